Background: an optimization exercise with open tools, aiming at small area. Do not read the settings as production practice.
RTL that was checked went through simulation tests only; none was proved equivalent to the original.
Runs are listed by start time; runs that overlapped did not see each other's results, and the first one shown may already differ from the original design.
Some runs may be left out. An edit can pass the tests and still lose a function that they never use.
The RTL of runs 1, 3 and 4 was laid out without a check of its function.
Power figures rest on the tool's default switching activity, not on a simulated workload.

$ cat config.mk
export PLATFORM = sky130hd
export DESIGN_NAME = top_fft
export DESIGN_NICKNAME = top_fft
export VERILOG_FILES = /design/flow/design.v
export SDC_FILE = /design/flow/constraint.sdc
export NUM_CORES = 4
export LEC_CHECK = 0
export CAP_MARGIN = 20
export CORE_MARGIN = 2
export CORE_UTILIZATION = 30
export PLACE_DENSITY = 0.4
export SLEW_MARGIN = 20
$ cat run.sh
#!/bin/bash
# synth_recipe.tcl (not shown) runs the flow's synth.tcl, then flattens the netlist and writes it again
# the make line also repeats each setting of config.mk as NAME=value (left out here)
make -C /OpenROAD-flow-scripts/flow DESIGN_CONFIG=/design/flow/config.mk WORK_HOME=/design/flow/orfs CLKGATE_MAP_FILE= SYNTH_SCRIPT=/design/flow/synth_recipe.tcl finish
$ cat constraint.sdc
create_clock -name core_clock -period 30.0 [get_ports {clk}]
set_input_delay 6.0000 -clock core_clock [delete_from_list [all_inputs] [get_ports {clk}]]
set_output_delay 6.0000 -clock core_clock [all_outputs]
set_load 0.01 [all_outputs]
$ cat design.v
module add(s,a,b,ci,co);
input ci;
input a;
input b;
output co;
output s;
assign s = (a^b)^ci;
assign co = ((a^b)&ci)|(a&b);
endmodule 
module adder8(out,a,b,cin);
parameter WIDTH=8;
input  [WIDTH-1:0]a;
input  [WIDTH-1:0]b;
input  cin;
output [WIDTH-1:0]out;
wire [WIDTH:0]s;
wire [WIDTH-1:0]c;
assign out = s[WIDTH-1:0];
add add_01(.s(s[0]),.a(a[0]),.b(b[0]^cin),.ci(cin),.co(c[0]));
add add_02(.s(s[1]),.a(a[1]),.b(b[1]^cin),.ci(c[0]),.co(c[1]));
add add_03(.s(s[2]),.a(a[2]),.b(b[2]^cin),.ci(c[1]),.co(c[2]));
add add_04(.s(s[3]),.a(a[3]),.b(b[3]^cin),.ci(c[2]),.co(c[3]));
add add_05(.s(s[4]),.a(a[4]),.b(b[4]^cin),.ci(c[3]),.co(c[4]));
add add_06(.s(s[5]),.a(a[5]),.b(b[5]^cin),.ci(c[4]),.co(c[5]));
add add_07(.s(s[6]),.a(a[6]),.b(b[6]^cin),.ci(c[5]),.co(c[6]));
add add_08(.s(s[7]),.a(a[7]),.b(b[7]^cin),.ci(c[6]),.co(c[7]));
assign s[8] = c[7]^cin;
endmodule
module adder24(out,a,b,cin,clk,rst_n);
parameter WIDTH=24;
input  clk;
input  rst_n;
input  [WIDTH-1:0]a;
input  [WIDTH-1:0]b;
input  cin;
output [WIDTH:0]out;
reg    [WIDTH:0]out;
wire [WIDTH:0]s;
wire [WIDTH-1:0]c;
always@(posedge clk or negedge rst_n) begin
	if (!rst_n) begin
		out <= 0;
	end
	else begin
		out <= s[WIDTH:0];
	end
end
add add_01(.s(s[0]),.a(a[0]),.b(b[0]^cin),.ci(cin),.co(c[0]));
add add_02(.s(s[1]),.a(a[1]),.b(b[1]^cin),.ci(c[0]),.co(c[1]));
add add_03(.s(s[2]),.a(a[2]),.b(b[2]^cin),.ci(c[1]),.co(c[2]));
add add_04(.s(s[3]),.a(a[3]),.b(b[3]^cin),.ci(c[2]),.co(c[3]));
add add_05(.s(s[4]),.a(a[4]),.b(b[4]^cin),.ci(c[3]),.co(c[4]));
add add_06(.s(s[5]),.a(a[5]),.b(b[5]^cin),.ci(c[4]),.co(c[5]));
add add_07(.s(s[6]),.a(a[6]),.b(b[6]^cin),.ci(c[5]),.co(c[6]));
add add_08(.s(s[7]),.a(a[7]),.b(b[7]^cin),.ci(c[6]),.co(c[7]));
add add_09(.s(s[8]),.a(a[8]),.b(b[8]^cin),.ci(c[7]),.co(c[8]));
add add_10(.s(s[9]),.a(a[9]),.b(b[9]^cin),.ci(c[8]),.co(c[9]));
add add_11(.s(s[10]),.a(a[10]),.b(b[10]^cin),.ci(c[9]),.co(c[10]));
add add_12(.s(s[11]),.a(a[11]),.b(b[11]^cin),.ci(c[10]),.co(c[11]));
add add_13(.s(s[12]),.a(a[12]),.b(b[12]^cin),.ci(c[11]),.co(c[12]));
add add_14(.s(s[13]),.a(a[13]),.b(b[13]^cin),.ci(c[12]),.co(c[13]));
add add_15(.s(s[14]),.a(a[14]),.b(b[14]^cin),.ci(c[13]),.co(c[14]));
add add_16(.s(s[15]),.a(a[15]),.b(b[15]^cin),.ci(c[14]),.co(c[15]));
add add_17(.s(s[16]),.a(a[16]),.b(b[16]^cin),.ci(c[15]),.co(c[16]));
add add_18(.s(s[17]),.a(a[17]),.b(b[17]^cin),.ci(c[16]),.co(c[17]));
add add_19(.s(s[18]),.a(a[18]),.b(b[18]^cin),.ci(c[17]),.co(c[18]));
add add_20(.s(s[19]),.a(a[19]),.b(b[19]^cin),.ci(c[18]),.co(c[19]));
add add_21(.s(s[20]),.a(a[20]),.b(b[20]^cin),.ci(c[19]),.co(c[20]));
add add_22(.s(s[21]),.a(a[21]),.b(b[21]^cin),.ci(c[20]),.co(c[21]));
add add_23(.s(s[22]),.a(a[22]),.b(b[22]^cin),.ci(c[21]),.co(c[22]));
add add_24(.s(s[23]),.a(a[23]),.b(b[23]^cin),.ci(c[22]),.co(c[23]));
assign s[24] = c[23]^cin;
endmodule
module cla_12bit(a,b,c_in,sum);
parameter ADDR_WIDTH = 12;
input [ADDR_WIDTH-1:0] a;
input [ADDR_WIDTH-1:0] b;
input c_in;
output [ADDR_WIDTH:0] sum;
wire [ADDR_WIDTH-1:0] p;
wire [ADDR_WIDTH-1:0] g;
wire [ADDR_WIDTH:0] c;
assign p[ADDR_WIDTH-1:0] = a[ADDR_WIDTH-1:0] ^ b[ADDR_WIDTH-1:0];
assign g[ADDR_WIDTH-1:0] = a[ADDR_WIDTH-1:0] & b[ADDR_WIDTH-1:0];
assign c[0] = c_in;
assign c[1] = g[0] | (p[0] & c[0]);
assign c[2] = g[1] | (p[1] & g[0]) | (p[1] & p[0] & c[0]);
assign c[3] = g[2] | (p[2] &  g[1]) | (p[2] & p[1] & g[0]) | (p[2] & p[1] & p[0] & c[0]);
assign c[4] = g[3] | (p[3] &  g[2]) | (p[3] & p[2] &  g[1]) | (p[3] & p[2] & p[1] & g[0]) | (p[3] & p[2] & p[1] & p[0] & c[0]);
assign c[5] = g[4] | (p[4] &  g[3]) | (p[4] & p[3] &  g[2]) | (p[4] & p[3] & p[2] &  g[1]) | (p[4] & p[3] & p[2] & p[1] & g[0]) | (p[4] & p[3] & p[2] & p[1] & p[0] & c[0]);
assign c[6] = g[5] | (p[5] &  g[4]) | (p[5] & p[4] &  g[3]) | (p[5] & p[4] & p[3] &  g[2]) | (p[5] & p[4] & p[3] & p[2] &  g[1]) | (p[5] & p[4] & p[3] & p[2] & p[1] & g[0]) | (p[5] & p[4] & p[3] & p[2] & p[1] & p[0] & c[0]);
assign c[7] = g[6] | (p[6] &  g[5]) | (p[6] & p[5] &  g[4]) | (p[6] & p[5] & p[4] &  g[3]) | (p[6] & p[5] & p[4] & p[3] &  g[2]) | (p[6] & p[5] & p[4] & p[3] & p[2] &  g[1]) | (p[6] & p[5] & p[4] & p[3] & p[2] & p[1] & g[0]) | (p[6] & p[5] & p[4] & p[3] & p[2] & p[1] & p[0] & c[0]);
assign c[8] = g[7] | (p[7] &  g[6]) | (p[7] & p[6] &  g[5]) | (p[7] & p[6] & p[5] &  g[4]) | (p[7] & p[6] & p[5] & p[4] &  g[3]) | (p[7] & p[6] & p[5] & p[4] & p[3] &  g[2]) | (p[7] & p[6] & p[5] & p[4] & p[3] & p[2] &  g[1]) | (p[7] & p[6] & p[5] & p[4] & p[3] & p[2] & p[1] & g[0]) | (p[7] & p[6] & p[5] & p[4] & p[3] & p[2] & p[1] & p[0] & c[0]);
assign c[9] = g[8] | (p[8] &  g[7]) | (p[8] & p[7] &  g[6]) | (p[8] & p[7] & p[6] &  g[5]) | (p[8] & p[7] & p[6] & p[5] &  g[4]) | (p[8] & p[7] & p[6] & p[5] & p[4] &  g[3]) | (p[8] & p[7] & p[6] & p[5] & p[4] & p[3] &  g[2]) | (p[8] & p[7] & p[6] & p[5] & p[4] & p[3] & p[2] &  g[1]) | (p[8] & p[7] & p[6] & p[5] & p[4] & p[3] & p[2] & p[1] & g[0]) | (p[8] & p[7] & p[6] & p[5] & p[4] & p[3] & p[2] & p[1] & p[0] & c[0]);
assign c[10] = g[9] | (p[9] &  g[8]) | (p[9] & p[8] &  g[7]) | (p[9] & p[8] & p[7] &  g[6]) | (p[9] & p[8] & p[7] & p[6] &  g[5]) | (p[9] & p[8] & p[7] & p[6] & p[5] &  g[4]) | (p[9] & p[8] & p[7] & p[6] & p[5] & p[4] &  g[3]) | (p[9] & p[8] & p[7] & p[6] & p[5] & p[4] & p[3] &  g[2]) | (p[9] & p[8] & p[7] & p[6] & p[5] & p[4] & p[3] & p[2] &  g[1]) | (p[9] & p[8] & p[7] & p[6] & p[5] & p[4] & p[3] & p[2] & p[1] & g[0]) | (p[9] & p[8] & p[7] & p[6] & p[5] & p[4] & p[3] & p[2] & p[1] & p[0] & c[0]);
assign c[11] = g[10] | (p[10] &  g[9]) | (p[10] & p[9] &  g[8]) | (p[10] & p[9] & p[8] &  g[7]) | (p[10] & p[9] & p[8] & p[7] &  g[6]) | (p[10] & p[9] & p[8] & p[7] & p[6] &  g[5]) | (p[10] & p[9] & p[8] & p[7] & p[6] & p[5] &  g[4]) | (p[10] & p[9] & p[8] & p[7] & p[6] & p[5] & p[4] &  g[3]) | (p[10] & p[9] & p[8] & p[7] & p[6] & p[5] & p[4] & p[3] &  g[2]) | (p[10] & p[9] & p[8] & p[7] & p[6] & p[5] & p[4] & p[3] & p[2] &  g[1]) | (p[10] & p[9] & p[8] & p[7] & p[6] & p[5] & p[4] & p[3] & p[2] & p[1] & g[0]) | (p[10] & p[9] & p[8] & p[7] & p[6] & p[5] & p[4] & p[3] & p[2] & p[1] & p[0] & c[0]);
assign c[12] = g[11] | (p[11] &  g[10]) | (p[11] & p[10] &  g[9]) | (p[11] & p[10] & p[9] &  g[8]) | (p[11] & p[10] & p[9] & p[8] &  g[7]) | (p[11] & p[10] & p[9] & p[8] & p[7] &  g[6]) | (p[11] & p[10] & p[9] & p[8] & p[7] & p[6] &  g[5]) | (p[11] & p[10] & p[9] & p[8] & p[7] & p[6] & p[5] &  g[4]) | (p[11] & p[10] & p[9] & p[8] & p[7] & p[5] & p[4] &  g[3]) | (p[11] & p[10] & p[9] & p[8] & p[7] & p[6] & p[5] & p[4] & p[3] &  g[2]) | (p[11] & p[10] & p[9] & p[8] & p[7] & p[6] & p[5] & p[4] & p[3] & p[2] &  g[1]) | (p[11] & p[10] & p[9] & p[8] & p[7] & p[6] & p[5] & p[4] & p[3] & p[2] & p[1] & g[0]) | (p[11] & p[10] & p[9] & p[8] & p[7] & p[6] & p[5] & p[4] & p[3] & p[2] & p[1] & p[0] & c[0]);
assign sum[ADDR_WIDTH:0] = {1'b0,p[ADDR_WIDTH-1:0]} ^ c[ADDR_WIDTH:0];
endmodule
module mul26(mulout
		,in1
		,in2
		,en
		,clk
		,reset
		);
input [25:0]in1;  
input [25:0]in2;  
input en;
input clk;
input reset;
output [50:0]mulout;  
wire   [50:0]mulout; 
wire [26:0]boothout1; 
wire [26:0]boothout2;
wire [26:0]boothout3;
wire [26:0]boothout4;
wire [26:0]boothout5;
wire [26:0]boothout6;
wire [26:0]boothout7;
wire [26:0]boothout8;
wire [26:0]boothout9;
wire [26:0]boothout10;
wire [26:0]boothout11;
wire [26:0]boothout12;
wire [26:0]boothout13;
wire [50:0]cout1;
wire [50:0]cout2;
wire [50:0]cout3;
wire [50:0]cout4;
wire [50:0]cout5;
wire [50:0]cout6;
wire [50:0]cout7;
wire [50:0]cout8;
wire [50:0]cout9;
wire [50:0]cout10;
wire [50:0]cout11;
wire [50:0]cout12;
wire [50:0]mulout1;
wire [50:0]mulout2;
wire [50:0]mulout3;
wire [50:0]mulout4;
wire [50:0]mulout5;
wire [50:0]mulout6;
wire [50:0]mulout7;
wire [50:0]mulout8;
wire [50:0]mulout9;
wire [50:0]mulout10;
wire [50:0]mulout11;
wire [50:0]mulout12;
reg  [50:0]a;
reg  [50:0]b;
wire [50:0]sum;
booth27 booth1(boothout1,{in1[1:0],1'b0},in2);
booth27 booth2(boothout2,in1[3:1],in2);
booth27 booth3(boothout3,in1[5:3],in2);
booth27 booth4(boothout4,in1[7:5],in2);
booth27 booth5(boothout5,in1[9:7],in2);
booth27 booth6(boothout6,in1[11:9],in2);
booth27 booth7(boothout7,in1[13:11],in2);
booth27 booth8(boothout8,in1[15:13],in2);
booth27 booth9(boothout9,in1[17:15],in2);
booth27 booth10(boothout10,in1[19:17],in2);
booth27 booth11(boothout11,in1[21:19],in2);
booth27 booth12(boothout12,in1[23:21],in2);
booth27 booth13(boothout13,{in1[25:23]},in2);
csa51squ csa51squ1(cout1,mulout1
			,{23'b0,~boothout1[26],boothout1}
			,{21'b0,~boothout2[26],boothout2,2'b0}
			,{19'b0,~boothout3[26],boothout3,4'b0});
csa51squ csa51squ2(cout2,mulout2
			,{17'b0,~boothout4[26],boothout4,6'b0}
			,{15'b0,~boothout5[26],boothout5,8'b0}
			,{13'b0,~boothout6[26],boothout6,10'b0});
csa51squ csa51squ3(cout3,mulout3
			,{11'b0,~boothout7[26],boothout7,12'b0}
			,{9'b0,~boothout8[26],boothout8,14'b0}
			,{7'b0,~boothout9[26],boothout9,16'b0});
csa51squ csa51squ4(cout4,mulout4
			,{5'b0,~boothout10[26],boothout10,18'b0}
			,{3'b0,~boothout11[26],boothout11,20'b0}
			,{1'b0,~boothout12[26],boothout12,22'b0});
csa51squ csa51squ5(cout5,mulout5
			,{cout1[49:0],1'b0}
			,mulout1
			,{boothout13,24'b0});
csa51squ csa51squ6(cout6,mulout6
			,{cout2[49:0],1'b0}
			,mulout2
			,{cout3[49:0],1'b0});
csa51squ csa51squ7(cout7,mulout7
			,mulout3
			,{cout4[49:0],1'b0}
			,mulout4);
csa51squ csa51squ8(cout8,mulout8
			,{cout5[49:0],1'b0}
			,mulout5
			,{cout6[49:0],1'b0});
csa51squ csa51squ9(cout9,mulout9
			,mulout6
			,{cout7[49:0],1'b0}
			,mulout7);
csa51squ csa51squ10(cout10,mulout10
			,{cout8[49:0],1'b0}
			,mulout8
			,{cout9[49:0],1'b0});
csa51squ csa51squ11(cout11,mulout11
			,mulout9
			,{cout10[49:0],1'b0}
			,mulout10);
csa51squ csa51squ12(cout12,mulout12
			,mulout11
			,{cout11[49:0],1'b0}
			,{24'b101010101010101010101011,27'b0});
cla51squ cla51squ(sum,a,b);
always @(negedge clk or negedge reset) begin
  if(!reset) begin
    a <= 0;
    b <= 0;
  end
  else begin
      	if(en==1)begin
        	a <= {cout12[49:0],1'b0};
        	b <= mulout12;
      	end
	else begin
		a <= 0;
		b <= 0;
    	end
  end
end
assign mulout = sum;
endmodule
module booth27(out1,in1,in2);
input  [2:0]in1;
input  [25:0]in2;
output [26:0]out1;
reg [26:0]out1_r;
always @(*) begin
  case (in1)
    3'b001: out1_r = {in2[25],in2};
    3'b010: out1_r = {in2[25],in2};
    3'b011: out1_r = {in2,1'b0};
    3'b100: out1_r = ~{in2,1'b0}+1'b1;
    3'b101: out1_r = (~{in2[25],in2})+1'b1;
    3'b110: out1_r = (~{in2[25],in2})+1'b1;
    default: out1_r = 27'b0;
  endcase
end
assign out1=out1_r;
endmodule
module csa51squ(cout,sumout,in1,in2,in3);
input[50:0]in1;
input[50:0]in2;
input[50:0]in3;
output[50:0]cout;
output[50:0]sumout;
assign sumout=(in1^in2)^in3;
assign cout=((in1^in2)&in3)|(in1&in2);
endmodule
module cla51squ(out,a,b);
parameter WIDTH=50;
input  [WIDTH:0]a;
input  [WIDTH:0]b;
output [WIDTH:0]out;
wire [WIDTH+1:0]s;
wire [WIDTH+1:0]c;
wire [WIDTH:0]g;
wire [WIDTH:0]p;
assign out = s[WIDTH:0];
assign c[0] = 1'b0;
assign g[0] = a[0] &  b[0];
assign p[0] = a[0] ^  b[0];
assign c[1] = g[0] | (p[0] & c[0]);
assign s[0] = p[0] ^  c[0];
assign g[1] = a[1] &  b[1];
assign p[1] = a[1] ^  b[1];
assign c[2] = g[1] | (p[1] & c[1]);
assign s[1] = p[1] ^  c[1];
assign g[2] = a[2] &  b[2];
assign p[2] = a[2] ^  b[2];
assign c[3] = g[2] | (p[2] & c[2]);
assign s[2] = p[2] ^  c[2];
assign g[3] = a[3] &  b[3];
assign p[3] = a[3] ^  b[3];
assign c[4] = g[3] | (p[3] & c[3]);
assign s[3] = p[3] ^  c[3];
assign g[4] = a[4] &  b[4];
assign p[4] = a[4] ^  b[4];
assign c[5] = g[4] | (p[4] & c[4]);
assign s[4] = p[4] ^  c[4];
assign g[5] = a[5] &  b[5];
assign p[5] = a[5] ^  b[5];
assign c[6] = g[5] | (p[5] & c[5]);
assign s[5] = p[5] ^  c[5];
assign g[6] = a[6] &  b[6];
assign p[6] = a[6] ^  b[6];
assign c[7] = g[6] | (p[6] & c[6]);
assign s[6] = p[6] ^  c[6];
assign g[7] = a[7] &  b[7];
assign p[7] = a[7] ^  b[7];
assign c[8] = g[7] | (p[7] & c[7]);
assign s[7] = p[7] ^  c[7];
assign g[8] = a[8] &  b[8];
assign p[8] = a[8] ^  b[8];
assign c[9] = g[8] | (p[8] & c[8]);
assign s[8] = p[8] ^  c[8];
assign g[9] = a[9] &  b[9];
assign p[9] = a[9] ^  b[9];
assign c[10] =g[9] | (p[9] & c[9]);
assign s[9] = p[9] ^  c[9];
assign g[10] = a[10] &  b[10];
assign p[10] = a[10] ^  b[10];
assign c[11] = g[10] | (p[10] & c[10]);
assign s[10] = p[10] ^  c[10];
assign g[11] = a[11] &  b[11];
assign p[11] = a[11] ^  b[11];
assign c[12] = g[11] | (p[11] & c[11]);
assign s[11] = p[11] ^  c[11];
assign g[12] = a[12] &  b[12];
assign p[12] = a[12] ^  b[12];
assign c[13] = g[12] | (p[12] & c[12]);
assign s[12] = p[12] ^  c[12];
assign g[13] = a[13] &  b[13];
assign p[13] = a[13] ^  b[13];
assign c[14] = g[13] | (p[13] & c[13]);
assign s[13] = p[13] ^  c[13];
assign g[14] = a[14] &  b[14];
assign p[14] = a[14] ^  b[14];
assign c[15] = g[14] | (p[14] & c[14]);
assign s[14] = p[14] ^  c[14];
assign g[15] = a[15] &  b[15];
assign p[15] = a[15] ^  b[15];
assign c[16] = g[15] | (p[15] & c[15]);
assign s[15] = p[15] ^  c[15];
assign g[16] = a[16] &  b[16];
assign p[16] = a[16] ^  b[16];
assign c[17] = g[16] | (p[16] & c[16]);
assign s[16] = p[16] ^  c[16];
assign g[17] = a[17] &  b[17];
assign p[17] = a[17] ^  b[17];
assign c[18] = g[17] | (p[17] & c[17]);
assign s[17] = p[17] ^  c[17];
assign g[18] = a[18] &  b[18];
assign p[18] = a[18] ^  b[18];
assign c[19] = g[18] | (p[18] & c[18]);
assign s[18] = p[18] ^  c[18];
assign g[19] = a[19] &  b[19];
assign p[19] = a[19] ^  b[19];
assign c[20] = g[19] | (p[19] & c[19]);
assign s[19] = p[19] ^  c[19];
assign g[20] = a[20] &  b[20];
assign p[20] = a[20] ^  b[20];
assign c[21] = g[20] | (p[20] & c[20]);
assign s[20] = p[20] ^  c[20];
assign g[21] = a[21] &  b[21];
assign p[21] = a[21] ^  b[21];
assign c[22] = g[21] | (p[21] & c[21]);
assign s[21] = p[21] ^  c[21];
assign g[22] = a[22] &  b[22];
assign p[22] = a[22] ^  b[22];
assign c[23] = g[22] | (p[22] & c[22]);
assign s[22] = p[22] ^  c[22];
assign g[23] = a[23] &  b[23];
assign p[23] = a[23] ^  b[23];
assign c[24] = g[23] | (p[23] & c[23]);
assign s[23] = p[23] ^  c[23];
assign g[24] = a[24] &  b[24];
assign p[24] = a[24] ^  b[24];
assign c[25] = g[24] | (p[24] & c[24]);
assign s[24] = p[24] ^  c[24];
assign g[25] = a[25] &  b[25];
assign p[25] = a[25] ^  b[25];
assign c[26] = g[25] | (p[25] & c[25]);
assign s[25] = p[25] ^  c[25];
assign g[26] = a[26] &  b[26];
assign p[26] = a[26] ^  b[26];
assign c[27] = g[26] | (p[26] & c[26]);
assign s[26] = p[26] ^  c[26];
assign g[27] = a[27] &  b[27];
assign p[27] = a[27] ^  b[27];
assign c[28] = g[27] | (p[27] & c[27]);
assign s[27] = p[27] ^  c[27];
assign g[28] = a[28] &  b[28];
assign p[28] = a[28] ^  b[28];
assign c[29] = g[28] | (p[28] & c[28]);
assign s[28] = p[28] ^  c[28];
assign g[29] = a[29] &  b[29];
assign p[29] = a[29] ^  b[29];
assign c[30] = g[29] | (p[29] & c[29]);
assign s[29] = p[29] ^  c[29];
assign g[30] = a[30] &  b[30];
assign p[30] = a[30] ^  b[30];
assign c[31] = g[30] | (p[30] & c[30]);
assign s[30] = p[30] ^  c[30];
assign g[31] = a[31] &  b[31];
assign p[31] = a[31] ^  b[31];
assign c[32] = g[31] | (p[31] & c[31]);
assign s[31] = p[31] ^  c[31];
assign g[32] = a[32] &  b[32];
assign p[32] = a[32] ^  b[32];
assign c[33] = g[32] | (p[32] & c[32]);
assign s[32] = p[32] ^  c[32];
assign g[33] = a[33] &  b[33];
assign p[33] = a[33] ^  b[33];
assign c[34] = g[33] | (p[33] & c[33]);
assign s[33] = p[33] ^  c[33];
assign g[34] = a[34] &  b[34];
assign p[34] = a[34] ^  b[34];
assign c[35] = g[34] | (p[34] & c[34]);
assign s[34] = p[34] ^  c[34];
assign g[35] = a[35] &  b[35];
assign p[35] = a[35] ^  b[35];
assign c[36] = g[35] | (p[35] & c[35]);
assign s[35] = p[35] ^  c[35];
assign g[36] = a[36] &  b[36];
assign p[36] = a[36] ^  b[36];
assign c[37] = g[36] | (p[36] & c[36]);
assign s[36] = p[36] ^  c[36];
assign g[37] = a[37] &  b[37];
assign p[37] = a[37] ^  b[37];
assign c[38] = g[37] | (p[37] & c[37]);
assign s[37] = p[37] ^  c[37];
assign g[38] = a[38] &  b[38];
assign p[38] = a[38] ^  b[38];
assign c[39] = g[38] | (p[38] & c[38]);
assign s[38] = p[38] ^  c[38];
assign g[39] = a[39] &  b[39];
assign p[39] = a[39] ^  b[39];
assign c[40] = g[39] | (p[39] & c[39]);
assign s[39] = p[39] ^  c[39];
assign g[40] = a[40] &  b[40];
assign p[40] = a[40] ^  b[40];
assign c[41] = g[40] | (p[40] & c[40]);
assign s[40] = p[40] ^  c[40];
assign g[41] = a[41] &  b[41];
assign p[41] = a[41] ^  b[41];
assign c[42] = g[41] | (p[41] & c[41]);
assign s[41] = p[41] ^  c[41];
assign g[42] = a[42] &  b[42];
assign p[42] = a[42] ^  b[42];
assign c[43] = g[42] | (p[42] & c[42]);
assign s[42] = p[42] ^  c[42];
assign g[43] = a[43] &  b[43];
assign p[43] = a[43] ^  b[43];
assign c[44] = g[43] | (p[43] & c[43]);
assign s[43] = p[43] ^  c[43];
assign g[44] = a[44] &  b[44];
assign p[44] = a[44] ^  b[44];
assign c[45] = g[44] | (p[44] & c[44]);
assign s[44] = p[44] ^  c[44];
assign g[45] = a[45] &  b[45];
assign p[45] = a[45] ^  b[45];
assign c[46] = g[45] | (p[45] & c[45]);
assign s[45] = p[45] ^  c[45];
assign g[46] = a[46] &  b[46];
assign p[46] = a[46] ^  b[46];
assign c[47] = g[46] | (p[46] & c[46]);
assign s[46] = p[46] ^  c[46];
assign g[47] = a[47] &  b[47];
assign p[47] = a[47] ^  b[47];
assign c[48] = g[47] | (p[47] & c[47]);
assign s[47] = p[47] ^  c[47];
assign g[48] = a[48] &  b[48];
assign p[48] = a[48] ^  b[48];
assign c[49] = g[48] | (p[48] & c[48]);
assign s[48] = p[48] ^  c[48];
assign g[49] = a[49] &  b[49];
assign p[49] = a[49] ^  b[49];
assign c[50] = g[49] | (p[49] & c[49]);
assign s[49] = p[49] ^  c[49];
assign g[50] = a[50] &  b[50];
assign p[50] = a[50] ^  b[50];
assign c[51] = g[50] | (p[50] & c[50]);
assign s[50] = p[50] ^  c[50];
assign s[51] = c[51];
endmodule
module floating_point_multiple (clk, rst_n, input_factor_01, input_factor_02, output_multiply);
parameter DATA_WIDTH         = 32;
parameter EXPONENT_WIDTH     = 8;
parameter SIGNIFICANDS_WIDTH = 23;
parameter MULTIPLY_WIDTH     = 48;
input clk;
input rst_n;
input [DATA_WIDTH-1:0] input_factor_01;
input [DATA_WIDTH-1:0] input_factor_02;
output [DATA_WIDTH-1:0] output_multiply;
wire   [DATA_WIDTH-1:0] output_multiply;
wire [EXPONENT_WIDTH-1:0]     exponent_factor_01;
wire [EXPONENT_WIDTH-1:0]     exponent_factor_02;
wire [EXPONENT_WIDTH-1:0]     exponent_factor_12;
wire [SIGNIFICANDS_WIDTH-1:0] significand_factor_01;
wire [SIGNIFICANDS_WIDTH-1:0] significand_factor_02;
wire [SIGNIFICANDS_WIDTH:0]   add_1_sig_factor_01;
wire [SIGNIFICANDS_WIDTH:0]   add_1_sig_factor_02;
wire [50:0] mulout;
wire sign_factor_01;
wire sign_factor_02;
wire is_factor_01_zero;
wire is_factor_02_zero;
wire is_factor_zero;
reg  exponent_larger_bias_flag_factor_01;
reg  exponent_larger_bias_flag_factor_02;
wire is_exp_01_lgr_eqr_bias;
wire is_exp_02_lgr_eqr_bias;
reg  [MULTIPLY_WIDTH-1:0] base_multiply_result;
wire  is_1_final_flag;
reg  mul_output_sign;
wire [EXPONENT_WIDTH-1:0]pre_mul_output_exponent;
reg  [EXPONENT_WIDTH-1:0]mul_output_exponent;
reg  [SIGNIFICANDS_WIDTH-1:0] mul_output_significand;
assign sign_factor_01        = input_factor_01[DATA_WIDTH-1]; 
assign sign_factor_02        = input_factor_02[DATA_WIDTH-1]; 
assign exponent_factor_01    = input_factor_01[DATA_WIDTH-2: DATA_WIDTH-9]; 
assign exponent_factor_02    = input_factor_02[DATA_WIDTH-2: DATA_WIDTH-9];
assign significand_factor_01 = input_factor_01[SIGNIFICANDS_WIDTH-1: 0]; 
assign significand_factor_02 = input_factor_02[SIGNIFICANDS_WIDTH-1: 0];
assign add_1_sig_factor_01[SIGNIFICANDS_WIDTH]     = 1'b1;    
assign add_1_sig_factor_02[SIGNIFICANDS_WIDTH]     = 1'b1;
assign add_1_sig_factor_01[SIGNIFICANDS_WIDTH-1:0] = significand_factor_01;
assign add_1_sig_factor_02[SIGNIFICANDS_WIDTH-1:0] = significand_factor_02;
assign is_factor_01_zero = !(|input_factor_01) ; 
assign is_factor_02_zero = !(|input_factor_02) ; 
assign is_factor_zero    = is_factor_01_zero || is_factor_02_zero; 
assign is_exp_01_lgr_eqr_bias = exponent_factor_01[7] || (&exponent_factor_01[6:0]);
assign is_exp_02_lgr_eqr_bias = exponent_factor_02[7] || (&exponent_factor_01[6:0]);
always@(posedge clk or negedge rst_n) begin 
    if(!rst_n) begin
        mul_output_sign <= 0;
    end
    else if (is_factor_zero) begin
        mul_output_sign <= 0;
    end
    else begin
        mul_output_sign <= sign_factor_01 ^ sign_factor_02;
    end
end
always@(posedge clk or negedge rst_n) begin
    if(!rst_n) begin
        base_multiply_result <= 0;
    end
    else begin
        base_multiply_result <= mulout[47:0]; 
    end
end
mul26 mul26_01(.mulout(mulout)
		, .in1({2'b0,add_1_sig_factor_01})
		, .in2({2'b0,add_1_sig_factor_02})
		, .en(1'b1)
		, .clk(clk) ,.reset(rst_n));
assign is_1_final_flag   = base_multiply_result[MULTIPLY_WIDTH -1];
adder8 adder8_01(.out(exponent_factor_12),.a(exponent_factor_01),.b(exponent_factor_02),.cin(1'b0));
adder8 adder8_02(.out(pre_mul_output_exponent),.a(exponent_factor_12),.b(8'b01111110),.cin(1'b1));
always@(posedge clk or negedge rst_n)begin
    if(!rst_n) begin
        mul_output_significand <= 0;
    end
    else if (is_factor_zero) begin
        mul_output_significand <= 0;
    end
    else if (is_1_final_flag) begin 
        mul_output_significand <= base_multiply_result[MULTIPLY_WIDTH-2: MULTIPLY_WIDTH-24]; 
    end
    else begin
        mul_output_significand <= base_multiply_result[MULTIPLY_WIDTH-3: MULTIPLY_WIDTH-25]; 
    end
end
always@(posedge clk or negedge rst_n) begin
    if(!rst_n) begin
        mul_output_exponent <= 0;
    end
    else if (is_factor_zero) begin
        mul_output_exponent <= 0;
    end
    else if (is_1_final_flag) begin
        mul_output_exponent <= pre_mul_output_exponent;
    end
    else begin 
        mul_output_exponent <= pre_mul_output_exponent - 1;
    end
end
assign output_multiply[DATA_WIDTH-1]                  = mul_output_sign;
assign output_multiply[(DATA_WIDTH-2):(DATA_WIDTH-9)] = mul_output_exponent;
assign output_multiply[(DATA_WIDTH-10):0]             = mul_output_significand;
endmodule
module floating_point_adder (clk, rst_n, input_factor_01, input_factor_02, output_adder);
parameter DATA_WIDTH         = 32;
parameter EXPONENT_WIDTH     = 8;
parameter SIGNIFICANDS_WIDTH = 23;
parameter ADDER_WIDTH        = 25;
input clk;
input rst_n;
input [DATA_WIDTH-1:0] input_factor_01;
input [DATA_WIDTH-1:0] input_factor_02;
output [DATA_WIDTH-1:0] output_adder;
wire   [DATA_WIDTH-1:0] output_adder;
wire sign_factor_01;
wire sign_factor_02;
wire [EXPONENT_WIDTH-1:0]   exponent_factor_01;
wire [EXPONENT_WIDTH-1:0]   exponent_factor_02;
wire [EXPONENT_WIDTH-1:0]   exponent_factor_21;
wire [EXPONENT_WIDTH-1:0]   exponent_factor_12;
wire [SIGNIFICANDS_WIDTH:0] significand_factor_01;
wire [SIGNIFICANDS_WIDTH:0] significand_factor_02;
wire [ADDER_WIDTH-1:0]      add_sub_result;
wire [ADDER_WIDTH-1:0]      sub_result;
wire [ADDER_WIDTH-1:0]      add_result;
wire is_factor_01_zero;
wire is_factor_02_zero;
wire [DATA_WIDTH-1:0]exp_xor_bit;
wire is_exp_eqr;
wire e0, e1, e2, e3, e4, e5, e6, e7;
wire s0, s1, s2, s3, s4, s5, s6, s7, s8, s9, s10, s11, s12, s13, s14, s15, s16, s17, s18, s19, s20, s21, s22;
wire is_sig2_lgr_eqr_sig1;
wire is_exp2_lgr_eqr_exp1;
wire is_add_sub_result_zero;
wire is_same_sign;
wire bit_00, bit_01,  bit_02,  bit_03,  bit_04,  bit_05,  bit_06,  bit_07,  bit_08,  bit_09;
wire bit_10, bit_11,  bit_12,  bit_13,  bit_14,  bit_15,  bit_16,  bit_17;
wire bit_18, bit_19,  bit_20, bit_21, bit_22, bit_23, bit_24;
wire bit_temp_01;
wire bit_temp_02;
wire bit_temp_03;
wire bit_temp_04;
reg [EXPONENT_WIDTH-1:0] exp_diff_value;
reg [EXPONENT_WIDTH-1:0] shift_temp_01;
reg [EXPONENT_WIDTH-1:0] shift_temp_02;
reg [EXPONENT_WIDTH-1:0] shift_temp_03;
reg [EXPONENT_WIDTH-1:0] shift_temp_04;
reg [EXPONENT_WIDTH-1:0] larger_exponent;
reg [SIGNIFICANDS_WIDTH:0] shift_smaller_factor;
reg [SIGNIFICANDS_WIDTH:0] larger_factor;
reg [SIGNIFICANDS_WIDTH-1:0] pre_sig_res_01;
reg [SIGNIFICANDS_WIDTH-1:0] pre_sig_res_02;
reg [SIGNIFICANDS_WIDTH-1:0] pre_sig_res_03;
reg [SIGNIFICANDS_WIDTH-1:0] pre_sig_res_04;
wire [SIGNIFICANDS_WIDTH:0] add_1_significand_01;  
wire [SIGNIFICANDS_WIDTH:0] add_1_significand_02;
reg  add_output_sign; 
reg  [EXPONENT_WIDTH-1:0]     add_output_exponent;
wire [EXPONENT_WIDTH-1:0]     add_output_exponent_w1;
wire [EXPONENT_WIDTH-1:0]     add_output_exponent_w2;
wire [EXPONENT_WIDTH-1:0]     add_output_exponent_w3;
wire [EXPONENT_WIDTH-1:0]     add_output_exponent_w4;
reg  [SIGNIFICANDS_WIDTH-1:0] add_output_significands;
assign sign_factor_01        = input_factor_01[DATA_WIDTH-1]; 
assign sign_factor_02        = input_factor_02[DATA_WIDTH-1]; 
assign exponent_factor_01    = input_factor_01[DATA_WIDTH-2: DATA_WIDTH-9]; 
assign exponent_factor_02    = input_factor_02[DATA_WIDTH-2: DATA_WIDTH-9];
assign significand_factor_01 = input_factor_01[SIGNIFICANDS_WIDTH-1: 0]; 
assign significand_factor_02 = input_factor_02[SIGNIFICANDS_WIDTH-1: 0];
assign is_factor_01_zero = !(|input_factor_01) ;  
assign is_factor_02_zero = !(|input_factor_02) ;  
assign exp_xor_bit = exponent_factor_01 ^ exponent_factor_02;  
assign is_exp_eqr = !(|exp_xor_bit); 
assign is_same_sign           = !(sign_factor_01 ^ sign_factor_02);  
assign e0 = (!exponent_factor_01[0]) || exponent_factor_02[0]; 
assign e1 = (e0 && exponent_factor_02[1]) || ( (!exponent_factor_01[1]) && (exponent_factor_02[1] || e0) );
assign e2 = (e1 && exponent_factor_02[2]) || ( (!exponent_factor_01[2]) && (exponent_factor_02[2] || e1) );
assign e3 = (e2 && exponent_factor_02[3]) || ( (!exponent_factor_01[3]) && (exponent_factor_02[3] || e2) );
assign e4 = (e3 && exponent_factor_02[4]) || ( (!exponent_factor_01[4]) && (exponent_factor_02[4] || e3) );
assign e5 = (e4 && exponent_factor_02[5]) || ( (!exponent_factor_01[5]) && (exponent_factor_02[5] || e4) );
assign e6 = (e5 && exponent_factor_02[6]) || ( (!exponent_factor_01[6]) && (exponent_factor_02[6] || e5) );
assign e7 = (e6 && exponent_factor_02[7]) || ( (!exponent_factor_01[7]) && (exponent_factor_02[7] || e6) );
assign is_exp2_lgr_eqr_exp1 = e7;
assign s0  = (!significand_factor_01[0]) || significand_factor_02[0]; 
assign s1  = (s0  && significand_factor_02[1 ]) || ( (!significand_factor_01[1 ]) && (significand_factor_02[1 ] || s0 ) );
assign s2  = (s1  && significand_factor_02[2 ]) || ( (!significand_factor_01[2 ]) && (significand_factor_02[2 ] || s1 ) );
assign s3  = (s2  && significand_factor_02[3 ]) || ( (!significand_factor_01[3 ]) && (significand_factor_02[3 ] || s2 ) );
assign s4  = (s3  && significand_factor_02[4 ]) || ( (!significand_factor_01[4 ]) && (significand_factor_02[4 ] || s3 ) );
assign s5  = (s4  && significand_factor_02[5 ]) || ( (!significand_factor_01[5 ]) && (significand_factor_02[5 ] || s4 ) );
assign s6  = (s5  && significand_factor_02[6 ]) || ( (!significand_factor_01[6 ]) && (significand_factor_02[6 ] || s5 ) );
assign s7  = (s6  && significand_factor_02[7 ]) || ( (!significand_factor_01[7 ]) && (significand_factor_02[7 ] || s6 ) );
assign s8  = (s7  && significand_factor_02[8 ]) || ( (!significand_factor_01[8 ]) && (significand_factor_02[8 ] || s7 ) );
assign s9  = (s8  && significand_factor_02[9 ]) || ( (!significand_factor_01[9 ]) && (significand_factor_02[9 ] || s8 ) );
assign s10 = (s9  && significand_factor_02[10]) || ( (!significand_factor_01[10]) && (significand_factor_02[10] || s9 ) );
assign s11 = (s10 && significand_factor_02[11]) || ( (!significand_factor_01[11]) && (significand_factor_02[11] || s10) );
assign s12 = (s11 && significand_factor_02[12]) || ( (!significand_factor_01[12]) && (significand_factor_02[12] || s11) );
assign s13 = (s12 && significand_factor_02[13]) || ( (!significand_factor_01[13]) && (significand_factor_02[13] || s12) );
assign s14 = (s13 && significand_factor_02[14]) || ( (!significand_factor_01[14]) && (significand_factor_02[14] || s13) );
assign s15 = (s14 && significand_factor_02[15]) || ( (!significand_factor_01[15]) && (significand_factor_02[15] || s14) );
assign s16 = (s15 && significand_factor_02[16]) || ( (!significand_factor_01[16]) && (significand_factor_02[16] || s15) );
assign s17 = (s16 && significand_factor_02[17]) || ( (!significand_factor_01[17]) && (significand_factor_02[17] || s16) );
assign s18 = (s17 && significand_factor_02[18]) || ( (!significand_factor_01[18]) && (significand_factor_02[18] || s17) );
assign s19 = (s18 && significand_factor_02[19]) || ( (!significand_factor_01[19]) && (significand_factor_02[19] || s18) );
assign s20 = (s19 && significand_factor_02[20]) || ( (!significand_factor_01[20]) && (significand_factor_02[20] || s19) );
assign s21 = (s20 && significand_factor_02[21]) || ( (!significand_factor_01[21]) && (significand_factor_02[21] || s20) );
assign s22 = (s21 && significand_factor_02[22]) || ( (!significand_factor_01[22]) && (significand_factor_02[22] || s21) );
assign is_sig2_lgr_eqr_sig1 = s22;
assign add_1_significand_01[SIGNIFICANDS_WIDTH-1:0] = significand_factor_01;
assign add_1_significand_02[SIGNIFICANDS_WIDTH-1:0] = significand_factor_02;
assign add_1_significand_01[SIGNIFICANDS_WIDTH] = 1'b1;
assign add_1_significand_02[SIGNIFICANDS_WIDTH] = 1'b1;
always@(posedge clk or negedge rst_n) begin
    if(rst_n == 1'b0) begin
        exp_diff_value <= 0;
    end
    else if(is_exp_eqr)begin
        exp_diff_value <= 0;
    end
    else if(is_exp2_lgr_eqr_exp1) begin
        exp_diff_value <= exponent_factor_21;  
    end
    else begin
        exp_diff_value <= exponent_factor_12; 
    end
end
adder8 adder8_01(.out(exponent_factor_21),.a(exponent_factor_02),.b(exponent_factor_01),.cin(1'b1));
adder8 adder8_02(.out(exponent_factor_12),.a(exponent_factor_01),.b(exponent_factor_02),.cin(1'b1));
always@(posedge clk or negedge rst_n) begin
    if(rst_n == 1'b0) begin
        shift_smaller_factor <= 0;
        larger_factor        <= 0;
    end
    else if(is_exp_eqr)begin
        if(is_sig2_lgr_eqr_sig1) begin
            shift_smaller_factor <= add_1_significand_01;
            larger_factor        <= add_1_significand_02;
            larger_exponent      <= exponent_factor_01;
        end
        else begin
            shift_smaller_factor <= add_1_significand_02;
            larger_factor        <= add_1_significand_01;
            larger_exponent      <= exponent_factor_01;
        end
    end
    else if(is_exp2_lgr_eqr_exp1) begin
        shift_smaller_factor <= (add_1_significand_01 >> exp_diff_value);
        larger_factor        <= add_1_significand_02;
        larger_exponent      <= exponent_factor_02;
    end
    else begin
        shift_smaller_factor <= (add_1_significand_02 >> exp_diff_value);
        larger_factor        <= add_1_significand_01;
        larger_exponent      <= exponent_factor_01;
    end
end
assign add_sub_result         = (is_same_sign) ? add_result : sub_result;
assign is_add_sub_result_zero = !(|add_sub_result);
adder24 adder24_01(.out(sub_result),.a(larger_factor),.b(shift_smaller_factor),.cin(1'b1),.clk(clk),.rst_n(rst_n));
adder24 adder24_02(.out(add_result),.a(larger_factor),.b(shift_smaller_factor),.cin(1'b0),.clk(clk),.rst_n(rst_n));
always@(posedge clk or negedge rst_n) begin
    if(rst_n == 1'b0) begin
        add_output_sign <= 0;
    end 
    else if(is_add_sub_result_zero) begin 
        add_output_sign <= 0;
    end
    else if(is_same_sign) begin  
        add_output_sign <= sign_factor_01;
    end
    else begin  
        if(is_factor_01_zero)begin
            add_output_sign <= sign_factor_02; 
        end
        else if(is_factor_02_zero) begin
            add_output_sign <= sign_factor_01; 
        end
        else if(is_exp_eqr) begin
            if(is_sig2_lgr_eqr_sig1)begin
                add_output_sign <= sign_factor_02 && (!sign_factor_01);
            end
            else begin
                add_output_sign <= (!sign_factor_02) && sign_factor_01;
            end
        end
        else if(is_exp2_lgr_eqr_exp1) begin
            add_output_sign <= sign_factor_02 && (!sign_factor_01);
        end
        else begin     
            add_output_sign <= (!sign_factor_02) && sign_factor_01;
        end            
    end                
end   
assign bit_24 = add_sub_result[24];
assign bit_23 = add_sub_result[23] && (!add_sub_result[24]);
assign bit_22 = add_sub_result[22] && (!(|add_sub_result[24:23]));
assign bit_21 = add_sub_result[21] && (!(|add_sub_result[24:22]));
assign bit_20 = add_sub_result[20] && (!(|add_sub_result[24:21]));
assign bit_19 = add_sub_result[19] && (!(|add_sub_result[24:20]));
assign bit_18 = add_sub_result[18] && (!(|add_sub_result[24:19]));
assign bit_17 = add_sub_result[17] && (!(|add_sub_result[24:18]));
assign bit_16 = add_sub_result[16] && (!(|add_sub_result[24:17]));
assign bit_15 = add_sub_result[15] && (!(|add_sub_result[24:16]));
assign bit_14 = add_sub_result[14] && (!(|add_sub_result[24:15]));
assign bit_13 = add_sub_result[13] && (!(|add_sub_result[24:14]));
assign bit_12 = add_sub_result[12] && (!(|add_sub_result[24:13]));
assign bit_11 = add_sub_result[11] && (!(|add_sub_result[24:12]));
assign bit_10 = add_sub_result[10] && (!(|add_sub_result[24:11]));
assign bit_09 = add_sub_result[09] && (!(|add_sub_result[24:10]));
assign bit_08 = add_sub_result[08] && (!(|add_sub_result[24:9] ));
assign bit_07 = add_sub_result[07] && (!(|add_sub_result[24:8] ));
assign bit_06 = add_sub_result[06] && (!(|add_sub_result[24:7] ));
assign bit_05 = add_sub_result[05] && (!(|add_sub_result[24:6] ));
assign bit_04 = add_sub_result[04] && (!(|add_sub_result[24:5] ));
assign bit_03 = add_sub_result[03] && (!(|add_sub_result[24:4] ));
assign bit_02 = add_sub_result[02] && (!(|add_sub_result[24:3] ));
assign bit_01 = add_sub_result[01] && (!(|add_sub_result[24:2] ));
assign bit_00 = add_sub_result[00] && (!(|add_sub_result[24:1] ));
assign bit_temp_01 = bit_24|bit_23;
assign bit_temp_02 = bit_22|bit_21|bit_20|bit_19|bit_18|bit_17|bit_16|bit_15;
assign bit_temp_03 = bit_14|bit_13|bit_12|bit_11|bit_10|bit_09|bit_08;
assign bit_temp_04 = bit_07|bit_06|bit_05|bit_04|bit_03|bit_02|bit_01|bit_00;
always@(posedge clk or negedge rst_n) begin
    if(!rst_n) begin
        shift_temp_01  <= 0;
        pre_sig_res_01 <= 0;
    end
    else if(bit_24) begin
        shift_temp_01  <= 1;
        pre_sig_res_01 <= add_sub_result[23:1];
    end
    else begin
        shift_temp_01  <= 0;
        pre_sig_res_01 <= add_sub_result[22:0];
    end
end 
always@(posedge clk or negedge rst_n) begin
    if(!rst_n) begin
        shift_temp_02  <= 0;
        pre_sig_res_02 <= 0;
    end
    else if(bit_22) begin
        shift_temp_02  <= 1; 
        pre_sig_res_02 <= {add_sub_result[21:0],1'b0};
    end
    else if(bit_21) begin
        shift_temp_02  <= 2;
        pre_sig_res_02 <= {add_sub_result[20:0],{2{1'b0}}};
    end
    else if(bit_20) begin
        shift_temp_02  <= 3;
        pre_sig_res_02 <= {add_sub_result[19:0],{3{1'b0}}};
    end
    else if(bit_19)begin
        shift_temp_02  <= 4; 
        pre_sig_res_02 <= {add_sub_result[18:0],{4{1'b0}}};
    end
    else if(bit_18) begin
        shift_temp_02  <= 5;
        pre_sig_res_02 <= {add_sub_result[17:0],{5{1'b0}}};
    end
    else if(bit_17) begin
        shift_temp_02  <= 6;
        pre_sig_res_02 <= {add_sub_result[16:0],{6{1'b0}}};
    end
    else if(bit_16) begin
        shift_temp_02  <= 7;
        pre_sig_res_02 <= {add_sub_result[15:0],{7{1'b0}}};
    end
    else begin
        shift_temp_02  <= 8;  
        pre_sig_res_02 <= {add_sub_result[14:0],{8{1'b0}}};
    end
end 
always@(posedge clk or negedge rst_n) begin
    if(!rst_n) begin
        shift_temp_03  <= 0;
    end
    else if(bit_14) begin
        shift_temp_03  <= 9;
        pre_sig_res_03 <= {add_sub_result[13:0],{9{1'b0}}};
    end
    else if(bit_13) begin
        shift_temp_03  <= 10;
        pre_sig_res_03 <= {add_sub_result[12:0],{10{1'b0}}};
    end
    else if(bit_12) begin
        shift_temp_03  <= 11;
        pre_sig_res_03 <= {add_sub_result[11:0],{11{1'b0}}};
    end
    else if(bit_11) begin
        shift_temp_03  <= 12;
        pre_sig_res_03 <= {add_sub_result[10:0],{12{1'b0}}};
    end
    else if(bit_10) begin
        shift_temp_03  <= 13;
        pre_sig_res_03 <= {add_sub_result[9:0], {13{1'b0}}};
    end
    else if(bit_09) begin
        shift_temp_03  <= 14;
        pre_sig_res_03 <= {add_sub_result[8:0], {14{1'b0}}};
    end
    else begin
        shift_temp_03  <= 15;  
        pre_sig_res_03 <= {add_sub_result[7:0], {15{1'b0}}};
    end
end
always@(posedge clk or negedge rst_n) begin
    if(!rst_n) begin
        shift_temp_04  <= 0;
        pre_sig_res_04 <= 0;
    end
    else if(bit_07) begin
        shift_temp_04  <= 16;
        pre_sig_res_04 <= {add_sub_result[6:0], {16{1'b0}}};
    end
    else if(bit_06) begin
        shift_temp_04 <= 17;
        pre_sig_res_04 <= {add_sub_result[5:0], {17{1'b0}}};
    end
    else if(bit_05) begin
        shift_temp_04 <= 18;
        pre_sig_res_04 <= {add_sub_result[4:0], {18{1'b0}}};
    end
    else if(bit_04) begin
        shift_temp_04 <= 19;
        pre_sig_res_04 <= {add_sub_result[3:0], {19{1'b0}}};
    end
    else if(bit_03) begin
        shift_temp_04 <= 20;
        pre_sig_res_04 <= {add_sub_result[2:0], {20{1'b0}}};
    end
    else if(bit_02) begin
        shift_temp_04 <= 21;
        pre_sig_res_04 <= {add_sub_result[1:0], {21{1'b0}}};
    end
    else if(bit_01) begin
        shift_temp_04 <= 22;
        pre_sig_res_04 <= {add_sub_result[0],   {22{1'b0}}};
    end
    else begin
        shift_temp_04  <= 23;  
        pre_sig_res_04 <= {23{1'b0}};
    end
end                      
always@(posedge clk or negedge rst_n) begin
    if(!rst_n) begin
         add_output_exponent     <= 0;
         add_output_significands <= 0;
    end
    else if(is_factor_01_zero) begin
         add_output_exponent     <= exponent_factor_02;
         add_output_significands <= significand_factor_02;
    end
    else if(is_factor_02_zero) begin
         add_output_exponent     <= exponent_factor_01;
         add_output_significands <= significand_factor_01;
    end
    else if(is_add_sub_result_zero) begin
         add_output_exponent     <= 0;
         add_output_significands <= 0;
    end
    else if(bit_temp_01) begin
         add_output_exponent     <= add_output_exponent_w1; 
         add_output_significands <= pre_sig_res_01;
    end
    else if(bit_temp_02) begin
         add_output_exponent     <= add_output_exponent_w2; 
         add_output_significands <= pre_sig_res_02;
    end
    else if(bit_temp_03) begin
         add_output_exponent     <= add_output_exponent_w3; 
         add_output_significands <= pre_sig_res_03;
    end
    else begin
         add_output_exponent     <= add_output_exponent_w4; 
         add_output_significands <= pre_sig_res_04;
    end
end
adder8 adder8_03(.out(add_output_exponent_w1),.a(larger_exponent),.b(shift_temp_01),.cin(1'b0));
adder8 adder8_04(.out(add_output_exponent_w2),.a(larger_exponent),.b(shift_temp_02),.cin(1'b1));
adder8 adder8_05(.out(add_output_exponent_w3),.a(larger_exponent),.b(shift_temp_03),.cin(1'b1));
adder8 adder8_06(.out(add_output_exponent_w4),.a(larger_exponent),.b(shift_temp_04),.cin(1'b1));
assign output_adder[DATA_WIDTH-1]                  = add_output_sign;
assign output_adder[(DATA_WIDTH-2):(DATA_WIDTH-9)] = add_output_exponent;
assign output_adder[(DATA_WIDTH-10):0]             = add_output_significands;
endmodule
module fft_core( clk, rst_n
                , ena_fft_core
                , ena_mul_fp_clk
                , ena_add_fp_clk
                , real_fft_input
                , image_fft_input
                , real_fft_input_jump
                , image_fft_input_jump
                , real_w_input
                , image_w_input
                , real_fft_core
                , image_fft_core
                );
parameter DATA_WIDTH = 32;
input clk;
input rst_n;
input ena_fft_core;
input ena_mul_fp_clk;
input ena_add_fp_clk;
input [DATA_WIDTH-1:0] real_fft_input;
input [DATA_WIDTH-1:0] image_fft_input;
input [DATA_WIDTH-1:0] real_fft_input_jump;
input [DATA_WIDTH-1:0] image_fft_input_jump;
input [DATA_WIDTH-1:0] real_w_input;
input [DATA_WIDTH-1:0] image_w_input;
output [DATA_WIDTH-1:0] real_fft_core;
output [DATA_WIDTH-1:0] image_fft_core;
reg    [DATA_WIDTH-1:0] real_fft_core;
reg    [DATA_WIDTH-1:0] image_fft_core;
reg   [DATA_WIDTH-1:0] real_next_fft_input;
reg   [DATA_WIDTH-1:0] real_next_fft_input_jump;
reg   [DATA_WIDTH-1:0] real_next_w_input;
reg   [DATA_WIDTH-1:0] real_next_fft_input_01;
reg   [DATA_WIDTH-1:0] real_next_fft_input_03;
reg   [DATA_WIDTH-1:0] real_next_mul_out_01;
reg   [DATA_WIDTH-1:0] real_next_mul_out_02;
wire  [DATA_WIDTH-1:0] sub_real_next_mul_out_02;
reg   [DATA_WIDTH-1:0] real_next_add_out_01;
reg   [DATA_WIDTH-1:0] image_next_fft_input;
reg   [DATA_WIDTH-1:0] image_next_fft_input_jump;
reg   [DATA_WIDTH-1:0] image_next_w_input;
reg   [DATA_WIDTH-1:0] image_next_fft_input_01;
reg   [DATA_WIDTH-1:0] image_next_fft_input_03;
reg   [DATA_WIDTH-1:0] image_next_mul_out_01;
reg   [DATA_WIDTH-1:0] image_next_mul_out_02;
reg   [DATA_WIDTH-1:0] image_next_add_out_01;
wire   [DATA_WIDTH-1:0] real_next_fft_input_02;
wire   [DATA_WIDTH-1:0] real_next_fft_input_04;
wire   [DATA_WIDTH-1:0] real_mul_out_01;
wire   [DATA_WIDTH-1:0] real_mul_out_02;
wire   [DATA_WIDTH-1:0] real_add_out_01;
wire   [DATA_WIDTH-1:0] real_add_out_02;
wire   [DATA_WIDTH-1:0] image_next_fft_input_02;
wire   [DATA_WIDTH-1:0] image_next_fft_input_04;
wire   [DATA_WIDTH-1:0] image_mul_out_01;
wire   [DATA_WIDTH-1:0] image_mul_out_02;
wire   [DATA_WIDTH-1:0] image_add_out_01;
wire   [DATA_WIDTH-1:0] image_add_out_02;
wire   [DATA_WIDTH-1:0] pre_real_fft_input; 
wire   [DATA_WIDTH-1:0] pre_image_fft_input;
wire   [DATA_WIDTH-1:0] pre_real_fft_input_jump;
wire   [DATA_WIDTH-1:0] pre_image_fft_input_jump;
wire   [DATA_WIDTH-1:0] pre_real_w_input;
wire   [DATA_WIDTH-1:0] pre_image_w_input;
wire   [DATA_WIDTH-1:0] pre_real_mul_out_01;
wire   [DATA_WIDTH-1:0] pre_real_mul_out_02;
wire   [DATA_WIDTH-1:0] pre_image_mul_out_01;
wire   [DATA_WIDTH-1:0] pre_image_mul_out_02;
wire   [DATA_WIDTH-1:0] pre_real_next_fft_input_02;
wire   [DATA_WIDTH-1:0] pre_image_next_fft_input_02;
wire   [DATA_WIDTH-1:0] pre_real_next_fft_input_04;
wire   [DATA_WIDTH-1:0] pre_image_next_fft_input_04;
wire   [DATA_WIDTH-1:0] pre_real_add_out_01;
wire   [DATA_WIDTH-1:0] pre_image_add_out_01;
wire   [DATA_WIDTH-1:0] pre_real_add_out_02;
wire   [DATA_WIDTH-1:0] pre_image_add_out_02;
always@(posedge clk or negedge rst_n) begin
    if(!rst_n) begin
       real_next_fft_input <= 0;
    end
    else if(ena_fft_core) begin 
            if(ena_mul_fp_clk)begin    
            	real_next_fft_input <= real_fft_input;
            end
            else begin
            	real_next_fft_input <= pre_real_fft_input;
            end
    end
    else begin
        real_next_fft_input <= 0;
    end
end
assign pre_real_fft_input = real_next_fft_input;
always@(posedge clk or negedge rst_n) begin
    if(!rst_n) begin
       image_next_fft_input <= 0;
    end
    else if(ena_fft_core) begin
            if(ena_mul_fp_clk)begin
                image_next_fft_input <= image_fft_input;
            end
            else begin
               image_next_fft_input <= pre_image_fft_input;
            end
    end
    else begin
        image_next_fft_input <= 0;
    end
end
assign pre_image_fft_input = image_next_fft_input;
always@(posedge clk or negedge rst_n) begin
    if(!rst_n) begin
        real_next_fft_input_jump <= 0;
    end
    else if(ena_fft_core) begin
             if(ena_mul_fp_clk)begin
                real_next_fft_input_jump <= real_fft_input_jump;
             end
             else begin
                real_next_fft_input_jump <= pre_real_fft_input_jump;
             end
    end
    else begin
        real_next_fft_input_jump <= 0;
    end
end
assign pre_real_fft_input_jump = real_next_fft_input_jump;
always@(posedge clk or negedge rst_n) begin
    if(!rst_n) begin
        image_next_fft_input_jump <= 0;
    end
    else if(ena_fft_core) begin
             if(ena_mul_fp_clk)begin
                image_next_fft_input_jump <= image_fft_input_jump;
             end
             else begin
                image_next_fft_input_jump <= pre_image_fft_input_jump;
             end
   end
   else begin
        image_next_fft_input_jump <= 0;
    end
end
assign pre_image_fft_input_jump = image_next_fft_input_jump;
always@(posedge clk or negedge rst_n) begin
    if(!rst_n) begin
        real_next_w_input <= 0;
    end
    else if(ena_fft_core) begin
             if(ena_mul_fp_clk)begin
                 real_next_w_input <= real_w_input;
             end
             else begin
                 real_next_w_input <= pre_real_w_input;
             end
    end
    else begin
        real_next_w_input <= 0;
    end
end
assign pre_real_w_input = real_next_w_input;
always@(posedge clk or negedge rst_n) begin
    if(!rst_n) begin
        image_next_w_input <= 0;
    end
    else if(ena_fft_core) begin
             if(ena_mul_fp_clk)begin
                 image_next_w_input <= image_w_input;
             end
             else begin
                 image_next_w_input <= pre_image_w_input;
             end
    end
    else begin
        image_next_w_input <= 0;
    end
end
assign pre_image_w_input = image_next_w_input;
floating_point_multiple floating_point_multiple_01 ( .clk(clk)
                                         , .rst_n(rst_n)
                                         , .input_factor_01(real_next_w_input)
                                         , .input_factor_02(real_next_fft_input_jump)
                                         , .output_multiply(real_mul_out_01)
                                         );
floating_point_multiple floating_point_multiple_02 ( .clk(clk)
                                         , .rst_n(rst_n)
                                         , .input_factor_01(image_next_w_input)
                                         , .input_factor_02(image_next_fft_input_jump)
                                         , .output_multiply(real_mul_out_02)
                                         );
floating_point_multiple floating_point_multiple_03 ( .clk(clk)
                                         , .rst_n(rst_n)
                                         , .input_factor_01(real_next_w_input)
                                         , .input_factor_02(image_next_fft_input_jump)
                                         , .output_multiply(image_mul_out_01)
                                         );
floating_point_multiple floating_point_multiple_04 ( .clk(clk)
                                         , .rst_n(rst_n)
                                         , .input_factor_01(image_next_w_input)
                                         , .input_factor_02(real_next_fft_input_jump)
                                         , .output_multiply(image_mul_out_02)
                                         );
always@(posedge clk or negedge rst_n) begin
    if(!rst_n) begin
       real_next_mul_out_01 <= 0;
    end
    else if(ena_fft_core)begin
             if(ena_add_fp_clk)begin
                 real_next_mul_out_01 <= real_mul_out_01;
             end
             else begin
                 real_next_mul_out_01 <= pre_real_mul_out_01;
             end
    end
    else begin
      real_next_mul_out_01 <= 0;
    end
end
assign pre_real_mul_out_01 = real_next_mul_out_01;
always@(posedge clk or negedge rst_n) begin
    if(!rst_n) begin
       real_next_mul_out_02 <= 0;
    end
    else if(ena_fft_core)begin
             if(ena_add_fp_clk)begin
             real_next_mul_out_02 <= real_mul_out_02;
             end
             else begin
             real_next_mul_out_02 <= pre_real_mul_out_02;
             end
    end
    else begin
       real_next_mul_out_02 <= 0;
    end
end
assign pre_real_mul_out_02 = real_next_mul_out_02;
assign sub_real_next_mul_out_02 = {~real_next_mul_out_02[31],real_next_mul_out_02[30:0]};
always@(posedge clk or negedge rst_n) begin
    if(!rst_n) begin
       image_next_mul_out_01 <= 0;
    end
    else if(ena_fft_core)begin
             if(ena_add_fp_clk)begin
                image_next_mul_out_01 <= image_mul_out_01;
             end
             else begin
                image_next_mul_out_01 <= pre_image_mul_out_01;
             end
    end
    else begin
       image_next_mul_out_01 <= 0;
    end
end
assign pre_image_mul_out_01 = image_next_mul_out_01;
always@(posedge clk or negedge rst_n) begin
    if(!rst_n) begin
       image_next_mul_out_02 <= 0;
    end
    else if(ena_fft_core)begin
             if(ena_add_fp_clk)begin
                 image_next_mul_out_02 <= image_mul_out_02;
             end
             else begin
                 image_next_mul_out_02 <= pre_image_mul_out_02;
             end
    end
    else begin
       image_next_mul_out_02 <= 0;
    end
end
assign pre_image_mul_out_02 = image_next_mul_out_02;
assign  real_next_fft_input_02 = real_next_fft_input;
always@(posedge clk or negedge rst_n) begin
    if(!rst_n) begin
        real_next_fft_input_01 <= 0;
    end
    else if(ena_fft_core)begin
             if(ena_add_fp_clk)begin
                real_next_fft_input_01 <= real_next_fft_input_02;
             end
             else begin
                real_next_fft_input_01 <= pre_real_next_fft_input_02; 
             end
    end
    else begin
        real_next_fft_input_01 <= 0;
    end
end
assign pre_real_next_fft_input_02 = real_next_fft_input_01;
assign  image_next_fft_input_02 = image_next_fft_input;
always@(posedge clk or negedge rst_n) begin
    if(!rst_n) begin
        image_next_fft_input_01 <= 0;
    end
    else if(ena_fft_core)begin
             if(ena_add_fp_clk)begin
                 image_next_fft_input_01 <= image_next_fft_input_02;
             end
             else begin
                 image_next_fft_input_01 <= pre_image_next_fft_input_02;
             end
    end
    else begin
        image_next_fft_input_01 <= 0;
    end   
end
assign pre_image_next_fft_input_02 = image_next_fft_input_01;
floating_point_adder floating_point_adder_01 ( .clk(clk)
                                      , .rst_n(rst_n)
                                      , .input_factor_01(real_next_mul_out_01)
                                      , .input_factor_02(sub_real_next_mul_out_02)
                                      , .output_adder(real_add_out_01)
                                      );
floating_point_adder floating_point_adder_02 ( .clk(clk)
                                      , .rst_n(rst_n)
                                      , .input_factor_01(image_next_mul_out_01)
                                      , .input_factor_02(image_next_mul_out_02)
                                      , .output_adder(image_add_out_01)
                                      );
assign  real_next_fft_input_04 = real_next_fft_input_01;
always@(posedge clk or negedge rst_n) begin
    if(!rst_n) begin
        real_next_fft_input_03 <= 0;
    end
    else if(ena_fft_core)begin
             if(ena_add_fp_clk)begin
                 real_next_fft_input_03 <= real_next_fft_input_04;
             end
             else begin
                 real_next_fft_input_03 <= pre_real_next_fft_input_04;
             end
    end
    else begin
         real_next_fft_input_03 <= 0;
    end
end
assign pre_real_next_fft_input_04 = real_next_fft_input_03;
assign  image_next_fft_input_04 = image_next_fft_input_01;
always@(posedge clk or negedge rst_n) begin
    if(!rst_n) begin
        image_next_fft_input_03 <= 0;
    end
    else if(ena_fft_core)begin
             if(ena_add_fp_clk)begin
                 image_next_fft_input_03 <= image_next_fft_input_04;
             end
             else begin
                 image_next_fft_input_03 <= pre_image_next_fft_input_04;
             end
    end
    else begin
        image_next_fft_input_03 <= 0;
    end
end
assign pre_image_next_fft_input_04 = image_next_fft_input_03;
always@(posedge clk or negedge rst_n) begin
    if(!rst_n) begin
        real_next_add_out_01 <= 0;
    end
    else if(ena_fft_core)begin
             if(ena_add_fp_clk)begin
                 real_next_add_out_01 <= real_add_out_01;
             end
             else begin
                 real_next_add_out_01 <= pre_real_add_out_01;
             end
    end
    else begin
        real_next_add_out_01 <= 0;
    end
end
assign pre_real_add_out_01 = real_next_add_out_01;
always@(posedge clk or negedge rst_n) begin
    if(!rst_n) begin
        image_next_add_out_01 <= 0;
    end
    else if(ena_fft_core)begin
             if(ena_add_fp_clk)begin
                 image_next_add_out_01 <= image_add_out_01;
             end
             else begin
                 image_next_add_out_01 <= pre_image_add_out_01;
             end
    end
    else begin
        image_next_add_out_01 <= 0;
    end
end
assign pre_image_add_out_01 = image_next_add_out_01;
floating_point_adder floating_point_adder_03 ( .clk(clk)
                                      , .rst_n(rst_n)
                                      , .input_factor_01(real_next_fft_input_03)
                                      , .input_factor_02(real_next_add_out_01)
                                      , .output_adder(real_add_out_02)
                                      );
floating_point_adder floating_point_adder_04 ( .clk(clk)
                                      , .rst_n(rst_n)
                                      , .input_factor_01(image_next_fft_input_03)
                                      , .input_factor_02(image_next_add_out_01)
                                      , .output_adder(image_add_out_02)
                                      );
always@(posedge clk or negedge rst_n) begin
    if(!rst_n) begin
       real_fft_core <= 0;
    end
    else begin
       if(ena_add_fp_clk) begin
       real_fft_core  <= real_add_out_02;
       end
       else begin
       real_fft_core  <= pre_real_add_out_02;
       end
    end
end
assign pre_real_add_out_02 = real_fft_core;
always@(posedge clk or negedge rst_n) begin
    if(!rst_n) begin
       image_fft_core <= 0;
    end
    else begin
       if(ena_add_fp_clk) begin
       image_fft_core  <= image_add_out_02;
       end
       else begin
       image_fft_core  <= pre_image_add_out_02;
       end
    end
end
assign pre_image_add_out_02 = image_fft_core;
endmodule
module control_floating_point(clk,rst_n
                              ,ena_fft_core
                              ,ena_mul_fp_clk
                              ,ena_add_fp_clk
                             );
parameter OVERLOAD = 9;
input clk;
input rst_n;
input ena_fft_core;
output ena_mul_fp_clk;
output ena_add_fp_clk;
reg [3:0] counter;
reg ena_mul_fp_clk;
reg ena_add_fp_clk;
reg  w1;
reg  w2;
reg  w3;
reg  w4;
reg  w5;
reg  w6;
reg  w7;
reg  w8;
reg  w9;
wire[3:0]pre_counter;
wire ena_fft_core;
always@(posedge clk or negedge rst_n) begin
    if(!rst_n) begin
      counter    <= 0;
      ena_mul_fp_clk <= 1'b0;
    end
    else begin
      if(ena_fft_core) begin
        if (pre_counter == OVERLOAD) begin
          counter    <= 0;
          ena_mul_fp_clk <= 1'b1;
        end
        else begin
          counter    <= pre_counter + 1;
          ena_mul_fp_clk <= 1'b0;
        end
       end
     else begin
          counter    <= 0;
          ena_mul_fp_clk <= 1'b0;
       end
    end
end
assign pre_counter = counter;
always@(posedge clk or negedge rst_n) begin
  if (!rst_n) begin
    w1        <= 0;
  end
  else begin
    w1        <= ena_mul_fp_clk;
  end
end
always@(posedge clk or negedge rst_n) begin
  if (!rst_n) begin
    w2        <= 0;
  end
  else begin
    w2        <= w1;
  end
end
always@(posedge clk or negedge rst_n) begin
  if (!rst_n) begin
    w3        <= 0;
  end
  else begin
    w3        <= w2;
  end
end
always@(posedge clk or negedge rst_n) begin
  if (!rst_n) begin
    w4        <= 0;
  end
  else begin
    w4        <= w3;
  end
end
always@(posedge clk or negedge rst_n) begin
  if (!rst_n) begin
    w5        <= 0;
  end
  else begin
    w5        <= w4;
  end
end
always@(posedge clk or negedge rst_n) begin
  if (!rst_n) begin
    w6        <= 0;
  end
  else begin
    w6        <= w5;
  end
end
always@(posedge clk or negedge rst_n) begin
  if (!rst_n) begin
    w7        <= 0;
  end
  else begin
    w7        <= w6;
  end
end
always@(posedge clk or negedge rst_n) begin
  if (!rst_n) begin
    w8        <= 0;
  end
  else begin
    w8        <= w7;
  end
end
always@(posedge clk or negedge rst_n) begin
  if (!rst_n) begin
    w9        <= 0;
  end
  else begin
    w9        <= w8;
  end
end
always@(posedge clk or negedge rst_n) begin
  if (!rst_n) begin
    ena_add_fp_clk        <= 0;
  end
  else begin
    ena_add_fp_clk        <= w9;
  end
end
endmodule
module arrange (clk,rst_n
            , ena_arrange
            , max_point_fft
            , arrange_addr
            , arrange_addr_out
            );
parameter ADDR_WIDTH = 12;
input clk;
input rst_n;
input ena_arrange;
input  [ADDR_WIDTH-1:0]max_point_fft;
output [ADDR_WIDTH-1:0]arrange_addr;
wire   [ADDR_WIDTH-1:0]arrange_addr;
output [ADDR_WIDTH-1:0]arrange_addr_out;
reg    [ADDR_WIDTH-1:0]arrange_addr_out; 
reg    [ADDR_WIDTH-1:0]w1;               
reg    [ADDR_WIDTH-1:0]w2;               
wire   [ADDR_WIDTH-1:0]pre_count_addr;
reg    [ADDR_WIDTH-1:0]count_addr;
always@(posedge clk or negedge rst_n) begin
  if (!rst_n) begin
    count_addr <= 0;
  end
  else if (ena_arrange) begin
    if (pre_count_addr == max_point_fft) begin
      count_addr <= 0;
    end
    else begin
      count_addr <= pre_count_addr + 1;
    end
  end
  else begin
    count_addr <= 0;
  end
end
assign pre_count_addr = count_addr;
assign arrange_addr = count_addr;
always@(posedge clk or negedge rst_n) begin 
  if (!rst_n) begin
    w1 <= 0;
  end
  else begin
    w1 <= arrange_addr;
  end
end
always@(posedge clk or negedge rst_n) begin 
  if (!rst_n) begin
    w2 <= 0;
  end
  else begin
    w2 <= w1;
  end
end
always@(posedge clk or negedge rst_n) begin 
  if (!rst_n) begin
    arrange_addr_out <= 0;
  end
  else begin
    arrange_addr_out <= w2;
  end
end
endmodule
module prepare(clk,rst_n
                , ena_prepare
                , stage_number
                , max_point_fft
                , input_addr
                , fft_addr_prepare);
parameter ADDR_WIDTH = 12;
input clk;
input rst_n;
input ena_prepare;
input [3:0]stage_number;
input [ADDR_WIDTH-1:0]max_point_fft;
output [ADDR_WIDTH-1:0]input_addr;
wire   [ADDR_WIDTH-1:0]input_addr;
output [ADDR_WIDTH-1:0]fft_addr_prepare;
reg    [ADDR_WIDTH-1:0]fft_addr_prepare;
wire [ADDR_WIDTH-1:0]pre_count_addr;
reg  [ADDR_WIDTH-1:0]count_addr;
reg  [ADDR_WIDTH-1:0]w1;
wire [ADDR_WIDTH-1:0]w2;
always@(posedge clk or negedge rst_n) begin
  if (!rst_n) begin
    count_addr <= 0;
  end
  else if (ena_prepare) begin
    if (pre_count_addr == max_point_fft) begin
      count_addr <= 0;
    end
    else begin
      count_addr <= pre_count_addr + 1;
    end
  end
  else begin
    count_addr <= 0;
  end
end
assign pre_count_addr = count_addr;
assign    input_addr = pre_count_addr;
always@(posedge clk or negedge rst_n) begin
  if (!rst_n) begin
    w1 <= 0;
  end
  else begin
    case (stage_number)
      1: begin
        w1 <= {11'b0,pre_count_addr[0]};
      end
      2: begin
        w1 <= {10'b0,pre_count_addr[0],pre_count_addr[1]};
      end
      3: begin
        w1 <= {9'b0,pre_count_addr[0],pre_count_addr[1],pre_count_addr[2]};
      end
      4: begin
        w1 <= {8'b0,pre_count_addr[0],pre_count_addr[1],pre_count_addr[2],pre_count_addr[3]};
      end
      5: begin
        w1 <= {7'b0,pre_count_addr[0],pre_count_addr[1],pre_count_addr[2],pre_count_addr[3],pre_count_addr[4]};
      end
      6: begin
        w1 <= {6'b0,pre_count_addr[0],pre_count_addr[1],pre_count_addr[2],pre_count_addr[3],pre_count_addr[4],pre_count_addr[5]};
      end
      7: begin
        w1 <= {5'b0,pre_count_addr[0],pre_count_addr[1],pre_count_addr[2],pre_count_addr[3],pre_count_addr[4],pre_count_addr[5],pre_count_addr[6]};
      end
      8: begin
        w1 <= {4'b0,pre_count_addr[0],pre_count_addr[1],pre_count_addr[2],pre_count_addr[3],pre_count_addr[4],pre_count_addr[5],pre_count_addr[6],pre_count_addr[7]};
      end
      9: begin
        w1 <= {3'b0,pre_count_addr[0],pre_count_addr[1],pre_count_addr[2],pre_count_addr[3],pre_count_addr[4],pre_count_addr[5],pre_count_addr[6],pre_count_addr[7],pre_count_addr[8]};
      end
      default: begin
        w1 <= {2'b0,pre_count_addr[0],pre_count_addr[1],pre_count_addr[2],pre_count_addr[3],pre_count_addr[4],pre_count_addr[5],pre_count_addr[6],pre_count_addr[7],pre_count_addr[8],pre_count_addr[9]};
      end
    endcase
  end
end
assign w2 = w1;
always@(posedge clk or negedge rst_n) begin
  if(!rst_n) begin
    fft_addr_prepare <= 0;
  end
  else if (ena_prepare) begin
    fft_addr_prepare <= w2+1;
  end
  else begin
    fft_addr_prepare <= 0;
  end
end
endmodule
module fft_core_control(clk,rst_n
                      , ena_fft_core
                      , ena_fft_wait
                      , ena_mul_fp_clk
                      , stage_number
                      , stage_level
                      , max_point_fft
                      , fft_addr
                      , jump_fft_addr
                      , w_addr
                      , out_fft_addr
                      );
parameter ADDR_WIDTH = 12;
input clk;
input rst_n;
input ena_fft_core;
input ena_mul_fp_clk;
input ena_fft_wait;
reg ena_fft_result;
input [3:0] stage_level;
input [3:0] stage_number;
input [ADDR_WIDTH-1:0] max_point_fft; 
output [ADDR_WIDTH-1:0] fft_addr;
reg    [ADDR_WIDTH-1:0] fft_addr;
output [ADDR_WIDTH-1:0] w_addr;
reg    [ADDR_WIDTH-1:0] w_addr;
output [ADDR_WIDTH:0] jump_fft_addr;
reg    [ADDR_WIDTH:0] jump_fft_addr;
output [ADDR_WIDTH-1:0] out_fft_addr;
wire   [ADDR_WIDTH-1:0] out_fft_addr;
wire [ADDR_WIDTH-1:0] w2;
wire [ADDR_WIDTH-1:0] w3;
wire [ADDR_WIDTH-1:0] w4;
wire [ADDR_WIDTH-1:0] jump_factor;
wire [ADDR_WIDTH-1:0] pre_w_addr;
wire [ADDR_WIDTH-1:0] pre_sub_jump_factor;  
wire [ADDR_WIDTH-1:0] sub_jump_factor;  
wire c_in = 1'b0;                       
wire [ADDR_WIDTH-1:0] pre_count_pos;
wire [ADDR_WIDTH-1:0] pre_count_addr;
wire [ADDR_WIDTH-1:0] pre_count_addr_out;
wire pre_is_low_pos;
wire [ADDR_WIDTH:0] jump_fft_addr_inc;
wire [ADDR_WIDTH:0] jump_fft_addr_dec;
wire [3:0] w5;
wire [3:0] w6;
reg ena_rd_w1;
reg [5:0] count_result;
wire [5:0] pre_count_result;
reg [5:0] count_rd;
wire [5:0] pre_count_rd;
wire ena_fft_result_xor_ena_fft_core;
reg ena_fft_core_delay_1clk;
reg [ADDR_WIDTH-1:0] w1;
reg [ADDR_WIDTH-1:0] count_pos;
reg [ADDR_WIDTH-1:0] count_addr;
reg [ADDR_WIDTH-1:0] count_addr_out;
reg is_low_pos;
reg [ADDR_WIDTH-1:0] w7;
wire [ADDR_WIDTH-1:0] w10;
wire w8;
reg w9;
wire pre_w9;
always@(posedge clk or negedge rst_n) begin
  if (!rst_n) begin
    w1 <= 0;
  end
  else begin
    case (stage_level)
      0: begin
        w1 <= 0;
      end
      1: begin
        w1 <= 1;
      end
      2: begin
        w1 <= 3;
      end
      3: begin
        w1 <= 7;
      end
      4: begin
        w1 <= 15;
      end
      5: begin
        w1 <= 31;
      end
      6: begin
        w1 <= 63;
      end
      7: begin
        w1 <= 127;
      end
      8: begin
        w1 <= 255;
      end
      9: begin
        w1 <= 511;
      end
      default: begin
        w1 <= 1023;
      end
    endcase
  end
end
assign w2 = w1;
assign w3 = w2 << 1;
assign w4 = w3 + 1;
assign jump_factor = w2 + 1;
always@(posedge clk or negedge rst_n) begin
	if (!rst_n) begin 
		ena_rd_w1 <= 0;
		count_rd <= 0;
	end
	else if (ena_fft_core) begin
	if (pre_count_rd == 9) begin
		ena_rd_w1 <= 0;
		count_rd  <= 0;
	end
	else if (pre_count_rd == 0) begin
		count_rd <= pre_count_rd + 1;
		ena_rd_w1 <= 1;
	end
	else begin
 		count_rd <= pre_count_rd + 1;
		ena_rd_w1 <= 0;
	end
	end
	else begin
		count_rd <= 0;
		ena_rd_w1 <= 0;
	end
end
assign pre_count_rd	= count_rd;
always@(posedge clk or negedge rst_n) begin
  if (!rst_n) begin
    count_pos <= 0;
    is_low_pos <= 1'b1;
  end
  else if (ena_fft_core) begin
	if (ena_rd_w1) begin
	    if (pre_count_pos == w4) begin
	      count_pos <= 0;
	      is_low_pos <= 1'b1;
	    end
	    else if (pre_count_pos == w2) begin
	      count_pos <= pre_count_pos + 1;
	      is_low_pos <= 1'b0;
	    end
	    else begin
	      count_pos <= pre_count_pos + 1;
	      is_low_pos <= pre_is_low_pos;
	    end
	end
	else begin
		count_pos <= pre_count_pos;
		is_low_pos <= pre_is_low_pos;
	end
  end
  else begin
    count_pos <= 0;
    is_low_pos <= 1'b1;
  end
end
assign pre_count_pos = count_pos;
assign pre_is_low_pos = is_low_pos;
assign pre_sub_jump_factor = {~jump_factor[11:0]};  
assign sub_jump_factor = pre_sub_jump_factor +1 ;  
always@(posedge clk or negedge rst_n) begin
  if (!rst_n) begin
    count_addr <= 0;
  end
  else if (ena_fft_core) begin
	if (ena_rd_w1) begin
	    if (pre_count_addr == max_point_fft) begin
	      count_addr <= 0;
	    end
	    else begin
	      count_addr <= pre_count_addr + 1;
	    end
	end
	else begin
	count_addr <= pre_count_addr;
	end
  end
  else begin
    count_addr <= 0;
  end
end
assign pre_count_addr = count_addr;
always@(posedge clk or negedge rst_n) begin
  if (!rst_n) begin
    count_addr_out <= 0;
  end
  else if (ena_fft_result_xor_ena_fft_core || ena_fft_wait) begin
	if(ena_mul_fp_clk) begin
          if (pre_count_addr_out == max_point_fft) begin
          count_addr_out <= 0;
          end
          else begin
          count_addr_out <= pre_count_addr_out + 1;
          end
        end
        else begin
        count_addr_out <= pre_count_addr_out;
        end
  end
  else begin
    count_addr_out <= 0;
  end
end
assign pre_count_addr_out = count_addr_out;
assign out_fft_addr = count_addr_out; 
assign ena_fft_result_xor_ena_fft_core = ena_fft_result ^ ena_fft_core;
always@(posedge clk or negedge rst_n) begin
        if (!rst_n) begin
                ena_fft_result <= 0;
                count_result <= 0;
        end
        else if (ena_fft_core) begin
        if (pre_count_result == 32) begin
                ena_fft_result <= 0;
                count_result  <= 0;
        end
	else if ((pre_count_result == 0) && ena_fft_core_delay_1clk) begin
                ena_fft_result <= 0;
                count_result  <= pre_count_result; 
	end
        else begin
                count_result <= pre_count_result + 1;
                ena_fft_result <= 1;
        end
        end
        else begin
                count_result <= 0;
                ena_fft_result <= 0;
        end
end
assign pre_count_result     = count_result;
always@(posedge clk or negedge rst_n) begin
	if(!rst_n) begin
		ena_fft_core_delay_1clk <= 0;
	end
	else begin
		ena_fft_core_delay_1clk <= ena_fft_core;
	end
end
cla_12bit cla_12bit_01(   .a(count_addr)
                         ,.b(jump_factor)
                         ,.c_in(c_in)
                         ,.sum(jump_fft_addr_inc)
                         );
cla_12bit cla_12bit_02(   .a(count_addr)
                         ,.b(sub_jump_factor)
                         ,.c_in(c_in)
                         ,.sum(jump_fft_addr_dec)
                         );
assign pre_count_addr = count_addr;
assign w8 = is_low_pos;
always@(posedge clk or negedge rst_n) begin
  if (!rst_n) begin
    w9 <=0;
  end
  else begin
	if (ena_rd_w1) begin
   	 w9 <=is_low_pos;
	end
	else begin
	w9 <= pre_w9;
	end
  end
end
assign pre_w9 = w9;
always@(posedge clk or negedge rst_n) begin
  if (!rst_n) begin
    jump_fft_addr <= 0;
    fft_addr      <= 0;
  end
  else begin
    if (ena_fft_core) begin
      if (w9) begin
        jump_fft_addr <= jump_fft_addr_inc;
        fft_addr      <= count_addr;
      end
      else begin
        jump_fft_addr <= count_addr;
        fft_addr      <= jump_fft_addr_dec;
      end
    end
    else begin
      jump_fft_addr   <= 0;
      fft_addr        <= 0;
    end
  end
end
assign w5 = stage_level + 1;
assign w6 = stage_number - w5;
always@(posedge clk or negedge rst_n) begin
  if (!rst_n) begin
    w7 <= 0;
  end
  else begin
    case (w6)
      0: begin
        w7 <= pre_count_pos;
      end
      1: begin
        w7 <= {pre_count_pos[10:0],1'b0};
      end
      2: begin
        w7 <= {pre_count_pos[9:0],2'b00};
      end
      3: begin
        w7 <= {pre_count_pos[8:0],3'b000};
      end
      4: begin
        w7 <= {pre_count_pos[7:0],4'b0000};
      end
      5: begin
        w7 <= {pre_count_pos[6:0],5'b0000_0};
      end
      6: begin
        w7 <= {pre_count_pos[5:0],6'b0000_00};
      end
      7: begin
        w7 <= {pre_count_pos[4:0],7'b0000_000};
      end
      8: begin
        w7 <= {pre_count_pos[3:0],8'b0000_0000};
      end
      default: begin
        w7 <= {pre_count_pos[2:0],9'b0000_0000_0};
      end
    endcase
  end
end
assign w10 = w7+1;
always@(posedge clk or negedge rst_n) begin
  if (!rst_n) begin
    w_addr <= 0;
  end
  else if (ena_fft_core) begin
	if (ena_rd_w1) begin
	    w_addr <= w10;
	end
	else begin
	    w_addr <= pre_w_addr;
	end
  end
  else begin
    w_addr <= 0;
  end
end
assign pre_w_addr = w_addr;
endmodule
module network_control (clk
           , rst_n
           , ena_fft
           , ena_prepare
           , ena_fft_core
           , ena_fft_wait
           , ena_arrange
           , end_fft
           , max_point_fft
           , max_point_fft_core
	         , stage_level
           , stage_number
           , wr_ena_int_01
           , wr_ena_int_02
           , wr_ena_int_03
           , wr_ena_int_04
           , wr_ena_int_05
           , wr_ena_int_06
           );
parameter RESET          = 0;
parameter INITIAL        = 1;
parameter PREPARE        = 2;
parameter FFT_CORE       = 3;
parameter FFT_WAIT       = 4;
parameter ARRANGE        = 5;
parameter ADDR_WIDTH = 12;
parameter MAX_WAIT_TIME = 7;
input clk;
input rst_n;
input ena_fft;
output ena_prepare;
reg    ena_prepare;
output ena_fft_core;
reg    ena_fft_core;
output ena_fft_wait;
reg    ena_fft_wait;
output ena_arrange;
reg    ena_arrange;
output end_fft;
wire   end_fft;
input  [ADDR_WIDTH -1:0]max_point_fft;
wire   [ADDR_WIDTH -1:0]max_point_fft;
input  [15:0]max_point_fft_core;
wire   [15:0]max_point_fft_core;
input  [3:0]stage_number;
wire   [3:0]stage_number;
output [3:0]stage_level;
output wr_ena_int_01;
output wr_ena_int_02;
output wr_ena_int_03;
output wr_ena_int_04;
output wr_ena_int_05;
output wr_ena_int_06;
reg    wr_ena_int_01;
reg    wr_ena_int_02;
reg    wr_ena_int_03;
reg    wr_ena_int_04;
reg    wr_ena_int_05;
reg    wr_ena_int_06;
reg    w_01;
reg    w_02;
reg    w_03;
reg    w_04;
reg    w_05;
reg    w_06;
reg    flag_end;
wire   pre_flag_end;
reg    [2:0] state;
reg    [ADDR_WIDTH -1:0] counter_prepare;
wire   [ADDR_WIDTH -1:0] pre_counter_prepare;
reg    [15:0] counter_fft_core;
wire   [15:0] pre_counter_fft_core;
reg    [ADDR_WIDTH -1:0] counter_fft_wait;
wire   [ADDR_WIDTH -1:0] pre_counter_fft_wait;
reg    [ADDR_WIDTH -1:0] counter_arrange;
wire   [ADDR_WIDTH -1:0] pre_counter_arrange;
reg    ena_state1;
reg    ena_state2;
reg    ena_state3;
reg    ena_state4;
wire   ena_state;   
reg    [2:0] next_state;
reg    w1;
wire   ena_fft_core_flag;
wire   w2;
reg    w3;
wire   w4;
wire pre_end_fft;
reg w5;
reg w6;
reg w7;
reg w8;
reg w9;
reg w10;
reg w11;
reg w12;
reg w13;
reg w14;
reg    [3:0]stage_level;
wire   [3:0]pre_stage_level;
always@(posedge clk or negedge rst_n) begin
    if(!rst_n) begin
        state <= RESET;
    end
    else begin
        state <= next_state;
    end
end
always@(*) begin
    case (state) 
        RESET: begin
            next_state <= INITIAL;
        end
        INITIAL: begin
            if (ena_fft) begin
               next_state   <= PREPARE;
            end
            else begin
               next_state <= state;
            end
        end
        PREPARE: begin
            if (ena_state) begin
               next_state <= FFT_CORE;
            end
            else begin
               next_state   <= state;
            end
        end
        ARRANGE: begin
            if(!flag_end) begin
               if (ena_state) begin
                  next_state <= FFT_CORE;
               end
               else begin
                  next_state   <= state;
               end
            end
            else begin
               next_state   <= INITIAL;
            end
        end
        FFT_CORE: begin
            if(ena_state) begin
               next_state <= FFT_WAIT;
            end
            else begin
               next_state   <= state;
            end
        end
        FFT_WAIT: begin
            if(ena_state) begin
               next_state <= ARRANGE;
            end
            else begin
               next_state   <= state;
            end
        end
        default: begin
            next_state <= RESET;
        end
  endcase
end
always@(state) begin
        case(state)
          INITIAL: begin
            ena_prepare    <= 1'b0;
            ena_fft_core   <= 1'b0;
            ena_fft_wait   <= 1'b0;
            ena_arrange    <= 1'b0;
            w_01  <= 1'b0;
            w_02  <= 1'b0;
            w_03  <= 1'b0;
            w_04  <= 1'b0;
            w_05  <= 1'b0;
            w_06  <= 1'b0;
          end
          PREPARE: begin
            ena_prepare    <= 1'b1;
            ena_fft_core   <= 1'b0;
            ena_fft_wait   <= 1'b0;
            ena_arrange    <= 1'b0;
            w_01  <= 1'b1;
            w_02  <= 1'b1;
            w_03  <= 1'b0;
            w_04  <= 1'b1;
            w_05  <= 1'b1;
            w_06  <= 1'b0;
          end
          FFT_CORE: begin
            ena_prepare    <= 1'b0;
            ena_fft_core   <= 1'b1;
            ena_fft_wait   <= 1'b0;
            ena_arrange    <= 1'b0;
            w_01  <= 1'b0;
            w_02  <= 1'b0;
            w_03  <= 1'b1;
            w_04  <= 1'b0;
            w_05  <= 1'b0;
            w_06  <= 1'b1;
          end
          FFT_WAIT: begin
            ena_prepare    <= 1'b0;
            ena_fft_core   <= 1'b0;
            ena_fft_wait   <= 1'b1;
            ena_arrange    <= 1'b0;
            w_01  <= 1'b0;
            w_02  <= 1'b0;
            w_03  <= 1'b1;
            w_04  <= 1'b0;
            w_05  <= 1'b0;
            w_06  <= 1'b1;
          end
          ARRANGE: begin
            ena_prepare    <= 1'b0;
            ena_fft_core   <= 1'b0;
            ena_fft_wait   <= 1'b0;
            ena_arrange    <= 1'b1;
            w_01  <= 1'b1;
            w_02  <= 1'b1;
            w_03  <= 1'b0;
            w_04  <= 1'b1;
            w_05  <= 1'b1;
            w_06  <= 1'b0;
          end
          default: begin 
            ena_prepare    <= 1'b0;
            ena_fft_core   <= 1'b0;
            ena_fft_wait   <= 1'b0;
            ena_arrange    <= 1'b0;
            w_01  <= 1'b0;
            w_02  <= 1'b0;
            w_03  <= 1'b0;
            w_04  <= 1'b0;
            w_05  <= 1'b0;
            w_06  <= 1'b0;
           end
        endcase
    end
always@(posedge clk or negedge rst_n) begin    
    if(!rst_n) begin
      counter_prepare  <= 0;
      ena_state1     <= 1'b0;
    end
    else begin
      if(ena_prepare) begin
        if (pre_counter_prepare == max_point_fft) begin
          counter_prepare  <= 0;
          ena_state1     <= 1'b1;
        end
        else begin               
          counter_prepare  <= pre_counter_prepare + 1;
          ena_state1     <= 1'b0;
        end
       end
       else begin
               counter_prepare <= 0;
               ena_state1    <= 1'b0;
       end
    end
end
assign pre_counter_prepare = counter_prepare;
always@(posedge clk or negedge rst_n) begin    
    if(!rst_n) begin
      counter_fft_core  <= 0;
      ena_state2        <= 1'b0;
    end
    else begin
      if(ena_fft_core) begin
        if (pre_counter_fft_core == max_point_fft_core) begin  
          counter_fft_core  <= 0;
          ena_state2        <= 1'b1;
        end
        else begin               
          counter_fft_core  <= pre_counter_fft_core + 1;
          ena_state2        <= 1'b0;
        end
       end
       else begin
          counter_fft_core <= 0;
          ena_state2       <= 1'b0;
       end
    end
end
assign pre_counter_fft_core = counter_fft_core;
always@(posedge clk or negedge rst_n) begin    
    if(!rst_n) begin
      counter_fft_wait  <= 0;
      ena_state3        <= 1'b0;
    end
    else begin
      if(ena_fft_wait) begin
        if (pre_counter_fft_wait == MAX_WAIT_TIME) begin  
          counter_fft_wait  <= 0;
          ena_state3        <= 1'b1;
        end
        else begin               
          counter_fft_wait  <= pre_counter_fft_wait + 1;
          ena_state3        <= 1'b0;
        end
       end
       else begin
          counter_fft_wait <= 0;
          ena_state3       <= 1'b0;
       end
    end
end
assign pre_counter_fft_wait = counter_fft_wait;
always@(posedge clk or negedge rst_n) begin    
    if(!rst_n) begin
      counter_arrange  <= 0;
      ena_state4        <= 1'b0;
    end
    else begin
      if(ena_arrange) begin
        if (pre_counter_arrange == max_point_fft+2) begin
          counter_arrange  <= 0;
          ena_state4        <= 1'b1;
        end
        else begin               
          counter_arrange  <= pre_counter_arrange + 1;
          ena_state4        <= 1'b0;
        end
       end
       else begin
               counter_arrange <= 0;
               ena_state4       <= 1'b0;
       end
    end
end
assign pre_counter_arrange = counter_arrange;
assign ena_state = ((ena_state1 | ena_state2) | ena_state3 | ena_state4); 
always@(posedge clk or negedge rst_n) begin
    if(!rst_n) begin
     	stage_level <= 0;
      flag_end    <= 1'b0;
    end
    else begin
      if (ena_fft_core_flag) begin
          if (stage_level == (stage_number - 1)) begin
            stage_level <= 0;
            flag_end    <= 1'b1;
          end
          else begin
            stage_level <= pre_stage_level + 1;
            flag_end    <= 1'b0;
          end
      end
      else begin
         stage_level <= pre_stage_level;
         flag_end    <= pre_flag_end;
      end
    end
end
assign pre_stage_level = stage_level;
assign pre_flag_end    = flag_end;
always@(posedge clk or negedge rst_n) begin
  if (!rst_n) begin
    wr_ena_int_01 <= 0;
    wr_ena_int_02 <= 0;
    wr_ena_int_03 <= 0;
    wr_ena_int_04 <= 0;
    wr_ena_int_05 <= 0;
    wr_ena_int_06 <= 0;
  end
  else begin
    wr_ena_int_01 <= w_01;
    wr_ena_int_02 <= w_02;
    wr_ena_int_03 <= w_03;
    wr_ena_int_04 <= w_04;
    wr_ena_int_05 <= w_05;
    wr_ena_int_06 <= w_06;
  end
end
always@(posedge clk or negedge rst_n) begin
	if (!rst_n) begin
		w1 <= 0;
	end
	else begin 
        	w1 <= ena_fft_core;
	end
end
assign w2 = w1 ^ ena_fft_core;
assign ena_fft_core_flag = w1 &  w2;
always@(posedge clk or negedge rst_n) begin
	if (!rst_n) begin
		w3 <= 1'b0;
	end
	else begin
       	 	w3 <= flag_end;
	end
end
assign w4 = w3 ^ flag_end;
assign pre_end_fft = flag_end &  w4;
always@(posedge clk or negedge rst_n) begin
        if (!rst_n) begin
                w5 <= 0;
        end
        else begin
                w5 <= pre_end_fft;
        end
end
always@(posedge clk or negedge rst_n) begin
        if (!rst_n) begin
                w6 <= 0;
        end
        else begin
                w6 <= w5;
        end
end
always@(posedge clk or negedge rst_n) begin
        if (!rst_n) begin
                w7 <= 0;
        end
        else begin
                w7 <= w6;
        end
end
always@(posedge clk or negedge rst_n) begin
        if (!rst_n) begin
                w8 <= 0;
        end
        else begin
                w8 <= w7;
        end
end
always@(posedge clk or negedge rst_n) begin
        if (!rst_n) begin
                w9 <= 0;
        end
        else begin
                w9 <= w8;
        end
end
always@(posedge clk or negedge rst_n) begin
        if (!rst_n) begin
                w10 <= 0;
        end
        else begin
                w10 <= w9;
        end
end
always@(posedge clk or negedge rst_n) begin
        if (!rst_n) begin
                w11 <= 0;
        end
        else begin
                w11 <= w10;
        end
end
always@(posedge clk or negedge rst_n) begin
        if (!rst_n) begin
                w12 <= 0;
        end
        else begin
                w12 <= w11;
        end
end
always@(posedge clk or negedge rst_n) begin
        if (!rst_n) begin
                w13 <= 0;
        end
        else begin
                w13 <= w12;
        end
end
always@(posedge clk or negedge rst_n) begin
        if (!rst_n) begin
                w14 <= 0;
        end
        else begin
                w14 <= w13;
        end
end
assign end_fft = w14;
endmodule
module top_fft(clk
               ,rst_n
               ,ena_fft
               ,ena_mag
               ,data_rd_int_01
               ,data_rd_int_02
               ,data_rd_int_03
               ,data_rd_int_04
               ,data_rd_int_05
               ,data_rd_int_06
               ,data_w_real
               ,data_w_image
               ,wr_ena_int_01        
               ,wr_ena_int_02
               ,wr_ena_int_03
               ,wr_ena_int_04
               ,wr_ena_int_05
               ,wr_ena_int_06
               ,addr_mem_int_01
               ,addr_mem_int_02
               ,addr_mem_int_03
               ,addr_mem_int_04
               ,addr_mem_int_05
               ,addr_mem_int_06
               ,addr_input
               ,addr_w
               ,data_wr_int_01
               ,data_wr_int_02
               ,data_wr_int_03
               ,data_wr_int_04
               ,data_wr_int_05
               ,data_wr_int_06
               ,data_input
               ,stage_number
               ,max_point_fft
               ,max_point_fft_core
               );
parameter ADDR_WIDTH = 12;
parameter DATA_WIDTH = 32;
input clk;
input rst_n;
input ena_fft;
input [3:0]stage_number;
input [ADDR_WIDTH-1:0]max_point_fft;
input [15:0]max_point_fft_core;
wire [3:0]stage_number;
wire [ADDR_WIDTH-1:0]max_point_fft;
wire [15:0]max_point_fft_core;
output ena_mag;
input[DATA_WIDTH-1:0] data_rd_int_01;
input[DATA_WIDTH-1:0] data_rd_int_02;
input[DATA_WIDTH-1:0] data_rd_int_03;
input[DATA_WIDTH-1:0] data_rd_int_04;
input[DATA_WIDTH-1:0] data_rd_int_05;
input[DATA_WIDTH-1:0] data_rd_int_06;
input[DATA_WIDTH-1:0] data_w_real;
input[DATA_WIDTH-1:0] data_w_image;
output wr_ena_int_01;
output wr_ena_int_02;
output wr_ena_int_03;
output wr_ena_int_04;
output wr_ena_int_05;
output wr_ena_int_06;
output[ADDR_WIDTH-1:0] addr_mem_int_01;
output[ADDR_WIDTH-1:0] addr_mem_int_02;
output[ADDR_WIDTH-1:0] addr_mem_int_03;
output[ADDR_WIDTH-1:0] addr_mem_int_04;
output[ADDR_WIDTH-1:0] addr_mem_int_05;
output[ADDR_WIDTH-1:0] addr_mem_int_06;
output[ADDR_WIDTH-1:0] addr_input;
output[ADDR_WIDTH-1:0] addr_w;
output[DATA_WIDTH-1:0] data_wr_int_01;
output[DATA_WIDTH-1:0] data_wr_int_02;
output[DATA_WIDTH-1:0] data_wr_int_03;
output[DATA_WIDTH-1:0] data_wr_int_04;
output[DATA_WIDTH-1:0] data_wr_int_05;
output[DATA_WIDTH-1:0] data_wr_int_06;
input [DATA_WIDTH-1:0] data_input;
wire ena_mag;
wire clk;
wire  wr_ena_int_01;
wire  wr_ena_int_02;
wire  wr_ena_int_03;
wire  wr_ena_int_04;
wire  wr_ena_int_05;
wire  wr_ena_int_06;
wire ena_prepare;
wire ena_fft_core;
wire ena_mul_fp_clk;
wire ena_add_fp_clk;
reg  w1;
reg  w2;
reg  w3;
reg  w4;
reg  w5;
reg  w6;
reg  w7;
reg  w8;
wire ena_fft_wait;
wire ena_arrange;
reg  w9;
reg  w10;
wire w11;
wire [3:0]ena_sel;
reg  [ADDR_WIDTH-1:0]addr_rd_int_01;
reg  [ADDR_WIDTH-1:0]addr_rd_int_02;
reg  [ADDR_WIDTH-1:0]addr_rd_int_03;
reg  [ADDR_WIDTH-1:0]addr_rd_int_04;
reg  [ADDR_WIDTH-1:0]addr_rd_int_05;
reg  [ADDR_WIDTH-1:0]addr_rd_int_06;
reg  [ADDR_WIDTH-1:0]addr_wr_int_01;
reg  [ADDR_WIDTH-1:0]addr_wr_int_02;
reg  [ADDR_WIDTH-1:0]addr_wr_int_03;
reg  [ADDR_WIDTH-1:0]addr_wr_int_04;
reg  [ADDR_WIDTH-1:0]addr_wr_int_05;
reg  [ADDR_WIDTH-1:0]addr_wr_int_06;
wire [ADDR_WIDTH-1:0]addr_input;
wire [ADDR_WIDTH-1:0]addr_fft_prepare;
wire [ADDR_WIDTH-1:0]addr_fft;
wire [ADDR_WIDTH:0]addr_jump_fft;
wire [ADDR_WIDTH-1:0]addr_fft_out;
reg  [ADDR_WIDTH-1:0]addr_w;
wire [ADDR_WIDTH-1:0]addr_w1;
reg  [ADDR_WIDTH-1:0]addr_w2;
wire [ADDR_WIDTH-1:0]addr_arrange;
wire [ADDR_WIDTH-1:0]addr_arrange_out;
wire [3:0]stage_level;
wire [DATA_WIDTH-1:0]data_rd_int_01;
wire [DATA_WIDTH-1:0]data_rd_int_02;
wire [DATA_WIDTH-1:0]data_rd_int_03;
wire [DATA_WIDTH-1:0]data_rd_int_04;
wire [DATA_WIDTH-1:0]data_rd_int_05;
wire [DATA_WIDTH-1:0]data_rd_int_06;
reg  [DATA_WIDTH-1:0]data_wr_int_01;
reg  [DATA_WIDTH-1:0]data_wr_int_02;
reg  [DATA_WIDTH-1:0]data_wr_int_03;
reg  [DATA_WIDTH-1:0]data_wr_int_04;
reg  [DATA_WIDTH-1:0]data_wr_int_05;
reg  [DATA_WIDTH-1:0]data_wr_int_06;
wire [DATA_WIDTH-1:0]data_w_real;
wire [DATA_WIDTH-1:0]data_w_image;
wire [DATA_WIDTH-1:0]data_input;
reg  [DATA_WIDTH-1:0]real_fft_input;
reg  [DATA_WIDTH-1:0]real_arrange_in;
wire [DATA_WIDTH-1:0]real_arrange_out;
wire [DATA_WIDTH-1:0]real_fft_core;
wire [DATA_WIDTH-1:0]real_w_input;
reg  [DATA_WIDTH-1:0]real_fft_input_jump;
reg  [DATA_WIDTH-1:0]image_arrange_in;
wire [DATA_WIDTH-1:0]image_arrange_out;
wire [DATA_WIDTH-1:0]image_fft_core;
reg  [DATA_WIDTH-1:0]image_fft_input;
reg  [DATA_WIDTH-1:0]image_fft_input_jump;
wire [DATA_WIDTH-1:0]image_w_input;
assign addr_mem_int_01 = (wr_ena_int_01)?addr_wr_int_01:addr_rd_int_01;
assign addr_mem_int_02 = (wr_ena_int_02)?addr_wr_int_02:addr_rd_int_02;
assign addr_mem_int_03 = (wr_ena_int_03)?addr_wr_int_03:addr_rd_int_03;
assign addr_mem_int_04 = (wr_ena_int_04)?addr_wr_int_04:addr_rd_int_04;
assign addr_mem_int_05 = (wr_ena_int_05)?addr_wr_int_05:addr_rd_int_05;
assign addr_mem_int_06 = (wr_ena_int_06)?addr_wr_int_06:addr_rd_int_06;
control_floating_point control_floating_point_01(.clk(clk)
                              , .rst_n(rst_n)
                              , .ena_fft_core(ena_fft_core)
                              , .ena_mul_fp_clk(ena_mul_fp_clk)
                              , .ena_add_fp_clk(ena_add_fp_clk)
                              );
assign ena_sel = {ena_arrange,ena_fft_wait,ena_fft_core,ena_prepare};
always@(posedge clk or negedge rst_n) begin
  if (!rst_n) begin
        addr_rd_int_01 <= 0; 
        addr_rd_int_02 <= 0;
        addr_rd_int_03 <= 0;
        addr_rd_int_04 <= 0;
        addr_rd_int_05 <= 0;
        addr_rd_int_06 <= 0;
        addr_wr_int_01 <= 0;
        addr_wr_int_02 <= 0;
        addr_wr_int_03 <= 0;
        addr_wr_int_04 <= 0;
        addr_wr_int_05 <= 0;
        addr_wr_int_06 <= 0;
        data_wr_int_01 <= 0;
        data_wr_int_02 <= 0;
        data_wr_int_03 <= 0;
        data_wr_int_04 <= 0;
        data_wr_int_05 <= 0;
        data_wr_int_06 <= 0;
  end
  else begin
    case (ena_sel)
      4'b0001: begin  
        addr_rd_int_01 <= 0;
        addr_rd_int_02 <= 0;
        addr_rd_int_03 <= 0;
        addr_rd_int_04 <= 0;
        addr_rd_int_05 <= 0;
        addr_rd_int_06 <= 0;
        addr_wr_int_01 <= addr_fft_prepare;
        addr_wr_int_02 <= addr_fft_prepare;
        addr_wr_int_03 <= 0;
        addr_wr_int_04 <= addr_fft_prepare;
        addr_wr_int_05 <= addr_fft_prepare;
        addr_wr_int_06 <= 0;
        data_wr_int_01 <= data_input;
        data_wr_int_02 <= data_input;
        data_wr_int_03 <= 0;
        data_wr_int_04 <= 0; 
        data_wr_int_05 <= 0;
        data_wr_int_06 <= 0;
      end
      4'b0010: begin  
        addr_rd_int_01 <= addr_fft; 
        addr_rd_int_02 <= addr_jump_fft;
        addr_rd_int_03 <= 0;
        addr_rd_int_04 <= addr_fft;
        addr_rd_int_05 <= addr_jump_fft;
        addr_rd_int_06 <= 0;
        addr_wr_int_01 <= 0;
        addr_wr_int_02 <= 0;
        addr_wr_int_03 <= addr_fft_out;
        addr_wr_int_04 <= 0;
        addr_wr_int_05 <= 0;
        addr_wr_int_06 <= addr_fft_out;
        data_wr_int_01 <= 0;
        data_wr_int_02 <= 0;
        data_wr_int_03 <= real_fft_core;
        data_wr_int_04 <= 0;
        data_wr_int_05 <= 0;
        data_wr_int_06 <= image_fft_core;
      end
      4'b0100: begin  
        addr_rd_int_01 <= 0; 
        addr_rd_int_02 <= 0;
        addr_rd_int_03 <= 0;
        addr_rd_int_04 <= 0;
        addr_rd_int_05 <= 0;
        addr_rd_int_06 <= 0;
        addr_wr_int_01 <= 0;
        addr_wr_int_02 <= 0;
        addr_wr_int_03 <= addr_fft_out;
        addr_wr_int_04 <= 0;
        addr_wr_int_05 <= 0;
        addr_wr_int_06 <= addr_fft_out;
        data_wr_int_01 <= 0;
        data_wr_int_02 <= 0;
        data_wr_int_03 <= real_fft_core;
        data_wr_int_04 <= 0;
        data_wr_int_05 <= 0;
        data_wr_int_06 <= image_fft_core;
      end
      4'b1000: begin  
        addr_rd_int_01 <= 0;
        addr_rd_int_02 <= 0;
        addr_rd_int_03 <= addr_arrange;
        addr_rd_int_04 <= 0;
        addr_rd_int_05 <= 0;
        addr_rd_int_06 <= addr_arrange;
        addr_wr_int_01 <= addr_arrange_out;
        addr_wr_int_02 <= addr_arrange_out;
        addr_wr_int_03 <= 0;
        addr_wr_int_04 <= addr_arrange_out;
        addr_wr_int_05 <= addr_arrange_out;
        addr_wr_int_06 <= 0;
        data_wr_int_01 <= real_arrange_out;
        data_wr_int_02 <= real_arrange_out;
        data_wr_int_03 <= 0;
        data_wr_int_04 <= image_arrange_out;
        data_wr_int_05 <= image_arrange_out;
        data_wr_int_06 <= 0;
      end
      default: begin
        addr_rd_int_01 <= 0; 
        addr_rd_int_02 <= 0;
        addr_rd_int_03 <= 0;
        addr_rd_int_04 <= 0;
        addr_rd_int_05 <= 0;
        addr_rd_int_06 <= 0;
        addr_wr_int_01 <= 0;
        addr_wr_int_02 <= 0;
        addr_wr_int_03 <= 0;
        addr_wr_int_04 <= 0;
        addr_wr_int_05 <= 0;
        addr_wr_int_06 <= 0;
        data_wr_int_01 <= 0;
        data_wr_int_02 <= 0;
        data_wr_int_03 <= 0;
        data_wr_int_04 <= 0;
        data_wr_int_05 <= 0;
        data_wr_int_06 <= 0;
      end
    endcase
  end
end
prepare prepare_01(.clk(clk), .rst_n(rst_n)
           , .ena_prepare(ena_prepare)
           , .stage_number(stage_number)
           , .max_point_fft(max_point_fft)
           , .input_addr(addr_input)
           , .fft_addr_prepare(addr_fft_prepare)
           );
always@(posedge clk or negedge rst_n) begin
  if (!rst_n) begin
    addr_w2 <= 0;
  end
  else begin
    addr_w2 <= addr_w1;
  end
end
always@(posedge clk or negedge rst_n) begin
  if (!rst_n) begin
    addr_w <= 0;
  end
  else begin
    addr_w <= addr_w2;
  end
end
assign real_w_input = data_w_real; 
assign image_w_input = data_w_image; 
fft_core_control fft_core_control_01(.clk(clk), .rst_n(rst_n)
           , .ena_fft_core(ena_fft_core)
           , .ena_mul_fp_clk(ena_mul_fp_clk)
           , .ena_fft_wait(ena_fft_wait)
           , .stage_number(stage_number)
           , .stage_level(stage_level)
           , .max_point_fft(max_point_fft)
           , .fft_addr(addr_fft)
           , .jump_fft_addr(addr_jump_fft)
           , .w_addr(addr_w1)
           , .out_fft_addr(addr_fft_out)
           );
always@(posedge clk or negedge rst_n) begin
  if (!rst_n) begin
    w1        <= 0;
  end
  else begin
    w1        <= ena_fft_core;
  end
end
always@(posedge clk or negedge rst_n) begin
  if (!rst_n) begin
    w2        <= 0;
  end
  else begin
    w2        <= w1;
  end
end 
always@(posedge clk or negedge rst_n) begin
  if (!rst_n) begin
    w3        <= 0;
  end
  else begin
    w3        <= w2;
  end
end 
always@(posedge clk or negedge rst_n) begin
  if (!rst_n) begin
    w4        <= 0;
  end
  else begin
    w4        <= w3;
  end
end 
always@(posedge clk or negedge rst_n) begin
  if (!rst_n) begin
    w5        <= 0;
  end
  else begin
    w5        <= w4;
  end
end 
always@(posedge clk or negedge rst_n) begin
  if (!rst_n) begin
    w6        <= 0;
  end
  else begin
    w6        <= w5;
  end
end 
always@(posedge clk or negedge rst_n) begin
  if (!rst_n) begin
    w7        <= 0;
  end
  else begin
    w7        <= w6;
  end
end 
always@(posedge clk or negedge rst_n) begin
  if (!rst_n) begin
    w8        <= 0;
  end
  else begin
    w8        <= w7;
  end
end 
always@(posedge clk or negedge rst_n) begin
  if (!rst_n) begin
    real_fft_input        <= 0;
    real_fft_input_jump   <= 0;
    image_fft_input       <= 0;
    image_fft_input_jump  <= 0;
  end
  else if (w2) begin
    real_fft_input        <= data_rd_int_01;
    real_fft_input_jump   <= data_rd_int_02;
    image_fft_input       <= data_rd_int_04;
    image_fft_input_jump  <= data_rd_int_05;
  end
  else begin
    real_fft_input        <= 0;
    real_fft_input_jump   <= 0;
    image_fft_input       <= 0;
    image_fft_input_jump  <= 0;
  end
end    
fft_core fft_core_01(.clk(clk), .rst_n(rst_n)
           , .ena_fft_core(ena_fft_core) 
           , .ena_mul_fp_clk(ena_mul_fp_clk)
           , .ena_add_fp_clk(ena_add_fp_clk)
           , .real_fft_input(real_fft_input)
           , .image_fft_input(image_fft_input)
           , .real_fft_input_jump(real_fft_input_jump)
           , .image_fft_input_jump(image_fft_input_jump)
           , .real_w_input(real_w_input)
           , .image_w_input(image_w_input)
           , .real_fft_core(real_fft_core)
           , .image_fft_core(image_fft_core)
           );
arrange arrange_01(.clk(clk), .rst_n(rst_n)
           , .ena_arrange(ena_arrange)
           , .max_point_fft(max_point_fft)
           , .arrange_addr(addr_arrange)
           , .arrange_addr_out(addr_arrange_out)
           );
always@(posedge clk or negedge rst_n) begin
  if (!rst_n) begin
    w9        <= 0;
  end
  else begin
    w9        <= ena_arrange;
  end
end 
always@(posedge clk or negedge rst_n) begin
  if (!rst_n) begin
    w10        <= 0;
  end
  else begin
    w10        <= w9;
  end
end 
assign w11 = w10 & ena_arrange;
always@(posedge clk or negedge rst_n) begin
  if (!rst_n) begin
    real_arrange_in   <= 0;
    image_arrange_in  <= 0;
  end
  else if (w11) begin
    real_arrange_in   <= data_rd_int_03;
    image_arrange_in  <= data_rd_int_06;
  end
  else begin
    real_arrange_in   <= 0;
    image_arrange_in  <= 0;
  end
end
assign real_arrange_out = real_arrange_in;
assign image_arrange_out = image_arrange_in;
network_control network_control_01 (.clk(clk)
          , .rst_n(rst_n)
          , .ena_fft(ena_fft)
          , .ena_prepare(ena_prepare)
          , .ena_fft_core(ena_fft_core)
          , .ena_fft_wait(ena_fft_wait)
          , .ena_arrange(ena_arrange)
          , .end_fft(ena_mag)
          , .max_point_fft(max_point_fft)
          , .max_point_fft_core(max_point_fft_core)
          , .stage_level(stage_level)
          , .stage_number(stage_number)
          , .wr_ena_int_01(wr_ena_int_01)
          , .wr_ena_int_02(wr_ena_int_02)
          , .wr_ena_int_03(wr_ena_int_03)
          , .wr_ena_int_04(wr_ena_int_04)
          , .wr_ena_int_05(wr_ena_int_05)
          , .wr_ena_int_06(wr_ena_int_06)
          );
endmodule
==> results of run 1 <==
[layer usage]
layer  vias to the layer above  share of wire  global-route usage
li1                      77300              -                   -
met1                     92800           0.41               0.397
met2                     10500           0.43               0.439
met3                      2637          0.091              0.0641
met4                        34          0.069               0.162
met5                         -        0.00029             0.00116
[where the power goes]
group / switching [mW] / internal [mW] / total (mW)
clock: 1.79 / 2.54 / 4.32
sequential: 0.0766 / 3.72 / 3.80
combinational: 0.453 / 0.296 / 0.750
[cell usage after synthesis (308+ instances only)]
cell,n,area share
xnor2_1,428,0.018
mux2i_1,1144,0.056
ha_1,761,0.046
o22ai_1,354,0.011
a221oi_1,596,0.025
dfrtn_1,320,0.039
xor2_1,320,0.014
nand2_1,1966,0.036
a21oi_1,1366,0.033
inv_1,1871,0.034
clkbuf_1,1866,0.034
dfrtp_1,2291,0.28
o21ai_0,1461,0.036
nor2_1,2343,0.043
fa_1,1431,0.14
a22oi_1,424,0.015
and2_1,308,0.0094
[cells in the final DEF, fill, tap and decap left out, drive strengths merged, types with 184 or more instances in the layout]
cell,Yosys,layout
nor2,2343,2343
dfrtp,2291,2291
nand2,1967,1967
inv,1876,1884
o21ai,1578,1578
fa,1431,1431
a21oi,1367,1367
mux2i,1148,1148
buf,374,831
ha,761,761
clkdlybuf4s50,0,616
a221oi,596,596
clkbuf,1868,482
xnor2,431,431
a22oi,424,424
o22ai,354,354
dfrtn,320,320
xor2,320,320
and2,310,310
mux2,262,262
nand3,240,240
o211ai,234,234
o221ai,198,198
a31oi,184,184
[what timing repair did]
item,in CTS,in global routing
resized for setup,0,6
endpoints found under the setup margin,0,5
hold buffers,0,0
buffers inserted,0,0
[cell families after synthesis]
logic type	synth area share
other cells	0.0000182
buf+inv	0.0778
simple gates	0.119
fa+ha+maj	0.186
mux	0.0727
compound gates	0.182
flops	0.330
xor+xnor	0.0320
[worst min path at each step]
stage	to	slack [ns]
after floorplan	addr_w[0]	0.33
after global placement	arrange_01.w2[10]	0.33
after detailed placement	network_control_01.w11	0.33
after CTS	arrange_01.arrange_addr_out[11]	0.31
after global routing	arrange_01.arrange_addr_out[11]	0.32
final	arrange_01.arrange_addr_out[11]	0.31
[through the flow]
stage	setup slack [ns]	total power [mW]	utilization	area (µm²)	hold WS, ns
2_1_floorplan	1.74	4.27	-	206000	0.331
3_3_place_gp	0.0783	4.62	0.325	223000	0.332
3_5_place_dp	0.207	4.62	0.326	223000	0.335
4_1_cts	0.235	9.02	0.343	235000	0.312
5_1_grt	0.0754	9.24	0.343	235000	0.319
6_report	0.518	8.87	0.343	235000	0.313
[final cells by class]
class	count	area, µm²
Clock buffer	482	9750
Antenna cell	48	120
Inverter	1889	7090
Clock inverter	132	1900
Tap cell	9027	11300
Sequential cell	2700	68200
Timing Repair Buffer	1447	12700
Multi-Input combinational cell	15900	124000
Fill cell	70700	450000
[registers in the layout (all words and copies together), names as in the netlist, 40 cells and up, named ones only]
name                                               flops
fft_core_01.floating_point_multiple_01.mul26_01.a     40
fft_core_01.floating_point_multiple_01.mul26_01.b     40
fft_core_01.floating_point_multiple_02.mul26_01.a     40
fft_core_01.floating_point_multiple_02.mul26_01.b     40
fft_core_01.floating_point_multiple_03.mul26_01.a     40
fft_core_01.floating_point_multiple_03.mul26_01.b     40
fft_core_01.floating_point_multiple_04.mul26_01.a     40
fft_core_01.floating_point_multiple_04.mul26_01.b     40
==> metrics.md, run 1 <==
| Metric | Value |
|---|---|
| Worst-Margin Slew | `1.24 ns` |
| DR vias/cell | `5.80` |
| Synth warnings | `12` |
| Die W | `833 µm` |
| Sequential area share after synthesis | `0.330` |
| First drt pass iteration count | `9` |
| Main flop type after synthesis | `dfrtp_1` |
| Vias in the first global route | `180,000` |
| P&R area growth vs syn | `14.0%` |
| Die footprint | `0.693 mm²` |
| Most used cell, CP | `fa_1` |
| Port bufs | `617` |
| First DRT Iteration DRCs | `23,600` |
| # rows | `304` |
| Crit Path Max Fanout | `1` |
| TritonCTS Buffers | `337` |
| Hold Vio Cnt, Final | `0` |
| Syn avg cell area | `9.06 µm²` |
| Total Nets Final | `24,800` |
| Max_slew headroom | `0.177` |
| Number of flops mapped to enable cells by yosys | `88` |
| RSZ-0062 raised after global routing | `false` |
| Root buf cell | `clkbuf_16` |
| Sink Count | `2,700` |
| Critical path class | `register to register` |
| Max Slew Vio Count | `0` |
| Async set-reset flop share out of synthesis | `0.967` |
| Post-placement cell count | `31,000` |
| Initial Utilization | `0.301` |
| Clock-pin slew on the worst setup and hold paths | `0.06 ns` |
| Final ANT Viol Nets | `0` |
| PwrDens | `37.8 mW/mm²` |
| Leak pwr | `98.6 nW` |
| Max-cap violations | `0` |
| Critical Path Source Type | `register` |
| DRC | `0` |
| Global route overflow | `0` |
| CTS tree | `built` |
| Vias | `183,000` |
| WP buf/inv | `0` |
| Maximum vdd drop | `0.0465 mV` |
| Gr usage total | `0.295` |
| Routed WL | `1,050,000 µm` |
| Initial antenna violation count | `119` |
| Yosys reg bits | `2,700` |
| Clock Tree Buf Depth | `4` |
| Largest net degree at the start of global routing | `158` |
| Die height | `833 µm` |
| RePlAce Congestion | `0.996` |
| Setup violations, final | `0` |
| Register-to-Register Path Depth | `36` |
| Finished Layout Cells | `31,600` |
| Drt wl/cell | `33.3 µm` |
| Critical Path RT | `30.89 ns` |
| Clk Latency, worst-skew pair | `1.08 ns` |
| Crit end category | `register` |
| R2R Setup Slk | `0.52 ns` |
| Mapped Area | `0.206 mm²` |
| Fraction of layout cells with a size suffix above 1 | `0.0921` |
| Hold depth | `0` |
| Slowest cell on the critical path | `fa_1` |
| Hold Path Origin | `arrange_01.w2[11]` |
| H-tree Lvls | `5` |
| Hold WC Path Type | `register to register` |
| Wire length of the first global-routing pass | `1,470,000 µm` |
| Number of cells on the critical path | `36` |
| I/O pin total | `618` |
| Status | `finished clean` |
| Post-Synthesis Cells | `22,700` |
| Family with the most delay on the worst path | `adder cells` |
| Final TNS setup | `0 ns` |
| Count of cell types in the netlist | `103` |
| Final HPWL DP | `743,000 µm` |
| Worst path max stage delay | `0.53 ns` |
| Clock Skew | `0.170 ns` |
| Critical Path AT | `30.37 ns` |
| Core area | `0.685 mm²` |
==> run 2: changes to the inputs <==
==> design.v (replaced) <==
module cla_12bit(a,b,c_in,sum);
parameter ADDR_WIDTH = 12;
input [ADDR_WIDTH-1:0] a;
input [ADDR_WIDTH-1:0] b;
input c_in;
output [ADDR_WIDTH:0] sum;
wire [ADDR_WIDTH-1:0] p;
wire [ADDR_WIDTH-1:0] g;
wire [ADDR_WIDTH:0] c;
assign p[ADDR_WIDTH-1:0] = a[ADDR_WIDTH-1:0] ^ b[ADDR_WIDTH-1:0];
assign g[ADDR_WIDTH-1:0] = a[ADDR_WIDTH-1:0] & b[ADDR_WIDTH-1:0];
assign c[0] = c_in;
assign c[1] = g[0] | (p[0] & c[0]);
assign c[2] = g[1] | (p[1] & g[0]) | (p[1] & p[0] & c[0]);
assign c[3] = g[2] | (p[2] &  g[1]) | (p[2] & p[1] & g[0]) | (p[2] & p[1] & p[0] & c[0]);
assign c[4] = g[3] | (p[3] &  g[2]) | (p[3] & p[2] &  g[1]) | (p[3] & p[2] & p[1] & g[0]) | (p[3] & p[2] & p[1] & p[0] & c[0]);
assign c[5] = g[4] | (p[4] &  g[3]) | (p[4] & p[3] &  g[2]) | (p[4] & p[3] & p[2] &  g[1]) | (p[4] & p[3] & p[2] & p[1] & g[0]) | (p[4] & p[3] & p[2] & p[1] & p[0] & c[0]);
assign c[6] = g[5] | (p[5] &  g[4]) | (p[5] & p[4] &  g[3]) | (p[5] & p[4] & p[3] &  g[2]) | (p[5] & p[4] & p[3] & p[2] &  g[1]) | (p[5] & p[4] & p[3] & p[2] & p[1] & g[0]) | (p[5] & p[4] & p[3] & p[2] & p[1] & p[0] & c[0]);
assign c[7] = g[6] | (p[6] &  g[5]) | (p[6] & p[5] &  g[4]) | (p[6] & p[5] & p[4] &  g[3]) | (p[6] & p[5] & p[4] & p[3] &  g[2]) | (p[6] & p[5] & p[4] & p[3] & p[2] &  g[1]) | (p[6] & p[5] & p[4] & p[3] & p[2] & p[1] & g[0]) | (p[6] & p[5] & p[4] & p[3] & p[2] & p[1] & p[0] & c[0]);
assign c[8] = g[7] | (p[7] &  g[6]) | (p[7] & p[6] &  g[5]) | (p[7] & p[6] & p[5] &  g[4]) | (p[7] & p[6] & p[5] & p[4] &  g[3]) | (p[7] & p[6] & p[5] & p[4] & p[3] &  g[2]) | (p[7] & p[6] & p[5] & p[4] & p[3] & p[2] &  g[1]) | (p[7] & p[6] & p[5] & p[4] & p[3] & p[2] & p[1] & g[0]) | (p[7] & p[6] & p[5] & p[4] & p[3] & p[2] & p[1] & p[0] & c[0]);
assign c[9] = g[8] | (p[8] &  g[7]) | (p[8] & p[7] &  g[6]) | (p[8] & p[7] & p[6] &  g[5]) | (p[8] & p[7] & p[6] & p[5] &  g[4]) | (p[8] & p[7] & p[6] & p[5] & p[4] &  g[3]) | (p[8] & p[7] & p[6] & p[5] & p[4] & p[3] &  g[2]) | (p[8] & p[7] & p[6] & p[5] & p[4] & p[3] & p[2] &  g[1]) | (p[8] & p[7] & p[6] & p[5] & p[4] & p[3] & p[2] & p[1] & g[0]) | (p[8] & p[7] & p[6] & p[5] & p[4] & p[3] & p[2] & p[1] & p[0] & c[0]);
assign c[10] = g[9] | (p[9] &  g[8]) | (p[9] & p[8] &  g[7]) | (p[9] & p[8] & p[7] &  g[6]) | (p[9] & p[8] & p[7] & p[6] &  g[5]) | (p[9] & p[8] & p[7] & p[6] & p[5] &  g[4]) | (p[9] & p[8] & p[7] & p[6] & p[5] & p[4] &  g[3]) | (p[9] & p[8] & p[7] & p[6] & p[5] & p[4] & p[3] &  g[2]) | (p[9] & p[8] & p[7] & p[6] & p[5] & p[4] & p[3] & p[2] &  g[1]) | (p[9] & p[8] & p[7] & p[6] & p[5] & p[4] & p[3] & p[2] & p[1] & g[0]) | (p[9] & p[8] & p[7] & p[6] & p[5] & p[4] & p[3] & p[2] & p[1] & p[0] & c[0]);
assign c[11] = g[10] | (p[10] &  g[9]) | (p[10] & p[9] &  g[8]) | (p[10] & p[9] & p[8] &  g[7]) | (p[10] & p[9] & p[8] & p[7] &  g[6]) | (p[10] & p[9] & p[8] & p[7] & p[6] &  g[5]) | (p[10] & p[9] & p[8] & p[7] & p[6] & p[5] &  g[4]) | (p[10] & p[9] & p[8] & p[7] & p[6] & p[5] & p[4] &  g[3]) | (p[10] & p[9] & p[8] & p[7] & p[6] & p[5] & p[4] & p[3] &  g[2]) | (p[10] & p[9] & p[8] & p[7] & p[6] & p[5] & p[4] & p[3] & p[2] &  g[1]) | (p[10] & p[9] & p[8] & p[7] & p[6] & p[5] & p[4] & p[3] & p[2] & p[1] & g[0]) | (p[10] & p[9] & p[8] & p[7] & p[6] & p[5] & p[4] & p[3] & p[2] & p[1] & p[0] & c[0]);
assign c[12] = g[11] | (p[11] &  g[10]) | (p[11] & p[10] &  g[9]) | (p[11] & p[10] & p[9] &  g[8]) | (p[11] & p[10] & p[9] & p[8] &  g[7]) | (p[11] & p[10] & p[9] & p[8] & p[7] &  g[6]) | (p[11] & p[10] & p[9] & p[8] & p[7] & p[6] &  g[5]) | (p[11] & p[10] & p[9] & p[8] & p[7] & p[6] & p[5] &  g[4]) | (p[11] & p[10] & p[9] & p[8] & p[7] & p[5] & p[4] &  g[3]) | (p[11] & p[10] & p[9] & p[8] & p[7] & p[6] & p[5] & p[4] & p[3] &  g[2]) | (p[11] & p[10] & p[9] & p[8] & p[7] & p[6] & p[5] & p[4] & p[3] & p[2] &  g[1]) | (p[11] & p[10] & p[9] & p[8] & p[7] & p[6] & p[5] & p[4] & p[3] & p[2] & p[1] & g[0]) | (p[11] & p[10] & p[9] & p[8] & p[7] & p[6] & p[5] & p[4] & p[3] & p[2] & p[1] & p[0] & c[0]);
assign sum[ADDR_WIDTH:0] = {1'b0,p[ADDR_WIDTH-1:0]} ^ c[ADDR_WIDTH:0];
endmodule
module mul24x12 (a, b, c, p);
input  [23:0] a;
input  [11:0] b;
input  [23:0] c;
output [35:0] p;
wire [23:0] s [0:12];
wire [23:0] k [0:12];
assign s[0] = c;
assign k[0] = 24'd0;
genvar i, j;
generate
  for (i = 0; i < 12; i = i + 1) begin : row
    for (j = 0; j < 24; j = j + 1) begin : col
      wire x = a[j] & b[i];
      wire y = s[i][j];
      wire z = k[i][j];
      wire sum = x ^ y ^ z;
      if (j > 0) begin : sh
        assign s[i+1][j-1] = sum;
      end else begin : lo
        assign p[i] = sum;
      end
      assign k[i+1][j] = (x & y) | (x & z) | (y & z);
    end
    assign s[i+1][23] = 1'b0;
  end
endgenerate
wire [24:0] cc;
assign cc[0] = 1'b0;
generate
  for (j = 0; j < 24; j = j + 1) begin : fin
    assign p[12+j] = s[12][j] ^ k[12][j] ^ cc[j];
    assign cc[j+1] = (s[12][j] & k[12][j]) | (s[12][j] & cc[j]) | (k[12][j] & cc[j]);
  end
endgenerate
endmodule
module fp_mul_fin (x, y, p, z);
input  [31:0] x;
input  [31:0] y;
input  [35:0] p;
output [31:0] z;
wire zr = ~(|x) | ~(|y);
wire n  = p[35];
wire [7:0] e = x[30:23] + y[30:23] + 8'd129 + {7'd0, n};
wire [22:0] f = n ? p[34:12] : p[33:11];
assign z = zr ? 32'd0 : {x[31] ^ y[31], e, f};
endmodule
module fp_add (x, y, z);
input  [31:0] x;
input  [31:0] y;
output [31:0] z;
wire s1 = x[31];
wire s2 = y[31];
wire [7:0] e1 = x[30:23];
wire [7:0] e2 = y[30:23];
wire zz = ~(|x) | ~(|y);
wire [31:0] cmp_c;
assign cmp_c[0] = 1'b1;
genvar i;
generate
  for (i = 0; i < 31; i = i + 1) begin : cmp
    assign cmp_c[i+1] = (y[i] & ~x[i]) | (y[i] & cmp_c[i]) | (~x[i] & cmp_c[i]);
  end
endgenerate
wire swap = cmp_c[31];
wire [8:0] dc;
wire [7:0] d;
assign dc[0] = 1'b1;
generate
  for (i = 0; i < 8; i = i + 1) begin : dsub
    assign d[i] = e2[i] ^ ~e1[i] ^ dc[i];
    assign dc[i+1] = (e2[i] & ~e1[i]) | (e2[i] & dc[i]) | (~e1[i] & dc[i]);
  end
endgenerate
wire [7:0] dn = d ^ {8{~swap}};
wire [8:0] nc;
wire [7:0] ed;
assign nc[0] = ~swap;
generate
  for (i = 0; i < 8; i = i + 1) begin : dneg
    assign ed[i] = dn[i] ^ nc[i];
    assign nc[i+1] = dn[i] & nc[i];
  end
endgenerate
wire [23:0] lg  = swap ? {1'b1, y[22:0]} : {1'b1, x[22:0]};
wire [23:0] msm = swap ? {1'b1, x[22:0]} : {1'b1, y[22:0]};
wire [7:0]  le  = swap ? e2 : e1;
wire [23:0] sh0 = ed[0] ? {1'b0,  msm[23:1]}  : msm;
wire [23:0] sh1 = ed[1] ? {2'b0,  sh0[23:2]}  : sh0;
wire [23:0] sh2 = ed[2] ? {4'b0,  sh1[23:4]}  : sh1;
wire [23:0] sh3 = ed[3] ? {8'b0,  sh2[23:8]}  : sh2;
wire [23:0] sh4 = ed[4] ? {16'b0, sh3[23:16]} : sh3;
wire [23:0] sm  = (|ed[7:5]) ? 24'd0 : sh4;
wire same = ~(s1 ^ s2);
wire [23:0] t = sm ^ {24{~same}};
wire [24:0] ac;
wire [24:0] r;
assign ac[0] = ~same;
generate
  for (i = 0; i < 24; i = i + 1) begin : addsub
    assign r[i] = lg[i] ^ t[i] ^ ac[i];
    assign ac[i+1] = (lg[i] & t[i]) | (lg[i] & ac[i]) | (t[i] & ac[i]);
  end
endgenerate
assign r[24] = ac[24] ^ ~same;
wire rz = ~(|r);
wire l4 = ~(|r[24:9]);
wire [24:0] n4 = l4 ? {r[8:0], 16'd0} : r;
wire l3 = ~(|n4[24:17]);
wire [24:0] n3 = l3 ? {n4[16:0], 8'd0} : n4;
wire l2 = ~(|n3[24:21]);
wire [24:0] n2 = l2 ? {n3[20:0], 4'd0} : n3;
wire l1 = ~(|n2[24:23]);
wire [24:0] n1 = l1 ? {n2[22:0], 2'd0} : n2;
wire l0 = ~n1[24];
wire [24:0] n0 = l0 ? {n1[23:0], 1'b0} : n1;
wire [4:0] lz = {l4, l3, l2, l1, l0};
wire [7:0] eo = le + 8'd1 - {3'b000, lz};
assign z[31]    = ~rz & (swap ? s2 : s1);
assign z[30:23] = zz ? le : (rz ? 8'd0 : eo);
assign z[22:0]  = zz ? lg[22:0] : n0[23:1];
endmodule
module fft_core (clk, rst_n
                , ena_fft_core
                , ena_arrange
                , w11
                , ena_mul_fp_clk
                , phase
                , data_rd_01, data_rd_02, data_rd_03
                , data_rd_04, data_rd_05, data_rd_06
                , data_w_real, data_w_image
                , q1_real, q1_image
                , q3_real, q3_image
                , load_out
                );
input clk;
input rst_n;
input ena_fft_core;
input ena_arrange;
input w11;
input ena_mul_fp_clk;
input [3:0] phase;
input [31:0] data_rd_01, data_rd_02, data_rd_03, data_rd_04, data_rd_05, data_rd_06;
input [31:0] data_w_real, data_w_image;
output [31:0] q1_real, q1_image, q3_real, q3_image;
output load_out;
reg started;    
reg started2;   
always @(posedge clk or negedge rst_n) begin
  if (!rst_n) begin
    started  <= 1'b0;
    started2 <= 1'b0;
  end else begin
    started  <= ena_fft_core & (started | ena_mul_fp_clk);
    started2 <= ena_fft_core & (started2 | (started & ena_mul_fp_clk));
  end
end
wire ph0 = (phase == 4'd0);
wire ph1 = (phase == 4'd1);
wire ph2 = (phase == 4'd2);
wire ph3 = (phase == 4'd3);
wire ph4 = (phase == 4'd4);
wire ph6 = (phase == 4'd6);
wire ph8 = (phase == 4'd8);
wire ph9 = (phase == 4'd9);
assign load_out = started2 & ph1;
reg [23:0] l;
reg [31:0] t1, t2;
reg [31:0] q1r, q1i, q2r, q2i, q3r, q3i;
wire x_im = phase[0] ? (phase == 4'd7 || phase == 4'd1) : (phase == 4'd8 || phase == 4'd2);
wire y_im = (phase >= 4'd7 && phase <= 4'd9) || ph0;
wire hi   = ~phase[0];
wire [31:0] mx = x_im ? data_w_image : data_w_real;
wire [31:0] my = y_im ? data_rd_05 : data_rd_02;
wire [35:0] mp;
mul24x12 mul (.a({1'b1, mx[22:0]}), .b(hi ? {1'b1, my[22:12]} : my[11:0]),
              .c(hi ? l : 24'd0), .p(mp));
wire [31:0] mf;
fp_mul_fin mfin (.x(mx), .y(my), .p(mp), .z(mf));
wire [31:0] a1 = ph2 ? data_rd_01 : ph4 ? data_rd_04 : t2;
wire [31:0] a2s = (ph3 | ph4) ? q1i : t1;
wire [31:0] a2 = {a2s[31] ^ ph9, a2s[30:0]};
wire [31:0] as;
fp_add add (.x(a1), .y(a2), .z(as));
always @(posedge clk) begin
  l <= mp[35:12];
  if (ph6 | ph0) t2 <= mf;
  if (ph8) t1 <= mf;
  else if (ph9) t1 <= as;
  if (ena_arrange) begin
    q1r <= w11 ? data_rd_03 : 32'd0;
    q1i <= w11 ? data_rd_06 : 32'd0;
  end else if (!started) begin
    q1r <= 32'd0;
    q1i <= 32'd0;
  end else begin
    if (ph2) q1r <= as;
    if (ph2) q1i <= mf;
    else if (ph3 | ph4) q1i <= as;
  end
  if (ph1) begin
    q2r <= q1r;
    q2i <= q1i;
    q3r <= q2r;
    q3i <= q2i;
  end
end
assign q1_real  = q1r;
assign q1_image = q1i;
assign q3_real  = q3r;
assign q3_image = q3i;
endmodule
module control_floating_point(clk,rst_n
                              ,ena_fft_core
                              ,ena_mul_fp_clk
                              ,phase
                             );
parameter OVERLOAD = 9;
input clk;
input rst_n;
input ena_fft_core;
output ena_mul_fp_clk;
output [3:0] phase;
reg [3:0] counter;
reg ena_mul_fp_clk;
always@(posedge clk or negedge rst_n) begin
    if(!rst_n) begin
      counter    <= 0;
      ena_mul_fp_clk <= 1'b0;
    end
    else begin
      if(ena_fft_core) begin
        if (counter == OVERLOAD) begin
          counter    <= 0;
          ena_mul_fp_clk <= 1'b1;
        end
        else begin
          counter    <= counter + 1;
          ena_mul_fp_clk <= 1'b0;
        end
       end
     else begin
          counter    <= 0;
          ena_mul_fp_clk <= 1'b0;
       end
    end
end
assign phase = counter;
endmodule
module arrange (clk,rst_n
            , ena_arrange
            , max_point_fft
            , arrange_addr
            , arrange_addr_out
            );
parameter ADDR_WIDTH = 12;
input clk;
input rst_n;
input ena_arrange;
input  [ADDR_WIDTH-1:0]max_point_fft;
output [ADDR_WIDTH-1:0]arrange_addr;
wire   [ADDR_WIDTH-1:0]arrange_addr;
output [ADDR_WIDTH-1:0]arrange_addr_out;
reg    [ADDR_WIDTH-1:0]arrange_addr_out; 
reg    [ADDR_WIDTH-1:0]w1;               
reg    [ADDR_WIDTH-1:0]w2;               
wire   [ADDR_WIDTH-1:0]pre_count_addr;
reg    [ADDR_WIDTH-1:0]count_addr;
always@(posedge clk or negedge rst_n) begin
  if (!rst_n) begin
    count_addr <= 0;
  end
  else if (ena_arrange) begin
    if (pre_count_addr == max_point_fft) begin
      count_addr <= 0;
    end
    else begin
      count_addr <= pre_count_addr + 1;
    end
  end
  else begin
    count_addr <= 0;
  end
end
assign pre_count_addr = count_addr;
assign arrange_addr = count_addr;
always@(posedge clk or negedge rst_n) begin 
  if (!rst_n) begin
    w1 <= 0;
  end
  else begin
    w1 <= arrange_addr;
  end
end
always@(posedge clk or negedge rst_n) begin 
  if (!rst_n) begin
    w2 <= 0;
  end
  else begin
    w2 <= w1;
  end
end
always@(posedge clk or negedge rst_n) begin 
  if (!rst_n) begin
    arrange_addr_out <= 0;
  end
  else begin
    arrange_addr_out <= w2;
  end
end
endmodule
module prepare(clk,rst_n
                , ena_prepare
                , stage_number
                , max_point_fft
                , input_addr
                , fft_addr_prepare);
parameter ADDR_WIDTH = 12;
input clk;
input rst_n;
input ena_prepare;
input [3:0]stage_number;
input [ADDR_WIDTH-1:0]max_point_fft;
output [ADDR_WIDTH-1:0]input_addr;
wire   [ADDR_WIDTH-1:0]input_addr;
output [ADDR_WIDTH-1:0]fft_addr_prepare;
reg    [ADDR_WIDTH-1:0]fft_addr_prepare;
wire [ADDR_WIDTH-1:0]pre_count_addr;
reg  [ADDR_WIDTH-1:0]count_addr;
reg  [ADDR_WIDTH-1:0]w1;
wire [ADDR_WIDTH-1:0]w2;
always@(posedge clk or negedge rst_n) begin
  if (!rst_n) begin
    count_addr <= 0;
  end
  else if (ena_prepare) begin
    if (pre_count_addr == max_point_fft) begin
      count_addr <= 0;
    end
    else begin
      count_addr <= pre_count_addr + 1;
    end
  end
  else begin
    count_addr <= 0;
  end
end
assign pre_count_addr = count_addr;
assign    input_addr = pre_count_addr;
always@(posedge clk or negedge rst_n) begin
  if (!rst_n) begin
    w1 <= 0;
  end
  else begin
    case (stage_number)
      1: begin
        w1 <= {11'b0,pre_count_addr[0]};
      end
      2: begin
        w1 <= {10'b0,pre_count_addr[0],pre_count_addr[1]};
      end
      3: begin
        w1 <= {9'b0,pre_count_addr[0],pre_count_addr[1],pre_count_addr[2]};
      end
      4: begin
        w1 <= {8'b0,pre_count_addr[0],pre_count_addr[1],pre_count_addr[2],pre_count_addr[3]};
      end
      5: begin
        w1 <= {7'b0,pre_count_addr[0],pre_count_addr[1],pre_count_addr[2],pre_count_addr[3],pre_count_addr[4]};
      end
      6: begin
        w1 <= {6'b0,pre_count_addr[0],pre_count_addr[1],pre_count_addr[2],pre_count_addr[3],pre_count_addr[4],pre_count_addr[5]};
      end
      7: begin
        w1 <= {5'b0,pre_count_addr[0],pre_count_addr[1],pre_count_addr[2],pre_count_addr[3],pre_count_addr[4],pre_count_addr[5],pre_count_addr[6]};
      end
      8: begin
        w1 <= {4'b0,pre_count_addr[0],pre_count_addr[1],pre_count_addr[2],pre_count_addr[3],pre_count_addr[4],pre_count_addr[5],pre_count_addr[6],pre_count_addr[7]};
      end
      9: begin
        w1 <= {3'b0,pre_count_addr[0],pre_count_addr[1],pre_count_addr[2],pre_count_addr[3],pre_count_addr[4],pre_count_addr[5],pre_count_addr[6],pre_count_addr[7],pre_count_addr[8]};
      end
      default: begin
        w1 <= {2'b0,pre_count_addr[0],pre_count_addr[1],pre_count_addr[2],pre_count_addr[3],pre_count_addr[4],pre_count_addr[5],pre_count_addr[6],pre_count_addr[7],pre_count_addr[8],pre_count_addr[9]};
      end
    endcase
  end
end
assign w2 = w1;
always@(posedge clk or negedge rst_n) begin
  if(!rst_n) begin
    fft_addr_prepare <= 0;
  end
  else if (ena_prepare) begin
    fft_addr_prepare <= w2+1;
  end
  else begin
    fft_addr_prepare <= 0;
  end
end
endmodule
module fft_core_control(clk,rst_n
                      , ena_fft_core
                      , ena_fft_wait
                      , ena_mul_fp_clk
                      , stage_number
                      , stage_level
                      , max_point_fft
                      , fft_addr
                      , jump_fft_addr
                      , w_addr
                      , out_fft_addr
                      );
parameter ADDR_WIDTH = 12;
input clk;
input rst_n;
input ena_fft_core;
input ena_mul_fp_clk;
input ena_fft_wait;
reg ena_fft_result;
input [3:0] stage_level;
input [3:0] stage_number;
input [ADDR_WIDTH-1:0] max_point_fft; 
output [ADDR_WIDTH-1:0] fft_addr;
reg    [ADDR_WIDTH-1:0] fft_addr;
output [ADDR_WIDTH-1:0] w_addr;
reg    [ADDR_WIDTH-1:0] w_addr;
output [ADDR_WIDTH:0] jump_fft_addr;
reg    [ADDR_WIDTH:0] jump_fft_addr;
output [ADDR_WIDTH-1:0] out_fft_addr;
wire   [ADDR_WIDTH-1:0] out_fft_addr;
wire [ADDR_WIDTH-1:0] w2;
wire [ADDR_WIDTH-1:0] w3;
wire [ADDR_WIDTH-1:0] w4;
wire [ADDR_WIDTH-1:0] jump_factor;
wire [ADDR_WIDTH-1:0] pre_w_addr;
wire [ADDR_WIDTH-1:0] pre_sub_jump_factor;  
wire [ADDR_WIDTH-1:0] sub_jump_factor;  
wire c_in = 1'b0;                       
wire [ADDR_WIDTH-1:0] pre_count_pos;
wire [ADDR_WIDTH-1:0] pre_count_addr;
wire [ADDR_WIDTH-1:0] pre_count_addr_out;
wire pre_is_low_pos;
wire [ADDR_WIDTH:0] jump_fft_addr_inc;
wire [ADDR_WIDTH:0] jump_fft_addr_dec;
wire [3:0] w5;
wire [3:0] w6;
reg ena_rd_w1;
reg [5:0] count_result;
wire [5:0] pre_count_result;
reg [5:0] count_rd;
wire [5:0] pre_count_rd;
wire ena_fft_result_xor_ena_fft_core;
reg ena_fft_core_delay_1clk;
reg [ADDR_WIDTH-1:0] w1;
reg [ADDR_WIDTH-1:0] count_pos;
reg [ADDR_WIDTH-1:0] count_addr;
reg [ADDR_WIDTH-1:0] count_addr_out;
reg is_low_pos;
reg [ADDR_WIDTH-1:0] w7;
wire [ADDR_WIDTH-1:0] w10;
wire w8;
reg w9;
wire pre_w9;
always@(posedge clk or negedge rst_n) begin
  if (!rst_n) begin
    w1 <= 0;
  end
  else begin
    case (stage_level)
      0: begin
        w1 <= 0;
      end
      1: begin
        w1 <= 1;
      end
      2: begin
        w1 <= 3;
      end
      3: begin
        w1 <= 7;
      end
      4: begin
        w1 <= 15;
      end
      5: begin
        w1 <= 31;
      end
      6: begin
        w1 <= 63;
      end
      7: begin
        w1 <= 127;
      end
      8: begin
        w1 <= 255;
      end
      9: begin
        w1 <= 511;
      end
      default: begin
        w1 <= 1023;
      end
    endcase
  end
end
assign w2 = w1;
assign w3 = w2 << 1;
assign w4 = w3 + 1;
assign jump_factor = w2 + 1;
always@(posedge clk or negedge rst_n) begin
	if (!rst_n) begin 
		ena_rd_w1 <= 0;
		count_rd <= 0;
	end
	else if (ena_fft_core) begin
	if (pre_count_rd == 9) begin
		ena_rd_w1 <= 0;
		count_rd  <= 0;
	end
	else if (pre_count_rd == 0) begin
		count_rd <= pre_count_rd + 1;
		ena_rd_w1 <= 1;
	end
	else begin
 		count_rd <= pre_count_rd + 1;
		ena_rd_w1 <= 0;
	end
	end
	else begin
		count_rd <= 0;
		ena_rd_w1 <= 0;
	end
end
assign pre_count_rd	= count_rd;
always@(posedge clk or negedge rst_n) begin
  if (!rst_n) begin
    count_pos <= 0;
    is_low_pos <= 1'b1;
  end
  else if (ena_fft_core) begin
	if (ena_rd_w1) begin
	    if (pre_count_pos == w4) begin
	      count_pos <= 0;
	      is_low_pos <= 1'b1;
	    end
	    else if (pre_count_pos == w2) begin
	      count_pos <= pre_count_pos + 1;
	      is_low_pos <= 1'b0;
	    end
	    else begin
	      count_pos <= pre_count_pos + 1;
	      is_low_pos <= pre_is_low_pos;
	    end
	end
	else begin
		count_pos <= pre_count_pos;
		is_low_pos <= pre_is_low_pos;
	end
  end
  else begin
    count_pos <= 0;
    is_low_pos <= 1'b1;
  end
end
assign pre_count_pos = count_pos;
assign pre_is_low_pos = is_low_pos;
assign pre_sub_jump_factor = {~jump_factor[11:0]};  
assign sub_jump_factor = pre_sub_jump_factor +1 ;  
always@(posedge clk or negedge rst_n) begin
  if (!rst_n) begin
    count_addr <= 0;
  end
  else if (ena_fft_core) begin
	if (ena_rd_w1) begin
	    if (pre_count_addr == max_point_fft) begin
	      count_addr <= 0;
	    end
	    else begin
	      count_addr <= pre_count_addr + 1;
	    end
	end
	else begin
	count_addr <= pre_count_addr;
	end
  end
  else begin
    count_addr <= 0;
  end
end
assign pre_count_addr = count_addr;
always@(posedge clk or negedge rst_n) begin
  if (!rst_n) begin
    count_addr_out <= 0;
  end
  else if (ena_fft_result_xor_ena_fft_core || ena_fft_wait) begin
	if(ena_mul_fp_clk) begin
          if (pre_count_addr_out == max_point_fft) begin
          count_addr_out <= 0;
          end
          else begin
          count_addr_out <= pre_count_addr_out + 1;
          end
        end
        else begin
        count_addr_out <= pre_count_addr_out;
        end
  end
  else begin
    count_addr_out <= 0;
  end
end
assign pre_count_addr_out = count_addr_out;
assign out_fft_addr = count_addr_out; 
assign ena_fft_result_xor_ena_fft_core = ena_fft_result ^ ena_fft_core;
always@(posedge clk or negedge rst_n) begin
        if (!rst_n) begin
                ena_fft_result <= 0;
                count_result <= 0;
        end
        else if (ena_fft_core) begin
        if (pre_count_result == 32) begin
                ena_fft_result <= 0;
                count_result  <= 0;
        end
	else if ((pre_count_result == 0) && ena_fft_core_delay_1clk) begin
                ena_fft_result <= 0;
                count_result  <= pre_count_result; 
	end
        else begin
                count_result <= pre_count_result + 1;
                ena_fft_result <= 1;
        end
        end
        else begin
                count_result <= 0;
                ena_fft_result <= 0;
        end
end
assign pre_count_result     = count_result;
always@(posedge clk or negedge rst_n) begin
	if(!rst_n) begin
		ena_fft_core_delay_1clk <= 0;
	end
	else begin
		ena_fft_core_delay_1clk <= ena_fft_core;
	end
end
cla_12bit cla_12bit_01(   .a(count_addr)
                         ,.b(jump_factor)
                         ,.c_in(c_in)
                         ,.sum(jump_fft_addr_inc)
                         );
cla_12bit cla_12bit_02(   .a(count_addr)
                         ,.b(sub_jump_factor)
                         ,.c_in(c_in)
                         ,.sum(jump_fft_addr_dec)
                         );
assign pre_count_addr = count_addr;
assign w8 = is_low_pos;
always@(posedge clk or negedge rst_n) begin
  if (!rst_n) begin
    w9 <=0;
  end
  else begin
	if (ena_rd_w1) begin
   	 w9 <=is_low_pos;
	end
	else begin
	w9 <= pre_w9;
	end
  end
end
assign pre_w9 = w9;
always@(posedge clk or negedge rst_n) begin
  if (!rst_n) begin
    jump_fft_addr <= 0;
    fft_addr      <= 0;
  end
  else begin
    if (ena_fft_core) begin
      if (w9) begin
        jump_fft_addr <= jump_fft_addr_inc;
        fft_addr      <= count_addr;
      end
      else begin
        jump_fft_addr <= count_addr;
        fft_addr      <= jump_fft_addr_dec;
      end
    end
    else begin
      jump_fft_addr   <= 0;
      fft_addr        <= 0;
    end
  end
end
assign w5 = stage_level + 1;
assign w6 = stage_number - w5;
always@(posedge clk or negedge rst_n) begin
  if (!rst_n) begin
    w7 <= 0;
  end
  else begin
    case (w6)
      0: begin
        w7 <= pre_count_pos;
      end
      1: begin
        w7 <= {pre_count_pos[10:0],1'b0};
      end
      2: begin
        w7 <= {pre_count_pos[9:0],2'b00};
      end
      3: begin
        w7 <= {pre_count_pos[8:0],3'b000};
      end
      4: begin
        w7 <= {pre_count_pos[7:0],4'b0000};
      end
      5: begin
        w7 <= {pre_count_pos[6:0],5'b0000_0};
      end
      6: begin
        w7 <= {pre_count_pos[5:0],6'b0000_00};
      end
      7: begin
        w7 <= {pre_count_pos[4:0],7'b0000_000};
      end
      8: begin
        w7 <= {pre_count_pos[3:0],8'b0000_0000};
      end
      default: begin
        w7 <= {pre_count_pos[2:0],9'b0000_0000_0};
      end
    endcase
  end
end
assign w10 = w7+1;
always@(posedge clk or negedge rst_n) begin
  if (!rst_n) begin
    w_addr <= 0;
  end
  else if (ena_fft_core) begin
	if (ena_rd_w1) begin
	    w_addr <= w10;
	end
	else begin
	    w_addr <= pre_w_addr;
	end
  end
  else begin
    w_addr <= 0;
  end
end
assign pre_w_addr = w_addr;
endmodule
module network_control (clk
           , rst_n
           , ena_fft
           , ena_prepare
           , ena_fft_core
           , ena_fft_wait
           , ena_arrange
           , end_fft
           , max_point_fft
           , max_point_fft_core
	         , stage_level
           , stage_number
           , wr_ena_int_01
           , wr_ena_int_02
           , wr_ena_int_03
           , wr_ena_int_04
           , wr_ena_int_05
           , wr_ena_int_06
           );
parameter RESET          = 0;
parameter INITIAL        = 1;
parameter PREPARE        = 2;
parameter FFT_CORE       = 3;
parameter FFT_WAIT       = 4;
parameter ARRANGE        = 5;
parameter ADDR_WIDTH = 12;
parameter MAX_WAIT_TIME = 7;
input clk;
input rst_n;
input ena_fft;
output ena_prepare;
reg    ena_prepare;
output ena_fft_core;
reg    ena_fft_core;
output ena_fft_wait;
reg    ena_fft_wait;
output ena_arrange;
reg    ena_arrange;
output end_fft;
wire   end_fft;
input  [ADDR_WIDTH -1:0]max_point_fft;
wire   [ADDR_WIDTH -1:0]max_point_fft;
input  [15:0]max_point_fft_core;
wire   [15:0]max_point_fft_core;
input  [3:0]stage_number;
wire   [3:0]stage_number;
output [3:0]stage_level;
output wr_ena_int_01;
output wr_ena_int_02;
output wr_ena_int_03;
output wr_ena_int_04;
output wr_ena_int_05;
output wr_ena_int_06;
reg    wr_ena_int_01;
reg    wr_ena_int_02;
reg    wr_ena_int_03;
reg    wr_ena_int_04;
reg    wr_ena_int_05;
reg    wr_ena_int_06;
reg    w_01;
reg    w_02;
reg    w_03;
reg    w_04;
reg    w_05;
reg    w_06;
reg    flag_end;
wire   pre_flag_end;
reg    [2:0] state;
reg    [ADDR_WIDTH -1:0] counter_prepare;
wire   [ADDR_WIDTH -1:0] pre_counter_prepare;
reg    [15:0] counter_fft_core;
wire   [15:0] pre_counter_fft_core;
reg    [ADDR_WIDTH -1:0] counter_fft_wait;
wire   [ADDR_WIDTH -1:0] pre_counter_fft_wait;
reg    [ADDR_WIDTH -1:0] counter_arrange;
wire   [ADDR_WIDTH -1:0] pre_counter_arrange;
reg    ena_state1;
reg    ena_state2;
reg    ena_state3;
reg    ena_state4;
wire   ena_state;   
reg    [2:0] next_state;
reg    w1;
wire   ena_fft_core_flag;
wire   w2;
reg    w3;
wire   w4;
wire pre_end_fft;
reg w5;
reg w6;
reg w7;
reg w8;
reg w9;
reg w10;
reg w11;
reg w12;
reg w13;
reg w14;
reg    [3:0]stage_level;
wire   [3:0]pre_stage_level;
always@(posedge clk or negedge rst_n) begin
    if(!rst_n) begin
        state <= RESET;
    end
    else begin
        state <= next_state;
    end
end
always@(*) begin
    case (state) 
        RESET: begin
            next_state <= INITIAL;
        end
        INITIAL: begin
            if (ena_fft) begin
               next_state   <= PREPARE;
            end
            else begin
               next_state <= state;
            end
        end
        PREPARE: begin
            if (ena_state) begin
               next_state <= FFT_CORE;
            end
            else begin
               next_state   <= state;
            end
        end
        ARRANGE: begin
            if(!flag_end) begin
               if (ena_state) begin
                  next_state <= FFT_CORE;
               end
               else begin
                  next_state   <= state;
               end
            end
            else begin
               next_state   <= INITIAL;
            end
        end
        FFT_CORE: begin
            if(ena_state) begin
               next_state <= FFT_WAIT;
            end
            else begin
               next_state   <= state;
            end
        end
        FFT_WAIT: begin
            if(ena_state) begin
               next_state <= ARRANGE;
            end
            else begin
               next_state   <= state;
            end
        end
        default: begin
            next_state <= RESET;
        end
  endcase
end
always@(state) begin
        case(state)
          INITIAL: begin
            ena_prepare    <= 1'b0;
            ena_fft_core   <= 1'b0;
            ena_fft_wait   <= 1'b0;
            ena_arrange    <= 1'b0;
            w_01  <= 1'b0;
            w_02  <= 1'b0;
            w_03  <= 1'b0;
            w_04  <= 1'b0;
            w_05  <= 1'b0;
            w_06  <= 1'b0;
          end
          PREPARE: begin
            ena_prepare    <= 1'b1;
            ena_fft_core   <= 1'b0;
            ena_fft_wait   <= 1'b0;
            ena_arrange    <= 1'b0;
            w_01  <= 1'b1;
            w_02  <= 1'b1;
            w_03  <= 1'b0;
            w_04  <= 1'b1;
            w_05  <= 1'b1;
            w_06  <= 1'b0;
          end
          FFT_CORE: begin
            ena_prepare    <= 1'b0;
            ena_fft_core   <= 1'b1;
            ena_fft_wait   <= 1'b0;
            ena_arrange    <= 1'b0;
            w_01  <= 1'b0;
            w_02  <= 1'b0;
            w_03  <= 1'b1;
            w_04  <= 1'b0;
            w_05  <= 1'b0;
            w_06  <= 1'b1;
          end
          FFT_WAIT: begin
            ena_prepare    <= 1'b0;
            ena_fft_core   <= 1'b0;
            ena_fft_wait   <= 1'b1;
            ena_arrange    <= 1'b0;
            w_01  <= 1'b0;
            w_02  <= 1'b0;
            w_03  <= 1'b1;
            w_04  <= 1'b0;
            w_05  <= 1'b0;
            w_06  <= 1'b1;
          end
          ARRANGE: begin
            ena_prepare    <= 1'b0;
            ena_fft_core   <= 1'b0;
            ena_fft_wait   <= 1'b0;
            ena_arrange    <= 1'b1;
            w_01  <= 1'b1;
            w_02  <= 1'b1;
            w_03  <= 1'b0;
            w_04  <= 1'b1;
            w_05  <= 1'b1;
            w_06  <= 1'b0;
          end
          default: begin 
            ena_prepare    <= 1'b0;
            ena_fft_core   <= 1'b0;
            ena_fft_wait   <= 1'b0;
            ena_arrange    <= 1'b0;
            w_01  <= 1'b0;
            w_02  <= 1'b0;
            w_03  <= 1'b0;
            w_04  <= 1'b0;
            w_05  <= 1'b0;
            w_06  <= 1'b0;
           end
        endcase
    end
always@(posedge clk or negedge rst_n) begin    
    if(!rst_n) begin
      counter_prepare  <= 0;
      ena_state1     <= 1'b0;
    end
    else begin
      if(ena_prepare) begin
        if (pre_counter_prepare == max_point_fft) begin
          counter_prepare  <= 0;
          ena_state1     <= 1'b1;
        end
        else begin               
          counter_prepare  <= pre_counter_prepare + 1;
          ena_state1     <= 1'b0;
        end
       end
       else begin
               counter_prepare <= 0;
               ena_state1    <= 1'b0;
       end
    end
end
assign pre_counter_prepare = counter_prepare;
always@(posedge clk or negedge rst_n) begin    
    if(!rst_n) begin
      counter_fft_core  <= 0;
      ena_state2        <= 1'b0;
    end
    else begin
      if(ena_fft_core) begin
        if (pre_counter_fft_core == max_point_fft_core) begin  
          counter_fft_core  <= 0;
          ena_state2        <= 1'b1;
        end
        else begin               
          counter_fft_core  <= pre_counter_fft_core + 1;
          ena_state2        <= 1'b0;
        end
       end
       else begin
          counter_fft_core <= 0;
          ena_state2       <= 1'b0;
       end
    end
end
assign pre_counter_fft_core = counter_fft_core;
always@(posedge clk or negedge rst_n) begin    
    if(!rst_n) begin
      counter_fft_wait  <= 0;
      ena_state3        <= 1'b0;
    end
    else begin
      if(ena_fft_wait) begin
        if (pre_counter_fft_wait == MAX_WAIT_TIME) begin  
          counter_fft_wait  <= 0;
          ena_state3        <= 1'b1;
        end
        else begin               
          counter_fft_wait  <= pre_counter_fft_wait + 1;
          ena_state3        <= 1'b0;
        end
       end
       else begin
          counter_fft_wait <= 0;
          ena_state3       <= 1'b0;
       end
    end
end
assign pre_counter_fft_wait = counter_fft_wait;
always@(posedge clk or negedge rst_n) begin    
    if(!rst_n) begin
      counter_arrange  <= 0;
      ena_state4        <= 1'b0;
    end
    else begin
      if(ena_arrange) begin
        if (pre_counter_arrange == max_point_fft+2) begin
          counter_arrange  <= 0;
          ena_state4        <= 1'b1;
        end
        else begin               
          counter_arrange  <= pre_counter_arrange + 1;
          ena_state4        <= 1'b0;
        end
       end
       else begin
               counter_arrange <= 0;
               ena_state4       <= 1'b0;
       end
    end
end
assign pre_counter_arrange = counter_arrange;
assign ena_state = ((ena_state1 | ena_state2) | ena_state3 | ena_state4); 
always@(posedge clk or negedge rst_n) begin
    if(!rst_n) begin
     	stage_level <= 0;
      flag_end    <= 1'b0;
    end
    else begin
      if (ena_fft_core_flag) begin
          if (stage_level == (stage_number - 1)) begin
            stage_level <= 0;
            flag_end    <= 1'b1;
          end
          else begin
            stage_level <= pre_stage_level + 1;
            flag_end    <= 1'b0;
          end
      end
      else begin
         stage_level <= pre_stage_level;
         flag_end    <= pre_flag_end;
      end
    end
end
assign pre_stage_level = stage_level;
assign pre_flag_end    = flag_end;
always@(posedge clk or negedge rst_n) begin
  if (!rst_n) begin
    wr_ena_int_01 <= 0;
    wr_ena_int_02 <= 0;
    wr_ena_int_03 <= 0;
    wr_ena_int_04 <= 0;
    wr_ena_int_05 <= 0;
    wr_ena_int_06 <= 0;
  end
  else begin
    wr_ena_int_01 <= w_01;
    wr_ena_int_02 <= w_02;
    wr_ena_int_03 <= w_03;
    wr_ena_int_04 <= w_04;
    wr_ena_int_05 <= w_05;
    wr_ena_int_06 <= w_06;
  end
end
always@(posedge clk or negedge rst_n) begin
	if (!rst_n) begin
		w1 <= 0;
	end
	else begin 
        	w1 <= ena_fft_core;
	end
end
assign w2 = w1 ^ ena_fft_core;
assign ena_fft_core_flag = w1 &  w2;
always@(posedge clk or negedge rst_n) begin
	if (!rst_n) begin
		w3 <= 1'b0;
	end
	else begin
       	 	w3 <= flag_end;
	end
end
assign w4 = w3 ^ flag_end;
assign pre_end_fft = flag_end &  w4;
always@(posedge clk or negedge rst_n) begin
        if (!rst_n) begin
                w5 <= 0;
        end
        else begin
                w5 <= pre_end_fft;
        end
end
always@(posedge clk or negedge rst_n) begin
        if (!rst_n) begin
                w6 <= 0;
        end
        else begin
                w6 <= w5;
        end
end
always@(posedge clk or negedge rst_n) begin
        if (!rst_n) begin
                w7 <= 0;
        end
        else begin
                w7 <= w6;
        end
end
always@(posedge clk or negedge rst_n) begin
        if (!rst_n) begin
                w8 <= 0;
        end
        else begin
                w8 <= w7;
        end
end
always@(posedge clk or negedge rst_n) begin
        if (!rst_n) begin
                w9 <= 0;
        end
        else begin
                w9 <= w8;
        end
end
always@(posedge clk or negedge rst_n) begin
        if (!rst_n) begin
                w10 <= 0;
        end
        else begin
                w10 <= w9;
        end
end
always@(posedge clk or negedge rst_n) begin
        if (!rst_n) begin
                w11 <= 0;
        end
        else begin
                w11 <= w10;
        end
end
always@(posedge clk or negedge rst_n) begin
        if (!rst_n) begin
                w12 <= 0;
        end
        else begin
                w12 <= w11;
        end
end
always@(posedge clk or negedge rst_n) begin
        if (!rst_n) begin
                w13 <= 0;
        end
        else begin
                w13 <= w12;
        end
end
always@(posedge clk or negedge rst_n) begin
        if (!rst_n) begin
                w14 <= 0;
        end
        else begin
                w14 <= w13;
        end
end
assign end_fft = w14;
endmodule
module top_fft(clk
               ,rst_n
               ,ena_fft
               ,ena_mag
               ,data_rd_int_01
               ,data_rd_int_02
               ,data_rd_int_03
               ,data_rd_int_04
               ,data_rd_int_05
               ,data_rd_int_06
               ,data_w_real
               ,data_w_image
               ,wr_ena_int_01        
               ,wr_ena_int_02
               ,wr_ena_int_03
               ,wr_ena_int_04
               ,wr_ena_int_05
               ,wr_ena_int_06
               ,addr_mem_int_01
               ,addr_mem_int_02
               ,addr_mem_int_03
               ,addr_mem_int_04
               ,addr_mem_int_05
               ,addr_mem_int_06
               ,addr_input
               ,addr_w
               ,data_wr_int_01
               ,data_wr_int_02
               ,data_wr_int_03
               ,data_wr_int_04
               ,data_wr_int_05
               ,data_wr_int_06
               ,data_input
               ,stage_number
               ,max_point_fft
               ,max_point_fft_core
               );
parameter ADDR_WIDTH = 12;
parameter DATA_WIDTH = 32;
input clk;
input rst_n;
input ena_fft;
input [3:0]stage_number;
input [ADDR_WIDTH-1:0]max_point_fft;
input [15:0]max_point_fft_core;
wire [3:0]stage_number;
wire [ADDR_WIDTH-1:0]max_point_fft;
wire [15:0]max_point_fft_core;
output ena_mag;
input[DATA_WIDTH-1:0] data_rd_int_01;
input[DATA_WIDTH-1:0] data_rd_int_02;
input[DATA_WIDTH-1:0] data_rd_int_03;
input[DATA_WIDTH-1:0] data_rd_int_04;
input[DATA_WIDTH-1:0] data_rd_int_05;
input[DATA_WIDTH-1:0] data_rd_int_06;
input[DATA_WIDTH-1:0] data_w_real;
input[DATA_WIDTH-1:0] data_w_image;
output wr_ena_int_01;
output wr_ena_int_02;
output wr_ena_int_03;
output wr_ena_int_04;
output wr_ena_int_05;
output wr_ena_int_06;
output[ADDR_WIDTH-1:0] addr_mem_int_01;
output[ADDR_WIDTH-1:0] addr_mem_int_02;
output[ADDR_WIDTH-1:0] addr_mem_int_03;
output[ADDR_WIDTH-1:0] addr_mem_int_04;
output[ADDR_WIDTH-1:0] addr_mem_int_05;
output[ADDR_WIDTH-1:0] addr_mem_int_06;
output[ADDR_WIDTH-1:0] addr_input;
output[ADDR_WIDTH-1:0] addr_w;
output[DATA_WIDTH-1:0] data_wr_int_01;
output[DATA_WIDTH-1:0] data_wr_int_02;
output[DATA_WIDTH-1:0] data_wr_int_03;
output[DATA_WIDTH-1:0] data_wr_int_04;
output[DATA_WIDTH-1:0] data_wr_int_05;
output[DATA_WIDTH-1:0] data_wr_int_06;
input [DATA_WIDTH-1:0] data_input;
wire ena_mag;
wire ena_prepare;
wire ena_fft_core;
wire ena_fft_wait;
wire ena_arrange;
wire ena_mul_fp_clk;
wire [3:0] phase;
wire [ADDR_WIDTH-1:0] addr_fft_prepare;
wire [ADDR_WIDTH-1:0] addr_fft;
wire [ADDR_WIDTH:0]   addr_jump_fft;
wire [ADDR_WIDTH-1:0] addr_fft_out;
wire [ADDR_WIDTH-1:0] addr_w1;
wire [ADDR_WIDTH-1:0] addr_arrange;
wire [ADDR_WIDTH-1:0] addr_arrange_out;
wire [3:0] stage_level;
reg  [ADDR_WIDTH-1:0] addr_w2;
reg  [ADDR_WIDTH-1:0] addr_w_r;
reg  [ADDR_WIDTH-1:0] a01, a02, a03;
reg  [DATA_WIDTH-1:0] out_real, out_image;
reg  w9, w10;
wire w11;
wire [DATA_WIDTH-1:0] q1_real, q1_image, q3_real, q3_image;
wire load_out;
control_floating_point control_floating_point_01(.clk(clk), .rst_n(rst_n)
                              , .ena_fft_core(ena_fft_core)
                              , .ena_mul_fp_clk(ena_mul_fp_clk)
                              , .phase(phase)
                              );
always@(posedge clk or negedge rst_n) begin
  if (!rst_n) begin
    a01 <= 0;
    a02 <= 0;
    a03 <= 0;
  end
  else begin
    a01 <= ena_prepare ? addr_fft_prepare : ena_arrange ? addr_arrange_out : ena_fft_core ? addr_fft : {ADDR_WIDTH{1'b0}};
    a02 <= ena_prepare ? addr_fft_prepare : ena_arrange ? addr_arrange_out : ena_fft_core ? addr_jump_fft[ADDR_WIDTH-1:0] : {ADDR_WIDTH{1'b0}};
    a03 <= (ena_fft_core | ena_fft_wait) ? addr_fft_out : ena_arrange ? addr_arrange : {ADDR_WIDTH{1'b0}};
  end
end
assign addr_mem_int_01 = a01;
assign addr_mem_int_04 = a01;
assign addr_mem_int_02 = a02;
assign addr_mem_int_05 = a02;
assign addr_mem_int_03 = a03;
assign addr_mem_int_06 = a03;
always@(posedge clk) begin
  if (ena_prepare) begin
    out_real  <= data_input;
    out_image <= 0;
  end
  else if (ena_fft_core | ena_fft_wait) begin
    if (!wr_ena_int_03) begin
      out_real  <= 0;
      out_image <= 0;
    end
    else if (load_out) begin
      out_real  <= q3_real;
      out_image <= q3_image;
    end
  end
  else begin
    out_real  <= q1_real;
    out_image <= q1_image;
  end
end
assign data_wr_int_01 = out_real;
assign data_wr_int_02 = out_real;
assign data_wr_int_03 = out_real;
assign data_wr_int_04 = out_image;
assign data_wr_int_05 = out_image;
assign data_wr_int_06 = out_image;
prepare prepare_01(.clk(clk), .rst_n(rst_n)
           , .ena_prepare(ena_prepare)
           , .stage_number(stage_number)
           , .max_point_fft(max_point_fft)
           , .input_addr(addr_input)
           , .fft_addr_prepare(addr_fft_prepare)
           );
always@(posedge clk or negedge rst_n) begin
  if (!rst_n) begin
    addr_w2  <= 0;
    addr_w_r <= 0;
  end
  else begin
    addr_w2  <= addr_w1;
    addr_w_r <= addr_w2;
  end
end
assign addr_w = addr_w_r;
fft_core_control fft_core_control_01(.clk(clk), .rst_n(rst_n)
           , .ena_fft_core(ena_fft_core)
           , .ena_mul_fp_clk(ena_mul_fp_clk)
           , .ena_fft_wait(ena_fft_wait)
           , .stage_number(stage_number)
           , .stage_level(stage_level)
           , .max_point_fft(max_point_fft)
           , .fft_addr(addr_fft)
           , .jump_fft_addr(addr_jump_fft)
           , .w_addr(addr_w1)
           , .out_fft_addr(addr_fft_out)
           );
fft_core fft_core_01(.clk(clk), .rst_n(rst_n)
           , .ena_fft_core(ena_fft_core)
           , .ena_arrange(ena_arrange)
           , .w11(w11)
           , .ena_mul_fp_clk(ena_mul_fp_clk)
           , .phase(phase)
           , .data_rd_01(data_rd_int_01), .data_rd_02(data_rd_int_02), .data_rd_03(data_rd_int_03)
           , .data_rd_04(data_rd_int_04), .data_rd_05(data_rd_int_05), .data_rd_06(data_rd_int_06)
           , .data_w_real(data_w_real), .data_w_image(data_w_image)
           , .q1_real(q1_real), .q1_image(q1_image)
           , .q3_real(q3_real), .q3_image(q3_image)
           , .load_out(load_out)
           );
arrange arrange_01(.clk(clk), .rst_n(rst_n)
           , .ena_arrange(ena_arrange)
           , .max_point_fft(max_point_fft)
           , .arrange_addr(addr_arrange)
           , .arrange_addr_out(addr_arrange_out)
           );
always@(posedge clk or negedge rst_n) begin
  if (!rst_n) begin
    w9  <= 0;
    w10 <= 0;
  end
  else begin
    w9  <= ena_arrange;
    w10 <= w9;
  end
end
assign w11 = w10 & ena_arrange;
network_control network_control_01 (.clk(clk)
          , .rst_n(rst_n)
          , .ena_fft(ena_fft)
          , .ena_prepare(ena_prepare)
          , .ena_fft_core(ena_fft_core)
          , .ena_fft_wait(ena_fft_wait)
          , .ena_arrange(ena_arrange)
          , .end_fft(ena_mag)
          , .max_point_fft(max_point_fft)
          , .max_point_fft_core(max_point_fft_core)
          , .stage_level(stage_level)
          , .stage_number(stage_number)
          , .wr_ena_int_01(wr_ena_int_01)
          , .wr_ena_int_02(wr_ena_int_02)
          , .wr_ena_int_03(wr_ena_int_03)
          , .wr_ena_int_04(wr_ena_int_04)
          , .wr_ena_int_05(wr_ena_int_05)
          , .wr_ena_int_06(wr_ena_int_06)
          );
endmodule
==> run 2 against run 1 <==
- critical path type is now input port to register
- clock skew decreased by 0.15 ns
- flip-flop and latch count decreased by 2018
- worst setup slack improved by 4.6 ns
- area after synthesis decreased by 77%
- count of clock-buffer cells in the layout decreased by 361
- core utilization increased by 2.3 points
- synthesized cell count decreased by 78%
- still clean
- largest cell class unchanged
- first-iteration DRC count decreased by 87%
==> metrics.md, run 2 <==
| Metric | Value |
|---|---|
| Core area | `0.159 mm² (-77%)` |
| Final core occ | `0.366 (+0.0232)` |
| Gr usage total | `0.224 (-0.0707)` |
| Die footprint | `0.163 mm² (-76%)` |
| Largest net degree at the start of global routing | `127 (-20%)` |
| Final period util | `0.829` |
| Vias in the first global route | `38,200 (-79%)` |
| R2R Setup Slk | `8.35 ns (+7.83 ns)` |
| Global route overflow | `0 (unchanged)` |
| P&R area growth vs syn | `21.0%` |
| RePlAce Congestion | `0.880 (-12%)` |
| Vias | `38,600 (-79%)` |
| Clock Tree Buf Depth | `3 (-1)` |
| Root buf cell | `clkbuf_16` |
| Crit path capture | `fft_core_01.q1i[30]` |
| Commonest non-fill, non-tap cell in the layout | `nor2_1` |
| Status | `finished clean` |
| Worst path max stage delay | `0.85 ns (+0.32 ns)` |
| Most common cell in the synthesized netlist | `nor2_1` |
| Count of cell types in the netlist | `109 (+5.8%)` |
| Commonest cells post-synth | `nor2_1, nand2_1, dfrtp_1` |
| Max Slew Vio Count | `0 (unchanged)` |
| Register-to-Register Path Depth | `60 (+67%)` |
| First drt pass iteration count | `8 (-1)` |
| Crit end category | `register` |
| Final ANT Viol Nets | `0 (unchanged)` |
| Critical Path Source Type | `input port` |
| DR vias/cell | `5.14 (-11%)` |
| Port bufs | `617 (unchanged)` |
| H-tree Lvls | `3 (-2)` |
| Sequential area share after synthesis | `0.380 (+0.0498)` |
| Routed WL | `185,000 µm (-82%)` |
| TritonCTS Buffers | `80 (-76%)` |
| Hold-fix buffers, CTS | `0 (unchanged)` |
| Main flop type after synthesis | `dfrtp_1` |
| CTS tree | `built` |
| Slowest cell on the critical path | `mux4_2` |
| Clock Skew | `0.0216 ns (-0.148 ns)` |
| Critical Path AT | `25.30 ns (-5.07 ns)` |
| Syn avg cell area | `9.55 µm² (+5.4%)` |
| Die height | `404 µm (-51%)` |
| Synth top area cells | `edfxtp_1, dfrtp_1, fa_1, nor2_1, nand2_1` |
| Fill cells | `16,100 (-77%)` |
| Post-CTS setup buffer count | `0 (unchanged)` |
| Synth top area share | `0.180 (-0.0981)` |
| Post-Synthesis Cells | `5,024 (-78%)` |
| Post-CTS Resized | `0 (unchanged)` |
| Highest-count cells in the layout ignoring fill and taps | `nor2_1, clkdlybuf4s50_1, nand2_1` |
| I/O pin total | `618 (unchanged)` |
| Clock-pin slew on the worst setup and hold paths | `0.06 ns (about the same)` |
| Most used cell, CP | `fa_1` |
| Hold Vio Cnt, Final | `0 (unchanged)` |
| Final TNS setup | `0 ns (unchanged)` |
| Synth warnings | `8 (-4)` |
| Worst-Margin Slew | `1.29 ns (+0.0533 ns)` |
| Crit Path Max Fanout | `25 (+24)` |
| Drt wl/cell | `24.7 µm (-26%)` |
| Yosys reg bits | `682 (-75%)` |
| DRC | `0 (unchanged)` |
| Fraction of layout cells with a size suffix above 1 | `0.0705 (-0.0215)` |
| Critical Path RT | `30.44 ns (-0.45 ns)` |
| Wire length of the first global-routing pass | `270,000 µm (-82%)` |
| Critical R2R Capture | `fft_core_01.q1i[30]` |
| Mapped Area | `0.0480 mm² (-77%)` |
| RSZ-0062 raised after global routing | `false` |
| # rows | `146 (-52%)` |
| Die W | `404 µm (-51%)` |
| Yosys top cell by area | `edfxtp_1` |
| Post-route minimum period | `24.86 ns` |
| First DRT Iteration DRCs | `3,077 (-87%)` |
| Sink Count | `682 (-75%)` |
| Async set-reset flop share out of synthesis | `0.496 (-0.472)` |
| Total Nets Final | `6,097 (-75%)` |
| Critical path class | `input port to register` |
| Worst r2r src | `control_floating_point_01.counter[0]` |
| Number of flops mapped to enable cells by yosys | `288 (+230%)` |
| Crit path launch | `data_rd_int_05[13]` |
| Peak Freq | `40.2 MHz` |
| Hold WC Path Type | `register to register` |
| Clk Latency, worst-skew pair | `0.68 ns (-0.40 ns)` |
| Setup violations, final | `0 (unchanged)` |
| Initial antenna violation count | `11 (-91%)` |
| Max-cap violations | `0 (unchanged)` |
| Final HPWL DP | `142,000 µm (-81%)` |
| Max_slew headroom | `0.132 (-0.0446)` |
| Initial Utilization | `0.303 (+0.00175)` |
-- run 2: how the worst min path moves through the flow --
stage	startpoint	endpoint	cells after the start
CTS	arrange_01.w2[5]	arrange_01.arrange_addr_out[5]	0
global placement	network_control_01.w7	network_control_01.w8	0
global route	arrange_01.w1[11]	arrange_01.w2[11]	0
finish	arrange_01.w1[11]	arrange_01.w2[11]	0
floorplan	addr_w2[0]	addr_w_r[0]	0
detailed placement	addr_w2[4]	addr_w_r[4]	0
-- run 2: critical path: cells and delay by family --
family | cells | cell delay, ns
buffers and inverters | 5 | 1.59
AND/OR/NAND/NOR | 3 | 0.40
multiplexers | 1 | 0.85
XOR/XNOR | 2 | 0.23
AO/OA/AOI/OAI | 7 | 1.25
adder cells (fa/ha/maj) | 36 | 14.91
-- run 2: routing by layer --
layer	GRT usage	vias up	wire, µm	share of wire
li1	-	17800	-	-
met1	0.315	19400	84400	0.46
met2	0.364	1181	86700	0.47
met3	0.0292	200	9820	0.053
met4	0.0551	6	4140	0.022
met5	0	-	37	0.00020
-- run 2: metrics by stage --
step           instances  hold slack (ns)  setup WS (ns)  instance area [µm²]
4_1_cts             7488            0.335           4.79                58000
2_1_floorplan       5024            0.331           6.12                48000
3_5_place_dp        7339            0.335           4.05                55300
6_report            7494            0.336           5.14                58000
3_3_place_gp        7339            0.332           4.12                55300
5_1_grt             7488            0.346           4.15                58000
-- run 2: kinds of logic (layout without fill, tap and decap cells) --
| group | after synthesis | in the layout | synth area share |
|---|---|---|---|
| buffers and inverters | 772 | 1164 | 0.0753 |
| flip-flops | 682 | 682 | 0.380 |
| AO/OA/AOI/OAI | 880 | 880 | 0.120 |
| adder cells (fa/ha/maj) | 430 | 430 | 0.159 |
| XOR/XNOR | 298 | 298 | 0.0544 |
| multiplexers | 192 | 192 | 0.0435 |
| other | 0 | 6 | 0 |
| AND/OR/NAND/NOR | 1770 | 1770 | 0.168 |
-- run 2: layout make-up --
type | instances | area (µm²) | area share
inverters | 288 | 1090 | 0.0187
multi-input cells | 3570 | 26300 | 0.454
repair buffers | 727 | 7020 | 0.121
clock buffers | 121 | 2430 | 0.0419
flip-flops and latches | 682 | 18200 | 0.314
clock inverters | 28 | 337 | 0.00580
well taps | 2072 | 2590 | 0.0447
diodes | 6 | 15.0 | 0.000259
Power of run 2 is left out: the tool's default activity adds up to more than one toggle a clock period on the data nets, which glitch-free logic cannot reach.
==> run 3: changes to the inputs <==
==> design.v (replaced) <==
module mul24x12 (a, b, c, p);
input  [23:0] a;
input  [11:0] b;
input  [23:0] c;
output [35:0] p;
wire [23:0] s [0:12];
wire [23:0] k [0:12];
assign s[0] = c;
assign k[0] = 24'd0;
genvar i, j;
generate
  for (i = 0; i < 12; i = i + 1) begin : row
    for (j = 0; j < 24; j = j + 1) begin : col
      wire x = a[j] & b[i];
      wire y = s[i][j];
      wire z = k[i][j];
      wire sum = x ^ y ^ z;
      if (j > 0) begin : sh
        assign s[i+1][j-1] = sum;
      end else begin : lo
        assign p[i] = sum;
      end
      assign k[i+1][j] = (x & y) | (x & z) | (y & z);
    end
    assign s[i+1][23] = 1'b0;
  end
endgenerate
wire [24:0] cc;
assign cc[0] = 1'b0;
generate
  for (j = 0; j < 24; j = j + 1) begin : fin
    assign p[12+j] = s[12][j] ^ k[12][j] ^ cc[j];
    assign cc[j+1] = (s[12][j] & k[12][j]) | (s[12][j] & cc[j]) | (k[12][j] & cc[j]);
  end
endgenerate
endmodule
module fp_mul_fin (x, y, p, z);
input  [31:0] x;
input  [31:0] y;
input  [35:0] p;
output [31:0] z;
wire zr = ~(|x) | ~(|y);
wire n  = p[35];
wire [7:0] e = x[30:23] + y[30:23] + 8'd129 + {7'd0, n};
wire [22:0] f = n ? p[34:12] : p[33:11];
assign z = zr ? 32'd0 : {x[31] ^ y[31], e, f};
endmodule
module fp_add (x, y, z);
input  [31:0] x;
input  [31:0] y;
output [31:0] z;
wire s1 = x[31];
wire s2 = y[31];
wire [7:0] e1 = x[30:23];
wire [7:0] e2 = y[30:23];
wire zz = ~(|x) | ~(|y);
wire [31:0] cmp_c;
assign cmp_c[0] = 1'b1;
genvar i;
generate
  for (i = 0; i < 31; i = i + 1) begin : cmp
    assign cmp_c[i+1] = (y[i] & ~x[i]) | (y[i] & cmp_c[i]) | (~x[i] & cmp_c[i]);
  end
endgenerate
wire swap = cmp_c[31];
wire [8:0] dc;
wire [7:0] d;
assign dc[0] = 1'b1;
generate
  for (i = 0; i < 8; i = i + 1) begin : dsub
    assign d[i] = e2[i] ^ ~e1[i] ^ dc[i];
    assign dc[i+1] = (e2[i] & ~e1[i]) | (e2[i] & dc[i]) | (~e1[i] & dc[i]);
  end
endgenerate
wire [7:0] dn = d ^ {8{~swap}};
wire [8:0] nc;
wire [7:0] ed;
assign nc[0] = ~swap;
generate
  for (i = 0; i < 8; i = i + 1) begin : dneg
    assign ed[i] = dn[i] ^ nc[i];
    assign nc[i+1] = dn[i] & nc[i];
  end
endgenerate
wire [23:0] lg  = swap ? {1'b1, y[22:0]} : {1'b1, x[22:0]};
wire [23:0] msm = swap ? {1'b1, x[22:0]} : {1'b1, y[22:0]};
wire [7:0]  le  = swap ? e2 : e1;
wire [23:0] sh0 = ed[0] ? {1'b0,  msm[23:1]}  : msm;
wire [23:0] sh1 = ed[1] ? {2'b0,  sh0[23:2]}  : sh0;
wire [23:0] sh2 = ed[2] ? {4'b0,  sh1[23:4]}  : sh1;
wire [23:0] sh3 = ed[3] ? {8'b0,  sh2[23:8]}  : sh2;
wire [23:0] sh4 = ed[4] ? {16'b0, sh3[23:16]} : sh3;
wire [23:0] sm  = (|ed[7:5]) ? 24'd0 : sh4;
wire same = ~(s1 ^ s2);
wire [23:0] t = sm ^ {24{~same}};
wire [24:0] ac;
wire [24:0] r;
assign ac[0] = ~same;
generate
  for (i = 0; i < 24; i = i + 1) begin : addsub
    assign r[i] = lg[i] ^ t[i] ^ ac[i];
    assign ac[i+1] = (lg[i] & t[i]) | (lg[i] & ac[i]) | (t[i] & ac[i]);
  end
endgenerate
assign r[24] = ac[24] ^ ~same;
wire rz = ~(|r);
wire l4 = ~(|r[24:9]);
wire [24:0] n4 = l4 ? {r[8:0], 16'd0} : r;
wire l3 = ~(|n4[24:17]);
wire [24:0] n3 = l3 ? {n4[16:0], 8'd0} : n4;
wire l2 = ~(|n3[24:21]);
wire [24:0] n2 = l2 ? {n3[20:0], 4'd0} : n3;
wire l1 = ~(|n2[24:23]);
wire [24:0] n1 = l1 ? {n2[22:0], 2'd0} : n2;
wire l0 = ~n1[24];
wire [24:0] n0 = l0 ? {n1[23:0], 1'b0} : n1;
wire [4:0] lz = {l4, l3, l2, l1, l0};
wire [7:0] eo = le + 8'd1 - {3'b000, lz};
assign z[31]    = ~rz & (swap ? s2 : s1);
assign z[30:23] = zz ? le : (rz ? 8'd0 : eo);
assign z[22:0]  = zz ? lg[22:0] : n0[23:1];
endmodule
module fft_core (clk, rst_n
                , ena_fft_core
                , ena_arrange
                , w11
                , started
                , started2
                , phase
                , data_rd_01, data_rd_02, data_rd_03
                , data_rd_04, data_rd_05, data_rd_06
                , data_w_real, data_w_image
                , q1_real, q1_image
                , q3_real, q3_image
                , load_out
                );
input clk;
input rst_n;
input ena_fft_core;
input ena_arrange;
input w11;
input started;    
input started2;   
input [3:0] phase;
input [31:0] data_rd_01, data_rd_02, data_rd_03, data_rd_04, data_rd_05, data_rd_06;
input [31:0] data_w_real, data_w_image;
output [31:0] q1_real, q1_image, q3_real, q3_image;
output load_out;
wire ph0 = (phase == 4'd0);
wire ph1 = (phase == 4'd1);
wire ph2 = (phase == 4'd2);
wire ph3 = (phase == 4'd3);
wire ph4 = (phase == 4'd4);
wire ph6 = (phase == 4'd6);
wire ph8 = (phase == 4'd8);
wire ph9 = (phase == 4'd9);
assign load_out = started2 & ph1;
reg [23:0] l;
reg [31:0] t1, t2;
reg [31:0] q1r, q1i, q2r, q2i, q3r, q3i;
wire x_im = phase[0] ? (phase == 4'd7 || phase == 4'd1) : (phase == 4'd8 || phase == 4'd2);
wire y_im = (phase >= 4'd7 && phase <= 4'd9) || ph0;
wire hi   = ~phase[0];
wire [31:0] mx = x_im ? data_w_image : data_w_real;
wire [31:0] my = y_im ? data_rd_05 : data_rd_02;
wire [35:0] mp;
mul24x12 mul (.a({1'b1, mx[22:0]}), .b(hi ? {1'b1, my[22:12]} : my[11:0]),
              .c(hi ? l : 24'd0), .p(mp));
wire [31:0] mf;
fp_mul_fin mfin (.x(mx), .y(my), .p(mp), .z(mf));
wire [31:0] a1 = ph2 ? data_rd_01 : ph4 ? data_rd_04 : t2;
wire [31:0] a2s = (ph3 | ph4) ? q1i : t1;
wire [31:0] a2 = {a2s[31] ^ ph9, a2s[30:0]};
wire [31:0] as;
fp_add add (.x(a1), .y(a2), .z(as));
always @(posedge clk) begin
  l <= mp[35:12];
  if (ph6 | ph0) t2 <= mf;
  if (ph8) t1 <= mf;
  else if (ph9) t1 <= as;
  if (ena_arrange) begin
    q1r <= w11 ? data_rd_03 : 32'd0;
    q1i <= w11 ? data_rd_06 : 32'd0;
  end else if (!started) begin
    q1r <= 32'd0;
    q1i <= 32'd0;
  end else begin
    if (ph2) q1r <= as;
    if (ph2) q1i <= mf;
    else if (ph3 | ph4) q1i <= as;
  end
  if (ph1) begin
    q2r <= q1r;
    q2i <= q1i;
    q3r <= q2r;
    q3i <= q2i;
  end
end
assign q1_real  = q1r;
assign q1_image = q1i;
assign q3_real  = q3r;
assign q3_image = q3i;
endmodule
module top_fft(clk
               ,rst_n
               ,ena_fft
               ,ena_mag
               ,data_rd_int_01
               ,data_rd_int_02
               ,data_rd_int_03
               ,data_rd_int_04
               ,data_rd_int_05
               ,data_rd_int_06
               ,data_w_real
               ,data_w_image
               ,wr_ena_int_01        
               ,wr_ena_int_02
               ,wr_ena_int_03
               ,wr_ena_int_04
               ,wr_ena_int_05
               ,wr_ena_int_06
               ,addr_mem_int_01
               ,addr_mem_int_02
               ,addr_mem_int_03
               ,addr_mem_int_04
               ,addr_mem_int_05
               ,addr_mem_int_06
               ,addr_input
               ,addr_w
               ,data_wr_int_01
               ,data_wr_int_02
               ,data_wr_int_03
               ,data_wr_int_04
               ,data_wr_int_05
               ,data_wr_int_06
               ,data_input
               ,stage_number
               ,max_point_fft
               ,max_point_fft_core
               );
parameter ADDR_WIDTH = 12;
parameter DATA_WIDTH = 32;
input clk;
input rst_n;
input ena_fft;
input [3:0]stage_number;
input [ADDR_WIDTH-1:0]max_point_fft;
input [15:0]max_point_fft_core;
wire [3:0]stage_number;
wire [ADDR_WIDTH-1:0]max_point_fft;
wire [15:0]max_point_fft_core;
output ena_mag;
input[DATA_WIDTH-1:0] data_rd_int_01;
input[DATA_WIDTH-1:0] data_rd_int_02;
input[DATA_WIDTH-1:0] data_rd_int_03;
input[DATA_WIDTH-1:0] data_rd_int_04;
input[DATA_WIDTH-1:0] data_rd_int_05;
input[DATA_WIDTH-1:0] data_rd_int_06;
input[DATA_WIDTH-1:0] data_w_real;
input[DATA_WIDTH-1:0] data_w_image;
output wr_ena_int_01;
output wr_ena_int_02;
output wr_ena_int_03;
output wr_ena_int_04;
output wr_ena_int_05;
output wr_ena_int_06;
output[ADDR_WIDTH-1:0] addr_mem_int_01;
output[ADDR_WIDTH-1:0] addr_mem_int_02;
output[ADDR_WIDTH-1:0] addr_mem_int_03;
output[ADDR_WIDTH-1:0] addr_mem_int_04;
output[ADDR_WIDTH-1:0] addr_mem_int_05;
output[ADDR_WIDTH-1:0] addr_mem_int_06;
output[ADDR_WIDTH-1:0] addr_input;
output[ADDR_WIDTH-1:0] addr_w;
output[DATA_WIDTH-1:0] data_wr_int_01;
output[DATA_WIDTH-1:0] data_wr_int_02;
output[DATA_WIDTH-1:0] data_wr_int_03;
output[DATA_WIDTH-1:0] data_wr_int_04;
output[DATA_WIDTH-1:0] data_wr_int_05;
output[DATA_WIDTH-1:0] data_wr_int_06;
input [DATA_WIDTH-1:0] data_input;
wire ena_mag;
localparam RESET    = 3'd0;
localparam INITIAL  = 3'd1;
localparam PREPARE  = 3'd2;
localparam FFT_CORE = 3'd3;
localparam FFT_WAIT = 3'd4;
localparam ARRANGE  = 3'd5;
reg  [2:0] state;
reg  [2:0] next_state;
reg        ena_state;     
reg        flag_end;
reg  [3:0] stage_level;
reg  [10:0] c;            
reg        arr_hit1, arr_hit2;
reg        mag_pending;
reg        ena_mag_r;
reg        wr01, wr03;
reg  [3:0] phase;         
reg  [3:0] pc;            
reg        w9;            
reg  [9:0] xw;            
reg        xw_v;
reg  [9:0] rc;            
reg  [11:0] a01, a02;
reg  [10:0] a03;
wire prep   = (state == PREPARE);
wire core   = (state == FFT_CORE);
wire wait_s = (state == FFT_WAIT);
wire arr    = (state == ARRANGE);
always @(*) begin
  case (state)
    RESET:    next_state = INITIAL;
    INITIAL:  next_state = ena_fft ? PREPARE : INITIAL;
    PREPARE:  next_state = ena_state ? FFT_CORE : PREPARE;
    ARRANGE:  next_state = flag_end ? INITIAL : (ena_state ? FFT_CORE : ARRANGE);
    FFT_CORE: next_state = ena_state ? FFT_WAIT : FFT_CORE;
    FFT_WAIT: next_state = ena_state ? ARRANGE : FFT_WAIT;
    default:  next_state = RESET;
  endcase
end
wire ph0 = (phase == 4'd0);
wire ph1 = (phase == 4'd1);
wire ph2 = (phase == 4'd2);
wire ph3 = (phase == 4'd3);
wire ena_mul = core & ph0 & wr03;           
wire [10:0] c_inc = c + 11'd1;
wire c_eqN  = ({1'b0, c} == max_point_fft);
wire c_eq0  = (c == 11'd0);
wire c_eq1  = (c == 11'd1);
wire wait0  = wait_s & c_eq0;               
wire wait1  = wait_s & c_eq1;               
wire [3:0] sn = stage_number;
wire [3:0] sh = sn - stage_level - 4'd1;    
reg  [9:0] sh_1h, sl_1h, sn_mask, sn_top;
integer i;
always @(*) begin
  for (i = 0; i < 10; i = i + 1) begin
    sh_1h[i]   = (sh == i) || (i == 9 && sh > 4'd9);
    sl_1h[i]   = (stage_level == i);
    sn_mask[i] = (i < sn) || (sn == 4'd0) || (sn > 4'd10);
    sn_top[i]  = (i == sn - 1) || (i == 9 && (sn == 4'd0 || sn > 4'd10));
  end
end
always @(posedge clk or negedge rst_n) begin
  if (!rst_n) begin
    state <= RESET;
    ena_state <= 1'b0;
    c <= 0;
    arr_hit1 <= 1'b0;
    arr_hit2 <= 1'b0;
    flag_end <= 1'b0;
    stage_level <= 0;
    mag_pending <= 1'b0;
    ena_mag_r <= 1'b0;
    wr01 <= 1'b0;
    wr03 <= 1'b0;
    phase <= 0;
    pc <= 0;
  end
  else begin
    state <= next_state;
    if (ena_state | (arr & flag_end) | ~(prep | core | wait_s | arr))
      c <= 0;
    else if (core) begin
      if (ph2) c <= c_eqN ? 11'd0 : c_inc;
    end
    else
      c <= c_inc;
    ena_state <= (prep & c_eqN) | (wait_s & (c == 11'd7)) | (arr & arr_hit2)
               | (ena_mul & ({1'b0, a03_inc} == max_point_fft));
    arr_hit1 <= arr & c_eqN;
    arr_hit2 <= arr & arr_hit1;
    if (wait0) flag_end <= (stage_level == sn - 4'd1);
    if (wait1) stage_level <= flag_end ? 4'd0 : stage_level + 4'd1;
    if (wait0 & (stage_level == sn - 4'd1) & ~flag_end) mag_pending <= 1'b1;
    else if (ena_mag_r) mag_pending <= 1'b0;
    ena_mag_r <= mag_pending & (state == INITIAL) & wr01;
    wr01 <= prep | arr;
    wr03 <= core | wait_s;
    phase <= (core & (phase != 4'd9)) ? phase + 4'd1 : 4'd0;
    pc <= core ? (pc | ({pc[2:0], 1'b1} & {4{ena_mul}})) : 4'd0;
  end
end
assign ena_mag = ena_mag_r;
assign wr_ena_int_01 = wr01;
assign wr_ena_int_02 = wr01;
assign wr_ena_int_04 = wr01;
assign wr_ena_int_05 = wr01;
assign wr_ena_int_03 = wr03;
assign wr_ena_int_06 = wr03;
wire [9:0] xw_step = sh_1h;
wire [9:0] xw_next;
wire [10:0] xw_c;
assign xw_c[0] = 1'b0;
genvar g;
generate
  for (g = 0; g < 10; g = g + 1) begin : xwadd
    assign xw_next[g] = (xw[g] ^ xw_step[g] ^ xw_c[g]) & sn_mask[g];
    assign xw_c[g+1] = (xw[g] & xw_step[g]) | (xw[g] & xw_c[g]) | (xw_step[g] & xw_c[g]);
  end
endgenerate
wire xw_ld = (core & ph3) | wait1;
wire xw_keep = core | wait0 | wait1;
always @(posedge clk) begin
  if (!xw_keep) begin
    xw <= 0;
    xw_v <= 1'b0;
  end
  else if (xw_ld) begin
    xw <= xw_v ? xw_next : 10'd0;
    xw_v <= 1'b1;
  end
end
assign addr_w = xw_v ? {2'b00, xw} + 12'd1 : 12'd0;
always @(posedge clk or negedge rst_n) begin
  if (!rst_n) w9 <= 1'b0;
  else if (ph2) w9 <= xw_v ? ~(|(xw_next & sn_top)) : 1'b1;
end
wire [9:0] rc_next;
wire [10:0] rc_c;
assign rc_c[10] = 1'b0;
generate
  for (g = 9; g >= 0; g = g - 1) begin : rcinc
    wire cin = sn_top[g] | rc_c[g+1];
    assign rc_next[g] = (rc[g] ^ cin) & sn_mask[g];
    assign rc_c[g] = cin & rc[g];
  end
endgenerate
always @(posedge clk) begin
  if (prep & ~c_eq0 & ~c_eq1) rc <= rc_next;
  else rc <= 0;
end
wire [11:0] jf = {2'b00, sl_1h};
wire [11:0] c_pj = {1'b0, c} + jf;
wire [11:0] c_mj = {1'b0, c} - jf;
wire [11:0] inc_in = prep ? {2'b00, rc} : a01;
wire [11:0] inc_out = inc_in + 12'd1;
wire [10:0] a03_inc = a03 + 11'd1;
reg  [11:0] a01_n, a02_n;
always @(*) begin
  if (prep) begin
    a01_n = wr01 ? inc_out : 12'd0;
    a02_n = a01_n;
  end else if (arr) begin
    a01_n = (|c[10:2]) ? inc_out : 12'd0;
    a02_n = a01_n;
  end else if (core) begin
    a01_n = ~wr03 ? 12'd0 : (w9 ? {1'b0, c} : c_mj);
    a02_n = ~wr03 ? 12'd0 : (w9 ? c_pj : {1'b0, c});
  end else begin
    a01_n = 12'd0;
    a02_n = 12'd0;
  end
end
always @(posedge clk or negedge rst_n) begin
  if (!rst_n) begin
    a01 <= 0;
    a02 <= 0;
    a03 <= 0;
  end
  else begin
    a01 <= a01_n;
    a02 <= a02_n;
    if (core)
      a03 <= ~wr03 ? 11'd0 : (ph1 & pc[3]) ? a03_inc : a03;
    else if (arr)
      a03 <= (~wr01 | arr_hit1) ? 11'd0 : a03_inc;
    else if (~wait_s)
      a03 <= 0;
  end
end
assign addr_mem_int_01 = a01;
assign addr_mem_int_04 = a01;
assign addr_mem_int_02 = a02;
assign addr_mem_int_05 = a02;
assign addr_mem_int_03 = {1'b0, a03};
assign addr_mem_int_06 = {1'b0, a03};
assign addr_input = (prep & ~ena_state) ? {1'b0, c} : {11'd0, core & ~wr03 & (stage_level == 4'd0)};
wire [DATA_WIDTH-1:0] q1_real, q1_image, q3_real, q3_image;
wire load_out;
reg  [DATA_WIDTH-1:0] out_real, out_image;
wire w11 = arr & (|c[10:1]);
fft_core fft_core_01(.clk(clk), .rst_n(rst_n)
           , .ena_fft_core(core)
           , .ena_arrange(arr)
           , .w11(w11)
           , .started(pc[0])
           , .started2(pc[1])
           , .phase(phase)
           , .data_rd_01(data_rd_int_01), .data_rd_02(data_rd_int_02), .data_rd_03(data_rd_int_03)
           , .data_rd_04(data_rd_int_04), .data_rd_05(data_rd_int_05), .data_rd_06(data_rd_int_06)
           , .data_w_real(data_w_real), .data_w_image(data_w_image)
           , .q1_real(q1_real), .q1_image(q1_image)
           , .q3_real(q3_real), .q3_image(q3_image)
           , .load_out(load_out)
           );
always@(posedge clk) begin
  if (prep) begin
    out_real  <= data_input;
    out_image <= 0;
  end
  else if (core | wait_s) begin
    if (!wr03) begin
      out_real  <= 0;
      out_image <= 0;
    end
    else if (load_out) begin
      out_real  <= q3_real;
      out_image <= q3_image;
    end
  end
  else begin
    out_real  <= q1_real;
    out_image <= q1_image;
  end
end
assign data_wr_int_01 = out_real;
assign data_wr_int_02 = out_real;
assign data_wr_int_03 = out_real;
assign data_wr_int_04 = out_image;
assign data_wr_int_05 = out_image;
assign data_wr_int_06 = out_image;
endmodule
--- a/config.mk
+++ b/config.mk
@@ -8,5 +8,6 @@
 export CAP_MARGIN = 20
 export CORE_MARGIN = 2
 export CORE_UTILIZATION = 30
+export CTS_BUF_LIST = sky130_fd_sc_hd__clkbuf_4
 export PLACE_DENSITY = 0.4
 export SLEW_MARGIN = 20
==> run 3 against run 2 <==
- clock skew grew 0.053 ns
- synthesized cell count shrank 17%
- area after synthesis shrank 20%
- global-route usage grew 1.3 points
- first-iteration DRC count shrank 15%
- count of clock-buffer cells in the layout grew 93
- register-to-register slack lost 0.96 ns
- cell count shrank 15%
- core utilization grew 0.32 points
==> metrics.md, run 3 <==
| Metric | Value |
|---|---|
| Main flop type after synthesis | `edfxtp_1` |
| Max-cap violations | `0 (unchanged)` |
| Wire length of the first global-routing pass | `230,000 µm (-15%)` |
| Finished Layout Cells | `6,348 (-15%)` |
| I/O pin total | `618 (unchanged)` |
| Final TNS setup | `0 ns (unchanged)` |
| Crit end category | `register` |
| Post-CTS setup buffer count | `0 (unchanged)` |
| Die W | `363 µm (-10%)` |
| Critical path class | `input port to register` |
| Final HPWL DP | `122,000 µm (-14%)` |
| Setup violations, final | `0 (unchanged)` |
| Hold WC Path Type | `register to register` |
| CTS tree | `built` |
| Post-Synthesis Cells | `4,150 (-17%)` |
| Worst-Margin Slew | `1.28 ns (-0.00483 ns)` |
| Crit Path Max Fanout | `34 (+36%)` |
| Core area | `0.128 mm² (-19%)` |
| Clock-pin slew on the worst setup and hold paths | `0.07 ns (about the same)` |
| Synth warnings | `3 (-5)` |
| Sequential area share after synthesis | `0.309 (-0.0707)` |
| Wire length on met2 | `70,300 µm (-19%)` |
| Fraction of layout cells with a size suffix above 1 | `0.107 (+0.0368)` |
| Mux cell area share after synthesis | `0.0700 (+0.0265)` |
| # rows | `131 (-10%)` |
| Final period util | `0.854 (+0.0254)` |
| Number of flops mapped to enable cells by yosys | `288 (unchanged)` |
| Count of cell types in the netlist | `105 (-3.7%)` |
| Status | `finished clean` |
| Gr usage total | `0.237 (+0.0131)` |
| Port bufs | `597 (-3.2%)` |
| Slowest cell on the critical path | `clkinv_1` |
| Mapped Area | `0.0386 mm² (-20%)` |
| WL met3 | `9980 µm (+1.6%)` |
| XOR/XNOR Fraction of Synth Area | `0.0274 (-0.0270)` |
| Hold Vio Cnt, Final | `0 (unchanged)` |
| Post-synthesis adder-cell area fraction | `0.203 (+0.0441)` |
| Synth top area cells | `edfxtp_1, fa_1, nor2_1, dfrtp_1, ha_1` |
| Highest-count cells in the layout ignoring fill and taps | `clkdlybuf4s50_1, nor2_1, nand2_1` |
| Syn avg cell area | `9.30 µm² (-2.6%)` |
| Critical Path AT | `26.36 ns (+1.06 ns)` |
| Die height | `363 µm (-10%)` |
| First drt pass iteration count | `8 (unchanged)` |
| Vias in the first global route | `33,000 (-14%)` |
| Die footprint | `0.132 mm² (-19%)` |
| P&R area growth vs syn | `22.1%` |
| Post-route minimum period | `25.63 ns (+0.763 ns)` |
| Root buf cell | `clkbuf_4` |
| Clock Tree Buf Depth | `3 (unchanged)` |
| Worst path max stage delay | `0.65 ns (-0.20 ns)` |
| Vias | `32,900 (-15%)` |
| Peak Freq | `39.0 MHz (-3.0%)` |
| Post-Synth Simple-Gate Area | `0.157 (-0.0109)` |
| Most used cell, CP | `fa_1` |
| Global route overflow | `0 (unchanged)` |
| Routed WL | `157,000 µm (-15%)` |
| Post-placement cell count | `6,094 (-17%)` |
| DRC | `0 (unchanged)` |
| Commonest cells post-synth | `nor2_1, nand2_1, fa_1` |
| Max_slew headroom | `0.144 (+0.0123)` |
| Yosys top cell by area | `edfxtp_1` |
| Async set-reset flop share out of synthesis | `0.161 (-0.335)` |
| Max Slew Vio Count | `0 (unchanged)` |
| Drt wl/cell | `24.8 µm (+0.32%)` |
| Initial antenna violation count | `16 (+5)` |
| Initial Utilization | `0.302 (about the same)` |
| First DRT Iteration DRCs | `2,629 (-15%)` |
| RePlAce Congestion | `0.892 (+1.3%)` |
| Sink Count | `435 (-36%)` |
| Largest net degree at the start of global routing | `86 (-32%)` |
| RSZ-0062 raised after global routing | `false` |
| Final ANT Viol Nets | `0 (unchanged)` |
| WL met1 | `73,400 µm (-13%)` |
| Most common cell in the synthesized netlist | `nor2_1` |
| DR top layer | `met5` |
| Yosys reg bits | `435 (-36%)` |
| TritonCTS Buffers | `138 (+73%)` |
| Commonest non-fill, non-tap cell in the layout | `clkdlybuf4s50_1` |
| Post-CTS Resized | `0 (unchanged)` |
| Hold-fix buffers, CTS | `0 (unchanged)` |
| Critical Path RT | `30.73 ns (+0.29 ns)` |
| Critical Path Source Type | `input port` |
| Synth top area share | `0.224 (+0.0437)` |
| Compound-cell area share of the yosys netlist | `0.143 (+0.0230)` |
| DR vias/cell | `5.19 (+0.84%)` |
| Clock Skew | `0.0750 ns (+0.0535 ns)` |
| H-tree Lvls | `4 (+1)` |
| Main combinational cell family by area after synthesis | `adder cells` |
| Clk Latency, worst-skew pair | `1.02 ns (+0.34 ns)` |
| Total Nets Final | `5,334 (-13%)` |
==> run 3: cell count changes after synthesis, sizes merged, moves of 28 or more <==
| cell | change |
|---|---|
| mux2i | +32 |
| nor2 | -155 |
| nor4 | -28 |
| xnor2 | -54 |
| nand3 | -33 |
| nand2 | -88 |
| xor2 | -124 |
| clkbuf | -72 |
| a22o | -65 |
| dfrtp | -267 |
| nor3 | -29 |
==> run 3: worst paths after layout <==
check                               startpoint                   to  slack (ns)  cells after the start
max in group asynchronous                rst_n             phase[2]       24.04                      2
setup / recovery            data_rd_int_01[24]  fft_core_01.q1i[30]        4.37                     71
hold reg to reg            fft_core_01.q2i[26]  fft_core_01.q3i[26]        0.38                      0
hold / removal             fft_core_01.q2i[26]  fft_core_01.q3i[26]        0.38                      0
setup reg to reg                      phase[0]  fft_core_01.q1i[30]        7.39                     75
min in group asynchronous                rst_n               a02[0]        5.02                      1
==> run 3: metrics by stage <==
stage	cell area, µm²	hold slack [ns]	utilization	setup slack [ns]
5_1_grt	47100	0.389	0.369	3.68
2_1_floorplan	38600	0.400	-	5.93
3_3_place_gp	45300	0.401	0.354	3.61
3_5_place_dp	45300	0.405	0.354	3.64
6_report	47100	0.375	0.369	4.37
4_1_cts	47100	0.365	0.369	4.70
==> run 3: layout make-up <==
class                      count  area, µm²
antenna                        8       20.0
clock buffer                 214       1610
clock inverter                29        196
fill                       13200      80500
inverter                     294       1110
multi-input combinational   3005      23400
sequential                   435      11900
tap                         1662       2080
timing repair buffer         701       6790
==> run 3: logic make-up after synthesis <==
kind of cell | after synthesis
buf+inv | 713
flops | 435
compound gates | 832
other cells | 1
xor+xnor | 120
fa+ha+maj | 443
simple gates | 1362
mux | 244
==> run 3: critical path, delay by kind of cell <==
kind,cells,cell delay (ns)
adders and majority gates,27,8.88
AOI/OAI and AO/OA,19,4.90
buffers and inverters,9,3.05
and+or+nand+nor,9,1.75
muxes,5,1.44
xor gates and xnor gates,2,0.23
==> run 3: layer usage <==
metal / GRT usage / vias up
li1: - / 15200
met1: 0.338 / 16300
met2: 0.371 / 1211
met3: 0.0370 / 181
met4: 0.0639 / 2
met5: 0 / -
Power of run 3 is left out for the same reason.
==> run 4: changes to the inputs <==
==> flow/run.sh (new file) <==
#!/bin/bash
set -euo pipefail
bash standard.sh "BUFFER_PORTS_ARGS=-buffer_cell sky130_fd_sc_hd__buf_1" finish > layout.log 2>&1
==> standard.sh (new file) <==
#!/bin/bash
# synth_recipe.tcl (not shown) runs the flow's synth.tcl, then flattens the netlist and writes it again
# the make line also repeats each setting of config.mk as NAME=value (left out here)
make -C /OpenROAD-flow-scripts/flow DESIGN_CONFIG=/design/flow/config.mk WORK_HOME=/design/flow/orfs CLKGATE_MAP_FILE= SYNTH_SCRIPT=/design/flow/synth_recipe.tcl "${@:-finish}"
removed: run.sh
==> run 4 against run 3 <==
- still clean
- hold slack improved by 0.0085 ns
- critical path depth decreased by 2
- area after synthesis unchanged
- global-route usage decreased by 0.69 points
- critical path type unchanged
- critical endpoint unchanged
- largest cell class unchanged
- highest routed layer unchanged
==> metrics.md, run 4 <==
| Metric | Value |
|---|---|
| Yosys reg bits | `435 (unchanged)` |
| Post-CTS setup buffer count | `0 (unchanged)` |
| RePlAce Congestion | `0.904 (+1.4%)` |
| Sequential area share after synthesis | `0.309 (unchanged)` |
| Post-Synth Simple-Gate Area | `0.157 (unchanged)` |
| Yosys top cell by area | `edfxtp_1` |
| Setup violations, final | `0 (unchanged)` |
| Slowest cell on the critical path | `xnor2_1` |
| RSZ-0062 raised after global routing | `false` |
| Critical path class | `input port to register` |
| Compound-cell area share of the yosys netlist | `0.143 (unchanged)` |
| Commonest non-fill, non-tap cell in the layout | `buf_1` |
| Peak Freq | `39.9 MHz (+2.3%)` |
| CTS tree | `built` |
| Initial antenna violation count | `21 (+5)` |
| Final TNS setup | `0 ns (unchanged)` |
| # rows | `131 (unchanged)` |
| Async set-reset flop share out of synthesis | `0.161 (unchanged)` |
| Synth warnings | `3 (unchanged)` |
| Port bufs | `597 (unchanged)` |
| DRC | `0 (unchanged)` |
| Hold Vio Cnt, Final | `0 (unchanged)` |
| Critical Path Source Type | `input port` |
| Post-CTS Resized | `0 (unchanged)` |
| P&R area growth vs syn | `12.3%` |
| Die height | `363 µm (unchanged)` |
| Post-Synthesis Cells | `4,150 (unchanged)` |
| Mux cell area share after synthesis | `0.0700 (unchanged)` |
| Crit Path Max Fanout | `30 (-12%)` |
| Wire length of the first global-routing pass | `223,000 µm (-3.0%)` |
| Hold WC Path Type | `register to register` |
| Worst-Margin Slew | `1.17 ns (-0.112 ns)` |
| Routed WL | `153,000 µm (-2.8%)` |
| Total Nets Final | `5,324 (-0.19%)` |
| Root buf cell | `clkbuf_4` |
| Post-synthesis adder-cell area fraction | `0.203 (unchanged)` |
| Global route overflow | `0 (unchanged)` |
| First drt pass iteration count | `9 (+1)` |
| First DRT Iteration DRCs | `2,970 (+13%)` |
| Post-DP Area | `0.0415 mm² (-8.3%)` |
| Number of flops mapped to enable cells by yosys | `288 (unchanged)` |
| Die footprint | `0.132 mm² (unchanged)` |
| H-tree Lvls | `4 (unchanged)` |
| Most used cell, CP | `fa_1` |
| Setup ws final | `4.94 ns (+0.568 ns)` |
| Core area | `0.128 mm² (unchanged)` |
| Final ANT Viol Nets | `0 (unchanged)` |
| Final HPWL DP | `119,000 µm (-2.7%)` |
| Fraction of layout cells with a size suffix above 1 | `0.105 (-0.00210)` |
| I/O pin total | `618 (unchanged)` |
| Family with the most delay on the worst path | `adder cells` |
| Clk Latency, worst-skew pair | `1.06 ns (+0.04 ns)` |
| Status | `finished clean` |
| Max_slew headroom | `0.211 (+0.0665)` |
| Syn avg cell area | `9.30 µm² (unchanged)` |
| Hold_ws | `0.384 ns (+0.00847 ns)` |
| Vias | `32,800 (-0.31%)` |
| Gr usage total | `0.230 (-0.00694)` |
| Clock-pin slew on the worst setup and hold paths | `0.07 ns (about the same)` |
| DR vias/cell | `5.18 (about the same)` |
| Max Slew Vio Count | `0 (unchanged)` |
| Drt wl/cell | `24.1 µm (-2.5%)` |
| Worst path max stage delay | `0.74 ns (+0.09 ns)` |
| Max-cap violations | `0 (unchanged)` |
| Crit end category | `register` |
| Die W | `363 µm (unchanged)` |
| Synth top area cells | `edfxtp_1, fa_1, nor2_1, dfrtp_1, ha_1` |
| Post-route minimum period | `25.06 ns (-0.568 ns)` |
| Highest-count cells in the layout ignoring fill and taps | `buf_1, nor2_1, nand2_1` |
| WP buf/inv | `6 (-3)` |
| Synth top area share | `0.224 (unchanged)` |
| Critical Path RT | `30.72 ns (about the same)` |
| Initial Utilization | `0.302 (unchanged)` |
| TritonCTS Buffers | `133 (-3.6%)` |
| XOR/XNOR Fraction of Synth Area | `0.0274 (unchanged)` |
| Main flop type after synthesis | `edfxtp_1` |
| Critical Path AT | `25.78 ns (-0.58 ns)` |
| Mapped Area | `0.0386 mm² (unchanged)` |
| Clock Skew | `0.153 ns (+0.0779 ns)` |
| Count of cell types in the netlist | `105 (unchanged)` |
| Clock Tree Buf Depth | `3 (unchanged)` |
| DP Worst Slack | `4.06 ns (+0.422 ns)` |
| Most common cell in the synthesized netlist | `nor2_1` |
| Sink Count | `435 (unchanged)` |
| Main combinational cell family by area after synthesis | `adder cells` |
| Largest net degree at the start of global routing | `79 (-8.1%)` |
| Vias in the first global route | `32,400 (-2.0%)` |
| Fin area | `0.0434 mm² (-8.0%)` |
| Final period util | `0.835 (-0.0189)` |
| Commonest cells post-synth | `nor2_1, nand2_1, fa_1` |
| Hold-fix buffers, CTS | `0 (unchanged)` |
-- run 4: worst paths after layout --
path | cells past startpoint | to | startpoint | slack (ns)
hold / removal | 0 | fft_core_01.q3i[30] | fft_core_01.q2i[30] | 0.38
hold reg to reg | 0 | fft_core_01.q3i[30] | fft_core_01.q2i[30] | 0.38
setup / recovery | 69 | fft_core_01.q1i[30] | data_rd_int_01[24] | 4.94
setup reg to reg | 78 | fft_core_01.q1i[30] | phase[0] | 7.70
min in group asynchronous | 1 | a03[4] | rst_n | 4.98
max in group asynchronous | 2 | phase[0] | rst_n | 23.97
-- run 4: layout make-up --
cell class,instances,area [µm²]
Timing Repair Buffer,696,3020
Fill cell,13500,84300
Clock inverter,33,251
Multi-Input combinational cell,3005,23400
Antenna cell,5,12.5
Sequential cell,435,11900
Clock buffer,204,1530
Tap cell,1662,2080
Inverter,294,1110
-- run 4: metal layers --
| metal | vias to the layer above | part of all wire | track usage |
|---|---|---|---|
| met5 | - | 0.00043 | 0 |
| met4 | 10 | 0.019 | 0.0548 |
| met3 | 171 | 0.071 | 0.0476 |
| met2 | 1219 | 0.45 | 0.359 |
| met1 | 16300 | 0.46 | 0.325 |
| li1 | 15200 | - | - |
-- run 4: worst register-to-register path: cells and delay by family (launching register included) --
family,cells,cell delay (ns)
compound gates,16,4.10
xor+xnor,4,1.14
fa+ha+maj,33,9.88
buf+inv,9,2.69
flops,1,0.52
mux,5,1.54
simple gates,11,2.15
-- run 4: cell families after synthesis --
group                      Yosys count
other                                1
adders and majority gates          443
muxes                              244
DFF                                435
buffers and inverters              713
xor gates and xnor gates           120
AOI/OAI and AO/OA                  832
and+or+nand+nor                   1362
-- run 4: stage by stage --
step / utilization / std cells
global placement: 0.325 / 6089
floorplan: - / 4153
finish: 0.340 / 6334
CTS: 0.339 / 6327
detailed placement: 0.325 / 6090
global route: 0.340 / 6330
Power of run 4 is left out for the same reason.
==> run 5: changes to the inputs <==
==> design.v: back to that of run 2 <==
==> run 5 against run 4 <==
- non-clock buffer count rose by 43
- fmax is 3.2% higher
- cell area increased by 25%
==> metrics.md, run 5 <==
| Metric | Value |
|---|---|
| Main flop type after synthesis | `dfrtp_1` |
| Port bufs | `617 (+3.4%)` |
| Fill cells | `16,500 (+22%)` |
| Initial Utilization | `0.303 (about the same)` |
| Most common cell in the synthesized netlist | `nor2_1` |
| Global routing met1 resource utilization | `0.313 (-0.0117)` |
| Vias in the first global route | `38,500 (+19%)` |
| Critical Path Source Type | `input port` |
| Worst-Margin Slew | `1.25 ns (+0.0766 ns)` |
| Wire length of the first global-routing pass | `266,000 µm (+19%)` |
| Family with the most delay on the worst path | `adder cells` |
| First DRT Iteration DRCs | `3,419 (+15%)` |
| RSZ-0062 raised after global routing | `false` |
| Synth top area cells | `edfxtp_1, dfrtp_1, fa_1, nor2_1, nand2_1` |
| Die footprint | `0.163 mm² (+24%)` |
| Async set-reset flop share out of synthesis | `0.496 (+0.335)` |
| Root buf cell | `clkbuf_4` |
| Register-to-Register Path Depth | `62 (-21%)` |
| Initial antenna violation count | `10 (-52%)` |
| First drt pass iteration count | `9 (unchanged)` |
| Routed WL | `182,000 µm (+19%)` |
| Final period util | `0.810 (-0.0256)` |
| Die height | `404 µm (+11%)` |
| P&R area growth vs syn | `12.6%` |
| Status | `finished clean` |
| Drt wl/cell | `23.6 µm (-2.2%)` |
| Most used cell, CP | `fa_1` |
| Slowest cell on the critical path | `mux4_2` |
| Yosys top cell by area | `edfxtp_1` |
| Met3 usage | `0.0326 (-0.0149)` |
| Critical Path AT | `25.18 ns (-0.60 ns)` |
| Number of flops mapped to enable cells by yosys | `288 (unchanged)` |
| Setup ws final | `5.71 ns (+0.767 ns)` |
| Critical Path RT | `30.89 ns (+0.17 ns)` |
| Setup violations, final | `0 (unchanged)` |
| Count of cell types in the netlist | `109 (+3.8%)` |
| Die W | `404 µm (+11%)` |
| Peak Freq | `41.2 MHz (+3.2%)` |
| Hold Vio Cnt, Final | `0 (unchanged)` |
| Post-CTS setup buffer count | `0 (unchanged)` |
| I/O pin total | `618 (unchanged)` |
| Critical path class | `input port to register` |
| GRT met2 Usage | `0.353 (-0.00529)` |
| Post-Synthesis Cells | `5,024 (+21%)` |
| Fraction of layout cells with a size suffix above 1 | `0.102 (-0.00309)` |
| Yosys reg bits | `682 (+57%)` |
| Final TNS setup | `0 ns (unchanged)` |
| H-tree Lvls | `4 (unchanged)` |
| Global route overflow | `0 (unchanged)` |
| Largest net degree at the start of global routing | `160 (+100%)` |
| R2R Setup Slk | `8.51 ns (+0.81 ns)` |
| Clock-pin slew on the worst setup and hold paths | `0.06 ns (about the same)` |
| Commonest cells post-synth | `nor2_1, nand2_1, dfrtp_1` |
| Clock Tree Buf Depth | `3 (unchanged)` |
| GR peak layer | `met2` |
| RePlAce Congestion | `0.880 (-2.7%)` |
| TritonCTS Buffers | `187 (+41%)` |
| Hold-fix buffers, CTS | `0 (unchanged)` |
| Hold WC Path Type | `register to register` |
| Number of cells on the critical path | `54 (-22%)` |
| Synth top area share | `0.180 (-0.0437)` |
| Clock Skew | `0.0691 ns (-0.0838 ns)` |
| Vias | `39,300 (+20%)` |
| Gr usage total | `0.220 (-0.00954)` |
| Core area | `0.159 mm² (+24%)` |
| Sink Count | `682 (+57%)` |
| Max Slew Vio Count | `0 (unchanged)` |
| Total Nets Final | `6,216 (+17%)` |
| Sequential area share after synthesis | `0.380 (+0.0707)` |
| Post-route minimum period | `24.29 ns (-0.767 ns)` |
| CTS tree | `built` |
| # rows | `146 (+11%)` |
| Highest-count cells in the layout ignoring fill and taps | `nor2_1, buf_1, nand2_1` |
| DP Worst Slack | `4.38 ns (+0.325 ns)` |
| Mapped Area | `0.0480 mm² (+24%)` |
| Post-CTS Resized | `0 (unchanged)` |
| Synth warnings | `8 (+5)` |
| DR vias/cell | `5.11 (-1.5%)` |
| WP buf/inv | `5 (-1)` |
| Syn avg cell area | `9.55 µm² (+2.6%)` |
| Max_slew headroom | `0.168 (-0.0428)` |
| Max-cap violations | `0 (unchanged)` |
| Hold depth | `0 (unchanged)` |
| Worst path max stage delay | `0.85 ns (+0.11 ns)` |
| Final ANT Viol Nets | `0 (unchanged)` |
| Clk Latency, worst-skew pair | `1.16 ns (+0.10 ns)` |
| Crit end category | `register` |
| Fin area | `0.0540 mm² (+25%)` |
| DRC | `0 (unchanged)` |
| Crit Path Max Fanout | `25 (-17%)` |
| Commonest non-fill, non-tap cell in the layout | `nor2_1` |
| Final HPWL DP | `138,000 µm (+16%)` |
| Post-DP Area | `0.0515 mm² (+24%)` |
[run 5: worst register-to-register path: cells and delay by family (launching register included)]
kind            cells  cell delay (ns)
buf+inv             9             2.12
mux                 1             0.30
fa+ha+maj          38            15.53
xor+xnor            2             0.83
compound gates      7             1.04
flops               1             0.34
simple gates        5             1.01
[run 5: kinds of logic (layout without fill, tap and decap cells)]
kind of cell	count (synthesis)	in the layout	synth area share
other	0	12	0
AOI/OAI and AO/OA	880	880	0.120
adders and majority gates	430	430	0.159
muxes	192	192	0.0435
and+or+nand+nor	1770	1770	0.168
DFF	682	682	0.380
xor gates and xnor gates	298	298	0.0544
buffers and inverters	772	1369	0.0753
[run 5: worst paths after layout]
path | start | endpoint
hold reg to reg | addr_w2[6] | addr_w_r[6]
setup / recovery | data_rd_int_02[13] | fft_core_01.q1i[29]
hold / removal | addr_w2[6] | addr_w_r[6]
max in group asynchronous | rst_n | control_floating_point_01.counter[0]
setup reg to reg | control_floating_point_01.counter[3] | fft_core_01.q1i[29]
min in group asynchronous | rst_n | network_control_01.counter_fft_core[6]
[run 5: layout make-up]
type,instances,area [µm²],area share
clock buffer,284,2130,0.0395
multi-input combinational,3570,26300,0.487
timing repair buffer,739,3250,0.0602
inverter,288,1090,0.0201
tap,2072,2590,0.0480
clock inverter,58,367,0.00679
sequential,682,18200,0.338
antenna,12,30.0,0.000556
[run 5: per-layer routing]
layer,routed length (µm),share of wire
met4,3490,0.019
met3,10500,0.057
met2,84800,0.47
met1,83100,0.46
met5,0,0
[run 5: stage by stage]
step | util | hold WS (ns) | cells
global route | 0.341 | 0.345 | 7702
detailed placement | 0.325 | 0.335 | 7351
floorplan | - | 0.331 | 5024
global placement | 0.325 | 0.332 | 7351
CTS | 0.340 | 0.328 | 7693
finish | 0.341 | 0.331 | 7705
Power of run 5 is left out for the same reason.
==> run 6: changes to the inputs <==
==> design.v (replaced) <==
module mul24x12 (a, b, c, p);
input  [23:0] a;
input  [11:0] b;
input  [23:0] c;
output [35:0] p;
wire [23:0] s0  = c;
wire [23:0] k0  = 24'd0;
wire [23:0] x0  = a & {24{b[0]}};
wire [23:0] u0  = s0 ^ k0 ^ x0;
wire [23:0] k1  = (s0 & k0) | (s0 & x0) | (k0 & x0);
wire [23:0] s1  = {1'b0, u0[23:1]};
wire [23:0] x1  = a & {24{b[1]}};
wire [23:0] u1  = s1 ^ k1 ^ x1;
wire [23:0] k2  = (s1 & k1) | (s1 & x1) | (k1 & x1);
wire [23:0] s2  = {1'b0, u1[23:1]};
wire [23:0] x2  = a & {24{b[2]}};
wire [23:0] u2  = s2 ^ k2 ^ x2;
wire [23:0] k3  = (s2 & k2) | (s2 & x2) | (k2 & x2);
wire [23:0] s3  = {1'b0, u2[23:1]};
wire [23:0] x3  = a & {24{b[3]}};
wire [23:0] u3  = s3 ^ k3 ^ x3;
wire [23:0] k4  = (s3 & k3) | (s3 & x3) | (k3 & x3);
wire [23:0] s4  = {1'b0, u3[23:1]};
wire [23:0] x4  = a & {24{b[4]}};
wire [23:0] u4  = s4 ^ k4 ^ x4;
wire [23:0] k5  = (s4 & k4) | (s4 & x4) | (k4 & x4);
wire [23:0] s5  = {1'b0, u4[23:1]};
wire [23:0] x5  = a & {24{b[5]}};
wire [23:0] u5  = s5 ^ k5 ^ x5;
wire [23:0] k6  = (s5 & k5) | (s5 & x5) | (k5 & x5);
wire [23:0] s6  = {1'b0, u5[23:1]};
wire [23:0] x6  = a & {24{b[6]}};
wire [23:0] u6  = s6 ^ k6 ^ x6;
wire [23:0] k7  = (s6 & k6) | (s6 & x6) | (k6 & x6);
wire [23:0] s7  = {1'b0, u6[23:1]};
wire [23:0] x7  = a & {24{b[7]}};
wire [23:0] u7  = s7 ^ k7 ^ x7;
wire [23:0] k8  = (s7 & k7) | (s7 & x7) | (k7 & x7);
wire [23:0] s8  = {1'b0, u7[23:1]};
wire [23:0] x8  = a & {24{b[8]}};
wire [23:0] u8  = s8 ^ k8 ^ x8;
wire [23:0] k9  = (s8 & k8) | (s8 & x8) | (k8 & x8);
wire [23:0] s9  = {1'b0, u8[23:1]};
wire [23:0] x9  = a & {24{b[9]}};
wire [23:0] u9  = s9 ^ k9 ^ x9;
wire [23:0] k10 = (s9 & k9) | (s9 & x9) | (k9 & x9);
wire [23:0] s10 = {1'b0, u9[23:1]};
wire [23:0] x10 = a & {24{b[10]}};
wire [23:0] u10 = s10 ^ k10 ^ x10;
wire [23:0] k11 = (s10 & k10) | (s10 & x10) | (k10 & x10);
wire [23:0] s11 = {1'b0, u10[23:1]};
wire [23:0] x11 = a & {24{b[11]}};
wire [23:0] u11 = s11 ^ k11 ^ x11;
wire [23:0] k12 = (s11 & k11) | (s11 & x11) | (k11 & x11);
wire [23:0] s12 = {1'b0, u11[23:1]};
assign p[11:0] = {u11[0], u10[0], u9[0], u8[0], u7[0], u6[0], u5[0], u4[0], u3[0], u2[0], u1[0], u0[0]};
wire fa_c0 = 1'b0;
assign p[12+0] = s12[0] ^ k12[0] ^ fa_c0;
wire fa_c1 = (s12[0] & k12[0]) | ((s12[0] | k12[0]) & fa_c0);
assign p[12+1] = s12[1] ^ k12[1] ^ fa_c1;
wire fa_c2 = (s12[1] & k12[1]) | ((s12[1] | k12[1]) & fa_c1);
assign p[12+2] = s12[2] ^ k12[2] ^ fa_c2;
wire fa_c3 = (s12[2] & k12[2]) | ((s12[2] | k12[2]) & fa_c2);
assign p[12+3] = s12[3] ^ k12[3] ^ fa_c3;
wire fa_c4 = (s12[3] & k12[3]) | ((s12[3] | k12[3]) & fa_c3);
assign p[12+4] = s12[4] ^ k12[4] ^ fa_c4;
wire fa_c5 = (s12[4] & k12[4]) | ((s12[4] | k12[4]) & fa_c4);
assign p[12+5] = s12[5] ^ k12[5] ^ fa_c5;
wire fa_c6 = (s12[5] & k12[5]) | ((s12[5] | k12[5]) & fa_c5);
assign p[12+6] = s12[6] ^ k12[6] ^ fa_c6;
wire fa_c7 = (s12[6] & k12[6]) | ((s12[6] | k12[6]) & fa_c6);
assign p[12+7] = s12[7] ^ k12[7] ^ fa_c7;
wire fa_c8 = (s12[7] & k12[7]) | ((s12[7] | k12[7]) & fa_c7);
assign p[12+8] = s12[8] ^ k12[8] ^ fa_c8;
wire fa_c9 = (s12[8] & k12[8]) | ((s12[8] | k12[8]) & fa_c8);
assign p[12+9] = s12[9] ^ k12[9] ^ fa_c9;
wire fa_c10 = (s12[9] & k12[9]) | ((s12[9] | k12[9]) & fa_c9);
assign p[12+10] = s12[10] ^ k12[10] ^ fa_c10;
wire fa_c11 = (s12[10] & k12[10]) | ((s12[10] | k12[10]) & fa_c10);
assign p[12+11] = s12[11] ^ k12[11] ^ fa_c11;
wire fa_c12 = (s12[11] & k12[11]) | ((s12[11] | k12[11]) & fa_c11);
assign p[12+12] = s12[12] ^ k12[12] ^ fa_c12;
wire fa_c13 = (s12[12] & k12[12]) | ((s12[12] | k12[12]) & fa_c12);
assign p[12+13] = s12[13] ^ k12[13] ^ fa_c13;
wire fa_c14 = (s12[13] & k12[13]) | ((s12[13] | k12[13]) & fa_c13);
assign p[12+14] = s12[14] ^ k12[14] ^ fa_c14;
wire fa_c15 = (s12[14] & k12[14]) | ((s12[14] | k12[14]) & fa_c14);
assign p[12+15] = s12[15] ^ k12[15] ^ fa_c15;
wire fa_c16 = (s12[15] & k12[15]) | ((s12[15] | k12[15]) & fa_c15);
assign p[12+16] = s12[16] ^ k12[16] ^ fa_c16;
wire fa_c17 = (s12[16] & k12[16]) | ((s12[16] | k12[16]) & fa_c16);
assign p[12+17] = s12[17] ^ k12[17] ^ fa_c17;
wire fa_c18 = (s12[17] & k12[17]) | ((s12[17] | k12[17]) & fa_c17);
assign p[12+18] = s12[18] ^ k12[18] ^ fa_c18;
wire fa_c19 = (s12[18] & k12[18]) | ((s12[18] | k12[18]) & fa_c18);
assign p[12+19] = s12[19] ^ k12[19] ^ fa_c19;
wire fa_c20 = (s12[19] & k12[19]) | ((s12[19] | k12[19]) & fa_c19);
assign p[12+20] = s12[20] ^ k12[20] ^ fa_c20;
wire fa_c21 = (s12[20] & k12[20]) | ((s12[20] | k12[20]) & fa_c20);
assign p[12+21] = s12[21] ^ k12[21] ^ fa_c21;
wire fa_c22 = (s12[21] & k12[21]) | ((s12[21] | k12[21]) & fa_c21);
assign p[12+22] = s12[22] ^ k12[22] ^ fa_c22;
wire fa_c23 = (s12[22] & k12[22]) | ((s12[22] | k12[22]) & fa_c22);
assign p[12+23] = s12[23] ^ k12[23] ^ fa_c23;
wire fa_c24 = (s12[23] & k12[23]) | ((s12[23] | k12[23]) & fa_c23);
endmodule
module fp_mul_fin (x, y, p, z);
input  [31:0] x;
input  [31:0] y;
input  [35:0] p;
output [31:0] z;
wire zr = ~(|x) | ~(|y);
wire n  = p[35];
wire [7:0] e = x[30:23] + y[30:23] + 8'd129 + {7'd0, n};
wire [22:0] f = n ? p[34:12] : p[33:11];
assign z = zr ? 32'd0 : {x[31] ^ y[31], e, f};
endmodule
module fp_add (x, y, z);
input  [31:0] x;
input  [31:0] y;
output [31:0] z;
wire s1 = x[31];
wire s2 = y[31];
wire [7:0] e1 = x[30:23];
wire [7:0] e2 = y[30:23];
wire zz = ~(|x) | ~(|y);
wire cmp_c0 = 1'b1;
wire cmp_c1 = (y[0] & ~x[0]) | ((y[0] | ~x[0]) & cmp_c0);
wire cmp_c2 = (y[1] & ~x[1]) | ((y[1] | ~x[1]) & cmp_c1);
wire cmp_c3 = (y[2] & ~x[2]) | ((y[2] | ~x[2]) & cmp_c2);
wire cmp_c4 = (y[3] & ~x[3]) | ((y[3] | ~x[3]) & cmp_c3);
wire cmp_c5 = (y[4] & ~x[4]) | ((y[4] | ~x[4]) & cmp_c4);
wire cmp_c6 = (y[5] & ~x[5]) | ((y[5] | ~x[5]) & cmp_c5);
wire cmp_c7 = (y[6] & ~x[6]) | ((y[6] | ~x[6]) & cmp_c6);
wire cmp_c8 = (y[7] & ~x[7]) | ((y[7] | ~x[7]) & cmp_c7);
wire cmp_c9 = (y[8] & ~x[8]) | ((y[8] | ~x[8]) & cmp_c8);
wire cmp_c10 = (y[9] & ~x[9]) | ((y[9] | ~x[9]) & cmp_c9);
wire cmp_c11 = (y[10] & ~x[10]) | ((y[10] | ~x[10]) & cmp_c10);
wire cmp_c12 = (y[11] & ~x[11]) | ((y[11] | ~x[11]) & cmp_c11);
wire cmp_c13 = (y[12] & ~x[12]) | ((y[12] | ~x[12]) & cmp_c12);
wire cmp_c14 = (y[13] & ~x[13]) | ((y[13] | ~x[13]) & cmp_c13);
wire cmp_c15 = (y[14] & ~x[14]) | ((y[14] | ~x[14]) & cmp_c14);
wire cmp_c16 = (y[15] & ~x[15]) | ((y[15] | ~x[15]) & cmp_c15);
wire cmp_c17 = (y[16] & ~x[16]) | ((y[16] | ~x[16]) & cmp_c16);
wire cmp_c18 = (y[17] & ~x[17]) | ((y[17] | ~x[17]) & cmp_c17);
wire cmp_c19 = (y[18] & ~x[18]) | ((y[18] | ~x[18]) & cmp_c18);
wire cmp_c20 = (y[19] & ~x[19]) | ((y[19] | ~x[19]) & cmp_c19);
wire cmp_c21 = (y[20] & ~x[20]) | ((y[20] | ~x[20]) & cmp_c20);
wire cmp_c22 = (y[21] & ~x[21]) | ((y[21] | ~x[21]) & cmp_c21);
wire cmp_c23 = (y[22] & ~x[22]) | ((y[22] | ~x[22]) & cmp_c22);
wire cmp_c24 = (y[23] & ~x[23]) | ((y[23] | ~x[23]) & cmp_c23);
wire cmp_c25 = (y[24] & ~x[24]) | ((y[24] | ~x[24]) & cmp_c24);
wire cmp_c26 = (y[25] & ~x[25]) | ((y[25] | ~x[25]) & cmp_c25);
wire cmp_c27 = (y[26] & ~x[26]) | ((y[26] | ~x[26]) & cmp_c26);
wire cmp_c28 = (y[27] & ~x[27]) | ((y[27] | ~x[27]) & cmp_c27);
wire cmp_c29 = (y[28] & ~x[28]) | ((y[28] | ~x[28]) & cmp_c28);
wire cmp_c30 = (y[29] & ~x[29]) | ((y[29] | ~x[29]) & cmp_c29);
wire cmp_c31 = (y[30] & ~x[30]) | ((y[30] | ~x[30]) & cmp_c30);
wire swap = cmp_c31;
wire [7:0] ed = swap ? e2 - e1 : e1 - e2;
wire [23:0] lg  = swap ? {1'b1, y[22:0]} : {1'b1, x[22:0]};
wire [23:0] msm = swap ? {1'b1, x[22:0]} : {1'b1, y[22:0]};
wire [7:0]  le  = swap ? e2 : e1;
wire [23:0] sh0 = ed[0] ? {1'b0,  msm[23:1]}  : msm;
wire [23:0] sh1 = ed[1] ? {2'b0,  sh0[23:2]}  : sh0;
wire [23:0] sh2 = ed[2] ? {4'b0,  sh1[23:4]}  : sh1;
wire [23:0] sh3 = ed[3] ? {8'b0,  sh2[23:8]}  : sh2;
wire [23:0] sh4 = ed[4] ? {16'b0, sh3[23:16]} : sh3;
wire [23:0] sm  = (|ed[7:5]) ? 24'd0 : sh4;
wire same = ~(s1 ^ s2);
wire [23:0] t = sm ^ {24{~same}};
wire [24:0] r;
wire as_c0 = ~same;
assign r[0] = lg[0] ^ t[0] ^ as_c0;
wire as_c1 = (lg[0] & t[0]) | ((lg[0] | t[0]) & as_c0);
assign r[1] = lg[1] ^ t[1] ^ as_c1;
wire as_c2 = (lg[1] & t[1]) | ((lg[1] | t[1]) & as_c1);
assign r[2] = lg[2] ^ t[2] ^ as_c2;
wire as_c3 = (lg[2] & t[2]) | ((lg[2] | t[2]) & as_c2);
assign r[3] = lg[3] ^ t[3] ^ as_c3;
wire as_c4 = (lg[3] & t[3]) | ((lg[3] | t[3]) & as_c3);
assign r[4] = lg[4] ^ t[4] ^ as_c4;
wire as_c5 = (lg[4] & t[4]) | ((lg[4] | t[4]) & as_c4);
assign r[5] = lg[5] ^ t[5] ^ as_c5;
wire as_c6 = (lg[5] & t[5]) | ((lg[5] | t[5]) & as_c5);
assign r[6] = lg[6] ^ t[6] ^ as_c6;
wire as_c7 = (lg[6] & t[6]) | ((lg[6] | t[6]) & as_c6);
assign r[7] = lg[7] ^ t[7] ^ as_c7;
wire as_c8 = (lg[7] & t[7]) | ((lg[7] | t[7]) & as_c7);
assign r[8] = lg[8] ^ t[8] ^ as_c8;
wire as_c9 = (lg[8] & t[8]) | ((lg[8] | t[8]) & as_c8);
assign r[9] = lg[9] ^ t[9] ^ as_c9;
wire as_c10 = (lg[9] & t[9]) | ((lg[9] | t[9]) & as_c9);
assign r[10] = lg[10] ^ t[10] ^ as_c10;
wire as_c11 = (lg[10] & t[10]) | ((lg[10] | t[10]) & as_c10);
assign r[11] = lg[11] ^ t[11] ^ as_c11;
wire as_c12 = (lg[11] & t[11]) | ((lg[11] | t[11]) & as_c11);
assign r[12] = lg[12] ^ t[12] ^ as_c12;
wire as_c13 = (lg[12] & t[12]) | ((lg[12] | t[12]) & as_c12);
assign r[13] = lg[13] ^ t[13] ^ as_c13;
wire as_c14 = (lg[13] & t[13]) | ((lg[13] | t[13]) & as_c13);
assign r[14] = lg[14] ^ t[14] ^ as_c14;
wire as_c15 = (lg[14] & t[14]) | ((lg[14] | t[14]) & as_c14);
assign r[15] = lg[15] ^ t[15] ^ as_c15;
wire as_c16 = (lg[15] & t[15]) | ((lg[15] | t[15]) & as_c15);
assign r[16] = lg[16] ^ t[16] ^ as_c16;
wire as_c17 = (lg[16] & t[16]) | ((lg[16] | t[16]) & as_c16);
assign r[17] = lg[17] ^ t[17] ^ as_c17;
wire as_c18 = (lg[17] & t[17]) | ((lg[17] | t[17]) & as_c17);
assign r[18] = lg[18] ^ t[18] ^ as_c18;
wire as_c19 = (lg[18] & t[18]) | ((lg[18] | t[18]) & as_c18);
assign r[19] = lg[19] ^ t[19] ^ as_c19;
wire as_c20 = (lg[19] & t[19]) | ((lg[19] | t[19]) & as_c19);
assign r[20] = lg[20] ^ t[20] ^ as_c20;
wire as_c21 = (lg[20] & t[20]) | ((lg[20] | t[20]) & as_c20);
assign r[21] = lg[21] ^ t[21] ^ as_c21;
wire as_c22 = (lg[21] & t[21]) | ((lg[21] | t[21]) & as_c21);
assign r[22] = lg[22] ^ t[22] ^ as_c22;
wire as_c23 = (lg[22] & t[22]) | ((lg[22] | t[22]) & as_c22);
assign r[23] = lg[23] ^ t[23] ^ as_c23;
wire as_c24 = (lg[23] & t[23]) | ((lg[23] | t[23]) & as_c23);
assign r[24] = as_c24 ^ ~same;
wire rz = ~(|r);
wire l4 = ~(|r[24:9]);
wire [24:0] n4 = l4 ? {r[8:0], 16'd0} : r;
wire l3 = ~(|n4[24:17]);
wire [24:0] n3 = l3 ? {n4[16:0], 8'd0} : n4;
wire l2 = ~(|n3[24:21]);
wire [24:0] n2 = l2 ? {n3[20:0], 4'd0} : n3;
wire l1 = ~(|n2[24:23]);
wire [24:0] n1 = l1 ? {n2[22:0], 2'd0} : n2;
wire l0 = ~n1[24];
wire [24:0] n0 = l0 ? {n1[23:0], 1'b0} : n1;
wire [4:0] lz = {l4, l3, l2, l1, l0};
wire [7:0] eo = le + 8'd1 - {3'b000, lz};
assign z[31]    = ~rz & (swap ? s2 : s1);
assign z[30:23] = zz ? le : (rz ? 8'd0 : eo);
assign z[22:0]  = zz ? lg[22:0] : n0[23:1];
endmodule
module fft_core (clk, rst_n
                , ena_fft_core
                , ena_arrange
                , w11
                , started
                , started2
                , phase
                , data_rd_01, data_rd_02, data_rd_03
                , data_rd_04, data_rd_05, data_rd_06
                , data_w_real, data_w_image
                , q1_real, q1_image
                , q3_real, q3_image
                , load_out
                );
input clk;
input rst_n;
input ena_fft_core;
input ena_arrange;
input w11;
input started;    
input started2;   
input [3:0] phase;
input [31:0] data_rd_01, data_rd_02, data_rd_03, data_rd_04, data_rd_05, data_rd_06;
input [31:0] data_w_real, data_w_image;
output [31:0] q1_real, q1_image, q3_real, q3_image;
output load_out;
wire ph0 = (phase == 4'd0);
wire ph1 = (phase == 4'd1);
wire ph2 = (phase == 4'd2);
wire ph3 = (phase == 4'd3);
wire ph4 = (phase == 4'd4);
wire ph6 = (phase == 4'd6);
wire ph8 = (phase == 4'd8);
wire ph9 = (phase == 4'd9);
assign load_out = started2 & ph1;
reg [23:0] l;
reg [31:0] t1, t2;
reg [31:0] q1r, q1i, q2r, q2i, q3r, q3i;
wire x_im = phase[0] ? (phase == 4'd7 || phase == 4'd1) : (phase == 4'd8 || phase == 4'd2);
wire y_im = (phase >= 4'd7 && phase <= 4'd9) || ph0;
wire hi   = ~phase[0];
wire [31:0] mx = x_im ? data_w_image : data_w_real;
wire [31:0] my = y_im ? data_rd_05 : data_rd_02;
wire [35:0] mp;
mul24x12 mul (.a({1'b1, mx[22:0]}), .b(hi ? {1'b1, my[22:12]} : my[11:0]),
              .c(hi ? l : 24'd0), .p(mp));
wire [31:0] mf;
fp_mul_fin mfin (.x(mx), .y(my), .p(mp), .z(mf));
wire [31:0] a1 = ph2 ? data_rd_01 : ph4 ? data_rd_04 : t2;
wire [31:0] a2s = (ph3 | ph4) ? q1i : t1;
wire [31:0] a2 = {a2s[31] ^ ph9, a2s[30:0]};
wire [31:0] as;
fp_add add (.x(a1), .y(a2), .z(as));
always @(posedge clk) begin
  l <= mp[35:12];
  if (ph6 | ph0) t2 <= mf;
  if (ph8) t1 <= mf;
  else if (ph9) t1 <= as;
  if (ena_arrange) begin
    q1r <= w11 ? data_rd_03 : 32'd0;
    q1i <= w11 ? data_rd_06 : 32'd0;
  end else if (!started) begin
    q1r <= 32'd0;
    q1i <= 32'd0;
  end else begin
    if (ph2) q1r <= as;
    if (ph2) q1i <= mf;
    else if (ph3 | ph4) q1i <= as;
  end
  if (ph1) begin
    q2r <= q1r;
    q2i <= q1i;
    q3r <= q2r;
    q3i <= q2i;
  end
end
assign q1_real  = q1r;
assign q1_image = q1i;
assign q3_real  = q3r;
assign q3_image = q3i;
endmodule
module top_fft(clk
               ,rst_n
               ,ena_fft
               ,ena_mag
               ,data_rd_int_01
               ,data_rd_int_02
               ,data_rd_int_03
               ,data_rd_int_04
               ,data_rd_int_05
               ,data_rd_int_06
               ,data_w_real
               ,data_w_image
               ,wr_ena_int_01        
               ,wr_ena_int_02
               ,wr_ena_int_03
               ,wr_ena_int_04
               ,wr_ena_int_05
               ,wr_ena_int_06
               ,addr_mem_int_01
               ,addr_mem_int_02
               ,addr_mem_int_03
               ,addr_mem_int_04
               ,addr_mem_int_05
               ,addr_mem_int_06
               ,addr_input
               ,addr_w
               ,data_wr_int_01
               ,data_wr_int_02
               ,data_wr_int_03
               ,data_wr_int_04
               ,data_wr_int_05
               ,data_wr_int_06
               ,data_input
               ,stage_number
               ,max_point_fft
               ,max_point_fft_core
               );
parameter ADDR_WIDTH = 12;
parameter DATA_WIDTH = 32;
input clk;
input rst_n;
input ena_fft;
input [3:0]stage_number;
input [ADDR_WIDTH-1:0]max_point_fft;
input [15:0]max_point_fft_core;
wire [3:0]stage_number;
wire [ADDR_WIDTH-1:0]max_point_fft;
wire [15:0]max_point_fft_core;
output ena_mag;
input[DATA_WIDTH-1:0] data_rd_int_01;
input[DATA_WIDTH-1:0] data_rd_int_02;
input[DATA_WIDTH-1:0] data_rd_int_03;
input[DATA_WIDTH-1:0] data_rd_int_04;
input[DATA_WIDTH-1:0] data_rd_int_05;
input[DATA_WIDTH-1:0] data_rd_int_06;
input[DATA_WIDTH-1:0] data_w_real;
input[DATA_WIDTH-1:0] data_w_image;
output wr_ena_int_01;
output wr_ena_int_02;
output wr_ena_int_03;
output wr_ena_int_04;
output wr_ena_int_05;
output wr_ena_int_06;
output[ADDR_WIDTH-1:0] addr_mem_int_01;
output[ADDR_WIDTH-1:0] addr_mem_int_02;
output[ADDR_WIDTH-1:0] addr_mem_int_03;
output[ADDR_WIDTH-1:0] addr_mem_int_04;
output[ADDR_WIDTH-1:0] addr_mem_int_05;
output[ADDR_WIDTH-1:0] addr_mem_int_06;
output[ADDR_WIDTH-1:0] addr_input;
output[ADDR_WIDTH-1:0] addr_w;
output[DATA_WIDTH-1:0] data_wr_int_01;
output[DATA_WIDTH-1:0] data_wr_int_02;
output[DATA_WIDTH-1:0] data_wr_int_03;
output[DATA_WIDTH-1:0] data_wr_int_04;
output[DATA_WIDTH-1:0] data_wr_int_05;
output[DATA_WIDTH-1:0] data_wr_int_06;
input [DATA_WIDTH-1:0] data_input;
wire ena_mag;
localparam RESET    = 3'd0;
localparam INITIAL  = 3'd1;
localparam PREPARE  = 3'd2;
localparam FFT_CORE = 3'd3;
localparam FFT_WAIT = 3'd4;
localparam ARRANGE  = 3'd5;
reg  [2:0] state;
reg  [2:0] next_state;
reg        ena_state;     
reg        flag_end;
reg  [3:0] stage_level;
reg  [10:0] c;            
reg        arr_hit1, arr_hit2;
reg        mag_pending;
reg        ena_mag_r;
reg        wr01, wr03;
reg  [3:0] phase;         
reg  [3:0] pc;            
reg        w9;            
reg  [9:0] xw;            
reg        xw_v;
reg  [9:0] rc;            
reg  [11:0] a01, a02;
reg  [10:0] a03;
wire prep   = (state == PREPARE);
wire core   = (state == FFT_CORE);
wire wait_s = (state == FFT_WAIT);
wire arr    = (state == ARRANGE);
always @(*) begin
  case (state)
    RESET:    next_state = INITIAL;
    INITIAL:  next_state = ena_fft ? PREPARE : INITIAL;
    PREPARE:  next_state = ena_state ? FFT_CORE : PREPARE;
    ARRANGE:  next_state = flag_end ? INITIAL : (ena_state ? FFT_CORE : ARRANGE);
    FFT_CORE: next_state = ena_state ? FFT_WAIT : FFT_CORE;
    FFT_WAIT: next_state = ena_state ? ARRANGE : FFT_WAIT;
    default:  next_state = RESET;
  endcase
end
wire ph0 = (phase == 4'd0);
wire ph1 = (phase == 4'd1);
wire ph2 = (phase == 4'd2);
wire ph3 = (phase == 4'd3);
wire ena_mul = core & ph0 & wr03;           
wire [10:0] c_inc = c + 11'd1;
wire c_eqN  = ({1'b0, c} == max_point_fft);
wire c_eq0  = (c == 11'd0);
wire c_eq1  = (c == 11'd1);
wire wait0  = wait_s & c_eq0;               
wire wait1  = wait_s & c_eq1;               
wire [3:0] sn = stage_number;
wire [3:0] sh = sn - stage_level - 4'd1;    
reg  [9:0] sh_1h, sl_1h, sn_mask, sn_top;
integer i;
always @(*) begin
  for (i = 0; i < 10; i = i + 1) begin
    sh_1h[i]   = (sh == i) || (i == 9 && sh > 4'd9);
    sl_1h[i]   = (stage_level == i);
    sn_mask[i] = (i < sn) || (sn == 4'd0) || (sn > 4'd10);
    sn_top[i]  = (i == sn - 1) || (i == 9 && (sn == 4'd0 || sn > 4'd10));
  end
end
always @(posedge clk or negedge rst_n) begin
  if (!rst_n) begin
    state <= RESET;
    ena_state <= 1'b0;
    c <= 0;
    arr_hit1 <= 1'b0;
    arr_hit2 <= 1'b0;
    flag_end <= 1'b0;
    stage_level <= 0;
    mag_pending <= 1'b0;
    ena_mag_r <= 1'b0;
    wr01 <= 1'b0;
    wr03 <= 1'b0;
    phase <= 0;
    pc <= 0;
  end
  else begin
    state <= next_state;
    if (ena_state | (arr & flag_end) | ~(prep | core | wait_s | arr))
      c <= 0;
    else if (core) begin
      if (ph2) c <= c_eqN ? 11'd0 : c_inc;
    end
    else
      c <= c_inc;
    ena_state <= (prep & c_eqN) | (wait_s & (c == 11'd7)) | (arr & arr_hit2)
               | (ena_mul & ({1'b0, a03_inc} == max_point_fft));
    arr_hit1 <= arr & c_eqN;
    arr_hit2 <= arr & arr_hit1;
    if (wait0) flag_end <= (stage_level == sn - 4'd1);
    if (wait1) stage_level <= flag_end ? 4'd0 : stage_level + 4'd1;
    if (wait0 & (stage_level == sn - 4'd1) & ~flag_end) mag_pending <= 1'b1;
    else if (ena_mag_r) mag_pending <= 1'b0;
    ena_mag_r <= mag_pending & (state == INITIAL) & wr01;
    wr01 <= prep | arr;
    wr03 <= core | wait_s;
    phase <= (core & (phase != 4'd9)) ? phase + 4'd1 : 4'd0;
    pc <= core ? (pc | ({pc[2:0], 1'b1} & {4{ena_mul}})) : 4'd0;
  end
end
assign ena_mag = ena_mag_r;
assign wr_ena_int_01 = wr01;
assign wr_ena_int_02 = wr01;
assign wr_ena_int_04 = wr01;
assign wr_ena_int_05 = wr01;
assign wr_ena_int_03 = wr03;
assign wr_ena_int_06 = wr03;
wire [9:0] xw_step = sh_1h;
wire [9:0] xw_next;
wire xa_c0 = 1'b0;
assign xw_next[0] = (xw[0] ^ xw_step[0] ^ xa_c0) & sn_mask[0];
wire xa_c1 = (xw[0] & xw_step[0]) | ((xw[0] | xw_step[0]) & xa_c0);
assign xw_next[1] = (xw[1] ^ xw_step[1] ^ xa_c1) & sn_mask[1];
wire xa_c2 = (xw[1] & xw_step[1]) | ((xw[1] | xw_step[1]) & xa_c1);
assign xw_next[2] = (xw[2] ^ xw_step[2] ^ xa_c2) & sn_mask[2];
wire xa_c3 = (xw[2] & xw_step[2]) | ((xw[2] | xw_step[2]) & xa_c2);
assign xw_next[3] = (xw[3] ^ xw_step[3] ^ xa_c3) & sn_mask[3];
wire xa_c4 = (xw[3] & xw_step[3]) | ((xw[3] | xw_step[3]) & xa_c3);
assign xw_next[4] = (xw[4] ^ xw_step[4] ^ xa_c4) & sn_mask[4];
wire xa_c5 = (xw[4] & xw_step[4]) | ((xw[4] | xw_step[4]) & xa_c4);
assign xw_next[5] = (xw[5] ^ xw_step[5] ^ xa_c5) & sn_mask[5];
wire xa_c6 = (xw[5] & xw_step[5]) | ((xw[5] | xw_step[5]) & xa_c5);
assign xw_next[6] = (xw[6] ^ xw_step[6] ^ xa_c6) & sn_mask[6];
wire xa_c7 = (xw[6] & xw_step[6]) | ((xw[6] | xw_step[6]) & xa_c6);
assign xw_next[7] = (xw[7] ^ xw_step[7] ^ xa_c7) & sn_mask[7];
wire xa_c8 = (xw[7] & xw_step[7]) | ((xw[7] | xw_step[7]) & xa_c7);
assign xw_next[8] = (xw[8] ^ xw_step[8] ^ xa_c8) & sn_mask[8];
wire xa_c9 = (xw[8] & xw_step[8]) | ((xw[8] | xw_step[8]) & xa_c8);
assign xw_next[9] = (xw[9] ^ xw_step[9] ^ xa_c9) & sn_mask[9];
wire xa_c10 = (xw[9] & xw_step[9]) | ((xw[9] | xw_step[9]) & xa_c9);
wire xw_ld = (core & ph3) | wait1;
wire xw_keep = core | wait0 | wait1;
always @(posedge clk) begin
  if (!xw_keep) begin
    xw <= 0;
    xw_v <= 1'b0;
  end
  else if (xw_ld) begin
    xw <= xw_v ? xw_next : 10'd0;
    xw_v <= 1'b1;
  end
end
assign addr_w = xw_v ? {2'b00, xw} + 12'd1 : 12'd0;
always @(posedge clk or negedge rst_n) begin
  if (!rst_n) w9 <= 1'b0;
  else if (ph2) w9 <= xw_v ? ~(|(xw_next & sn_top)) : 1'b1;
end
wire [9:0] rc_next;
wire rc_k10 = 1'b0;
wire rc_k9 = sn_top[9];
assign rc_next[9] = (rc[9] ^ rc_k9) & sn_mask[9];
wire rc_k8 = sn_top[8] | rc_k9 & rc[9];
assign rc_next[8] = (rc[8] ^ rc_k8) & sn_mask[8];
wire rc_k7 = sn_top[7] | rc_k8 & rc[8];
assign rc_next[7] = (rc[7] ^ rc_k7) & sn_mask[7];
wire rc_k6 = sn_top[6] | rc_k7 & rc[7];
assign rc_next[6] = (rc[6] ^ rc_k6) & sn_mask[6];
wire rc_k5 = sn_top[5] | rc_k6 & rc[6];
assign rc_next[5] = (rc[5] ^ rc_k5) & sn_mask[5];
wire rc_k4 = sn_top[4] | rc_k5 & rc[5];
assign rc_next[4] = (rc[4] ^ rc_k4) & sn_mask[4];
wire rc_k3 = sn_top[3] | rc_k4 & rc[4];
assign rc_next[3] = (rc[3] ^ rc_k3) & sn_mask[3];
wire rc_k2 = sn_top[2] | rc_k3 & rc[3];
assign rc_next[2] = (rc[2] ^ rc_k2) & sn_mask[2];
wire rc_k1 = sn_top[1] | rc_k2 & rc[2];
assign rc_next[1] = (rc[1] ^ rc_k1) & sn_mask[1];
wire rc_k0 = sn_top[0] | rc_k1 & rc[1];
assign rc_next[0] = (rc[0] ^ rc_k0) & sn_mask[0];
always @(posedge clk) begin
  if (prep & ~c_eq0 & ~c_eq1) rc <= rc_next;
  else rc <= 0;
end
wire [11:0] jf = {2'b00, sl_1h};
wire [11:0] c_pj = {1'b0, c} + jf;
wire [11:0] c_mj = {1'b0, c} - jf;
wire [11:0] inc_in = prep ? {2'b00, rc} : a01;
wire [11:0] inc_out = inc_in + 12'd1;
wire [10:0] a03_inc = a03 + 11'd1;
reg  [11:0] a01_n, a02_n;
always @(*) begin
  if (prep) begin
    a01_n = wr01 ? inc_out : 12'd0;
    a02_n = a01_n;
  end else if (arr) begin
    a01_n = (|c[10:2]) ? inc_out : 12'd0;
    a02_n = a01_n;
  end else if (core) begin
    a01_n = ~wr03 ? 12'd0 : (w9 ? {1'b0, c} : c_mj);
    a02_n = ~wr03 ? 12'd0 : (w9 ? c_pj : {1'b0, c});
  end else begin
    a01_n = 12'd0;
    a02_n = 12'd0;
  end
end
always @(posedge clk or negedge rst_n) begin
  if (!rst_n) begin
    a01 <= 0;
    a02 <= 0;
    a03 <= 0;
  end
  else begin
    a01 <= a01_n;
    a02 <= a02_n;
    if (core)
      a03 <= ~wr03 ? 11'd0 : (ph1 & pc[3]) ? a03_inc : a03;
    else if (arr)
      a03 <= (~wr01 | arr_hit1) ? 11'd0 : a03_inc;
    else if (~wait_s)
      a03 <= 0;
  end
end
assign addr_mem_int_01 = a01;
assign addr_mem_int_04 = a01;
assign addr_mem_int_02 = a02;
assign addr_mem_int_05 = a02;
assign addr_mem_int_03 = {1'b0, a03};
assign addr_mem_int_06 = {1'b0, a03};
assign addr_input = (prep & ~ena_state) ? {1'b0, c} : {11'd0, core & ~wr03 & (stage_level == 4'd0)};
wire [DATA_WIDTH-1:0] q1_real, q1_image, q3_real, q3_image;
wire load_out;
reg  [DATA_WIDTH-1:0] out_real, out_image;
wire w11 = arr & (|c[10:1]);
fft_core fft_core_01(.clk(clk), .rst_n(rst_n)
           , .ena_fft_core(core)
           , .ena_arrange(arr)
           , .w11(w11)
           , .started(pc[0])
           , .started2(pc[1])
           , .phase(phase)
           , .data_rd_01(data_rd_int_01), .data_rd_02(data_rd_int_02), .data_rd_03(data_rd_int_03)
           , .data_rd_04(data_rd_int_04), .data_rd_05(data_rd_int_05), .data_rd_06(data_rd_int_06)
           , .data_w_real(data_w_real), .data_w_image(data_w_image)
           , .q1_real(q1_real), .q1_image(q1_image)
           , .q3_real(q3_real), .q3_image(q3_image)
           , .load_out(load_out)
           );
always@(posedge clk) begin
  if (prep) begin
    out_real  <= data_input;
    out_image <= 0;
  end
  else if (core | wait_s) begin
    if (!wr03) begin
      out_real  <= 0;
      out_image <= 0;
    end
    else if (load_out) begin
      out_real  <= q3_real;
      out_image <= q3_image;
    end
  end
  else begin
    out_real  <= q1_real;
    out_image <= q1_image;
  end
end
assign data_wr_int_01 = out_real;
assign data_wr_int_02 = out_real;
assign data_wr_int_03 = out_real;
assign data_wr_int_04 = out_image;
assign data_wr_int_05 = out_image;
assign data_wr_int_06 = out_image;
endmodule
--- a/config.mk
+++ b/config.mk
@@ -5,6 +5,7 @@
 export SDC_FILE = /design/flow/constraint.sdc
 export NUM_CORES = 4
 export LEC_CHECK = 0
+export ABC_AREA = 1
 export CAP_MARGIN = 20
 export CORE_MARGIN = 2
 export CORE_UTILIZATION = 30
==> run 6 against run 5 <==
- still clean on timing, DRC and antenna
- synthesized cell count is 8.1% lower
- first-iteration DRC count is 32% lower
- critical path depth is 12 higher
==> metrics.md, run 6 <==
| Metric | Value |
|---|---|
| Status | `finished clean` |
| Synth warnings | `2 (-6)` |
| Count of cell types in the netlist | `67 (-39%)` |
| Async set-reset flop share out of synthesis | `0.161 (-0.335)` |
| Die footprint | `0.128 mm² (-22%)` |
| Initial Utilization | `0.303 (about the same)` |
| Number of flops mapped to enable cells by yosys | `288 (unchanged)` |
| Mapped Area | `0.0375 mm² (-22%)` |
| I/O pin total | `618 (unchanged)` |
| Total Nets Final | `5,806 (-6.6%)` |
| Final TNS setup | `0 ns (unchanged)` |
| Die W | `358 µm (-11%)` |
| Root buf cell | `clkbuf_4` |
| Gr usage total | `0.215 (-0.00527)` |
| Routed WL | `139,000 µm (-23%)` |
| Critical path class | `input port to register` |
| Max-cap violations | `0 (unchanged)` |
| P&R area growth vs syn | `12.2%` |
| Clk Latency, worst-skew pair | `1.03 ns (-0.13 ns)` |
| CTS tree | `built` |
| Peak Freq | `39.9 MHz (-3.0%)` |
| Vias in the first global route | `32,000 (-17%)` |
| Setup violations, final | `0 (unchanged)` |
| Setup ws final | `4.96 ns (-0.749 ns)` |
| DP Worst Slack | `3.53 ns (-0.853 ns)` |
| Max Slew Vio Count | `0 (unchanged)` |
| Final HPWL DP | `112,000 µm (-19%)` |
| Core area | `0.124 mm² (-22%)` |
| Final ANT Viol Nets | `0 (unchanged)` |
| Wire length of the first global-routing pass | `204,000 µm (-23%)` |
| Hold-fix buffers, CTS | `0 (unchanged)` |
| Synth top area cells | `edfxtp_1, fa_1, nand2_1, inv_1, dfrtp_1` |
| Initial antenna violation count | `17 (+7)` |
| Main flop type after synthesis | `edfxtp_1` |
| # rows | `129 (-12%)` |
| Post-DP Area | `0.0403 mm² (-22%)` |
| Most common cell in the synthesized netlist | `nand2_1` |
| Sink Count | `435 (-36%)` |
| Synth top area share | `0.231 (+0.0504)` |
| Slowest cell on the critical path | `o21a_2` |
| Global route overflow | `0 (unchanged)` |
| Critical Path AT | `25.75 ns (+0.57 ns)` |
| Highest-count cells in the layout ignoring fill and taps | `nand2_1, buf_1, inv_1` |
| Post-CTS Resized | `0 (unchanged)` |
| Most used cell, CP | `fa_1` |
| Max_slew headroom | `0.226 (+0.0581)` |
| Worst-Margin Slew | `1.16 ns (-0.0871 ns)` |
| Clock Skew | `0.0993 ns (+0.0302 ns)` |
| Post-Synthesis Cells | `4,618 (-8.1%)` |
| Hold WC Path Type | `register to register` |
| RSZ-0062 raised after global routing | `false` |
| Commonest non-fill, non-tap cell in the layout | `nand2_1` |
| Fraction of layout cells with a size suffix above 1 | `0.0863 (-0.0158)` |
| Post-route minimum period | `25.04 ns (+0.749 ns)` |
| Port bufs | `597 (-3.2%)` |
| Critical Path Source Type | `input port` |
| H-tree Lvls | `4 (unchanged)` |
| Worst path max stage delay | `0.61 ns (-0.24 ns)` |
| Syn avg cell area | `8.12 µm² (-15%)` |
| Commonest cells post-synth | `nand2_1, inv_1, fa_1` |
| DRC | `0 (unchanged)` |
| Post-CTS setup buffer count | `0 (unchanged)` |
| Hold Vio Cnt, Final | `0 (unchanged)` |
| RePlAce Congestion | `0.908 (+3.1%)` |
| DR vias/cell | `4.82 (-5.5%)` |
| Crit end category | `register` |
| Final period util | `0.835 (+0.0250)` |
| Fin area | `0.0421 mm² (-22%)` |
| Clock Tree Buf Depth | `3 (unchanged)` |
| Vias | `32,800 (-17%)` |
| First drt pass iteration count | `6 (-3)` |
| Sequential area share after synthesis | `0.319 (-0.0615)` |
| First DRT Iteration DRCs | `2,319 (-32%)` |
| Crit Path Max Fanout | `24 (-4.0%)` |
| Final core occ | `0.340 (-0.000779)` |
| Drt wl/cell | `20.5 µm (-13%)` |
| Clock-pin slew on the worst setup and hold paths | `0.06 ns (about the same)` |
| Largest net degree at the start of global routing | `97 (-39%)` |
| Yosys reg bits | `435 (-36%)` |
| TritonCTS Buffers | `132 (-29%)` |
| Die height | `358 µm (-11%)` |
| Yosys top cell by area | `edfxtp_1` |
| Critical Path RT | `30.71 ns (-0.18 ns)` |
-- run 6: cells by family after synthesis --
group,synth area share
AOI/OAI and AO/OA,0.107
buffers and inverters,0.117
adders and majority gates,0.206
other,0.000100
and+or+nand+nor,0.219
xor gates and xnor gates,0.0187
muxes,0.0124
DFF,0.319
-- run 6: worst max-delay path, delay by kind of cell --
family	cells	cell delay, ns
AO/OA/AOI/OAI	5	1.35
AND/OR/NAND/NOR	16	1.68
buffers and inverters	8	0.74
adder cells (fa/ha/maj)	37	15.96
-- run 6: metal layers --
metal / vias up / routed length (µm) / global-route usage
li1: 15700 / - / -
met1: 15800 / 65200 / 0.299
met2: 1033 / 63500 / 0.348
met3: 166 / 7550 / 0.0334
met4: 6 / 3120 / 0.0577
met5: - / 41 / 0
-- run 6: cell type report --
cell class | instances | area [µm²]
fill | 13600 | 81700
sequential | 435 | 11900
inverter | 590 | 2220
multi-input combinational | 3215 | 21300
tap | 1637 | 2050
clock inverter | 32 | 229
clock buffer | 200 | 1500
timing repair buffer | 674 | 2830
antenna | 6 | 15.0
-- run 6: path summary, 6_finish.rpt --
kind                                     start                  end  slack [ns]  cells after the start
max in group asynchronous                rst_n               a03[2]       24.29                      2
min in group asynchronous                rst_n               a01[5]        5.16                      2
max reg2reg                           phase[2]  fft_core_01.q1i[30]        7.43                     71
min reg2reg                fft_core_01.q2r[19]  fft_core_01.q3r[19]        0.37                      0
max                         data_rd_int_02[12]  fft_core_01.q1i[30]        4.96                     66
min                        fft_core_01.q2r[19]  fft_core_01.q3r[19]        0.37                      0
-- run 6: stage by stage --
stage               hold slack (ns)  std cells
finish                        0.368       6789
global route                  0.368       6784
CTS                           0.346       6782
detailed placement            0.405       6550
global placement              0.400       6549
floorplan                     0.400       4621
Power of run 6 is left out for the same reason.
==> run 7: changes to the inputs <==
--- a/design.v
+++ b/design.v
@@ -3,106 +3,634 @@
 input  [11:0] b;
 input  [23:0] c;
 output [35:0] p;
-wire [23:0] s0  = c;
-wire [23:0] k0  = 24'd0;
-wire [23:0] x0  = a & {24{b[0]}};
-wire [23:0] u0  = s0 ^ k0 ^ x0;
-wire [23:0] k1  = (s0 & k0) | (s0 & x0) | (k0 & x0);
-wire [23:0] s1  = {1'b0, u0[23:1]};
-wire [23:0] x1  = a & {24{b[1]}};
-wire [23:0] u1  = s1 ^ k1 ^ x1;
-wire [23:0] k2  = (s1 & k1) | (s1 & x1) | (k1 & x1);
-wire [23:0] s2  = {1'b0, u1[23:1]};
-wire [23:0] x2  = a & {24{b[2]}};
-wire [23:0] u2  = s2 ^ k2 ^ x2;
-wire [23:0] k3  = (s2 & k2) | (s2 & x2) | (k2 & x2);
-wire [23:0] s3  = {1'b0, u2[23:1]};
-wire [23:0] x3  = a & {24{b[3]}};
-wire [23:0] u3  = s3 ^ k3 ^ x3;
-wire [23:0] k4  = (s3 & k3) | (s3 & x3) | (k3 & x3);
-wire [23:0] s4  = {1'b0, u3[23:1]};
-wire [23:0] x4  = a & {24{b[4]}};
-wire [23:0] u4  = s4 ^ k4 ^ x4;
-wire [23:0] k5  = (s4 & k4) | (s4 & x4) | (k4 & x4);
-wire [23:0] s5  = {1'b0, u4[23:1]};
-wire [23:0] x5  = a & {24{b[5]}};
-wire [23:0] u5  = s5 ^ k5 ^ x5;
-wire [23:0] k6  = (s5 & k5) | (s5 & x5) | (k5 & x5);
-wire [23:0] s6  = {1'b0, u5[23:1]};
-wire [23:0] x6  = a & {24{b[6]}};
-wire [23:0] u6  = s6 ^ k6 ^ x6;
-wire [23:0] k7  = (s6 & k6) | (s6 & x6) | (k6 & x6);
-wire [23:0] s7  = {1'b0, u6[23:1]};
-wire [23:0] x7  = a & {24{b[7]}};
-wire [23:0] u7  = s7 ^ k7 ^ x7;
-wire [23:0] k8  = (s7 & k7) | (s7 & x7) | (k7 & x7);
-wire [23:0] s8  = {1'b0, u7[23:1]};
-wire [23:0] x8  = a & {24{b[8]}};
-wire [23:0] u8  = s8 ^ k8 ^ x8;
-wire [23:0] k9  = (s8 & k8) | (s8 & x8) | (k8 & x8);
-wire [23:0] s9  = {1'b0, u8[23:1]};
-wire [23:0] x9  = a & {24{b[9]}};
-wire [23:0] u9  = s9 ^ k9 ^ x9;
-wire [23:0] k10 = (s9 & k9) | (s9 & x9) | (k9 & x9);
-wire [23:0] s10 = {1'b0, u9[23:1]};
-wire [23:0] x10 = a & {24{b[10]}};
-wire [23:0] u10 = s10 ^ k10 ^ x10;
-wire [23:0] k11 = (s10 & k10) | (s10 & x10) | (k10 & x10);
-wire [23:0] s11 = {1'b0, u10[23:1]};
-wire [23:0] x11 = a & {24{b[11]}};
-wire [23:0] u11 = s11 ^ k11 ^ x11;
-wire [23:0] k12 = (s11 & k11) | (s11 & x11) | (k11 & x11);
-wire [23:0] s12 = {1'b0, u11[23:1]};
-assign p[11:0] = {u11[0], u10[0], u9[0], u8[0], u7[0], u6[0], u5[0], u4[0], u3[0], u2[0], u1[0], u0[0]};
-wire fa_c0 = 1'b0;
-assign p[12+0] = s12[0] ^ k12[0] ^ fa_c0;
-wire fa_c1 = (s12[0] & k12[0]) | ((s12[0] | k12[0]) & fa_c0);
-assign p[12+1] = s12[1] ^ k12[1] ^ fa_c1;
-wire fa_c2 = (s12[1] & k12[1]) | ((s12[1] | k12[1]) & fa_c1);
-assign p[12+2] = s12[2] ^ k12[2] ^ fa_c2;
-wire fa_c3 = (s12[2] & k12[2]) | ((s12[2] | k12[2]) & fa_c2);
-assign p[12+3] = s12[3] ^ k12[3] ^ fa_c3;
-wire fa_c4 = (s12[3] & k12[3]) | ((s12[3] | k12[3]) & fa_c3);
-assign p[12+4] = s12[4] ^ k12[4] ^ fa_c4;
-wire fa_c5 = (s12[4] & k12[4]) | ((s12[4] | k12[4]) & fa_c4);
-assign p[12+5] = s12[5] ^ k12[5] ^ fa_c5;
-wire fa_c6 = (s12[5] & k12[5]) | ((s12[5] | k12[5]) & fa_c5);
-assign p[12+6] = s12[6] ^ k12[6] ^ fa_c6;
-wire fa_c7 = (s12[6] & k12[6]) | ((s12[6] | k12[6]) & fa_c6);
-assign p[12+7] = s12[7] ^ k12[7] ^ fa_c7;
-wire fa_c8 = (s12[7] & k12[7]) | ((s12[7] | k12[7]) & fa_c7);
-assign p[12+8] = s12[8] ^ k12[8] ^ fa_c8;
-wire fa_c9 = (s12[8] & k12[8]) | ((s12[8] | k12[8]) & fa_c8);
-assign p[12+9] = s12[9] ^ k12[9] ^ fa_c9;
-wire fa_c10 = (s12[9] & k12[9]) | ((s12[9] | k12[9]) & fa_c9);
-assign p[12+10] = s12[10] ^ k12[10] ^ fa_c10;
-wire fa_c11 = (s12[10] & k12[10]) | ((s12[10] | k12[10]) & fa_c10);
-assign p[12+11] = s12[11] ^ k12[11] ^ fa_c11;
-wire fa_c12 = (s12[11] & k12[11]) | ((s12[11] | k12[11]) & fa_c11);
-assign p[12+12] = s12[12] ^ k12[12] ^ fa_c12;
-wire fa_c13 = (s12[12] & k12[12]) | ((s12[12] | k12[12]) & fa_c12);
-assign p[12+13] = s12[13] ^ k12[13] ^ fa_c13;
-wire fa_c14 = (s12[13] & k12[13]) | ((s12[13] | k12[13]) & fa_c13);
-assign p[12+14] = s12[14] ^ k12[14] ^ fa_c14;
-wire fa_c15 = (s12[14] & k12[14]) | ((s12[14] | k12[14]) & fa_c14);
-assign p[12+15] = s12[15] ^ k12[15] ^ fa_c15;
-wire fa_c16 = (s12[15] & k12[15]) | ((s12[15] | k12[15]) & fa_c15);
-assign p[12+16] = s12[16] ^ k12[16] ^ fa_c16;
-wire fa_c17 = (s12[16] & k12[16]) | ((s12[16] | k12[16]) & fa_c16);
-assign p[12+17] = s12[17] ^ k12[17] ^ fa_c17;
-wire fa_c18 = (s12[17] & k12[17]) | ((s12[17] | k12[17]) & fa_c17);
-assign p[12+18] = s12[18] ^ k12[18] ^ fa_c18;
-wire fa_c19 = (s12[18] & k12[18]) | ((s12[18] | k12[18]) & fa_c18);
-assign p[12+19] = s12[19] ^ k12[19] ^ fa_c19;
-wire fa_c20 = (s12[19] & k12[19]) | ((s12[19] | k12[19]) & fa_c19);
-assign p[12+20] = s12[20] ^ k12[20] ^ fa_c20;
-wire fa_c21 = (s12[20] & k12[20]) | ((s12[20] | k12[20]) & fa_c20);
-assign p[12+21] = s12[21] ^ k12[21] ^ fa_c21;
-wire fa_c22 = (s12[21] & k12[21]) | ((s12[21] | k12[21]) & fa_c21);
-assign p[12+22] = s12[22] ^ k12[22] ^ fa_c22;
-wire fa_c23 = (s12[22] & k12[22]) | ((s12[22] | k12[22]) & fa_c22);
-assign p[12+23] = s12[23] ^ k12[23] ^ fa_c23;
-wire fa_c24 = (s12[23] & k12[23]) | ((s12[23] | k12[23]) & fa_c23);
+wire n1 = b[1];
+wire n2 = b[0] ^ 1'b0;
+wire n3 = (b[1] & ~b[0] & ~1'b0) | (~b[1] & b[0] & 1'b0);
+wire n4 = ((n2 & a[0])) ^ n1;
+wire n5 = ((n2 & a[1]) | (n3 & a[0])) ^ n1;
+wire n6 = ((n2 & a[2]) | (n3 & a[1])) ^ n1;
+wire n7 = ((n2 & a[3]) | (n3 & a[2])) ^ n1;
+wire n8 = ((n2 & a[4]) | (n3 & a[3])) ^ n1;
+wire n9 = ((n2 & a[5]) | (n3 & a[4])) ^ n1;
+wire n10 = ((n2 & a[6]) | (n3 & a[5])) ^ n1;
+wire n11 = ((n2 & a[7]) | (n3 & a[6])) ^ n1;
+wire n12 = ((n2 & a[8]) | (n3 & a[7])) ^ n1;
+wire n13 = ((n2 & a[9]) | (n3 & a[8])) ^ n1;
+wire n14 = ((n2 & a[10]) | (n3 & a[9])) ^ n1;
+wire n15 = ((n2 & a[11]) | (n3 & a[10])) ^ n1;
+wire n16 = ((n2 & a[12]) | (n3 & a[11])) ^ n1;
+wire n17 = ((n2 & a[13]) | (n3 & a[12])) ^ n1;
+wire n18 = ((n2 & a[14]) | (n3 & a[13])) ^ n1;
+wire n19 = ((n2 & a[15]) | (n3 & a[14])) ^ n1;
+wire n20 = ((n2 & a[16]) | (n3 & a[15])) ^ n1;
+wire n21 = ((n2 & a[17]) | (n3 & a[16])) ^ n1;
+wire n22 = ((n2 & a[18]) | (n3 & a[17])) ^ n1;
+wire n23 = ((n2 & a[19]) | (n3 & a[18])) ^ n1;
+wire n24 = ((n2 & a[20]) | (n3 & a[19])) ^ n1;
+wire n25 = ((n2 & a[21]) | (n3 & a[20])) ^ n1;
+wire n26 = ((n2 & a[22]) | (n3 & a[21])) ^ n1;
+wire n27 = ((n2 & a[23]) | (n3 & a[22])) ^ n1;
+wire n28 = ((n3 & a[23])) ^ n1;
+wire n29 = ~n1;
+wire n30 = b[3];
+wire n31 = b[2] ^ b[1];
+wire n32 = (b[3] & ~b[2] & ~b[1]) | (~b[3] & b[2] & b[1]);
+wire n33 = ((n31 & a[0])) ^ n30;
+wire n34 = ((n31 & a[1]) | (n32 & a[0])) ^ n30;
+wire n35 = ((n31 & a[2]) | (n32 & a[1])) ^ n30;
+wire n36 = ((n31 & a[3]) | (n32 & a[2])) ^ n30;
+wire n37 = ((n31 & a[4]) | (n32 & a[3])) ^ n30;
+wire n38 = ((n31 & a[5]) | (n32 & a[4])) ^ n30;
+wire n39 = ((n31 & a[6]) | (n32 & a[5])) ^ n30;
+wire n40 = ((n31 & a[7]) | (n32 & a[6])) ^ n30;
+wire n41 = ((n31 & a[8]) | (n32 & a[7])) ^ n30;
+wire n42 = ((n31 & a[9]) | (n32 & a[8])) ^ n30;
+wire n43 = ((n31 & a[10]) | (n32 & a[9])) ^ n30;
+wire n44 = ((n31 & a[11]) | (n32 & a[10])) ^ n30;
+wire n45 = ((n31 & a[12]) | (n32 & a[11])) ^ n30;
+wire n46 = ((n31 & a[13]) | (n32 & a[12])) ^ n30;
+wire n47 = ((n31 & a[14]) | (n32 & a[13])) ^ n30;
+wire n48 = ((n31 & a[15]) | (n32 & a[14])) ^ n30;
+wire n49 = ((n31 & a[16]) | (n32 & a[15])) ^ n30;
+wire n50 = ((n31 & a[17]) | (n32 & a[16])) ^ n30;
+wire n51 = ((n31 & a[18]) | (n32 & a[17])) ^ n30;
+wire n52 = ((n31 & a[19]) | (n32 & a[18])) ^ n30;
+wire n53 = ((n31 & a[20]) | (n32 & a[19])) ^ n30;
+wire n54 = ((n31 & a[21]) | (n32 & a[20])) ^ n30;
+wire n55 = ((n31 & a[22]) | (n32 & a[21])) ^ n30;
+wire n56 = ((n31 & a[23]) | (n32 & a[22])) ^ n30;
+wire n57 = ((n32 & a[23])) ^ n30;
+wire n58 = ~n30;
+wire n59 = b[5];
+wire n60 = b[4] ^ b[3];
+wire n61 = (b[5] & ~b[4] & ~b[3]) | (~b[5] & b[4] & b[3]);
+wire n62 = ((n60 & a[0])) ^ n59;
+wire n63 = ((n60 & a[1]) | (n61 & a[0])) ^ n59;
+wire n64 = ((n60 & a[2]) | (n61 & a[1])) ^ n59;
+wire n65 = ((n60 & a[3]) | (n61 & a[2])) ^ n59;
+wire n66 = ((n60 & a[4]) | (n61 & a[3])) ^ n59;
+wire n67 = ((n60 & a[5]) | (n61 & a[4])) ^ n59;
+wire n68 = ((n60 & a[6]) | (n61 & a[5])) ^ n59;
+wire n69 = ((n60 & a[7]) | (n61 & a[6])) ^ n59;
+wire n70 = ((n60 & a[8]) | (n61 & a[7])) ^ n59;
+wire n71 = ((n60 & a[9]) | (n61 & a[8])) ^ n59;
+wire n72 = ((n60 & a[10]) | (n61 & a[9])) ^ n59;
+wire n73 = ((n60 & a[11]) | (n61 & a[10])) ^ n59;
+wire n74 = ((n60 & a[12]) | (n61 & a[11])) ^ n59;
+wire n75 = ((n60 & a[13]) | (n61 & a[12])) ^ n59;
+wire n76 = ((n60 & a[14]) | (n61 & a[13])) ^ n59;
+wire n77 = ((n60 & a[15]) | (n61 & a[14])) ^ n59;
+wire n78 = ((n60 & a[16]) | (n61 & a[15])) ^ n59;
+wire n79 = ((n60 & a[17]) | (n61 & a[16])) ^ n59;
+wire n80 = ((n60 & a[18]) | (n61 & a[17])) ^ n59;
+wire n81 = ((n60 & a[19]) | (n61 & a[18])) ^ n59;
+wire n82 = ((n60 & a[20]) | (n61 & a[19])) ^ n59;
+wire n83 = ((n60 & a[21]) | (n61 & a[20])) ^ n59;
+wire n84 = ((n60 & a[22]) | (n61 & a[21])) ^ n59;
+wire n85 = ((n60 & a[23]) | (n61 & a[22])) ^ n59;
+wire n86 = ((n61 & a[23])) ^ n59;
+wire n87 = ~n59;
+wire n88 = b[7];
+wire n89 = b[6] ^ b[5];
+wire n90 = (b[7] & ~b[6] & ~b[5]) | (~b[7] & b[6] & b[5]);
+wire n91 = ((n89 & a[0])) ^ n88;
+wire n92 = ((n89 & a[1]) | (n90 & a[0])) ^ n88;
+wire n93 = ((n89 & a[2]) | (n90 & a[1])) ^ n88;
+wire n94 = ((n89 & a[3]) | (n90 & a[2])) ^ n88;
+wire n95 = ((n89 & a[4]) | (n90 & a[3])) ^ n88;
+wire n96 = ((n89 & a[5]) | (n90 & a[4])) ^ n88;
+wire n97 = ((n89 & a[6]) | (n90 & a[5])) ^ n88;
+wire n98 = ((n89 & a[7]) | (n90 & a[6])) ^ n88;
+wire n99 = ((n89 & a[8]) | (n90 & a[7])) ^ n88;
+wire n100 = ((n89 & a[9]) | (n90 & a[8])) ^ n88;
+wire n101 = ((n89 & a[10]) | (n90 & a[9])) ^ n88;
+wire n102 = ((n89 & a[11]) | (n90 & a[10])) ^ n88;
+wire n103 = ((n89 & a[12]) | (n90 & a[11])) ^ n88;
+wire n104 = ((n89 & a[13]) | (n90 & a[12])) ^ n88;
+wire n105 = ((n89 & a[14]) | (n90 & a[13])) ^ n88;
+wire n106 = ((n89 & a[15]) | (n90 & a[14])) ^ n88;
+wire n107 = ((n89 & a[16]) | (n90 & a[15])) ^ n88;
+wire n108 = ((n89 & a[17]) | (n90 & a[16])) ^ n88;
+wire n109 = ((n89 & a[18]) | (n90 & a[17])) ^ n88;
+wire n110 = ((n89 & a[19]) | (n90 & a[18])) ^ n88;
+wire n111 = ((n89 & a[20]) | (n90 & a[19])) ^ n88;
+wire n112 = ((n89 & a[21]) | (n90 & a[20])) ^ n88;
+wire n113 = ((n89 & a[22]) | (n90 & a[21])) ^ n88;
+wire n114 = ((n89 & a[23]) | (n90 & a[22])) ^ n88;
+wire n115 = ((n90 & a[23])) ^ n88;
+wire n116 = ~n88;
+wire n117 = b[9];
+wire n118 = b[8] ^ b[7];
+wire n119 = (b[9] & ~b[8] & ~b[7]) | (~b[9] & b[8] & b[7]);
+wire n120 = ((n118 & a[0])) ^ n117;
+wire n121 = ((n118 & a[1]) | (n119 & a[0])) ^ n117;
+wire n122 = ((n118 & a[2]) | (n119 & a[1])) ^ n117;
+wire n123 = ((n118 & a[3]) | (n119 & a[2])) ^ n117;
+wire n124 = ((n118 & a[4]) | (n119 & a[3])) ^ n117;
+wire n125 = ((n118 & a[5]) | (n119 & a[4])) ^ n117;
+wire n126 = ((n118 & a[6]) | (n119 & a[5])) ^ n117;
+wire n127 = ((n118 & a[7]) | (n119 & a[6])) ^ n117;
+wire n128 = ((n118 & a[8]) | (n119 & a[7])) ^ n117;
+wire n129 = ((n118 & a[9]) | (n119 & a[8])) ^ n117;
+wire n130 = ((n118 & a[10]) | (n119 & a[9])) ^ n117;
+wire n131 = ((n118 & a[11]) | (n119 & a[10])) ^ n117;
+wire n132 = ((n118 & a[12]) | (n119 & a[11])) ^ n117;
+wire n133 = ((n118 & a[13]) | (n119 & a[12])) ^ n117;
+wire n134 = ((n118 & a[14]) | (n119 & a[13])) ^ n117;
+wire n135 = ((n118 & a[15]) | (n119 & a[14])) ^ n117;
+wire n136 = ((n118 & a[16]) | (n119 & a[15])) ^ n117;
+wire n137 = ((n118 & a[17]) | (n119 & a[16])) ^ n117;
+wire n138 = ((n118 & a[18]) | (n119 & a[17])) ^ n117;
+wire n139 = ((n118 & a[19]) | (n119 & a[18])) ^ n117;
+wire n140 = ((n118 & a[20]) | (n119 & a[19])) ^ n117;
+wire n141 = ((n118 & a[21]) | (n119 & a[20])) ^ n117;
+wire n142 = ((n118 & a[22]) | (n119 & a[21])) ^ n117;
+wire n143 = ((n118 & a[23]) | (n119 & a[22])) ^ n117;
+wire n144 = ((n119 & a[23])) ^ n117;
+wire n145 = ~n117;
+wire n146 = b[11];
+wire n147 = b[10] ^ b[9];
+wire n148 = (b[11] & ~b[10] & ~b[9]) | (~b[11] & b[10] & b[9]);
+wire n149 = ((n147 & a[0])) ^ n146;
+wire n150 = ((n147 & a[1]) | (n148 & a[0])) ^ n146;
+wire n151 = ((n147 & a[2]) | (n148 & a[1])) ^ n146;
+wire n152 = ((n147 & a[3]) | (n148 & a[2])) ^ n146;
+wire n153 = ((n147 & a[4]) | (n148 & a[3])) ^ n146;
+wire n154 = ((n147 & a[5]) | (n148 & a[4])) ^ n146;
+wire n155 = ((n147 & a[6]) | (n148 & a[5])) ^ n146;
+wire n156 = ((n147 & a[7]) | (n148 & a[6])) ^ n146;
+wire n157 = ((n147 & a[8]) | (n148 & a[7])) ^ n146;
+wire n158 = ((n147 & a[9]) | (n148 & a[8])) ^ n146;
+wire n159 = ((n147 & a[10]) | (n148 & a[9])) ^ n146;
+wire n160 = ((n147 & a[11]) | (n148 & a[10])) ^ n146;
+wire n161 = ((n147 & a[12]) | (n148 & a[11])) ^ n146;
+wire n162 = ((n147 & a[13]) | (n148 & a[12])) ^ n146;
+wire n163 = ((n147 & a[14]) | (n148 & a[13])) ^ n146;
+wire n164 = ((n147 & a[15]) | (n148 & a[14])) ^ n146;
+wire n165 = ((n147 & a[16]) | (n148 & a[15])) ^ n146;
+wire n166 = ((n147 & a[17]) | (n148 & a[16])) ^ n146;
+wire n167 = ((n147 & a[18]) | (n148 & a[17])) ^ n146;
+wire n168 = ((n147 & a[19]) | (n148 & a[18])) ^ n146;
+wire n169 = ((n147 & a[20]) | (n148 & a[19])) ^ n146;
+wire n170 = ((n147 & a[21]) | (n148 & a[20])) ^ n146;
+wire n171 = ((n147 & a[22]) | (n148 & a[21])) ^ n146;
+wire n172 = ((n147 & a[23]) | (n148 & a[22])) ^ n146;
+wire n173 = ((n148 & a[23])) ^ n146;
+wire n174 = ~n146;
+wire n175 = a[0] & b[11];
+wire n176 = a[1] & b[11];
+wire n177 = a[2] & b[11];
+wire n178 = a[3] & b[11];
+wire n179 = a[4] & b[11];
+wire n180 = a[5] & b[11];
+wire n181 = a[6] & b[11];
+wire n182 = a[7] & b[11];
+wire n183 = a[8] & b[11];
+wire n184 = a[9] & b[11];
+wire n185 = a[10] & b[11];
+wire n186 = a[11] & b[11];
+wire n187 = a[12] & b[11];
+wire n188 = a[13] & b[11];
+wire n189 = a[14] & b[11];
+wire n190 = a[15] & b[11];
+wire n191 = a[16] & b[11];
+wire n192 = a[17] & b[11];
+wire n193 = a[18] & b[11];
+wire n194 = a[19] & b[11];
+wire n195 = a[20] & b[11];
+wire n196 = a[21] & b[11];
+wire n197 = a[22] & b[11];
+wire n198 = a[23] & b[11];
+wire n199 = n12 ^ n39;
+wire n200 = n12 & n39;
+wire n201 = n13 ^ n40;
+wire n202 = n13 & n40;
+wire n203 = n14 ^ n41 ^ n68;
+wire n204 = (n14 & n41) | ((n14 | n41) & n68);
+wire n205 = n95 ^ n122;
+wire n206 = n95 & n122;
+wire n207 = n15 ^ n42 ^ n69;
+wire n208 = (n15 & n42) | ((n15 | n42) & n69);
+wire n209 = n96 ^ n123;
+wire n210 = n96 & n123;
+wire n211 = n16 ^ n43 ^ n70;
+wire n212 = (n16 & n43) | ((n16 | n43) & n70);
+wire n213 = n97 ^ n124 ^ n151;
+wire n214 = (n97 & n124) | ((n97 | n124) & n151);
+wire n215 = n17 ^ n44 ^ n71;
+wire n216 = (n17 & n44) | ((n17 | n44) & n71);
+wire n217 = n98 ^ n125 ^ n152;
+wire n218 = (n98 & n125) | ((n98 | n125) & n152);
+wire n219 = n18 ^ n45 ^ n72;
+wire n220 = (n18 & n45) | ((n18 | n45) & n72);
+wire n221 = n99 ^ n126 ^ n153;
+wire n222 = (n99 & n126) | ((n99 | n126) & n153);
+wire n223 = n19 ^ n46 ^ n73;
+wire n224 = (n19 & n46) | ((n19 | n46) & n73);
+wire n225 = n100 ^ n127 ^ n154;
+wire n226 = (n100 & n127) | ((n100 | n127) & n154);
+wire n227 = n20 ^ n47 ^ n74;
+wire n228 = (n20 & n47) | ((n20 | n47) & n74);
+wire n229 = n101 ^ n128 ^ n155;
+wire n230 = (n101 & n128) | ((n101 | n128) & n155);
+wire n231 = n21 ^ n48 ^ n75;
+wire n232 = (n21 & n48) | ((n21 | n48) & n75);
+wire n233 = n102 ^ n129 ^ n156;
+wire n234 = (n102 & n129) | ((n102 | n129) & n156);
+wire n235 = n22 ^ n49 ^ n76;
+wire n236 = (n22 & n49) | ((n22 | n49) & n76);
+wire n237 = n103 ^ n130 ^ n157;
+wire n238 = (n103 & n130) | ((n103 | n130) & n157);
+wire n239 = n23 ^ n50 ^ n77;
+wire n240 = (n23 & n50) | ((n23 | n50) & n77);
+wire n241 = n104 ^ n131 ^ n158;
+wire n242 = (n104 & n131) | ((n104 | n131) & n158);
+wire n243 = n24 ^ n51 ^ n78;
+wire n244 = (n24 & n51) | ((n24 | n51) & n78);
+wire n245 = n105 ^ n132 ^ n159;
+wire n246 = (n105 & n132) | ((n105 | n132) & n159);
+wire n247 = n25 ^ n52 ^ n79;
+wire n248 = (n25 & n52) | ((n25 | n52) & n79);
+wire n249 = n106 ^ n133 ^ n160;
+wire n250 = (n106 & n133) | ((n106 | n133) & n160);
+wire n251 = n26 ^ n53 ^ n80;
+wire n252 = (n26 & n53) | ((n26 | n53) & n80);
+wire n253 = n107 ^ n134 ^ n161;
+wire n254 = (n107 & n134) | ((n107 | n134) & n161);
+wire n255 = n27 ^ n54 ^ n81;
+wire n256 = (n27 & n54) | ((n27 | n54) & n81);
+wire n257 = n108 ^ n135 ^ n162;
+wire n258 = (n108 & n135) | ((n108 | n135) & n162);
+wire n259 = n28 ^ n55 ^ n82;
+wire n260 = (n28 & n55) | ((n28 | n55) & n82);
+wire n261 = n109 ^ n136;
+wire n262 = n109 & n136;
+wire n263 = n29 ^ n56 ^ n83;
+wire n264 = (n29 & n56) | ((n29 | n56) & n83);
+wire n265 = n110 ^ n137 ^ n164;
+wire n266 = (n110 & n137) | ((n110 | n137) & n164);
+wire n267 = n57 ^ n84 ^ n111;
+wire n268 = (n57 & n84) | ((n57 | n84) & n111);
+wire n269 = n138 ^ n165;
+wire n270 = n138 & n165;
+wire n271 = n58 ^ n85 ^ n112;
+wire n272 = (n58 & n85) | ((n58 | n85) & n112);
+wire n273 = n86 ^ n113;
+wire n274 = n86 & n113;
+wire n275 = n8 ^ n35;
+wire n276 = n8 & n35;
+wire n277 = n9 ^ n36;
+wire n278 = n9 & n36;
+wire n279 = n10 ^ n37 ^ n64;
+wire n280 = (n10 & n37) | ((n10 | n37) & n64);
+wire n281 = n91 ^ n88;
+wire n282 = n91 & n88;
+wire n283 = n11 ^ n38 ^ n65;
+wire n284 = (n11 & n38) | ((n11 | n38) & n65);
+wire n285 = n92 ^ c[7];
+wire n286 = n92 & c[7];
+wire n287 = n199 ^ n66 ^ n93;
+wire n288 = (n199 & n66) | ((n199 | n66) & n93);
+wire n289 = n120 ^ n117 ^ c[8];
+wire n290 = (n120 & n117) | (n120 & c[8]) | (n117 & c[8]);
+wire n291 = n200 ^ n201 ^ n67;
+wire n292 = (n200 & n201) | ((n200 | n201) & n67);
+wire n293 = n94 ^ n121 ^ c[9];
+wire n294 = (n94 & n121) | (n94 & c[9]) | (n121 & c[9]);
+wire n295 = n202 ^ n203 ^ n205;
+wire n296 = (n202 & n203) | ((n202 | n203) & n205);
+wire n297 = n149 ^ n146 ^ c[10];
+wire n298 = (n149 & n146) | (n149 & c[10]) | (n146 & c[10]);
+wire n299 = n204 ^ n206 ^ n207;
+wire n300 = (n204 & n206) | ((n204 | n206) & n207);
+wire n301 = n209 ^ n150 ^ c[11];
+wire n302 = (n209 & n150) | (n209 & c[11]) | (n150 & c[11]);
+wire n303 = n208 ^ n210 ^ n211;
+wire n304 = (n208 & n210) | ((n208 | n210) & n211);
+wire n305 = n213 ^ n175 ^ c[12];
+wire n306 = (n213 & n175) | (n213 & c[12]) | (n175 & c[12]);
+wire n307 = n212 ^ n214 ^ n215;
+wire n308 = (n212 & n214) | ((n212 | n214) & n215);
+wire n309 = n217 ^ n176 ^ c[13];
+wire n310 = (n217 & n176) | (n217 & c[13]) | (n176 & c[13]);
+wire n311 = n216 ^ n218 ^ n219;
+wire n312 = (n216 & n218) | ((n216 | n218) & n219);
+wire n313 = n221 ^ n177 ^ c[14];
+wire n314 = (n221 & n177) | (n221 & c[14]) | (n177 & c[14]);
+wire n315 = n220 ^ n222 ^ n223;
+wire n316 = (n220 & n222) | ((n220 | n222) & n223);
+wire n317 = n225 ^ n178 ^ c[15];
+wire n318 = (n225 & n178) | (n225 & c[15]) | (n178 & c[15]);
+wire n319 = n224 ^ n226 ^ n227;
+wire n320 = (n224 & n226) | ((n224 | n226) & n227);
+wire n321 = n229 ^ n179 ^ c[16];
+wire n322 = (n229 & n179) | (n229 & c[16]) | (n179 & c[16]);
+wire n323 = n228 ^ n230 ^ n231;
+wire n324 = (n228 & n230) | ((n228 | n230) & n231);
+wire n325 = n233 ^ n180 ^ c[17];
+wire n326 = (n233 & n180) | (n233 & c[17]) | (n180 & c[17]);
+wire n327 = n232 ^ n234 ^ n235;
+wire n328 = (n232 & n234) | ((n232 | n234) & n235);
+wire n329 = n237 ^ n181 ^ c[18];
+wire n330 = (n237 & n181) | (n237 & c[18]) | (n181 & c[18]);
+wire n331 = n236 ^ n238 ^ n239;
+wire n332 = (n236 & n238) | ((n236 | n238) & n239);
+wire n333 = n241 ^ n182 ^ c[19];
+wire n334 = (n241 & n182) | (n241 & c[19]) | (n182 & c[19]);
+wire n335 = n240 ^ n242 ^ n243;
+wire n336 = (n240 & n242) | ((n240 | n242) & n243);
+wire n337 = n245 ^ n183 ^ c[20];
+wire n338 = (n245 & n183) | (n245 & c[20]) | (n183 & c[20]);
+wire n339 = n244 ^ n246 ^ n247;
+wire n340 = (n244 & n246) | ((n244 | n246) & n247);
+wire n341 = n249 ^ n184 ^ c[21];
+wire n342 = (n249 & n184) | (n249 & c[21]) | (n184 & c[21]);
+wire n343 = n248 ^ n250 ^ n251;
+wire n344 = (n248 & n250) | ((n248 | n250) & n251);
+wire n345 = n253 ^ n185 ^ c[22];
+wire n346 = (n253 & n185) | (n253 & c[22]) | (n185 & c[22]);
+wire n347 = n252 ^ n254 ^ n255;
+wire n348 = (n252 & n254) | ((n252 | n254) & n255);
+wire n349 = n257 ^ n186 ^ c[23];
+wire n350 = (n257 & n186) | (n257 & c[23]) | (n186 & c[23]);
+wire n351 = n256 ^ n258 ^ n259;
+wire n352 = (n256 & n258) | ((n256 | n258) & n259);
+wire n353 = n261 ^ n163 ^ n187;
+wire n354 = (n261 & n163) | ((n261 | n163) & n187);
+wire n355 = n260 ^ n262 ^ n263;
+wire n356 = (n260 & n262) | ((n260 | n262) & n263);
+wire n357 = n265 ^ n188 ^ 1'b1;
+wire n358 = (n265 & n188) | (n265 & 1'b1) | (n188 & 1'b1);
+wire n359 = n264 ^ n266 ^ n267;
+wire n360 = (n264 & n266) | ((n264 | n266) & n267);
+wire n361 = n269 ^ n189 ^ 1'b1;
+wire n362 = (n269 & n189) | (n269 & 1'b1) | (n189 & 1'b1);
+wire n363 = n268 ^ n270 ^ n271;
+wire n364 = (n268 & n270) | ((n268 | n270) & n271);
+wire n365 = n139 ^ n166 ^ n190;
+wire n366 = (n139 & n166) | ((n139 | n166) & n190);
+wire n367 = n272 ^ n273 ^ n140;
+wire n368 = (n272 & n273) | ((n272 | n273) & n140);
+wire n369 = n167 ^ n191 ^ 1'b1;
+wire n370 = (n167 & n191) | (n167 & 1'b1) | (n191 & 1'b1);
+wire n371 = n274 ^ n87 ^ n114;
+wire n372 = (n274 & n87) | ((n274 | n87) & n114);
+wire n373 = n141 ^ n168 ^ n192;
+wire n374 = (n141 & n168) | ((n141 | n168) & n192);
+wire n375 = n115 ^ n142 ^ n169;
+wire n376 = (n115 & n142) | ((n115 | n142) & n169);
+wire n377 = n193 ^ 1'b1;
+wire n378 = n193 & 1'b1;
+wire n379 = n116 ^ n143 ^ n170;
+wire n380 = (n116 & n143) | ((n116 | n143) & n170);
+wire n381 = n144 ^ n171;
+wire n382 = n144 & n171;
+wire n383 = n6 ^ n33;
+wire n384 = n6 & n33;
+wire n385 = n7 ^ n34;
+wire n386 = n7 & n34;
+wire n387 = n275 ^ n62 ^ n59;
+wire n388 = (n275 & n62) | ((n275 | n62) & n59);
+wire n389 = n276 ^ n277 ^ n63;
+wire n390 = (n276 & n277) | ((n276 | n277) & n63);
+wire n391 = n278 ^ n279 ^ n281;
+wire n392 = (n278 & n279) | ((n278 | n279) & n281);
+wire n393 = n280 ^ n282 ^ n283;
+wire n394 = (n280 & n282) | ((n280 | n282) & n283);
+wire n395 = n284 ^ n286 ^ n287;
+wire n396 = (n284 & n286) | ((n284 | n286) & n287);
+wire n397 = n288 ^ n290 ^ n291;
+wire n398 = (n288 & n290) | ((n288 | n290) & n291);
+wire n399 = n292 ^ n294 ^ n295;
+wire n400 = (n292 & n294) | ((n292 | n294) & n295);
+wire n401 = n296 ^ n298 ^ n299;
+wire n402 = (n296 & n298) | ((n296 | n298) & n299);
+wire n403 = n300 ^ n302 ^ n303;
+wire n404 = (n300 & n302) | ((n300 | n302) & n303);
+wire n405 = n304 ^ n306 ^ n307;
+wire n406 = (n304 & n306) | ((n304 | n306) & n307);
+wire n407 = n308 ^ n310 ^ n311;
+wire n408 = (n308 & n310) | ((n308 | n310) & n311);
+wire n409 = n312 ^ n314 ^ n315;
+wire n410 = (n312 & n314) | ((n312 | n314) & n315);
+wire n411 = n316 ^ n318 ^ n319;
+wire n412 = (n316 & n318) | ((n316 | n318) & n319);
+wire n413 = n320 ^ n322 ^ n323;
+wire n414 = (n320 & n322) | ((n320 | n322) & n323);
+wire n415 = n324 ^ n326 ^ n327;
+wire n416 = (n324 & n326) | ((n324 | n326) & n327);
+wire n417 = n328 ^ n330 ^ n331;
+wire n418 = (n328 & n330) | ((n328 | n330) & n331);
+wire n419 = n332 ^ n334 ^ n335;
+wire n420 = (n332 & n334) | ((n332 | n334) & n335);
+wire n421 = n336 ^ n338 ^ n339;
+wire n422 = (n336 & n338) | ((n336 | n338) & n339);
+wire n423 = n340 ^ n342 ^ n343;
+wire n424 = (n340 & n342) | ((n340 | n342) & n343);
+wire n425 = n344 ^ n346 ^ n347;
+wire n426 = (n344 & n346) | ((n344 | n346) & n347);
+wire n427 = n348 ^ n350 ^ n351;
+wire n428 = (n348 & n350) | ((n348 | n350) & n351);
+wire n429 = n352 ^ n354 ^ n355;
+wire n430 = (n352 & n354) | ((n352 | n354) & n355);
+wire n431 = n356 ^ n358 ^ n359;
+wire n432 = (n356 & n358) | ((n356 | n358) & n359);
+wire n433 = n360 ^ n362 ^ n363;
+wire n434 = (n360 & n362) | ((n360 | n362) & n363);
+wire n435 = n364 ^ n366 ^ n367;
+wire n436 = (n364 & n366) | ((n364 | n366) & n367);
+wire n437 = n368 ^ n370 ^ n371;
+wire n438 = (n368 & n370) | ((n368 | n370) & n371);
+wire n439 = n372 ^ n374 ^ n375;
+wire n440 = (n372 & n374) | ((n372 | n374) & n375);
+wire n441 = n376 ^ n378 ^ n379;
+wire n442 = (n376 & n378) | ((n376 | n378) & n379);
+wire n443 = n380 ^ n381 ^ n195;
+wire n444 = (n380 & n381) | ((n380 | n381) & n195);
+wire n445 = n382 ^ n145 ^ n172;
+wire n446 = (n382 & n145) | ((n382 | n145) & n172);
+wire n447 = n173 ^ n197;
+wire n448 = n173 & n197;
+wire n449 = n4 ^ n1;
+wire n450 = n4 & n1;
+wire n451 = n5 ^ c[1];
+wire n452 = n5 & c[1];
+wire n453 = n383 ^ n30 ^ c[2];
+wire n454 = (n383 & n30) | (n383 & c[2]) | (n30 & c[2]);
+wire n455 = n384 ^ n385 ^ c[3];
+wire n456 = (n384 & n385) | (n384 & c[3]) | (n385 & c[3]);
+wire n457 = n386 ^ n387 ^ c[4];
+wire n458 = (n386 & n387) | (n386 & c[4]) | (n387 & c[4]);
+wire n459 = n388 ^ n389 ^ c[5];
+wire n460 = (n388 & n389) | (n388 & c[5]) | (n389 & c[5]);
+wire n461 = n390 ^ n391 ^ c[6];
+wire n462 = (n390 & n391) | (n390 & c[6]) | (n391 & c[6]);
+wire n463 = n392 ^ n393 ^ n285;
+wire n464 = (n392 & n393) | ((n392 | n393) & n285);
+wire n465 = n394 ^ n395 ^ n289;
+wire n466 = (n394 & n395) | ((n394 | n395) & n289);
+wire n467 = n396 ^ n397 ^ n293;
+wire n468 = (n396 & n397) | ((n396 | n397) & n293);
+wire n469 = n398 ^ n399 ^ n297;
+wire n470 = (n398 & n399) | ((n398 | n399) & n297);
+wire n471 = n400 ^ n401 ^ n301;
+wire n472 = (n400 & n401) | ((n400 | n401) & n301);
+wire n473 = n402 ^ n403 ^ n305;
+wire n474 = (n402 & n403) | ((n402 | n403) & n305);
+wire n475 = n404 ^ n405 ^ n309;
+wire n476 = (n404 & n405) | ((n404 | n405) & n309);
+wire n477 = n406 ^ n407 ^ n313;
+wire n478 = (n406 & n407) | ((n406 | n407) & n313);
+wire n479 = n408 ^ n409 ^ n317;
+wire n480 = (n408 & n409) | ((n408 | n409) & n317);
+wire n481 = n410 ^ n411 ^ n321;
+wire n482 = (n410 & n411) | ((n410 | n411) & n321);
+wire n483 = n412 ^ n413 ^ n325;
+wire n484 = (n412 & n413) | ((n412 | n413) & n325);
+wire n485 = n414 ^ n415 ^ n329;
+wire n486 = (n414 & n415) | ((n414 | n415) & n329);
+wire n487 = n416 ^ n417 ^ n333;
+wire n488 = (n416 & n417) | ((n416 | n417) & n333);
+wire n489 = n418 ^ n419 ^ n337;
+wire n490 = (n418 & n419) | ((n418 | n419) & n337);
+wire n491 = n420 ^ n421 ^ n341;
+wire n492 = (n420 & n421) | ((n420 | n421) & n341);
+wire n493 = n422 ^ n423 ^ n345;
+wire n494 = (n422 & n423) | ((n422 | n423) & n345);
+wire n495 = n424 ^ n425 ^ n349;
+wire n496 = (n424 & n425) | ((n424 | n425) & n349);
+wire n497 = n426 ^ n427 ^ n353;
+wire n498 = (n426 & n427) | ((n426 | n427) & n353);
+wire n499 = n428 ^ n429 ^ n357;
+wire n500 = (n428 & n429) | ((n428 | n429) & n357);
+wire n501 = n430 ^ n431 ^ n361;
+wire n502 = (n430 & n431) | ((n430 | n431) & n361);
+wire n503 = n432 ^ n433 ^ n365;
+wire n504 = (n432 & n433) | ((n432 | n433) & n365);
+wire n505 = n434 ^ n435 ^ n369;
+wire n506 = (n434 & n435) | ((n434 | n435) & n369);
+wire n507 = n436 ^ n437 ^ n373;
+wire n508 = (n436 & n437) | ((n436 | n437) & n373);
+wire n509 = n438 ^ n439 ^ n377;
+wire n510 = (n438 & n439) | ((n438 | n439) & n377);
+wire n511 = n440 ^ n441 ^ n194;
+wire n512 = (n440 & n441) | ((n440 | n441) & n194);
+wire n513 = n442 ^ n443 ^ 1'b1;
+wire n514 = (n442 & n443) | (n442 & 1'b1) | (n443 & 1'b1);
+wire n515 = n444 ^ n445 ^ n196;
+wire n516 = (n444 & n445) | ((n444 | n445) & n196);
+wire n517 = n446 ^ n447 ^ 1'b1;
+wire n518 = (n446 & n447) | (n446 & 1'b1) | (n447 & 1'b1);
+wire n519 = n448 ^ n174 ^ n198;
+wire n520 = (n448 & n174) | ((n448 | n174) & n198);
+wire n521 = n449 ^ c[0];
+wire n522 = n449 & c[0];
+wire n523 = n450 ^ n451 ^ n522;
+wire n524 = (n450 & n451) | ((n450 | n451) & n522);
+wire n525 = n452 ^ n453 ^ n524;
+wire n526 = (n452 & n453) | ((n452 | n453) & n524);
+wire n527 = n454 ^ n455 ^ n526;
+wire n528 = (n454 & n455) | ((n454 | n455) & n526);
+wire n529 = n456 ^ n457 ^ n528;
+wire n530 = (n456 & n457) | ((n456 | n457) & n528);
+wire n531 = n458 ^ n459 ^ n530;
+wire n532 = (n458 & n459) | ((n458 | n459) & n530);
+wire n533 = n460 ^ n461 ^ n532;
+wire n534 = (n460 & n461) | ((n460 | n461) & n532);
+wire n535 = n462 ^ n463 ^ n534;
+wire n536 = (n462 & n463) | ((n462 | n463) & n534);
+wire n537 = n464 ^ n465 ^ n536;
+wire n538 = (n464 & n465) | ((n464 | n465) & n536);
+wire n539 = n466 ^ n467 ^ n538;
+wire n540 = (n466 & n467) | ((n466 | n467) & n538);
+wire n541 = n468 ^ n469 ^ n540;
+wire n542 = (n468 & n469) | ((n468 | n469) & n540);
+wire n543 = n470 ^ n471 ^ n542;
+wire n544 = (n470 & n471) | ((n470 | n471) & n542);
+wire n545 = n472 ^ n473 ^ n544;
+wire n546 = (n472 & n473) | ((n472 | n473) & n544);
+wire n547 = n474 ^ n475 ^ n546;
+wire n548 = (n474 & n475) | ((n474 | n475) & n546);
+wire n549 = n476 ^ n477 ^ n548;
+wire n550 = (n476 & n477) | ((n476 | n477) & n548);
+wire n551 = n478 ^ n479 ^ n550;
+wire n552 = (n478 & n479) | ((n478 | n479) & n550);
+wire n553 = n480 ^ n481 ^ n552;
+wire n554 = (n480 & n481) | ((n480 | n481) & n552);
+wire n555 = n482 ^ n483 ^ n554;
+wire n556 = (n482 & n483) | ((n482 | n483) & n554);
+wire n557 = n484 ^ n485 ^ n556;
+wire n558 = (n484 & n485) | ((n484 | n485) & n556);
+wire n559 = n486 ^ n487 ^ n558;
+wire n560 = (n486 & n487) | ((n486 | n487) & n558);
+wire n561 = n488 ^ n489 ^ n560;
+wire n562 = (n488 & n489) | ((n488 | n489) & n560);
+wire n563 = n490 ^ n491 ^ n562;
+wire n564 = (n490 & n491) | ((n490 | n491) & n562);
+wire n565 = n492 ^ n493 ^ n564;
+wire n566 = (n492 & n493) | ((n492 | n493) & n564);
+wire n567 = n494 ^ n495 ^ n566;
+wire n568 = (n494 & n495) | ((n494 | n495) & n566);
+wire n569 = n496 ^ n497 ^ n568;
+wire n570 = (n496 & n497) | ((n496 | n497) & n568);
+wire n571 = n498 ^ n499 ^ n570;
+wire n572 = (n498 & n499) | ((n498 | n499) & n570);
+wire n573 = n500 ^ n501 ^ n572;
+wire n574 = (n500 & n501) | ((n500 | n501) & n572);
+wire n575 = n502 ^ n503 ^ n574;
+wire n576 = (n502 & n503) | ((n502 | n503) & n574);
+wire n577 = n504 ^ n505 ^ n576;
+wire n578 = (n504 & n505) | ((n504 | n505) & n576);
+wire n579 = n506 ^ n507 ^ n578;
+wire n580 = (n506 & n507) | ((n506 | n507) & n578);
+wire n581 = n508 ^ n509 ^ n580;
+wire n582 = (n508 & n509) | ((n508 | n509) & n580);
+wire n583 = n510 ^ n511 ^ n582;
+wire n584 = (n510 & n511) | ((n510 | n511) & n582);
+wire n585 = n512 ^ n513 ^ n584;
+wire n586 = (n512 & n513) | ((n512 | n513) & n584);
+wire n587 = n514 ^ n515 ^ n586;
+wire n588 = (n514 & n515) | ((n514 | n515) & n586);
+wire n589 = n516 ^ n517 ^ n588;
+wire n590 = (n516 & n517) | ((n516 | n517) & n588);
+wire n591 = n518 ^ n519 ^ n590;
+wire n592 = (n518 & n519) | ((n518 | n519) & n590);
+assign p[0] = n521;
+assign p[1] = n523;
+assign p[2] = n525;
+assign p[3] = n527;
+assign p[4] = n529;
+assign p[5] = n531;
+assign p[6] = n533;
+assign p[7] = n535;
+assign p[8] = n537;
+assign p[9] = n539;
+assign p[10] = n541;
+assign p[11] = n543;
+assign p[12] = n545;
+assign p[13] = n547;
+assign p[14] = n549;
+assign p[15] = n551;
+assign p[16] = n553;
+assign p[17] = n555;
+assign p[18] = n557;
+assign p[19] = n559;
+assign p[20] = n561;
+assign p[21] = n563;
+assign p[22] = n565;
+assign p[23] = n567;
+assign p[24] = n569;
+assign p[25] = n571;
+assign p[26] = n573;
+assign p[27] = n575;
+assign p[28] = n577;
+assign p[29] = n579;
+assign p[30] = n581;
+assign p[31] = n583;
+assign p[32] = n585;
+assign p[33] = n587;
+assign p[34] = n589;
+assign p[35] = n591;
 endmodule
 module fp_mul_fin (x, y, p, z);
 input  [31:0] x;
==> run 7 against run 6 <==
- still clean
- cell area fell by 2.7%
- non-clock buffer count rose by 5
- fmax rose by 0.57%
- cell count fell by 1.5%
- count of clock-buffer cells in the layout fell by 2
- worst setup slack improved by 0.14 ns
- flip-flop and latch count did not move
- die area fell by 2.8%
- global-route usage rose by 0.86 points
- synthesized cell count fell by 1.2%
- wire length rose by 2.3%
- clock skew fell by 0.016 ns
- critical endpoint unchanged
==> metrics.md, run 7 <==
| Metric | Value |
|---|---|
| Worst r2r src | `phase[0]` |
| Clock-pin slew on the worst setup and hold paths | `0.06 ns (about the same)` |
| Vias in the first global route | `31,600 (-1.4%)` |
| Setup violations, final | `0 (unchanged)` |
| Post-CTS setup buffer count | `0 (unchanged)` |
| Sink Count | `435 (unchanged)` |
| First drt pass iteration count | `8 (+2)` |
| Most common cell in the synthesized netlist | `nand2_1` |
| Hold-fix buffers, CTS | `0 (unchanged)` |
| Mapped Area | `0.0364 mm² (-2.8%)` |
| Gr usage total | `0.224 (+0.00857)` |
| Routed WL | `143,000 µm (+2.3%)` |
| RePlAce Congestion | `0.908 (about the same)` |
| Crit end category | `register` |
| Global route overflow | `0 (unchanged)` |
| Critical Path RT | `30.81 ns (+0.10 ns)` |
| Async set-reset flop share out of synthesis | `0.161 (unchanged)` |
| Root buf cell | `clkbuf_4` |
| # rows | `127 (-1.6%)` |
| Worst-Margin Slew | `1.12 ns (-0.0458 ns)` |
| Largest net degree at the start of global routing | `93 (-4.1%)` |
| Synth warnings | `2 (unchanged)` |
| Setup ws final | `5.10 ns (+0.141 ns)` |
| Yosys reg bits | `435 (unchanged)` |
| Syn avg cell area | `7.98 µm² (-1.7%)` |
| Synth top area share | `0.237 (+0.00669)` |
| H-tree Lvls | `4 (unchanged)` |
| Yosys top cell by area | `edfxtp_1` |
| Final HPWL DP | `111,000 µm (-0.47%)` |
| Slowest cell on the critical path | `buf_4` |
| I/O pin total | `618 (unchanged)` |
| Crit Path Max Fanout | `92 (+280%)` |
| Post-route minimum period | `24.90 ns (-0.141 ns)` |
| Die W | `352 µm (-1.4%)` |
| Commonest cells post-synth | `nand2_1, inv_1, o21ai_0` |
| Vias | `32,700 (-0.20%)` |
| R2R Setup Slk | `8.07 ns (+0.64 ns)` |
| Hold_ws | `0.379 ns (+0.0112 ns)` |
| Hold Vio Cnt, Final | `0 (unchanged)` |
| Main flop type after synthesis | `edfxtp_1` |
| First DRT Iteration DRCs | `2,403 (+3.6%)` |
| Number of cells on the critical path | `115 (+74%)` |
| Sequential area share after synthesis | `0.328 (+0.00923)` |
| Clock Tree Buf Depth | `3 (unchanged)` |
| Total Nets Final | `5,604 (-3.5%)` |
| Fraction of layout cells with a size suffix above 1 | `0.0951 (+0.00883)` |
| Initial Utilization | `0.303 (+0.000454)` |
| Initial antenna violation count | `12 (-5)` |
| Port bufs | `597 (unchanged)` |
| WP buf/inv | `13 (+5)` |
| Most used cell, CP | `nand2_1` |
| Final period util | `0.830 (-0.00470)` |
| Final ANT Viol Nets | `0 (unchanged)` |
| Critical path class | `input port to register` |
| Critical Path AT | `25.71 ns (-0.04 ns)` |
| Die footprint | `0.124 mm² (-2.8%)` |
| Post-Synthesis Cells | `4,564 (-1.2%)` |
| Clk Latency, worst-skew pair | `1.00 ns (-0.03 ns)` |
| Final TNS setup | `0 ns (unchanged)` |
| DP Worst Slack | `4.33 ns (+0.800 ns)` |
| Synth top area cells | `edfxtp_1, fa_1, nand2_1, inv_1, xor2_1` |
| Worst path max stage delay | `0.68 ns (+0.07 ns)` |
| Die height | `352 µm (-1.4%)` |
| Hold WC Path Type | `register to register` |
| TritonCTS Buffers | `131 (-0.76%)` |
| Hold depth | `0 (unchanged)` |
| Max-cap violations | `0 (unchanged)` |
| Final core occ | `0.341 (+0.000856)` |
| DR vias/cell | `4.89 (+1.3%)` |
| Number of flops mapped to enable cells by yosys | `288 (unchanged)` |
| Fill cells | `12,900 (-5.1%)` |
| CTS tree | `built` |
| RSZ-0062 raised after global routing | `false` |
| Post-CTS Resized | `0 (unchanged)` |
| Max_slew headroom | `0.257 (+0.0305)` |
| Drt wl/cell | `21.3 µm (+3.8%)` |
| Hold Path Origin | `fft_core_01.q2i[0]` |
| Family with the most delay on the worst path | `adder cells` |
| Wire length of the first global-routing pass | `208,000 µm (+2.2%)` |
| P&R area growth vs syn | `12.4%` |
| DRC | `0 (unchanged)` |
| Clock Skew | `0.0832 ns (-0.0161 ns)` |
| Core area | `0.120 mm² (-3.0%)` |
| Critical R2R Capture | `fft_core_01.q1i[30]` |
| Commonest non-fill, non-tap cell in the layout | `nand2_1` |
| Count of cell types in the netlist | `64 (-4.5%)` |
| Register-to-Register Path Depth | `119 (+68%)` |
| Max Slew Vio Count | `0 (unchanged)` |
| Hold worst-path end | `fft_core_01.q3i[0]` |
| Highest-count cells in the layout ignoring fill and taps | `nand2_1, buf_1, inv_1` |
| Status | `finished clean` |
| Critical Path Source Type | `input port` |
| Peak Freq | `40.2 MHz (+0.57%)` |
-- run 7: changes by cell type after synthesis, moves of 15 or more --
cell	before	now
nand2_1	1210	991
xor2_1	66	204
o22ai_1	23	157
fa_1	302	193
inv_1	568	535
or2_2	65	92
o21ai_0	275	300
mux2_2	5	21
clkbuf_1	169	184
o21a_1	18	3
-- run 7: worst reg2reg max path: cells and delay by family (launching register included) --
| kind | cells | cell delay [ns] |
|---|---|---|
| AOI/OAI and AO/OA | 10 | 2.33 |
| xor gates and xnor gates | 2 | 0.38 |
| adders and majority gates | 26 | 8.01 |
| buffers and inverters | 17 | 3.53 |
| DFF | 1 | 0.32 |
| and+or+nand+nor | 64 | 7.21 |
-- run 7: worst max path at each step --
| stage | start | end | slack, ns |
|---|---|---|---|
| 4_1_cts | data_rd_int_04[1] | fft_core_01.q1i[30] | 5.36 |
| 6_report | data_rd_int_04[1] | fft_core_01.q1i[30] | 5.10 |
| 3_3_place_gp | data_rd_int_04[1] | fft_core_01.q1i[30] | 4.17 |
| 2_1_floorplan | data_rd_int_05[3] | fft_core_01.q1i[30] | 7.92 |
| 5_1_grt | data_rd_int_04[1] | fft_core_01.q1i[30] | 3.55 |
| 3_5_place_dp | data_rd_int_04[1] | fft_core_01.q1i[30] | 4.33 |
-- run 7: cell families (layout without fill, tap and decap cells) --
logic type / count (synthesis) / count (layout) / synth area share
simple gates: 1728 / 1728 / 0.203
buf+inv: 966 / 1467 / 0.120
compound gates: 851 / 851 / 0.134
flops: 435 / 435 / 0.328
fa+ha+maj: 313 / 313 / 0.147
xor+xnor: 222 / 222 / 0.0534
mux: 48 / 48 / 0.0139
other cells: 1 / 13 / 0.000103
-- run 7: layer usage --
metal,vias up,GRT usage,part of all wire
li1,15800,-,-
met2,1106,0.352,0.45
met1,15600,0.317,0.47
met4,2,0.0625,0.025
met3,184,0.0356,0.058
met5,-,0,0.000091
-- run 7: per-stage QoR --
stage | instances | area [µm²]
3_3_place_gp | 6446 | 39200
5_1_grt | 6686 | 40900
6_report | 6689 | 40900
3_5_place_dp | 6446 | 39200
4_1_cts | 6678 | 40900
2_1_floorplan | 4567 | 36400
-- run 7: layout make-up --
type                    instances  area, µm²  share of cell area
clock inverters                34        224             0.00547
well taps                    1612       2020              0.0493
inverters                     556       2090              0.0511
repair buffers                679       2890              0.0705
multi-input cells            3166      20300               0.495
diodes                          9       22.5            0.000550
flip-flops and latches        435      11900               0.292
clock buffers                 198       1490              0.0363
Power of run 7 is left out for the same reason.
==> run 8: changes to the inputs <==
--- a/config.mk
+++ b/config.mk
@@ -6,9 +6,9 @@
 export NUM_CORES = 4
 export LEC_CHECK = 0
 export ABC_AREA = 1
-export CAP_MARGIN = 20
+export CAP_MARGIN = 0
 export CORE_MARGIN = 2
 export CORE_UTILIZATION = 30
 export CTS_BUF_LIST = sky130_fd_sc_hd__clkbuf_4
 export PLACE_DENSITY = 0.4
-export SLEW_MARGIN = 20
+export SLEW_MARGIN = 0
==> run 8 against run 7 <==
- synthesized cell count is the same
- register-to-register slack lost 0.12 ns
- fmax shrank 0.40%
- flip-flop and latch count is the same
- largest cell class unchanged
- cell area shrank 0.11%
- non-clock buffer count shrank 2
- global-route usage is essentially flat
- via count grew 0.10%
- die area is the same
- cell count is essentially flat
- still clean
- critical path depth is the same
==> metrics.md, run 8 <==
| Metric | Value |
|---|---|
| Status | `finished clean` |
| First drt pass iteration count | `6 (-2)` |
| Sequential area share after synthesis | `0.328 (unchanged)` |
| Vias | `32,700 (+0.10%)` |
| Clock Tree Buf Depth | `3 (unchanged)` |
| Yosys top cell by area | `edfxtp_1` |
| Number of flops mapped to enable cells by yosys | `288 (unchanged)` |
| H-tree Lvls | `4 (unchanged)` |
| Gr usage total | `0.224 (about the same)` |
| Worst-Margin Slew | `1.25 ns (+0.137 ns)` |
| Post-route minimum period | `25.00 ns (+0.100 ns)` |
| Clk Latency, worst-skew pair | `0.99 ns (about the same)` |
| Mapped Area | `0.0364 mm² (unchanged)` |
| Peak Freq | `40.0 MHz (-0.40%)` |
| Max Slew Vio Count | `0 (unchanged)` |
| Global route overflow | `0 (unchanged)` |
| RSZ-0062 raised after global routing | `false` |
| Fraction of layout cells with a size suffix above 1 | `0.0947 (-0.000357)` |
| DP Worst Slack | `4.14 ns (-0.189 ns)` |
| Commonest non-fill, non-tap cell in the layout | `nand2_1` |
| Routed WL | `143,000 µm (about the same)` |
| GR peak layer | `met2` |
| Hold worst-path end | `fft_core_01.q3i[0]` |
| Critical Path RT | `30.68 ns (-0.13 ns)` |
| Synth warnings | `2 (unchanged)` |
| Hold Path Origin | `fft_core_01.q2i[0]` |
| RePlAce Congestion | `0.908 (unchanged)` |
| DRC | `0 (unchanged)` |
| Die W | `352 µm (unchanged)` |
| GRT met2 Usage | `0.352 (about the same)` |
| Total Nets Final | `5,602 (-0.036%)` |
| Max-cap violations | `0 (unchanged)` |
| Initial antenna violation count | `12 (unchanged)` |
| Final period util | `0.833 (+0.00334)` |
| Port bufs | `597 (unchanged)` |
| Register-to-Register Path Depth | `119 (unchanged)` |
| Fill cells | `12,900 (+0.015%)` |
| Critical R2R Capture | `fft_core_01.q1i[30]` |
| Setup violations, final | `0 (unchanged)` |
| Commonest cells post-synth | `nand2_1, inv_1, o21ai_0` |
| Post-Synthesis Cells | `4,564 (unchanged)` |
| Worst r2r src | `phase[0]` |
| Root buf cell | `clkbuf_4` |
| Synth top area share | `0.237 (unchanged)` |
| Sink Count | `435 (unchanged)` |
| Slowest cell on the critical path | `buf_4` |
| DR vias/cell | `4.89 (+0.15%)` |
| Core area | `0.120 mm² (unchanged)` |
| Main flop type after synthesis | `edfxtp_1` |
| Count of cell types in the netlist | `64 (unchanged)` |
| Yosys reg bits | `435 (unchanged)` |
| Met3 usage | `0.0354 (-0.000155)` |
| Highest-count cells in the layout ignoring fill and taps | `nand2_1, buf_1, inv_1` |
| Post-CTS Resized | `0 (unchanged)` |
| Crit Path Max Fanout | `92 (unchanged)` |
| Setup ws final | `5.00 ns (-0.100 ns)` |
| Critical Path Source Type | `input port` |
| I/O pin total | `618 (unchanged)` |
| Die height | `352 µm (unchanged)` |
| Worst path max stage delay | `0.68 ns (about the same)` |
| Global routing met1 resource utilization | `0.317 (about the same)` |
| Post-CTS setup buffer count | `0 (unchanged)` |
| # rows | `127 (unchanged)` |
| Max_slew headroom | `0.156 (-0.100)` |
| Most common cell in the synthesized netlist | `nand2_1` |
| Die footprint | `0.124 mm² (unchanged)` |
| Critical Path AT | `25.68 ns (-0.03 ns)` |
| Async set-reset flop share out of synthesis | `0.161 (unchanged)` |
| Final TNS setup | `0 ns (unchanged)` |
| Drt wl/cell | `21.3 µm (about the same)` |
| Vias in the first global route | `31,600 (-0.0032%)` |
| Hold-fix buffers, CTS | `0 (unchanged)` |
| Clock Skew | `0.0826 ns (-0.000643 ns)` |
| Synth top area cells | `edfxtp_1, fa_1, nand2_1, inv_1, xor2_1` |
| P&R area growth vs syn | `12.2%` |
| R2R Setup Slk | `7.95 ns (-0.12 ns)` |
| Hold depth | `0 (unchanged)` |
| Hold Vio Cnt, Final | `0 (unchanged)` |
| Final HPWL DP | `111,000 µm (about the same)` |
| Hold WC Path Type | `register to register` |
| Initial Utilization | `0.303 (unchanged)` |
| CTS tree | `built` |
| Wire length of the first global-routing pass | `208,000 µm (about the same)` |
| Critical path class | `input port to register` |
| Clock-pin slew on the worst setup and hold paths | `0.06 ns (about the same)` |
| Final ANT Viol Nets | `0 (unchanged)` |
| First DRT Iteration DRCs | `2,347 (-2.3%)` |
| Largest net degree at the start of global routing | `93 (unchanged)` |
| Most used cell, CP | `nand2_1` |
| Crit end category | `register` |
| TritonCTS Buffers | `131 (unchanged)` |
| Syn avg cell area | `7.98 µm² (unchanged)` |
==> run 8: worst max-delay path by stage <==
stage                            startpoint             endpoint  slack (ns)  cells past startpoint
final                     data_rd_int_04[1]  fft_core_01.q1i[30]        5.00                    115
after CTS                 data_rd_int_04[1]  fft_core_01.q1i[30]        5.18                    115
after detailed placement  data_rd_int_04[1]  fft_core_01.q1i[30]        4.14                    115
after global placement    data_rd_int_04[1]  fft_core_01.q1i[30]        4.17                    115
after floorplan           data_rd_int_05[3]  fft_core_01.q1i[30]        7.92                     70
after global routing      data_rd_int_04[1]  fft_core_01.q1i[30]        3.39                    115
==> run 8: layout make-up <==
type                       count  area (µm²)  area share
inverter                     556        2090      0.0512
antenna                        8        20.0    0.000490
sequential                   435       11900       0.292
clock inverter                34         224     0.00548
clock buffer                 198        1490      0.0364
multi-input combinational   3166       20300       0.496
tap                         1612        2020      0.0493
timing repair buffer         677        2850      0.0696
==> run 8: critical path, delay by kind of cell <==
family | cells | cell delay [ns]
xor+xnor | 2 | 0.29
simple gates | 66 | 7.20
buf+inv | 13 | 2.33
fa+ha+maj | 25 | 7.66
compound gates | 9 | 2.12
==> run 8: logic make-up after synthesis <==
logic type,Yosys count,synth area share
other,1,0.000103
buffers and inverters,966,0.120
xor gates and xnor gates,222,0.0534
muxes,48,0.0139
DFF,435,0.328
and+or+nand+nor,1728,0.203
AOI/OAI and AO/OA,851,0.134
adders and majority gates,313,0.147
==> run 8: through the flow <==
stage	hold slack (ns)	cell area (µm²)	cells	util
floorplan	0.400	36400	4567	-
global placement	0.400	39200	6446	0.326
detailed placement	0.405	39200	6446	0.326
CTS	0.369	40900	6678	0.340
global route	0.392	40900	6684	0.340
finish	0.378	40900	6686	0.340
==> run 8: routing by layer <==
layer  part of all wire  vias to the layer above
met5           0.000091                        -
met4              0.025                        2
met3              0.055                      185
met2               0.45                     1028
met1               0.47                    15700
li1                   -                    15800
Power of run 8 is left out for the same reason.
==> run 9: changes to the inputs <==
--- a/config.mk
+++ b/config.mk
@@ -6,9 +6,11 @@
 export NUM_CORES = 4
 export LEC_CHECK = 0
 export ABC_AREA = 1
-export CAP_MARGIN = 0
+export CAP_MARGIN = 20
 export CORE_MARGIN = 2
 export CORE_UTILIZATION = 30
-export CTS_BUF_LIST = sky130_fd_sc_hd__clkbuf_4
+export CTS_BUF_LIST = sky130_fd_sc_hd__clkbuf_8
+export CTS_CLUSTER_DIAMETER = 60
+export CTS_CLUSTER_SIZE = 14
 export PLACE_DENSITY = 0.4
-export SLEW_MARGIN = 0
+export SLEW_MARGIN = 20
==> run 9 against run 8 <==
- non-clock buffer count grew 2
- area after synthesis did not move
- critical path depth unchanged
- critical endpoint unchanged
- cell count fell by 2.0%
- die area stayed put
- worst setup slack worse by 0.074 ns
- highest routed layer unchanged
- critical path type unchanged
- cell area shrank 1.2%
- fmax shrank 0.29%
- global-route usage is 0.29 points lower
- via count decreased by 1.7%
==> metrics.md, run 9 <==
| Metric | Value |
|---|---|
| Critical Path RT | `30.56 ns (-0.12 ns)` |
| Hold-fix buffers, CTS | `0 (unchanged)` |
| Total Nets Final | `5,525 (-1.4%)` |
| Max-cap violations | `0 (unchanged)` |
| Max Slew Vio Count | `0 (unchanged)` |
| Vias in the first global route | `30,800 (-2.5%)` |
| Final HPWL DP | `111,000 µm (about the same)` |
| Sink Count | `435 (unchanged)` |
| Crit end category | `register` |
| Number of flops mapped to enable cells by yosys | `288 (unchanged)` |
| Synth top area share | `0.237 (unchanged)` |
| Initial Utilization | `0.303 (unchanged)` |
| Status | `finished clean` |
| Count of cell types in the netlist | `64 (unchanged)` |
| Final TNS setup | `0 ns (unchanged)` |
| CTS tree | `built` |
| Die height | `352 µm (unchanged)` |
| Peak Freq | `39.9 MHz (-0.29%)` |
| Die footprint | `0.124 mm² (unchanged)` |
| Slowest cell on the critical path | `buf_4` |
| H-tree Lvls | `2 (-2)` |
| Port bufs | `597 (unchanged)` |
| First drt pass iteration count | `5 (-1)` |
| Initial antenna violation count | `14 (+2)` |
| Clock Skew | `0.105 ns (+0.0222 ns)` |
| Clk Latency, worst-skew pair | `0.76 ns (-0.23 ns)` |
| Setup violations, final | `0 (unchanged)` |
| Synth top area cells | `edfxtp_1, fa_1, nand2_1, inv_1, xor2_1` |
| Critical path class | `input port to register` |
| P&R area growth vs syn | `10.9%` |
| Sequential area share after synthesis | `0.328 (unchanged)` |
| Commonest non-fill, non-tap cell in the layout | `nand2_1` |
| Commonest cells post-synth | `nand2_1, inv_1, o21ai_0` |
| Largest net degree at the start of global routing | `93 (unchanged)` |
| Worst path max stage delay | `0.69 ns (about the same)` |
| Most common cell in the synthesized netlist | `nand2_1` |
| TritonCTS Buffers | `52 (-60%)` |
| DP Worst Slack | `4.33 ns (+0.189 ns)` |
| RSZ-0062 raised after global routing | `false` |
| Most used cell, CP | `nand2_1` |
| Critical Path Source Type | `input port` |
| Fraction of layout cells with a size suffix above 1 | `0.0718 (-0.0230)` |
| Clock Tree Buf Depth | `3 (unchanged)` |
| Syn avg cell area | `7.98 µm² (unchanged)` |
| Main flop type after synthesis | `edfxtp_1` |
| Max_slew headroom | `0.252 (+0.0958)` |
| Mapped Area | `0.0364 mm² (unchanged)` |
| RePlAce Congestion | `0.908 (unchanged)` |
| Clock-pin slew on the worst setup and hold paths | `0.10 ns (+0.04 ns)` |
| Yosys top cell by area | `edfxtp_1` |
| Highest-count cells in the layout ignoring fill and taps | `nand2_1, buf_1, inv_1` |
| Drt wl/cell | `21.6 µm (+1.4%)` |
| Final period util | `0.836 (+0.00245)` |
| Routed WL | `142,000 µm (-0.64%)` |
| Core area | `0.120 mm² (unchanged)` |
| DR vias/cell | `4.91 (+0.39%)` |
| Post-CTS setup buffer count | `0 (unchanged)` |
| Vias | `32,200 (-1.7%)` |
| Worst-Margin Slew | `1.11 ns (-0.142 ns)` |
| Root buf cell | `clkbuf_8` |
| Yosys reg bits | `435 (unchanged)` |
| Global route overflow | `0 (unchanged)` |
| Die W | `352 µm (unchanged)` |
| Post-Synthesis Cells | `4,564 (unchanged)` |
| Wire length of the first global-routing pass | `206,000 µm (-1.0%)` |
| Synth warnings | `2 (unchanged)` |
| Post-CTS Resized | `0 (unchanged)` |
| Post-route minimum period | `25.07 ns (+0.0736 ns)` |
| Hold Vio Cnt, Final | `0 (unchanged)` |
| Critical Path AT | `25.64 ns (-0.04 ns)` |
| Final ANT Viol Nets | `0 (unchanged)` |
| DRC | `0 (unchanged)` |
| Crit Path Max Fanout | `92 (unchanged)` |
| # rows | `127 (unchanged)` |
| First DRT Iteration DRCs | `2,369 (+0.94%)` |
| Setup ws final | `4.93 ns (-0.0736 ns)` |
| Gr usage total | `0.221 (-0.00294)` |
| Hold WC Path Type | `register to register` |
| Async set-reset flop share out of synthesis | `0.161 (unchanged)` |
| I/O pin total | `618 (unchanged)` |
run 9: changes by cell type in the layout (fill, tap and decap cells not counted), moves of 3 or more:
cell,before,now
o21ai_0,290,287
clkinvlp_4,1,9
bufinv_16,1,5
clkinv_1,21,8
o21ai_1,92,95
clkbuf_4,199,1
inv_1,534,539
clkbuf_8,0,53
run 9: stage by stage:
step / instances / hold WS (ns) / util / area, µm²
2_1_floorplan: 4567 / 0.400 / - / 36400
3_3_place_gp: 6446 / 0.400 / 0.326 / 39200
3_5_place_dp: 6446 / 0.405 / 0.326 / 39200
4_1_cts: 6542 / 0.417 / 0.336 / 40300
5_1_grt: 6549 / 0.425 / 0.336 / 40400
6_report: 6550 / 0.420 / 0.336 / 40400
run 9: final timing paths:
path,to,slack (ns),cells past startpoint,startpoint
max,fft_core_01.q1i[30],4.93,115,data_rd_int_04[1]
min,fft_core_01.q3r[27],0.42,0,fft_core_01.q2r[27]
max reg2reg,fft_core_01.q1i[30],8.17,119,phase[0]
min reg2reg,fft_core_01.q3r[27],0.42,0,fft_core_01.q2r[27]
max in group asynchronous,phase[0],24.07,3,rst_n
min in group asynchronous,a02[0],5.28,2,rst_n
run 9: cells by family (layout without fill, tap and decap cells):
logic type | after synthesis | after routing | synth area share
multiplexers | 48 | 48 | 0.0139
AND/OR/NAND/NOR | 1728 | 1728 | 0.203
adder cells (fa/ha/maj) | 313 | 313 | 0.147
flip-flops | 435 | 435 | 0.328
XOR/XNOR | 222 | 222 | 0.0534
buffers and inverters | 966 | 1331 | 0.120
other | 1 | 10 | 0.000103
AO/OA/AOI/OAI | 851 | 851 | 0.134
run 9: routing by layer:
metal / up-vias / part of all wire / track usage
li1: 15600 / - / -
met1: 15500 / 0.48 / 0.319
met2: 984 / 0.45 / 0.354
met3: 111 / 0.050 / 0.0238
met4: 2 / 0.020 / 0.0473
met5: - / 0.000092 / 0
run 9: cell type report:
type | count | area [µm²]
Antenna cell | 6 | 15.0
Clock buffer | 53 | 729
Clock inverter | 43 | 440
Fill cell | 12900 | 79700
Inverter | 556 | 2090
Multi-Input combinational cell | 3166 | 20300
Sequential cell | 435 | 11900
Tap cell | 1612 | 2020
Timing Repair Buffer | 679 | 2890
run 9: worst max-delay path: cells and delay by family:
kind | cells | cell delay [ns]
buf+inv | 13 | 2.35
xor+xnor | 2 | 0.38
compound gates | 9 | 1.89
fa+ha+maj | 25 | 7.68
simple gates | 66 | 7.22
Power of run 9 is left out for the same reason.
==> run 10: changes to the inputs <==
--- a/config.mk
+++ b/config.mk
@@ -9,8 +9,8 @@
 export CAP_MARGIN = 20
 export CORE_MARGIN = 2
 export CORE_UTILIZATION = 30
-export CTS_BUF_LIST = sky130_fd_sc_hd__clkbuf_8
-export CTS_CLUSTER_DIAMETER = 60
-export CTS_CLUSTER_SIZE = 14
+export CTS_BUF_LIST = sky130_fd_sc_hd__clkbuf_4
+export CTS_CLUSTER_DIAMETER = 50
+export CTS_CLUSTER_SIZE = 10
 export PLACE_DENSITY = 0.4
 export SLEW_MARGIN = 20
==> run 10 against run 9 <==
- highest routed layer unchanged
- non-clock buffer count is the same
- die area is the same
- sequential share of layout area is essentially flat
- count of clock-buffer cells in the layout grew 39
- global-route usage grew 0.079 points
- cell area is essentially flat
- hold slack lost 0.043 ns
- cell count grew 0.67%
- critical path depth is the same
- first-iteration DRC count grew 1.9%
- clock skew shrank 0.0035 ns
- worst setup slack gained 0.14 ns
==> metrics.md, run 10 <==
| Metric | Value |
|---|---|
| Critical Path AT | `25.64 ns (about the same)` |
| Hold Vio Cnt, Final | `0 (unchanged)` |
| Area taken by multi-input logic gates | `0.0203 mm² (unchanged)` |
| Global routing met1 resource utilization | `0.320 (+0.000552)` |
| GRT met2 Usage | `0.354 (about the same)` |
| Die W | `352 µm (unchanged)` |
| Die footprint | `0.124 mm² (unchanged)` |
| Post-route minimum period | `24.93 ns (-0.140 ns)` |
| Crit Path Max Fanout | `92 (unchanged)` |
| Largest net degree at the start of global routing | `93 (unchanged)` |
| Sink Count | `435 (unchanged)` |
| Peak Freq | `40.1 MHz (+0.56%)` |
| Syn avg cell area | `7.98 µm² (unchanged)` |
| Drt wl/cell | `21.5 µm (-0.77%)` |
| Fill cells | `12,900 (+0.085%)` |
| Synth top area cells | `edfxtp_1, fa_1, nand2_1, inv_1, xor2_1` |
| Worst path max stage delay | `0.68 ns (about the same)` |
| Commonest cells post-synth | `nand2_1, inv_1, o21ai_0` |
| DRC | `0 (unchanged)` |
| H-tree Lvls | `3 (+1)` |
| RSZ-0062 raised after global routing | `false` |
| Final TNS setup | `0 ns (unchanged)` |
| Post-Synthesis Cells | `4,564 (unchanged)` |
| Sequential area share after synthesis | `0.328 (unchanged)` |
| Core area | `0.120 mm² (unchanged)` |
| Critical Path RT | `30.71 ns (+0.15 ns)` |
| Slowest cell on the critical path | `buf_4` |
| Max Slew Vio Count | `0 (unchanged)` |
| Post-CTS setup buffer count | `0 (unchanged)` |
| Commonest non-fill, non-tap cell in the layout | `nand2_1` |
| Fraction of layout cells with a size suffix above 1 | `0.0795 (+0.00768)` |
| Setup violations, final | `0 (unchanged)` |
| TritonCTS Buffers | `73 (+40%)` |
| First drt pass iteration count | `5 (unchanged)` |
| Total Nets Final | `5,546 (+0.38%)` |
| Mapped Area | `0.0364 mm² (unchanged)` |
| DR vias/cell | `4.89 (-0.50%)` |
| Global route overflow | `0 (unchanged)` |
| Max_slew headroom | `0.249 (-0.00348)` |
| Root buf cell | `clkbuf_4` |
| Initial antenna violation count | `14 (unchanged)` |
| Routed WL | `142,000 µm (-0.11%)` |
| Synth warnings | `2 (unchanged)` |
| Hold-fix buffers, CTS | `0 (unchanged)` |
| P&R area growth vs syn | `10.9% (about the same)` |
| Hold WC Path Type | `register to register` |
| Vias in the first global route | `31,000 (+0.70%)` |
| Async set-reset flop share out of synthesis | `0.161 (unchanged)` |
| Crit end category | `register` |
| Most used cell, CP | `nand2_1` |
| Worst-Margin Slew | `1.13 ns (+0.0170 ns)` |
| Status | `finished clean` |
| Count of cell types in the netlist | `64 (unchanged)` |
| Yosys reg bits | `435 (unchanged)` |
| Highest-count cells in the layout ignoring fill and taps | `nand2_1, buf_1, inv_1` |
| Hold_ws | `0.377 ns (-0.0433 ns)` |
| Port bufs | `597 (unchanged)` |
| # rows | `127 (unchanged)` |
| GR peak layer | `met2` |
| Gr usage total | `0.222 (+0.000787)` |
| CTS tree | `built` |
| Main flop type after synthesis | `edfxtp_1` |
| Die height | `352 µm (unchanged)` |
| Clk Latency, worst-skew pair | `0.92 ns (+0.16 ns)` |
| Critical path class | `input port to register` |
| Clock Skew | `0.101 ns (-0.00349 ns)` |
| Yosys top cell by area | `edfxtp_1` |
| Clock Tree Buf Depth | `3 (unchanged)` |
| Critical Path Source Type | `input port` |
| Final ANT Viol Nets | `0 (unchanged)` |
| Max-cap violations | `0 (unchanged)` |
| Clock-pin slew on the worst setup and hold paths | `0.12 ns (+0.02 ns)` |
| Most common cell in the synthesized netlist | `nand2_1` |
| Wire length of the first global-routing pass | `206,000 µm (+0.16%)` |
| Post-CTS Resized | `0 (unchanged)` |
| Final period util | `0.831 (-0.00468)` |
| Final HPWL DP | `111,000 µm (unchanged)` |
| RePlAce Congestion | `0.908 (unchanged)` |
| Vias | `32,200 (+0.17%)` |
| Number of flops mapped to enable cells by yosys | `288 (unchanged)` |
| Initial Utilization | `0.303 (unchanged)` |
| Register area | `0.0119 mm² (unchanged)` |
| Met3 usage | `0.0266 (+0.00290)` |
| I/O pin total | `618 (unchanged)` |
| First DRT Iteration DRCs | `2,413 (+1.9%)` |
| Synth top area share | `0.237 (unchanged)` |
run 10: worst paths after layout:
path                       depth (start not counted)                 from  slack, ns                   to
setup / recovery                                 115    data_rd_int_04[1]       5.07  fft_core_01.q1i[30]
hold / removal                                     0  fft_core_01.q2i[14]       0.38  fft_core_01.q3i[14]
setup reg to reg                                 119             phase[0]       8.16  fft_core_01.q1i[30]
hold reg to reg                                    0  fft_core_01.q2i[14]       0.38  fft_core_01.q3i[14]
max in group asynchronous                          3                rst_n      24.22               a03[7]
min in group asynchronous                          2                rst_n       5.10               a02[0]
run 10: worst max-delay path, delay by kind of cell:
| family | cells | cell delay, ns |
|---|---|---|
| buffers and inverters | 13 | 2.35 |
| XOR/XNOR | 2 | 0.38 |
| AO/OA/AOI/OAI | 9 | 1.89 |
| AND/OR/NAND/NOR | 66 | 7.25 |
| adder cells (fa/ha/maj) | 25 | 7.68 |
run 10: per-layer routing:
layer	wire [µm]	share of wire
met4	2730	0.019
met5	10	0.000071
met2	64100	0.45
met3	7640	0.054
met1	67100	0.47
run 10: final cells by class:
class	instances	area share
well taps	1612	0.0499
clock inverters	43	0.0121
diodes	11	0.000681
multi-input cells	3166	0.501
clock buffers	92	0.0171
inverters	556	0.0518
repair buffers	679	0.0715
flip-flops and latches	435	0.296
run 10: logic make-up (layout without fill, tap and decap cells):
| kind of cell | Yosys count | in the layout | share of synthesized area |
|---|---|---|---|
| AO/OA/AOI/OAI | 851 | 851 | 0.134 |
| XOR/XNOR | 222 | 222 | 0.0534 |
| adder cells (fa/ha/maj) | 313 | 313 | 0.147 |
| buffers and inverters | 966 | 1370 | 0.120 |
| flip-flops | 435 | 435 | 0.328 |
| multiplexers | 48 | 48 | 0.0139 |
| other | 1 | 15 | 0.000103 |
| AND/OR/NAND/NOR | 1728 | 1728 | 0.203 |
run 10: metrics by stage:
stage	std cells	utilization	cell area [µm²]	setup WS [ns]
after floorplan	4567	-	36400	7.92
after global placement	6446	0.326	39200	4.17
after detailed placement	6446	0.326	39200	4.33
after CTS	6581	0.336	40300	5.23
after global routing	6592	0.336	40400	3.44
final	6594	0.336	40400	5.07
Power of run 10 is left out for the same reason.
==> run 11: changes to the inputs <==
--- a/config.mk
+++ b/config.mk
@@ -9,8 +9,8 @@
 export CAP_MARGIN = 20
 export CORE_MARGIN = 2
 export CORE_UTILIZATION = 30
-export CTS_BUF_LIST = sky130_fd_sc_hd__clkbuf_4
-export CTS_CLUSTER_DIAMETER = 50
-export CTS_CLUSTER_SIZE = 10
+export CTS_BUF_LIST = sky130_fd_sc_hd__clkbuf_16
+export CTS_CLUSTER_DIAMETER = 80
+export CTS_CLUSTER_SIZE = 24
 export PLACE_DENSITY = 0.4
 export SLEW_MARGIN = 20
==> run 11 against run 10 <==
- hold slack better by 0.041 ns
- cell area is 0.44% lower
- wire length is 0.45% lower
- cell count is 1.3% lower
- area after synthesis stayed put
- core utilization is 0.15 points lower
- via count is 0.92% lower
- flip-flop and latch count stayed put
- critical path depth stayed put
- die area stayed put
- highest routed layer is now met4
==> metrics.md, run 11 <==
| Metric | Value |
|---|---|
| Count of cell types in the netlist | `64 (unchanged)` |
| H-tree Lvls | `1 (-2)` |
| Hold WC Path Type | `register to register` |
| Main flop type after synthesis | `edfxtp_1` |
| RSZ-0062 raised after global routing | `false` |
| Max_slew headroom | `0.262 (+0.0128)` |
| Clock Skew | `0.0626 ns (-0.0386 ns)` |
| Worst-Margin Slew | `1.10 ns (-0.0307 ns)` |
| Synth warnings | `2 (unchanged)` |
| Register-to-Register Path Depth | `119 (unchanged)` |
| Hold Vio Cnt, Final | `0 (unchanged)` |
| Highest-count cells in the layout ignoring fill and taps | `nand2_1, buf_1, inv_1` |
| Status | `finished clean` |
| Commonest cells post-synth | `nand2_1, inv_1, o21ai_0` |
| R2R Setup Slk | `8.30 ns (+0.14 ns)` |
| Sink Count | `435 (unchanged)` |
| Critical R2R Capture | `fft_core_01.q1i[30]` |
| Clk Latency, worst-skew pair | `0.67 ns (-0.25 ns)` |
| Hold-fix buffers, CTS | `0 (unchanged)` |
| Mapped Area | `0.0364 mm² (unchanged)` |
| Initial antenna violation count | `12 (-2)` |
| Clock Tree Buf Depth | `3 (unchanged)` |
| Yosys top cell by area | `edfxtp_1` |
| Hold worst-path end | `fft_core_01.q3r[25]` |
| Fraction of layout cells with a size suffix above 1 | `0.0650 (-0.0145)` |
| Port bufs | `597 (unchanged)` |
| Worst path max stage delay | `0.68 ns (about the same)` |
| Drt wl/cell | `21.7 µm (+0.82%)` |
| Post-route minimum period | `24.96 ns (+0.0255 ns)` |
| Max Slew Vio Count | `0 (unchanged)` |
| Family with the most delay on the worst path | `adder cells` |
| Total Nets Final | `5,503 (-0.78%)` |
| Post-Synthesis Cells | `4,564 (unchanged)` |
| WP buf/inv | `13 (unchanged)` |
| Final ANT Viol Nets | `0 (unchanged)` |
| DR vias/cell | `4.91 (+0.34%)` |
| P&R area growth vs syn | `10.4%` |
| Hold Path Origin | `fft_core_01.q2r[25]` |
| Most used cell, CP | `nand2_1` |
| Die W | `352 µm (unchanged)` |
| Syn avg cell area | `7.98 µm² (unchanged)` |
| Post-CTS setup buffer count | `0 (unchanged)` |
| Final TNS setup | `0 ns (unchanged)` |
| Synth top area cells | `edfxtp_1, fa_1, nand2_1, inv_1, xor2_1` |
| Critical path class | `input port to register` |
| Yosys reg bits | `435 (unchanged)` |
| Vias | `31,900 (-0.92%)` |
| Setup violations, final | `0 (unchanged)` |
| Critical Path Source Type | `input port` |
| Worst r2r src | `phase[0]` |
| Most common cell in the synthesized netlist | `nand2_1` |
| Critical Path RT | `30.55 ns (-0.16 ns)` |
| Peak Freq | `40.1 MHz (-0.10%)` |
| First DRT Iteration DRCs | `2,429 (+0.66%)` |
| Critical Path AT | `25.51 ns (-0.13 ns)` |
| Hold depth | `0 (unchanged)` |
| Sequential area share after synthesis | `0.328 (unchanged)` |
| Slowest cell on the critical path | `buf_4` |
| Async set-reset flop share out of synthesis | `0.161 (unchanged)` |
| Largest net degree at the start of global routing | `93 (unchanged)` |
| Synth top area share | `0.237 (unchanged)` |
| Clock-pin slew on the worst setup and hold paths | `0.10 ns (-0.02 ns)` |
| Die height | `352 µm (unchanged)` |
| Gr usage total | `0.219 (-0.00257)` |
| Routed WL | `141,000 µm (-0.45%)` |
| CTS tree | `built` |
| # rows | `127 (unchanged)` |
| I/O pin total | `618 (unchanged)` |
| TritonCTS Buffers | `30 (-59%)` |
| Final HPWL DP | `111,000 µm (unchanged)` |
| Initial Utilization | `0.303 (unchanged)` |
| Commonest non-fill, non-tap cell in the layout | `nand2_1` |
| Max-cap violations | `0 (unchanged)` |
| RePlAce Congestion | `0.908 (unchanged)` |
| First drt pass iteration count | `6 (+1)` |
| Vias in the first global route | `30,700 (-1.2%)` |
| Number of flops mapped to enable cells by yosys | `288 (unchanged)` |
| Wire length of the first global-routing pass | `205,000 µm (-0.62%)` |
| Die footprint | `0.124 mm² (unchanged)` |
| DRC | `0 (unchanged)` |
| Crit end category | `register` |
| Global route overflow | `0 (unchanged)` |
| Post-CTS Resized | `0 (unchanged)` |
| Crit Path Max Fanout | `92 (unchanged)` |
| Final period util | `0.832 (+0.000849)` |
| Core area | `0.120 mm² (unchanged)` |
| Root buf cell | `clkbuf_16` |
==> run 11: cell counts after synthesis <==
Identical to the previous run, type by type.
==> run 11: kinds of logic after synthesis <==
kind of cell    count (synthesis)  synth area share
simple gates                 1728             0.203
fa+ha+maj                     313             0.147
flops                         435             0.328
other cells                     1          0.000103
xor+xnor                      222            0.0534
buf+inv                       966             0.120
compound gates                851             0.134
mux                            48            0.0139
==> run 11: worst max path at each step <==
stage	start	endpoint	slack, ns	depth (start not counted)
floorplan	data_rd_int_05[3]	fft_core_01.q1i[30]	7.92	70
global placement	data_rd_int_04[1]	fft_core_01.q1i[30]	4.17	115
detailed placement	data_rd_int_04[1]	fft_core_01.q1i[30]	4.33	115
CTS	data_rd_int_04[1]	fft_core_01.q1i[30]	5.02	115
global route	data_rd_int_04[1]	fft_core_01.t1[30]	3.22	115
finish	data_rd_int_04[1]	fft_core_01.q1i[30]	5.04	115
==> run 11: worst reg2reg max path: cells and delay by family (launching register included) <==
| family | cells | cell delay, ns |
|---|---|---|
| AND/OR/NAND/NOR | 64 | 7.17 |
| adder cells (fa/ha/maj) | 26 | 8.00 |
| flip-flops | 1 | 0.32 |
| XOR/XNOR | 2 | 0.38 |
| buffers and inverters | 17 | 3.55 |
| AO/OA/AOI/OAI | 10 | 2.23 |
==> run 11: area by class of cell <==
| class | instances | area, µm² |
|---|---|---|
| antenna | 7 | 17.5 |
| timing repair buffer | 679 | 2890 |
| tap | 1612 | 2020 |
| sequential | 435 | 11900 |
| clock buffer | 31 | 776 |
| multi-input combinational | 3166 | 20300 |
| fill | 12900 | 79900 |
| inverter | 556 | 2090 |
| clock inverter | 25 | 236 |
==> run 11: per-layer routing <==
layer,track usage,vias up,routed length (µm)
li1,-,15500,-
met1,0.319,15400,66800
met2,0.353,930,64100
met3,0.0197,90,7370
met4,0.0421,0,2750
met5,0,-,0
==> run 11: per-stage QoR <==
stage	std cells	instance area, µm²	setup WS [ns]	utilization	hold WS (ns)
3_3_place_gp	6446	39200	4.17	0.326	0.400
4_1_cts	6502	40200	5.02	0.334	0.421
6_report	6511	40200	5.04	0.335	0.418
2_1_floorplan	4567	36400	7.92	-	0.400
5_1_grt	6507	40200	3.22	0.335	0.422
3_5_place_dp	6446	39200	4.33	0.326	0.405
Power of run 11 is left out for the same reason.
==> run 12: changes to the inputs <==
--- a/config.mk
+++ b/config.mk
@@ -8,9 +8,9 @@
 export ABC_AREA = 1
 export CAP_MARGIN = 20
 export CORE_MARGIN = 2
-export CORE_UTILIZATION = 30
+export CORE_UTILIZATION = 50
 export CTS_BUF_LIST = sky130_fd_sc_hd__clkbuf_16
 export CTS_CLUSTER_DIAMETER = 80
 export CTS_CLUSTER_SIZE = 24
-export PLACE_DENSITY = 0.4
+export PLACE_DENSITY = 0.6
 export SLEW_MARGIN = 20
==> run 12 against run 11 <==
- critical path type unchanged
- register-to-register slack got worse by 0.03 ns
- fmax decreased by 0.35%
- still clean
- via count increased by 0.99%
==> metrics.md, run 12 <==
| Metric | Value |
|---|---|
| Die footprint | `0.0750 mm² (-40%)` |
| Critical Path RT | `30.35 ns (-0.20 ns)` |
| H-tree Lvls | `1 (unchanged)` |
| First drt pass iteration count | `6 (unchanged)` |
| Critical path class | `input port to register` |
| Hold WC Path Type | `register to register` |
| Setup ws final | `4.95 ns (-0.0866 ns)` |
| Port bufs | `597 (unchanged)` |
| Hold-fix buffers, CTS | `0 (unchanged)` |
| Crit Path Max Fanout | `69 (-25%)` |
| Die W | `274 µm (-22%)` |
| Post-CTS setup buffer count | `0 (unchanged)` |
| Clk Latency, worst-skew pair | `0.59 ns (-0.08 ns)` |
| DRC | `0 (unchanged)` |
| Clock-pin slew on the worst setup and hold paths | `0.10 ns (about the same)` |
| I/O pin total | `618 (unchanged)` |
| P&R area growth vs syn | `7.48%` |
| First DRT Iteration DRCs | `3,008 (+24%)` |
| Drt wl/cell | `20.7 µm (-4.2%)` |
| TritonCTS Buffers | `27 (-10%)` |
| Commonest cells post-synth | `nand2_1, inv_1, o21ai_0` |
| Synth top area share | `0.237 (unchanged)` |
| Highest-count cells in the layout ignoring fill and taps | `nand2_1, buf_1, inv_1` |
| Max-cap violations | `0 (unchanged)` |
| Most common cell in the synthesized netlist | `nand2_1` |
| Vias | `32,300 (+0.99%)` |
| Wire length on met2 | `55,300 µm (-14%)` |
| Crit end category | `register` |
| Gr usage total | `0.315 (+0.0963)` |
| Commonest non-fill, non-tap cell in the layout | `nand2_1` |
| Final period util | `0.835 (+0.00289)` |
| Final TNS setup | `0 ns (unchanged)` |
| Die height | `274 µm (-22%)` |
| Clock Skew | `0.0194 ns (-0.0432 ns)` |
| Count of cell types in the netlist | `64 (unchanged)` |
| Main flop type after synthesis | `edfxtp_1` |
| CTS tree | `built` |
| RePlAce Congestion | `0.980 (+7.9%)` |
| Critical Path AT | `25.40 ns (-0.11 ns)` |
| Peak Freq | `39.9 MHz (-0.35%)` |
| Sequential area share after synthesis | `0.328 (unchanged)` |
| Status | `finished clean` |
| Fraction of layout cells with a size suffix above 1 | `0.0607 (-0.00426)` |
| Global route overflow | `0 (unchanged)` |
| Finished Layout Cells | `5,830 (-10%)` |
| Synth warnings | `2 (unchanged)` |
| Post-placement cell count | `5,775 (-10%)` |
| Critical Path Source Type | `input port` |
| Async set-reset flop share out of synthesis | `0.161 (unchanged)` |
| Synth top area cells | `edfxtp_1, fa_1, nand2_1, inv_1, xor2_1` |
| WL met3 | `8910 µm (+21%)` |
| Routed WL | `121,000 µm (-14%)` |
| # rows | `98 (-23%)` |
| Number of flops mapped to enable cells by yosys | `288 (unchanged)` |
| Post-route minimum period | `25.05 ns (+0.0866 ns)` |
| Syn avg cell area | `7.98 µm² (unchanged)` |
| Hold_ws | `0.420 ns (+0.00169 ns)` |
| Mapped Area | `0.0364 mm² (unchanged)` |
| Max_slew headroom | `0.175 (-0.0867)` |
| Initial Utilization | `0.507 (+0.204)` |
| Max Slew Vio Count | `0 (unchanged)` |
| Total Nets Final | `5,489 (-0.25%)` |
| Yosys reg bits | `435 (unchanged)` |
| Most used cell, CP | `nand2_1` |
| Worst-Margin Slew | `1.22 ns (+0.129 ns)` |
| Root buf cell | `clkbuf_16` |
| Sink Count | `435 (unchanged)` |
| Final ANT Viol Nets | `0 (unchanged)` |
| Setup violations, final | `0 (unchanged)` |
| Largest net degree at the start of global routing | `104 (+12%)` |
| Post-Synthesis Cells | `4,564 (unchanged)` |
| DP Worst Slack | `4.81 ns (+0.477 ns)` |
| DR vias/cell | `5.53 (+13%)` |
| Yosys top cell by area | `edfxtp_1` |
| DR top layer | `met5` |
| Core area | `0.0719 mm² (-40%)` |
| Slowest cell on the critical path | `buf_4` |
| WL met1 | `53,500 µm (-20%)` |
| Vias in the first global route | `29,600 (-3.3%)` |
| Post-CTS Resized | `0 (unchanged)` |
| RSZ-0062 raised after global routing | `false` |
| Initial antenna violation count | `13 (+1)` |
| Wire length of the first global-routing pass | `181,000 µm (-12%)` |
| Final HPWL DP | `94,700 µm (-15%)` |
| Hold Vio Cnt, Final | `0 (unchanged)` |
| Worst path max stage delay | `0.60 ns (-0.08 ns)` |
| Clock Tree Buf Depth | `3 (unchanged)` |
==> run 12: changes by cell type in the layout (fill, tap and decap cells not counted), moves of 2 or more <==
cell	previous run	this run
a211oi_1	3	6
a211oi_2	6	3
buf_4	80	71
clkbuf_16	31	28
clkinv_2	3	1
clkinv_4	3	1
clkinv_8	4	2
inv_2	19	17
o21ai_0	287	294
o21ai_1	95	88
==> run 12: metal layers <==
metal,vias up,global-route usage
li1,15500,-
met1,15300,0.456
met2,1305,0.504
met3,148,0.0355
met4,2,0.0834
met5,-,0
==> run 12: critical path, delay by kind of cell <==
kind / cells / cell delay [ns]
compound gates: 10 / 2.26
xor+xnor: 2 / 0.29
fa+ha+maj: 25 / 7.69
buf+inv: 10 / 1.24
simple gates: 69 / 7.87
==> run 12: kinds of logic after synthesis <==
| logic type | after synthesis | synth area share |
|---|---|---|
| AO/OA/AOI/OAI | 851 | 0.134 |
| adder cells (fa/ha/maj) | 313 | 0.147 |
| multiplexers | 48 | 0.0139 |
| AND/OR/NAND/NOR | 1728 | 0.203 |
| other | 1 | 0.000103 |
| XOR/XNOR | 222 | 0.0534 |
| buffers and inverters | 966 | 0.120 |
| flip-flops | 435 | 0.328 |
==> run 12: worst paths after layout <==
path                               startpoint             endpoint  slack (ns)  depth (start not counted)
setup / recovery            data_rd_int_04[1]  fft_core_01.q1i[30]        4.95                        116
hold / removal             fft_core_01.q2r[6]   fft_core_01.q3r[6]        0.42                          0
setup reg to reg                     phase[0]  fft_core_01.q1i[30]        8.27                        117
hold reg to reg            fft_core_01.q2r[6]   fft_core_01.q3r[6]        0.42                          0
max in group asynchronous               rst_n             phase[3]       23.84                          1
min in group asynchronous               rst_n                 c[5]        5.54                          1
==> run 12: area by class of cell <==
| cell class | instances | area [µm²] |
|---|---|---|
| fillers | 7049 | 32700 |
| multi-input cells | 3166 | 20300 |
| flip-flops and latches | 435 | 11900 |
| repair buffers | 668 | 2780 |
| inverters | 556 | 2090 |
| well taps | 950 | 1190 |
| clock buffers | 28 | 701 |
| clock inverters | 20 | 184 |
| diodes | 7 | 17.5 |
==> run 12: per-stage QoR <==
step | utilization | area [µm²]
after floorplan | - | 36400
after global placement | 0.532 | 38200
after detailed placement | 0.532 | 38200
after CTS | 0.545 | 39100
after global routing | 0.545 | 39200
final | 0.545 | 39200
Power of run 12 is left out for the same reason.

## static timing again, ports no longer ideal
The results above use ideal ports. As a check the final layouts listed here were re-extracted and re-timed, cells and wires unchanged. Step 1 sets driving cells, clkbuf_16 on the clock port and buf_2 on the other inputs (assumed; they add their load-dependent delay and slew). Step 2, shift: input delay + t, output delay - t, t = (earliest + latest rising clock arrival at the registers) / 2. This alone moves slack from input paths to output paths. Slacks: ideal / step 1 / step 2; pairs: ideal / step 1.
run | t (ns) | slack for setup (ns) | worst register clock-pin slew, ns
run 2 | 0.742 | 5.136 / 5.181 / 4.439 | 0.07 / 0.07
run 3 | 1.052 | 4.373 / 4.422 / 3.369 | 0.08 / 0.08
run 4 | 1.051 | 4.941 / 4.988 / 3.937 | 0.08 / 0.08
run 5 | 1.199 | 5.708 / 5.751 / 4.553 | 0.08 / 0.08
run 6 | 1.049 | 4.959 / 4.997 / 3.948 | 0.07 / 0.07
run 7 | 1.020 | 5.100 / 5.138 / 4.118 | 0.08 / 0.08
run 8 | 1.014 | 5.000 / 5.038 / 4.023 | 0.08 / 0.08
run 9 | 0.774 | 4.926 / 4.965 / 4.191 | 0.10 / 0.10
run 10 | 0.927 | 5.066 / 5.105 / 4.178 | 0.12 / 0.12
run 11 | 0.707 | 5.041 / 5.083 / 4.376 | 0.10 / 0.10
run 12 | 0.646 | 4.954 / 4.957 / 4.311 | 0.10 / 0.10
After both steps setup and hold are still met in every run listed. For run 5, which loses most, drivers alone change the setup slack by +0.043 ns; drivers and shift together by -1.155 ns.
